Background: an optimization exercise with open tools, aiming at small area and a short achievable clock period. Do not read the settings as production practice.
RTL that was checked went through simulation tests only; none was proved equivalent to the original.
Runs are listed by start time; runs that overlapped did not see each other's results, and the first one shown may already differ from the original design.
The series may have gaps, and a smaller design here may also do less where the tests do not look.
Function not checked in runs 1 to 7, 10, 11, 13 to 19, 21 to 24, 27 to 29, 43, 44, 46, 48, 52 and 53: the RTL went through the layout flow alone.
The clock cells of runs 4 to 24 and 26 to 57 come from the design's own scripts or RTL, not from TritonCTS.
No driver is modelled on the clock port, so clock power and skew are understated where the tree is cut down; a real chip needs a root buffer or a tree.
Power and IR drop assume default switching activity.

===== design/flow/run.sh =====
#!/bin/bash
# synth_recipe.tcl (not shown) runs the flow's synth.tcl, then flattens the netlist and writes it again
# the make line also repeats each setting of config.mk as NAME=value (left out here)
make -C /OpenROAD-flow-scripts/flow DESIGN_CONFIG=/design/flow/config.mk WORK_HOME=/design/flow/orfs CLKGATE_MAP_FILE= SYNTH_SCRIPT=/design/flow/synth_recipe.tcl finish

===== design/flow/config.mk =====
export PLATFORM = sky130hd
export DESIGN_NAME = PacketArbiter
export DESIGN_NICKNAME = PacketArbiter
export VERILOG_FILES = /design/flow/design.v
export SDC_FILE = /design/flow/constraint.sdc
export NUM_CORES = 4
export LEC_CHECK = 0
export ABC_CLOCK_PERIOD_IN_PS = 1200
export CAP_MARGIN = 20
export CORE_MARGIN = 2
export CORE_UTILIZATION = 40
export SETUP_SLACK_MARGIN = 2.5
export SLEW_MARGIN = 20

===== design/flow/constraint.sdc =====
create_clock -name core_clock -period 4.0 [get_ports {clk}]
set_input_delay 0.8000 -clock core_clock [delete_from_list [all_inputs] [get_ports {clk}]]
set_output_delay 0.8000 -clock core_clock [all_outputs]
set_load 0.01 [all_outputs]

===== design/flow/design.v =====
module PacketArbiter #
 ( parameter WIDTH = 8,
   parameter DEPTH = 8,
   parameter DLOG2 = 3,
   parameter KLOG2 = 3)
 ( input   clk,
   input   reset,
   input  [WIDTH-1:0]  A_tdata,
   input   A_tvalid,
   input   A_tlast,
   output reg A_tready,
   input  [WIDTH-1:0]  B_tdata,
   input   B_tvalid,
   input   B_tlast,
   output reg B_tready,
   output reg [WIDTH-1:0]  K_tdata,
   output reg K_tvalid,
   output reg K_tlast,
   input   K_tready);
  reg [WIDTH-1:0] A_mem [0:DEPTH-1];
  reg [WIDTH-1:0] B_mem [0:DEPTH-1];
  reg [WIDTH-1:0] K_mem [0:DEPTH-1];
  reg [DLOG2-1:0] wa, wb, lenA, lenB, ra, rb;
  reg [KLOG2-1:0] kw, kr;
  reg grant;
  reg [WIDTH-1:0] cdata;
  reg [KLOG2-1:0] kwd;
  reg             kwv;
  wire endA = (lenA != 0) && (lenA == kw);
  wire endB = (lenB != 0) && (lenB == kw);
  wire endc = grant ? endB : endA;
  wire klast = grant ? ((lenA != 0) && (lenA == kr))
                     : ((lenB != 0) && (lenB == kr));
  always @(posedge clk, posedge reset) begin
    if (reset) begin
      wa <= 0; wb <= 0; lenA <= 0; lenB <= 0;
      A_tready <= 1'b0; B_tready <= 1'b0;
    end else begin
      if (A_tvalid) begin
        A_tready <= ~A_tlast;
        wa <= A_tlast ? {DLOG2{1'b0}} : wa + 1'b1;
        if (A_tlast) lenA <= wa;
      end
      if (B_tvalid) begin
        B_tready <= ~B_tlast;
        wb <= B_tlast ? {DLOG2{1'b0}} : wb + 1'b1;
        if (B_tlast) lenB <= wb;
      end
    end
  end
  always @(posedge clk, posedge reset) begin
    if (reset) begin
      ra <= 0; rb <= 0; kw <= 0; grant <= 1'b0;
    end else begin
      if (grant) rb <= rb + 1'b1;
      else       ra <= ra + 1'b1;
      kw <= endc ? {KLOG2{1'b0}} : kw + 1'b1;
      grant <= grant ^ endc;
    end
  end
  always @(posedge clk, posedge reset) begin
    if (reset) begin
      kr <= 0; K_tvalid <= 1'b0; K_tlast <= 1'b0;
    end else if (K_tready) begin
      K_tvalid <= 1'b1;
      K_tlast <= klast;
      kr <= klast ? {KLOG2{1'b0}} : kr + 1'b1;
    end
  end
  always @(posedge clk) begin
    if (A_tvalid && !reset) A_mem[wa] <= A_tdata;
    if (B_tvalid && !reset) B_mem[wb] <= B_tdata;
    cdata <= grant ? B_mem[rb] : A_mem[ra];
    kwd <= kw;
    kwv <= ~reset;
    if (kwv) K_mem[kwd] <= cdata;
    if (K_tready) K_tdata <= (kwv && kwd == kr) ? cdata : K_mem[kr];
  end
endmodule

==> summary.txt, run 1 <==
outcome finished clean; post-synthesis sequential area ratio 0.731; top post-synthesis cells by area edfxtp_1, dfrtp_1, mux4_2, mux4_1, dfxtp_1; core region area 0.0234 mm²; antenna violations before repair 0; Remaining DRCs 0; FF-to-FF setup slack approximately 2300 ps; Starting Density 0.407; # clock sinks between 200 and 250; hold path depth 0; number of top-level pins 35; Max Cap Viol 0; Max Clock Skew about 8 ps; final wirelength between 15,000 and 20,000 µm; Startpoint Class register; Hold Path Class reg2reg; slowest stage delay, CP 380 ps; fin area between 0.01 and 0.015 mm²; Setup Viol. Count Final 0; post-DR wirelength/cell between 20 and 25 µm; CTS root buf clkbuf_16; EDFF count, synth 200; worst-margin pin slew just under 800 ps; Slowest-stage cell, CP dfrtp_1; H-tree levels 1; critical path data required time 3200 ps; logic gate share of total power 0.300; Min-Delay Startpoint kw[1]; met1 usage 0.219; hold violation count in the final report 0; largest net degree at the start of global routing 20; critical-path cell list buf_2; Inserted Clock Buffers 24; GR peak layer met2; WP depth 1; ys async rst share 0.120; cts hold-fix bufs 0; WP buf/inv 1; Core Rows 56; Final min period 1830 ps; Ys Warns 1; Max Root-Sink Buffers 3; Chip Height between 150 and 200 µm; grt met3 use 0.0240; Switching Power ~0.0025 W; sequential power share 0.438; met2 global-route usage 0.271; Post-Syn Nets about 540; DP Area ~0.010 mm²; first-pass GRT wire length roughly 30,000 µm; CP top delay family flip-flops; synthesized area per cell ~19 µm²; clk slew on worst S/H paths ~60 ps; Netlist cell types 44; Lkg Pwr a little over 4 nW; fmax between 0.5 and 0.6 GHz; clock network fraction of total power 0.262; diode count 0; Die Width about 160 µm; Nets 633; R2R Path Start ra[0]; DRT iter0 DRCs 258; Slew Viols, Final 0; layout cell share with drive strength beyond 1 0.394; via count 4,822; CP Max Fanout 2; Routed Antenna Nets 0; hpwl dp 11,900 µm; type of destination of the critical path output pin; Post-Synthesis Cells 509; internal power approximately 0.006 W; total track usage 0.160; CTS tree built; drt pass-1 iters 4; Skew-Pair Late Insertion Delay between 500 and 600 ps; Synth area leader edfxtp_1; most common flop cell mapped by yosys edfxtp_1; Switching Share 0.294; Tcrit/Tclk final 0.458; port bufs 34; synthesized cell area around 0.0095 mm²; Via density 5.12; post-synth top area share 0.630; setup TNS 0 ps; R2R cell count 5; Setup CP Type reg2out; Seq cells post-synth between 200 and 250; RSZ-0062 raised after global routing yes; Slew Limit Headroom 0.486; grt ovf 0; Power Density around 700 mW/mm²; Synth-to-Final Area Change 25.2%; Worst Setup SP B_tready; RD Place Congestion ~0.76; Max VDD drop around 330 µV; DIE AREA 0.0251 mm²; vias in the first global route ~5,000; Worst Path Arrival a little over 1000 ps
[placed cells by master, fill, tap and decap left out, types with 10 or more instances in the layout]
master             n
edfxtp_1         200
buf_4             38
a21oi_1           15
dfxtp_1           12
dfrtp_1           14
clkbuf_16         25
buf_12            10
nand2_1           16
clkdlybuf4s50_1   18
buf_6             10
mux2i_1           19
nor2_1            14
mux4_2            46
buf_2             13
dfrtp_2           13
inv_1             10
[through the flow]
stage | total power [W] | setup WS [ps] | utilization | hold slack (ps) | std cells
final | 0.00850 | 2170 | 0.510 | 491 | 941
after global routing | 0.00891 | 2120 | 0.510 | 520 | 941
after CTS | 0.00843 | 2140 | 0.504 | 497 | 936
after detailed placement | 0.00557 | 984 | 0.438 | 457 | 842
after global placement | 0.00550 | 1070 | 0.438 | 450 | 842
after floorplan | 0.00512 | 1830 | - | 427 | 509
[synth_stat cells (all sizes together), types with 11 or more instances]
master,n
edfxtp,200
mux4,48
dfrtp,29
nor2,29
nand2,22
mux2i,19
a21oi,18
buf,15
inv,14
dfxtp,12
clkbuf,11
o21ai,11
[cell families after synthesis]
group,after synthesis,synth area share
mux,72,0.146
compound gates,49,0.0316
xor+xnor,16,0.0147
fa+ha+maj,6,0.00787
flops,241,0.731
simple gates,85,0.0421
buf+inv,40,0.0265
[worst paths after layout]
kind                             to
hold reg to reg              kwd[1]
setup reg to reg           cdata[4]
min in group asynchronous  B_tready
max in group asynchronous     rb[0]
hold / removal               kwd[1]
setup / recovery           B_tready
[area by class of cell]
class	instances	area, µm²
inverters	14	63.8
clock inverters	13	119
flip-flops and latches	241	7000
multi-input cells	228	2680
fillers	1908	11500
well taps	319	399
clock buffers	31	678
repair buffers	95	995
[per-layer routing]
metal,part of all wire,vias to the layer above
met3,0.052,29
met4,0.022,0
met1,0.43,2472
li1,-,2191
met2,0.50,130
met5,0,-
[registers in the layout, summed over array words and instances (netlist names)]
name      flops
grant         1
B_tready      1
kr            3
lenB          3
K_tvalid      1
B_mem        64
kwd           3
A_mem        64
rb            3
K_tlast       1
kwv           1
ra            3
kw            3
K_tdata       8
wa            3
cdata         8
wb            3
lenA          3
A_tready      1
K_mem        64
[power groups by stage]
stage | clock, W | combinational, W | sequential (W)
floorplan | 0 | 0.00164 | 0.00348
global placement | 0 | 0.00174 | 0.00376
detailed placement | 0 | 0.00177 | 0.00380
CTS | 0.00228 | 0.00243 | 0.00372
global route | 0.00237 | 0.00275 | 0.00379
finish | 0.00223 | 0.00255 | 0.00372
[timing repair]
item,CTS,global route
buffers inserted,45,5
cloned,5,0
pin swaps,22,18
resized for setup,134,29
setup endpoints to repair,247,125
==> inputs of run 2 (changes only) <==
--- a/design/flow/design.v
+++ b/design/flow/design.v
@@ -67,13 +67,33 @@
       kr <= klast ? {KLOG2{1'b0}} : kr + 1'b1;
     end
   end
+  wire [DEPTH-1:0] sa, sb, sk;
+  genvar j;
+  generate
+    for (j = 0; j < DEPTH; j = j + 1) begin : g_sel
+      assign sa[j] = ~grant & (ra == j);
+      assign sb[j] =  grant & (rb == j);
+      assign sk[j] = (kr == j);
+    end
+  endgenerate
+  reg [WIDTH-1:0] crd, krd;
+  integer i;
+  always @* begin
+    crd = {WIDTH{1'b0}};
+    krd = {WIDTH{1'b0}};
+    for (i = 0; i < DEPTH; i = i + 1) begin
+      crd = crd | ({WIDTH{sa[i]}} & A_mem[i]) | ({WIDTH{sb[i]}} & B_mem[i]);
+      krd = krd | ({WIDTH{sk[i]}} & K_mem[i]);
+    end
+  end
+  wire kbyp = kwv & (kwd == kr);
   always @(posedge clk) begin
     if (A_tvalid && !reset) A_mem[wa] <= A_tdata;
     if (B_tvalid && !reset) B_mem[wb] <= B_tdata;
-    cdata <= grant ? B_mem[rb] : A_mem[ra];
+    cdata <= crd;
     kwd <= kw;
     kwv <= ~reset;
     if (kwv) K_mem[kwd] <= cdata;
-    if (K_tready) K_tdata <= (kwv && kwd == kr) ? cdata : K_mem[kr];
+    if (K_tready) K_tdata <= kbyp ? cdata : krd;
   end
 endmodule
==> summary.txt, run 2 <==
clock network fraction of total power 0.255 (-0.007); diode count 0 (unchanged); R2R Path Start ra[1]; H-tree levels 1 (unchanged); number of top-level pins 35 (unchanged); Startpoint Class register; vias in the first global route 5,728 (+15%); CTS tree built; Synth Area in Simple Gates 0.0663 (+0.0241); first-pass GRT wire length 34,100 µm (+14%); Hold Path Class in2async; drt pass-1 iters 5 (+1); Ys Warns 1 (unchanged); Setup Viol. Count Final 0 (unchanged); Post-Syn Nets 671 (+25%); CTS root buf clkbuf_16; grt ovf 0 (unchanged); slowest stage delay, CP 410 ps (+30 ps); clk slew on worst S/H paths 60 ps (about the same); Lkg Pwr 4.06 nW (-0.30%); R2R cell count 6 (+1); Slew Viols, Final 0 (unchanged); Routed Antenna Nets 0 (unchanged); setup TNS 0 ps (unchanged); hpwl dp 14,300 µm (+20%); Die Width 159 µm (+0.30%); Synth top cells by count edfxtp_1, nor2_1, nand2_1, dfrtp_1; Max Cap Viol 0 (unchanged); Final min period 1870 ps (+38.8 ps); final wirelength 22,200 µm (+15%); RD Place Congestion 0.904 (+19%); RSZ-0062 raised after global routing yes; Max Clock Skew 22.1 ps (+13.9 ps); Max VDD drop 361 µV (+11%); core region area 0.0235 mm² (+0.60%); Synth Area in Adders 0.0274 (+0.0195); Synth area leader edfxtp_1; total track usage 0.174 (+0.0135); biggest regs A_mem: 64 flops, B_mem: 64 flops, K_mem: 64 flops; most common flop cell mapped by yosys edfxtp_1; Hold Worst Slack 398 ps (-93.4 ps); fmax 0.534 GHz (-2.1%); # clock sinks 241 (unchanged); CP top delay family flip-flops; antenna violations before repair 1 (+1); worst setup margin 2130 ps (-38.8 ps); critical path data required time 3200 ps (about the same); port bufs 34 (unchanged); Slew Limit Headroom 0.630 (+0.144); largest net degree at the start of global routing 27 (+35%); post-synthesis xor/xnor area fraction 0.0127 (-0.00205); DIE AREA 0.0252 mm² (+0.60%); post-DR wirelength/cell 21.3 µm (+4.2%); layout cell share with drive strength beyond 1 0.310 (-0.0841); Starting Density 0.407 (about the same); internal power 0.00575 W (-4.1%); Post-Synthesis Cells 627 (+23%); synthesized cell area 0.00959 mm² (+0.62%); Remaining DRCs 0 (unchanged); synthesized area per cell 15.3 µm² (-18%); most frequent cells in the layout edfxtp_1, buf_4, nand2_1; Max Root-Sink Buffers 3 (unchanged); outcome finished clean; Synth Area in Compound Gates 0.112 (+0.0802); logic gate share of total power 0.326 (+0.026); Slowest-stage cell, CP dfrtp_1; WP buf/inv 1 (unchanged); fillers 1,935 (+1.4%); Via density 5.46 (+6.5%); Core Rows 56 (unchanged); Inserted Clock Buffers 25 (+4.2%); Tcrit/Tclk final 0.468 (+0.00971); ys async rst share 0.120 (unchanged); hold violation count in the final report 0 (unchanged); top post-synthesis cells by area edfxtp_1, dfrtp_1, ha_1, dfxtp_1, nor2_1; post-synthesis sequential area ratio 0.727 (-0.00448); sequential power share 0.419 (-0.019); Netlist cell types 59 (+34%); Switching Share 0.330 (+0.0358); worst-margin pin slew 554 ps (-217 ps); DRT iter0 DRCs 490 (+90%); post-synth top area share 0.626 (-0.00386); Setup CP Type reg2out; Chip Height 159 µm (+0.30%); Synth-to-Final Area Change 27.2%; Power Density 703 mW/mm² (-1.3%); Finished Core Util 0.518 (+0.00855); worst r2r dst cdata[4]; via count 5,689 (+18%); most frequent cell after synthesis edfxtp_1; Nets 748 (+18%); pre-CTS WS 1130 ps (+150 ps); Seq cells post-synth 241 (unchanged); EDFF count, synth 200 (unchanged); Skew-Pair Late Insertion Delay 530 ps (+20 ps); FF-to-FF setup slack 2160 ps (-90 ps); type of destination of the critical path output pin; Worst Path Arrival 1070 ps (+40 ps); critical-path cell list buf_2; multiplexer area fraction after synthesis 0.0270 (-0.119); commonest non-fill, non-tap cell in the layout edfxtp_1; dominant combinational cell family by area after synthesis compound AO/OA/AOI/OAI gates; Switching Power 0.00283 W (+13%); CP Max Fanout 2 (unchanged)
run 2: cell type report:
cell class / count / area (µm²) / area share
flip-flops and latches: 241 / 6990 / 0.573
repair buffers: 85 / 832 / 0.0682
multi-input cells: 331 / 3120 / 0.255
clock inverters: 8 / 71.3 / 0.00584
inverters: 20 / 92.6 / 0.00759
well taps: 319 / 399 / 0.0327
clock buffers: 38 / 704 / 0.0577
run 2: cell families (layout without fill, tap and decap cells):
| logic type | Yosys count | in the layout |
|---|---|---|
| AOI/OAI and AO/OA | 139 | 139 |
| DFF | 241 | 241 |
| muxes | 24 | 24 |
| xor gates and xnor gates | 13 | 13 |
| buffers and inverters | 55 | 151 |
| adders and majority gates | 21 | 21 |
| and+or+nand+nor | 134 | 134 |
run 2: how the worst max path moves through the flow:
| stage | from | to | slack (ps) | cells past startpoint |
|---|---|---|---|---|
| floorplan | reset | B_mem[4][0] | 1940 | 3 |
| global placement | reset | B_mem[4][1] | 1230 | 4 |
| detailed placement | reset | B_mem[4][5] | 1130 | 4 |
| CTS | B_tready | B_tready | 2120 | 1 |
| global route | B_tready | B_tready | 2090 | 1 |
| finish | B_tready | B_tready | 2130 | 1 |
run 2: metal layers:
metal / global-route usage / share of wire / up-vias
li1: - / - / 2626
met1: 0.233 / 0.44 / 2850
met2: 0.290 / 0.49 / 172
met3: 0.0324 / 0.054 / 39
met4: 0.0508 / 0.023 / 2
met5: 0 / 0.00054 / -
run 2: stage by stage:
stage                     area [µm²]  std cells  power (W)
final                          12200       1042    0.00858
after global placement         10600        950    0.00575
after global routing           12200       1042    0.00899
after CTS                      12000       1032    0.00845
after detailed placement       10600        950    0.00581
after floorplan                10100        627    0.00519
run 2: repair_timing:
item                       4_1_cts  5_1_grt
resized for setup              126       33
setup buffers                   35       10
cloned                           1        0
hold buffers                     0        0
setup endpoints to repair      259      108
pin swaps                       32       25
run 2: power groups by stage:
stage          combinational [W]  clock [W]  sequential, W
4_1_cts                  0.00264    0.00224        0.00358
3_3_place_gp             0.00211          0        0.00364
5_1_grt                  0.00300    0.00234        0.00365
3_5_place_dp             0.00214          0        0.00367
6_report                 0.00280    0.00219        0.00360
2_1_floorplan            0.00167          0        0.00352
==> inputs of run 3 (changes only) <==
==> design/flow/flow/run.sh (new file) <==
#!/bin/bash
# Standard ORFS layout with a shallower clock tree: larger sink clusters and
# no dummy clock loads. Tool output goes to make.log here; ORFS's per-step
# logs stay under orfs/logs.
set -euo pipefail
bash standard.sh \
  "CTS_ARGS=-sink_clustering_enable -repair_clock_nets -dont_use_dummy_load -sink_clustering_size 30 -sink_clustering_max_diameter 80" \
  finish > make.log 2>&1
==> design/flow/standard.sh (new file) <==
#!/bin/bash
# synth_recipe.tcl (not shown) runs the flow's synth.tcl, then flattens the netlist and writes it again
# the make line also repeats each setting of config.mk as NAME=value (left out here)
make -C /OpenROAD-flow-scripts/flow DESIGN_CONFIG=/design/flow/config.mk WORK_HOME=/design/flow/orfs CLKGATE_MAP_FILE= SYNTH_SCRIPT=/design/flow/synth_recipe.tcl "${@:-finish}"
--- a/design/flow/config.mk
+++ b/design/flow/config.mk
@@ -8,6 +8,6 @@
 export ABC_CLOCK_PERIOD_IN_PS = 1200
 export CAP_MARGIN = 20
 export CORE_MARGIN = 2
-export CORE_UTILIZATION = 40
+export CORE_UTILIZATION = 60
 export SETUP_SLACK_MARGIN = 2.5
 export SLEW_MARGIN = 20
removed: design/flow/run.sh
==> summary.txt, run 3 <==
Synth area leader edfxtp_1; GR peak layer met2; diode count 0 (unchanged); biggest regs A_mem: 64 flops, B_mem: 64 flops, K_mem: 64 flops; Setup Viol. Count Final 0 (unchanged); post-synthesis sequential area ratio 0.727 (unchanged); Slew Limit Headroom 0.560 (-0.0704); Max Root-Sink Buffers 3 (unchanged); Max Cap Viol 0 (unchanged); clock network fraction of total power 0.161 (-0.094); Slowest-stage cell, CP dfrtp_1; Core Rows 46 (-18%); DIE AREA 0.0170 mm² (-33%); RSZ-0062 raised after global routing yes; post-synth top area share 0.626 (unchanged); commonest non-fill, non-tap cell in the layout edfxtp_1; Cells after DPL 846 (-11%); hpwl dp 14,200 µm (-0.67%); Ys Warns 1 (unchanged); most frequent cells in the layout edfxtp_1, buf_4, nand2_1; Seq cells post-synth 241 (unchanged); Skew-Pair Late Insertion Delay 480 ps (-50 ps); DRT iter0 DRCs 871 (+78%); post-synthesis xor/xnor area fraction 0.0127 (unchanged); hold violation count in the final report 0 (unchanged); Startpoint Class register; R2R cell count 5 (-1); internal power 0.00504 W (-12%); clk slew on worst S/H paths 110 ps (+50 ps); Setup CP Type reg2out; most frequent cell after synthesis edfxtp_1; CP Max Fanout 2 (unchanged); logic gate share of total power 0.373 (+0.047); Routed Antenna Nets 0 (unchanged); Inserted Clock Buffers 12 (-52%); outcome finished clean; WP buf/inv 1 (unchanged); layout cell share with drive strength beyond 1 0.302 (-0.00810); type of destination of the critical path output pin; Post-Synthesis Cells 627 (unchanged); Post-Syn Nets 671 (unchanged); antenna violations before repair 0 (-1); met2 global-route usage 0.456 (+0.166); # clock sinks 241 (unchanged); met1 usage 0.337 (+0.104); most common flop cell mapped by yosys edfxtp_1; core region area 0.0158 mm² (-33%); Final min period 1830 ps (-42.1 ps); top post-synthesis cells by area edfxtp_1, dfrtp_1, ha_1, dfxtp_1, nor2_1; fmax 0.547 GHz (+2.3%); Max VDD drop 485 µV (+34%); synthesized area per cell 15.3 µm² (unchanged); Synth top cells by count edfxtp_1, nor2_1, nand2_1, dfrtp_1; Final Power 0.00773 W (-10%); Lkg Pwr 3.84 nW (-5.5%); multiplexer area fraction after synthesis 0.0270 (unchanged); R2R Path Start ra[1]; Via density 6.35 (+16%); port bufs 34 (unchanged); cts hold-fix bufs 0 (unchanged); grt ovf 0 (unchanged); slowest stage delay, CP 410 ps (about the same); number of top-level pins 35 (unchanged); EDFF count, synth 200 (unchanged); dominant combinational cell family by area after synthesis compound AO/OA/AOI/OAI gates; Chip Height 130 µm (-18%); via count 5,790 (+1.8%); critical-path cell list buf_2; Netlist cell types 59 (unchanged); Nets 742 (-0.80%); Switching Share 0.348 (+0.0183); CP top delay family flip-flops; sequential power share 0.466 (+0.047); vias in the first global route 5,616 (-2.0%); largest net degree at the start of global routing 41 (+52%); Synth-to-Final Area Change 21.2%; setup TNS 0 ps (unchanged); synthesized cell area 0.00959 mm² (unchanged); Remaining DRCs 0 (unchanged); Finished Core Util 0.737 (+0.219); H-tree levels 1 (unchanged); Starting Density 0.608 (+0.201); FF-to-FF setup slack 2200 ps (+40 ps); total track usage 0.259 (+0.0855); CTS tree built; ys async rst share 0.120 (unchanged); worst-margin pin slew 661 ps (+106 ps); final wirelength 21,900 µm (-1.3%); Power Density 665 mW/mm² (-5.5%); Switching Power 0.00269 W (-5.0%); Synth Area in Adders 0.0274 (unchanged); Worst Path Arrival 1030 ps (-40 ps); Slew Viols, Final 0 (unchanged); drt pass-1 iters 6 (+1); critical path data required time 3200 ps (about the same); RD Place Congestion 0.869 (-3.9%); Max Clock Skew 43.6 ps (+21.4 ps); Hold Path Class in2async; post-DR wirelength/cell 24.0 µm (+13%); first-pass GRT wire length 32,400 µm (-4.9%); Tcrit/Tclk final 0.457 (-0.0105); grt met3 use 0.0297 (-0.00267); worst r2r dst cdata[3]; Post-Layout Cell Count 912 (-12%); Die Width 130 µm (-18%); Synth Area in Simple Gates 0.0663 (unchanged); CTS root buf clkbuf_16; Synth Area in Compound Gates 0.112 (unchanged)
run 3: cell counts after synthesis:
No cell type changed its count.
run 3: layout make-up:
| cell class | instances | area, µm² |
|---|---|---|
| flip-flops and latches | 241 | 6990 |
| fillers | 1000 | 4150 |
| multi-input cells | 332 | 3140 |
| repair buffers | 91 | 828 |
| clock buffers | 12 | 300 |
| well taps | 216 | 270 |
| inverters | 20 | 91.3 |
run 3: kinds of logic (layout without fill, tap and decap cells):
kind of cell	Yosys count	count (layout)
AND/OR/NAND/NOR	134	135
adder cells (fa/ha/maj)	21	21
AO/OA/AOI/OAI	139	139
buffers and inverters	55	123
XOR/XNOR	13	13
multiplexers	24	24
flip-flops	241	241
run 3: worst max path at each step:
stage	slack, ps	endpoint	cells past startpoint	from
after floorplan	1940	B_mem[4][0]	3	reset
after global placement	1250	B_mem[4][3]	4	reset
after detailed placement	1170	A_mem[3][3]	4	reset
after CTS	2170	B_tready	1	B_tready
after global routing	2150	B_tready	1	B_tready
final	2170	B_tready	1	B_tready
run 3: power by group through the flow:
stage                     clock (W)  combinational, W  sequential, W
after floorplan                   0           0.00167        0.00352
after global placement            0           0.00204        0.00366
after global routing        0.00133           0.00307        0.00364
after CTS                   0.00124           0.00276        0.00358
final                       0.00124           0.00289        0.00360
after detailed placement          0           0.00209        0.00369
run 3: tightest hold or removal path: stages:
cell and delay, ps:
buf_6 130, clkinvlp_4 90, buf_12 120
run 3: timing repair:
action	CTS	global route
endpoints found under the setup margin	248	152
gates resized for setup	138	22
pin swaps	32	21
buffers inserted	40	13
cloned	1	0
run 3: through the flow:
step / cell area [µm²] / hold WS [ps] / setup WS (ps)
floorplan: 10100 / 411 / 1940
global placement: 10400 / 448 / 1250
detailed placement: 10400 / 451 / 1170
CTS: 11500 / 373 / 2170
global route: 11600 / 338 / 2150
finish: 11600 / 328 / 2170
run 3: per-layer routing:
metal | vias to the layer above | share of wire
met1 | 2915 | 0.39
met2 | 243 | 0.51
li1 | 2582 | -
met4 | 0 | 0.040
met5 | - | 0
met3 | 50 | 0.057
==> inputs of run 4 (changes only) <==
==> design/flow/flow/run.sh (replaced) <==
#!/bin/bash
# Standard ORFS layout, except that the clock tree is built by flow/cts_pre.tcl
# (hooked in through PRE_CTS_TCL) instead of TritonCTS. make's output goes to
# make.log here; ORFS's per-step logs stay under orfs/logs.
set -euo pipefail
here=$(pwd)
bash standard.sh "PRE_CTS_TCL=$here/flow/cts_pre.tcl" finish > make.log 2>&1
==> design/flow/flow/cts_pre.tcl (new file) <==
# Sourced by ORFS's cts.tcl before clock_tree_synthesis (PRE_CTS_TCL): builds
# a two-level clock tree by hand (the clock port drives 4 mid buffers, which
# drive 8 leaf buffers, each leaf driving about 30 flip-flops), then turns
# the clock_tree_synthesis call that follows into a no-op.
source [file join [file dirname [info script]] mycts.tcl]
mycts_run 4 8 sky130_fd_sc_hd__clkbuf_16 sky130_fd_sc_hd__clkbuf_16
set_propagated_clock [all_clocks]
proc clock_tree_synthesis {args} {
  puts "clock_tree_synthesis skipped: manual clock tree in place"
}
==> design/flow/flow/mycts.tcl (new file) <==
proc mycts_centre {items} {
  set sx 0; set sy 0
  foreach s $items { set sx [expr {$sx + [lindex $s 1]}]; set sy [expr {$sy + [lindex $s 2]}] }
  set n [llength $items]
  return [list [expr {int($sx / $n)}] [expr {int($sy / $n)}]]
}
proc mycts_split {items ngroups} {
  set groups [list $items]
  set axis 0
  while {[llength $groups] < $ngroups} {
    set ng {}
    foreach g $groups {
      set idx [expr {$axis ? 2 : 1}]
      set s [lsort -real -index $idx $g]
      set h [expr {[llength $s] / 2}]
      lappend ng [lrange $s 0 [expr {$h - 1}]] [lrange $s $h end]
    }
    set groups $ng
    set axis [expr {1 - $axis}]
  }
  return $groups
}
proc mycts_buf {name cell xy innet} {
  set block [ord::get_db_block]
  set m [[ord::get_db] findMaster $cell]
  set b [odb::dbInst_create $block $m $name]
  set w [$m getWidth]
  $b setLocation [expr {[lindex $xy 0] - $w / 2}] [lindex $xy 1]
  $b setPlacementStatus PLACED
  set net [odb::dbNet_create $block net_$name]
  $net setSigType CLOCK
  [$b findITerm A] connect $innet
  [$b findITerm X] connect $net
  return $net
}
proc mycts_run {nmid nleaf midcell leafcell} {
  set block [ord::get_db_block]
  set clknet [$block findNet clk]
  $clknet setSigType CLOCK
  set sinks {}
  foreach it [$clknet getITerms] {
    set bb [[$it getInst] getBBox]
    lappend sinks [list $it [expr {([$bb xMin] + [$bb xMax]) / 2.0}] [expr {([$bb yMin] + [$bb yMax]) / 2.0}]]
  }
  set leaves {}
  set i 0
  foreach g [mycts_split $sinks $nleaf] {
    set c [mycts_centre $g]
    lappend leaves [list $g [lindex $c 0] [lindex $c 1] $i]
    incr i
  }
  set j 0
  foreach mg [mycts_split $leaves $nmid] {
    set mnet [mycts_buf clkmid_$j $midcell [mycts_centre $mg] $clknet]
    foreach lf $mg {
      set lnet [mycts_buf clkleaf_[lindex $lf 3] $leafcell [lrange $lf 1 2] $mnet]
      foreach s [lindex $lf 0] {
        set it [lindex $s 0]
        $it disconnect
        $it connect $lnet
      }
    }
    incr j
  }
}
==> design/flow/config.mk (replaced) <==
export PLATFORM = sky130hd
export DESIGN_NAME = PacketArbiter
export DESIGN_NICKNAME = PacketArbiter
export VERILOG_FILES = /design/flow/design.v
export SDC_FILE = /design/flow/constraint.sdc
export NUM_CORES = 4
export LEC_CHECK = 0
export CAP_MARGIN = 20
export CORE_MARGIN = 2
export CORE_UTILIZATION = 60
export SETUP_SLACK_MARGIN = 2.3
export SLEW_MARGIN = 20
==> summary.txt, run 4 <==
outcome finished clean; R2R Path Start ra[1]; Max VDD drop 549 µV (+13%); Seq cells post-synth 241 (unchanged); Final min period 1780 ps (-52.4 ps); most frequent cells in the layout edfxtp_1, buf_4, nand2_1; synthesized area per cell 15.3 µm² (unchanged); vias in the first global route 5,648 (+0.57%); Power Density 669 mW/mm² (+0.64%); fmax 0.563 GHz (+2.9%); Nets 733 (-1.2%); Starting Density 0.608 (unchanged); FF-to-FF setup slack 2220 ps (+20 ps); Hold Worst Slack 477 ps (+150 ps); EDFF count, synth 200 (unchanged); Setup Viol. Count Final 0 (unchanged); CP top delay family compound AO/OA/AOI/OAI gates; Worst Hold Path EP K_tvalid; critical path data required time 4190 ps (+990 ps); Slowest-stage cell, CP dfrtp_1; multiplexer area fraction after synthesis 0.0270 (unchanged); cts hold-fix bufs 0 (unchanged); Synth Area in Compound Gates 0.112 (unchanged); RSZ-0062 raised after global routing yes; most common flop cell mapped by yosys edfxtp_1; Ys Warns 1 (unchanged); Synth Area in Simple Gates 0.0663 (unchanged); area of the multi-input gates 0.00307 mm² (-2.4%); number of top-level pins 35 (unchanged); Storage cell area 0.00699 mm² (about the same); final wirelength 22,200 µm (+1.2%); largest net degree at the start of global routing 32 (-22%); drt pass-1 iters 7 (+1); Synth Area in Adders 0.0274 (unchanged); Core Rows 46 (unchanged); Lkg Pwr 3.81 nW (-0.92%); antenna violations before repair 1 (+1); most frequent cell after synthesis edfxtp_1; Post-Synthesis Cells 627 (unchanged); Synth area leader edfxtp_1; critical-path cell list buf_6, ha_4, ha_4, a221oi_2, a41oi_1, a211o_1; slowest stage delay, CP 430 ps (+20 ps); core region area 0.0158 mm² (unchanged); Setup CP Type reg2reg; CP Max Fanout 8 (+6); Routed Antenna Nets 0 (unchanged); hpwl dp 14,300 µm (+0.19%); layout cell share with drive strength beyond 1 0.278 (-0.0237); dominant combinational cell family by area after synthesis compound AO/OA/AOI/OAI gates; biggest regs A_mem: 64 flops, B_mem: 64 flops, K_mem: 64 flops; Max Cap Viol 0 (unchanged); Most common cell on crit path ha_4; post-synth top area share 0.626 (unchanged); post-synthesis xor/xnor area fraction 0.0127 (unchanged); Slew Limit Headroom 0.622 (+0.0625); post-DR wirelength/cell 24.5 µm (+2.1%); Skew-Pair Late Insertion Delay 300 ps (-180 ps); port bufs 34 (unchanged); Remaining DRCs 0 (unchanged); Synth-to-Final Area Change 19.8%; Post-Syn Nets 671 (unchanged); synthesized cell area 0.00959 mm² (unchanged); Netlist cell types 59 (unchanged); DIE AREA 0.0170 mm² (unchanged); Hold Path Class reg2reg; type of destination of the critical path register; RD Place Congestion 0.872 (+0.33%); via count 5,780 (-0.17%); R2R cell count 6 (+1); first-pass GRT wire length 33,100 µm (+2.1%); DRT iter0 DRCs 544 (-38%); Worst Path Arrival 1970 ps (+940 ps); fillers 1,047 (+4.7%); Min-Delay Startpoint K_tvalid; hold path depth 1; Die Width 130 µm (unchanged); grt ovf 0 (unchanged); Via density 6.39 (+0.71%); ys async rst share 0.120 (unchanged); commonest non-fill, non-tap cell in the layout edfxtp_1; setup TNS 0 ps (unchanged); Startpoint Class register; Synth top cells by count edfxtp_1, nor2_1, nand2_1, dfrtp_1; worst r2r dst cdata[1]; top post-synthesis cells by area edfxtp_1, dfrtp_1, ha_1, dfxtp_1, nor2_1; Slew Viols, Final 0 (unchanged); Max Clock Skew 18.1 ps (-25.5 ps); clk slew on worst S/H paths 110 ps (about the same); worst-margin pin slew 566 ps (-94.4 ps); total track usage 0.262 (+0.00283); Tcrit/Tclk final 0.444 (-0.0131); WP buf/inv 1 (unchanged); hold violation count in the final report 0 (unchanged); Chip Height 130 µm (unchanged); post-synthesis sequential area ratio 0.727 (unchanged)
-- run 4: changes by cell type in the layout (fill, tap and decap cells not counted), moves of 5 or more --
cell	change
buf_4	-7
inv_1	+5
nor2_4	-6
nor2_2	+6
-- run 4: what timing repair did --
item                       in CTS  in global routing
gates cloned                    3                  0
setup endpoints to repair     212                 91
buffers inserted               37                  3
pin swaps                      32                 22
gates resized for setup       141                 26
-- run 4: metal layers --
layer,track usage,wire length (µm),vias to the layer above
met2,0.461,11400,200
met5,0,0,-
li1,-,-,2576
met4,0.0601,580,0
met3,0.0338,1320,40
met1,0.356,8890,2964
-- run 4: worst max path at each step --
stage | startpoint | end | slack (ps) | depth (start not counted)
final | ra[1] | cdata[1] | 2220 | 6
after global routing | ra[1] | cdata[2] | 2190 | 7
after CTS | kwv | K_mem[5][4] | 2220 | 2
after detailed placement | reset | B_mem[4][5] | 1230 | 4
after global placement | A_tvalid | A_mem[4][3] | 1270 | 3
after floorplan | reset | B_mem[4][0] | 1940 | 3
-- run 4: layout make-up --
| type | instances | share of cell area |
|---|---|---|
| flip-flops and latches | 241 | 0.608 |
| multi-input cells | 332 | 0.267 |
| repair buffers | 82 | 0.0676 |
| plain buffers | 12 | 0.0261 |
| well taps | 216 | 0.0235 |
| inverters | 20 | 0.00762 |
| diodes | 1 | 0.000218 |
-- run 4: logic make-up (layout without fill, tap and decap cells) --
family / after synthesis / after routing
AOI/OAI and AO/OA: 139 / 139
adders and majority gates: 21 / 21
muxes: 24 / 24
other: 0 / 1
xor gates and xnor gates: 13 / 13
and+or+nand+nor: 134 / 135
DFF: 241 / 241
buffers and inverters: 55 / 114
-- run 4: report_power, final --
group          total (W)  internal [W]  leakage (nW)  switching [W]
clock network    0.00121      0.000544         0.148       0.000665
registers        0.00360       0.00322          2.26       0.000383
logic            0.00288       0.00131          1.40        0.00157
total            0.00769       0.00507          3.81        0.00262
-- run 4: per-stage QoR --
stage	cell area [µm²]	total power, W	util	worst slack, ps	std cells
2_1_floorplan	9910	0.00503	-	1940	627
3_3_place_gp	10300	0.00559	0.654	1270	848
3_5_place_dp	10300	0.00566	0.654	1230	848
4_1_cts	11400	0.00753	0.721	2220	900
5_1_grt	11500	0.00802	0.729	2190	904
6_report	11500	0.00769	0.729	2220	904
==> inputs of run 5 (changes only) <==
--- a/design/flow/design.v
+++ b/design/flow/design.v
@@ -20,7 +20,8 @@
   reg [WIDTH-1:0] A_mem [0:DEPTH-1];
   reg [WIDTH-1:0] B_mem [0:DEPTH-1];
   reg [WIDTH-1:0] K_mem [0:DEPTH-1];
-  reg [DLOG2-1:0] wa, wb, lenA, lenB, ra, rb;
+  reg [DLOG2-1:0] wa, wb, lenA, lenB;
+  reg [DEPTH-1:0] ra, rb;    
   reg [KLOG2-1:0] kw, kr;
   reg grant;
   reg [WIDTH-1:0] cdata;
@@ -50,10 +51,10 @@
   end
   always @(posedge clk, posedge reset) begin
     if (reset) begin
-      ra <= 0; rb <= 0; kw <= 0; grant <= 1'b0;
+      ra <= 1; rb <= 1; kw <= 0; grant <= 1'b0;
     end else begin
-      if (grant) rb <= rb + 1'b1;
-      else       ra <= ra + 1'b1;
+      if (grant) rb <= {rb[DEPTH-2:0], rb[DEPTH-1]};
+      else       ra <= {ra[DEPTH-2:0], ra[DEPTH-1]};
       kw <= endc ? {KLOG2{1'b0}} : kw + 1'b1;
       grant <= grant ^ endc;
     end
@@ -71,8 +72,8 @@
   genvar j;
   generate
     for (j = 0; j < DEPTH; j = j + 1) begin : g_sel
-      assign sa[j] = ~grant & (ra == j);
-      assign sb[j] =  grant & (rb == j);
+      assign sa[j] = ~grant & ra[j];
+      assign sb[j] =  grant & rb[j];
       assign sk[j] = (kr == j);
     end
   endgenerate
==> summary.txt, run 5 <==
core region area 0.0153 mm² (-3.2%); Remaining DRCs 0 (unchanged); R2R Path Start kr[1]; worst r2r dst K_tdata[2]; RSZ-0062 raised after global routing yes; R2R cell count 7 (+1); diode count 0 (-1); Final min period 1910 ps (+133 ps); sequential power share 0.585 (+0.117); Seq cells post-synth 251 (+4.1%); first-pass GRT wire length 32,000 µm (-3.4%); Nets 656 (-11%); Cells after DPL 794 (-6.4%); fmax 0.524 GHz (-6.9%); worst-margin pin slew 852 ps (+286 ps); Ys Warns 1 (unchanged); Max VDD drop 502 µV (-8.7%); most frequent cell after synthesis edfxtp_1; FF-to-FF setup slack 2090 ps (-130 ps); most frequent cells in the layout edfxtp_1, a22oi_1, dfrtp_1; Via density 6.50 (+1.6%); post-DR wirelength/cell 25.0 µm (+2.2%); Chip Height 129 µm (-0.82%); Starting Density 0.618 (+0.00982); Die Width 129 µm (-0.82%); cts hold-fix bufs 0 (unchanged); largest net degree at the start of global routing 41 (+28%); Most common cell on crit path a222oi_1; vias in the first global route 5,406 (-4.3%); Slew Viols, Final 0 (unchanged); EDFF count, synth 200 (unchanged); DRT iter0 DRCs 646 (+19%); WP buf/inv 2 (+1); Setup Viol. Count Final 0 (unchanged); Lkg Pwr 3.60 nW (-5.4%); slowest stage delay, CP 450 ps (+20 ps); Max Cap Viol 0 (unchanged); Worst Hold Path EP K_tvalid; biggest regs A_mem: 64 flops, B_mem: 64 flops, K_mem: 64 flops; Skew-Pair Late Insertion Delay 310 ps (about the same); setup TNS 0 ps (unchanged); Worst Path Arrival 1970 ps (about the same); Tcrit/Tclk final 0.477 (+0.0332); logic gate share of total power 0.213 (-0.162); antenna violations before repair 1 (unchanged); hold violation count in the final report 0 (unchanged); Synth top cells by count edfxtp_1, dfrtp_1, a22oi_1, nor2_1, nand2_1; Min-Delay Startpoint K_tvalid; Netlist cell types 46 (-22%); Switching Share 0.283 (-0.0575); internal power 0.00436 W (-14%); synthesized cell area 0.00943 mm² (-1.7%); Post-Synthesis Cells 582 (-7.2%); commonest non-fill, non-tap cell in the layout edfxtp_1; hold path depth 1 (unchanged); number of top-level pins 35 (unchanged); post-synthesis sequential area ratio 0.766 (+0.0392); critical-path cell list inv_4, ha_4, buf_4, a222oi_1, nand2_1, a222oi_1, a21oi_1; drt pass-1 iters 5 (-2); ys async rst share 0.155 (+0.0350); RD Place Congestion 0.900 (+3.3%); final wirelength 20,900 µm (-5.9%); Synth area leader edfxtp_1; Startpoint Class register; Slowest-stage cell, CP dfrtp_2; most common flop cell mapped by yosys edfxtp_1; grt ovf 0 (unchanged); type of destination of the critical path register; clk slew on worst S/H paths 120 ps (about the same); Max Clock Skew 19.8 ps (+1.69 ps); DIE AREA 0.0167 mm² (-1.6%); Post-Syn Nets 614 (-8.5%); Synth-to-Final Area Change 13.9%; total track usage 0.256 (-0.00620); top post-synthesis cells by area edfxtp_1, dfrtp_1, a22oi_1, dfxtp_1, mux2_2; hpwl dp 13,800 µm (-3.2%); synthesized area per cell 16.2 µm² (+5.9%); Switching Power 0.00172 W (-34%); Routed Antenna Nets 0 (unchanged); fillers 1,021 (-2.5%); layout cell share with drive strength beyond 1 0.211 (-0.0674); CP top delay family compound AO/OA/AOI/OAI gates; Hold Path Class reg2reg; outcome finished clean; port bufs 34 (unchanged); clock network fraction of total power 0.202 (+0.045); Post-Layout Cell Count 833 (-7.9%); Core Rows 45 (-2.2%); post-synth top area share 0.637 (+0.0107); via count 5,413 (-6.3%); critical path data required time 4060 ps (-130 ps); Power Density 566 mW/mm² (-15%); Slew Limit Headroom 0.429 (-0.193); CP Max Fanout 12 (+4); Setup CP Type reg2reg
[run 5: metal layers]
layer	GRT usage	routed length, µm
met5	0	0
met4	0.0518	380
met2	0.430	10200
met3	0.0314	1310
met1	0.370	8990
[run 5: worst max path at each step]
stage | start | end | slack, ps | cells after the start
finish | kr[1] | K_tdata[2] | 2090 | 7
global route | kr[1] | K_tdata[5] | 1940 | 6
CTS | kr[1] | K_tdata[5] | 2060 | 6
detailed placement | B_tvalid | B_mem[1][0] | 1100 | 3
global placement | B_tvalid | B_mem[1][4] | 1160 | 3
floorplan | reset | A_mem[0][0] | 1790 | 3
[run 5: cell type report]
class,instances,area (µm²),area share
sequential,251,7240,0.674
multi-input combinational,280,2340,0.218
timing repair buffer,63,531,0.0494
buffer,12,300,0.0280
tap,211,264,0.0246
inverter,16,71.3,0.00664
[run 5: logic make-up after synthesis]
| logic type | after synthesis | synth area share |
|---|---|---|
| adders and majority gates | 9 | 0.0119 |
| DFF | 251 | 0.766 |
| AOI/OAI and AO/OA | 133 | 0.110 |
| buffers and inverters | 51 | 0.0243 |
| muxes | 22 | 0.0259 |
| and+or+nand+nor | 105 | 0.0517 |
| xor gates and xnor gates | 11 | 0.0102 |
[run 5: per-stage QoR]
stage	cell area [µm²]	utilization	worst slack, ps	power, W	hold WS [ps]
after floorplan	9760	-	1790	0.00436	411
after global placement	10200	0.667	1160	0.00473	452
after detailed placement	10200	0.667	1100	0.00478	456
after CTS	10700	0.703	2060	0.00606	483
after global routing	10700	0.704	1940	0.00634	496
final	10700	0.704	2090	0.00608	480
[run 5: power groups by stage]
stage	Clock, W	Sequential, W	Combinational (W)
finish	0.00123	0.00355	0.00130
global route	0.00132	0.00359	0.00142
CTS	0.00123	0.00355	0.00128
detailed placement	0	0.00364	0.00114
global placement	0	0.00361	0.00112
floorplan	0	0.00352	0.000845
[run 5: repair_timing]
action	4_1_cts	5_1_grt
endpoints found under the setup margin	238	69
pin swaps	17	10
setup buffers	27	0
resized for setup	82	8
==> inputs of run 6 (changes only) <==
--- a/design/flow/design.v
+++ b/design/flow/design.v
@@ -24,9 +24,6 @@
   reg [DEPTH-1:0] ra, rb;    
   reg [KLOG2-1:0] kw, kr;
   reg grant;
-  reg [WIDTH-1:0] cdata;
-  reg [KLOG2-1:0] kwd;
-  reg             kwv;
   wire endA = (lenA != 0) && (lenA == kw);
   wire endB = (lenB != 0) && (lenB == kw);
   wire endc = grant ? endB : endA;
@@ -87,14 +84,10 @@
       krd = krd | ({WIDTH{sk[i]}} & K_mem[i]);
     end
   end
-  wire kbyp = kwv & (kwd == kr);
   always @(posedge clk) begin
     if (A_tvalid && !reset) A_mem[wa] <= A_tdata;
     if (B_tvalid && !reset) B_mem[wb] <= B_tdata;
-    cdata <= crd;
-    kwd <= kw;
-    kwv <= ~reset;
-    if (kwv) K_mem[kwd] <= cdata;
-    if (K_tready) K_tdata <= kbyp ? cdata : krd;
+    if (!reset) K_mem[kw] <= crd;
+    if (K_tready) K_tdata <= krd;
   end
 endmodule
==> summary.txt, run 6 <==
core region area 0.0150 mm² (-1.5%); CP top delay family compound AO/OA/AOI/OAI gates; pre-CTS WS 1130 ps (+31.9 ps); R2R cell count 5 (-2); fillers 962 (-5.8%); met1 usage 0.355 (-0.0146); EDFF count, synth 200 (unchanged); Slowest-stage cell, CP a222oi_1; GR peak layer met2; Synth-to-Final Area Change 17.8%; Post-Layout Cell Count 773 (-7.2%); Setup CP Type reg2reg; clk slew on worst S/H paths 120 ps (about the same); Worst Hold Path EP K_tvalid; worst setup margin 2030 ps (-62.7 ps); Max Clock Skew 19.1 ps (-0.635 ps); Startpoint Class register; synthesized cell area 0.00910 mm² (-3.5%); Hold Path Class reg2reg; most frequent cells in the layout edfxtp_1, buf_4, a22oi_1; Post-Syn Nets 568 (-7.5%); largest net degree at the start of global routing 35 (-15%); hold violation count in the final report 0 (unchanged); Seq cells post-synth 239 (-4.8%); critical-path cell list inv_4, ha_2, a222oi_1, mux2i_1, a221o_1; DRT iter0 DRCs 635 (-1.7%); Final Power 0.00596 W (-1.9%); Finished Core Util 0.713 (+0.00947); Skew-Pair Late Insertion Delay 300 ps (about the same); cts hold-fix bufs 0 (unchanged); hpwl dp 13,700 µm (-0.50%); WP buf/inv 1 (-1); worst r2r dst K_tdata[7]; post-DR wirelength/cell 26.8 µm (+6.9%); Synth area leader edfxtp_1; Tcrit/Tclk final 0.493 (+0.0157); grt met3 use 0.0289 (-0.00248); Power Density 556 mW/mm² (-1.8%); met2 global-route usage 0.445 (+0.0153); post-synthesis sequential area ratio 0.767 (+0.00141); RSZ-0062 raised after global routing yes; drt pass-1 iters 5 (unchanged); via count 5,096 (-5.9%); Setup Viol. Count Final 0 (unchanged); Chip Height 127 µm (-1.7%); Final min period 1970 ps (+62.7 ps); vias in the first global route 5,045 (-6.7%); # resized after CTS 111 (+35%); type of destination of the critical path register; worst-margin pin slew 625 ps (-227 ps); biggest regs A_mem: 64 flops, B_mem: 64 flops, K_mem: 64 flops; Ys Warns 1 (unchanged); hold path depth 1 (unchanged); Synth top cells by count edfxtp_1, dfrtp_1, a22oi_1, nor2_1, clkbuf_1; CP Max Fanout 16 (+4); setup TNS 0 ps (unchanged); antenna violations before repair 0 (-1); outcome finished clean; synthesized area per cell 17.0 µm² (+4.8%); Worst Path Arrival 2040 ps (+70 ps); Netlist cell types 40 (-13%); top post-synthesis cells by area edfxtp_1, dfrtp_1, a22oi_1, mux2_2, a222oi_1; DIE AREA 0.0162 mm² (-3.4%); commonest non-fill, non-tap cell in the layout edfxtp_1; fmax 0.507 GHz (-3.2%); Via density 6.59 (+1.5%); R2R Path Start kr[1]; Starting Density 0.605 (-0.0127); Lkg Pwr 3.60 nW (about the same); Min-Delay Startpoint K_tvalid; number of top-level pins 35 (unchanged); Routed Antenna Nets 0 (unchanged); Slew Viols, Final 0 (unchanged); total track usage 0.253 (-0.00271); FF-to-FF setup slack 2030 ps (-60 ps); Post-Synthesis Cells 536 (-7.9%); final wirelength 20,700 µm (-0.83%); Cells after DPL 726 (-8.6%); ys async rst share 0.163 (+0.00780); most frequent cell after synthesis edfxtp_1; port bufs 34 (unchanged); Die Width 127 µm (-1.7%); Max VDD drop 575 µV (+15%); layout cell share with drive strength beyond 1 0.303 (+0.0920); postcts setup bufs 26 (-3.7%); Remaining DRCs 0 (unchanged); most common flop cell mapped by yosys edfxtp_1; diode count 0 (unchanged); Core Rows 45 (unchanged); Max Cap Viol 0 (unchanged); slowest stage delay, CP 480 ps (+30 ps); post-synth top area share 0.660 (+0.0231); Slew Limit Headroom 0.580 (+0.151); RD Place Congestion 0.888 (-1.3%); Nets 619 (-5.6%); grt ovf 0 (unchanged); first-pass GRT wire length 30,800 µm (-3.7%); critical path data required time 4070 ps (about the same)
==> run 6: changes by cell type after synthesis, moves of 4 or more <==
cell and delta:
nand2_1 -11, a21oi_1 -6, mux2i_1 +8, a221o_1 +7, nor3_1 -5, nor2_1 -7
buf_1 -4, dfxtp_1 -12
==> run 6: final cells by class <==
class / instances / area, µm² / share of cell area
sequential: 239 / 7010 / 0.654
timing repair buffer: 72 / 622 / 0.0580
inverter: 15 / 68.8 / 0.00642
multi-input combinational: 247 / 2490 / 0.232
tap: 188 / 235 / 0.0219
buffer: 12 / 300 / 0.0280
==> run 6: worst max-delay path by stage <==
stage	from	endpoint	slack, ps	cells past startpoint
3_3_place_gp	reset	A_mem[4][0]	1220	4
5_1_grt	kr[0]	K_tdata[4]	2000	6
6_report	kr[1]	K_tdata[7]	2030	5
4_1_cts	kr[0]	K_tdata[7]	2040	5
2_1_floorplan	reset	A_mem[0][0]	1810	3
3_5_place_dp	reset	K_mem[6][2]	1130	4
==> run 6: per-layer routing <==
layer  wire (µm)  share of wire  vias up
met3        1320          0.064       30
li1            -              -     2242
met5           0              0        -
met2       10300           0.50      202
met1        8550           0.41     2622
met4         463          0.022        0
==> run 6: worst register-to-register path, stage by stage (launching register included) <==
cell,delay (ps)
dfrtp_2,440
inv_4,60
ha_2,290
a222oi_1,490
mux2i_1,180
a221o_1,290
==> run 6: kinds of logic after synthesis <==
group / after synthesis / share of synthesized area
buffers and inverters: 50 / 0.0249
AO/OA/AOI/OAI: 118 / 0.108
flip-flops: 239 / 0.767
AND/OR/NAND/NOR: 80 / 0.0418
multiplexers: 31 / 0.0368
XOR/XNOR: 9 / 0.00866
adder cells (fa/ha/maj): 9 / 0.0124
==> run 6: power by group <==
group / internal (W) / leakage, nW / total [W] / switching [W]
Combinational: 0.000597 / 1.15 / 0.00140 / 0.000799
Sequential: 0.00309 / 2.30 / 0.00336 / 0.000269
Clock: 0.000544 / 0.148 / 0.00120 / 0.000661
==> run 6: stage by stage <==
step	hold slack (ps)	instance area, µm²
after floorplan	502	9480
after global placement	449	9870
after detailed placement	449	9870
after CTS	475	10600
after global routing	484	10700
final	470	10700
==> inputs of run 7 (changes only) <==
--- a/design/flow/design.v
+++ b/design/flow/design.v
@@ -17,12 +17,14 @@
    output reg K_tvalid,
    output reg K_tlast,
    input   K_tready);
+  function [2:0] inc3(input [2:0] v);
+    inc3 = {v[2] ^ (v[1] & v[0]), v[1] ^ v[0], ~v[0]};
+  endfunction
   reg [WIDTH-1:0] A_mem [0:DEPTH-1];
   reg [WIDTH-1:0] B_mem [0:DEPTH-1];
   reg [WIDTH-1:0] K_mem [0:DEPTH-1];
-  reg [DLOG2-1:0] wa, wb, lenA, lenB;
+  reg [2:0] wa, wb, lenA, lenB, kw, kr;
   reg [DEPTH-1:0] ra, rb;    
-  reg [KLOG2-1:0] kw, kr;
   reg grant;
   wire endA = (lenA != 0) && (lenA == kw);
   wire endB = (lenB != 0) && (lenB == kw);
@@ -36,12 +38,12 @@
     end else begin
       if (A_tvalid) begin
         A_tready <= ~A_tlast;
-        wa <= A_tlast ? {DLOG2{1'b0}} : wa + 1'b1;
+        wa <= A_tlast ? 3'd0 : inc3(wa);
         if (A_tlast) lenA <= wa;
       end
       if (B_tvalid) begin
         B_tready <= ~B_tlast;
-        wb <= B_tlast ? {DLOG2{1'b0}} : wb + 1'b1;
+        wb <= B_tlast ? 3'd0 : inc3(wb);
         if (B_tlast) lenB <= wb;
       end
     end
@@ -52,7 +54,7 @@
     end else begin
       if (grant) rb <= {rb[DEPTH-2:0], rb[DEPTH-1]};
       else       ra <= {ra[DEPTH-2:0], ra[DEPTH-1]};
-      kw <= endc ? {KLOG2{1'b0}} : kw + 1'b1;
+      kw <= endc ? 3'd0 : inc3(kw);
       grant <= grant ^ endc;
     end
   end
@@ -62,32 +64,25 @@
     end else if (K_tready) begin
       K_tvalid <= 1'b1;
       K_tlast <= klast;
-      kr <= klast ? {KLOG2{1'b0}} : kr + 1'b1;
+      kr <= klast ? 3'd0 : inc3(kr);
     end
   end
-  wire [DEPTH-1:0] sa, sb, sk;
-  genvar j;
-  generate
-    for (j = 0; j < DEPTH; j = j + 1) begin : g_sel
-      assign sa[j] = ~grant & ra[j];
-      assign sb[j] =  grant & rb[j];
-      assign sk[j] = (kr == j);
-    end
-  endgenerate
-  reg [WIDTH-1:0] crd, krd;
+  reg [WIDTH-1:0] ard, brd, krd;
   integer i;
   always @* begin
-    crd = {WIDTH{1'b0}};
+    ard = {WIDTH{1'b0}};
+    brd = {WIDTH{1'b0}};
     krd = {WIDTH{1'b0}};
     for (i = 0; i < DEPTH; i = i + 1) begin
-      crd = crd | ({WIDTH{sa[i]}} & A_mem[i]) | ({WIDTH{sb[i]}} & B_mem[i]);
-      krd = krd | ({WIDTH{sk[i]}} & K_mem[i]);
+      ard = ard | ({WIDTH{ra[i]}} & A_mem[i]);
+      brd = brd | ({WIDTH{rb[i]}} & B_mem[i]);
+      krd = krd | ({WIDTH{kr == i}} & K_mem[i]);
     end
   end
   always @(posedge clk) begin
     if (A_tvalid && !reset) A_mem[wa] <= A_tdata;
     if (B_tvalid && !reset) B_mem[wb] <= B_tdata;
-    if (!reset) K_mem[kw] <= crd;
+    if (!reset) K_mem[kw] <= grant ? brd : ard;
     if (K_tready) K_tdata <= krd;
   end
 endmodule
==> summary.txt, run 7 <==
RD Place Congestion 0.914 (+2.9%); Tcrit/Tclk final 0.494 (+0.00139); grt ovf 0 (unchanged); Slowest-stage cell, CP dfrtp_2; fmax 0.506 GHz (-0.28%); hold violation count in the final report 0 (unchanged); ys async rst share 0.163 (unchanged); Post-Layout Cell Count 783 (+1.3%); commonest non-fill, non-tap cell in the layout edfxtp_1; Lkg Pwr 3.67 nW (+2.0%); post-synthesis sequential area ratio 0.770 (+0.00265); GR peak layer met2; type of destination of the critical path register; most common flop cell mapped by yosys edfxtp_1; Max Clock Skew 16.7 ps (-2.46 ps); worst r2r dst K_tdata[6]; Chip Height 127 µm (-0.17%); Setup Viol. Count Final 0 (unchanged); Seq cells post-synth 239 (unchanged); most frequent cells in the layout edfxtp_1, buf_4, a222oi_1; Via density 6.55 (-0.64%); Ys Warns 1 (unchanged); post-synth top area share 0.662 (+0.00228); diode count 0 (unchanged); met1 WL 8030 µm (-6.1%); post-DR wirelength/cell 25.3 µm (-5.4%); setup TNS 0 ps (unchanged); biggest regs A_mem: 64 flops, B_mem: 64 flops, K_mem: 64 flops; EDFF count, synth 200 (unchanged); Synth top cells by count edfxtp_1, dfrtp_1, a222oi_1, nand2_1, a22oi_1; Hold Path Class reg2reg; synthesized area per cell 16.9 µm² (-0.34%); Finished Core Util 0.741 (+0.0277); worst setup margin 2020 ps (-5.54 ps); synthesized cell area 0.00907 mm² (-0.34%); Power Density 571 mW/mm² (+2.8%); Starting Density 0.619 (+0.0140); worst-margin pin slew 680 ps (+54.9 ps); grt met3 use 0.0202 (-0.00865); antenna violations before repair 0 (unchanged); area of the multi-input gates 0.00246 mm² (-0.96%); critical-path cell list inv_4, ha_4, buf_6, clkbuf_16, a222oi_1, mux2i_1, a221o_1; highest routed layer met4; Skew-Pair Late Insertion Delay 300 ps (about the same); hpwl dp 13,200 µm (-4.3%); Setup CP Type reg2reg; via count 5,129 (+0.65%); Slew Viols, Final 0 (unchanged); first-pass GRT wire length 29,400 µm (-4.4%); pre-CTS WS 1070 ps (-65.0 ps); total track usage 0.240 (-0.0131); R2R cell count 7 (+2); Worst Path Arrival 2040 ps (about the same); RSZ-0062 raised after global routing yes; Post-Synthesis Cells 536 (unchanged); Max VDD drop 424 µV (-26%); top post-synthesis cells by area edfxtp_1, dfrtp_1, a222oi_1, mux2_2, a22oi_1; worst setup path end K_tdata[6]; Post-Syn Nets 568 (unchanged); Slew Limit Headroom 0.547 (-0.0335); number of top-level pins 35 (unchanged); drt pass-1 iters 6 (+1); core region area 0.0146 mm² (-2.6%); Die Width 127 µm (-0.17%); clk slew on worst S/H paths 110 ps (about the same); Cells after DPL 724 (-0.28%); layout cell share with drive strength beyond 1 0.331 (+0.0280); met2 wire len 10,200 µm (-1.8%); critical path data required time 4070 ps (about the same); port bufs 34 (unchanged); Synth area leader edfxtp_1; Nets 633 (+2.3%); Startpoint Class register; met1 usage 0.339 (-0.0163); R2R Path Start kr[0]; Remaining DRCs 0 (unchanged); DP Area 0.00984 mm² (-0.27%); Routed Antenna Nets 0 (unchanged); DRT iter0 DRCs 736 (+16%); met2 global-route usage 0.420 (-0.0250); fin area 0.0109 mm² (+1.2%); FF-to-FF setup slack 2020 ps (about the same); Hold Worst Slack 466 ps (-4.21 ps); Netlist cell types 44 (+10%); Core Rows 44 (-2.2%); Final Power 0.00620 W (+4.0%); Max Cap Viol 0 (unchanged); Synth-to-Final Area Change 19.7%; outcome finished clean; DIE AREA 0.0161 mm² (-0.33%); final wirelength 19,800 µm (-4.1%); met3 wire len 1180 µm (-10%); slowest stage delay, CP 440 ps (-40 ps); largest net degree at the start of global routing 31 (-11%); fillers 899 (-6.5%); Storage cell area 0.00701 mm² (unchanged); most frequent cell after synthesis edfxtp_1; Worst Setup SP kr[0]; CP Max Fanout 6 (-10); vias in the first global route 5,104 (+1.2%); Final min period 1980 ps (+5.54 ps); Min-Delay Startpoint K_tvalid
run 7: cell types whose count changed after synthesis, sizes merged, moves of 6 or more:
| cell | previous run | this run |
|---|---|---|
| nand4 | 8 | 0 |
| a22o | 16 | 4 |
| a222oi | 16 | 30 |
| nor2 | 25 | 16 |
| a211oi | 0 | 7 |
| nand2 | 19 | 29 |
| a21oi | 2 | 8 |
| nand3 | 2 | 17 |
| a31oi | 8 | 1 |
| a22oi | 32 | 21 |
run 7: worst min-delay path by stage:
stage / to / slack [ps] / depth (start not counted)
6_report: K_tvalid / 470 / 1
5_1_grt: K_tvalid / 510 / 1
4_1_cts: K_tvalid / 470 / 1
3_5_place_dp: K_tvalid / 450 / 1
3_3_place_gp: K_tvalid / 450 / 1
2_1_floorplan: K_tvalid / 510 / 1
run 7: final cells by class:
class / count / share of cell area
flip-flops and latches: 239 / 0.646
multi-input cells: 248 / 0.227
repair buffers: 85 / 0.0716
plain buffers: 12 / 0.0277
well taps: 184 / 0.0212
inverters: 15 / 0.00646
run 7: where the power goes:
group          total (W)  internal [W]  switching, W
clock            0.00118      0.000543      0.000637
combinational    0.00170      0.000752      0.000953
sequential       0.00331       0.00309      0.000219
run 7: timing repair:
action / in CTS / in global routing
pin swaps: 33 / 20
hold buffers: 0 / 0
endpoints found under the setup margin: 340 / 167
cloned: 0 / 1
gates resized for setup: 126 / 24
setup buffers: 30 / 16
run 7: cells by family (layout without fill, tap and decap cells):
| family | Yosys count | in the layout | share of synthesized area |
|---|---|---|---|
| flops | 239 | 239 | 0.770 |
| compound gates | 113 | 113 | 0.103 |
| xor+xnor | 9 | 9 | 0.00869 |
| mux | 30 | 30 | 0.0363 |
| buf+inv | 49 | 112 | 0.0247 |
| simple gates | 87 | 87 | 0.0447 |
| fa+ha+maj | 9 | 9 | 0.0124 |
run 7: critical path: cells and delay by family, from the launching register on:
kind | cells | cell delay [ps]
AO/OA/AOI/OAI | 2 | 630
adder cells (fa/ha/maj) | 1 | 190
buffers and inverters | 3 | 350
flip-flops | 1 | 440
multiplexers | 1 | 140
==> inputs of run 8 (changes only) <==
--- a/design/flow/design.v
+++ b/design/flow/design.v
@@ -23,14 +23,16 @@
   reg [WIDTH-1:0] A_mem [0:DEPTH-1];
   reg [WIDTH-1:0] B_mem [0:DEPTH-1];
   reg [WIDTH-1:0] K_mem [0:DEPTH-1];
-  reg [2:0] wa, wb, lenA, lenB, kw, kr;
-  reg [DEPTH-1:0] ra, rb;    
+  reg [2:0] wa, wb, lenA, lenB, kw;
+  reg [DEPTH-1:0] ra, rb, kr;    
   reg grant;
+  reg [WIDTH-1:0] cdata;
+  reg [DEPTH-1:0] kwe;
   wire endA = (lenA != 0) && (lenA == kw);
   wire endB = (lenB != 0) && (lenB == kw);
   wire endc = grant ? endB : endA;
-  wire klast = grant ? ((lenA != 0) && (lenA == kr))
-                     : ((lenB != 0) && (lenB == kr));
+  wire [DEPTH-1:0] krn = {kr[DEPTH-1:1], 1'b0};
+  wire klast = grant ? krn[lenA] : krn[lenB];
   always @(posedge clk, posedge reset) begin
     if (reset) begin
       wa <= 0; wb <= 0; lenA <= 0; lenB <= 0;
@@ -60,29 +62,33 @@
   end
   always @(posedge clk, posedge reset) begin
     if (reset) begin
-      kr <= 0; K_tvalid <= 1'b0; K_tlast <= 1'b0;
+      kr <= 1; K_tvalid <= 1'b0; K_tlast <= 1'b0;
     end else if (K_tready) begin
       K_tvalid <= 1'b1;
       K_tlast <= klast;
-      kr <= klast ? 3'd0 : inc3(kr);
+      kr <= klast ? {{(DEPTH-1){1'b0}}, 1'b1} : {kr[DEPTH-2:0], kr[DEPTH-1]};
     end
   end
-  reg [WIDTH-1:0] ard, brd, krd;
+  reg [WIDTH-1:0] crd, krd;
   integer i;
   always @* begin
-    ard = {WIDTH{1'b0}};
-    brd = {WIDTH{1'b0}};
+    crd = {WIDTH{1'b0}};
     krd = {WIDTH{1'b0}};
     for (i = 0; i < DEPTH; i = i + 1) begin
-      ard = ard | ({WIDTH{ra[i]}} & A_mem[i]);
-      brd = brd | ({WIDTH{rb[i]}} & B_mem[i]);
-      krd = krd | ({WIDTH{kr == i}} & K_mem[i]);
+      crd = crd | ({WIDTH{~grant & ra[i]}} & A_mem[i])
+                | ({WIDTH{ grant & rb[i]}} & B_mem[i]);
+      krd = krd | ({WIDTH{kr[i]}} & K_mem[i]);
     end
   end
+  wire kbyp = |(kwe & kr);
   always @(posedge clk) begin
     if (A_tvalid && !reset) A_mem[wa] <= A_tdata;
     if (B_tvalid && !reset) B_mem[wb] <= B_tdata;
-    if (!reset) K_mem[kw] <= grant ? brd : ard;
-    if (K_tready) K_tdata <= krd;
+    cdata <= crd;
+    for (i = 0; i < DEPTH; i = i + 1) begin
+      kwe[i] <= !reset && kw == i;
+      if (kwe[i]) K_mem[i] <= cdata;
+    end
+    if (K_tready) K_tdata <= kbyp ? cdata : krd;
   end
 endmodule
==> summary.txt, run 8 <==
outcome finished clean; Slowest-stage cell, CP dfrtp_2; GR peak layer met2; commonest non-fill, non-tap cell in the layout edfxtp_1; EDFF count, synth 200 (unchanged); Die Width 131 µm (+3.4%); worst-margin pin slew 619 ps (-60.9 ps); most frequent cells in the layout edfxtp_1, a22oi_1, dfrtp_1; post-synth top area share 0.618 (-0.0437); layout cell share with drive strength beyond 1 0.217 (-0.114); Remaining DRCs 0 (unchanged); ys async rst share 0.169 (+0.00605); critical path data required time 4160 ps (+90 ps); slowest stage delay, CP 440 ps (about the same); cts hold-fix bufs 0 (unchanged); CP Max Fanout 7 (+1); Slew Limit Headroom 0.587 (+0.0406); via count 5,308 (+3.5%); core region area 0.0158 mm² (+8.1%); synthesized area per cell 16.4 µm² (-3.1%); Hold Worst Slack 487 ps (+21.9 ps); Worst Path Arrival 1870 ps (-170 ps); Synth area leader edfxtp_1; hold violation count in the final report 0 (unchanged); Startpoint Class register; type of destination of the critical path register; Post-Syn Nets 623 (+9.7%); RD Place Congestion 0.780 (-15%); Setup CP Type reg2reg; Chip Height 131 µm (+3.4%); Synth-to-Final Area Change 14.0%; most frequent cell after synthesis edfxtp_1; vias in the first global route 5,462 (+7.0%); Max Cap Viol 0 (unchanged); Post-Synthesis Cells 592 (+10%); Hold Path Class reg2reg; Power Density 575 mW/mm² (+0.72%); Cells after DPL 812 (+12%); antenna violations before repair 1 (+1); first-pass GRT wire length 31,000 µm (+5.2%); grt ovf 0 (unchanged); Seq cells post-synth 260 (+8.8%); met1 usage 0.304 (-0.0352); number of top-level pins 35 (unchanged); setup TNS 0 ps (unchanged); top post-synthesis cells by area edfxtp_1, dfrtp_1, a22oi_1, dfxtp_1, mux2_2; drt pass-1 iters 5 (-1); synthesized cell area 0.00971 mm² (+7.1%); port bufs 34 (unchanged); critical-path cell list buf_12, mux2i_4, mux2i_1, o22ai_2, a2bb2oi_4, o22ai_1; Final Power 0.00637 W (+2.7%); Nets 670 (+5.8%); clk slew on worst S/H paths 120 ps (about the same); Final min period 1710 ps (-267 ps); fmax 0.585 GHz (+16%); Slew Viols, Final 0 (unchanged); final wirelength 19,500 µm (-1.6%); post-synthesis sequential area ratio 0.765 (-0.00480); Setup Viol. Count Final 0 (unchanged); Starting Density 0.614 (-0.00584); hpwl dp 12,500 µm (-4.6%); Core Rows 46 (+4.5%); RSZ-0062 raised after global routing yes; most common flop cell mapped by yosys edfxtp_1; Via density 6.22 (-5.1%); Max Clock Skew 14.1 ps (-2.52 ps); Tcrit/Tclk final 0.428 (-0.0667); total track usage 0.229 (-0.0114); met2 global-route usage 0.429 (+0.00896); Netlist cell types 49 (+11%); Lkg Pwr 3.81 nW (+3.9%); Skew-Pair Late Insertion Delay 300 ps (about the same); largest net degree at the start of global routing 34 (+9.7%); post-DR wirelength/cell 22.8 µm (-9.8%); Ys Warns 2 (+1); Post-Layout Cell Count 854 (+9.1%); worst setup margin 2290 ps (+267 ps); Max VDD drop 559 µV (+32%); Synth top cells by count edfxtp_1, a22oi_1, dfrtp_1, clkbuf_1, nor2_1; DRT iter0 DRCs 435 (-41%); DIE AREA 0.0172 mm² (+6.8%); pre-CTS WS 1140 ps (+69.0 ps); Finished Core Util 0.699 (-0.0419); DP Area 0.0103 mm² (+5.0%); biggest regs A_mem: 64 flops, B_mem: 64 flops, K_mem: 64 flops; Routed Antenna Nets 0 (unchanged); FF-to-FF setup slack 2290 ps (+270 ps); fin area 0.0111 mm² (+2.0%); grt met3 use 0.0154 (-0.00481)
## run 8: changes by cell type in the layout (fill, tap and decap cells not counted), moves of 10 or more
cell / delta
a22oi_1: +37
nand3_1: -13
nand4_1: +10
a221oi_1: +20
a222oi_1: -30
a22o_1: +20
dfxtp_1: +13
a31oi_1: +16
buf_4: -14
dfrtp_1: +14
nor2_1: +14
## run 8: cell families (layout without fill, tap and decap cells)
logic type	Yosys count	in the layout	synth area share
xor gates and xnor gates	4	4	0.00361
other	0	1	0
and+or+nand+nor	87	87	0.0434
adders and majority gates	8	8	0.0103
muxes	28	28	0.0338
DFF	260	260	0.765
buffers and inverters	51	95	0.0209
AOI/OAI and AO/OA	154	155	0.123
## run 8: layout make-up
class | count | area (µm²)
multi-input cells | 282 | 2300
inverters | 14 | 56.3
diodes | 1 | 2.50
repair inverters | 1 | 5.00
well taps | 216 | 270
repair buffers | 68 | 682
flip-flops and latches | 260 | 7450
plain buffers | 12 | 300
fillers | 1045 | 4760
## run 8: repair_timing
item | 4_1_cts | 5_1_grt
setup buffers | 21 | 4
cloned | 3 | 1
pin swaps | 9 | 7
resized for setup | 81 | 20
endpoints found under the setup margin | 194 | 83
## run 8: metal layers
metal | wire length [µm] | part of all wire
met1 | 8040 | 0.41
met2 | 10500 | 0.54
met3 | 676 | 0.035
met4 | 256 | 0.013
met5 | 0 | 0
## run 8: path summary, 6_finish.rpt
check | startpoint | endpoint | cells after the start
setup / recovery | grant | kr[2] | 6
hold / removal | K_tvalid | K_tvalid | 1
setup reg to reg | grant | kr[2] | 6
hold reg to reg | K_tvalid | K_tvalid | 1
max in group asynchronous | reset | kr[0] | 5
min in group asynchronous | reset | lenB[0] | 4
## run 8: report_power, final
| part | internal, W | switching (W) | total, W | leakage [nW] |
|---|---|---|---|---|
| Sequential | 0.00339 | 0.000463 | 0.00385 | 2.52 |
| Clock | 0.000544 | 0.000673 | 0.00122 | 0.148 |
| Combinational | 0.000666 | 0.000632 | 0.00130 | 1.15 |
| Total | 0.00460 | 0.00177 | 0.00637 | 3.81 |
## run 8: critical path: cells and delay by family (launching register included)
family / cells / cell delay, ps
AO/OA/AOI/OAI: 3 / 660
buffers and inverters: 1 / 140
flip-flops: 1 / 440
multiplexers: 2 / 340
==> inputs of run 9 (changes only) <==
--- a/design/flow/config.mk
+++ b/design/flow/config.mk
@@ -5,6 +5,7 @@
 export SDC_FILE = /design/flow/constraint.sdc
 export NUM_CORES = 4
 export LEC_CHECK = 0
+export ABC_CLOCK_PERIOD_IN_PS = 1500
 export CAP_MARGIN = 20
 export CORE_MARGIN = 2
 export CORE_UTILIZATION = 60
==> summary.txt, run 9 <==
logic gate share of total power 0.204 (about the same); highest routed layer met4; first-pass GRT wire length 31,000 µm (unchanged); Cells after DPL 812 (unchanged); via count 5,308 (unchanged); Remaining DRCs 0 (unchanged); most common flop cell mapped by yosys edfxtp_1; Max Cap Viol 0 (unchanged); largest net degree at the start of global routing 34 (unchanged); Post-Synthesis Cells 592 (unchanged); synthesized cell area 0.00971 mm² (unchanged); area of the multi-input gates 0.00230 mm² (unchanged); setup TNS 0 ps (unchanged); final wirelength 19,500 µm (unchanged); type of destination of the critical path register; DIE AREA 0.0172 mm² (unchanged); Skew-Pair Late Insertion Delay 300 ps (about the same); Worst Path Arrival 1870 ps (about the same); Storage cell area 0.00745 mm² (unchanged); internal power 0.00460 W (unchanged); drt pass-1 iters 5 (unchanged); Post-Layout Cell Count 854 (unchanged); met1 WL 8040 µm (unchanged); fillers 1,045 (unchanged); Setup Viol. Count Final 0 (unchanged); grt met3 use 0.0154 (unchanged); met2 wire len 10,500 µm (unchanged); met1 usage 0.304 (unchanged); synthesized area per cell 16.4 µm² (unchanged); port bufs 34 (unchanged); commonest non-fill, non-tap cell in the layout edfxtp_1; vias in the first global route 5,462 (unchanged); DRT iter0 DRCs 435 (unchanged); Power Density 575 mW/mm² (unchanged); Switching Share 0.278 (unchanged); outcome finished clean; Core Rows 46 (unchanged); EDFF count, synth 200 (unchanged); post-DR wirelength/cell 22.8 µm (unchanged); layout cell share with drive strength beyond 1 0.217 (unchanged); Startpoint Class register; core region area 0.0158 mm² (unchanged); ys async rst share 0.169 (unchanged); biggest regs A_mem: 64 flops, B_mem: 64 flops, K_mem: 64 flops; Switching Power 0.00177 W (unchanged); most frequent cells in the layout edfxtp_1, a22oi_1, dfrtp_1; Slew Viols, Final 0 (unchanged); Hold Path Class reg2reg; Slew Limit Headroom 0.587 (unchanged); Ys Warns 2 (unchanged); Chip Height 131 µm (unchanged); RSZ-0062 raised after global routing yes; sequential power share 0.605 (about the same); Final Power 0.00637 W (unchanged); hold violation count in the final report 0 (unchanged); met3 wire len 676 µm (unchanged); most frequent cell after synthesis edfxtp_1; Max VDD drop 559 µV (unchanged); Nets 670 (unchanged); CP Max Fanout 7 (unchanged); GR peak layer met2; post-synthesis sequential area ratio 0.765 (unchanged); grt ovf 0 (unchanged); fmax 0.585 GHz (unchanged); Tcrit/Tclk final 0.428 (unchanged); Via density 6.22 (unchanged); Synth area leader edfxtp_1; Seq cells post-synth 260 (unchanged); post-synth top area share 0.618 (unchanged); hpwl dp 12,500 µm (unchanged); clock network fraction of total power 0.191 (about the same); Hold Worst Slack 487 ps (unchanged); Routed Antenna Nets 0 (unchanged); antenna violations before repair 1 (unchanged); top post-synthesis cells by area edfxtp_1, dfrtp_1, a22oi_1, dfxtp_1, mux2_2; cts hold-fix bufs 0 (unchanged); RD Place Congestion 0.780 (unchanged); Netlist cell types 49 (unchanged); Starting Density 0.614 (unchanged); Lkg Pwr 3.81 nW (unchanged); critical path data required time 4160 ps (about the same); met2 global-route usage 0.429 (unchanged); number of top-level pins 35 (unchanged); Setup CP Type reg2reg; total track usage 0.229 (unchanged); Final min period 1710 ps (unchanged); worst-margin pin slew 619 ps (unchanged); Post-Syn Nets 623 (unchanged); Synth top cells by count edfxtp_1, a22oi_1, dfrtp_1, clkbuf_1, nor2_1; Max Clock Skew 14.1 ps (unchanged); Synth-to-Final Area Change 14.0% (unchanged); clk slew on worst S/H paths 120 ps (about the same); Die Width 131 µm (unchanged)
[run 9: cell counts in the layout (fill, tap and decap cells not counted)]
Identical to the previous run, type by type.
[run 9: what timing repair did]
item,4_1_cts,5_1_grt
setup endpoints to repair,194,83
cloned,3,1
resized for setup,81,20
buffers inserted,21,4
pin swaps,9,7
[run 9: through the flow]
stage / util / setup WS, ps / area, µm²
4_1_cts: 0.691 / 2300 / 10900
5_1_grt: 0.699 / 2200 / 11100
3_3_place_gp: 0.653 / 1190 / 10300
2_1_floorplan: - / 1660 / 9850
6_report: 0.699 / 2290 / 11100
3_5_place_dp: 0.653 / 1140 / 10300
[run 9: power by group through the flow]
stage	clock network (W)	registers, W	logic, W
after CTS	0.00124	0.00387	0.00121
after global routing	0.00134	0.00391	0.00142
after floorplan	0	0.00366	0.000846
after global placement	0	0.00390	0.00102
after detailed placement	0	0.00393	0.00106
final	0.00122	0.00385	0.00130
[run 9: kinds of logic (layout without fill, tap and decap cells)]
kind of cell / count (synthesis) / in the layout / synth area share
other: 0 / 1 / 0
AND/OR/NAND/NOR: 87 / 87 / 0.0434
AO/OA/AOI/OAI: 154 / 155 / 0.123
flip-flops: 260 / 260 / 0.765
XOR/XNOR: 4 / 4 / 0.00361
buffers and inverters: 51 / 95 / 0.0209
adder cells (fa/ha/maj): 8 / 8 / 0.0103
multiplexers: 28 / 28 / 0.0338
[run 9: cell type report]
type	count	share of cell area
timing repair buffer	68	0.0616
sequential	260	0.673
timing repair inverter	1	0.000452
tap	216	0.0244
antenna	1	0.000226
buffer	12	0.0271
multi-input combinational	282	0.208
inverter	14	0.00509
[run 9: path summary, 6_finish.rpt]
check	from	end	slack, ps	depth (start not counted)
worst min-delay path	K_tvalid	K_tvalid	490	1
max in group asynchronous	reset	kr[0]	2810	5
worst max register to register	grant	kr[2]	2290	6
min in group asynchronous	reset	lenB[0]	820	4
worst max-delay path	grant	kr[2]	2290	6
worst min register to register	K_tvalid	K_tvalid	490	1
[run 9: worst max-delay path, cell delays in order, from the launching register on]
cell	delay (ps)
dfrtp_2	440
buf_12	140
mux2i_4	190
mux2i_1	150
o22ai_2	270
a2bb2oi_4	260
o22ai_1	130
==> inputs of run 10 (changes only) <==
--- a/design/flow/design.v
+++ b/design/flow/design.v
@@ -26,8 +26,6 @@
   reg [2:0] wa, wb, lenA, lenB, kw;
   reg [DEPTH-1:0] ra, rb, kr;    
   reg grant;
-  reg [WIDTH-1:0] cdata;
-  reg [DEPTH-1:0] kwe;
   wire endA = (lenA != 0) && (lenA == kw);
   wire endB = (lenB != 0) && (lenB == kw);
   wire endc = grant ? endB : endA;
@@ -80,15 +78,10 @@
       krd = krd | ({WIDTH{kr[i]}} & K_mem[i]);
     end
   end
-  wire kbyp = |(kwe & kr);
   always @(posedge clk) begin
     if (A_tvalid && !reset) A_mem[wa] <= A_tdata;
     if (B_tvalid && !reset) B_mem[wb] <= B_tdata;
-    cdata <= crd;
-    for (i = 0; i < DEPTH; i = i + 1) begin
-      kwe[i] <= !reset && kw == i;
-      if (kwe[i]) K_mem[i] <= cdata;
-    end
-    if (K_tready) K_tdata <= kbyp ? cdata : krd;
+    if (!reset) K_mem[kw] <= crd;
+    if (K_tready) K_tdata <= krd;
   end
 endmodule
--- a/design/flow/config.mk
+++ b/design/flow/config.mk
@@ -5,7 +5,6 @@
 export SDC_FILE = /design/flow/constraint.sdc
 export NUM_CORES = 4
 export LEC_CHECK = 0
-export ABC_CLOCK_PERIOD_IN_PS = 1500
 export CAP_MARGIN = 20
 export CORE_MARGIN = 2
 export CORE_UTILIZATION = 60
==> summary.txt, run 10 <==
hpwl dp 14,000 µm (+11%); type of destination of the critical path register; Slew Limit Headroom 0.603 (+0.0158); Remaining DRCs 0 (unchanged); Post-Synthesis Cells 569 (-3.9%); R2R Path Start grant; worst-margin pin slew 596 ps (-23.6 ps); most frequent cells in the layout edfxtp_1, a22oi_1, dfrtp_1; Storage cell area 0.00713 mm² (-4.3%); R2R cell count 6 (unchanged); Hold Worst Slack 479 ps (-8.29 ps); cts hold-fix bufs 0 (unchanged); outcome finished clean; grt ovf 0 (unchanged); Power Density 557 mW/mm² (-3.2%); Hold Path Class reg2reg; final wirelength 21,000 µm (+7.6%); Final min period 1770 ps (+57.9 ps); Max Clock Skew 19.5 ps (+5.38 ps); Lkg Pwr 3.59 nW (-6.0%); WP buf/inv 1 (unchanged); Core Rows 45 (-2.2%); first-pass GRT wire length 32,200 µm (+3.9%); top post-synthesis cells by area edfxtp_1, dfrtp_1, a22oi_1, mux2_2, a221oi_1; drt pass-1 iters 5 (unchanged); clk slew on worst S/H paths 110 ps (about the same); Netlist cell types 42 (-14%); worst r2r dst K_tlast; Cells after DPL 761 (-6.3%); ys async rst share 0.180 (+0.0111); post-DR wirelength/cell 26.3 µm (+15%); most common flop cell mapped by yosys edfxtp_1; Setup Viol. Count Final 0 (unchanged); port bufs 34 (unchanged); Synth area leader edfxtp_1; antenna violations before repair 0 (-1); Synth-to-Final Area Change 17.4%; DIE AREA 0.0163 mm² (-5.2%); vias in the first global route 5,249 (-3.9%); RD Place Congestion 0.879 (+13%); synthesized cell area 0.00919 mm² (-5.3%); area of the multi-input gates 0.00242 mm² (+4.9%); hold violation count in the final report 0 (unchanged); Post-Syn Nets 595 (-4.5%); critical-path cell list buf_4, or2b_1, o32ai_4, o21ai_2, o22a_2, mux2_4; synthesized area per cell 16.2 µm² (-1.5%); commonest non-fill, non-tap cell in the layout edfxtp_1; hold path depth 1 (unchanged); DRT iter0 DRCs 723 (+66%); Max Cap Viol 0 (unchanged); Nets 637 (-4.9%); post-synth top area share 0.653 (+0.0349); Die Width 128 µm (-2.6%); core region area 0.0151 mm² (-4.7%); RSZ-0062 raised after global routing yes; layout cell share with drive strength beyond 1 0.266 (+0.0494); Post-Layout Cell Count 797 (-6.7%); diode count 0 (-1); CP top delay family compound AO/OA/AOI/OAI gates; Slew Viols, Final 0 (unchanged); post-synthesis sequential area ratio 0.774 (+0.00828); fmax 0.565 GHz (-3.3%); Min-Delay Startpoint K_tvalid; slowest stage delay, CP 470 ps (+30 ps); most frequent cell after synthesis edfxtp_1; Starting Density 0.609 (-0.00431); setup TNS 0 ps (unchanged); Seq cells post-synth 244 (-6.2%); biggest regs A_mem: 64 flops, B_mem: 64 flops, K_mem: 64 flops; worst setup margin 2230 ps (-57.9 ps); FF-to-FF setup slack 2230 ps (-60 ps); Worst Path Arrival 1980 ps (+110 ps); via count 5,305 (-0.057%); Startpoint Class register; Setup CP Type reg2reg; fillers 943 (-9.8%); pre-CTS WS 1050 ps (-90.1 ps); Tcrit/Tclk final 0.442 (+0.0145); critical path data required time 4210 ps (+50 ps); Max VDD drop 522 µV (-6.7%); Routed Antenna Nets 0 (unchanged); total track usage 0.261 (+0.0323); Worst Hold Path EP K_tvalid; Synth top cells by count edfxtp_1, a22oi_1, dfrtp_1, clkbuf_1, nand2_1; Chip Height 128 µm (-2.6%); largest net degree at the start of global routing 32 (-5.9%); EDFF count, synth 200 (unchanged); Skew-Pair Late Insertion Delay 310 ps (about the same); Slowest-stage cell, CP dfrtp_2; number of top-level pins 35 (unchanged); Ys Warns 1 (-1); Via density 6.66 (+7.1%); CP Max Fanout 5 (-2)
run 10: stage by stage:
step / total power (W) / cell area [µm²] / utilization
6_report: 0.00600 / 10800 / 0.715
5_1_grt: 0.00622 / 10800 / 0.715
4_1_cts: 0.00592 / 10600 / 0.701
3_5_place_dp: 0.00457 / 9870 / 0.654
3_3_place_gp: 0.00453 / 9870 / 0.654
2_1_floorplan: 0.00414 / 9400 / -
run 10: logic make-up (layout without fill, tap and decap cells):
kind of cell	Yosys count	after routing	synth area share
AO/OA/AOI/OAI	133	134	0.109
multiplexers	26	26	0.0314
XOR/XNOR	5	5	0.00476
AND/OR/NAND/NOR	101	101	0.0524
adder cells (fa/ha/maj)	3	3	0.00408
flip-flops	244	244	0.774
buffers and inverters	57	96	0.0246
run 10: repair_timing:
item                                    CTS  global route
buffers inserted                         20             2
endpoints found under the setup margin  334           137
gates cloned                              2             0
hold endpoints to repair                  0             0
pin swaps                                17            10
gates resized for setup                 108            33
run 10: power by group:
group / switching [W] / internal [W]
Clock: 0.000671 / 0.000544
Sequential: 0.000307 / 0.00316
Combinational: 0.000753 / 0.000572
Total: 0.00173 / 0.00427
run 10: layout make-up:
type / instances / area share
Buffer: 12 / 0.0278
Inverter: 18 / 0.00661
Multi-Input combinational cell: 269 / 0.224
Sequential cell: 244 / 0.661
Tap cell: 188 / 0.0218
Timing Repair Buffer: 66 / 0.0592
run 10: worst max path at each step:
stage,startpoint,to,slack (ps),cells after the start
2_1_floorplan,reset,B_mem[6][0],1580,4
3_3_place_gp,reset,B_mem[7][5],1110,4
3_5_place_dp,reset,B_mem[7][3],1050,4
4_1_cts,grant,K_tlast,2220,5
5_1_grt,grant,K_tlast,2180,5
6_report,grant,K_tlast,2230,6
run 10: layer usage:
| layer | vias to the layer above | wire length, µm | global-route usage |
|---|---|---|---|
| met1 | 2710 | 8850 | 0.390 |
| met2 | 254 | 10400 | 0.439 |
| met5 | - | 0 | 0 |
| met3 | 29 | 1390 | 0.0238 |
| met4 | 0 | 343 | 0.0375 |
| li1 | 2312 | - | - |
==> inputs of run 11 (changes only) <==
--- a/design/flow/design.v
+++ b/design/flow/design.v
@@ -20,12 +20,19 @@
   function [2:0] inc3(input [2:0] v);
     inc3 = {v[2] ^ (v[1] & v[0]), v[1] ^ v[0], ~v[0]};
   endfunction
+  function [7:0] jdec(input [3:0] j);
+    jdec = { j[3] & ~j[2], j[2] & ~j[1], j[1] & ~j[0], j[3] &  j[0],
+             j[2] & ~j[3], j[1] & ~j[2], j[0] & ~j[1], ~j[3] & ~j[0]};
+  endfunction
   reg [WIDTH-1:0] A_mem [0:DEPTH-1];
   reg [WIDTH-1:0] B_mem [0:DEPTH-1];
   reg [WIDTH-1:0] K_mem [0:DEPTH-1];
   reg [2:0] wa, wb, lenA, lenB, kw;
-  reg [DEPTH-1:0] ra, rb, kr;    
+  reg [3:0] ra, rb;              
+  reg [DEPTH-1:0] kr;            
   reg grant;
+  reg [WIDTH-1:0] cdata;
+  reg [DEPTH-1:0] kwe;
   wire endA = (lenA != 0) && (lenA == kw);
   wire endB = (lenB != 0) && (lenB == kw);
   wire endc = grant ? endB : endA;
@@ -50,10 +57,10 @@
   end
   always @(posedge clk, posedge reset) begin
     if (reset) begin
-      ra <= 1; rb <= 1; kw <= 0; grant <= 1'b0;
+      ra <= 0; rb <= 0; kw <= 0; grant <= 1'b0;
     end else begin
-      if (grant) rb <= {rb[DEPTH-2:0], rb[DEPTH-1]};
-      else       ra <= {ra[DEPTH-2:0], ra[DEPTH-1]};
+      if (grant) rb <= {rb[2:0], ~rb[3]};
+      else       ra <= {ra[2:0], ~ra[3]};
       kw <= endc ? 3'd0 : inc3(kw);
       grant <= grant ^ endc;
     end
@@ -67,21 +74,28 @@
       kr <= klast ? {{(DEPTH-1){1'b0}}, 1'b1} : {kr[DEPTH-2:0], kr[DEPTH-1]};
     end
   end
+  wire [DEPTH-1:0] sa = jdec(ra);
+  wire [DEPTH-1:0] sb = jdec(rb);
   reg [WIDTH-1:0] crd, krd;
   integer i;
   always @* begin
     crd = {WIDTH{1'b0}};
     krd = {WIDTH{1'b0}};
     for (i = 0; i < DEPTH; i = i + 1) begin
-      crd = crd | ({WIDTH{~grant & ra[i]}} & A_mem[i])
-                | ({WIDTH{ grant & rb[i]}} & B_mem[i]);
+      crd = crd | ({WIDTH{~grant & sa[i]}} & A_mem[i])
+                | ({WIDTH{ grant & sb[i]}} & B_mem[i]);
       krd = krd | ({WIDTH{kr[i]}} & K_mem[i]);
     end
   end
+  wire kbyp = |(kwe & kr);
   always @(posedge clk) begin
     if (A_tvalid && !reset) A_mem[wa] <= A_tdata;
     if (B_tvalid && !reset) B_mem[wb] <= B_tdata;
-    if (!reset) K_mem[kw] <= crd;
-    if (K_tready) K_tdata <= krd;
+    cdata <= crd;
+    for (i = 0; i < DEPTH; i = i + 1) begin
+      kwe[i] <= !reset && kw == i;
+      if (kwe[i]) K_mem[i] <= cdata;
+    end
+    if (K_tready) K_tdata <= kbyp ? cdata : krd;
   end
 endmodule
==> summary.txt, run 11 <==
outcome finished clean; RSZ-0062 raised after global routing yes; cts hold-fix bufs 0 (unchanged); most common flop cell mapped by yosys edfxtp_1; Hold Path Class in2async; Seq cells post-synth 252 (+3.3%); DIE AREA 0.0170 mm² (+3.9%); DRT iter0 DRCs 820 (+13%); core region area 0.0157 mm² (+4.1%); logic gate share of total power 0.300 (+0.079); Max VDD drop 596 µV (+14%); fmax 0.580 GHz (+2.6%); internal power 0.00489 W (+14%); Setup Viol. Count Final 0 (unchanged); Setup CP Type reg2reg; Tcrit/Tclk final 0.431 (-0.0112); drt pass-1 iters 5 (unchanged); Startpoint Class register; Core Rows 46 (+2.2%); vias in the first global route 5,709 (+8.8%); commonest non-fill, non-tap cell in the layout edfxtp_1; RD Place Congestion 0.873 (-0.71%); worst-margin pin slew 530 ps (-65.7 ps); diode count 0 (unchanged); post-synthesis sequential area ratio 0.756 (-0.0179); EDFF count, synth 200 (unchanged); grt ovf 0 (unchanged); largest net degree at the start of global routing 34 (+6.3%); Nets 702 (+10%); Starting Density 0.609 (about the same); Synth top cells by count edfxtp_1, a22oi_1, a221oi_1, dfrtp_1, nor2_1; Slew Limit Headroom 0.643 (+0.0400); total track usage 0.269 (+0.00805); most frequent cell after synthesis edfxtp_1; Pwr top sequential cells; type of destination of the critical path register; Die Width 130 µm (+1.9%); biggest regs A_mem: 64 flops, B_mem: 64 flops, K_mem: 64 flops; CP Max Fanout 6 (+1); Cells after DPL 834 (+9.6%); Routed Antenna Nets 0 (unchanged); number of top-level pins 35 (unchanged); ys async rst share 0.143 (-0.0375); Ys Warns 2 (+1); clock network fraction of total power 0.168 (-0.034); antenna violations before repair 0 (unchanged); Synth area leader edfxtp_1; Worst Path Arrival 1930 ps (-50 ps); final wirelength 22,500 µm (+7.0%); Post-Synthesis Cells 614 (+7.9%); FF-to-FF setup slack 2280 ps (+40 ps); critical path data required time 4200 ps (about the same); Power Density 671 mW/mm² (+20%); hpwl dp 14,300 µm (+2.5%); first-pass GRT wire length 34,000 µm (+5.6%); Max Cap Viol 0 (unchanged); hold violation count in the final report 0 (unchanged); Chip Height 130 µm (+1.9%); Netlist cell types 56 (+33%); Hold Worst Slack 474 ps (-5.65 ps); synthesized area per cell 15.6 µm² (-3.6%); Switching Share 0.335 (+0.0469); sequential power share 0.533 (-0.044); post-synth top area share 0.628 (-0.0255); Synth-to-Final Area Change 14.7%; via count 5,731 (+8.0%); Slew Viols, Final 0 (unchanged); Skew-Pair Late Insertion Delay 310 ps (about the same); Clock group 0.00123 W (about the same); Power Combinational 0.00220 W (+65%); most frequent cells in the layout edfxtp_1, a22oi_1, buf_4; port bufs 34 (unchanged); Lkg Pwr 3.72 nW (+3.6%); Seq group 0.00392 W (+13%); synthesized cell area 0.00957 mm² (+4.1%); Post-Syn Nets 645 (+8.4%); Via density 6.48 (-2.7%); Switching Power 0.00246 W (+42%); top post-synthesis cells by area edfxtp_1, dfrtp_1, a22oi_1, dfxtp_1, a221oi_1; setup TNS 0 ps (unchanged); layout cell share with drive strength beyond 1 0.212 (-0.0538); post-DR wirelength/cell 25.4 µm (-3.6%); clk slew on worst S/H paths 120 ps (about the same); Final min period 1720 ps (-44.7 ps); Post-Layout Cell Count 885 (+11%); Remaining DRCs 0 (unchanged); Max Clock Skew 23.0 ps (+3.43 ps)
-- run 11: cell types whose count changed after synthesis, moves of 7 or more --
cell,previous run,this run
a21o_1,0,9
a221oi_1,16,35
a22oi_1,64,47
buf_2,1,8
clkbuf_1,34,16
dfxtp_1,0,16
mux2_2,19,3
nand4_1,17,3
nor2_1,25,33
o21ai_0,7,17
-- run 11: worst max-delay path: stages, from the launching register on --
cell	delay, ps
dfrtp_2	500
buf_4	180
a22oi_1	230
nor2_1	80
a221oi_2	240
o2111ai_1	170
a22o_1	210
-- run 11: layout make-up --
class / instances / area [µm²]
buffer: 12 / 300
tap: 216 / 270
multi-input combinational: 305 / 2360
timing repair buffer: 73 / 627
inverter: 26 / 135
timing repair inverter: 1 / 16.3
sequential: 252 / 7260
fill: 1083 / 4740
-- run 11: what timing repair did --
item	4_1_cts	5_1_grt
hold endpoints to repair	0	0
gates resized for setup	107	23
pin swaps	7	0
setup buffers	28	9
setup endpoints to repair	186	41
gates cloned	1	1
-- run 11: cells by family after synthesis --
family                     synth area share
xor gates and xnor gates            0.00366
adders and majority gates            0.0105
AOI/OAI and AO/OA                     0.143
DFF                                   0.756
buffers and inverters                0.0259
muxes                                0.0102
and+or+nand+nor                      0.0509
-- run 11: path summary, 6_finish.rpt --
| path | from | to | cells past startpoint |
|---|---|---|---|
| min in group core_clock | K_tvalid | K_tvalid | 1 |
| worst max register to register | ra[2] | cdata[3] | 6 |
| worst min register to register | K_tvalid | K_tvalid | 1 |
| max in group asynchronous | reset | kr[0] | 2 |
| worst max-delay path | ra[2] | cdata[3] | 6 |
| worst min-delay path | reset | ra[2] | 2 |
-- run 11: metal layers --
metal  up-vias  share of wire  global-route usage
met5         -              0                   0
met2       299           0.48               0.445
met4         0          0.031              0.0753
li1       2539              -                   -
met1      2839           0.41               0.385
met3        54          0.077              0.0320
-- run 11: per-stage QoR --
step           setup WS [ps]  utilization  instance area [µm²]  power [W]
3_3_place_gp            1230        0.649                10200    0.00568
5_1_grt                 2230        0.698                11000    0.00767
6_report                2280        0.698                11000    0.00736
4_1_cts                 2270        0.688                10800    0.00714
2_1_floorplan           2220            -                 9770    0.00504
3_5_place_dp            1140        0.649                10200    0.00573
==> inputs of run 12 (changes only) <==
--- a/design/flow/design.v
+++ b/design/flow/design.v
@@ -20,16 +20,11 @@
   function [2:0] inc3(input [2:0] v);
     inc3 = {v[2] ^ (v[1] & v[0]), v[1] ^ v[0], ~v[0]};
   endfunction
-  function [7:0] jdec(input [3:0] j);
-    jdec = { j[3] & ~j[2], j[2] & ~j[1], j[1] & ~j[0], j[3] &  j[0],
-             j[2] & ~j[3], j[1] & ~j[2], j[0] & ~j[1], ~j[3] & ~j[0]};
-  endfunction
   reg [WIDTH-1:0] A_mem [0:DEPTH-1];
   reg [WIDTH-1:0] B_mem [0:DEPTH-1];
   reg [WIDTH-1:0] K_mem [0:DEPTH-1];
   reg [2:0] wa, wb, lenA, lenB, kw;
-  reg [3:0] ra, rb;              
-  reg [DEPTH-1:0] kr;            
+  reg [DEPTH-1:0] ra, rb, kr;    
   reg grant;
   reg [WIDTH-1:0] cdata;
   reg [DEPTH-1:0] kwe;
@@ -57,10 +52,10 @@
   end
   always @(posedge clk, posedge reset) begin
     if (reset) begin
-      ra <= 0; rb <= 0; kw <= 0; grant <= 1'b0;
+      ra <= 1; rb <= 1; kw <= 0; grant <= 1'b0;
     end else begin
-      if (grant) rb <= {rb[2:0], ~rb[3]};
-      else       ra <= {ra[2:0], ~ra[3]};
+      if (grant) rb <= {rb[DEPTH-2:0], rb[DEPTH-1]};
+      else       ra <= {ra[DEPTH-2:0], ra[DEPTH-1]};
       kw <= endc ? 3'd0 : inc3(kw);
       grant <= grant ^ endc;
     end
@@ -74,16 +69,14 @@
       kr <= klast ? {{(DEPTH-1){1'b0}}, 1'b1} : {kr[DEPTH-2:0], kr[DEPTH-1]};
     end
   end
-  wire [DEPTH-1:0] sa = jdec(ra);
-  wire [DEPTH-1:0] sb = jdec(rb);
   reg [WIDTH-1:0] crd, krd;
   integer i;
   always @* begin
     crd = {WIDTH{1'b0}};
     krd = {WIDTH{1'b0}};
     for (i = 0; i < DEPTH; i = i + 1) begin
-      crd = crd | ({WIDTH{~grant & sa[i]}} & A_mem[i])
-                | ({WIDTH{ grant & sb[i]}} & B_mem[i]);
+      crd = crd | ({WIDTH{~grant & ra[i]}} & A_mem[i])
+                | ({WIDTH{ grant & rb[i]}} & B_mem[i]);
       krd = krd | ({WIDTH{kr[i]}} & K_mem[i]);
     end
   end
==> design/flow/flow/run.sh (replaced) <==
#!/bin/bash
# Standard ORFS layout, except that:
# - the clock tree is built by flow/cts_pre.tcl (hooked in through PRE_CTS_TCL)
#   instead of TritonCTS;
# - a few slow cells are added to the platform's don't-use list, so that
#   synthesis maps their logic to other gates (registers are unaffected).
# make's output goes to make.log here; ORFS's per-step logs stay under orfs/logs.
set -euo pipefail
here=$(pwd)
platform_dont_use=$(awk '/^export DONT_USE_CELLS \+= /{on=1} on{print; if ($0 !~ /\\$/) exit}' \
  "$FLOW_HOME/platforms/sky130hd/config.mk" | grep -o 'sky130_fd_sc_hd__[A-Za-z0-9_]*' | tr '\n' ' ')
extra=$(cat "$here/flow/dont_use.txt" | tr -s ' \n' ' ')
bash standard.sh "PRE_CTS_TCL=$here/flow/cts_pre.tcl" "DONT_USE_CELLS=$platform_dont_use $extra" finish > make.log 2>&1
==> design/flow/flow/cts_pre.tcl (replaced) <==
# Sourced by ORFS's cts.tcl before clock_tree_synthesis (PRE_CTS_TCL): builds
# a two-level clock tree by hand (the clock port drives 4 mid buffers, which
# drive 10 leaf buffers, each leaf driving about 26 flip-flops), then turns
# the clock_tree_synthesis call that follows into a no-op.
source [file join [file dirname [info script]] mycts.tcl]
mycts_run 4 10 sky130_fd_sc_hd__clkbuf_16 sky130_fd_sc_hd__clkbuf_16
set_propagated_clock [all_clocks]
proc clock_tree_synthesis {args} {
  puts "clock_tree_synthesis skipped: manual clock tree in place"
}
==> design/flow/flow/dont_use.txt (new file) <==
sky130_fd_sc_hd__ha_1 sky130_fd_sc_hd__ha_2 sky130_fd_sc_hd__ha_4
sky130_fd_sc_hd__a222oi_1
--- a/design/flow/flow/mycts.tcl
+++ b/design/flow/flow/mycts.tcl
@@ -4,21 +4,17 @@
   set n [llength $items]
   return [list [expr {int($sx / $n)}] [expr {int($sy / $n)}]]
 }
-proc mycts_split {items ngroups} {
-  set groups [list $items]
-  set axis 0
-  while {[llength $groups] < $ngroups} {
-    set ng {}
-    foreach g $groups {
-      set idx [expr {$axis ? 2 : 1}]
-      set s [lsort -real -index $idx $g]
-      set h [expr {[llength $s] / 2}]
-      lappend ng [lrange $s 0 [expr {$h - 1}]] [lrange $s $h end]
-    }
-    set groups $ng
-    set axis [expr {1 - $axis}]
-  }
-  return $groups
+proc mycts_split {items ngroups {axis 0}} {
+  # cut items into ngroups groups of near-equal size, alternating the cut axis
+  if {$ngroups <= 1} { return [list $items] }
+  set n1 [expr {$ngroups / 2}]
+  set n2 [expr {$ngroups - $n1}]
+  set idx [expr {$axis ? 2 : 1}]
+  set s [lsort -real -index $idx $items]
+  set h [expr {int(round([llength $s] * double($n1) / $ngroups))}]
+  set next [expr {1 - $axis}]
+  return [concat [mycts_split [lrange $s 0 [expr {$h - 1}]] $n1 $next] \
+                 [mycts_split [lrange $s $h end] $n2 $next]]
 }
 proc mycts_buf {name cell xy innet} {
   set block [ord::get_db_block]
==> summary.txt, run 12 <==
outcome finished clean; critical path data required time 4200 ps (about the same); Post-Synthesis Cells 583 (-5.0%); number of top-level pins 35 (unchanged); synthesized area per cell 16.5 µm² (+5.7%); type of destination of the critical path register; Chip Height 130 µm (+0.17%); top post-synthesis cells by area edfxtp_1, dfrtp_1, a22oi_1, dfxtp_1, a22o_1; diode count 0 (unchanged); slowest stage delay, CP 430 ps (-70 ps); worst setup path end kr[7]; via count 5,445 (-5.0%); core region area 0.0158 mm² (+0.37%); Routed Antenna Nets 0 (unchanged); total track usage 0.254 (-0.0154); worst-margin pin slew 520 ps (-10.3 ps); fillers 1,053 (-2.8%); post-synthesis xor/xnor area fraction 0.00456 (+0.000900); most common flop cell mapped by yosys edfxtp_1; Worst Setup SP grant; vias in the first global route 5,401 (-5.4%); port bufs 34 (unchanged); Post-Syn Nets 606 (-6.0%); Worst Path Arrival 1970 ps (+40 ps); Starting Density 0.609 (about the same); Final min period 1760 ps (+38.1 ps); Storage cell area 0.00746 mm² (+2.7%); final wirelength 20,900 µm (-6.8%); EDFF count, synth 200 (unchanged); FF-to-FF setup slack 2240 ps (-40 ps); Tcrit/Tclk final 0.441 (+0.00951); Slowest-stage cell, CP dfrtp_2; Setup CP Type reg2reg; Hold Path Class reg2reg; Via density 6.39 (-1.3%); fin area 0.0111 mm² (+1.5%); Core Rows 46 (unchanged); Ys Warns 2 (unchanged); setup TNS 0 ps (unchanged); hold violation count in the final report 0 (unchanged); dominant combinational cell family by area after synthesis compound AO/OA/AOI/OAI gates; Synth top cells by count edfxtp_1, a22oi_1, dfrtp_1, nor2_1, a22o_1; DRT iter0 DRCs 550 (-33%); Remaining DRCs 0 (unchanged); Max VDD drop 461 µV (-23%); Synth-to-Final Area Change 16.0%; Final Power 0.00648 W (-12%); Synth Area in Simple Gates 0.0446 (-0.00631); Synth area leader edfxtp_1; synthesized cell area 0.00960 mm² (+0.35%); R2R cell count 7 (+1); RD Place Congestion 0.851 (-2.6%); Skew-Pair Late Insertion Delay 310 ps (about the same); Hold Worst Slack 473 ps (-0.552 ps); ys async rst share 0.169 (+0.0264); most frequent cell after synthesis edfxtp_1; Power Density 582 mW/mm² (-13%); post-DR wirelength/cell 24.6 µm (-3.2%); post-synthesis sequential area ratio 0.774 (+0.0185); Seq cells post-synth 260 (+3.2%); DIE AREA 0.0170 mm² (+0.34%); Lkg Pwr 3.84 nW (+3.4%); RSZ-0062 raised after global routing yes; most frequent cells in the layout edfxtp_1, a22oi_1, a22o_1; hpwl dp 13,100 µm (-8.8%); clk slew on worst S/H paths 100 ps (-20 ps); Max Cap Viol 0 (unchanged); layout cell share with drive strength beyond 1 0.242 (+0.0299); Synth Area in Compound Gates 0.127 (-0.0160); area of the multi-input gates 0.00221 mm² (-6.4%); DP Area 0.0102 mm² (+0.12%); drt pass-1 iters 5 (unchanged); Die Width 130 µm (+0.17%); Netlist cell types 41 (-27%); WP depth 7 (+1); Synth Area in Adders 0 (-0.0105); Slew Viols, Final 0 (unchanged); Max Clock Skew 35.8 ps (+12.8 ps); biggest regs A_mem: 64 flops, B_mem: 64 flops, K_mem: 64 flops; Startpoint Class register; WP buf/inv 3 (+2); Setup Viol. Count Final 0 (unchanged); CP Max Fanout 7 (+1); commonest non-fill, non-tap cell in the layout edfxtp_1; largest net degree at the start of global routing 46 (+35%); Slew Limit Headroom 0.654 (+0.0106); multiplexer area fraction after synthesis 0.0308 (+0.0206); antenna violations before repair 0 (unchanged); CP top delay family compound AO/OA/AOI/OAI gates; fmax 0.568 GHz (-2.2%); R2R Path Start grant; first-pass GRT wire length 32,300 µm (-4.9%); worst r2r dst kr[7]; critical-path cell list buf_12, buf_4, nor3_1, a2bb2oi_1, a211oi_4, buf_6, a22o_1; Nets 661 (-5.8%); grt ovf 0 (unchanged); post-synth top area share 0.626 (-0.00221)
[run 12: cell count changes in the layout (fill, tap and decap cells not counted), moves of 10 or more]
cell / previous run / this run
dfrtp_1: 19 / 29
mux2_2: 3 / 24
nand2_1: 29 / 11
a22o_1: 17 / 31
inv_1: 20 / 6
o21ai_0: 16 / 6
[run 12: worst min-delay path by stage]
stage / to / depth (start not counted) / start / slack [ps]
floorplan: wb[2] / 2 / wb[2] / 480
global placement: K_tvalid / 1 / K_tvalid / 450
detailed placement: K_tvalid / 1 / K_tvalid / 460
CTS: K_tvalid / 1 / K_tvalid / 470
global route: K_tvalid / 1 / K_tvalid / 510
finish: K_tvalid / 1 / K_tvalid / 470
[run 12: worst reg2reg max path, delay by kind of cell, from the launching register on]
family / cells / cell delay [ps]
buffers and inverters: 3 / 410
DFF: 1 / 430
AOI/OAI and AO/OA: 3 / 590
and+or+nand+nor: 1 / 220
[run 12: per-layer routing]
layer  global-route usage  share of wire
met5                    0              0
met4               0.0544          0.023
met3               0.0191          0.053
met2                0.439           0.50
met1                0.362           0.42
[run 12: final cells by class]
cell class,instances,area share
tap,216,0.0243
sequential,260,0.669
timing repair buffer,76,0.0736
multi-input combinational,278,0.198
buffer,14,0.0315
inverter,8,0.00315
[run 12: kinds of logic after synthesis]
family / count (synthesis)
DFF: 260
AOI/OAI and AO/OA: 158
and+or+nand+nor: 89
buffers and inverters: 45
muxes: 26
xor gates and xnor gates: 5
[run 12: what timing repair did]
action / in CTS / in global routing
cloned: 3 / 0
resized for setup: 95 / 25
buffers inserted: 32 / 3
hold buffers: 0 / 0
setup endpoints to repair: 179 / 59
pin swaps: 14 / 2
[run 12: report_power, final]
group / total, W / internal [W] / switching, W
Clock: 0.00135 / 0.000632 / 0.000722
Combinational: 0.00132 / 0.000692 / 0.000627
Sequential: 0.00381 / 0.00339 / 0.000422
Total: 0.00648 / 0.00471 / 0.00177
[run 12: stage by stage]
| stage | worst slack (ps) | utilization | instances |
|---|---|---|---|
| final | 2240 | 0.706 | 852 |
| after global routing | 2220 | 0.706 | 852 |
| after CTS | 2270 | 0.702 | 849 |
| after detailed placement | 1060 | 0.647 | 800 |
| after global placement | 1100 | 0.647 | 800 |
| after floorplan | 1640 | - | 583 |
==> inputs of run 13 (changes only) <==
--- a/design/flow/design.v
+++ b/design/flow/design.v
@@ -20,11 +20,16 @@
   function [2:0] inc3(input [2:0] v);
     inc3 = {v[2] ^ (v[1] & v[0]), v[1] ^ v[0], ~v[0]};
   endfunction
+  function [7:0] jdec(input [3:0] j);
+    jdec = { j[3] & ~j[2], j[2] & ~j[1], j[1] & ~j[0], j[3] &  j[0],
+             j[2] & ~j[3], j[1] & ~j[2], j[0] & ~j[1], ~j[3] & ~j[0]};
+  endfunction
   reg [WIDTH-1:0] A_mem [0:DEPTH-1];
   reg [WIDTH-1:0] B_mem [0:DEPTH-1];
   reg [WIDTH-1:0] K_mem [0:DEPTH-1];
   reg [2:0] wa, wb, lenA, lenB, kw;
-  reg [DEPTH-1:0] ra, rb, kr;    
+  reg [3:0] ra, rb;              
+  reg [DEPTH-1:0] kr;            
   reg grant;
   reg [WIDTH-1:0] cdata;
   reg [DEPTH-1:0] kwe;
@@ -52,10 +57,10 @@
   end
   always @(posedge clk, posedge reset) begin
     if (reset) begin
-      ra <= 1; rb <= 1; kw <= 0; grant <= 1'b0;
+      ra <= 0; rb <= 0; kw <= 0; grant <= 1'b0;
     end else begin
-      if (grant) rb <= {rb[DEPTH-2:0], rb[DEPTH-1]};
-      else       ra <= {ra[DEPTH-2:0], ra[DEPTH-1]};
+      if (grant) rb <= {rb[2:0], ~rb[3]};
+      else       ra <= {ra[2:0], ~ra[3]};
       kw <= endc ? 3'd0 : inc3(kw);
       grant <= grant ^ endc;
     end
@@ -69,14 +74,16 @@
       kr <= klast ? {{(DEPTH-1){1'b0}}, 1'b1} : {kr[DEPTH-2:0], kr[DEPTH-1]};
     end
   end
+  wire [DEPTH-1:0] sa = jdec(ra);
+  wire [DEPTH-1:0] sb = jdec(rb);
   reg [WIDTH-1:0] crd, krd;
   integer i;
   always @* begin
     crd = {WIDTH{1'b0}};
     krd = {WIDTH{1'b0}};
     for (i = 0; i < DEPTH; i = i + 1) begin
-      crd = crd | ({WIDTH{~grant & ra[i]}} & A_mem[i])
-                | ({WIDTH{ grant & rb[i]}} & B_mem[i]);
+      crd = crd | ({WIDTH{~grant & sa[i]}} & A_mem[i])
+                | ({WIDTH{ grant & sb[i]}} & B_mem[i]);
       krd = krd | ({WIDTH{kr[i]}} & K_mem[i]);
     end
   end
==> summary.txt, run 13 <==
outcome finished clean; DRT iter0 DRCs 698 (+27%); Skew-Pair Late Insertion Delay 310 ps (about the same); post-synthesis sequential area ratio 0.751 (-0.0235); vias in the first global route 5,749 (+6.4%); Slew Limit Headroom 0.670 (+0.0160); Synth-to-Final Area Change 18.4%; commonest non-fill, non-tap cell in the layout edfxtp_1; Post-Syn Nets 663 (+9.4%); Die Width 131 µm (+0.15%); grt ovf 0 (unchanged); Final Power 0.00753 W (+16%); diode count 0 (unchanged); ys async rst share 0.143 (-0.0264); Remaining DRCs 0 (unchanged); Netlist cell types 54 (+32%); pre-CTS WS 1110 ps (+49.3 ps); Hold Path Class reg2reg; core region area 0.0158 mm² (unchanged); Via density 6.51 (+1.8%); post-DR wirelength/cell 25.0 µm (+1.8%); DIE AREA 0.0171 mm² (+0.31%); post-synth top area share 0.624 (-0.00195); EDFF count, synth 200 (unchanged); port bufs 34 (unchanged); R2R Path Start grant; Power Density 661 mW/mm² (+14%); top post-synthesis cells by area edfxtp_1, dfrtp_1, a22oi_1, dfxtp_1, a221oi_1; synthesized area per cell 15.0 µm² (-8.6%); first-pass GRT wire length 34,700 µm (+7.2%); critical-path cell list or3b_1, a21o_1, a311oi_4, nor4b_4, buf_4, a211o_1; fin area 0.0114 mm² (+2.4%); fmax 0.537 GHz (-5.4%); RSZ-0062 raised after global routing yes; Worst Path Arrival 2100 ps (+130 ps); Core Rows 46 (unchanged); biggest regs A_mem: 64 flops, B_mem: 64 flops, K_mem: 64 flops; Nets 744 (+13%); CP Max Fanout 8 (+1); number of top-level pins 35 (unchanged); Seq cells post-synth 252 (-3.1%); Lkg Pwr 3.92 nW (+2.1%); Starting Density 0.611 (+0.00190); Max Cap Viol 0 (unchanged); Max Clock Skew 25.2 ps (-10.6 ps); antenna violations before repair 0 (unchanged); hpwl dp 14,700 µm (+12%); Tcrit/Tclk final 0.466 (+0.0252); fillers 1,065 (+1.1%); worst-margin pin slew 483 ps (-36.6 ps); most common flop cell mapped by yosys edfxtp_1; Synth top cells by count edfxtp_1, a22oi_1, nor2_1, dfrtp_1, clkbuf_1; Startpoint Class register; layout cell share with drive strength beyond 1 0.259 (+0.0166); Synth area leader edfxtp_1; clk slew on worst S/H paths 90 ps (about the same); worst setup margin 2140 ps (-101 ps); slowest stage delay, CP 450 ps (+20 ps); synthesized cell area 0.00963 mm² (+0.31%); via count 6,085 (+12%); Slew Viols, Final 0 (unchanged); most frequent cell after synthesis edfxtp_1; total track usage 0.273 (+0.0196); final wirelength 23,400 µm (+12%); Slowest-stage cell, CP dfrtp_2; Ys Warns 2 (unchanged); DP Area 0.0103 mm² (+0.49%); Final min period 1860 ps (+101 ps); Post-Synthesis Cells 640 (+9.8%); RD Place Congestion 0.898 (+5.6%); type of destination of the critical path register; Max VDD drop 554 µV (+20%); Chip Height 131 µm (+0.15%); hold violation count in the final report 0 (unchanged); Routed Antenna Nets 0 (unchanged); drt pass-1 iters 5 (unchanged); Worst Setup SP grant; largest net degree at the start of global routing 36 (-22%); critical path data required time 4240 ps (+40 ps); Min-Delay Startpoint K_tvalid; Setup CP Type reg2reg; most frequent cells in the layout edfxtp_1, buf_4, a22oi_1; Hold Worst Slack 487 ps (+14.4 ps); setup TNS 0 ps (unchanged); Setup Viol. Count Final 0 (unchanged)
[run 13: cell count changes in the layout (fill, tap and decap cells not counted), moves of 9 or more]
cell      previous run  this run
buf_4               25        52
a22o_1              31        12
mux2_2              24         5
nand2_1             11        28
o21ai_0              6        21
dfrtp_1             29        15
a221oi_1            24        11
mux2i_1              1        10
nand3_1              0         9
[run 13: worst paths after layout]
kind	endpoint	slack, ps	depth (start not counted)
setup / recovery	kr[0]	2140	6
hold / removal	K_tvalid	490	1
setup reg to reg	kr[0]	2140	6
hold reg to reg	K_tvalid	490	1
max in group asynchronous	kr[0]	3050	3
min in group asynchronous	wb[1]	540	3
[run 13: layout make-up]
type,count,area [µm²],share of cell area
plain buffers,14,350,0.0307
inverters,20,95.1,0.00834
multi-input cells,332,2530,0.222
flip-flops and latches,252,7270,0.637
well taps,216,270,0.0237
repair buffers,101,896,0.0786
[run 13: where the power goes]
group	switching [W]	leakage (nW)	total [W]	internal, W
logic	0.00130	1.38	0.00236	0.00106
clock network	0.000711	0.173	0.00134	0.000631
registers	0.000503	2.37	0.00383	0.00333
[run 13: kinds of logic after synthesis]
group	Yosys count	share of synthesized area
AO/OA/AOI/OAI	176	0.135
flip-flops	252	0.751
buffers and inverters	56	0.0227
AND/OR/NAND/NOR	135	0.0696
XOR/XNOR	5	0.00455
multiplexers	16	0.0173
[run 13: repair_timing]
| action | 4_1_cts | 5_1_grt |
|---|---|---|
| setup endpoints to repair | 208 | 85 |
| setup buffers | 49 | 12 |
| gates resized for setup | 111 | 52 |
| hold buffers | 0 | 0 |
| gates cloned | 0 | 1 |
| pin swaps | 16 | 14 |
[run 13: worst max-delay path, delay by kind of cell, from the launching register on]
| kind | cells | cell delay (ps) |
|---|---|---|
| AO/OA/AOI/OAI | 3 | 700 |
| AND/OR/NAND/NOR | 2 | 470 |
| flip-flops | 1 | 450 |
| buffers and inverters | 1 | 170 |
[run 13: through the flow]
stage	std cells	util
after floorplan	640	-
after global placement	859	0.651
after detailed placement	859	0.651
after CTS	922	0.707
after global routing	935	0.723
final	935	0.723
[run 13: per-layer routing]
layer	share of wire	track usage
met5	0	0
met1	0.41	0.394
met2	0.48	0.450
met4	0.030	0.0645
met3	0.079	0.0403
==> inputs of run 14 (changes only) <==
--- a/design/flow/design.v
+++ b/design/flow/design.v
@@ -31,13 +31,17 @@
   reg [3:0] ra, rb;              
   reg [DEPTH-1:0] kr;            
   reg grant;
+  reg [2:0] lsel;    
   reg [WIDTH-1:0] cdata;
   reg [DEPTH-1:0] kwe;
   wire endA = (lenA != 0) && (lenA == kw);
   wire endB = (lenB != 0) && (lenB == kw);
   wire endc = grant ? endB : endA;
   wire [DEPTH-1:0] krn = {kr[DEPTH-1:1], 1'b0};
-  wire klast = grant ? krn[lenA] : krn[lenB];
+  wire klast = krn[lsel];
+  wire [2:0] lenA_n = (A_tvalid && A_tlast) ? wa : lenA;
+  wire [2:0] lenB_n = (B_tvalid && B_tlast) ? wb : lenB;
+  wire grant_n = grant ^ endc;
   always @(posedge clk, posedge reset) begin
     if (reset) begin
       wa <= 0; wb <= 0; lenA <= 0; lenB <= 0;
@@ -57,12 +61,13 @@
   end
   always @(posedge clk, posedge reset) begin
     if (reset) begin
-      ra <= 0; rb <= 0; kw <= 0; grant <= 1'b0;
+      ra <= 0; rb <= 0; kw <= 0; grant <= 1'b0; lsel <= 0;
     end else begin
+      lsel <= grant_n ? lenA_n : lenB_n;
       if (grant) rb <= {rb[2:0], ~rb[3]};
       else       ra <= {ra[2:0], ~ra[3]};
       kw <= endc ? 3'd0 : inc3(kw);
-      grant <= grant ^ endc;
+      grant <= grant_n;
     end
   end
   always @(posedge clk, posedge reset) begin
==> design/flow/flow/run.sh (replaced) <==
#!/bin/bash
# Standard ORFS layout, except that the clock tree is built by flow/cts_pre.tcl
# (hooked in through PRE_CTS_TCL) instead of TritonCTS. make's output goes to
# make.log here; ORFS's per-step logs stay under orfs/logs.
set -euo pipefail
here=$(pwd)
bash standard.sh "PRE_CTS_TCL=$here/flow/cts_pre.tcl" finish > make.log 2>&1
removed: design/flow/flow/dont_use.txt
==> summary.txt, run 14 <==
ys async rst share 0.153 (+0.0101); Cells after DPL 827 (-3.7%); Starting Density 0.608 (-0.00301); Ys Warns 2 (unchanged); Post-Synthesis Cells 607 (-5.2%); final wirelength 22,200 µm (-5.2%); RSZ-0062 raised after global routing yes; number of top-level pins 35 (unchanged); antenna violations before repair 0 (unchanged); Max VDD drop 523 µV (-5.7%); cts hold-fix bufs 0 (unchanged); Chip Height 130 µm (-0.24%); pre-CTS WS 1140 ps (+29.6 ps); Worst Hold Path EP K_tvalid; total track usage 0.267 (-0.00607); grt ovf 0 (unchanged); DIE AREA 0.0170 mm² (-0.48%); diode count 0 (unchanged); drt pass-1 iters 5 (unchanged); DP Area 0.0104 mm² (+1.5%); largest net degree at the start of global routing 36 (unchanged); port bufs 34 (unchanged); Skew-Pair Late Insertion Delay 300 ps (about the same); synthesized cell area 0.00958 mm² (-0.49%); setup TNS 0 ps (unchanged); most common flop cell mapped by yosys edfxtp_1; post-DR wirelength/cell 24.4 µm (-2.2%); biggest regs A_mem: 64 flops, B_mem: 64 flops, K_mem: 64 flops; synthesized area per cell 15.8 µm² (+4.9%); Via density 6.39 (-1.9%); Max Cap Viol 0 (unchanged); Slew Viols, Final 0 (unchanged); vias in the first global route 5,640 (-1.9%); Nets 724 (-2.7%); Hold Path Class reg2reg; most frequent cells in the layout edfxtp_1, buf_4, a22oi_1; hold violation count in the final report 0 (unchanged); Tcrit/Tclk final 0.417 (-0.0485); first-pass GRT wire length 33,600 µm (-3.1%); EDFF count, synth 200 (unchanged); type of destination of the critical path register; Routed Antenna Nets 0 (unchanged); hold path depth 1 (unchanged); core region area 0.0158 mm² (unchanged); Post-Layout Cell Count 907 (-3.0%); hpwl dp 14,200 µm (-3.3%); R2R cell count 5 (-1); Netlist cell types 49 (-9.3%); Setup Viol. Count Final 0 (unchanged); via count 5,793 (-4.8%); most frequent cell after synthesis edfxtp_1; Core Rows 46 (unchanged); RD Place Congestion 0.892 (-0.65%); Synth area leader edfxtp_1; Hold Worst Slack 491 ps (+3.42 ps); Setup CP Type reg2reg; Post-Syn Nets 638 (-3.8%); outcome finished clean; FF-to-FF setup slack 2330 ps (+190 ps); post-synthesis sequential area ratio 0.762 (+0.0116); Synth top cells by count edfxtp_1, a22oi_1, dfrtp_1, clkbuf_1, nand2_1; worst-margin pin slew 636 ps (+152 ps); Slew Limit Headroom 0.576 (-0.0933); Seq cells post-synth 255 (+1.2%); Max Clock Skew 24.6 ps (-0.539 ps); post-synth top area share 0.627 (+0.00309); Final Power 0.00764 W (+1.4%); DRT iter0 DRCs 616 (-12%); Finished Core Util 0.730 (+0.00690); fin area 0.0115 mm² (+0.95%); critical path data required time 4170 ps (-70 ps); top post-synthesis cells by area edfxtp_1, dfrtp_1, a22oi_1, dfxtp_1, a221oi_1; Final min period 1670 ps (-194 ps); commonest non-fill, non-tap cell in the layout edfxtp_1; Power Density 663 mW/mm² (+0.42%); worst setup margin 2330 ps (+194 ps); Lkg Pwr 3.99 nW (+1.8%); Synth-to-Final Area Change 20.2%; CP Max Fanout 4 (-4); Min-Delay Startpoint K_tvalid; layout cell share with drive strength beyond 1 0.263 (+0.00469); worst r2r dst cdata[3]; Worst Path Arrival 1840 ps (-260 ps); clk slew on worst S/H paths 90 ps (about the same); R2R Path Start rb[3]; fmax 0.599 GHz (+12%); Remaining DRCs 0 (unchanged); Startpoint Class register; Die Width 130 µm (-0.24%)
-- run 14: worst max path at each step --
stage | slack, ps | start | depth (start not counted) | endpoint
floorplan | 1840 | reset | 3 | B_mem[3][0]
global placement | 1170 | A_tvalid | 4 | A_mem[2][2]
detailed placement | 1140 | A_tvalid | 4 | A_mem[2][2]
CTS | 2300 | K_tdata[4] | 1 | K_tdata[4]
global route | 2280 | rb[3] | 5 | cdata[3]
finish | 2330 | rb[3] | 5 | cdata[3]
-- run 14: power breakdown --
part | leakage [nW] | total, W | internal (W) | switching (W)
clock network | 0.173 | 0.00133 | 0.000631 | 0.000701
registers | 2.40 | 0.00387 | 0.00339 | 0.000473
logic | 1.42 | 0.00244 | 0.00112 | 0.00132
-- run 14: cells by family (layout without fill, tap and decap cells) --
kind of cell | Yosys count | in the layout | synth area share
xor gates and xnor gates | 5 | 5 | 0.00457
adders and majority gates | 8 | 8 | 0.0104
muxes | 13 | 13 | 0.0155
DFF | 255 | 255 | 0.762
and+or+nand+nor | 91 | 91 | 0.0462
AOI/OAI and AO/OA | 176 | 176 | 0.137
buffers and inverters | 59 | 143 | 0.0244
-- run 14: critical path, cell delays in order, from the launching register on --
cell	delay, ps
dfrtp_2	440
buf_4	150
buf_4	150
a221oi_1	280
o21ai_1	160
a221o_1	380
-- run 14: cell type report --
type | instances | area, µm²
multi-input cells | 293 | 2440
fillers | 1057 | 4260
inverters | 25 | 115
repair buffers | 104 | 1000
well taps | 216 | 270
plain buffers | 14 | 350
flip-flops and latches | 255 | 7330
-- run 14: timing repair --
item / 4_1_cts / 5_1_grt
buffers inserted: 42 / 24
pin swaps: 15 / 5
endpoints found under the setup margin: 224 / 41
gates resized for setup: 103 / 23
-- run 14: layer usage --
| layer | track usage | routed length, µm | vias up |
|---|---|---|---|
| met3 | 0.0281 | 1490 | 44 |
| met1 | 0.397 | 9240 | 2928 |
| met4 | 0.0501 | 530 | 0 |
| li1 | - | - | 2572 |
| met2 | 0.445 | 10900 | 249 |
| met5 | 0 | 0 | - |
==> inputs of run 15 (changes only) <==
==> design/flow/flow/run.sh (replaced) <==
#!/bin/bash
# Standard ORFS layout, except that:
# - the clock tree is built by flow/cts_pre.tcl (hooked in through PRE_CTS_TCL)
#   instead of TritonCTS;
# - the port buffers are buf_2 cells (BUFFER_PORTS_ARGS).
# make's output goes to make.log here; ORFS's per-step logs stay under orfs/logs.
set -euo pipefail
here=$(pwd)
bash standard.sh "PRE_CTS_TCL=$here/flow/cts_pre.tcl" \
  "BUFFER_PORTS_ARGS=-buffer_cell sky130_fd_sc_hd__buf_2" \
  finish > make.log 2>&1
==> summary.txt, run 15 <==
final wirelength 22,500 µm (+1.5%); Starting Density 0.608 (unchanged); layout cell share with drive strength beyond 1 0.305 (+0.0418); vias in the first global route 5,705 (+1.2%); Via density 6.40 (+0.19%); Slew Viols, Final 0 (unchanged); post-synth top area share 0.627 (unchanged); biggest regs A_mem: 64 flops, B_mem: 64 flops, K_mem: 64 flops; DP Area 0.0102 mm² (-1.8%); Slew Limit Headroom 0.614 (+0.0376); synthesized area per cell 15.8 µm² (unchanged); fin area 0.0115 mm² (-0.47%); Post-Synthesis Cells 607 (unchanged); Hold Path Class reg2reg; post-DR wirelength/cell 24.6 µm (+0.77%); Skew-Pair Late Insertion Delay 310 ps (about the same); Max VDD drop 477 µV (-8.8%); Synth area leader edfxtp_1; Worst Path Arrival 1920 ps (+80 ps); port bufs 34 (unchanged); Remaining DRCs 0 (unchanged); first-pass GRT wire length 33,600 µm (about the same); Setup Viol. Count Final 0 (unchanged); top post-synthesis cells by area edfxtp_1, dfrtp_1, a22oi_1, dfxtp_1, a221oi_1; outcome finished clean; synthesized cell area 0.00958 mm² (unchanged); hold violation count in the final report 0 (unchanged); EDFF count, synth 200 (unchanged); worst-margin pin slew 575 ps (-60.7 ps); diode count 0 (unchanged); Core Rows 46 (unchanged); Routed Antenna Nets 0 (unchanged); Netlist cell types 49 (unchanged); drt pass-1 iters 6 (+1); Chip Height 130 µm (unchanged); Seq cells post-synth 255 (unchanged); setup TNS 0 ps (unchanged); Startpoint Class register; Synth-to-Final Area Change 19.6%; post-synthesis sequential area ratio 0.762 (unchanged); total track usage 0.265 (-0.00255); fillers 1,058 (+0.095%); core region area 0.0158 mm² (unchanged); RD Place Congestion 0.898 (+0.67%); ys async rst share 0.153 (unchanged); postcts setup bufs 45 (+7.1%); DRT iter0 DRCs 630 (+2.3%); critical path data required time 4180 ps (about the same); hpwl dp 14,100 µm (-0.58%); Die Width 130 µm (unchanged); CP Max Fanout 5 (+1); DIE AREA 0.0170 mm² (unchanged); Finished Core Util 0.727 (-0.00341); Nets 731 (+0.97%); most common flop cell mapped by yosys edfxtp_1; # resized after CTS 35 (-66%); Post-Syn Nets 638 (unchanged); clk slew on worst S/H paths 100 ps (about the same); Ys Warns 2 (unchanged); commonest non-fill, non-tap cell in the layout edfxtp_1; Final min period 1750 ps (+80.6 ps); type of destination of the critical path register; Final Power 0.00775 W (+1.5%); Setup CP Type reg2reg; number of top-level pins 35 (unchanged); via count 5,849 (+0.97%); grt ovf 0 (unchanged); Max Cap Viol 0 (unchanged); most frequent cell after synthesis edfxtp_1; antenna violations before repair 0 (unchanged); largest net degree at the start of global routing 27 (-25%); Tcrit/Tclk final 0.437 (+0.0202); most frequent cells in the layout edfxtp_1, buf_4, a22oi_1; Synth top cells by count edfxtp_1, a22oi_1, dfrtp_1, clkbuf_1, nand2_1; RSZ-0062 raised after global routing yes; fmax 0.572 GHz (-4.6%); Lkg Pwr 4.00 nW (+0.19%); cts hold-fix bufs 0 (unchanged); Power Density 677 mW/mm² (+2.0%); Max Clock Skew 28.0 ps (+3.39 ps)
run 15: cell types whose count changed in the layout (fill, tap and decap cells not counted), moves of 5 or more:
cell,before,now
buf_2,13,31
clkdlybuf4s50_1,16,0
buf_4,50,64
buf_6,7,2
run 15: cell families (layout without fill, tap and decap cells):
group	Yosys count	count (layout)	synth area share
xor gates and xnor gates	5	5	0.00457
buffers and inverters	59	150	0.0244
adders and majority gates	8	8	0.0104
and+or+nand+nor	91	91	0.0462
muxes	13	13	0.0155
AOI/OAI and AO/OA	176	176	0.137
DFF	255	255	0.762
run 15: layout make-up:
type | instances | area (µm²) | share of cell area
Buffer | 14 | 350 | 0.0306
Multi-Input combinational cell | 293 | 2450 | 0.214
Timing Repair inverter | 1 | 5.00 | 0.000437
Sequential cell | 255 | 7350 | 0.641
Timing Repair Buffer | 110 | 918 | 0.0801
Tap cell | 216 | 270 | 0.0236
Inverter | 25 | 123 | 0.0107
run 15: critical path, cell delays in order (launching register included):
cell	delay (ps)
dfrtp_2	470
buf_4	180
a221oi_1	390
o21bai_2	190
a221o_1	390
run 15: worst paths after layout:
check | start | cells after the start | endpoint | slack [ps]
worst min-delay path | K_tvalid | 1 | K_tvalid | 470
worst max-delay path | ra[3] | 4 | cdata[3] | 2250
min in group asynchronous | reset | 2 | K_tlast | 560
worst min register to register | K_tvalid | 1 | K_tvalid | 470
worst max register to register | ra[3] | 4 | cdata[3] | 2250
max in group asynchronous | reset | 4 | wa[1] | 2810
run 15: power breakdown:
group | total [W] | switching [W] | internal, W
logic | 0.00252 | 0.00134 | 0.00117
registers | 0.00390 | 0.000499 | 0.00340
clock network | 0.00134 | 0.000704 | 0.000631
run 15: per-stage QoR:
stage	hold slack, ps	setup slack, ps	instances
finish	467	2250	914
global route	516	2240	914
CTS	468	2300	885
detailed placement	446	1350	825
global placement	451	1400	825
floorplan	456	1840	607
run 15: routing by layer:
metal / up-vias / share of wire / global-route usage
li1: 2593 / - / -
met1: 2950 / 0.42 / 0.397
met2: 274 / 0.49 / 0.431
met3: 32 / 0.077 / 0.0350
met4: 0 / 0.018 / 0.0494
met5: - / 0 / 0
==> inputs of run 16 (changes only) <==
==> design/flow/flow/run.sh (replaced) <==
#!/bin/bash
# Standard ORFS layout, except that the clock tree is built by flow/cts_pre.tcl
# (hooked in through PRE_CTS_TCL) instead of TritonCTS. make's output goes to
# make.log here; ORFS's per-step logs stay under orfs/logs.
set -euo pipefail
here=$(pwd)
bash standard.sh "PRE_CTS_TCL=$here/flow/cts_pre.tcl" finish > make.log 2>&1
--- a/design/flow/config.mk
+++ b/design/flow/config.mk
@@ -10,3 +10,4 @@
 export CORE_UTILIZATION = 60
 export SETUP_SLACK_MARGIN = 2.3
 export SLEW_MARGIN = 20
+export TNS_END_PERCENT = 5
==> summary.txt, run 16 <==
vias in the first global route 5,477 (-4.0%); dominant combinational cell family by area after synthesis compound AO/OA/AOI/OAI gates; antenna violations before repair 0 (unchanged); multiplexer area fraction after synthesis 0.0155 (unchanged); post-DR wirelength/cell 24.5 µm (-0.45%); critical path data required time 3200 ps (-980 ps); pre-CTS WS 1200 ps (-147 ps); clk slew on worst S/H paths 90 ps (about the same); Synth-to-Final Area Change 18.6%; first-pass GRT wire length 32,300 µm (-3.7%); most common flop cell mapped by yosys edfxtp_1; hpwl dp 13,600 µm (-3.6%); outcome finished clean; top post-synthesis cells by area edfxtp_1, dfrtp_1, a22oi_1, dfxtp_1, a221oi_1; RSZ-0062 raised after global routing yes; Setup CP Type reg2out; type of destination of the critical path output pin; Slowest-stage cell, CP edfxtp_1; slowest stage delay, CP 360 ps (-110 ps); grt ovf 0 (unchanged); DRT iter0 DRCs 818 (+30%); Remaining DRCs 0 (unchanged); Nets 706 (-3.4%); Synth Area in Simple Gates 0.0462 (unchanged); Max Cap Viol 0 (unchanged); RD Place Congestion 0.850 (-5.4%); core region area 0.0158 mm² (unchanged); biggest regs A_mem: 64 flops, B_mem: 64 flops, K_mem: 64 flops; Routed Antenna Nets 0 (unchanged); layout cell share with drive strength beyond 1 0.230 (-0.0748); post-synthesis sequential area ratio 0.762 (unchanged); number of top-level pins 35 (unchanged); Max VDD drop 529 µV (+11%); Hold Worst Slack 476 ps (+9.12 ps); Core Rows 46 (unchanged); Starting Density 0.608 (unchanged); Slew Limit Headroom 0.605 (-0.00868); setup TNS 0 ps (unchanged); WP buf/inv 1 (unchanged); Setup Viol. Count Final 0 (unchanged); most frequent cell after synthesis edfxtp_1; Synth area leader edfxtp_1; critical-path cell list dlygate4sd2_1; Slew Viols, Final 0 (unchanged); Netlist cell types 49 (unchanged); worst setup margin 2240 ps (-10.2 ps); fin area 0.0114 mm² (-0.80%); diode count 0 (unchanged); Die Width 130 µm (unchanged); Synth top cells by count edfxtp_1, a22oi_1, dfrtp_1, clkbuf_1, nand2_1; commonest non-fill, non-tap cell in the layout edfxtp_1; DIE AREA 0.0170 mm² (unchanged); fmax 0.568 GHz (-0.58%); Via density 6.36 (-0.60%); CP top delay family flip-flops; Power Density 671 mW/mm² (-0.81%); final wirelength 21,800 µm (-3.2%); Hold Path Class reg2reg; EDFF count, synth 200 (unchanged); Seq cells post-synth 255 (unchanged); worst-margin pin slew 592 ps (+17.3 ps); synthesized area per cell 15.8 µm² (unchanged); post-synthesis xor/xnor area fraction 0.00457 (unchanged); Synth Area in Compound Gates 0.137 (unchanged); via count 5,655 (-3.3%); Worst Path Arrival 960 ps (-960 ps); Post-Syn Nets 638 (unchanged); drt pass-1 iters 5 (-1); CP Max Fanout 1 (-4); Max Clock Skew 29.2 ps (+1.17 ps); Startpoint Class register; largest net degree at the start of global routing 37 (+37%); FF-to-FF setup slack 2280 ps (+30 ps); Lkg Pwr 3.89 nW (-2.6%); Tcrit/Tclk final 0.440 (+0.00255); most frequent cells in the layout edfxtp_1, a22oi_1, buf_4; Final min period 1760 ps (+10.2 ps); Synth Area in Adders 0.0104 (unchanged); Skew-Pair Late Insertion Delay 310 ps (about the same); Chip Height 130 µm (unchanged); ys async rst share 0.153 (unchanged); hold violation count in the final report 0 (unchanged); port bufs 34 (unchanged); synthesized cell area 0.00958 mm² (unchanged); total track usage 0.253 (-0.0113); post-synth top area share 0.627 (unchanged); DP Area 0.0103 mm² (+0.29%); Ys Warns 2 (unchanged); Post-Synthesis Cells 607 (unchanged)
## run 16: cell counts after synthesis
No cell type changed its count.
## run 16: cells by family after synthesis
kind of cell / after synthesis
flops: 255
compound gates: 176
simple gates: 91
buf+inv: 59
mux: 13
fa+ha+maj: 8
xor+xnor: 5
## run 16: final cells by class
cell class | count | area, µm²
Buffer | 14 | 350
Fill cell | 1037 | 4400
Inverter | 25 | 121
Multi-Input combinational cell | 293 | 2400
Sequential cell | 255 | 7330
Tap cell | 216 | 270
Timing Repair Buffer | 86 | 892
## run 16: power breakdown
group	total (W)	switching (W)	internal (W)
combinational	0.00233	0.00124	0.00109
clock	0.00134	0.000712	0.000631
sequential	0.00396	0.000566	0.00339
## run 16: path summary, 6_finish.rpt
check,from,endpoint,cells after the start
max,K_tdata[0],K_tdata[0],1
min,K_tvalid,K_tvalid,1
max reg2reg,ra[3],cdata[4],6
min reg2reg,K_tvalid,K_tvalid,1
max in group asynchronous,reset,kr[0],3
min in group asynchronous,reset,lsel[0],3
## run 16: routing by layer
metal	global-route usage	up-vias	share of wire
li1	-	2533	-
met1	0.358	2825	0.41
met2	0.438	261	0.50
met3	0.0269	36	0.067
met4	0.0551	0	0.024
met5	0	-	0
## run 16: through the flow
step / cells / total power, W / utilization
2_1_floorplan: 607 / 0.00506 / -
3_3_place_gp: 829 / 0.00572 / 0.650
3_5_place_dp: 829 / 0.00577 / 0.650
4_1_cts: 872 / 0.00729 / 0.701
5_1_grt: 889 / 0.00797 / 0.721
6_report: 889 / 0.00763 / 0.721
## run 16: what timing repair did
| action | in CTS | in global routing |
|---|---|---|
| hold endpoints to repair | 0 | 0 |
| resized for setup | 76 | 44 |
| setup buffers | 29 | 15 |
| cloned | 0 | 2 |
| setup endpoints to repair | 186 | 152 |
| hold buffers | 0 | 0 |
| pin swaps | 14 | 11 |
==> inputs of run 17 (changes only) <==
==> design/flow/flow/run.sh (replaced) <==
#!/bin/bash
# Standard ORFS layout, except that:
# - the clock tree is built by flow/cts_pre.tcl (hooked in through PRE_CTS_TCL)
#   instead of TritonCTS;
# - the port buffers are buf_2 cells (BUFFER_PORTS_ARGS);
# - setup repair only resizes gates and swaps pins (SETUP_MOVE_SEQUENCE).
# make's output goes to make.log here; ORFS's per-step logs stay under orfs/logs.
set -euo pipefail
here=$(pwd)
bash standard.sh "PRE_CTS_TCL=$here/flow/cts_pre.tcl" \
  "BUFFER_PORTS_ARGS=-buffer_cell sky130_fd_sc_hd__buf_2" \
  "SETUP_MOVE_SEQUENCE=unbuffer,sizeup,swap" \
  finish > make.log 2>&1
--- a/design/flow/config.mk
+++ b/design/flow/config.mk
@@ -10,4 +10,3 @@
 export CORE_UTILIZATION = 60
 export SETUP_SLACK_MARGIN = 2.3
 export SLEW_MARGIN = 20
-export TNS_END_PERCENT = 5
==> summary.txt, run 17 <==
Tcrit/Tclk final 0.516 (+0.0763); synthesized area per cell 15.8 µm² (unchanged); DRT iter0 DRCs 602 (-26%); critical path data required time 4160 ps (+960 ps); Hold Path Class reg2reg; Worst Path Arrival 2230 ps (+1270 ps); Final min period 2070 ps (+305 ps); Ys Warns 2 (unchanged); Post-Syn Nets 638 (unchanged); Max Cap Viol 0 (unchanged); Die Width 130 µm (unchanged); type of destination of the critical path register; post-synth top area share 0.627 (unchanged); hold violation count in the final report 0 (unchanged); Min-Delay Startpoint K_tvalid; Starting Density 0.608 (unchanged); DIE AREA 0.0170 mm² (unchanged); total track usage 0.253 (-0.000431); ys async rst share 0.153 (unchanged); post-DR wirelength/cell 25.0 µm (+2.2%); Synth-to-Final Area Change 13.2%; Netlist cell types 49 (unchanged); Nets 656 (-7.1%); Via density 6.55 (+2.9%); RSZ-0062 raised after global routing yes; core region area 0.0158 mm² (unchanged); area of the multi-input gates 0.00252 mm² (+4.8%); Synth top cells by count edfxtp_1, a22oi_1, dfrtp_1, clkbuf_1, nand2_1; Routed Antenna Nets 0 (unchanged); slowest stage delay, CP 630 ps (+270 ps); Lkg Pwr 3.63 nW (-6.9%); Seq cells post-synth 255 (unchanged); clk slew on worst S/H paths 100 ps (about the same); met3 wire len 1270 µm (-13%); met2 wire len 10,100 µm (-7.8%); fillers 1,109 (+6.9%); Skew-Pair Late Insertion Delay 310 ps (about the same); most common flop cell mapped by yosys edfxtp_1; EDFF count, synth 200 (unchanged); most frequent cell after synthesis edfxtp_1; Chip Height 130 µm (unchanged); Post-Synthesis Cells 607 (unchanged); final wirelength 21,000 µm (-3.6%); RD Place Congestion 0.898 (+5.7%); Synth area leader edfxtp_1; CP Max Fanout 16 (+15); CP top delay family compound AO/OA/AOI/OAI gates; number of top-level pins 35 (unchanged); Startpoint Class register; most frequent cells in the layout edfxtp_1, a22oi_1, buf_2; port bufs 34 (unchanged); Setup CP Type reg2reg; Worst Setup SP kr[3]; antenna violations before repair 0 (unchanged); outcome finished clean; vias in the first global route 5,439 (-0.69%); Slew Limit Headroom 0.483 (-0.122); worst-margin pin slew 773 ps (+181 ps); post-synthesis sequential area ratio 0.762 (unchanged); Remaining DRCs 0 (unchanged); Slowest-stage cell, CP nand4_1; met1 WL 9220 µm (+4.4%); critical-path cell list a22oi_2, nand4_1, a31oi_1, a21o_1; synthesized cell area 0.00958 mm² (unchanged); Setup Viol. Count Final 0 (unchanged); Power Density 667 mW/mm² (-0.70%); grt ovf 0 (unchanged); highest routed layer met4; postcts setup bufs 0 (-100%); top post-synthesis cells by area edfxtp_1, dfrtp_1, a22oi_1, dfxtp_1, a221oi_1; diode count 0 (unchanged); R2R Path Start kr[3]; fmax 0.484 GHz (-15%); layout cell share with drive strength beyond 1 0.236 (+0.00564); first-pass GRT wire length 32,200 µm (-0.36%); cts hold-fix bufs 0 (unchanged); fin area 0.0109 mm² (-4.6%); Hold Worst Slack 470 ps (-6.12 ps); Max VDD drop 477 µV (-9.7%); Slew Viols, Final 0 (unchanged); Core Rows 46 (unchanged); hpwl dp 14,100 µm (+3.8%); DP Area 0.0102 mm² (-0.29%); drt pass-1 iters 8 (+3); Storage cell area 0.00734 mm² (+0.20%); WP buf/inv 0 (-1); setup TNS 0 ps (unchanged); largest net degree at the start of global routing 27 (-27%); biggest regs A_mem: 64 flops, B_mem: 64 flops, K_mem: 64 flops; Max Clock Skew 27.8 ps (-1.43 ps); via count 5,492 (-2.9%); commonest non-fill, non-tap cell in the layout edfxtp_1
-- run 17: timing repair --
action / in CTS / in global routing
resized for setup: 59 / 22
pin swaps: 17 / 13
endpoints found under the setup margin: 158 / 134
endpoints found under the hold margin: 0 / 0
-- run 17: worst paths after layout --
check,slack [ps],endpoint,cells after the start
worst min register to register,470,K_tvalid,1
worst max-delay path,1930,K_tdata[6],4
worst max register to register,1930,K_tdata[6],4
min in group asynchronous,570,wb[2],2
max in group asynchronous,2710,wa[1],3
worst min-delay path,470,K_tvalid,1
-- run 17: cell families after synthesis --
kind of cell / Yosys count / synth area share
and+or+nand+nor: 91 / 0.0462
muxes: 13 / 0.0155
DFF: 255 / 0.762
buffers and inverters: 59 / 0.0244
adders and majority gates: 8 / 0.0104
xor gates and xnor gates: 5 / 0.00457
AOI/OAI and AO/OA: 176 / 0.137
-- run 17: worst register-to-register path, cell delays in order (launching register included) --
cell,delay (ps)
dfrtp_2,560
a22oi_2,210
nand4_1,630
a31oi_1,390
a21o_1,140
-- run 17: per-layer routing --
| layer | up-vias | track usage |
|---|---|---|
| li1 | 2440 | - |
| met1 | 2802 | 0.389 |
| met2 | 217 | 0.409 |
| met3 | 33 | 0.0269 |
| met4 | 0 | 0.0426 |
| met5 | - | 0 |
-- run 17: layout make-up --
type / instances / share of cell area
plain buffers: 14 / 0.0323
inverters: 25 / 0.0111
multi-input cells: 293 / 0.232
flip-flops and latches: 255 / 0.677
well taps: 216 / 0.0249
repair buffers: 36 / 0.0226
-- run 17: where the power goes --
part / internal, W / total [W] / leakage, nW / switching [W]
Clock: 0.000631 / 0.00133 / 0.173 / 0.000698
Sequential: 0.00340 / 0.00416 / 2.39 / 0.000757
Combinational: 0.000792 / 0.00174 / 1.06 / 0.000953
Total: 0.00482 / 0.00723 / 3.63 / 0.00241
-- run 17: per-stage QoR --
stage / power, W / cells / setup slack [ps] / util
floorplan: 0.00511 / 607 / 1840 / -
global placement: 0.00571 / 825 / 1400 / 0.648
detailed placement: 0.00575 / 825 / 1350 / 0.648
CTS: 0.00714 / 839 / 1940 / 0.682
global route: 0.00757 / 839 / 1800 / 0.688
finish: 0.00723 / 839 / 1930 / 0.688
==> inputs of run 18 (changes only) <==
--- a/design/flow/config.mk
+++ b/design/flow/config.mk
@@ -8,5 +8,5 @@
 export CAP_MARGIN = 20
 export CORE_MARGIN = 2
 export CORE_UTILIZATION = 60
-export SETUP_SLACK_MARGIN = 2.3
+export SETUP_SLACK_MARGIN = 2.4
 export SLEW_MARGIN = 20
==> summary.txt, run 18 <==
dominant combinational cell family by area after synthesis compound AO/OA/AOI/OAI gates; CP top delay family compound AO/OA/AOI/OAI gates; number of top-level pins 35 (unchanged); fillers 1,101 (-0.72%); commonest non-fill, non-tap cell in the layout edfxtp_1; Setup Viol. Count Final 0 (unchanged); drt pass-1 iters 5 (-3); Netlist cell types 49 (unchanged); largest net degree at the start of global routing 39 (+44%); post-synthesis sequential area ratio 0.762 (unchanged); post-DR wirelength/cell 25.2 µm (+0.72%); layout cell share with drive strength beyond 1 0.250 (+0.0140); Setup CP Type reg2reg; antenna violations before repair 0 (unchanged); Slowest-stage cell, CP nand4_1; Final min period 2120 ps (+50.1 ps); Chip Height 130 µm (unchanged); fin area 0.0110 mm² (+0.96%); port bufs 34 (unchanged); grt ovf 0 (unchanged); synthesized area per cell 15.8 µm² (unchanged); hpwl dp 13,900 µm (-1.4%); DP Area 0.0102 mm² (about the same); Synth-to-Final Area Change 14.3%; Seq cells post-synth 255 (unchanged); WP depth 4 (unchanged); Synth Area in Simple Gates 0.0462 (unchanged); DIE AREA 0.0170 mm² (unchanged); via count 5,486 (-0.11%); Synth top cells by count edfxtp_1, a22oi_1, dfrtp_1, clkbuf_1, nand2_1; WP buf/inv 0 (unchanged); ys async rst share 0.153 (unchanged); Max Clock Skew 25.0 ps (-2.80 ps); Ys Warns 2 (unchanged); Synth Area in Adders 0.0104 (unchanged); Skew-Pair Late Insertion Delay 310 ps (about the same); Slew Limit Headroom 0.502 (+0.0189); RSZ-0062 raised after global routing yes; biggest regs A_mem: 64 flops, B_mem: 64 flops, K_mem: 64 flops; Routed Antenna Nets 0 (unchanged); CP Max Fanout 16 (unchanged); total track usage 0.253 (about the same); worst-margin pin slew 745 ps (-28.3 ps); most common flop cell mapped by yosys edfxtp_1; Nets 657 (+0.15%); slowest stage delay, CP 620 ps (about the same); post-synthesis xor/xnor area fraction 0.00457 (unchanged); multiplexer area fraction after synthesis 0.0155 (unchanged); Worst Path Arrival 2290 ps (+60 ps); Tcrit/Tclk final 0.529 (+0.0125); Starting Density 0.608 (unchanged); Hold Path Class in2async; most frequent cell after synthesis edfxtp_1; setup TNS 0 ps (unchanged); cts hold-fix bufs 0 (unchanged); Core Rows 46 (unchanged); critical-path cell list a22oi_2, nand4_1, a31oi_1, a21o_1; area of the multi-input gates 0.00258 mm² (+2.6%); Max Cap Viol 0 (unchanged); Lkg Pwr 3.64 nW (+0.44%); Power Density 675 mW/mm² (+1.2%); RD Place Congestion 0.850 (-5.4%); clk slew on worst S/H paths 90 ps (about the same); Max VDD drop 570 µV (+20%); fmax 0.473 GHz (-2.4%); R2R cell count 4 (unchanged); Storage cell area 0.00735 mm² (about the same); DRT iter0 DRCs 552 (-8.3%); Die Width 130 µm (unchanged); synthesized cell area 0.00958 mm² (unchanged); post-synth top area share 0.627 (unchanged); Via density 6.53 (-0.23%); type of destination of the critical path register; Post-Syn Nets 638 (unchanged); Slew Viols, Final 0 (unchanged); diode count 0 (unchanged); Remaining DRCs 0 (unchanged); first-pass GRT wire length 32,100 µm (-0.19%); critical path data required time 4180 ps (+20 ps); Synth Area in Compound Gates 0.137 (unchanged); hold violation count in the final report 0 (unchanged); top post-synthesis cells by area edfxtp_1, dfrtp_1, a22oi_1, dfxtp_1, a221oi_1; vias in the first global route 5,299 (-2.6%); final wirelength 21,200 µm (+0.84%); Post-Synthesis Cells 607 (unchanged); most frequent cells in the layout edfxtp_1, a22oi_1, buf_2; core region area 0.0158 mm² (unchanged); Startpoint Class register; EDFF count, synth 200 (unchanged); Synth area leader edfxtp_1; outcome finished clean
[run 18: cell counts after synthesis]
Identical to the previous run, type by type.
[run 18: cell families after synthesis]
group | Yosys count
simple gates | 91
buf+inv | 59
xor+xnor | 5
mux | 13
flops | 255
fa+ha+maj | 8
compound gates | 176
[run 18: area by class of cell]
type,instances,area share
Multi-Input combinational cell,293,0.236
Inverter,25,0.0114
Buffer,14,0.0320
Timing Repair Buffer,37,0.0250
Tap cell,216,0.0247
Sequential cell,255,0.671
[run 18: per-stage QoR]
stage | std cells | worst slack [ps] | total power (W) | util | hold WS [ps]
2_1_floorplan | 607 | 1840 | 0.00511 | - | 456
3_3_place_gp | 826 | 1640 | 0.00574 | 0.649 | 445
3_5_place_dp | 826 | 1590 | 0.00580 | 0.649 | 450
4_1_cts | 840 | 1920 | 0.00728 | 0.687 | 472
5_1_grt | 840 | 1740 | 0.00774 | 0.695 | 476
6_report | 840 | 1880 | 0.00739 | 0.695 | 480
[run 18: report_power, final]
part	leakage, nW	switching (W)	internal (W)
clock network	0.173	0.000714	0.000631
logic	1.07	0.00105	0.000851
registers	2.39	0.000736	0.00341
total	3.64	0.00250	0.00489
[run 18: routing by layer]
metal,routed length [µm],track usage
met1,9320,0.390
met2,10400,0.408
met3,1220,0.0297
met4,289,0.0369
met5,0,0
[run 18: path summary, 6_finish.rpt]
path	from	to	slack [ps]
setup / recovery	kwe[2]	K_tdata[3]	1880
hold / removal	reset	rb[0]	480
setup reg to reg	kwe[2]	K_tdata[3]	1880
hold reg to reg	K_tvalid	K_tvalid	480
max in group asynchronous	reset	kr[0]	3010
min in group core_clock	K_tvalid	K_tvalid	480
[run 18: what timing repair did]
action	CTS	global route
setup buffers	0	0
pin swaps	28	21
endpoints found under the hold margin	0	0
gates cloned	0	0
gates resized for setup	78	28
endpoints found under the setup margin	171	161
==> inputs of run 19 (changes only) <==
==> design/flow/flow/run.sh (replaced) <==
#!/bin/bash
# Standard ORFS layout, except that:
# - the clock tree is built by flow/cts_pre.tcl (hooked in through PRE_CTS_TCL)
#   instead of TritonCTS;
# - the port buffers are buf_2 cells (BUFFER_PORTS_ARGS).
# make's output goes to make.log here; ORFS's per-step logs stay under orfs/logs.
set -euo pipefail
here=$(pwd)
bash standard.sh "PRE_CTS_TCL=$here/flow/cts_pre.tcl" \
  "BUFFER_PORTS_ARGS=-buffer_cell sky130_fd_sc_hd__buf_2" \
  finish > make.log 2>&1
--- a/design/flow/config.mk
+++ b/design/flow/config.mk
@@ -5,8 +5,9 @@
 export SDC_FILE = /design/flow/constraint.sdc
 export NUM_CORES = 4
 export LEC_CHECK = 0
+export ABC_CLOCK_PERIOD_IN_PS = 1000
 export CAP_MARGIN = 20
 export CORE_MARGIN = 2
 export CORE_UTILIZATION = 60
-export SETUP_SLACK_MARGIN = 2.4
+export SETUP_SLACK_MARGIN = 2.3
 export SLEW_MARGIN = 20
==> summary.txt, run 19 <==
diode count 0 (unchanged); Starting Density 0.608 (unchanged); hpwl dp 14,100 µm (+1.5%); antenna violations before repair 0 (unchanged); Slowest-stage cell, CP dfrtp_2; Post-Synthesis Cells 607 (unchanged); drt pass-1 iters 6 (+1); most frequent cell after synthesis edfxtp_1; Hold Path Class reg2reg; worst-margin pin slew 575 ps (-170 ps); Power Density 677 mW/mm² (+0.27%); ys async rst share 0.153 (unchanged); Chip Height 130 µm (unchanged); Synth area leader edfxtp_1; Worst Path Arrival 1920 ps (-370 ps); Seq cells post-synth 255 (unchanged); Via density 6.40 (-2.0%); number of top-level pins 35 (unchanged); Skew-Pair Late Insertion Delay 310 ps (about the same); Cells after DPL 825 (-0.12%); outcome finished clean; Ys Warns 2 (unchanged); pre-CTS WS 1350 ps (-237 ps); synthesized cell area 0.00958 mm² (unchanged); final wirelength 22,500 µm (+6.2%); Synth-to-Final Area Change 19.6%; met2 global-route usage 0.431 (+0.0222); Startpoint Class register; Synth top cells by count edfxtp_1, a22oi_1, dfrtp_1, clkbuf_1, nand2_1; Nets 731 (+11%); port bufs 34 (unchanged); largest net degree at the start of global routing 27 (-31%); Tcrit/Tclk final 0.437 (-0.0914); RSZ-0062 raised after global routing yes; Final min period 1750 ps (-366 ps); Die Width 130 µm (unchanged); Hold Worst Slack 467 ps (-12.8 ps); fin area 0.0115 mm² (+4.6%); type of destination of the critical path register; Setup CP Type reg2reg; top post-synthesis cells by area edfxtp_1, dfrtp_1, a22oi_1, dfxtp_1, a221oi_1; worst setup margin 2250 ps (+366 ps); commonest non-fill, non-tap cell in the layout edfxtp_1; vias in the first global route 5,705 (+7.7%); Max Cap Viol 0 (unchanged); GR peak layer met2; Final Power 0.00775 W (+4.9%); critical-path cell list buf_4, a221oi_1, o21bai_2, a221o_1; CP Max Fanout 5 (-11); met1 usage 0.397 (+0.00723); setup TNS 0 ps (unchanged); post-DR wirelength/cell 24.6 µm (-2.4%); hold violation count in the final report 0 (unchanged); DP Area 0.0102 mm² (about the same); most common flop cell mapped by yosys edfxtp_1; DIE AREA 0.0170 mm² (unchanged); slowest stage delay, CP 470 ps (-150 ps); clk slew on worst S/H paths 100 ps (about the same); EDFF count, synth 200 (unchanged); Routed Antenna Nets 0 (unchanged); DRT iter0 DRCs 630 (+14%); fillers 1,058 (-3.9%); Remaining DRCs 0 (unchanged); Slew Limit Headroom 0.614 (+0.112); via count 5,849 (+6.6%); RD Place Congestion 0.898 (+5.7%); Max Clock Skew 28.0 ps (+3.06 ps); Max VDD drop 477 µV (-16%); grt ovf 0 (unchanged); area of the multi-input gates 0.00245 mm² (-5.3%); Post-Syn Nets 638 (unchanged); FF-to-FF setup slack 2250 ps (+370 ps); first-pass GRT wire length 33,600 µm (+4.4%); most frequent cells in the layout edfxtp_1, buf_4, a22oi_1; Post-Layout Cell Count 914 (+8.8%); Lkg Pwr 4.00 nW (+9.8%); Finished Core Util 0.727 (+0.0321); synthesized area per cell 15.8 µm² (unchanged); layout cell share with drive strength beyond 1 0.305 (+0.0552); total track usage 0.265 (+0.0116); biggest regs A_mem: 64 flops, B_mem: 64 flops, K_mem: 64 flops; Slew Viols, Final 0 (unchanged); Setup Viol. Count Final 0 (unchanged); post-synth top area share 0.627 (unchanged); grt met3 use 0.0350 (+0.00529); fmax 0.572 GHz (+21%); Netlist cell types 49 (unchanged); Core Rows 46 (unchanged); Storage cell area 0.00735 mm² (about the same); critical path data required time 4180 ps (about the same); core region area 0.0158 mm² (unchanged); post-synthesis sequential area ratio 0.762 (unchanged)
==> run 19: path summary, 6_finish.rpt <==
kind,startpoint,endpoint,depth (start not counted)
worst min-delay path,K_tvalid,K_tvalid,1
worst max register to register,ra[3],cdata[3],4
max in group asynchronous,reset,wa[1],4
worst max-delay path,ra[3],cdata[3],4
worst min register to register,K_tvalid,K_tvalid,1
min in group asynchronous,reset,K_tlast,2
==> run 19: final cells by class <==
cell class	instances	share of cell area
Multi-Input combinational cell	293	0.214
Timing Repair inverter	1	0.000437
Sequential cell	255	0.641
Buffer	14	0.0306
Inverter	25	0.0107
Tap cell	216	0.0236
Timing Repair Buffer	110	0.0801
==> run 19: worst max-delay path, delay by kind of cell, from the launching register on <==
| kind | cells | cell delay [ps] |
|---|---|---|
| AOI/OAI and AO/OA | 3 | 970 |
| buffers and inverters | 1 | 180 |
| DFF | 1 | 470 |
==> run 19: what timing repair did <==
action | in CTS | in global routing
pin swaps | 13 | 7
gates resized for setup | 35 | 28
hold buffers | 0 | 0
setup buffers | 45 | 29
endpoints found under the setup margin | 158 | 76
gates cloned | 1 | 0
==> run 19: where the power goes <==
group	leakage [nW]	internal (W)	switching (W)
clock	0.173	0.000631	0.000704
sequential	2.40	0.00340	0.000499
combinational	1.43	0.00117	0.00134
==> run 19: per-layer routing <==
metal | vias to the layer above | share of wire
met4 | 0 | 0.018
met2 | 274 | 0.49
met5 | - | 0
met1 | 2950 | 0.42
met3 | 32 | 0.077
li1 | 2593 | -
==> run 19: kinds of logic after synthesis <==
kind of cell	synth area share
flip-flops	0.762
AO/OA/AOI/OAI	0.137
AND/OR/NAND/NOR	0.0462
buffers and inverters	0.0244
multiplexers	0.0155
adder cells (fa/ha/maj)	0.0104
XOR/XNOR	0.00457
==> inputs of run 20 (changes only) <==
--- a/design/flow/design.v
+++ b/design/flow/design.v
@@ -20,28 +20,19 @@
   function [2:0] inc3(input [2:0] v);
     inc3 = {v[2] ^ (v[1] & v[0]), v[1] ^ v[0], ~v[0]};
   endfunction
-  function [7:0] jdec(input [3:0] j);
-    jdec = { j[3] & ~j[2], j[2] & ~j[1], j[1] & ~j[0], j[3] &  j[0],
-             j[2] & ~j[3], j[1] & ~j[2], j[0] & ~j[1], ~j[3] & ~j[0]};
-  endfunction
   reg [WIDTH-1:0] A_mem [0:DEPTH-1];
   reg [WIDTH-1:0] B_mem [0:DEPTH-1];
   reg [WIDTH-1:0] K_mem [0:DEPTH-1];
   reg [2:0] wa, wb, lenA, lenB, kw;
-  reg [3:0] ra, rb;              
-  reg [DEPTH-1:0] kr;            
+  reg [DEPTH-1:0] ra, rb, kr;    
   reg grant;
-  reg [2:0] lsel;    
   reg [WIDTH-1:0] cdata;
   reg [DEPTH-1:0] kwe;
   wire endA = (lenA != 0) && (lenA == kw);
   wire endB = (lenB != 0) && (lenB == kw);
   wire endc = grant ? endB : endA;
   wire [DEPTH-1:0] krn = {kr[DEPTH-1:1], 1'b0};
-  wire klast = krn[lsel];
-  wire [2:0] lenA_n = (A_tvalid && A_tlast) ? wa : lenA;
-  wire [2:0] lenB_n = (B_tvalid && B_tlast) ? wb : lenB;
-  wire grant_n = grant ^ endc;
+  wire klast = grant ? krn[lenA] : krn[lenB];
   always @(posedge clk, posedge reset) begin
     if (reset) begin
       wa <= 0; wb <= 0; lenA <= 0; lenB <= 0;
@@ -61,13 +52,12 @@
   end
   always @(posedge clk, posedge reset) begin
     if (reset) begin
-      ra <= 0; rb <= 0; kw <= 0; grant <= 1'b0; lsel <= 0;
+      ra <= 1; rb <= 1; kw <= 0; grant <= 1'b0;
     end else begin
-      lsel <= grant_n ? lenA_n : lenB_n;
-      if (grant) rb <= {rb[2:0], ~rb[3]};
-      else       ra <= {ra[2:0], ~ra[3]};
+      if (grant) rb <= {rb[DEPTH-2:0], rb[DEPTH-1]};
+      else       ra <= {ra[DEPTH-2:0], ra[DEPTH-1]};
       kw <= endc ? 3'd0 : inc3(kw);
-      grant <= grant_n;
+      grant <= grant ^ endc;
     end
   end
   always @(posedge clk, posedge reset) begin
@@ -79,16 +69,14 @@
       kr <= klast ? {{(DEPTH-1){1'b0}}, 1'b1} : {kr[DEPTH-2:0], kr[DEPTH-1]};
     end
   end
-  wire [DEPTH-1:0] sa = jdec(ra);
-  wire [DEPTH-1:0] sb = jdec(rb);
   reg [WIDTH-1:0] crd, krd;
   integer i;
   always @* begin
     crd = {WIDTH{1'b0}};
     krd = {WIDTH{1'b0}};
     for (i = 0; i < DEPTH; i = i + 1) begin
-      crd = crd | ({WIDTH{~grant & sa[i]}} & A_mem[i])
-                | ({WIDTH{ grant & sb[i]}} & B_mem[i]);
+      crd = crd | ({WIDTH{~grant & ra[i]}} & A_mem[i])
+                | ({WIDTH{ grant & rb[i]}} & B_mem[i]);
       krd = krd | ({WIDTH{kr[i]}} & K_mem[i]);
     end
   end
==> summary.txt, run 20 <==
Synth-to-Final Area Change 12.1%; Startpoint Class register; Routed Antenna Nets 0 (unchanged); type of destination of the critical path register; Netlist cell types 49 (unchanged); Slew Limit Headroom 0.631 (+0.0168); Setup CP Type reg2reg; largest net degree at the start of global routing 34 (+26%); slowest stage delay, CP 440 ps (-30 ps); outcome finished clean; Ys Warns 2 (unchanged); worst setup margin 2190 ps (-58.7 ps); Chip Height 131 µm (+0.65%); antenna violations before repair 1 (+1); via count 5,354 (-8.5%); Core Rows 46 (unchanged); fmax 0.553 GHz (-3.2%); DIE AREA 0.0172 mm² (+1.3%); Storage cell area 0.00745 mm² (+1.5%); CP Max Fanout 4 (-1); most frequent cell after synthesis edfxtp_1; cts hold-fix bufs 0 (unchanged); R2R cell count 6 (+2); first-pass GRT wire length 32,100 µm (-4.4%); Remaining DRCs 0 (unchanged); Synth area leader edfxtp_1; area of the multi-input gates 0.00232 mm² (-5.2%); Max Cap Viol 0 (unchanged); Hold Worst Slack 478 ps (+10.5 ps); ys async rst share 0.169 (+0.0163); WP depth 6 (+2); post-DR wirelength/cell 24.0 µm (-2.5%); Tcrit/Tclk final 0.452 (+0.0147); hpwl dp 13,300 µm (-5.8%); critical path data required time 4190 ps (about the same); Slowest-stage cell, CP dfrtp_2; RSZ-0062 raised after global routing yes; Lkg Pwr 3.75 nW (-6.2%); Post-Synthesis Cells 592 (-2.5%); Final min period 1810 ps (+58.7 ps); Power Density 593 mW/mm² (-12%); CP top delay family multiplexers; Post-Syn Nets 623 (-2.4%); core region area 0.0158 mm² (+0.37%); hold path depth 1 (unchanged); Setup Viol. Count Final 0 (unchanged); most common flop cell mapped by yosys edfxtp_1; most frequent cells in the layout edfxtp_1, a22oi_1, buf_2; RD Place Congestion 0.876 (-2.5%); Synth top cells by count edfxtp_1, a22oi_1, dfrtp_1, clkbuf_1, nor2_1; clk slew on worst S/H paths 90 ps (about the same); drt pass-1 iters 5 (-1); number of top-level pins 35 (unchanged); post-synth top area share 0.618 (-0.00832); Nets 660 (-9.7%); EDFF count, synth 200 (unchanged); post-synthesis sequential area ratio 0.765 (+0.00303); Worst Path Arrival 2000 ps (+80 ps); Hold Path Class reg2reg; total track usage 0.239 (-0.0255); WP buf/inv 1 (unchanged); Via density 6.34 (-0.87%); port bufs 34 (unchanged); Seq cells post-synth 260 (+2.0%); synthesized area per cell 16.4 µm² (+3.9%); synthesized cell area 0.00971 mm² (+1.3%); Skew-Pair Late Insertion Delay 300 ps (about the same); DRT iter0 DRCs 528 (-16%); grt ovf 0 (unchanged); setup TNS 0 ps (unchanged); Starting Density 0.614 (+0.00593); Max Clock Skew 20.3 ps (-7.70 ps); Slew Viols, Final 0 (unchanged); Max VDD drop 416 µV (-13%); vias in the first global route 5,486 (-3.8%); top post-synthesis cells by area edfxtp_1, dfrtp_1, a22oi_1, dfxtp_1, mux2_2; biggest regs A_mem: 64 flops, B_mem: 64 flops, K_mem: 64 flops; pre-CTS WS 1630 ps (+280 ps); Die Width 131 µm (+0.65%); layout cell share with drive strength beyond 1 0.241 (-0.0643); worst-margin pin slew 554 ps (-20.9 ps); commonest non-fill, non-tap cell in the layout edfxtp_1; fillers 1,087 (+2.7%); hold violation count in the final report 0 (unchanged); final wirelength 20,300 µm (-10%); critical-path cell list buf_12, mux2i_4, mux2i_2, o22ai_4, a2bb2oi_4, mux2_4
==> run 20: final cells by class <==
class,count,share of cell area
Multi-Input combinational cell,282,0.213
Inverter,14,0.00517
Buffer,14,0.0322
Sequential cell,260,0.685
Antenna cell,1,0.000230
Timing Repair Buffer,57,0.0398
Tap cell,216,0.0248
==> run 20: worst register-to-register path: stages (launching register included) <==
cell,delay (ps)
dfrtp_2,440
buf_12,130
mux2i_4,250
mux2i_2,300
o22ai_4,130
a2bb2oi_4,170
mux2_4,270
==> run 20: metrics by stage <==
step           area [µm²]  std cells  total power [W]   util
2_1_floorplan        9850        592          0.00450      -
3_3_place_gp        10200        810          0.00485  0.642
3_5_place_dp        10200        810          0.00492  0.642
4_1_cts             10800        839          0.00640  0.682
5_1_grt             10900        844          0.00675  0.688
6_report            10900        844          0.00645  0.688
==> run 20: final timing paths <==
kind | from | end | slack (ps)
setup / recovery | grant | K_tlast | 2190
hold / removal | K_tvalid | K_tvalid | 480
setup reg to reg | grant | K_tlast | 2190
hold reg to reg | K_tvalid | K_tvalid | 480
max in group asynchronous | reset | rb[0] | 2830
min in group asynchronous | reset | ra[2] | 720
==> run 20: kinds of logic (layout without fill, tap and decap cells) <==
logic type	after synthesis	after routing	share of synthesized area
multiplexers	28	28	0.0338
AND/OR/NAND/NOR	87	87	0.0434
adder cells (fa/ha/maj)	8	8	0.0103
flip-flops	260	260	0.765
other	0	1	0
XOR/XNOR	4	4	0.00361
buffers and inverters	51	85	0.0209
AO/OA/AOI/OAI	154	155	0.123
==> run 20: routing by layer <==
layer | wire [µm] | global-route usage
met1 | 8710 | 0.339
met2 | 10300 | 0.419
met3 | 896 | 0.0185
met4 | 307 | 0.0423
met5 | 0 | 0
==> run 20: timing repair <==
action | 4_1_cts | 5_1_grt
setup endpoints to repair | 120 | 80
cloned | 2 | 0
resized for setup | 22 | 22
setup buffers | 13 | 4
pin swaps | 16 | 8
==> run 20: report_power, final <==
part | total (W) | internal (W) | leakage (nW) | switching, W
Clock | 0.00135 | 0.000632 | 0.173 | 0.000715
Combinational | 0.00123 | 0.000617 | 1.06 | 0.000609
Sequential | 0.00388 | 0.00339 | 2.52 | 0.000488
Total | 0.00645 | 0.00464 | 3.75 | 0.00181
==> inputs of run 21 (changes only) <==
==> design/flow/design.v (replaced) <==
module PacketArbiter #
 ( parameter WIDTH = 8,
   parameter DEPTH = 8,
   parameter DLOG2 = 3,
   parameter KLOG2 = 3)
 ( input   clk,
   input   reset,
   input  [WIDTH-1:0]  A_tdata,
   input   A_tvalid,
   input   A_tlast,
   output reg A_tready,
   input  [WIDTH-1:0]  B_tdata,
   input   B_tvalid,
   input   B_tlast,
   output reg B_tready,
   output reg [WIDTH-1:0]  K_tdata,
   output reg K_tvalid,
   output reg K_tlast,
   input   K_tready);
  function [2:0] nxt3(input [2:0] v);
    nxt3 = {v[1], v[0], v[2] ^ (v[1] | ~v[0])};
  endfunction
  function [7:0] c2e(input [7:0] c);
    c2e = {c[5], c[6], c[3], c[7], c[4], c[2], c[1], c[0]};
  endfunction
  function [7:0] jdec(input [3:0] j);
    jdec = { j[3] & ~j[2], j[2] & ~j[1], j[1] & ~j[0], j[3] &  j[0],
             j[2] & ~j[3], j[1] & ~j[2], j[0] & ~j[1], ~j[3] & ~j[0]};
  endfunction
  reg [WIDTH-1:0] A_mem [0:DEPTH-1];
  reg [WIDTH-1:0] B_mem [0:DEPTH-1];
  reg [WIDTH-1:0] K_mem [0:DEPTH-1];
  reg [2:0] wa, wb, lenA, lenB, kw;
  reg [3:0] ra, rb;              
  reg [DEPTH-1:0] kr;            
  reg grant;
  reg [2:0] lsel;                
  reg [WIDTH-1:0] cdata;
  reg [DEPTH-1:0] kwe;
  wire endA = (lenA != 0) && (lenA == kw);
  wire endB = (lenB != 0) && (lenB == kw);
  wire endc = grant ? endB : endA;
  wire [DEPTH-1:0] ks = c2e(kr);           
  wire [DEPTH-1:0] ksn = {ks[DEPTH-1:1], 1'b0};
  wire klast = ksn[lsel];
  wire [2:0] lenA_n = (A_tvalid && A_tlast) ? wa : lenA;
  wire [2:0] lenB_n = (B_tvalid && B_tlast) ? wb : lenB;
  wire grant_n = grant ^ endc;
  always @(posedge clk, posedge reset) begin
    if (reset) begin
      wa <= 0; wb <= 0; lenA <= 0; lenB <= 0;
      A_tready <= 1'b0; B_tready <= 1'b0;
    end else begin
      if (A_tvalid) begin
        A_tready <= ~A_tlast;
        wa <= A_tlast ? 3'd0 : nxt3(wa);
        if (A_tlast) lenA <= wa;
      end
      if (B_tvalid) begin
        B_tready <= ~B_tlast;
        wb <= B_tlast ? 3'd0 : nxt3(wb);
        if (B_tlast) lenB <= wb;
      end
    end
  end
  always @(posedge clk, posedge reset) begin
    if (reset) begin
      ra <= 0; rb <= 0; kw <= 0; grant <= 1'b0; lsel <= 0;
    end else begin
      lsel <= grant_n ? lenA_n : lenB_n;
      if (grant) rb <= {rb[2:0], ~rb[3]};
      else       ra <= {ra[2:0], ~ra[3]};
      kw <= endc ? 3'd0 : nxt3(kw);
      grant <= grant_n;
    end
  end
  always @(posedge clk, posedge reset) begin
    if (reset) begin
      kr <= 1; K_tvalid <= 1'b0; K_tlast <= 1'b0;
    end else if (K_tready) begin
      K_tvalid <= 1'b1;
      K_tlast <= klast;
      kr <= klast ? {{(DEPTH-1){1'b0}}, 1'b1} : {kr[DEPTH-2:0], kr[DEPTH-1]};
    end
  end
  wire [DEPTH-1:0] sa = c2e(jdec(ra));
  wire [DEPTH-1:0] sb = c2e(jdec(rb));
  reg [WIDTH-1:0] crd, krd;
  integer i;
  always @* begin
    crd = {WIDTH{1'b0}};
    krd = {WIDTH{1'b0}};
    for (i = 0; i < DEPTH; i = i + 1) begin
      crd = crd | ({WIDTH{~grant & sa[i]}} & A_mem[i])
                | ({WIDTH{ grant & sb[i]}} & B_mem[i]);
      krd = krd | ({WIDTH{ks[i]}} & K_mem[i]);
    end
  end
  wire kbyp = |(kwe & ks);
  always @(posedge clk) begin
    if (A_tvalid && !reset) A_mem[wa] <= A_tdata;
    if (B_tvalid && !reset) B_mem[wb] <= B_tdata;
    cdata <= crd;
    for (i = 0; i < DEPTH; i = i + 1) begin
      kwe[i] <= !reset && kw == i;
      if (kwe[i]) K_mem[i] <= cdata;
    end
    if (K_tready) K_tdata <= kbyp ? cdata : krd;
  end
endmodule
==> design/flow/flow/run.sh (replaced) <==
#!/bin/bash
# Standard ORFS layout, except that the clock tree is built by flow/cts_pre.tcl
# (hooked in through PRE_CTS_TCL) instead of TritonCTS. make's output goes to
# make.log here; ORFS's per-step logs stay under orfs/logs.
set -euo pipefail
here=$(pwd)
bash standard.sh "PRE_CTS_TCL=$here/flow/cts_pre.tcl" finish > make.log 2>&1
--- a/design/flow/config.mk
+++ b/design/flow/config.mk
@@ -5,7 +5,6 @@
 export SDC_FILE = /design/flow/constraint.sdc
 export NUM_CORES = 4
 export LEC_CHECK = 0
-export ABC_CLOCK_PERIOD_IN_PS = 1000
 export CAP_MARGIN = 20
 export CORE_MARGIN = 2
 export CORE_UTILIZATION = 60
==> summary.txt, run 21 <==
FF-to-FF setup slack 2280 ps (+90 ps); Nets 722 (+9.4%); Lkg Pwr 3.98 nW (+5.9%); Startpoint Class register; EDFF count, synth 200 (unchanged); R2R Path Start kw[0]; Setup CP Type reg2reg; number of top-level pins 35 (unchanged); Tcrit/Tclk final 0.430 (-0.0217); Hold Path Class reg2reg; port bufs 34 (unchanged); Slowest-stage cell, CP dfrtp_1; Max VDD drop 533 µV (+28%); Chip Height 130 µm (-0.67%); most common flop cell mapped by yosys edfxtp_1; outcome finished clean; Synth top cells by count edfxtp_1, a22oi_1, dfrtp_1, clkbuf_1, nand2_1; Worst Hold Path EP K_tvalid; biggest regs A_mem: 64 flops, B_mem: 64 flops, K_mem: 64 flops; RD Place Congestion 0.878 (+0.26%); critical path data required time 4200 ps (about the same); via count 5,863 (+9.5%); Slew Limit Headroom 0.594 (-0.0371); worst-margin pin slew 610 ps (+55.6 ps); Core Rows 46 (unchanged); Power Density 658 mW/mm² (+11%); largest net degree at the start of global routing 41 (+21%); critical-path cell list buf_6, xor2_4, nor4_4, o32ai_4, mux2_4; R2R cell count 5 (-1); diode count 0 (-1); Setup Viol. Count Final 0 (unchanged); setup TNS 0 ps (unchanged); layout cell share with drive strength beyond 1 0.266 (+0.0254); WP depth 5 (-1); Worst Path Arrival 1920 ps (-80 ps); Min-Delay Startpoint K_tvalid; synthesized area per cell 15.7 µm² (-4.1%); first-pass GRT wire length 34,800 µm (+8.6%); worst r2r dst lsel[0]; hpwl dp 14,700 µm (+10%); slowest stage delay, CP 430 ps (about the same); drt pass-1 iters 5 (unchanged); core region area 0.0157 mm² (-0.73%); ys async rst share 0.153 (-0.0163); Starting Density 0.609 (-0.00403); Synth area leader edfxtp_1; Post-Syn Nets 634 (+1.8%); Final min period 1720 ps (-86.9 ps); worst setup path end lsel[0]; synthesized cell area 0.00958 mm² (-1.4%); CP Max Fanout 4 (unchanged); hold path depth 1 (unchanged); Seq cells post-synth 255 (-1.9%); Finished Core Util 0.731 (+0.0433); Slew Viols, Final 0 (unchanged); Worst Setup SP kw[0]; hold violation count in the final report 0 (unchanged); most frequent cells in the layout edfxtp_1, buf_4, a22oi_1; clk slew on worst S/H paths 100 ps (about the same); fmax 0.581 GHz (+5.0%); antenna violations before repair 0 (-1); grt ovf 0 (unchanged); vias in the first global route 5,720 (+4.3%); total track usage 0.277 (+0.0380); Post-Synthesis Cells 609 (+2.9%); Ys Warns 2 (unchanged); DRT iter0 DRCs 622 (+18%); WP buf/inv 1 (unchanged); final wirelength 23,400 µm (+16%); RSZ-0062 raised after global routing yes; DIE AREA 0.0170 mm² (-1.3%); post-DR wirelength/cell 25.7 µm (+7.2%); Via density 6.44 (+1.5%); Skew-Pair Late Insertion Delay 310 ps (about the same); type of destination of the critical path register; Max Cap Viol 0 (unchanged); Max Clock Skew 31.3 ps (+11.0 ps); commonest non-fill, non-tap cell in the layout edfxtp_1; post-synth top area share 0.627 (+0.00865); post-synthesis sequential area ratio 0.763 (-0.00263); Synth-to-Final Area Change 20.0%; cts hold-fix bufs 0 (unchanged); Routed Antenna Nets 0 (unchanged); Netlist cell types 57 (+16%); top post-synthesis cells by area edfxtp_1, dfrtp_1, dfxtp_1, a22oi_1, a221oi_1; Die Width 130 µm (-0.67%); Remaining DRCs 0 (unchanged); CP top delay family flip-flops; most frequent cell after synthesis edfxtp_1
run 21: cell count changes in the layout (fill, tap and decap cells not counted), moves of 7 or more:
| cell | previous run | this run |
|---|---|---|
| dfrtp_2 | 10 | 20 |
| nand4_1 | 10 | 1 |
| clkdlybuf4s50_1 | 0 | 16 |
| mux2_2 | 23 | 2 |
| buf_6 | 0 | 9 |
| dfrtp_1 | 31 | 17 |
| buf_2 | 33 | 11 |
| a22oi_1 | 52 | 40 |
| o21ai_0 | 5 | 19 |
| nand2_1 | 16 | 28 |
| nor4_4 | 2 | 9 |
| buf_4 | 18 | 56 |
run 21: metrics by stage:
step                instances  hold slack, ps  cell area (µm²)  total power [W]  worst slack [ps]
finish                    911             475            11500          0.00757              2280
global placement          830             450            10300          0.00559              1100
global route              911             511            11500          0.00786              2230
detailed placement        830             459            10300          0.00563              1020
CTS                       894             476            11300          0.00736              2290
floorplan                 609             429             9820          0.00492              1770
run 21: what timing repair did:
item | 4_1_cts | 5_1_grt
cloned | 1 | 0
resized for setup | 123 | 24
pin swaps | 20 | 3
endpoints found under the setup margin | 232 | 71
setup buffers | 49 | 17
run 21: layout make-up:
type | count | area [µm²]
flip-flops and latches | 255 | 7340
fillers | 1049 | 4220
multi-input cells | 296 | 2430
repair buffers | 107 | 973
plain buffers | 14 | 350
well taps | 216 | 270
inverters | 23 | 118
run 21: kinds of logic (layout without fill, tap and decap cells):
group,Yosys count,in the layout,share of synthesized area
compound gates,175,175,0.139
xor+xnor,6,6,0.00549
fa+ha+maj,2,2,0.00261
buf+inv,58,144,0.0235
flops,255,255,0.763
mux,11,11,0.0135
simple gates,102,102,0.0532
run 21: routing by layer:
layer | share of wire | GRT usage | wire length, µm | up-vias
met4 | 0.028 | 0.0663 | 660 | 0
met3 | 0.074 | 0.0361 | 1740 | 51
met2 | 0.50 | 0.460 | 11700 | 308
li1 | - | - | - | 2585
met5 | 0 | 0 | 0 | -
met1 | 0.40 | 0.400 | 9330 | 2919
run 21: power by group:
part	switching (W)	internal, W
registers	0.000508	0.00337
logic	0.00126	0.00107
clock network	0.000728	0.000632
==> inputs of run 22 (changes only) <==
==> design/flow/flow/run.sh (replaced) <==
#!/bin/bash
# Standard ORFS layout, except that:
# - the clock tree is built by flow/cts_pre.tcl (hooked in through PRE_CTS_TCL)
#   instead of TritonCTS;
# - the port buffers are buf_2 cells (BUFFER_PORTS_ARGS).
# make's output goes to make.log here; ORFS's per-step logs stay under orfs/logs.
set -euo pipefail
here=$(pwd)
bash standard.sh "PRE_CTS_TCL=$here/flow/cts_pre.tcl" \
  "BUFFER_PORTS_ARGS=-buffer_cell sky130_fd_sc_hd__buf_2" \
  finish > make.log 2>&1
==> summary.txt, run 22 <==
Worst Setup SP rb[1]; diode count 0 (unchanged); layout cell share with drive strength beyond 1 0.260 (-0.00577); internal power 0.00498 W (-1.8%); cts hold-fix bufs 0 (unchanged); met1 WL 9150 µm (-1.9%); Netlist cell types 57 (unchanged); Synth top cells by count edfxtp_1, a22oi_1, dfrtp_1, clkbuf_1, nand2_1; most frequent cells in the layout edfxtp_1, a22oi_1, buf_2; Die Width 130 µm (unchanged); Setup Viol. Count Final 0 (unchanged); Max Clock Skew 32.4 ps (+1.07 ps); port bufs 34 (unchanged); setup TNS 0 ps (unchanged); clock network fraction of total power 0.183 (+0.003); largest net degree at the start of global routing 41 (unchanged); synthesized area per cell 15.7 µm² (unchanged); biggest regs A_mem: 64 flops, B_mem: 64 flops, K_mem: 64 flops; Power Density 655 mW/mm² (-0.47%); Via density 6.41 (-0.37%); hold violation count in the final report 0 (unchanged); final wirelength 22,000 µm (-6.2%); Final min period 1700 ps (-21.2 ps); Storage cell area 0.00735 mm² (about the same); R2R Path Start rb[1]; worst-margin pin slew 543 ps (-66.9 ps); total track usage 0.257 (-0.0201); Max Cap Viol 0 (unchanged); met3 wire len 1160 µm (-33%); Tcrit/Tclk final 0.425 (-0.00531); RSZ-0062 raised after global routing yes; post-synth top area share 0.627 (unchanged); grt ovf 0 (unchanged); Skew-Pair Late Insertion Delay 310 ps (about the same); hold path depth 1 (unchanged); sequential power share 0.537 (+0.024); Starting Density 0.609 (unchanged); critical-path cell list inv_1, a221oi_1, o221ai_1, o31a_1; Setup CP Type reg2reg; RD Place Congestion 0.867 (-1.3%); CP Max Fanout 16 (+12); clk slew on worst S/H paths 100 ps (about the same); antenna violations before repair 0 (unchanged); via count 5,694 (-2.9%); Worst Hold Path EP K_tvalid; Ys Warns 2 (unchanged); Lkg Pwr 3.86 nW (-2.9%); outcome finished clean; logic gate share of total power 0.280 (-0.028); Synth-to-Final Area Change 17.2%; Min-Delay Startpoint K_tvalid; post-synthesis sequential area ratio 0.763 (unchanged); Worst Path Arrival 1880 ps (-40 ps); Remaining DRCs 0 (unchanged); Core Rows 46 (unchanged); number of top-level pins 35 (unchanged); hpwl dp 13,600 µm (-7.0%); Slew Viols, Final 0 (unchanged); core region area 0.0157 mm² (unchanged); critical path data required time 4180 ps (-20 ps); fillers 1,024 (-2.4%); Finished Core Util 0.714 (-0.0171); most frequent cell after synthesis edfxtp_1; Startpoint Class register; first-pass GRT wire length 32,700 µm (-6.1%); Slowest-stage cell, CP dfrtp_2; Chip Height 130 µm (unchanged); met2 wire len 11,300 µm (-3.4%); type of destination of the critical path register; fmax 0.588 GHz (+1.2%); EDFF count, synth 200 (unchanged); Max VDD drop 528 µV (-0.86%); FF-to-FF setup slack 2300 ps (+20 ps); highest routed layer met4; Switching Power 0.00237 W (-4.8%); drt pass-1 iters 5 (unchanged); post-DR wirelength/cell 24.8 µm (-3.8%); ys async rst share 0.153 (unchanged); Seq cells post-synth 255 (unchanged); Post-Syn Nets 634 (unchanged); commonest non-fill, non-tap cell in the layout edfxtp_1; DRT iter0 DRCs 624 (+0.32%); area of the multi-input gates 0.00239 mm² (-1.7%); vias in the first global route 5,487 (-4.1%); R2R cell count 4 (-1); DIE AREA 0.0170 mm² (unchanged); Routed Antenna Nets 0 (unchanged); top post-synthesis cells by area edfxtp_1, dfrtp_1, dfxtp_1, a22oi_1, a221oi_1; slowest stage delay, CP 590 ps (+160 ps); worst r2r dst cdata[5]; synthesized cell area 0.00958 mm² (unchanged); Switching Share 0.323 (-0.00687); most common flop cell mapped by yosys edfxtp_1; Hold Path Class reg2reg; Synth area leader edfxtp_1; Nets 699 (-3.2%); Post-Synthesis Cells 609 (unchanged); Slew Limit Headroom 0.638 (+0.0441)
[run 22: cell counts after synthesis]
No cell type changed its count.
[run 22: layout make-up]
type                    instances  share of cell area
multi-input cells             296               0.213
flip-flops and latches        255               0.655
inverters                      23             0.00881
repair buffers                 84              0.0680
plain buffers                  14              0.0312
well taps                     216              0.0241
[run 22: routing by layer]
metal | vias to the layer above | GRT usage
met5 | - | 0
met4 | 0 | 0.0350
met3 | 26 | 0.0238
met2 | 209 | 0.453
met1 | 2912 | 0.365
li1 | 2547 | -
[run 22: through the flow]
stage	worst slack, ps	std cells	area (µm²)	power [W]	hold slack (ps)
finish	2300	888	11200	0.00735	472
global route	2260	888	11200	0.00768	489
CTS	1940	864	10900	0.00710	470
detailed placement	1570	827	10100	0.00555	449
global placement	1590	827	10100	0.00549	444
floorplan	1770	609	9820	0.00492	429
[run 22: timing repair]
| item | CTS | global route |
|---|---|---|
| resized for setup | 40 | 27 |
| gates cloned | 1 | 0 |
| setup endpoints to repair | 162 | 88 |
| setup buffers | 22 | 24 |
| pin swaps | 14 | 5 |
[run 22: worst max-delay path, delay by kind of cell (launching register included)]
| family | cells | cell delay [ps] |
|---|---|---|
| buffers and inverters | 1 | 240 |
| flip-flops | 1 | 590 |
| AO/OA/AOI/OAI | 3 | 740 |
[run 22: power by group through the flow]
stage	clock, W	sequential, W	combinational, W
floorplan	0	0.00363	0.00129
global placement	0	0.00403	0.00147
detailed placement	0	0.00405	0.00150
CTS	0.00136	0.00400	0.00174
global route	0.00145	0.00401	0.00222
finish	0.00134	0.00395	0.00206
[run 22: logic make-up (layout without fill, tap and decap cells)]
group                      after synthesis  in the layout  synth area share
xor gates and xnor gates                 6              6           0.00549
AOI/OAI and AO/OA                      175            175             0.139
adders and majority gates                2              2           0.00261
muxes                                   11             11            0.0135
buffers and inverters                   58            121            0.0235
and+or+nand+nor                        102            102            0.0532
DFF                                    255            255             0.763
[run 22: worst max-delay path by stage]
stage,to,slack [ps],cells after the start
floorplan,B_mem[7][0],1770,4
global placement,cdata[4],1590,4
detailed placement,cdata[4],1570,4
CTS,A_mem[5][5],1940,3
global route,lsel[1],2260,4
finish,cdata[5],2300,4
==> inputs of run 23 (changes only) <==
==> design/flow/design.v: back to that of run 14 <==
==> design/flow/flow/run.sh (replaced) <==
#!/bin/bash
# Standard ORFS layout, except that the clock tree is built by flow/cts_pre.tcl
# (hooked in through PRE_CTS_TCL) instead of TritonCTS. make's output goes to
# make.log here; ORFS's per-step logs stay under orfs/logs.
set -euo pipefail
here=$(pwd)
bash standard.sh "PRE_CTS_TCL=$here/flow/cts_pre.tcl" finish > make.log 2>&1
--- a/design/flow/config.mk
+++ b/design/flow/config.mk
@@ -8,5 +8,5 @@
 export CAP_MARGIN = 20
 export CORE_MARGIN = 2
 export CORE_UTILIZATION = 60
-export SETUP_SLACK_MARGIN = 2.3
+export SETUP_SLACK_MARGIN = 2.0
 export SLEW_MARGIN = 20
==> summary.txt, run 23 <==
outcome finished clean; Max Clock Skew 30.6 ps (-1.80 ps); synthesized area per cell 15.8 µm² (+0.38%); drt pass-1 iters 5 (unchanged); hold violation count in the final report 0 (unchanged); ys async rst share 0.153 (unchanged); Setup CP Type reg2reg; Core Rows 46 (unchanged); WP depth 4 (unchanged); Tcrit/Tclk final 0.497 (+0.0718); number of top-level pins 35 (unchanged); Startpoint Class register; Slew Limit Headroom 0.581 (-0.0565); most frequent cell after synthesis edfxtp_1; post-DR wirelength/cell 24.1 µm (-2.6%); Remaining DRCs 0 (unchanged); FF-to-FF setup slack 2010 ps (-290 ps); Worst Setup SP rb[1]; grt ovf 0 (unchanged); via count 5,488 (-3.6%); Starting Density 0.608 (-0.00191); final wirelength 20,800 µm (-5.2%); antenna violations before repair 0 (unchanged); fin area 0.0109 mm² (-2.5%); Routed Antenna Nets 0 (unchanged); Slew Viols, Final 0 (unchanged); fillers 1,079 (+5.4%); Setup Viol. Count Final 0 (unchanged); DRT iter0 DRCs 484 (-22%); Power Density 653 mW/mm² (-0.32%); WP buf/inv 1 (unchanged); RD Place Congestion 0.872 (+0.57%); Synth area leader edfxtp_1; DP Area 0.0103 mm² (+1.7%); most common flop cell mapped by yosys edfxtp_1; synthesized cell area 0.00958 mm² (about the same); Nets 681 (-2.6%); clk slew on worst S/H paths 90 ps (about the same); R2R cell count 4 (unchanged); Max VDD drop 489 µV (-7.4%); fmax 0.503 GHz (-14%); Synth-to-Final Area Change 14.2%; slowest stage delay, CP 570 ps (-20 ps); Final min period 1990 ps (+287 ps); biggest regs A_mem: 64 flops, B_mem: 64 flops, K_mem: 64 flops; Post-Synthesis Cells 607 (-0.33%); Seq cells post-synth 255 (unchanged); most frequent cells in the layout edfxtp_1, a22oi_1, dfrtp_1; top post-synthesis cells by area edfxtp_1, dfrtp_1, a22oi_1, dfxtp_1, a221oi_1; setup TNS 0 ps (unchanged); hpwl dp 13,600 µm (-0.46%); layout cell share with drive strength beyond 1 0.137 (-0.123); Hold Path Class reg2reg; DIE AREA 0.0170 mm² (about the same); Chip Height 130 µm (about the same); total track usage 0.250 (-0.00765); port bufs 34 (unchanged); worst setup margin 2010 ps (-287 ps); post-synth top area share 0.627 (about the same); Die Width 130 µm (about the same); type of destination of the critical path register; Ys Warns 2 (unchanged); cts hold-fix bufs 0 (unchanged); Via density 6.35 (-0.94%); Slowest-stage cell, CP dfrtp_2; Skew-Pair Late Insertion Delay 310 ps (about the same); Netlist cell types 49 (-14%); R2R Path Start rb[1]; core region area 0.0158 mm² (+0.37%); post-synthesis sequential area ratio 0.762 (about the same); worst-margin pin slew 628 ps (+85.5 ps); Hold Worst Slack 511 ps (+38.9 ps); Lkg Pwr 3.78 nW (-2.0%); first-pass GRT wire length 31,900 µm (-2.3%); worst setup path end cdata[3]; EDFF count, synth 200 (unchanged); Finished Core Util 0.694 (-0.0203); CP Max Fanout 14 (-2); worst r2r dst cdata[3]; largest net degree at the start of global routing 36 (-12%); Synth top cells by count edfxtp_1, a22oi_1, dfrtp_1, clkbuf_1, nand2_1; Worst Path Arrival 2150 ps (+270 ps); vias in the first global route 5,464 (-0.42%); Max Cap Viol 0 (unchanged); commonest non-fill, non-tap cell in the layout edfxtp_1; Post-Syn Nets 638 (+0.63%); critical-path cell list inv_1, a221oi_1, o21ai_0, a221o_1; RSZ-0062 raised after global routing yes; pre-CTS WS 870 ps (-702 ps); diode count 0 (unchanged); CP top delay family compound AO/OA/AOI/OAI gates; critical path data required time 4170 ps (about the same)
-- run 23: changes by cell type after synthesis, moves of 4 or more --
cell / change
a221oi_1: -9
a22oi_1: +6
and3_1: +4
clkbuf_1: -5
ha_1: +6
inv_1: +5
nand2_1: -7
nand2b_1: -4
o21ai_0: +6
-- run 23: repair_timing --
item / in CTS / in global routing
cloned: 1 / 0
setup endpoints to repair: 184 / 17
hold endpoints to repair: 0 / 0
pin swaps: 13 / 0
resized for setup: 25 / 9
buffers inserted: 20 / 0
-- run 23: metrics by stage --
step                      std cells  power, W
after global placement          829   0.00575
after global routing            864   0.00748
after CTS                       864   0.00715
after floorplan                 607   0.00506
final                           864   0.00715
after detailed placement        829   0.00581
-- run 23: where the power goes --
group          total [W]  switching [W]  internal, W  leakage, nW
Sequential       0.00405       0.000672      0.00338         2.42
Clock            0.00134       0.000705     0.000631        0.173
Combinational    0.00176       0.000968     0.000795         1.20
-- run 23: routing by layer --
metal	track usage	wire [µm]	share of wire
met5	0	0	0
met4	0.0532	529	0.025
met3	0.0171	1110	0.053
met2	0.432	10400	0.50
met1	0.358	8760	0.42
-- run 23: kinds of logic (layout without fill, tap and decap cells) --
kind of cell / Yosys count / after routing / synth area share
flip-flops: 255 / 255 / 0.762
AO/OA/AOI/OAI: 176 / 176 / 0.137
AND/OR/NAND/NOR: 91 / 91 / 0.0462
buffers and inverters: 59 / 100 / 0.0244
multiplexers: 13 / 13 / 0.0155
adder cells (fa/ha/maj): 8 / 8 / 0.0104
XOR/XNOR: 5 / 5 / 0.00457
-- run 23: final cells by class --
type	instances	area [µm²]	share of cell area
sequential	255	7310	0.668
multi-input combinational	293	2260	0.207
timing repair buffer	60	638	0.0583
buffer	14	350	0.0320
tap	216	270	0.0247
inverter	25	104	0.00949
timing repair inverter	1	5.00	0.000457
-- run 23: how the worst min path moves through the flow --
stage	startpoint	end	slack (ps)	cells after the start
floorplan	B_mem[1][6]	cdata[6]	460	2
global placement	K_tlast	K_tlast	490	2
detailed placement	K_tlast	K_tlast	500	2
CTS	K_tlast	K_tlast	520	2
global route	K_tvalid	K_tvalid	540	1
finish	K_tlast	K_tlast	510	2
==> inputs of run 24 (changes only) <==
--- a/design/flow/config.mk
+++ b/design/flow/config.mk
@@ -8,5 +8,5 @@
 export CAP_MARGIN = 20
 export CORE_MARGIN = 2
 export CORE_UTILIZATION = 60
-export SETUP_SLACK_MARGIN = 2.0
+export SETUP_SLACK_MARGIN = 2.2
 export SLEW_MARGIN = 20
==> summary.txt, run 24 <==
top post-synthesis cells by area edfxtp_1, dfrtp_1, a22oi_1, dfxtp_1, a221oi_1; Cells after DPL 828 (-0.12%); RSZ-0062 raised after global routing yes; synthesized area per cell 15.8 µm² (unchanged); Synth area leader edfxtp_1; Nets 704 (+3.4%); Lkg Pwr 3.88 nW (+2.6%); R2R cell count 5 (+1); drt pass-1 iters 5 (unchanged); number of top-level pins 35 (unchanged); Netlist cell types 49 (unchanged); Tcrit/Tclk final 0.446 (-0.0507); diode count 0 (unchanged); post-synthesis sequential area ratio 0.762 (unchanged); Slew Viols, Final 0 (unchanged); Max VDD drop 543 µV (+11%); Finished Core Util 0.716 (+0.0222); synthesized cell area 0.00958 mm² (unchanged); layout cell share with drive strength beyond 1 0.218 (+0.0802); Core Rows 46 (unchanged); Synth-to-Final Area Change 17.9%; cts hold-fix bufs 0 (unchanged); core region area 0.0158 mm² (unchanged); post-synth top area share 0.627 (unchanged); Hold Path Class reg2reg; largest net degree at the start of global routing 36 (unchanged); Ys Warns 2 (unchanged); Slowest-stage cell, CP dfrtp_4; Skew-Pair Late Insertion Delay 320 ps (about the same); Max Cap Viol 0 (unchanged); vias in the first global route 5,677 (+3.9%); Worst Path Arrival 1920 ps (-230 ps); Starting Density 0.608 (unchanged); Seq cells post-synth 255 (unchanged); DRT iter0 DRCs 652 (+35%); Routed Antenna Nets 0 (unchanged); Post-Layout Cell Count 887 (+2.7%); most frequent cells in the layout edfxtp_1, a22oi_1, buf_4; Chip Height 130 µm (unchanged); Remaining DRCs 0 (unchanged); fillers 1,068 (-1.0%); worst-margin pin slew 663 ps (+34.7 ps); Via density 6.46 (+1.7%); clock network fraction of total power 0.179 (-0.008); type of destination of the critical path register; commonest non-fill, non-tap cell in the layout edfxtp_1; internal power 0.00503 W (+4.7%); Storage cell area 0.00733 mm² (+0.29%); port bufs 34 (unchanged); final wirelength 22,500 µm (+7.8%); first-pass GRT wire length 34,000 µm (+6.6%); hold path depth 1 (-1); FF-to-FF setup slack 2220 ps (+200 ps); CP Max Fanout 10 (-4); EDFF count, synth 200 (unchanged); area of the multi-input gates 0.00238 mm² (+5.0%); sequential power share 0.529 (-0.037); grt ovf 0 (unchanged); Setup Viol. Count Final 0 (unchanged); Power Density 665 mW/mm² (+1.7%); post-DR wirelength/cell 25.3 µm (+5.0%); fmax 0.560 GHz (+11%); ys async rst share 0.153 (unchanged); Startpoint Class register; biggest regs A_mem: 64 flops, B_mem: 64 flops, K_mem: 64 flops; Post-Synthesis Cells 607 (unchanged); logic gate share of total power 0.292 (+0.045); slowest stage delay, CP 540 ps (-30 ps); Setup CP Type reg2reg; hpwl dp 14,400 µm (+6.5%); Slew Limit Headroom 0.558 (-0.0231); setup TNS 0 ps (unchanged); Final min period 1780 ps (-203 ps); critical-path cell list buf_12, a221oi_1, nor2_1, nor3_2, o221ai_1; RD Place Congestion 0.851 (-2.4%); Synth top cells by count edfxtp_1, a22oi_1, dfrtp_1, clkbuf_1, nand2_1; total track usage 0.269 (+0.0195); hold violation count in the final report 0 (unchanged); Max Clock Skew 42.0 ps (+11.5 ps); most frequent cell after synthesis edfxtp_1; Die Width 130 µm (unchanged); Final Power 0.00751 W (+5.0%); pre-CTS WS 1150 ps (+281 ps); DIE AREA 0.0170 mm² (unchanged); antenna violations before repair 0 (unchanged); critical path data required time 4130 ps (-40 ps); Post-Syn Nets 638 (unchanged); worst setup margin 2220 ps (+203 ps); Switching Power 0.00248 W (+5.7%); via count 5,732 (+4.4%); clk slew on worst S/H paths 90 ps (about the same); most common flop cell mapped by yosys edfxtp_1; outcome finished clean; Switching Share 0.330 (+0.00206)
==> run 24: stage by stage <==
stage	cell area, µm²	hold WS, ps
2_1_floorplan	9900	456
3_3_place_gp	10400	453
3_5_place_dp	10400	452
4_1_cts	11100	471
5_1_grt	11300	478
6_report	11300	467
==> run 24: worst max-delay path: cells and delay by family, from the launching register on <==
kind | cells | cell delay [ps]
and+or+nand+nor | 2 | 330
DFF | 1 | 540
buffers and inverters | 1 | 160
AOI/OAI and AO/OA | 2 | 580
==> run 24: routing by layer <==
layer	routed length (µm)	up-vias	GRT usage	share of wire
met1	9050	2886	0.385	0.40
li1	-	2532	-	-
met4	393	0	0.0451	0.017
met2	11300	284	0.465	0.50
met5	0	-	0	0
met3	1710	30	0.0293	0.076
==> run 24: path summary, 6_finish.rpt <==
path | to | from
worst max register to register | cdata[6] | ra[1]
worst max-delay path | cdata[6] | ra[1]
worst min-delay path | K_tvalid | K_tvalid
max in group asynchronous | kr[0] | reset
worst min register to register | K_tvalid | K_tvalid
min in group asynchronous | ra[0] | reset
==> run 24: power groups by stage <==
stage	Sequential, W	Combinational (W)	Clock, W
floorplan	0.00369	0.00141	0
global placement	0.00409	0.00170	0
detailed placement	0.00410	0.00173	0
CTS	0.00399	0.00200	0.00136
global route	0.00403	0.00237	0.00145
finish	0.00397	0.00219	0.00134
==> run 24: kinds of logic after synthesis <==
group           count (synthesis)  share of synthesized area
flops                         255                      0.762
compound gates                176                      0.137
simple gates                   91                     0.0462
buf+inv                        59                     0.0244
mux                            13                     0.0155
fa+ha+maj                       8                     0.0104
xor+xnor                        5                    0.00457
==> run 24: repair_timing <==
item / CTS / global route
pin swaps: 16 / 2
gates cloned: 1 / 1
setup endpoints to repair: 185 / 55
buffers inserted: 33 / 10
resized for setup: 56 / 29
hold endpoints to repair: 0 / 0
==> run 24: final cells by class <==
class | count | share of cell area
tap | 216 | 0.0239
buffer | 14 | 0.0310
timing repair buffer | 83 | 0.0743
multi-input combinational | 293 | 0.210
timing repair inverter | 1 | 0.000443
sequential | 255 | 0.649
inverter | 25 | 0.0105
==> inputs of run 25 (changes only) <==
--- a/design/flow/design.v
+++ b/design/flow/design.v
@@ -20,28 +20,19 @@
   function [2:0] inc3(input [2:0] v);
     inc3 = {v[2] ^ (v[1] & v[0]), v[1] ^ v[0], ~v[0]};
   endfunction
-  function [7:0] jdec(input [3:0] j);
-    jdec = { j[3] & ~j[2], j[2] & ~j[1], j[1] & ~j[0], j[3] &  j[0],
-             j[2] & ~j[3], j[1] & ~j[2], j[0] & ~j[1], ~j[3] & ~j[0]};
-  endfunction
   reg [WIDTH-1:0] A_mem [0:DEPTH-1];
   reg [WIDTH-1:0] B_mem [0:DEPTH-1];
   reg [WIDTH-1:0] K_mem [0:DEPTH-1];
   reg [2:0] wa, wb, lenA, lenB, kw;
-  reg [3:0] ra, rb;              
-  reg [DEPTH-1:0] kr;            
+  reg [DEPTH-1:0] ra, rb, kr;    
   reg grant;
-  reg [2:0] lsel;    
   reg [WIDTH-1:0] cdata;
   reg [DEPTH-1:0] kwe;
   wire endA = (lenA != 0) && (lenA == kw);
   wire endB = (lenB != 0) && (lenB == kw);
   wire endc = grant ? endB : endA;
   wire [DEPTH-1:0] krn = {kr[DEPTH-1:1], 1'b0};
-  wire klast = krn[lsel];
-  wire [2:0] lenA_n = (A_tvalid && A_tlast) ? wa : lenA;
-  wire [2:0] lenB_n = (B_tvalid && B_tlast) ? wb : lenB;
-  wire grant_n = grant ^ endc;
+  wire klast = grant ? krn[lenA] : krn[lenB];
   always @(posedge clk, posedge reset) begin
     if (reset) begin
       wa <= 0; wb <= 0; lenA <= 0; lenB <= 0;
@@ -61,13 +52,12 @@
   end
   always @(posedge clk, posedge reset) begin
     if (reset) begin
-      ra <= 0; rb <= 0; kw <= 0; grant <= 1'b0; lsel <= 0;
+      ra <= 1; rb <= 1; kw <= 0; grant <= 1'b0;
     end else begin
-      lsel <= grant_n ? lenA_n : lenB_n;
-      if (grant) rb <= {rb[2:0], ~rb[3]};
-      else       ra <= {ra[2:0], ~ra[3]};
+      if (grant) rb <= {rb[DEPTH-2:0], rb[DEPTH-1]};
+      else       ra <= {ra[DEPTH-2:0], ra[DEPTH-1]};
       kw <= endc ? 3'd0 : inc3(kw);
-      grant <= grant_n;
+      grant <= grant ^ endc;
     end
   end
   always @(posedge clk, posedge reset) begin
@@ -79,16 +69,14 @@
       kr <= klast ? {{(DEPTH-1){1'b0}}, 1'b1} : {kr[DEPTH-2:0], kr[DEPTH-1]};
     end
   end
-  wire [DEPTH-1:0] sa = jdec(ra);
-  wire [DEPTH-1:0] sb = jdec(rb);
   reg [WIDTH-1:0] crd, krd;
   integer i;
   always @* begin
     crd = {WIDTH{1'b0}};
     krd = {WIDTH{1'b0}};
     for (i = 0; i < DEPTH; i = i + 1) begin
-      crd = crd | ({WIDTH{~grant & sa[i]}} & A_mem[i])
-                | ({WIDTH{ grant & sb[i]}} & B_mem[i]);
+      crd = crd | ({WIDTH{~grant & ra[i]}} & A_mem[i])
+                | ({WIDTH{ grant & rb[i]}} & B_mem[i]);
       krd = krd | ({WIDTH{kr[i]}} & K_mem[i]);
     end
   end
==> design/flow/flow/run.sh (replaced) <==
#!/bin/bash
# Standard ORFS layout, except that:
# - the clock tree is built by flow/cts_pre.tcl (hooked in through PRE_CTS_TCL)
#   instead of TritonCTS;
# - the port buffers are buf_2 cells (BUFFER_PORTS_ARGS).
# make's output goes to make.log here; ORFS's per-step logs stay under orfs/logs.
set -euo pipefail
here=$(pwd)
bash standard.sh "PRE_CTS_TCL=$here/flow/cts_pre.tcl" \
  "BUFFER_PORTS_ARGS=-buffer_cell sky130_fd_sc_hd__buf_2" \
  finish > make.log 2>&1
==> design/flow/flow/cts_pre.tcl (replaced) <==
# Sourced by ORFS's cts.tcl before clock_tree_synthesis (PRE_CTS_TCL): builds
# a two-level clock tree by hand (the clock port drives 4 mid clock inverters,
# which drive 10 leaf clock inverters, each leaf driving about 26 flip-flops;
# two inversions, so the flip-flops see the port's clock), then turns the
# clock_tree_synthesis call that follows into a no-op.
source [file join [file dirname [info script]] mycts.tcl]
mycts_run 4 10 sky130_fd_sc_hd__clkinv_16 sky130_fd_sc_hd__clkinv_16
set_propagated_clock [all_clocks]
proc clock_tree_synthesis {args} {
  puts "clock_tree_synthesis skipped: manual clock tree in place"
}
--- a/design/flow/flow/mycts.tcl
+++ b/design/flow/flow/mycts.tcl
@@ -26,7 +26,9 @@
   set net [odb::dbNet_create $block net_$name]
   $net setSigType CLOCK
   [$b findITerm A] connect $innet
-  [$b findITerm X] connect $net
+  set out [$b findITerm X]
+  if {$out eq "NULL" || $out eq ""} { set out [$b findITerm Y] }
+  $out connect $net
   return $net
 }
 proc mycts_run {nmid nleaf midcell leafcell} {
--- a/design/flow/config.mk
+++ b/design/flow/config.mk
@@ -8,5 +8,5 @@
 export CAP_MARGIN = 20
 export CORE_MARGIN = 2
 export CORE_UTILIZATION = 60
-export SETUP_SLACK_MARGIN = 2.2
+export SETUP_SLACK_MARGIN = 2.4
 export SLEW_MARGIN = 20
==> summary.txt, run 25 <==
Starting Density 0.614 (+0.00593); post-synthesis sequential area ratio 0.765 (+0.00303); most common flop cell mapped by yosys edfxtp_1; hpwl dp 12,900 µm (-11%); Chip Height 131 µm (+0.65%); Post-Synthesis Cells 592 (-2.5%); synthesized cell area 0.00971 mm² (+1.3%); Ys Warns 2 (unchanged); Post-Syn Nets 623 (-2.4%); Synth area leader edfxtp_1; Synth top cells by count edfxtp_1, a22oi_1, dfrtp_1, clkbuf_1, nor2_1; number of top-level pins 35 (unchanged); Core Rows 46 (unchanged); most frequent cell after synthesis edfxtp_1; outcome aborted with a tool error; port bufs 34 (unchanged); failing step clock tree synthesis; top post-synthesis cells by area edfxtp_1, dfrtp_1, a22oi_1, dfxtp_1, mux2_2; Seq cells post-synth 260 (+2.0%); ys async rst share 0.169 (+0.0163); post-synth top area share 0.618 (-0.00832); First Err [ERROR DPL-0038] Utilization greater than 100%, impossible to legalize; pre-CTS WS 1610 ps (+457 ps); Netlist cell types 49 (unchanged); synthesized area per cell 16.4 µm² (+3.9%); Die Width 131 µm (+0.65%); RD Place Congestion 0.841 (-1.2%); EDFF count, synth 200 (unchanged)
-- run 25: cell count changes after synthesis, moves of 5 or more --
cell     before  now
mux2_2        5   24
mux2i_1       7    2
nand4_1       3   10
o21ai_0      25    5
nor2_1       17   27
a22oi_1      46   52
inv_1        21   14
a21oi_1      10    4
nand2_1      26   19
nor3_1       10    4
nor4_1        9    4
-- run 25: cells by family after synthesis --
logic type / Yosys count / share of synthesized area
buffers and inverters: 51 / 0.0209
AND/OR/NAND/NOR: 87 / 0.0434
XOR/XNOR: 4 / 0.00361
adder cells (fa/ha/maj): 8 / 0.0103
flip-flops: 260 / 0.765
AO/OA/AOI/OAI: 154 / 0.123
multiplexers: 28 / 0.0338
-- run 25: metrics by stage --
step | utilization | instance area, µm² | cells
after global placement | 0.642 | 10200 | 810
after floorplan | - | 9850 | 592
after detailed placement | 0.642 | 10200 | 810
-- run 25: how the worst min path moves through the flow --
stage / from / end / slack (ps) / cells past startpoint
floorplan: wa[2] / wa[2] / 480 / 2
global placement: K_tvalid / K_tvalid / 450 / 1
detailed placement: K_tvalid / K_tvalid / 450 / 1
-- run 25: power groups by stage --
| stage | sequential, W | clock [W] | combinational (W) |
|---|---|---|---|
| after floorplan | 0.00366 | 0 | 0.000846 |
| after global placement | 0.00389 | 0 | 0.000959 |
| after detailed placement | 0.00392 | 0 | 0.000986 |
==> inputs of run 26 (changes only) <==
==> design/flow/flow/cts_pre.tcl (replaced) <==
# Sourced by ORFS's cts.tcl before clock_tree_synthesis (PRE_CTS_TCL): builds
# a two-level clock tree by hand (the clock port drives 4 mid clock inverters,
# which drive 10 leaf clock inverters, each leaf driving about 26 flip-flops;
# two inversions, so the flip-flops see the port's clock), then turns the
# repair_clock_inverters and clock_tree_synthesis calls that follow into
# no-ops (repair_clock_inverters would clone the leaf inverters per flip-flop).
source [file join [file dirname [info script]] mycts.tcl]
mycts_run 4 10 sky130_fd_sc_hd__clkinv_16 sky130_fd_sc_hd__clkinv_16
set_propagated_clock [all_clocks]
proc repair_clock_inverters {args} {
  puts "repair_clock_inverters skipped: manual clock tree in place"
}
proc clock_tree_synthesis {args} {
  puts "clock_tree_synthesis skipped: manual clock tree in place"
}
==> summary.txt, run 26 <==
Skew-Pair Late Insertion Delay roughly 180 ps; largest net degree at the start of global routing 42; Seq group 0.00383 W; number of top-level pins 35 (unchanged); Worst Path Arrival ~1800 ps; Remaining DRCs 0; outcome finished clean; Power Density 578 mW/mm²; Startpoint Class register; Pwr top sequential cells; hold violation count in the final report 0; Nets 690; Slew Limit Headroom 0.616; hpwl dp 12,900 µm (unchanged); Slowest-stage cell, CP dfrtp_2; total track usage 0.245; Synth top cells by count edfxtp_1, a22oi_1, dfrtp_1, clkbuf_1, nor2_1; antenna violations before repair 0; ys async rst share 0.169 (unchanged); Synth area leader edfxtp_1; top post-synthesis cells by area edfxtp_1, dfrtp_1, a22oi_1, dfxtp_1, mux2_2; port bufs 34 (unchanged); Chip Height 131 µm (unchanged); EDFF count, synth 200 (unchanged); post-DR wirelength/cell between 20 and 25 µm; most common flop cell mapped by yosys edfxtp_1; Ys Warns 2 (unchanged); fin area 0.0115 mm²; Clock group around 0.0013 W; type of destination of the critical path register; drt pass-1 iters 5; DP Area 0.0102 mm² (unchanged); Post-Synthesis Cells 592 (unchanged); grt ovf 0; Routed Antenna Nets 0; DRT iter0 DRCs just over 500; Via density roughly 6.3; commonest non-fill, non-tap cell in the layout edfxtp_1; biggest regs A_mem: 64 flops, B_mem: 64 flops, K_mem: 64 flops; clk slew on worst S/H paths around 60 ps; vias in the first global route ~5,600; critical-path cell list mux2i_4, mux2i_2, o22ai_4, a2bb2oi_4, mux2_4; Seq cells post-synth 260 (unchanged); post-synthesis sequential area ratio 0.765 (unchanged); core region area 0.0158 mm²; Final min period 1690 ps; synthesized cell area 0.00971 mm² (unchanged); Netlist cell types 49 (unchanged); fmax 0.592 GHz; Max Cap Viol 0; RSZ-0062 raised after global routing yes; Tcrit/Tclk final 0.422; worst-margin pin slew between 500 and 600 ps; Synth-to-Final Area Change 18.3%; most frequent cells in the layout edfxtp_1, a22oi_1, buf_2; clock network fraction of total power 0.189; Setup CP Type reg2reg; slowest stage delay, CP 420 ps; Finished Core Util 0.726; RD Place Congestion 0.841 (unchanged); DIE AREA 0.0172 mm²; Max Clock Skew ~37 ps; Slew Viols, Final 0; Starting Density 0.614 (unchanged); via count approximately 5,500; critical path data required time 4060 ps; sequential power share 0.576; Setup Viol. Count Final 0; Lkg Pwr 3.99 nW; Switching Share 0.326; post-synth top area share 0.618 (unchanged); Power Combinational between 0.0015 and 0.002 W; most frequent cell after synthesis edfxtp_1; CP Max Fanout 4; Die Width 131 µm (unchanged); first-pass GRT wire length roughly 33,000 µm; internal power between 0.004 and 0.005 W; Core Rows 46 (unchanged); Post-Syn Nets 623 (unchanged); final wirelength 21,100 µm; Hold Path Class reg2reg; layout cell share with drive strength beyond 1 0.292; setup TNS 0 ps; logic gate share of total power 0.235; Switching Power 0.00216 W; FF-to-FF setup slack roughly 2300 ps; synthesized area per cell 16.4 µm² (unchanged); diode count 0; Max VDD drop approximately 410 µV
[run 26: cell counts after synthesis]
Identical to the previous run, type by type.
[run 26: cell type report]
| class | count | area (µm²) |
|---|---|---|
| flip-flops and latches | 260 | 7450 |
| fillers | 974 | 4340 |
| multi-input cells | 282 | 2420 |
| repair buffers | 87 | 865 |
| inverters | 28 | 477 |
| well taps | 216 | 270 |
[run 26: logic make-up after synthesis]
| group | share of synthesized area |
|---|---|
| AO/OA/AOI/OAI | 0.123 |
| XOR/XNOR | 0.00361 |
| adder cells (fa/ha/maj) | 0.0103 |
| buffers and inverters | 0.0209 |
| flip-flops | 0.765 |
| multiplexers | 0.0338 |
| AND/OR/NAND/NOR | 0.0434 |
[run 26: worst paths after layout]
check / from / to / depth (start not counted)
setup / recovery: grant / K_tlast / 5
hold / removal: K_tvalid / K_tvalid / 1
setup reg to reg: grant / K_tlast / 5
hold reg to reg: K_tvalid / K_tvalid / 1
max in group asynchronous: reset / kr[0] / 4
min in group asynchronous: reset / rb[5] / 3
[run 26: critical path: cells and delay by family, from the launching register on]
family,cells,cell delay [ps]
flops,1,420
mux,3,860
compound gates,2,290
[run 26: through the flow]
| step | hold slack [ps] | cells | setup slack [ps] | total power (W) |
|---|---|---|---|---|
| 2_1_floorplan | 477 | 592 | 1660 | 0.00450 |
| 3_3_place_gp | 446 | 810 | 1700 | 0.00485 |
| 6_report | 460 | 873 | 2310 | 0.00664 |
| 5_1_grt | 506 | 873 | 2270 | 0.00694 |
| 4_1_cts | 467 | 860 | 2320 | 0.00649 |
| 3_5_place_dp | 451 | 810 | 1610 | 0.00491 |
[run 26: what timing repair did]
action                                 CTS  global route
gates cloned                             3             0
buffers inserted                        33            13
resized for setup                       62            22
setup endpoints to repair              148           131
hold buffers                             0             0
pin swaps                               18            14
endpoints found under the hold margin    0             0
[run 26: routing by layer]
| layer | vias up | routed length (µm) | GRT usage |
|---|---|---|---|
| met1 | 2841 | 8560 | 0.332 |
| met3 | 37 | 916 | 0.0243 |
| met5 | - | 0 | 0 |
| met2 | 156 | 11000 | 0.426 |
| met4 | 0 | 631 | 0.0737 |
| li1 | 2468 | - | - |
==> inputs of run 27 (changes only) <==
--- a/design/flow/design.v
+++ b/design/flow/design.v
@@ -20,19 +20,28 @@
   function [2:0] inc3(input [2:0] v);
     inc3 = {v[2] ^ (v[1] & v[0]), v[1] ^ v[0], ~v[0]};
   endfunction
+  function [7:0] jdec(input [3:0] j);
+    jdec = { j[3] & ~j[2], j[2] & ~j[1], j[1] & ~j[0], j[3] &  j[0],
+             j[2] & ~j[3], j[1] & ~j[2], j[0] & ~j[1], ~j[3] & ~j[0]};
+  endfunction
   reg [WIDTH-1:0] A_mem [0:DEPTH-1];
   reg [WIDTH-1:0] B_mem [0:DEPTH-1];
   reg [WIDTH-1:0] K_mem [0:DEPTH-1];
   reg [2:0] wa, wb, lenA, lenB, kw;
-  reg [DEPTH-1:0] ra, rb, kr;    
+  reg [3:0] ra, rb;              
+  reg [DEPTH-1:0] kr;            
   reg grant;
+  reg [2:0] lsel;    
   reg [WIDTH-1:0] cdata;
   reg [DEPTH-1:0] kwe;
   wire endA = (lenA != 0) && (lenA == kw);
   wire endB = (lenB != 0) && (lenB == kw);
   wire endc = grant ? endB : endA;
   wire [DEPTH-1:0] krn = {kr[DEPTH-1:1], 1'b0};
-  wire klast = grant ? krn[lenA] : krn[lenB];
+  wire klast = krn[lsel];
+  wire [2:0] lenA_n = (A_tvalid && A_tlast) ? wa : lenA;
+  wire [2:0] lenB_n = (B_tvalid && B_tlast) ? wb : lenB;
+  wire grant_n = grant ^ endc;
   always @(posedge clk, posedge reset) begin
     if (reset) begin
       wa <= 0; wb <= 0; lenA <= 0; lenB <= 0;
@@ -52,12 +61,13 @@
   end
   always @(posedge clk, posedge reset) begin
     if (reset) begin
-      ra <= 1; rb <= 1; kw <= 0; grant <= 1'b0;
+      ra <= 0; rb <= 0; kw <= 0; grant <= 1'b0; lsel <= 0;
     end else begin
-      if (grant) rb <= {rb[DEPTH-2:0], rb[DEPTH-1]};
-      else       ra <= {ra[DEPTH-2:0], ra[DEPTH-1]};
+      lsel <= grant_n ? lenA_n : lenB_n;
+      if (grant) rb <= {rb[2:0], ~rb[3]};
+      else       ra <= {ra[2:0], ~ra[3]};
       kw <= endc ? 3'd0 : inc3(kw);
-      grant <= grant ^ endc;
+      grant <= grant_n;
     end
   end
   always @(posedge clk, posedge reset) begin
@@ -69,14 +79,16 @@
       kr <= klast ? {{(DEPTH-1){1'b0}}, 1'b1} : {kr[DEPTH-2:0], kr[DEPTH-1]};
     end
   end
+  wire [DEPTH-1:0] sa = jdec(ra);
+  wire [DEPTH-1:0] sb = jdec(rb);
   reg [WIDTH-1:0] crd, krd;
   integer i;
   always @* begin
     crd = {WIDTH{1'b0}};
     krd = {WIDTH{1'b0}};
     for (i = 0; i < DEPTH; i = i + 1) begin
-      crd = crd | ({WIDTH{~grant & ra[i]}} & A_mem[i])
-                | ({WIDTH{ grant & rb[i]}} & B_mem[i]);
+      crd = crd | ({WIDTH{~grant & sa[i]}} & A_mem[i])
+                | ({WIDTH{ grant & sb[i]}} & B_mem[i]);
       krd = krd | ({WIDTH{kr[i]}} & K_mem[i]);
     end
   end
==> summary.txt, run 27 <==
post-synth top area share 0.627 (+0.00832); Netlist cell types 49 (unchanged); Storage cell area 0.00734 mm² (-1.5%); Core Rows 46 (unchanged); EDFF count, synth 200 (unchanged); Max Clock Skew 43.3 ps (+5.82 ps); total track usage 0.279 (+0.0343); most common flop cell mapped by yosys edfxtp_1; worst setup margin 2230 ps (-84.8 ps); Setup Viol. Count Final 0 (unchanged); Setup CP Type reg2reg; Lkg Pwr 4.23 nW (+6.1%); Hold Path Class reg2reg; via count 5,944 (+8.0%); Hold Worst Slack 472 ps (+11.7 ps); Min-Delay Startpoint K_tvalid; commonest non-fill, non-tap cell in the layout edfxtp_1; pre-CTS WS 1590 ps (-20.0 ps); largest net degree at the start of global routing 39 (-7.1%); Startpoint Class register; core region area 0.0158 mm² (-0.36%); Synth-to-Final Area Change 26.5%; setup TNS 0 ps (unchanged); Post-Syn Nets 638 (+2.4%); DIE AREA 0.0170 mm² (-1.3%); Final Power 0.00800 W (+20%); grt ovf 0 (unchanged); antenna violations before repair 0 (unchanged); most frequent cell after synthesis edfxtp_1; Via density 6.36 (+0.98%); hpwl dp 13,900 µm (+7.5%); Skew-Pair Late Insertion Delay 180 ps (about the same); Power Density 660 mW/mm² (+14%); fmax 0.564 GHz (-4.8%); Chip Height 130 µm (-0.64%); biggest regs A_mem: 64 flops, B_mem: 64 flops, K_mem: 64 flops; number of top-level pins 35 (unchanged); Remaining DRCs 0 (unchanged); R2R cell count 7 (+2); outcome finished clean; type of destination of the critical path register; diode count 0 (unchanged); synthesized area per cell 15.8 µm² (-3.8%); fillers 934 (-4.1%); Slew Limit Headroom 0.648 (+0.0318); critical path data required time 4040 ps (-20 ps); FF-to-FF setup slack 2230 ps (-80 ps); Seq cells post-synth 255 (-1.9%); Synth top cells by count edfxtp_1, a22oi_1, dfrtp_1, clkbuf_1, nand2_1; Slew Viols, Final 0 (unchanged); Worst Setup SP ra[3]; area of the multi-input gates 0.00262 mm² (+8.0%); Routed Antenna Nets 0 (unchanged); most frequent cells in the layout edfxtp_1, buf_4, a22oi_1; Post-Synthesis Cells 607 (+2.5%); post-synthesis sequential area ratio 0.762 (-0.00303); post-DR wirelength/cell 25.2 µm (+4.5%); Die Width 130 µm (-0.64%); Nets 751 (+8.8%); CP Max Fanout 10 (+6); Final min period 1770 ps (+84.8 ps); worst setup path end cdata[4]; RSZ-0062 raised after global routing yes; vias in the first global route 5,830 (+3.5%); first-pass GRT wire length 35,000 µm (+7.7%); DRT iter0 DRCs 560 (+9.6%); R2R Path Start ra[3]; worst r2r dst cdata[4]; clk slew on worst S/H paths 70 ps (about the same); final wirelength 23,600 µm (+12%); Max Cap Viol 0 (unchanged); ys async rst share 0.153 (-0.0163); hold violation count in the final report 0 (unchanged); drt pass-1 iters 5 (unchanged); Worst Path Arrival 1810 ps (+60 ps); RD Place Congestion 0.850 (+1.0%); cts hold-fix bufs 0 (unchanged); port bufs 34 (unchanged); # resized after CTS 81 (+31%); Max VDD drop 526 µV (+28%); layout cell share with drive strength beyond 1 0.364 (+0.0713); Synth area leader edfxtp_1; worst-margin pin slew 529 ps (-47.7 ps); Tcrit/Tclk final 0.443 (+0.0212); top post-synthesis cells by area edfxtp_1, dfrtp_1, a22oi_1, dfxtp_1, a221oi_1; postcts setup bufs 77 (+130%); Ys Warns 2 (unchanged); Finished Core Util 0.768 (+0.0425); synthesized cell area 0.00958 mm² (-1.3%); Starting Density 0.608 (-0.00593)
==> run 27: per-stage QoR <==
step | std cells | cell area, µm²
6_report | 934 | 12100
5_1_grt | 934 | 12100
3_5_place_dp | 826 | 10200
4_1_cts | 918 | 11800
2_1_floorplan | 607 | 9960
3_3_place_gp | 826 | 10200
==> run 27: cell type report <==
class / count / share of cell area
Inverter: 39 / 0.0446
Multi-Input combinational cell: 293 / 0.216
Tap cell: 216 / 0.0223
Timing Repair Buffer: 131 / 0.111
Sequential cell: 255 / 0.606
==> run 27: worst max-delay path, cell delays in order, from the launching register on <==
cell     delay (ps)
dfrtp_1         410
buf_4           150
buf_4           120
buf_6           120
buf_16          140
a32o_2          270
nor4_4          330
a31oi_2          90
==> run 27: report_power, final <==
part / leakage [nW] / switching [W] / internal [W]
Sequential: 2.40 / 0.000461 / 0.00340
Combinational: 1.67 / 0.00153 / 0.00134
Clock: 0.160 / 0.000976 / 0.000287
==> run 27: per-layer routing <==
| layer | global-route usage | wire, µm | share of wire | vias up |
|---|---|---|---|---|
| met5 | 0 | 0 | 0 | - |
| met3 | 0.0293 | 1310 | 0.056 | 36 |
| met1 | 0.416 | 9870 | 0.42 | 3047 |
| met2 | 0.467 | 11900 | 0.51 | 239 |
| met4 | 0.0426 | 443 | 0.019 | 0 |
| li1 | - | - | - | 2622 |
==> run 27: kinds of logic (layout without fill, tap and decap cells) <==
logic type                 count (synthesis)  after routing  synth area share
DFF                                      255            255             0.762
AOI/OAI and AO/OA                        176            176             0.137
and+or+nand+nor                           91             91            0.0462
buffers and inverters                     59            170            0.0244
muxes                                     13             13            0.0155
adders and majority gates                  8              8            0.0104
xor gates and xnor gates                   5              5           0.00457
==> run 27: worst min-delay path by stage <==
| stage | to | slack [ps] | depth (start not counted) |
|---|---|---|---|
| 6_report | K_tvalid | 470 | 1 |
| 5_1_grt | K_tvalid | 500 | 1 |
| 4_1_cts | K_tvalid | 470 | 1 |
| 3_5_place_dp | K_tvalid | 450 | 1 |
| 3_3_place_gp | K_tvalid | 450 | 1 |
| 2_1_floorplan | cdata[6] | 460 | 2 |
==> inputs of run 28 (changes only) <==
--- a/design/flow/design.v
+++ b/design/flow/design.v
@@ -20,16 +20,11 @@
   function [2:0] inc3(input [2:0] v);
     inc3 = {v[2] ^ (v[1] & v[0]), v[1] ^ v[0], ~v[0]};
   endfunction
-  function [7:0] jdec(input [3:0] j);
-    jdec = { j[3] & ~j[2], j[2] & ~j[1], j[1] & ~j[0], j[3] &  j[0],
-             j[2] & ~j[3], j[1] & ~j[2], j[0] & ~j[1], ~j[3] & ~j[0]};
-  endfunction
   reg [WIDTH-1:0] A_mem [0:DEPTH-1];
   reg [WIDTH-1:0] B_mem [0:DEPTH-1];
   reg [WIDTH-1:0] K_mem [0:DEPTH-1];
   reg [2:0] wa, wb, lenA, lenB, kw;
-  reg [3:0] ra, rb;              
-  reg [DEPTH-1:0] kr;            
+  reg [DEPTH-1:0] ra, rb, kr;    
   reg grant;
   reg [2:0] lsel;    
   reg [WIDTH-1:0] cdata;
@@ -61,11 +56,11 @@
   end
   always @(posedge clk, posedge reset) begin
     if (reset) begin
-      ra <= 0; rb <= 0; kw <= 0; grant <= 1'b0; lsel <= 0;
+      ra <= 1; rb <= 1; kw <= 0; grant <= 1'b0; lsel <= 0;
     end else begin
       lsel <= grant_n ? lenA_n : lenB_n;
-      if (grant) rb <= {rb[2:0], ~rb[3]};
-      else       ra <= {ra[2:0], ~ra[3]};
+      if (grant) rb <= {rb[DEPTH-2:0], rb[DEPTH-1]};
+      else       ra <= {ra[DEPTH-2:0], ra[DEPTH-1]};
       kw <= endc ? 3'd0 : inc3(kw);
       grant <= grant_n;
     end
@@ -79,16 +74,14 @@
       kr <= klast ? {{(DEPTH-1){1'b0}}, 1'b1} : {kr[DEPTH-2:0], kr[DEPTH-1]};
     end
   end
-  wire [DEPTH-1:0] sa = jdec(ra);
-  wire [DEPTH-1:0] sb = jdec(rb);
   reg [WIDTH-1:0] crd, krd;
   integer i;
   always @* begin
     crd = {WIDTH{1'b0}};
     krd = {WIDTH{1'b0}};
     for (i = 0; i < DEPTH; i = i + 1) begin
-      crd = crd | ({WIDTH{~grant & sa[i]}} & A_mem[i])
-                | ({WIDTH{ grant & sb[i]}} & B_mem[i]);
+      crd = crd | ({WIDTH{~grant & ra[i]}} & A_mem[i])
+                | ({WIDTH{ grant & rb[i]}} & B_mem[i]);
       krd = krd | ({WIDTH{kr[i]}} & K_mem[i]);
     end
   end
==> design/flow/flow/cts_pre.tcl (replaced) <==
# Sourced by ORFS's cts.tcl before clock_tree_synthesis (PRE_CTS_TCL): builds
# a two-level clock tree by hand (the clock port drives 4 mid buffers, which
# drive 10 leaf buffers, each leaf driving about 26 flip-flops), then turns
# the clock_tree_synthesis call that follows into a no-op.
source [file join [file dirname [info script]] mycts.tcl]
mycts_run 4 10 sky130_fd_sc_hd__clkbuf_16 sky130_fd_sc_hd__clkbuf_16
set_propagated_clock [all_clocks]
proc clock_tree_synthesis {args} {
  puts "clock_tree_synthesis skipped: manual clock tree in place"
}
--- a/design/flow/flow/mycts.tcl
+++ b/design/flow/flow/mycts.tcl
@@ -26,9 +26,7 @@
   set net [odb::dbNet_create $block net_$name]
   $net setSigType CLOCK
   [$b findITerm A] connect $innet
-  set out [$b findITerm X]
-  if {$out eq "NULL" || $out eq ""} { set out [$b findITerm Y] }
-  $out connect $net
+  [$b findITerm X] connect $net
   return $net
 }
 proc mycts_run {nmid nleaf midcell leafcell} {
--- a/design/flow/config.mk
+++ b/design/flow/config.mk
@@ -8,5 +8,5 @@
 export CAP_MARGIN = 20
 export CORE_MARGIN = 2
 export CORE_UTILIZATION = 60
-export SETUP_SLACK_MARGIN = 2.4
+export SETUP_SLACK_MARGIN = 2.3
 export SLEW_MARGIN = 20
==> summary.txt, run 28 <==
Storage cell area 0.00753 mm² (+2.6%); Final min period 1730 ps (-45.9 ps); setup TNS 0 ps (unchanged); diode count 0 (unchanged); Core Rows 46 (unchanged); DIE AREA 0.0172 mm² (+1.3%); Max Cap Viol 0 (unchanged); Post-Syn Nets 604 (-5.3%); fillers 1,024 (+9.6%); Worst Path Arrival 1930 ps (+120 ps); core region area 0.0158 mm² (+0.37%); Setup CP Type reg2reg; Synth area leader edfxtp_1; Die Width 131 µm (+0.67%); cts hold-fix bufs 0 (unchanged); Remaining DRCs 0 (unchanged); most frequent cells in the layout edfxtp_1, a22oi_1, buf_4; total track usage 0.251 (-0.0282); fmax 0.579 GHz (+2.7%); Synth top cells by count edfxtp_1, a22oi_1, dfrtp_1, clkbuf_1, a22o_1; Seq cells post-synth 263 (+3.1%); most frequent cell after synthesis edfxtp_1; worst r2r dst lsel[1]; commonest non-fill, non-tap cell in the layout edfxtp_1; # resized after CTS 14 (-83%); outcome finished clean; hold path depth 1 (unchanged); largest net degree at the start of global routing 36 (-7.7%); post-synth top area share 0.618 (-0.00856); postcts setup bufs 35 (-55%); Synth-to-Final Area Change 15.0%; Power Density 592 mW/mm² (-10%); CP top delay family simple AND/OR/NAND/NOR gates; Min-Delay Startpoint K_tvalid; clk slew on worst S/H paths 90 ps (+20 ps); post-DR wirelength/cell 24.9 µm (-1.1%); Netlist cell types 43 (-12%); layout cell share with drive strength beyond 1 0.286 (-0.0776); first-pass GRT wire length 32,900 µm (-6.0%); most common flop cell mapped by yosys edfxtp_1; Lkg Pwr 3.94 nW (-6.8%); worst-margin pin slew 816 ps (+287 ps); ys async rst share 0.179 (+0.0258); number of top-level pins 35 (unchanged); EDFF count, synth 200 (unchanged); hpwl dp 13,800 µm (-0.55%); final wirelength 21,200 µm (-10%); FF-to-FF setup slack 2270 ps (+50 ps); antenna violations before repair 0 (unchanged); Setup Viol. Count Final 0 (unchanged); CP Max Fanout 4 (-6); R2R Path Start kw[2]; RD Place Congestion 0.888 (+4.5%); Worst Hold Path EP K_tvalid; Hold Path Class reg2reg; Post-Synthesis Cells 573 (-5.6%); type of destination of the critical path register; WP buf/inv 0 (-4); top post-synthesis cells by area edfxtp_1, dfrtp_1, a22oi_1, dfxtp_1, a22o_1; Slew Limit Headroom 0.453 (-0.194); Max Clock Skew 25.2 ps (-18.0 ps); Startpoint Class register; Max VDD drop 488 µV (-7.2%); Tcrit/Tclk final 0.432 (-0.0115); Finished Core Util 0.706 (-0.0627); Slowest-stage cell, CP or4_4; biggest regs A_mem: 64 flops, B_mem: 64 flops, K_mem: 64 flops; Skew-Pair Late Insertion Delay 310 ps (+130 ps); Ys Warns 2 (unchanged); grt ovf 0 (unchanged); Via density 6.32 (-0.65%); Nets 666 (-11%); critical-path cell list xor2_1, or4_4, o2bb2ai_4, mux2_4; drt pass-1 iters 5 (unchanged); RSZ-0062 raised after global routing yes; synthesized cell area 0.00971 mm² (+1.4%); R2R cell count 4 (-3); synthesized area per cell 17.0 µm² (+7.4%); DRT iter0 DRCs 563 (+0.54%); critical path data required time 4200 ps (+160 ps); slowest stage delay, CP 560 ps (+150 ps); Routed Antenna Nets 0 (unchanged); vias in the first global route 5,492 (-5.8%); via count 5,368 (-9.7%); Slew Viols, Final 0 (unchanged); area of the multi-input gates 0.00227 mm² (-13%); Starting Density 0.614 (+0.00617); hold violation count in the final report 0 (unchanged); post-synthesis sequential area ratio 0.773 (+0.0105); port bufs 34 (unchanged); Chip Height 131 µm (+0.67%)
## run 28: changes by cell type after synthesis, moves of 5 or more
cell     change
a22oi_1      +6
nor2_1       +5
nand2_1     -15
o21ai_0     -20
inv_1        -8
a21oi_1      -9
a22o_1      +11
mux2_2      +17
nand4_1      +6
and3_1       -5
nor4_1       -7
dfrtp_1      +6
## run 28: kinds of logic after synthesis
family | synth area share
AND/OR/NAND/NOR | 0.0374
XOR/XNOR | 0.00451
AO/OA/AOI/OAI | 0.119
buffers and inverters | 0.0198
adder cells (fa/ha/maj) | 0.0103
multiplexers | 0.0366
flip-flops | 0.773
## run 28: worst register-to-register path: stages, from the launching register on
cell and delay, ps:
dfrtp_2 440, xor2_1 140, or4_4 560, o2bb2ai_4 170, mux2_4 320
## run 28: per-stage QoR
step                      worst slack (ps)  instance area (µm²)  power, W  hold slack (ps)  cells
after global placement                1270                10300   0.00494              448    790
final                                 2270                11200   0.00661              478    849
after CTS                             2270                11000   0.00657              480    840
after global routing                  2230                11200   0.00691              512    849
after floorplan                       1680                 9980   0.00457              509    573
after detailed placement              1190                10300   0.00499              455    790
## run 28: worst max-delay path by stage
| stage | start | to | slack, ps | cells after the start |
|---|---|---|---|---|
| 2_1_floorplan | reset | A_mem[4][0] | 1680 | 3 |
| 3_3_place_gp | reset | A_mem[4][2] | 1270 | 4 |
| 3_5_place_dp | reset | A_mem[4][5] | 1190 | 4 |
| 4_1_cts | lenA[2] | lsel[2] | 2270 | 4 |
| 5_1_grt | kw[2] | lsel[1] | 2230 | 4 |
| 6_report | kw[2] | lsel[1] | 2270 | 4 |
## run 28: area by class of cell
cell class	instances	share of cell area
Inverter	14	0.00504
Tap cell	216	0.0242
Buffer	14	0.0314
Multi-Input combinational cell	261	0.203
Timing Repair inverter	1	0.000448
Sequential cell	263	0.674
Timing Repair Buffer	80	0.0611
## run 28: report_power, final
group	internal (W)	leakage [nW]	switching, W
sequential	0.00345	2.56	0.000355
combinational	0.000716	1.21	0.000726
clock	0.000632	0.173	0.000736
## run 28: metal layers
metal,share of wire,vias up,wire [µm],global-route usage
met3,0.054,33,1140,0.0239
met2,0.51,188,10700,0.429
li1,-,2394,-,-
met1,0.42,2753,8870,0.360
met4,0.021,0,454,0.0507
met5,0,-,0,0
==> inputs of run 29 (changes only) <==
==> design/flow/flow/cts_pre.tcl (replaced) <==
# Sourced by ORFS's cts.tcl before clock_tree_synthesis (PRE_CTS_TCL): builds
# a two-level clock tree by hand (the clock port drives 4 mid clock inverters,
# which drive 10 leaf clock inverters, each leaf driving about 26 flip-flops;
# two inversions, so the flip-flops see the port's clock), then turns the
# repair_clock_inverters and clock_tree_synthesis calls that follow into
# no-ops (repair_clock_inverters would clone the leaf inverters per flip-flop).
source [file join [file dirname [info script]] mycts.tcl]
mycts_run 4 10 sky130_fd_sc_hd__clkinv_8 sky130_fd_sc_hd__clkinv_16
set_propagated_clock [all_clocks]
proc repair_clock_inverters {args} {
  puts "repair_clock_inverters skipped: manual clock tree in place"
}
proc clock_tree_synthesis {args} {
  puts "clock_tree_synthesis skipped: manual clock tree in place"
}
--- a/design/flow/flow/mycts.tcl
+++ b/design/flow/flow/mycts.tcl
@@ -26,7 +26,9 @@
   set net [odb::dbNet_create $block net_$name]
   $net setSigType CLOCK
   [$b findITerm A] connect $innet
-  [$b findITerm X] connect $net
+  set out [$b findITerm X]
+  if {$out eq "NULL" || $out eq ""} { set out [$b findITerm Y] }
+  $out connect $net
   return $net
 }
 proc mycts_run {nmid nleaf midcell leafcell} {
--- a/design/flow/config.mk
+++ b/design/flow/config.mk
@@ -8,5 +8,5 @@
 export CAP_MARGIN = 20
 export CORE_MARGIN = 2
 export CORE_UTILIZATION = 60
-export SETUP_SLACK_MARGIN = 2.3
+export SETUP_SLACK_MARGIN = 2.4
 export SLEW_MARGIN = 20
==> summary.txt, run 29 <==
CP Max Fanout 6 (+2); worst r2r dst K_tdata[3]; DRT iter0 DRCs 549 (-2.5%); slowest stage delay, CP 490 ps (-70 ps); Slew Viols, Final 0 (unchanged); Synth-to-Final Area Change 18.5%; Startpoint Class register; drt pass-1 iters 5 (unchanged); Setup CP Type reg2reg; commonest non-fill, non-tap cell in the layout edfxtp_1; most frequent cells in the layout edfxtp_1, a22oi_1, buf_2, buf_4, a22o_1; Switching Share 0.322 (+0.0474); antenna violations before repair 0 (unchanged); internal power 0.00452 W (-5.7%); Max VDD drop 386 µV (-21%); CP top delay family flip-flops; Max Clock Skew 57.4 ps (+32.2 ps); RSZ-0062 raised after global routing yes; logic gate share of total power 0.245 (+0.027); Hold Path Class reg2reg; first-pass GRT wire length 33,600 µm (+2.1%); Slowest-stage cell, CP dfrtp_2; Via density 6.37 (+0.82%); most common flop cell mapped by yosys edfxtp_1; RD Place Congestion 0.888 (unchanged); synthesized area per cell 17.0 µm² (unchanged); Core Rows 46 (unchanged); R2R Path Start kr[4]; Routed Antenna Nets 0 (unchanged); Seq cells post-synth 263 (unchanged); pre-CTS WS 1190 ps (unchanged); sequential power share 0.572 (-0.003); diode count 0 (unchanged); hold violation count in the final report 0 (unchanged); fmax 0.577 GHz (-0.35%); Post-Layout Cell Count 863 (+1.6%); Setup Viol. Count Final 0 (unchanged); critical-path cell list buf_6, a22oi_2, nand4_1, buf_6, a21o_1; Post-Synthesis Cells 573 (unchanged); clk slew on worst S/H paths 70 ps (-20 ps); top post-synthesis cells by area edfxtp_1, dfrtp_1, a22oi_1, dfxtp_1, a22o_1; Starting Density 0.614 (unchanged); port bufs 34 (unchanged); post-DR wirelength/cell 25.2 µm (+1.1%); Hold Worst Slack 486 ps (+7.44 ps); Most common cell on crit path buf_6; Nets 680 (+2.1%); FF-to-FF setup slack 2270 ps (about the same); number of top-level pins 35 (unchanged); hold path depth 1 (unchanged); Final min period 1730 ps (+6.06 ps); Slew Limit Headroom 0.535 (+0.0822); Synth area leader edfxtp_1; Worst Hold Path EP K_tvalid; core region area 0.0158 mm² (unchanged); Max Cap Viol 0 (unchanged); largest net degree at the start of global routing 36 (unchanged); outcome finished clean; type of destination of the critical path register; post-synth top area share 0.618 (unchanged); worst setup margin 2270 ps (-6.06 ps); clock network fraction of total power 0.182 (-0.025); Ys Warns 2 (unchanged); R2R cell count 5 (+1); Netlist cell types 43 (unchanged); Cells after DPL 790 (unchanged); hpwl dp 13,800 µm (unchanged); Die Width 131 µm (unchanged); post-synthesis sequential area ratio 0.773 (unchanged); most frequent cell after synthesis edfxtp_1; setup TNS 0 ps (unchanged); Post-Syn Nets 604 (unchanged); via count 5,501 (+2.5%); WP buf/inv 2 (+2); DIE AREA 0.0172 mm² (unchanged); grt ovf 0 (unchanged); Lkg Pwr 4.02 nW (+2.1%); worst-margin pin slew 697 ps (-119 ps); EDFF count, synth 200 (unchanged); cts hold-fix bufs 0 (unchanged); Power Density 579 mW/mm² (-2.1%); vias in the first global route 5,508 (+0.29%); total track usage 0.258 (+0.00677); biggest regs A_mem: 64 flops, B_mem: 64 flops, K_mem: 64 flops; synthesized cell area 0.00971 mm² (unchanged); Chip Height 131 µm (unchanged); Switching Power 0.00215 W (+18%); Skew-Pair Late Insertion Delay 220 ps (-90 ps); Worst Path Arrival 1660 ps (-270 ps); ys async rst share 0.179 (unchanged); Min-Delay Startpoint K_tvalid; critical path data required time 3930 ps (-270 ps); layout cell share with drive strength beyond 1 0.328 (+0.0417); Finished Core Util 0.727 (+0.0216); Tcrit/Tclk final 0.434 (+0.00152); Synth top cells by count edfxtp_1, a22oi_1, dfrtp_1, clkbuf_1, a22o_1; Remaining DRCs 0 (unchanged); final wirelength 21,800 µm (+2.8%)
run 29: per-layer routing:
metal	share of wire	GRT usage
met5	0	0
met3	0.058	0.0255
met1	0.41	0.370
met2	0.51	0.443
met4	0.024	0.0459
run 29: cell type report:
| class | count | area (µm²) |
|---|---|---|
| fill | 985 | 4320 |
| inverter | 28 | 425 |
| multi-input combinational | 261 | 2360 |
| sequential | 263 | 7540 |
| tap | 216 | 270 |
| timing repair buffer | 94 | 912 |
| timing repair inverter | 1 | 7.51 |
run 29: worst max-delay path by stage:
stage	from	to	slack, ps	depth (start not counted)
floorplan	reset	A_mem[4][0]	1680	3
global placement	reset	A_mem[4][2]	1270	4
detailed placement	reset	A_mem[4][5]	1190	4
CTS	lenA[2]	lsel[2]	2270	4
global route	kw[2]	lsel[1]	2240	4
finish	kr[4]	K_tdata[3]	2270	5
run 29: worst reg2reg max path: stages, from the launching register on:
cell and delay (ps):
dfrtp_2 490, buf_6 160, a22oi_2 150, nand4_1 240
buf_6 230, a21o_1 180
run 29: logic make-up (layout without fill, tap and decap cells):
logic type / after synthesis / in the layout / share of synthesized area
DFF: 263 / 263 / 0.773
adders and majority gates: 8 / 8 / 0.0103
buffers and inverters: 49 / 123 / 0.0198
xor gates and xnor gates: 5 / 5 / 0.00451
and+or+nand+nor: 72 / 72 / 0.0374
AOI/OAI and AO/OA: 146 / 146 / 0.119
muxes: 30 / 30 / 0.0366
run 29: what timing repair did:
action / CTS / global route
buffers inserted: 46 / 11
pin swaps: 16 / 14
endpoints found under the setup margin: 174 / 126
gates resized for setup: 42 / 28
cloned: 1 / 1
run 29: power groups by stage:
stage	registers (W)	logic (W)	clock network [W]
6_report	0.00382	0.00164	0.00122
5_1_grt	0.00387	0.00178	0.00135
4_1_cts	0.00381	0.00146	0.00124
3_5_place_dp	0.00400	0.000990	0
3_3_place_gp	0.00398	0.000963	0
2_1_floorplan	0.00372	0.000849	0
run 29: per-stage QoR:
| step | instance area (µm²) | total power [W] |
|---|---|---|
| floorplan | 9980 | 0.00457 |
| global placement | 10300 | 0.00494 |
| detailed placement | 10300 | 0.00499 |
| CTS | 11300 | 0.00652 |
| global route | 11500 | 0.00700 |
| finish | 11500 | 0.00667 |
==> inputs of run 30 (changes only) <==
--- a/design/flow/design.v
+++ b/design/flow/design.v
@@ -23,46 +23,45 @@
   reg [WIDTH-1:0] A_mem [0:DEPTH-1];
   reg [WIDTH-1:0] B_mem [0:DEPTH-1];
   reg [WIDTH-1:0] K_mem [0:DEPTH-1];
-  reg [2:0] wa, wb, lenA, lenB, kw;
+  reg [2:0] wa, wb, kw;
+  reg [2:0] lsel;                
+  reg [2:0] csel;                
   reg [DEPTH-1:0] ra, rb, kr;    
   reg grant;
-  reg [2:0] lsel;    
   reg [WIDTH-1:0] cdata;
   reg [DEPTH-1:0] kwe;
-  wire endA = (lenA != 0) && (lenA == kw);
-  wire endB = (lenB != 0) && (lenB == kw);
-  wire endc = grant ? endB : endA;
+  wire endc = (csel != 0) && (csel == kw);
   wire [DEPTH-1:0] krn = {kr[DEPTH-1:1], 1'b0};
   wire klast = krn[lsel];
-  wire [2:0] lenA_n = (A_tvalid && A_tlast) ? wa : lenA;
-  wire [2:0] lenB_n = (B_tvalid && B_tlast) ? wb : lenB;
-  wire grant_n = grant ^ endc;
+  wire alast = A_tvalid && A_tlast;
+  wire blast = B_tvalid && B_tlast;
+  wire [2:0] lsel_n = (grant ? alast : blast) ? (grant ? wa : wb) : lsel;
+  wire [2:0] csel_n = (grant ? blast : alast) ? (grant ? wb : wa) : csel;
   always @(posedge clk, posedge reset) begin
     if (reset) begin
-      wa <= 0; wb <= 0; lenA <= 0; lenB <= 0;
+      wa <= 0; wb <= 0;
       A_tready <= 1'b0; B_tready <= 1'b0;
     end else begin
       if (A_tvalid) begin
         A_tready <= ~A_tlast;
         wa <= A_tlast ? 3'd0 : inc3(wa);
-        if (A_tlast) lenA <= wa;
       end
       if (B_tvalid) begin
         B_tready <= ~B_tlast;
         wb <= B_tlast ? 3'd0 : inc3(wb);
-        if (B_tlast) lenB <= wb;
       end
     end
   end
   always @(posedge clk, posedge reset) begin
     if (reset) begin
-      ra <= 1; rb <= 1; kw <= 0; grant <= 1'b0; lsel <= 0;
+      ra <= 1; rb <= 1; kw <= 0; grant <= 1'b0; lsel <= 0; csel <= 0;
     end else begin
-      lsel <= grant_n ? lenA_n : lenB_n;
+      lsel <= endc ? csel_n : lsel_n;
+      csel <= endc ? lsel_n : csel_n;
       if (grant) rb <= {rb[DEPTH-2:0], rb[DEPTH-1]};
       else       ra <= {ra[DEPTH-2:0], ra[DEPTH-1]};
       kw <= endc ? 3'd0 : inc3(kw);
-      grant <= grant_n;
+      grant <= grant ^ endc;
     end
   end
   always @(posedge clk, posedge reset) begin
==> design/flow/flow/run.sh (replaced) <==
#!/bin/bash
# Standard ORFS layout, except that the clock tree is built by flow/cts_pre.tcl
# (hooked in through PRE_CTS_TCL) instead of TritonCTS. make's output goes to
# make.log here; ORFS's per-step logs stay under orfs/logs.
set -euo pipefail
here=$(pwd)
bash standard.sh "PRE_CTS_TCL=$here/flow/cts_pre.tcl" finish > make.log 2>&1
==> design/flow/flow/cts_pre.tcl (replaced) <==
# Sourced by ORFS's cts.tcl before clock_tree_synthesis (PRE_CTS_TCL): builds
# a two-level clock tree by hand (the clock port drives 4 mid buffers, which
# drive 10 leaf buffers, each leaf driving about 26 flip-flops), then turns
# the clock_tree_synthesis call that follows into a no-op.
source [file join [file dirname [info script]] mycts.tcl]
mycts_run 4 10 sky130_fd_sc_hd__clkbuf_16 sky130_fd_sc_hd__clkbuf_16
set_propagated_clock [all_clocks]
proc clock_tree_synthesis {args} {
  puts "clock_tree_synthesis skipped: manual clock tree in place"
}
--- a/design/flow/flow/mycts.tcl
+++ b/design/flow/flow/mycts.tcl
@@ -26,9 +26,7 @@
   set net [odb::dbNet_create $block net_$name]
   $net setSigType CLOCK
   [$b findITerm A] connect $innet
-  set out [$b findITerm X]
-  if {$out eq "NULL" || $out eq ""} { set out [$b findITerm Y] }
-  $out connect $net
+  [$b findITerm X] connect $net
   return $net
 }
 proc mycts_run {nmid nleaf midcell leafcell} {
--- a/design/flow/config.mk
+++ b/design/flow/config.mk
@@ -8,5 +8,5 @@
 export CAP_MARGIN = 20
 export CORE_MARGIN = 2
 export CORE_UTILIZATION = 60
-export SETUP_SLACK_MARGIN = 2.4
+export SETUP_SLACK_MARGIN = 2.3
 export SLEW_MARGIN = 20
==> summary.txt, run 30 <==
hold violation count in the final report 0 (unchanged); DP Area 0.0104 mm² (+1.1%); number of top-level pins 35 (unchanged); ys async rst share 0.169 (-0.00948); type of destination of the critical path register; Skew-Pair Late Insertion Delay 310 ps (+90 ps); Via density 6.28 (-1.5%); Worst Path Arrival 1690 ps (+30 ps); grt ovf 0 (unchanged); Post-Layout Cell Count 840 (-2.7%); Core Rows 46 (unchanged); area of the multi-input gates 0.00235 mm² (-0.37%); worst-margin pin slew 500 ps (-197 ps); RSZ-0062 raised after global routing yes; CP Max Fanout 8 (+2); R2R Path Start wb[2]; Remaining DRCs 0 (unchanged); Startpoint Class input pin; Synth-to-Final Area Change 14.6%; antenna violations before repair 0 (unchanged); final wirelength 20,200 µm (-7.4%); RD Place Congestion 0.814 (-8.3%); Tcrit/Tclk final 0.420 (-0.0132); clk slew on worst S/H paths 100 ps (+30 ps); Max VDD drop 477 µV (+24%); most common flop cell mapped by yosys edfxtp_1; Ys Warns 2 (unchanged); Setup Viol. Count Final 0 (unchanged); outcome finished clean; Max Clock Skew 28.3 ps (-29.1 ps); Lkg Pwr 3.81 nW (-5.2%); worst r2r dst B_mem[6][1]; most frequent cells in the layout edfxtp_1, a22oi_1, dfrtp_1; pre-CTS WS 1170 ps (-29.1 ps); drt pass-1 iters 5 (unchanged); R2R cell count 3 (-2); fillers 1,038 (+5.4%); first-pass GRT wire length 31,800 µm (-5.4%); Nets 657 (-3.4%); hpwl dp 12,700 µm (-8.3%); diode count 0 (unchanged); Die Width 131 µm (about the same); setup TNS 0 ps (unchanged); total track usage 0.238 (-0.0191); critical path data required time 4010 ps (+80 ps); synthesized area per cell 16.7 µm² (-1.8%); Cells after DPL 800 (+1.3%); Routed Antenna Nets 0 (unchanged); worst setup margin 2320 ps (+52.8 ps); Synth area leader edfxtp_1; via count 5,276 (-4.1%); Chip Height 131 µm (about the same); EDFF count, synth 200 (unchanged); fin area 0.0111 mm² (-3.3%); Slew Limit Headroom 0.666 (+0.131); layout cell share with drive strength beyond 1 0.234 (-0.0937); Final min period 1680 ps (-52.8 ps); Post-Synthesis Cells 583 (+1.7%); Setup CP Type in2reg; post-DR wirelength/cell 24.0 µm (-4.8%); worst setup path end B_mem[5][1]; Synth top cells by count edfxtp_1, a22oi_1, dfrtp_1, a22o_1, mux2_2; Netlist cell types 44 (+2.3%); Storage cell area 0.00746 mm² (-1.0%); core region area 0.0158 mm² (unchanged); Starting Density 0.614 (about the same); FF-to-FF setup slack 2360 ps (+90 ps); Post-Syn Nets 614 (+1.7%); DRT iter0 DRCs 477 (-13%); most frequent cell after synthesis edfxtp_1; synthesized cell area 0.00971 mm² (about the same); Max Cap Viol 0 (unchanged); Power Density 575 mW/mm² (-0.80%); post-synth top area share 0.618 (about the same); commonest non-fill, non-tap cell in the layout edfxtp_1; Worst Setup SP reset; post-synthesis sequential area ratio 0.765 (-0.00743); top post-synthesis cells by area edfxtp_1, dfrtp_1, a22oi_1, dfxtp_1, mux2_2; DIE AREA 0.0172 mm² (about the same); largest net degree at the start of global routing 35 (-2.8%); biggest regs A_mem: 64 flops, B_mem: 64 flops, K_mem: 64 flops; Hold Path Class reg2reg; port bufs 34 (unchanged); Seq cells post-synth 260 (-1.1%); fmax 0.595 GHz (+3.1%); vias in the first global route 5,444 (-1.2%); Slew Viols, Final 0 (unchanged)
-- run 30: worst min-delay path by stage --
stage / end / slack (ps) / from / cells after the start
2_1_floorplan: cdata[0] / 480 / A_mem[0][0] / 2
3_3_place_gp: K_tvalid / 460 / K_tvalid / 1
3_5_place_dp: K_tvalid / 470 / K_tvalid / 1
4_1_cts: K_tvalid / 490 / K_tvalid / 1
5_1_grt: K_tvalid / 520 / K_tvalid / 1
6_report: B_tready / 490 / B_tready / 1
-- run 30: logic make-up (layout without fill, tap and decap cells) --
kind of cell	count (synthesis)	after routing	share of synthesized area
XOR/XNOR	3	3	0.00271
multiplexers	38	38	0.0420
adder cells (fa/ha/maj)	8	8	0.0103
flip-flops	260	260	0.765
AND/OR/NAND/NOR	80	80	0.0421
buffers and inverters	48	89	0.0220
AO/OA/AOI/OAI	146	146	0.116
-- run 30: power breakdown --
group	total [W]	internal [W]	leakage, nW	switching (W)
Sequential	0.00393	0.00340	2.51	0.000529
Combinational	0.00112	0.000581	1.13	0.000544
Clock	0.00134	0.000631	0.173	0.000713
Total	0.00640	0.00461	3.81	0.00179
-- run 30: per-stage QoR --
stage	total power, W	utilization	hold WS (ps)
finish	0.00640	0.703	490
global placement	0.00500	0.656	459
detailed placement	0.00504	0.656	474
CTS	0.00637	0.698	493
global route	0.00670	0.703	523
floorplan	0.00456	-	484
-- run 30: final cells by class --
class,instances,area share
repair buffers,65,0.0591
well taps,216,0.0243
inverters,10,0.00382
multi-input cells,275,0.211
flip-flops and latches,260,0.670
plain buffers,14,0.0315
-- run 30: worst max-delay path, stage by stage --
cell and delay [ps]:
buf_6 100, buf_12 120, clkinvlp_4 140, nand2_4 130, nor3_4 240, buf_12 160
-- run 30: timing repair --
item                       4_1_cts  5_1_grt
gates resized for setup         83       30
pin swaps                       15        5
setup buffers                   19        7
hold buffers                     0        0
setup endpoints to repair      227       65
-- run 30: per-layer routing --
layer	global-route usage	vias up	share of wire
li1	-	2386	-
met1	0.340	2722	0.42
met2	0.413	141	0.51
met3	0.0150	27	0.039
met4	0.0543	0	0.025
met5	0	-	0
==> inputs of run 31 (changes only) <==
==> design/flow/flow/run.sh (replaced) <==
#!/bin/bash
# Standard ORFS layout, except that:
# - the clock tree is built by flow/cts_pre.tcl (hooked in through PRE_CTS_TCL)
#   instead of TritonCTS;
# - the port buffers are buf_2 cells (BUFFER_PORTS_ARGS).
# make's output goes to make.log here; ORFS's per-step logs stay under orfs/logs.
set -euo pipefail
here=$(pwd)
bash standard.sh "PRE_CTS_TCL=$here/flow/cts_pre.tcl" \
  "BUFFER_PORTS_ARGS=-buffer_cell sky130_fd_sc_hd__buf_2" \
  finish > make.log 2>&1
==> summary.txt, run 31 <==
Synth area leader edfxtp_1; core region area 0.0158 mm² (unchanged); Slowest-stage cell, CP nor3_4; Setup CP Type in2reg; antenna violations before repair 0 (unchanged); worst r2r dst B_mem[5][2]; biggest regs A_mem: 64 flops, B_mem: 64 flops, K_mem: 64 flops; diode count 0 (unchanged); fillers 1,073 (+3.4%); Synth top cells by count edfxtp_1, a22oi_1, dfrtp_1, a22o_1, mux2_2; R2R Path Start wb[0]; largest net degree at the start of global routing 28 (-20%); cts hold-fix bufs 0 (unchanged); Max Clock Skew 30.5 ps (+2.16 ps); EDFF count, synth 200 (unchanged); total track usage 0.246 (+0.00730); DP Area 0.0102 mm² (-1.8%); outcome finished clean; Worst Path Arrival 1670 ps (-20 ps); Slew Viols, Final 0 (unchanged); port bufs 34 (unchanged); worst-margin pin slew 787 ps (+287 ps); Worst Setup SP B_tvalid; critical-path cell list buf_4, nand3_1, nor3_4, buf_4; Core Rows 46 (unchanged); ys async rst share 0.169 (unchanged); Die Width 131 µm (unchanged); Synth-to-Final Area Change 12.2%; Most common cell on crit path buf_4; Final min period 1660 ps (-17.5 ps); via count 5,322 (+0.87%); grt ovf 0 (unchanged); synthesized cell area 0.00971 mm² (unchanged); post-synth top area share 0.618 (unchanged); Post-Syn Nets 614 (unchanged); DIE AREA 0.0172 mm² (unchanged); WP buf/inv 2 (-2); post-DR wirelength/cell 25.1 µm (+4.4%); Post-Layout Cell Count 836 (-0.48%); Max Cap Viol 0 (unchanged); Routed Antenna Nets 0 (unchanged); Storage cell area 0.00746 mm² (about the same); Chip Height 131 µm (unchanged); Ys Warns 2 (unchanged); Skew-Pair Late Insertion Delay 310 ps (about the same); worst setup margin 2340 ps (+17.5 ps); most common flop cell mapped by yosys edfxtp_1; Cells after DPL 798 (-0.25%); Setup Viol. Count Final 0 (unchanged); worst setup path end B_mem[6][3]; Seq cells post-synth 260 (unchanged); final wirelength 21,000 µm (+3.9%); synthesized area per cell 16.7 µm² (unchanged); Nets 653 (-0.61%); CP top delay family simple AND/OR/NAND/NOR gates; post-synthesis sequential area ratio 0.765 (unchanged); number of top-level pins 35 (unchanged); vias in the first global route 5,541 (+1.8%); setup TNS 0 ps (unchanged); Startpoint Class input pin; WP depth 4 (-2); FF-to-FF setup slack 2360 ps (about the same); Hold Path Class reg2reg; Max VDD drop 493 µV (+3.4%); Slew Limit Headroom 0.473 (-0.194); most frequent cells in the layout edfxtp_1, a22oi_1, buf_2; CP Max Fanout 11 (+3); commonest non-fill, non-tap cell in the layout edfxtp_1; DRT iter0 DRCs 517 (+8.4%); type of destination of the critical path register; RD Place Congestion 0.788 (-3.2%); hpwl dp 13,300 µm (+4.9%); Netlist cell types 44 (unchanged); most frequent cell after synthesis edfxtp_1; first-pass GRT wire length 32,800 µm (+3.1%); Post-Synthesis Cells 583 (unchanged); top post-synthesis cells by area edfxtp_1, dfrtp_1, a22oi_1, dfxtp_1, mux2_2; hold violation count in the final report 0 (unchanged); RSZ-0062 raised after global routing yes; clk slew on worst S/H paths 100 ps (about the same); area of the multi-input gates 0.00231 mm² (-1.6%); drt pass-1 iters 5 (unchanged); Starting Density 0.614 (unchanged); slowest stage delay, CP 260 ps (+20 ps); Via density 6.37 (+1.4%); Min-Delay Startpoint K_tvalid; critical path data required time 4000 ps (about the same); Remaining DRCs 0 (unchanged); fmax 0.601 GHz (+1.1%); fin area 0.0109 mm² (-2.1%); layout cell share with drive strength beyond 1 0.250 (+0.0160); pre-CTS WS 1310 ps (+145 ps); Tcrit/Tclk final 0.416 (-0.00438); R2R cell count 3 (unchanged); Lkg Pwr 3.77 nW (-1.1%); Power Density 588 mW/mm² (+2.4%)
-- run 31: per-layer routing --
layer / wire, µm / GRT usage / up-vias
met3: 992 / 0.0201 / 42
met2: 10800 / 0.430 / 180
met4: 582 / 0.0598 / 0
met1: 8620 / 0.340 / 2719
met5: 0 / 0 / -
li1: - / - / 2381
-- run 31: cells by family after synthesis --
family / share of synthesized area
AO/OA/AOI/OAI: 0.116
XOR/XNOR: 0.00271
adder cells (fa/ha/maj): 0.0103
buffers and inverters: 0.0220
flip-flops: 0.765
multiplexers: 0.0420
AND/OR/NAND/NOR: 0.0421
-- run 31: stage by stage --
step	hold WS (ps)	power (W)	util
after floorplan	484	0.00456	-
after global placement	452	0.00492	0.644
after detailed placement	455	0.00497	0.644
after CTS	479	0.00637	0.683
after global routing	496	0.00670	0.688
final	480	0.00641	0.688
-- run 31: how the worst min path moves through the flow --
stage | slack (ps) | cells past startpoint | to
2_1_floorplan | 480 | 2 | cdata[0]
3_3_place_gp | 450 | 1 | K_tvalid
3_5_place_dp | 450 | 1 | K_tvalid
4_1_cts | 480 | 1 | K_tvalid
5_1_grt | 500 | 1 | K_tvalid
6_report | 480 | 1 | K_tvalid
-- run 31: repair_timing --
action                     CTS  global route
setup endpoints to repair  169            52
buffers inserted            18             5
pin swaps                    9             6
resized for setup           27             8
gates cloned                 1             0
-- run 31: power breakdown --
part / switching [W] / total [W] / internal (W)
combinational: 0.000572 / 0.00114 / 0.000566
sequential: 0.000511 / 0.00391 / 0.00340
clock: 0.000731 / 0.00136 / 0.000632
-- run 31: layout make-up --
cell class / instances / area share
buffer: 14 / 0.0322
sequential: 260 / 0.684
timing repair inverter: 1 / 0.000459
timing repair buffer: 60 / 0.0421
tap: 216 / 0.0248
multi-input combinational: 275 / 0.212
inverter: 10 / 0.00390
-- run 31: worst reg2reg max path, cell delays in order, from the launching register on --
cell and delay [ps]:
dfrtp_1 760, nand2_4 190, nor3_4 230, buf_12 150
==> inputs of run 32 (changes only) <==
--- a/design/flow/design.v
+++ b/design/flow/design.v
@@ -86,11 +86,11 @@
   end
   wire kbyp = |(kwe & kr);
   always @(posedge clk) begin
-    if (A_tvalid && !reset) A_mem[wa] <= A_tdata;
-    if (B_tvalid && !reset) B_mem[wb] <= B_tdata;
+    if (A_tvalid && (wa != 0 || !reset)) A_mem[wa] <= A_tdata;
+    if (B_tvalid && (wb != 0 || !reset)) B_mem[wb] <= B_tdata;
     cdata <= crd;
     for (i = 0; i < DEPTH; i = i + 1) begin
-      kwe[i] <= !reset && kw == i;
+      kwe[i] <= kw == i && (i != 0 || !reset);
       if (kwe[i]) K_mem[i] <= cdata;
     end
     if (K_tready) K_tdata <= kbyp ? cdata : krd;
==> summary.txt, run 32 <==
Seq cells post-synth 260 (unchanged); antenna violations before repair 0 (unchanged); diode count 0 (unchanged); Post-Syn Nets 621 (+1.1%); Slew Limit Headroom 0.474 (+0.00131); most frequent cells in the layout edfxtp_1, a22oi_1, buf_2; Synth top cells by count edfxtp_1, a22oi_1, dfrtp_1, a22o_1, nand2_1; worst setup margin 2290 ps (-50.5 ps); port bufs 34 (unchanged); post-DR wirelength/cell 24.2 µm (-3.5%); Netlist cell types 44 (unchanged); ys async rst share 0.169 (unchanged); Worst Setup SP A_tvalid; RD Place Congestion 0.814 (+3.3%); Min-Delay Startpoint K_tvalid; hold violation count in the final report 0 (unchanged); fmax 0.583 GHz (-2.9%); most common flop cell mapped by yosys edfxtp_1; synthesized cell area 0.00978 mm² (+0.68%); FF-to-FF setup slack 2350 ps (about the same); type of destination of the critical path register; Max Clock Skew 34.6 ps (+4.14 ps); clk slew on worst S/H paths 100 ps (about the same); critical path data required time 3950 ps (-50 ps); Core Rows 46 (unchanged); total track usage 0.233 (-0.0125); Routed Antenna Nets 0 (unchanged); Synth-to-Final Area Change 11.1%; Startpoint Class input pin; fillers 1,087 (+1.3%); layout cell share with drive strength beyond 1 0.228 (-0.0221); CP Max Fanout 10 (-1); largest net degree at the start of global routing 54 (+93%); post-synthesis sequential area ratio 0.760 (-0.00519); drt pass-1 iters 5 (unchanged); Power Density 625 mW/mm² (+6.1%); final wirelength 20,300 µm (-3.1%); Chip Height 132 µm (+0.33%); R2R Path Start kwe[2]; post-synth top area share 0.614 (-0.00419); hpwl dp 12,600 µm (-5.3%); Starting Density 0.615 (+0.00195); DRT iter0 DRCs 514 (-0.58%); Max VDD drop 460 µV (-6.8%); RSZ-0062 raised after global routing yes; Final Power 0.00679 W (+5.9%); Die Width 132 µm (+0.33%); Synth area leader edfxtp_1; Setup CP Type in2reg; grt met3 use 0.0150 (-0.00502); Slew Viols, Final 0 (unchanged); Max Cap Viol 0 (unchanged); via count 5,337 (+0.28%); DIE AREA 0.0173 mm² (+0.66%); Ys Warns 2 (unchanged); Skew-Pair Late Insertion Delay 310 ps (about the same); worst-margin pin slew 785 ps (-1.96 ps); outcome finished clean; Hold Path Class reg2reg; DP Area 0.0102 mm² (-0.44%); Nets 658 (+0.77%); Final min period 1710 ps (+50.5 ps); biggest regs A_mem: 64 flops, B_mem: 64 flops, K_mem: 64 flops; met1 usage 0.339 (-0.000855); fin area 0.0109 mm² (-0.26%); core region area 0.0159 mm² (+0.36%); first-pass GRT wire length 31,300 µm (-4.6%); pre-CTS WS 1810 ps (+498 ps); most frequent cell after synthesis edfxtp_1; Via density 6.36 (about the same); EDFF count, synth 200 (unchanged); synthesized area per cell 16.6 µm² (-0.17%); Setup Viol. Count Final 0 (unchanged); number of top-level pins 35 (unchanged); cts hold-fix bufs 0 (unchanged); vias in the first global route 5,213 (-5.9%); GR peak layer met2; grt ovf 0 (unchanged); Worst Path Arrival 1660 ps (about the same); top post-synthesis cells by area edfxtp_1, dfrtp_1, a22oi_1, dfxtp_1, a22o_1; met2 global-route usage 0.391 (-0.0392); setup TNS 0 ps (unchanged); Tcrit/Tclk final 0.429 (+0.0126); Remaining DRCs 0 (unchanged); commonest non-fill, non-tap cell in the layout edfxtp_1; Post-Synthesis Cells 588 (+0.86%); Lkg Pwr 3.76 nW (-0.16%)
-- run 32: cell count changes after synthesis, moves of 4 or more --
cell and delta:
mux2_2 -6, inv_1 +5, nand3_1 -6, clkbuf_1 -7, nand2_1 +10, nor4_1 -4
-- run 32: layout make-up --
class	count	area, µm²	share of cell area
plain buffers	14	350	0.0322
multi-input cells	281	2310	0.213
well taps	216	270	0.0249
repair buffers	52	413	0.0380
flip-flops and latches	260	7450	0.686
repair inverters	1	5.00	0.000461
inverters	15	63.8	0.00587
-- run 32: power breakdown --
part	leakage [nW]	switching, W	internal, W	total (W)
Sequential	2.52	0.000563	0.00355	0.00411
Combinational	1.07	0.000712	0.000608	0.00132
Clock	0.173	0.000722	0.000632	0.00135
-- run 32: kinds of logic after synthesis --
kind of cell / Yosys count / synth area share
compound gates: 154 / 0.121
simple gates: 78 / 0.0398
mux: 34 / 0.0369
buf+inv: 49 / 0.0265
xor+xnor: 3 / 0.00269
flops: 260 / 0.760
fa+ha+maj: 10 / 0.0128
-- run 32: critical path: stages --
cell,delay [ps]
buf_2,170
nand2_1,220
nor2_2,460
-- run 32: repair_timing --
| item | 4_1_cts | 5_1_grt |
|---|---|---|
| buffers inserted | 14 | 2 |
| pin swaps | 9 | 3 |
| setup endpoints to repair | 111 | 102 |
| resized for setup | 15 | 24 |
| gates cloned | 2 | 1 |
-- run 32: metrics by stage --
step	hold WS (ps)	util	std cells
floorplan	454	-	588
global placement	460	0.639	806
detailed placement	456	0.639	806
CTS	491	0.678	836
global route	528	0.684	839
finish	484	0.684	839
-- run 32: per-layer routing --
| layer | up-vias | wire length (µm) |
|---|---|---|
| li1 | 2390 | - |
| met4 | 0 | 519 |
| met1 | 2720 | 8440 |
| met5 | - | 0 |
| met3 | 36 | 1120 |
| met2 | 191 | 10200 |
-- run 32: path summary, 6_finish.rpt --
check	to	depth (start not counted)
max in group asynchronous	ra[0]	3
worst min-delay path	K_tvalid	1
worst max-delay path	A_mem[7][6]	3
min in group asynchronous	wb[0]	2
worst min register to register	K_tvalid	1
worst max register to register	K_tdata[6]	3
==> inputs of run 33 (changes only) <==
==> design/flow/flow/cts_pre.tcl (replaced) <==
# Sourced by ORFS's cts.tcl before clock_tree_synthesis (PRE_CTS_TCL): builds
# a two-level clock tree by hand (the clock port drives 4 mid clock inverters,
# which drive 10 leaf clock inverters, each leaf driving about 26 flip-flops;
# two inversions, so the flip-flops see the port's clock), then turns the
# repair_clock_inverters and clock_tree_synthesis calls that follow into
# no-ops (repair_clock_inverters would clone the leaf inverters per flip-flop).
source [file join [file dirname [info script]] mycts.tcl]
mycts_run 4 10 sky130_fd_sc_hd__clkinv_8 sky130_fd_sc_hd__clkinv_16
set_propagated_clock [all_clocks]
proc repair_clock_inverters {args} {
  puts "repair_clock_inverters skipped: manual clock tree in place"
}
proc clock_tree_synthesis {args} {
  puts "clock_tree_synthesis skipped: manual clock tree in place"
}
--- a/design/flow/flow/mycts.tcl
+++ b/design/flow/flow/mycts.tcl
@@ -26,7 +26,9 @@
   set net [odb::dbNet_create $block net_$name]
   $net setSigType CLOCK
   [$b findITerm A] connect $innet
-  [$b findITerm X] connect $net
+  set out [$b findITerm X]
+  if {$out eq "NULL" || $out eq ""} { set out [$b findITerm Y] }
+  $out connect $net
   return $net
 }
 proc mycts_run {nmid nleaf midcell leafcell} {
--- a/design/flow/config.mk
+++ b/design/flow/config.mk
@@ -8,5 +8,5 @@
 export CAP_MARGIN = 20
 export CORE_MARGIN = 2
 export CORE_UTILIZATION = 60
-export SETUP_SLACK_MARGIN = 2.3
+export SETUP_SLACK_MARGIN = 2.4
 export SLEW_MARGIN = 20
==> summary.txt, run 33 <==
CP Max Fanout 8 (-2); WP depth 3 (unchanged); core region area 0.0159 mm² (unchanged); Worst Setup SP kr[2]; EDFF count, synth 200 (unchanged); Ys Warns 2 (unchanged); Synth Area in Simple Gates 0.0398 (unchanged); first-pass GRT wire length 32,200 µm (+2.8%); post-DR wirelength/cell 24.0 µm (-0.77%); Max Clock Skew 55.4 ps (+20.8 ps); Setup Viol. Count Final 0 (unchanged); post-synth top area share 0.614 (unchanged); WP buf/inv 0 (-1); setup TNS 0 ps (unchanged); FF-to-FF setup slack 2350 ps (about the same); Routed Antenna Nets 0 (unchanged); Max Cap Viol 0 (unchanged); Min-Delay Startpoint K_tvalid; most common flop cell mapped by yosys edfxtp_1; cts hold-fix bufs 0 (unchanged); Setup CP Type reg2reg; commonest non-fill, non-tap cell in the layout edfxtp_1; Core Rows 46 (unchanged); multiplexer area fraction after synthesis 0.0369 (unchanged); total track usage 0.242 (+0.00832); CP top delay family compound AO/OA/AOI/OAI gates; Synth-to-Final Area Change 15.2%; Post-Synthesis Cells 588 (unchanged); synthesized cell area 0.00978 mm² (unchanged); Remaining DRCs 0 (unchanged); RD Place Congestion 0.792 (-2.7%); R2R Path Start kr[2]; Synth Area in Compound Gates 0.121 (unchanged); synthesized area per cell 16.6 µm² (unchanged); biggest regs A_mem: 64 flops, B_mem: 64 flops, K_mem: 64 flops; antenna violations before repair 0 (unchanged); DRT iter0 DRCs 465 (-9.5%); Slew Viols, Final 0 (unchanged); critical path data required time 3920 ps (-30 ps); most frequent cell after synthesis edfxtp_1; post-synthesis xor/xnor area fraction 0.00269 (unchanged); Hold Path Class reg2reg; DP Area 0.0102 mm² (+0.33%); layout cell share with drive strength beyond 1 0.288 (+0.0600); Synth top cells by count edfxtp_1, a22oi_1, dfrtp_1, a22o_1, nand2_1; Via density 6.35 (-0.25%); Lkg Pwr 3.93 nW (+4.5%); most frequent cells in the layout edfxtp_1, a22oi_1, buf_4; Startpoint Class register; Post-Layout Cell Count 869 (+3.6%); Die Width 132 µm (unchanged); Chip Height 132 µm (unchanged); Starting Density 0.615 (unchanged); vias in the first global route 5,494 (+5.4%); Slowest-stage cell, CP dfrtp_4; hold path depth 1 (unchanged); clk slew on worst S/H paths 70 ps (-30 ps); pre-CTS WS 1890 ps (+78.3 ps); type of destination of the critical path register; hpwl dp 12,500 µm (-0.88%); grt ovf 0 (unchanged); fmax 0.605 GHz (+3.6%); Nets 688 (+4.6%); Tcrit/Tclk final 0.414 (-0.0151); Seq cells post-synth 260 (unchanged); Netlist cell types 44 (unchanged); DIE AREA 0.0173 mm² (unchanged); number of top-level pins 35 (unchanged); Synth Area in Adders 0.0128 (unchanged); Max VDD drop 401 µV (-13%); via count 5,514 (+3.3%); RSZ-0062 raised after global routing yes; outcome finished clean; drt pass-1 iters 4 (-1); Skew-Pair Late Insertion Delay 220 ps (-90 ps); worst setup margin 2350 ps (+60.3 ps); Finished Core Util 0.709 (+0.0251); Synth area leader edfxtp_1; final wirelength 20,900 µm (+2.8%); diode count 0 (unchanged); Cells after DPL 806 (unchanged); post-synthesis sequential area ratio 0.760 (unchanged); Power Density 614 mW/mm² (-1.7%); dominant combinational cell family by area after synthesis compound AO/OA/AOI/OAI gates; Post-Syn Nets 621 (unchanged); Worst Path Arrival 1570 ps (-90 ps); port bufs 34 (unchanged); fin area 0.0113 mm² (+3.7%); Final min period 1650 ps (-60.3 ps); hold violation count in the final report 0 (unchanged); Slew Limit Headroom 0.619 (+0.145); worst-margin pin slew 569 ps (-216 ps); fillers 1,068 (-1.7%); critical-path cell list a22oi_2, nand4_4, a21o_1; slowest stage delay, CP 530 ps (+70 ps); R2R cell count 3 (unchanged); ys async rst share 0.169 (unchanged); top post-synthesis cells by area edfxtp_1, dfrtp_1, a22oi_1, dfxtp_1, a22o_1; largest net degree at the start of global routing 33 (-39%)
==> run 33: cell counts after synthesis <==
Identical to the previous run, type by type.
==> run 33: kinds of logic after synthesis <==
family          count (synthesis)
flops                         260
fa+ha+maj                      10
compound gates                154
mux                            34
xor+xnor                        3
buf+inv                        49
simple gates                   78
==> run 33: path summary, 6_finish.rpt <==
| check | end |
|---|---|
| min in group asynchronous | wb[2] |
| setup / recovery | K_tdata[6] |
| hold / removal | K_tvalid |
| hold reg to reg | K_tvalid |
| setup reg to reg | K_tdata[6] |
| max in group asynchronous | rb[0] |
==> run 33: repair_timing <==
action | 4_1_cts | 5_1_grt
buffers inserted | 26 | 21
setup endpoints to repair | 176 | 88
pin swaps | 12 | 11
cloned | 2 | 0
resized for setup | 54 | 15
==> run 33: layer usage <==
layer | vias up | global-route usage | wire length (µm)
met3 | 41 | 0.0193 | 982
met1 | 2844 | 0.339 | 8460
met4 | 0 | 0.0797 | 733
li1 | 2447 | - | -
met5 | - | 0 | 0
met2 | 182 | 0.407 | 10700
==> run 33: worst reg2reg max path, stage by stage, from the launching register on <==
cell and delay, ps:
dfrtp_4 530, a22oi_2 340, nand4_4 230, a21o_1 250
==> run 33: power breakdown <==
group          leakage [nW]  internal [W]  switching (W)
clock                 0.142      0.000230       0.000962
combinational          1.27      0.000786       0.000828
sequential             2.52       0.00356       0.000547
==> run 33: layout make-up <==
class	instances	area (µm²)	share of cell area
inverters	29	429	0.0381
multi-input cells	280	2400	0.213
flip-flops and latches	260	7460	0.663
well taps	216	270	0.0240
repair buffers	83	696	0.0618
repair inverters	1	5.00	0.000444
==> run 33: through the flow <==
step	hold WS [ps]	power [W]
floorplan	454	0.00493
global placement	445	0.00531
detailed placement	445	0.00538
CTS	465	0.00678
global route	501	0.00726
finish	469	0.00691
==> inputs of run 34 (changes only) <==
--- a/design/flow/design.v
+++ b/design/flow/design.v
@@ -86,11 +86,11 @@
   end
   wire kbyp = |(kwe & kr);
   always @(posedge clk) begin
-    if (A_tvalid && (wa != 0 || !reset)) A_mem[wa] <= A_tdata;
-    if (B_tvalid && (wb != 0 || !reset)) B_mem[wb] <= B_tdata;
+    if (A_tvalid && !reset) A_mem[wa] <= A_tdata;
+    if (B_tvalid && !reset) B_mem[wb] <= B_tdata;
     cdata <= crd;
     for (i = 0; i < DEPTH; i = i + 1) begin
-      kwe[i] <= kw == i && (i != 0 || !reset);
+      kwe[i] <= !reset && kw == i;
       if (kwe[i]) K_mem[i] <= cdata;
     end
     if (K_tready) K_tdata <= kbyp ? cdata : krd;
==> summary.txt, run 34 <==
sequential power share 0.584 (-0.010); met2 wire len 10,900 µm (+1.9%); Hold Path Class reg2reg; RSZ-0062 raised after global routing yes; Netlist cell types 44 (unchanged); vias in the first global route 5,345 (-2.7%); commonest non-fill, non-tap cell in the layout edfxtp_1; biggest regs A_mem: 64 flops, B_mem: 64 flops, K_mem: 64 flops; R2R cell count 2 (-1); Slew Viols, Final 0 (unchanged); Synth area leader edfxtp_1; most common flop cell mapped by yosys edfxtp_1; critical-path cell list buf_16, or3_4, nor2_4; most frequent cell after synthesis edfxtp_1; Startpoint Class input pin; clk slew on worst S/H paths 70 ps (about the same); Remaining DRCs 0 (unchanged); highest routed layer met4; Die Width 131 µm (-0.33%); critical path data required time 3840 ps (-80 ps); drt pass-1 iters 5 (+1); largest net degree at the start of global routing 41 (+24%); Chip Height 131 µm (-0.33%); via count 5,462 (-0.94%); port bufs 34 (unchanged); layout cell share with drive strength beyond 1 0.320 (+0.0317); Worst Path Arrival 1560 ps (about the same); Core Rows 46 (unchanged); most frequent cells in the layout edfxtp_1, a22oi_1, buf_4; Switching Power 0.00215 W (-7.8%); first-pass GRT wire length 32,100 µm (about the same); clock network fraction of total power 0.183 (+0.011); met1 WL 8800 µm (+3.9%); antenna violations before repair 0 (unchanged); hpwl dp 12,900 µm (+3.7%); CP Max Fanout 8 (unchanged); outcome finished clean; post-synth top area share 0.618 (+0.00419); number of top-level pins 35 (unchanged); setup TNS 0 ps (unchanged); Slew Limit Headroom 0.651 (+0.0326); Max Clock Skew 60.5 ps (+5.15 ps); internal power 0.00442 W (-3.4%); Setup CP Type in2reg; post-DR wirelength/cell 24.1 µm (+0.43%); DIE AREA 0.0172 mm² (-0.66%); Ys Warns 2 (unchanged); Max VDD drop 392 µV (-2.4%); met3 wire len 987 µm (+0.51%); Seq cells post-synth 260 (unchanged); Switching Share 0.328 (-0.0105); EDFF count, synth 200 (unchanged); hold violation count in the final report 0 (unchanged); total track usage 0.241 (-0.000408); Slowest-stage cell, CP or3_4; worst-margin pin slew 520 ps (-48.6 ps); Hold Worst Slack 477 ps (+8.48 ps); Nets 687 (-0.15%); Skew-Pair Late Insertion Delay 220 ps (about the same); Routed Antenna Nets 0 (unchanged); Max Cap Viol 0 (unchanged); Tcrit/Tclk final 0.428 (+0.0141); Post-Synthesis Cells 583 (-0.85%); Starting Density 0.614 (-0.00195); diode count 0 (unchanged); RD Place Congestion 0.855 (+7.9%); grt ovf 0 (unchanged); Synth-to-Final Area Change 17.9%; Power Density 575 mW/mm² (-6.4%); synthesized area per cell 16.7 µm² (+0.17%); Post-Syn Nets 614 (-1.1%); Final Power 0.00658 W (-4.9%); cts hold-fix bufs 0 (unchanged); post-synthesis sequential area ratio 0.765 (+0.00519); final wirelength 21,000 µm (+0.55%); DRT iter0 DRCs 536 (+15%); synthesized cell area 0.00971 mm² (-0.68%); type of destination of the critical path register; fmax 0.585 GHz (-3.3%); core region area 0.0158 mm² (-0.36%); Lkg Pwr 3.98 nW (+1.1%); hold path depth 1 (unchanged); Final min period 1710 ps (+56.5 ps); logic gate share of total power 0.233 (about the same); slowest stage delay, CP 360 ps (-170 ps); Setup Viol. Count Final 0 (unchanged); Via density 6.28 (-1.1%); ys async rst share 0.169 (unchanged); FF-to-FF setup slack 2390 ps (+40 ps); Synth top cells by count edfxtp_1, a22oi_1, dfrtp_1, a22o_1, mux2_2; top post-synthesis cells by area edfxtp_1, dfrtp_1, a22oi_1, dfxtp_1, mux2_2
run 34: path summary, 6_finish.rpt:
kind / start / to
worst min register to register: B_tready / B_tready
min in group asynchronous: reset / wb[0]
worst max-delay path: reset / A_mem[6][2]
max in group asynchronous: reset / kr[0]
worst max register to register: wa[0] / A_mem[6][2]
worst min-delay path: B_tready / B_tready
run 34: power groups by stage:
stage                     logic (W)  registers (W)  clock network, W
after global routing        0.00167        0.00389           0.00134
after global placement     0.000998        0.00393                 0
after CTS                   0.00122        0.00387           0.00123
after detailed placement    0.00102        0.00395                 0
after floorplan            0.000907        0.00366                 0
final                       0.00153        0.00384           0.00120
run 34: metal layers:
layer  up-vias  global-route usage
li1       2455                   -
met1      2820               0.352
met2       160               0.414
met3        27              0.0201
met4         0              0.0356
met5         -                   0
run 34: repair_timing:
action	CTS	global route
pin swaps	17	11
gates resized for setup	55	24
endpoints found under the hold margin	0	0
buffers inserted	34	21
cloned	2	1
endpoints found under the setup margin	187	130
run 34: cell families after synthesis:
family | count (synthesis) | synth area share
AO/OA/AOI/OAI | 146 | 0.116
XOR/XNOR | 3 | 0.00271
adder cells (fa/ha/maj) | 8 | 0.0103
buffers and inverters | 48 | 0.0220
flip-flops | 260 | 0.765
multiplexers | 38 | 0.0420
AND/OR/NAND/NOR | 80 | 0.0421
run 34: critical path, delay by kind of cell:
family	cells	cell delay (ps)
AND/OR/NAND/NOR	2	610
buffers and inverters	1	130
run 34: final cells by class:
type | count | area (µm²)
well taps | 216 | 270
multi-input cells | 276 | 2450
fillers | 988 | 4380
inverters | 24 | 409
repair inverters | 1 | 5.00
repair buffers | 93 | 852
flip-flops and latches | 260 | 7460
run 34: stage by stage:
stage          instance area (µm²)  cells  utilization  setup slack [ps]
6_report                     11400    870        0.723              2290
5_1_grt                      11400    870        0.723              2280
4_1_cts                      11100    848        0.704              2300
3_5_place_dp                 10200    798        0.646              1450
3_3_place_gp                 10200    798        0.646              1500
2_1_floorplan                 9980    583            -              1830
==> inputs of run 35 (changes only) <==
--- a/design/flow/design.v
+++ b/design/flow/design.v
@@ -86,11 +86,11 @@
   end
   wire kbyp = |(kwe & kr);
   always @(posedge clk) begin
-    if (A_tvalid && !reset) A_mem[wa] <= A_tdata;
-    if (B_tvalid && !reset) B_mem[wb] <= B_tdata;
+    if (A_tvalid && (wa != 0 || !reset)) A_mem[wa] <= A_tdata;
+    if (B_tvalid && (wb != 0 || !reset)) B_mem[wb] <= B_tdata;
     cdata <= crd;
     for (i = 0; i < DEPTH; i = i + 1) begin
-      kwe[i] <= !reset && kw == i;
+      kwe[i] <= kw == i && (i != 0 || !reset);
       if (kwe[i]) K_mem[i] <= cdata;
     end
     if (K_tready) K_tdata <= kbyp ? cdata : krd;
==> design/flow/flow/cts_pre.tcl (replaced) <==
# Sourced by ORFS's cts.tcl before clock_tree_synthesis (PRE_CTS_TCL): builds
# a two-level clock tree by hand (the clock port drives 4 mid buffers, which
# drive 10 leaf buffers, each leaf driving about 26 flip-flops), then turns
# the clock_tree_synthesis call that follows into a no-op.
source [file join [file dirname [info script]] mycts.tcl]
mycts_run 4 10 sky130_fd_sc_hd__clkbuf_16 sky130_fd_sc_hd__clkbuf_16
set_propagated_clock [all_clocks]
proc clock_tree_synthesis {args} {
  puts "clock_tree_synthesis skipped: manual clock tree in place"
}
--- a/design/flow/flow/mycts.tcl
+++ b/design/flow/flow/mycts.tcl
@@ -26,9 +26,7 @@
   set net [odb::dbNet_create $block net_$name]
   $net setSigType CLOCK
   [$b findITerm A] connect $innet
-  set out [$b findITerm X]
-  if {$out eq "NULL" || $out eq ""} { set out [$b findITerm Y] }
-  $out connect $net
+  [$b findITerm X] connect $net
   return $net
 }
 proc mycts_run {nmid nleaf midcell leafcell} {
--- a/design/flow/config.mk
+++ b/design/flow/config.mk
@@ -8,5 +8,5 @@
 export CAP_MARGIN = 20
 export CORE_MARGIN = 2
 export CORE_UTILIZATION = 60
-export SETUP_SLACK_MARGIN = 2.4
+export SETUP_SLACK_MARGIN = 2.35
 export SLEW_MARGIN = 20
==> summary.txt, run 35 <==
area of the multi-input gates 0.00231 mm² (-5.6%); Remaining DRCs 0 (unchanged); grt met3 use 0.0185 (-0.00154); RD Place Congestion 0.818 (-4.2%); critical path data required time 3200 ps (-640 ps); Slew Limit Headroom 0.507 (-0.144); Netlist cell types 44 (unchanged); final wirelength 20,400 µm (-2.8%); Seq cells post-synth 260 (unchanged); GR peak layer met2; Setup CP Type reg2out; RSZ-0062 raised after global routing yes; met2 global-route usage 0.406 (-0.00769); diode count 0 (unchanged); Routed Antenna Nets 0 (unchanged); drt pass-1 iters 4 (-1); post-DR wirelength/cell 24.3 µm (+0.67%); vias in the first global route 5,396 (+0.95%); Synth area leader edfxtp_1; outcome finished clean; core region area 0.0159 mm² (+0.36%); Synth-to-Final Area Change 11.7%; Synth top cells by count edfxtp_1, a22oi_1, dfrtp_1, a22o_1, nand2_1; clock network fraction of total power 0.200 (+0.017); CP Max Fanout 1 (-7); critical-path cell list buf_2; ys async rst share 0.169 (unchanged); setup TNS 0 ps (unchanged); logic gate share of total power 0.191 (-0.042); Switching Share 0.291 (-0.0364); met1 usage 0.340 (-0.0121); number of top-level pins 35 (unchanged); synthesized area per cell 16.6 µm² (-0.17%); Hold Path Class reg2reg; hold violation count in the final report 0 (unchanged); biggest regs A_mem: 64 flops, B_mem: 64 flops, K_mem: 64 flops; pre-CTS WS 1900 ps (+452 ps); Setup Viol. Count Final 0 (unchanged); worst setup margin 2330 ps (+43.1 ps); DIE AREA 0.0173 mm² (+0.66%); Max Clock Skew 24.9 ps (-35.7 ps); most frequent cell after synthesis edfxtp_1; type of destination of the critical path output pin; slowest stage delay, CP 400 ps (+40 ps); hpwl dp 12,800 µm (-1.4%); largest net degree at the start of global routing 33 (-20%); Via density 6.20 (-1.2%); port bufs 34 (unchanged); top post-synthesis cells by area edfxtp_1, dfrtp_1, a22oi_1, dfxtp_1, a22o_1; first-pass GRT wire length 31,900 µm (-0.86%); fmax 0.600 GHz (+2.6%); clk slew on worst S/H paths 100 ps (+30 ps); Slowest-stage cell, CP edfxtp_1; fin area 0.0109 mm² (-4.6%); sequential power share 0.609 (+0.025); Lkg Pwr 3.78 nW (-4.9%); Max Cap Viol 0 (unchanged); EDFF count, synth 200 (unchanged); most common flop cell mapped by yosys edfxtp_1; internal power 0.00483 W (+9.3%); cts hold-fix bufs 0 (unchanged); post-synth top area share 0.614 (-0.00419); Worst Path Arrival 870 ps (-690 ps); grt ovf 0 (unchanged); antenna violations before repair 0 (unchanged); Final min period 1670 ps (-43.1 ps); commonest non-fill, non-tap cell in the layout edfxtp_1; Max VDD drop 503 µV (+29%); DP Area 0.0102 mm² (-0.33%); Core Rows 46 (unchanged); WP buf/inv 1 (unchanged); Nets 659 (-4.1%); Post-Syn Nets 621 (+1.1%); Ys Warns 2 (unchanged); Post-Synthesis Cells 588 (+0.86%); synthesized cell area 0.00978 mm² (+0.68%); Skew-Pair Late Insertion Delay 310 ps (+90 ps); Switching Power 0.00199 W (-7.8%); fillers 1,084 (+9.7%); Slew Viols, Final 0 (unchanged); total track usage 0.236 (-0.00479); Chip Height 132 µm (+0.33%); DRT iter0 DRCs 534 (-0.37%); Startpoint Class register; via count 5,209 (-4.6%); layout cell share with drive strength beyond 1 0.239 (-0.0808); worst-margin pin slew 736 ps (+215 ps); Starting Density 0.615 (+0.00195); Storage cell area 0.00746 mm² (unchanged); Tcrit/Tclk final 0.417 (-0.0108); CP top delay family flip-flops; Die Width 132 µm (+0.33%); post-synthesis sequential area ratio 0.760 (-0.00519); Power Density 625 mW/mm² (+8.7%); most frequent cells in the layout edfxtp_1, a22oi_1, buf_2
==> run 35: metal layers <==
layer | vias to the layer above | wire length (µm)
li1 | 2388 | -
met3 | 26 | 747
met5 | - | 0
met1 | 2671 | 8760
met4 | 0 | 410
met2 | 124 | 10500
==> run 35: power by group through the flow <==
stage,clock network (W),logic (W),registers [W]
final,0.00136,0.00130,0.00415
after global routing,0.00147,0.00145,0.00423
after CTS,0.00138,0.00121,0.00417
after detailed placement,0,0.00114,0.00422
after global placement,0,0.00112,0.00419
after floorplan,0,0.00105,0.00388
==> run 35: cells by family (layout without fill, tap and decap cells) <==
family | after synthesis | in the layout | share of synthesized area
DFF | 260 | 260 | 0.760
AOI/OAI and AO/OA | 154 | 154 | 0.121
and+or+nand+nor | 78 | 78 | 0.0398
buffers and inverters | 49 | 85 | 0.0265
muxes | 34 | 34 | 0.0369
adders and majority gates | 10 | 10 | 0.0128
xor gates and xnor gates | 3 | 3 | 0.00269
==> run 35: final cells by class <==
class,instances,area share
Buffer,14,0.0321
Inverter,15,0.00562
Multi-Input combinational cell,279,0.212
Sequential cell,260,0.683
Tap cell,216,0.0248
Timing Repair Buffer,55,0.0421
Timing Repair inverter,1,0.000458
==> run 35: final timing paths <==
check,from,to,slack [ps],depth (start not counted)
max,K_tdata[1],K_tdata[1],2330,1
min,kw[0],kw[0],490,1
max reg2reg,rb[4],cdata[7],2410,3
min reg2reg,kw[0],kw[0],490,1
max in group asynchronous,reset,grant,2650,3
min in group asynchronous,reset,wb[0],550,2
==> run 35: repair_timing <==
action / in CTS / in global routing
setup endpoints to repair: 155 / 121
resized for setup: 24 / 17
pin swaps: 6 / 5
gates cloned: 1 / 0
buffers inserted: 10 / 9
==> run 35: stage by stage <==
stage | util | instances | hold WS [ps] | total power, W
after CTS | 0.677 | 831 | 504 | 0.00675
final | 0.687 | 840 | 495 | 0.00682
after global routing | 0.687 | 840 | 526 | 0.00714
after global placement | 0.641 | 806 | 454 | 0.00531
after floorplan | - | 588 | 454 | 0.00493
after detailed placement | 0.641 | 806 | 489 | 0.00536
==> inputs of run 36 (changes only) <==
--- a/design/flow/config.mk
+++ b/design/flow/config.mk
@@ -8,5 +8,5 @@
 export CAP_MARGIN = 20
 export CORE_MARGIN = 2
 export CORE_UTILIZATION = 60
-export SETUP_SLACK_MARGIN = 2.35
+export SETUP_SLACK_MARGIN = 2.45
 export SLEW_MARGIN = 20
==> summary.txt, run 36 <==
R2R Path Start wb[1]; core region area 0.0159 mm² (unchanged); commonest non-fill, non-tap cell in the layout edfxtp_1; Ys Warns 2 (unchanged); Seq cells post-synth 260 (unchanged); clock network fraction of total power 0.188 (-0.012); hpwl dp 12,500 µm (-2.4%); DIE AREA 0.0173 mm² (unchanged); Max Clock Skew 31.1 ps (+6.28 ps); CP Max Fanout 2 (+1); RD Place Congestion 0.803 (-1.8%); met3 wire len 1060 µm (+42%); total track usage 0.244 (+0.00794); antenna violations before repair 0 (unchanged); final wirelength 21,200 µm (+4.0%); R2R cell count 5 (+2); fin area 0.0114 mm² (+4.3%); Post-Synthesis Cells 588 (unchanged); Synth top cells by count edfxtp_1, a22oi_1, dfrtp_1, a22o_1, nand2_1; Slew Limit Headroom 0.480 (-0.0272); Routed Antenna Nets 0 (unchanged); Max Cap Viol 0 (unchanged); post-DR wirelength/cell 24.1 µm (-0.69%); via count 5,547 (+6.5%); Power Density 631 mW/mm² (+1.0%); highest routed layer met4; Die Width 132 µm (unchanged); Startpoint Class register; grt ovf 0 (unchanged); diode count 0 (unchanged); Synth-to-Final Area Change 16.5%; post-synthesis sequential area ratio 0.760 (unchanged); biggest regs A_mem: 64 flops, B_mem: 64 flops, K_mem: 64 flops; type of destination of the critical path output pin; DP Area 0.0102 mm² (+0.55%); met2 wire len 10,700 µm (+2.0%); critical-path cell list buf_2; logic gate share of total power 0.245 (+0.054); Core Rows 46 (unchanged); hold path depth 1 (unchanged); most frequent cell after synthesis edfxtp_1; port bufs 34 (unchanged); first-pass GRT wire length 32,400 µm (+1.8%); Max VDD drop 574 µV (+14%); Hold Path Class reg2reg; Switching Power 0.00213 W (+7.2%); EDFF count, synth 200 (unchanged); Final min period 1680 ps (+7.67 ps); Switching Share 0.296 (+0.00497); worst r2r dst B_mem[1][2]; most common flop cell mapped by yosys edfxtp_1; critical path data required time 3200 ps (about the same); Netlist cell types 44 (unchanged); top post-synthesis cells by area edfxtp_1, dfrtp_1, a22oi_1, dfxtp_1, a22o_1; Lkg Pwr 4.04 nW (+6.8%); hold violation count in the final report 0 (unchanged); worst setup path end B_tready; synthesized area per cell 16.6 µm² (unchanged); clk slew on worst S/H paths 100 ps (about the same); most frequent cells in the layout edfxtp_1, a22oi_1, buf_4; WP buf/inv 1 (unchanged); drt pass-1 iters 6 (+2); vias in the first global route 5,527 (+2.4%); number of top-level pins 35 (unchanged); CP top delay family flip-flops; Post-Syn Nets 621 (unchanged); DRT iter0 DRCs 481 (-9.9%); fmax 0.597 GHz (-0.46%); synthesized cell area 0.00978 mm² (unchanged); Skew-Pair Late Insertion Delay 310 ps (about the same); fillers 1,034 (-4.6%); RSZ-0062 raised after global routing yes; layout cell share with drive strength beyond 1 0.307 (+0.0684); cts hold-fix bufs 0 (unchanged); sequential power share 0.567 (-0.042); Remaining DRCs 0 (unchanged); Nets 699 (+6.1%); Synth area leader edfxtp_1; Slew Viols, Final 0 (unchanged); Via density 6.30 (+1.6%); met1 WL 8910 µm (+1.7%); largest net degree at the start of global routing 27 (-18%); Chip Height 132 µm (unchanged); internal power 0.00506 W (+4.6%); FF-to-FF setup slack 2420 ps (about the same); WP depth 1 (unchanged); Worst Setup SP B_tready; Starting Density 0.615 (unchanged); Worst Path Arrival 880 ps (about the same); Tcrit/Tclk final 0.419 (+0.00192); setup TNS 0 ps (unchanged); ys async rst share 0.169 (unchanged); slowest stage delay, CP 420 ps (+20 ps); worst-margin pin slew 776 ps (+40.5 ps); Setup CP Type reg2out; Setup Viol. Count Final 0 (unchanged); outcome finished clean; post-synth top area share 0.614 (unchanged); Slowest-stage cell, CP dfrtp_1
==> run 36: logic make-up after synthesis <==
logic type	Yosys count	synth area share
xor+xnor	3	0.00269
flops	260	0.760
buf+inv	49	0.0265
fa+ha+maj	10	0.0128
mux	34	0.0369
simple gates	78	0.0398
compound gates	154	0.121
==> run 36: final cells by class <==
type                            instances  area (µm²)  area share
Buffer                                 14         350      0.0308
Sequential cell                       260        7460       0.655
Inverter                               15        62.6     0.00549
Tap cell                              216         270      0.0237
Timing Repair Buffer                   94         818      0.0719
Timing Repair inverter                  1        5.00    0.000439
Multi-Input combinational cell        280        2420       0.212
==> run 36: routing by layer <==
metal  vias to the layer above  global-route usage
li1                       2473                   -
met4                         0              0.0598
met2                       180               0.422
met3                        42              0.0193
met1                      2852               0.342
met5                         -                   0
==> run 36: how the worst min path moves through the flow <==
stage | slack, ps | from | endpoint
floorplan | 450 | kw[0] | kw[0]
global placement | 450 | K_tvalid | K_tvalid
detailed placement | 450 | K_tvalid | K_tvalid
CTS | 480 | K_tvalid | K_tvalid
global route | 540 | reset | wb[2]
finish | 510 | kw[0] | kw[0]
==> run 36: through the flow <==
step	hold WS [ps]	worst slack (ps)	std cells	util	power, W
4_1_cts	480	2320	863	0.703	0.00704
3_3_place_gp	450	1900	805	0.645	0.00532
5_1_grt	537	2310	880	0.717	0.00750
2_1_floorplan	454	2130	588	-	0.00494
3_5_place_dp	454	1850	805	0.645	0.00538
6_report	511	2320	880	0.717	0.00718
==> run 36: power groups by stage <==
stage               logic, W  registers, W  clock network [W]
floorplan            0.00107       0.00388                  0
global placement     0.00109       0.00423                  0
detailed placement   0.00111       0.00427                  0
CTS                  0.00160       0.00408            0.00136
global route         0.00191       0.00413            0.00146
finish               0.00176       0.00407            0.00135
==> run 36: timing repair <==
action / CTS / global route
pin swaps: 19 / 11
endpoints found under the setup margin: 160 / 77
gates resized for setup: 38 / 22
buffers inserted: 42 / 16
gates cloned: 2 / 1
==> inputs of run 37 (changes only) <==
==> design/flow/flow/cts_pre.tcl (replaced) <==
# Sourced by ORFS's cts.tcl before clock_tree_synthesis (PRE_CTS_TCL): builds
# a two-level clock tree by hand (the clock port drives 4 mid clock inverters,
# which drive 10 leaf clock inverters, each leaf driving about 26 flip-flops;
# two inversions, so the flip-flops see the port's clock), then turns the
# repair_clock_inverters and clock_tree_synthesis calls that follow into
# no-ops (repair_clock_inverters would clone the leaf inverters per flip-flop).
source [file join [file dirname [info script]] mycts.tcl]
mycts_run 4 10 sky130_fd_sc_hd__clkinv_8 sky130_fd_sc_hd__clkinv_16
set_propagated_clock [all_clocks]
proc repair_clock_inverters {args} {
  puts "repair_clock_inverters skipped: manual clock tree in place"
}
proc clock_tree_synthesis {args} {
  puts "clock_tree_synthesis skipped: manual clock tree in place"
}
--- a/design/flow/flow/mycts.tcl
+++ b/design/flow/flow/mycts.tcl
@@ -26,7 +26,9 @@
   set net [odb::dbNet_create $block net_$name]
   $net setSigType CLOCK
   [$b findITerm A] connect $innet
-  [$b findITerm X] connect $net
+  set out [$b findITerm X]
+  if {$out eq "NULL" || $out eq ""} { set out [$b findITerm Y] }
+  $out connect $net
   return $net
 }
 proc mycts_run {nmid nleaf midcell leafcell} {
--- a/design/flow/config.mk
+++ b/design/flow/config.mk
@@ -8,5 +8,5 @@
 export CAP_MARGIN = 20
 export CORE_MARGIN = 2
 export CORE_UTILIZATION = 60
-export SETUP_SLACK_MARGIN = 2.45
+export SETUP_SLACK_MARGIN = 2.3
 export SLEW_MARGIN = 20
==> summary.txt, run 37 <==
outcome finished clean; Max Clock Skew 64.4 ps (+33.3 ps); grt ovf 0 (unchanged); post-DR wirelength/cell 24.1 µm (about the same); number of top-level pins 35 (unchanged); Chip Height 132 µm (unchanged); post-synth top area share 0.614 (unchanged); slowest stage delay, CP 250 ps (-170 ps); worst-margin pin slew 757 ps (-19.2 ps); Hold Worst Slack 472 ps (-38.5 ps); CP top delay family buffers and inverters; Synth-to-Final Area Change 11.7%; Synth area leader edfxtp_1; EDFF count, synth 200 (unchanged); diode count 0 (unchanged); synthesized area per cell 16.6 µm² (unchanged); type of destination of the critical path register; Slowest-stage cell, CP nor3b_4; Core Rows 46 (unchanged); antenna violations before repair 0 (unchanged); Synth top cells by count edfxtp_1, a22oi_1, dfrtp_1, a22o_1, nand2_1; commonest non-fill, non-tap cell in the layout edfxtp_1; critical-path cell list buf_2, a21oi_4, nor3b_4, buf_12; DP Area 0.0102 mm² (-0.86%); Ys Warns 2 (unchanged); Setup CP Type in2reg; Slew Viols, Final 0 (unchanged); post-synthesis sequential area ratio 0.760 (unchanged); drt pass-1 iters 5 (-1); Starting Density 0.615 (unchanged); total track usage 0.234 (-0.0102); clk slew on worst S/H paths 60 ps (-40 ps); Hold Path Class reg2reg; Setup Viol. Count Final 0 (unchanged); Die Width 132 µm (unchanged); CP Max Fanout 8 (+6); RD Place Congestion 0.814 (+1.3%); DRT iter0 DRCs 551 (+15%); Slew Limit Headroom 0.492 (+0.0129); Via density 6.34 (+0.64%); Max Cap Viol 0 (unchanged); WP buf/inv 2 (+1); hpwl dp 12,600 µm (+1.1%); Routed Antenna Nets 0 (unchanged); fillers 1,079 (+4.4%); layout cell share with drive strength beyond 1 0.229 (-0.0784); worst setup margin 2320 ps (-8.28 ps); Final min period 1680 ps (+8.28 ps); hold violation count in the final report 0 (unchanged); fmax 0.594 GHz (-0.49%); Nets 660 (-5.6%); Netlist cell types 44 (unchanged); Post-Synthesis Cells 588 (unchanged); Worst Path Arrival 1570 ps (+690 ps); Startpoint Class input pin; biggest regs A_mem: 64 flops, B_mem: 64 flops, K_mem: 64 flops; Final Power 0.00665 W (-7.4%); Post-Syn Nets 621 (unchanged); first-pass GRT wire length 31,400 µm (-3.2%); fin area 0.0109 mm² (-4.1%); Power Density 609 mW/mm² (-3.4%); DIE AREA 0.0173 mm² (unchanged); core region area 0.0159 mm² (unchanged); RSZ-0062 raised after global routing yes; Skew-Pair Late Insertion Delay 220 ps (-90 ps); via count 5,335 (-3.8%); ys async rst share 0.169 (unchanged); pre-CTS WS 1810 ps (-39.2 ps); Seq cells post-synth 260 (unchanged); port bufs 34 (unchanged); synthesized cell area 0.00978 mm² (unchanged); most common flop cell mapped by yosys edfxtp_1; largest net degree at the start of global routing 54 (+100%); Lkg Pwr 3.75 nW (-7.1%); top post-synthesis cells by area edfxtp_1, dfrtp_1, a22oi_1, dfxtp_1, a22o_1; most frequent cell after synthesis edfxtp_1; final wirelength 20,300 µm (-4.4%); vias in the first global route 5,250 (-5.0%); Tcrit/Tclk final 0.421 (+0.00207); Max VDD drop 392 µV (-32%); most frequent cells in the layout edfxtp_1, a22oi_1, buf_2; Remaining DRCs 0 (unchanged); setup TNS 0 ps (unchanged); critical path data required time 3880 ps (+680 ps); cts hold-fix bufs 0 (unchanged)
run 37: cell counts after synthesis:
Identical to the previous run, type by type.
run 37: worst paths after layout:
check                      slack, ps  cells past startpoint          end     start
max in group asynchronous       2520                      3        ra[0]     reset
max reg2reg                     2340                      5   K_tdata[6]    kwe[2]
min reg2reg                      470                      1     K_tvalid  K_tvalid
max                             2320                      4  B_mem[1][4]     reset
min                              470                      1     K_tvalid  K_tvalid
min in group asynchronous        640                      2        wb[0]     reset
run 37: layout make-up:
| type | count | area [µm²] | area share |
|---|---|---|---|
| Multi-Input combinational cell | 280 | 2310 | 0.212 |
| Timing Repair Buffer | 55 | 452 | 0.0414 |
| Tap cell | 216 | 270 | 0.0248 |
| Inverter | 29 | 427 | 0.0391 |
| Sequential cell | 260 | 7450 | 0.683 |
| Timing Repair inverter | 1 | 5.00 | 0.000458 |
run 37: per-layer routing:
layer,up-vias,global-route usage,wire length (µm)
met5,-,0,0
met4,0,0.0489,410
met3,33,0.0154,807
met2,154,0.403,10500
met1,2761,0.336,8520
li1,2387,-,-
run 37: timing repair:
action	CTS	global route
buffers inserted	15	4
pin swaps	8	3
gates resized for setup	19	23
setup endpoints to repair	152	85
cloned	2	0
run 37: per-stage QoR:
stage	utilization	cells
final	0.687	841
after global routing	0.687	841
after CTS	0.680	837
after detailed placement	0.639	806
after global placement	0.639	806
after floorplan	-	588
run 37: power by group:
part	internal (W)	switching, W	leakage [nW]	total, W
Clock	0.000229	0.000971	0.142	0.00120
Combinational	0.000634	0.000709	1.09	0.00134
Sequential	0.00355	0.000560	2.52	0.00411
run 37: kinds of logic after synthesis:
family          share of synthesized area
compound gates                      0.121
simple gates                       0.0398
mux                                0.0369
flops                               0.760
xor+xnor                          0.00269
fa+ha+maj                          0.0128
buf+inv                            0.0265
run 37: worst register-to-register path, cell delays in order, from the launching register on:
cell and delay [ps]:
dfxtp_1 670, a22oi_2 200, nand4_4 120, buf_12 150
a31oi_1 60, a21o_1 170
==> inputs of run 38 (changes only) <==
--- a/design/flow/config.mk
+++ b/design/flow/config.mk
@@ -7,6 +7,6 @@
 export LEC_CHECK = 0
 export CAP_MARGIN = 20
 export CORE_MARGIN = 2
-export CORE_UTILIZATION = 60
-export SETUP_SLACK_MARGIN = 2.3
+export CORE_UTILIZATION = 72
+export SETUP_SLACK_MARGIN = 2.35
 export SLEW_MARGIN = 20
==> summary.txt, run 38 <==
Finished Core Util 0.831 (+0.144); critical path data required time 3970 ps (+90 ps); Startpoint Class register; biggest regs A_mem: 64 flops, B_mem: 64 flops, K_mem: 64 flops; Post-Synthesis Cells 588 (unchanged); R2R Path Start kr[2]; grt ovf 0 (unchanged); largest net degree at the start of global routing 54 (unchanged); Synth-to-Final Area Change 12.6%; core region area 0.0132 mm² (-17%); Worst Setup SP kr[2]; diode count 0 (unchanged); Hold Path Class reg2reg; post-synthesis sequential area ratio 0.760 (unchanged); Seq cells post-synth 260 (unchanged); Setup Viol. Count Final 0 (unchanged); clk slew on worst S/H paths 70 ps (about the same); Slew Limit Headroom 0.663 (+0.171); post-synthesis xor/xnor area fraction 0.00269 (unchanged); most common flop cell mapped by yosys edfxtp_1; multiplexer area fraction after synthesis 0.0369 (unchanged); sequential power share 0.600 (-0.018); clock network fraction of total power 0.176 (-0.004); layout cell share with drive strength beyond 1 0.255 (+0.0263); Max Cap Viol 0 (unchanged); Worst Path Arrival 1620 ps (+50 ps); port bufs 34 (unchanged); EDFF count, synth 200 (unchanged); Skew-Pair Late Insertion Delay 220 ps (about the same); vias in the first global route 5,505 (+4.9%); Synth Area in Simple Gates 0.0398 (unchanged); RD Place Congestion 0.837 (+2.8%); worst setup path end K_tdata[3]; top post-synthesis cells by area edfxtp_1, dfrtp_1, a22oi_1, dfxtp_1, a22o_1; Post-Syn Nets 621 (unchanged); post-DR wirelength/cell 25.4 µm (+5.3%); Max VDD drop 419 µV (+6.8%); DRT iter0 DRCs 653 (+19%); internal power 0.00449 W (+1.7%); RSZ-0062 raised after global routing yes; FF-to-FF setup slack 2350 ps (about the same); hpwl dp 12,700 µm (+0.73%); CP Max Fanout 8 (unchanged); worst r2r dst K_tdata[3]; synthesized cell area 0.00978 mm² (unchanged); Setup CP Type reg2reg; dominant combinational cell family by area after synthesis compound AO/OA/AOI/OAI gates; hold violation count in the final report 0 (unchanged); most frequent cells in the layout edfxtp_1, a22oi_1, buf_2; Routed Antenna Nets 0 (unchanged); outcome finished clean; commonest non-fill, non-tap cell in the layout edfxtp_1; via count 5,612 (+5.2%); Die Width 121 µm (-8.4%); Remaining DRCs 0 (unchanged); Worst Hold Path EP kw[0]; type of destination of the critical path register; DIE AREA 0.0145 mm² (-16%); Synth Area in Adders 0.0128 (unchanged); Netlist cell types 44 (unchanged); Chip Height 121 µm (-8.4%); total track usage 0.288 (+0.0539); worst-margin pin slew 505 ps (-252 ps); ys async rst share 0.169 (unchanged); post-synth top area share 0.614 (unchanged); Power Density 619 mW/mm² (+1.6%); Switching Share 0.341 (+0.00438); Via density 6.89 (+8.5%); Nets 674 (+2.1%); hold path depth 1 (unchanged); logic gate share of total power 0.224 (+0.022); Synth top cells by count edfxtp_1, a22oi_1, dfrtp_1, a22o_1, nand2_1; Slew Viols, Final 0 (unchanged); final wirelength 20,700 µm (+2.1%); cts hold-fix bufs 0 (unchanged); drt pass-1 iters 5 (unchanged); Synth area leader edfxtp_1; most frequent cell after synthesis edfxtp_1; Synth Area in Compound Gates 0.121 (unchanged); Final min period 1650 ps (-37.2 ps); Tcrit/Tclk final 0.412 (-0.00930); Min-Delay Startpoint kw[0]; number of top-level pins 35 (unchanged); setup TNS 0 ps (unchanged); fmax 0.607 GHz (+2.3%); synthesized area per cell 16.6 µm² (unchanged); Starting Density 0.738 (+0.123); Lkg Pwr 3.84 nW (+2.3%); Core Rows 42 (-8.7%); Switching Power 0.00232 W (+3.7%); Max Clock Skew 54.9 ps (-9.48 ps); R2R cell count 4 (-1); Ys Warns 2 (unchanged); first-pass GRT wire length 31,500 µm (+0.13%); antenna violations before repair 0 (unchanged)
-- run 38: changes by cell type in the layout (fill, tap and decap cells not counted), sizes merged --
cell / delta
nand4: +1
buf: +16
clkbuf: -2
nor3: -1
inv: +1
clkinv: -1
-- run 38: timing repair --
| item | in CTS | in global routing |
|---|---|---|
| gates resized for setup | 32 | 19 |
| endpoints found under the setup margin | 151 | 53 |
| pin swaps | 6 | 10 |
| cloned | 1 | 1 |
| setup buffers | 14 | 19 |
-- run 38: layer usage --
| layer | vias to the layer above | global-route usage | part of all wire |
|---|---|---|---|
| li1 | 2418 | - | - |
| met1 | 2850 | 0.414 | 0.39 |
| met2 | 293 | 0.482 | 0.51 |
| met3 | 51 | 0.0269 | 0.074 |
| met4 | 0 | 0.0828 | 0.029 |
| met5 | - | 0 | 0 |
-- run 38: cell families after synthesis --
family | count (synthesis)
adder cells (fa/ha/maj) | 10
AND/OR/NAND/NOR | 78
flip-flops | 260
buffers and inverters | 49
XOR/XNOR | 3
AO/OA/AOI/OAI | 154
multiplexers | 34
-- run 38: stage by stage --
stage / std cells / hold WS [ps] / instance area, µm² / power (W) / setup slack (ps)
after floorplan: 588 / 454 / 9950 / 0.00493 / 2130
after global placement: 766 / 473 / 10100 / 0.00528 / 1990
after detailed placement: 766 / 498 / 10100 / 0.00538 / 1940
after CTS: 795 / 510 / 10800 / 0.00666 / 2340
after global routing: 815 / 525 / 11000 / 0.00709 / 2320
final: 815 / 507 / 11000 / 0.00681 / 2350
-- run 38: final cells by class --
class                           count  area [µm²]
Tap cell                          176         220
Fill cell                         684        2240
Multi-Input combinational cell    280        2330
Inverter                           29         428
Timing Repair Buffer               69         567
Sequential cell                   260        7460
Timing Repair inverter              1        5.00
-- run 38: power groups by stage --
stage | Combinational (W) | Clock (W) | Sequential (W)
2_1_floorplan | 0.00105 | 0 | 0.00388
3_3_place_gp | 0.00116 | 0 | 0.00413
3_5_place_dp | 0.00122 | 0 | 0.00417
4_1_cts | 0.00132 | 0.00120 | 0.00413
5_1_grt | 0.00164 | 0.00131 | 0.00414
6_report | 0.00153 | 0.00120 | 0.00409
-- run 38: worst max-delay path, stage by stage (launching register included) --
cell     delay (ps)
dfrtp_2         490
a22oi_2         310
buf_4           180
nand4_4         170
a21o_1          250
==> inputs of run 39 (changes only) <==
--- a/design/flow/config.mk
+++ b/design/flow/config.mk
@@ -7,6 +7,6 @@
 export LEC_CHECK = 0
 export CAP_MARGIN = 20
 export CORE_MARGIN = 2
-export CORE_UTILIZATION = 72
+export CORE_UTILIZATION = 50
 export SETUP_SLACK_MARGIN = 2.35
 export SLEW_MARGIN = 20
==> summary.txt, run 39 <==
outcome finished clean; Chip Height 144 µm (+19%); total track usage 0.202 (-0.0858); Final min period 1640 ps (-7.21 ps); worst-margin pin slew 490 ps (-15.0 ps); Hold Worst Slack 462 ps (-45.5 ps); worst setup margin 2360 ps (+7.21 ps); Core Rows 51 (+21%); sequential power share 0.599 (about the same); most frequent cells in the layout edfxtp_1, a22oi_1, buf_4; RD Place Congestion 0.772 (-7.8%); Post-Syn Nets 621 (unchanged); hpwl dp 12,600 µm (-0.95%); Final Power 0.00681 W (about the same); post-DR wirelength/cell 22.8 µm (-10%); clk slew on worst S/H paths 70 ps (about the same); Switching Power 0.00229 W (-1.6%); layout cell share with drive strength beyond 1 0.270 (+0.0154); core region area 0.0193 mm² (+46%); Hold Path Class reg2reg; Via density 5.88 (-15%); fillers 1,497 (+120%); post-synthesis sequential area ratio 0.760 (unchanged); synthesized cell area 0.00978 mm² (unchanged); critical path data required time 4060 ps (+90 ps); diode count 0 (unchanged); setup TNS 0 ps (unchanged); slowest stage delay, CP 560 ps (+70 ps); Slowest-stage cell, CP dfrtp_1; Synth top cells by count edfxtp_1, a22oi_1, dfrtp_1, a22o_1, nand2_1; top post-synthesis cells by area edfxtp_1, dfrtp_1, a22oi_1, dfxtp_1, a22o_1; Slew Limit Headroom 0.673 (+0.0100); Power Density 608 mW/mm² (-1.8%); Max Clock Skew 54.2 ps (-0.731 ps); hold violation count in the final report 0 (unchanged); EDFF count, synth 200 (unchanged); Min-Delay Startpoint K_tvalid; CP top delay family compound AO/OA/AOI/OAI gates; R2R Path Start ra[3]; Routed Antenna Nets 0 (unchanged); Seq cells post-synth 260 (unchanged); first-pass GRT wire length 31,800 µm (+1.0%); commonest non-fill, non-tap cell in the layout edfxtp_1; Netlist cell types 44 (unchanged); DRT iter0 DRCs 360 (-45%); final wirelength 20,800 µm (+0.38%); Synth area leader edfxtp_1; antenna violations before repair 0 (unchanged); internal power 0.00452 W (+0.76%); type of destination of the critical path register; Setup CP Type reg2reg; synthesized area per cell 16.6 µm² (unchanged); cts hold-fix bufs 0 (unchanged); grt ovf 0 (unchanged); port bufs 34 (unchanged); WP buf/inv 0 (-1); Tcrit/Tclk final 0.410 (-0.00180); FF-to-FF setup slack 2360 ps (about the same); via count 5,366 (-4.4%); Synth-to-Final Area Change 14.6%; most common flop cell mapped by yosys edfxtp_1; Post-Synthesis Cells 588 (unchanged); CP Max Fanout 10 (+2); Worst Path Arrival 1700 ps (+80 ps); R2R cell count 4 (unchanged); Ys Warns 2 (unchanged); Max VDD drop 279 µV (-33%); biggest regs A_mem: 64 flops, B_mem: 64 flops, K_mem: 64 flops; ys async rst share 0.169 (unchanged); Switching Share 0.336 (-0.00524); hold path depth 1 (unchanged); DIE AREA 0.0207 mm² (+42%); Slew Viols, Final 0 (unchanged); number of top-level pins 35 (unchanged); drt pass-1 iters 5 (unchanged); post-synth top area share 0.614 (unchanged); Die Width 144 µm (+19%); Worst Hold Path EP K_tvalid; clock network fraction of total power 0.179 (+0.003); worst r2r dst cdata[3]; Startpoint Class register; logic gate share of total power 0.221 (-0.003); Skew-Pair Late Insertion Delay 220 ps (about the same); Setup Viol. Count Final 0 (unchanged); Lkg Pwr 3.88 nW (+1.2%); Max Cap Viol 0 (unchanged); pre-CTS WS 1910 ps (-34.4 ps); fmax 0.610 GHz (+0.44%); RSZ-0062 raised after global routing yes; largest net degree at the start of global routing 29 (-46%); critical-path cell list a22o_1, a221oi_1, nand3_1, a21o_1; Remaining DRCs 0 (unchanged); Starting Density 0.506 (-0.233); vias in the first global route 5,259 (-4.5%); most frequent cell after synthesis edfxtp_1; Nets 682 (+1.2%)
run 39: cell counts after synthesis:
No cell type changed its count.
run 39: per-layer routing:
metal | routed length [µm] | GRT usage | vias up
met5 | 0 | 0 | -
met4 | 386 | 0.0325 | 0
met3 | 989 | 0.0160 | 28
met2 | 10700 | 0.359 | 148
met1 | 8670 | 0.280 | 2762
li1 | - | - | 2428
run 39: what timing repair did:
action	4_1_cts	5_1_grt
setup endpoints to repair	152	74
pin swaps	9	8
resized for setup	34	20
buffers inserted	18	25
cloned	1	0
run 39: worst register-to-register path, delay by kind of cell (launching register included):
family / cells / cell delay [ps]
AND/OR/NAND/NOR: 1 / 140
AO/OA/AOI/OAI: 3 / 770
flip-flops: 1 / 560
run 39: cell families (layout without fill, tap and decap cells):
kind of cell	count (synthesis)	in the layout	share of synthesized area
compound gates	154	154	0.121
xor+xnor	3	3	0.00269
fa+ha+maj	10	10	0.0128
buf+inv	49	107	0.0265
flops	260	260	0.760
mux	34	34	0.0369
simple gates	78	79	0.0398
run 39: final cells by class:
cell class              count  area, µm²  area share
well taps                 265        332      0.0296
multi-input cells         280       2330       0.208
repair buffers             78        649      0.0580
inverters                  29        427      0.0381
flip-flops and latches    260       7470       0.666
run 39: worst max path at each step:
| stage | to | cells past startpoint | from |
|---|---|---|---|
| after floorplan | kwe[0] | 2 | reset |
| after global placement | B_mem[1][2] | 3 | reset |
| after detailed placement | kr[7] | 4 | K_tready |
| after CTS | B_mem[0][4] | 4 | reset |
| after global routing | K_tdata[3] | 4 | kr[4] |
| final | cdata[3] | 4 | ra[3] |
run 39: stage by stage:
stage               utilization  area [µm²]  instances
finish                    0.579       11200        912
global route              0.579       11200        912
CTS                       0.567       11000        887
detailed placement        0.530       10200        854
global placement          0.530       10200        854
floorplan                     -        9950        588
run 39: power by group through the flow:
stage	clock [W]	combinational (W)	sequential, W
final	0.00122	0.00151	0.00408
after global routing	0.00137	0.00166	0.00416
after CTS	0.00125	0.00127	0.00419
after detailed placement	0	0.00110	0.00426
after global placement	0	0.00107	0.00424
after floorplan	0	0.00105	0.00388
==> inputs of run 40 (changes only) <==
--- a/design/flow/design.v
+++ b/design/flow/design.v
@@ -86,11 +86,11 @@
   end
   wire kbyp = |(kwe & kr);
   always @(posedge clk) begin
-    if (A_tvalid && (wa != 0 || !reset)) A_mem[wa] <= A_tdata;
-    if (B_tvalid && (wb != 0 || !reset)) B_mem[wb] <= B_tdata;
+    if (A_tvalid && !reset) A_mem[wa] <= A_tdata;
+    if (B_tvalid && !reset) B_mem[wb] <= B_tdata;
     cdata <= crd;
     for (i = 0; i < DEPTH; i = i + 1) begin
-      kwe[i] <= kw == i && (i != 0 || !reset);
+      kwe[i] <= !reset && kw == i;
       if (kwe[i]) K_mem[i] <= cdata;
     end
     if (K_tready) K_tdata <= kbyp ? cdata : krd;
--- a/design/flow/config.mk
+++ b/design/flow/config.mk
@@ -7,6 +7,6 @@
 export LEC_CHECK = 0
 export CAP_MARGIN = 20
 export CORE_MARGIN = 2
-export CORE_UTILIZATION = 50
+export CORE_UTILIZATION = 60
 export SETUP_SLACK_MARGIN = 2.35
 export SLEW_MARGIN = 20
==> summary.txt, run 40 <==
FF-to-FF setup slack 2370 ps (about the same); slowest stage delay, CP 190 ps (-370 ps); Core Rows 46 (-9.8%); worst r2r dst cdata[2]; port bufs 34 (unchanged); post-synthesis xor/xnor area fraction 0.00271 (+0.0000184); grt ovf 0 (unchanged); total track usage 0.238 (+0.0360); met1 WL 8660 µm (-0.14%); met1 usage 0.336 (+0.0562); worst-margin pin slew 683 ps (+193 ps); hold violation count in the final report 0 (unchanged); Post-Synthesis Cells 583 (-0.85%); met2 wire len 10,700 µm (-0.59%); Worst Path Arrival 1570 ps (-130 ps); Lkg Pwr 3.93 nW (+1.3%); Starting Density 0.614 (+0.108); DIE AREA 0.0172 mm² (-17%); Startpoint Class input pin; dominant combinational cell family by area after synthesis compound AO/OA/AOI/OAI gates; Die Width 131 µm (-8.8%); GR peak layer met2; R2R Path Start ra[1]; Synth Area in Adders 0.0103 (-0.00249); antenna violations before repair 0 (unchanged); Slowest-stage cell, CP nor3_4; vias in the first global route 5,460 (+3.8%); top post-synthesis cells by area edfxtp_1, dfrtp_1, a22oi_1, dfxtp_1, mux2_2; Synth Area in Compound Gates 0.116 (-0.00574); Chip Height 131 µm (-8.8%); Max Clock Skew 59.0 ps (+4.83 ps); Setup Viol. Count Final 0 (unchanged); biggest regs A_mem: 64 flops, B_mem: 64 flops, K_mem: 64 flops; cts hold-fix bufs 0 (unchanged); commonest non-fill, non-tap cell in the layout edfxtp_1; Setup CP Type in2reg; post-DR wirelength/cell 23.8 µm (+4.5%); drt pass-1 iters 5 (unchanged); Hold Path Class reg2reg; setup TNS 0 ps (unchanged); Ys Warns 2 (unchanged); clk slew on worst S/H paths 70 ps (about the same); most frequent cell after synthesis edfxtp_1; Synth-to-Final Area Change 16.3%; most frequent cells in the layout edfxtp_1, a22oi_1, buf_4; EDFF count, synth 200 (unchanged); CP Max Fanout 8 (-2); Post-Layout Cell Count 867 (-4.9%); Synth Area in Simple Gates 0.0421 (+0.00233); R2R cell count 4 (unchanged); post-synthesis sequential area ratio 0.765 (+0.00519); outcome finished clean; Remaining DRCs 0 (unchanged); most common flop cell mapped by yosys edfxtp_1; Worst Setup SP reset; DRT iter0 DRCs 464 (+29%); Slew Limit Headroom 0.544 (-0.129); met3 wire len 872 µm (-12%); grt met3 use 0.0231 (+0.00715); Skew-Pair Late Insertion Delay 220 ps (about the same); multiplexer area fraction after synthesis 0.0420 (+0.00515); Via density 6.24 (+6.1%); met2 global-route usage 0.409 (+0.0499); fmax 0.598 GHz (-1.9%); fillers 1,049 (-30%); type of destination of the critical path register; Tcrit/Tclk final 0.418 (+0.00805); Netlist cell types 44 (unchanged); Max VDD drop 390 µV (+40%); largest net degree at the start of global routing 32 (+10%); Seq cells post-synth 260 (unchanged); hpwl dp 13,100 µm (+4.1%); Synth area leader edfxtp_1; Nets 684 (+0.29%); Post-Syn Nets 614 (-1.1%); core region area 0.0158 mm² (-18%); Max Cap Viol 0 (unchanged); Power Density 568 mW/mm² (-6.6%); synthesized area per cell 16.7 µm² (+0.17%); Final min period 1670 ps (+32.2 ps); Synth top cells by count edfxtp_1, a22oi_1, dfrtp_1, a22o_1, mux2_2; post-synth top area share 0.618 (+0.00419); Slew Viols, Final 0 (unchanged); diode count 0 (unchanged); ys async rst share 0.169 (unchanged); critical-path cell list buf_16, clkinvlp_4, nand2_4, nor3_4, buf_12; RSZ-0062 raised after global routing yes; Cells after DPL 799 (-6.4%); layout cell share with drive strength beyond 1 0.300 (+0.0291); via count 5,412 (+0.86%); RD Place Congestion 0.811 (+5.1%); highest routed layer met4; number of top-level pins 35 (unchanged); worst setup path end B_mem[1][6]; Routed Antenna Nets 0 (unchanged); final wirelength 20,600 µm (-0.64%); synthesized cell area 0.00971 mm² (-0.68%); critical path data required time 3900 ps (-160 ps); first-pass GRT wire length 32,000 µm (+0.61%)
[run 40: cell types whose count changed in the layout (fill, tap and decap cells not counted), sizes merged, moves of 4 or more]
cell,before,now
buf,77,88
inv,13,9
mux2,16,22
nand2,23,13
nand3,4,10
nor4,0,4
[run 40: where the power goes]
group          leakage, nW  total [W]  switching, W  internal (W)
combinational         1.28    0.00137      0.000686      0.000686
clock                0.142    0.00122      0.000985      0.000230
sequential            2.51    0.00383      0.000426       0.00340
total                 3.93    0.00641       0.00210       0.00432
[run 40: worst min-delay path by stage]
stage	start	end	slack, ps	depth (start not counted)
detailed placement	K_tvalid	K_tvalid	450	1
finish	K_tvalid	K_tvalid	470	1
global placement	K_tvalid	K_tvalid	450	1
CTS	K_tvalid	K_tvalid	470	1
floorplan	A_mem[0][0]	cdata[0]	480	2
global route	K_tvalid	K_tvalid	480	1
[run 40: cell type report]
cell class / instances / area [µm²] / share of cell area
inverter: 24 / 409 / 0.0362
sequential: 260 / 7460 / 0.661
multi-input combinational: 276 / 2390 / 0.212
timing repair buffer: 90 / 756 / 0.0669
tap: 216 / 270 / 0.0239
timing repair inverter: 1 / 5.00 / 0.000443
[run 40: cells by family (layout without fill, tap and decap cells)]
kind of cell             after synthesis  in the layout
flip-flops                           260            260
XOR/XNOR                               3              3
AO/OA/AOI/OAI                        146            146
AND/OR/NAND/NOR                       80             81
multiplexers                          38             38
buffers and inverters                 48            115
adder cells (fa/ha/maj)                8              8
[run 40: repair_timing]
item                                    CTS  global route
pin swaps                                16            12
gates cloned                              1             1
buffers inserted                         23            29
gates resized for setup                  40            18
endpoints found under the hold margin     0             0
endpoints found under the setup margin  174            98
[run 40: worst max-delay path: cells and delay by family]
family / cells / cell delay [ps]
buffers and inverters: 3 / 450
and+or+nand+nor: 2 / 310
[run 40: metrics by stage]
step,util,area [µm²],power [W],setup WS [ps],hold WS (ps)
after floorplan,-,9980,0.00457,1830,484
after global placement,0.646,10200,0.00492,1520,451
after detailed placement,0.646,10200,0.00497,1490,447
after CTS,0.695,11000,0.00629,2310,465
after global routing,0.714,11300,0.00673,2280,478
final,0.714,11300,0.00641,2330,469
==> inputs of run 41 (changes only) <==
==> design/flow/flow/cts_pre.tcl (replaced) <==
# Sourced by ORFS's cts.tcl before clock_tree_synthesis (PRE_CTS_TCL): builds
# a two-level clock tree by hand (the clock port drives 4 mid buffers, which
# drive 10 leaf buffers, each leaf driving about 26 flip-flops), then turns
# the clock_tree_synthesis call that follows into a no-op.
source [file join [file dirname [info script]] mycts.tcl]
mycts_run 4 10 sky130_fd_sc_hd__clkbuf_16 sky130_fd_sc_hd__clkbuf_16
set_propagated_clock [all_clocks]
proc clock_tree_synthesis {args} {
  puts "clock_tree_synthesis skipped: manual clock tree in place"
}
--- a/design/flow/flow/mycts.tcl
+++ b/design/flow/flow/mycts.tcl
@@ -26,9 +26,7 @@
   set net [odb::dbNet_create $block net_$name]
   $net setSigType CLOCK
   [$b findITerm A] connect $innet
-  set out [$b findITerm X]
-  if {$out eq "NULL" || $out eq ""} { set out [$b findITerm Y] }
-  $out connect $net
+  [$b findITerm X] connect $net
   return $net
 }
 proc mycts_run {nmid nleaf midcell leafcell} {
==> summary.txt, run 41 <==
outcome finished clean; Synth-to-Final Area Change 15.4%; Slew Limit Headroom 0.665 (+0.120); slowest stage delay, CP 410 ps (+220 ps); Setup CP Type reg2out; post-DR wirelength/cell 24.1 µm (+1.1%); largest net degree at the start of global routing 32 (unchanged); met2 wire len 10,800 µm (+1.7%); most frequent cell after synthesis edfxtp_1; critical path data required time 3200 ps (-700 ps); fillers 1,067 (+1.7%); drt pass-1 iters 5 (unchanged); Remaining DRCs 0 (unchanged); total track usage 0.236 (-0.00181); Finished Core Util 0.708 (-0.00553); DRT iter0 DRCs 482 (+3.9%); Synth top cells by count edfxtp_1, a22oi_1, dfrtp_1, a22o_1, mux2_2; Nets 682 (-0.29%); antenna violations before repair 0 (unchanged); Slowest-stage cell, CP dfrtp_1; core region area 0.0158 mm² (unchanged); met3 wire len 973 µm (+12%); Startpoint Class register; RSZ-0062 raised after global routing yes; Ys Warns 2 (unchanged); worst-margin pin slew 500 ps (-183 ps); grt ovf 0 (unchanged); Power Density 586 mW/mm² (+3.1%); setup TNS 0 ps (unchanged); commonest non-fill, non-tap cell in the layout edfxtp_1; Worst Path Arrival 850 ps (-720 ps); critical-path cell list buf_6; Skew-Pair Late Insertion Delay 310 ps (+90 ps); vias in the first global route 5,425 (-0.64%); pre-CTS WS 1490 ps (unchanged); Lkg Pwr 3.94 nW (+0.20%); CP top delay family flip-flops; Max VDD drop 470 µV (+21%); area of the multi-input gates 0.00236 mm² (-1.4%); Setup Viol. Count Final 0 (unchanged); Netlist cell types 44 (unchanged); cts hold-fix bufs 0 (unchanged); Post-Syn Nets 614 (unchanged); WP buf/inv 1 (-2); Die Width 131 µm (unchanged); highest routed layer met4; WP depth 1 (-4); clk slew on worst S/H paths 100 ps (+30 ps); Chip Height 131 µm (unchanged); Post-Synthesis Cells 583 (unchanged); hold path depth 1 (unchanged); RD Place Congestion 0.811 (unchanged); Max Clock Skew 26.0 ps (-33.0 ps); port bufs 34 (unchanged); Starting Density 0.614 (unchanged); hpwl dp 13,100 µm (unchanged); Seq cells post-synth 260 (unchanged); post-synthesis sequential area ratio 0.765 (unchanged); layout cell share with drive strength beyond 1 0.297 (-0.00216); diode count 0 (unchanged); DIE AREA 0.0172 mm² (unchanged); hold violation count in the final report 0 (unchanged); post-synth top area share 0.618 (unchanged); Hold Path Class reg2reg; Tcrit/Tclk final 0.412 (-0.00571); EDFF count, synth 200 (unchanged); ys async rst share 0.169 (unchanged); final wirelength 20,800 µm (+0.82%); Synth area leader edfxtp_1; via count 5,418 (+0.11%); top post-synthesis cells by area edfxtp_1, dfrtp_1, a22oi_1, dfxtp_1, mux2_2; met1 WL 8580 µm (-0.92%); most frequent cells in the layout edfxtp_1, a22oi_1, buf_4; biggest regs A_mem: 64 flops, B_mem: 64 flops, K_mem: 64 flops; worst setup margin 2350 ps (+22.9 ps); number of top-level pins 35 (unchanged); synthesized cell area 0.00971 mm² (unchanged); R2R cell count 4 (unchanged); most common flop cell mapped by yosys edfxtp_1; first-pass GRT wire length 31,900 µm (-0.19%); fmax 0.607 GHz (+1.4%); Via density 6.26 (+0.34%); CP Max Fanout 2 (-6); Routed Antenna Nets 0 (unchanged); synthesized area per cell 16.7 µm² (unchanged); Final min period 1650 ps (-22.9 ps); Max Cap Viol 0 (unchanged); Core Rows 46 (unchanged); Storage cell area 0.00746 mm² (about the same); type of destination of the critical path output pin; Slew Viols, Final 0 (unchanged)
run 41: cell counts after synthesis:
No cell type changed its count.
run 41: stage by stage:
stage / area [µm²] / hold WS [ps] / total power, W / std cells
floorplan: 9980 / 484 / 0.00457 / 583
global placement: 10200 / 451 / 0.00492 / 799
detailed placement: 10200 / 447 / 0.00497 / 799
CTS: 10900 / 472 / 0.00637 / 832
global route: 11200 / 485 / 0.00684 / 865
finish: 11200 / 476 / 0.00656 / 865
run 41: metal layers:
metal / track usage / up-vias
li1: - / 2440
met1: 0.333 / 2781
met2: 0.415 / 164
met3: 0.0181 / 33
met4: 0.0453 / 0
met5: 0 / -
run 41: power by group:
group	switching, W	internal [W]	leakage [nW]
Sequential	0.000435	0.00340	2.51
Combinational	0.000674	0.000685	1.26
Clock	0.000737	0.000633	0.173
Total	0.00185	0.00472	3.94
run 41: area by class of cell:
class / count / area share
sequential: 260 / 0.666
multi-input combinational: 276 / 0.211
timing repair buffer: 88 / 0.0639
buffer: 14 / 0.0313
tap: 216 / 0.0241
inverter: 10 / 0.00380
timing repair inverter: 1 / 0.000447
run 41: timing repair:
action,in CTS,in global routing
gates cloned,1,1
gates resized for setup,29,20
endpoints found under the hold margin,0,0
pin swaps,12,10
setup endpoints to repair,172,88
setup buffers,18,32
run 41: path summary, 6_finish.rpt:
kind,from,end,slack (ps)
max,K_tlast,K_tlast,2350
min,K_tvalid,K_tvalid,480
max reg2reg,kr[7],K_tdata[0],2360
min reg2reg,K_tvalid,K_tvalid,480
max in group asynchronous,reset,kr[0],2520
min in group asynchronous,reset,wb[0],580
run 41: cell families (layout without fill, tap and decap cells):
logic type               Yosys count  in the layout  share of synthesized area
AO/OA/AOI/OAI                    146            146                      0.116
multiplexers                      38             38                     0.0420
flip-flops                       260            260                      0.765
buffers and inverters             48            113                     0.0220
adder cells (fa/ha/maj)            8              8                     0.0103
AND/OR/NAND/NOR                   80             81                     0.0421
XOR/XNOR                           3              3                    0.00271
==> inputs of run 42 (changes only) <==
--- a/design/flow/design.v
+++ b/design/flow/design.v
@@ -86,11 +86,11 @@
   end
   wire kbyp = |(kwe & kr);
   always @(posedge clk) begin
-    if (A_tvalid && !reset) A_mem[wa] <= A_tdata;
-    if (B_tvalid && !reset) B_mem[wb] <= B_tdata;
+    if (A_tvalid && (wa != 0 || !reset)) A_mem[wa] <= A_tdata;
+    if (B_tvalid && (wb != 0 || !reset)) B_mem[wb] <= B_tdata;
     cdata <= crd;
     for (i = 0; i < DEPTH; i = i + 1) begin
-      kwe[i] <= !reset && kw == i;
+      kwe[i] <= kw == i && (i != 0 || !reset);
       if (kwe[i]) K_mem[i] <= cdata;
     end
     if (K_tready) K_tdata <= kbyp ? cdata : krd;
==> design/flow/flow/cts_pre.tcl (replaced) <==
# Sourced by ORFS's cts.tcl before clock_tree_synthesis (PRE_CTS_TCL): builds
# a two-level clock tree by hand (the clock port drives 4 mid clock inverters,
# which drive 10 leaf clock inverters, each leaf driving about 26 flip-flops;
# two inversions, so the flip-flops see the port's clock), then turns the
# repair_clock_inverters and clock_tree_synthesis calls that follow into
# no-ops (repair_clock_inverters would clone the leaf inverters per flip-flop).
source [file join [file dirname [info script]] mycts.tcl]
mycts_run 4 10 sky130_fd_sc_hd__clkinv_8 sky130_fd_sc_hd__clkinv_16
set_propagated_clock [all_clocks]
proc repair_clock_inverters {args} {
  puts "repair_clock_inverters skipped: manual clock tree in place"
}
proc clock_tree_synthesis {args} {
  puts "clock_tree_synthesis skipped: manual clock tree in place"
}
--- a/design/flow/flow/mycts.tcl
+++ b/design/flow/flow/mycts.tcl
@@ -26,7 +26,9 @@
   set net [odb::dbNet_create $block net_$name]
   $net setSigType CLOCK
   [$b findITerm A] connect $innet
-  [$b findITerm X] connect $net
+  set out [$b findITerm X]
+  if {$out eq "NULL" || $out eq ""} { set out [$b findITerm Y] }
+  $out connect $net
   return $net
 }
 proc mycts_run {nmid nleaf midcell leafcell} {
==> summary.txt, run 42 <==
Slew Viols, Final 0 (unchanged); Post-Synthesis Cells 588 (+0.86%); final wirelength 20,600 µm (-0.89%); Max VDD drop 485 µV (+3.3%); post-synthesis xor/xnor area fraction 0.00269 (-0.0000184); largest net degree at the start of global routing 33 (+3.1%); Ys Warns 2 (unchanged); DIE AREA 0.0173 mm² (+0.66%); internal power 0.00445 W (-5.6%); via count 5,263 (-2.9%); CP Max Fanout 8 (+6); RSZ-0062 raised after global routing yes; fmax 0.610 GHz (+0.57%); Seq cells post-synth 260 (unchanged); Switching Power 0.00228 W (+23%); Starting Density 0.615 (+0.00195); worst-margin pin slew 772 ps (+272 ps); first-pass GRT wire length 32,100 µm (+0.60%); Synth Area in Compound Gates 0.121 (+0.00574); Storage cell area 0.00746 mm² (unchanged); hold violation count in the final report 0 (unchanged); sequential power share 0.616 (+0.032); DRT iter0 DRCs 464 (-3.7%); layout cell share with drive strength beyond 1 0.250 (-0.0478); dominant combinational cell family by area after synthesis compound AO/OA/AOI/OAI gates; EDFF count, synth 200 (unchanged); Synth top cells by count edfxtp_1, a22oi_1, dfrtp_1, a22o_1, nand2_1; Max Clock Skew 54.2 ps (+28.2 ps); Via density 6.23 (-0.56%); post-DR wirelength/cell 24.4 µm (+1.5%); Slowest-stage cell, CP nor3b_4; fin area 0.0110 mm² (-1.6%); diode count 0 (unchanged); type of destination of the critical path register; Slew Limit Headroom 0.482 (-0.182); critical-path cell list buf_12, a21oi_4, nor3b_4, buf_12; Lkg Pwr 3.79 nW (-3.7%); antenna violations before repair 0 (unchanged); logic gate share of total power 0.203 (-0.004); most common flop cell mapped by yosys edfxtp_1; DP Area 0.0102 mm² (-0.37%); most frequent cell after synthesis edfxtp_1; most frequent cells in the layout edfxtp_1, a22oi_1, buf_2; Setup Viol. Count Final 0 (unchanged); Nets 664 (-2.6%); Netlist cell types 44 (unchanged); Synth Area in Adders 0.0128 (+0.00249); Max Cap Viol 0 (unchanged); Hold Path Class reg2reg; number of top-level pins 35 (unchanged); critical path data required time 3890 ps (+690 ps); hpwl dp 12,800 µm (-2.4%); Synth area leader edfxtp_1; clock network fraction of total power 0.181 (-0.028); outcome finished clean; Setup CP Type in2reg; synthesized cell area 0.00978 mm² (+0.68%); CP top delay family buffers and inverters; cts hold-fix bufs 0 (unchanged); Final min period 1640 ps (-9.33 ps); commonest non-fill, non-tap cell in the layout edfxtp_1; Post-Syn Nets 621 (+1.1%); setup TNS 0 ps (unchanged); Remaining DRCs 0 (unchanged); RD Place Congestion 0.818 (+0.85%); Most common cell on crit path buf_12; synthesized area per cell 16.6 µm² (-0.17%); vias in the first global route 5,426 (+0.018%); Finished Core Util 0.694 (-0.0137); top post-synthesis cells by area edfxtp_1, dfrtp_1, a22oi_1, dfxtp_1, a22o_1; Routed Antenna Nets 0 (unchanged); multiplexer area fraction after synthesis 0.0369 (-0.00515); ys async rst share 0.169 (unchanged); post-synthesis sequential area ratio 0.760 (-0.00519); biggest regs A_mem: 64 flops, B_mem: 64 flops, K_mem: 64 flops; Startpoint Class input pin; Tcrit/Tclk final 0.410 (-0.00233); core region area 0.0159 mm² (+0.36%); Core Rows 46 (unchanged); drt pass-1 iters 5 (unchanged); grt ovf 0 (unchanged); WP buf/inv 2 (+1); Synth Area in Simple Gates 0.0398 (-0.00233); Die Width 132 µm (+0.33%); port bufs 34 (unchanged); fillers 1,073 (+0.56%); slowest stage delay, CP 260 ps (-150 ps); Worst Path Arrival 1530 ps (+680 ps); Synth-to-Final Area Change 12.8%; area of the multi-input gates 0.00235 mm² (-0.37%); post-synth top area share 0.614 (-0.00419); Switching Share 0.338 (+0.0569); Chip Height 132 µm (+0.33%); total track usage 0.239 (+0.00256); clk slew on worst S/H paths 70 ps (-30 ps); Skew-Pair Late Insertion Delay 220 ps (-90 ps); Power Density 610 mW/mm² (+4.2%)
## run 42: changes by cell type after synthesis, sizes merged, moves of 4 or more
cell and change:
nand2 +10, inv +5, mux2 -6, nor4 -4, nand3 -6, clkbuf -5
## run 42: worst register-to-register path, stage by stage (launching register included)
cell     delay, ps
dfrtp_4        660
buf_4          350
nor2_1         150
a31oi_1        290
## run 42: layout make-up
class,count,area share
inverter,29,0.0388
tap,216,0.0245
sequential,260,0.676
timing repair inverter,1,0.000454
multi-input combinational,280,0.213
timing repair buffer,59,0.0465
## run 42: worst paths after layout
| kind | from | endpoint | slack [ps] | cells past startpoint |
|---|---|---|---|---|
| setup / recovery | reset | B_mem[0][0] | 2360 | 4 |
| hold / removal | kw[0] | kw[0] | 490 | 1 |
| setup reg to reg | grant | cdata[0] | 2390 | 3 |
| hold reg to reg | kw[0] | kw[0] | 490 | 1 |
| max in group asynchronous | reset | grant | 2480 | 4 |
| min in group asynchronous | reset | ra[7] | 560 | 2 |
## run 42: metal layers
layer / global-route usage / part of all wire / vias up
met5: 0 / 0 / -
met2: 0.408 / 0.51 / 120
li1: - / - / 2394
met3: 0.0193 / 0.037 / 26
met4: 0.0513 / 0.020 / 0
met1: 0.343 / 0.43 / 2723
## run 42: timing repair
| action | CTS | global route |
|---|---|---|
| endpoints found under the setup margin | 174 | 66 |
| buffers inserted | 12 | 11 |
| cloned | 1 | 1 |
| resized for setup | 20 | 36 |
| pin swaps | 8 | 8 |
## run 42: power groups by stage
stage | sequential (W) | clock (W) | combinational, W
final | 0.00415 | 0.00122 | 0.00137
after global routing | 0.00422 | 0.00135 | 0.00151
after CTS | 0.00416 | 0.00124 | 0.00121
after detailed placement | 0.00422 | 0 | 0.00114
after global placement | 0.00419 | 0 | 0.00112
after floorplan | 0.00388 | 0 | 0.00105
## run 42: metrics by stage
| stage | hold WS, ps | std cells | setup slack [ps] | total power [W] |
|---|---|---|---|---|
| 2_1_floorplan | 454 | 588 | 2130 | 0.00493 |
| 3_3_place_gp | 454 | 806 | 1930 | 0.00531 |
| 3_5_place_dp | 489 | 806 | 1900 | 0.00536 |
| 4_1_cts | 500 | 833 | 2170 | 0.00662 |
| 5_1_grt | 521 | 845 | 2340 | 0.00708 |
| 6_report | 491 | 845 | 2360 | 0.00673 |
==> inputs of run 43 (changes only) <==
--- a/design/flow/design.v
+++ b/design/flow/design.v
@@ -28,8 +28,6 @@
   reg [2:0] csel;                
   reg [DEPTH-1:0] ra, rb, kr;    
   reg grant;
-  reg [WIDTH-1:0] cdata;
-  reg [DEPTH-1:0] kwe;
   wire endc = (csel != 0) && (csel == kw);
   wire [DEPTH-1:0] krn = {kr[DEPTH-1:1], 1'b0};
   wire klast = krn[lsel];
@@ -84,15 +82,10 @@
       krd = krd | ({WIDTH{kr[i]}} & K_mem[i]);
     end
   end
-  wire kbyp = |(kwe & kr);
   always @(posedge clk) begin
-    if (A_tvalid && (wa != 0 || !reset)) A_mem[wa] <= A_tdata;
-    if (B_tvalid && (wb != 0 || !reset)) B_mem[wb] <= B_tdata;
-    cdata <= crd;
-    for (i = 0; i < DEPTH; i = i + 1) begin
-      kwe[i] <= kw == i && (i != 0 || !reset);
-      if (kwe[i]) K_mem[i] <= cdata;
-    end
-    if (K_tready) K_tdata <= kbyp ? cdata : krd;
+    if (A_tvalid && !reset) A_mem[wa] <= A_tdata;
+    if (B_tvalid && !reset) B_mem[wb] <= B_tdata;
+    if (!reset) K_mem[kw] <= crd;
+    if (K_tready) K_tdata <= krd;
   end
 endmodule
==> design/flow/flow/cts_pre.tcl (replaced) <==
# Sourced by ORFS's cts.tcl before clock_tree_synthesis (PRE_CTS_TCL): builds
# a two-level clock tree by hand (the clock port drives 4 mid buffers, which
# drive 10 leaf buffers, each leaf driving about 26 flip-flops), then turns
# the clock_tree_synthesis call that follows into a no-op.
source [file join [file dirname [info script]] mycts.tcl]
mycts_run 4 10 sky130_fd_sc_hd__clkbuf_16 sky130_fd_sc_hd__clkbuf_16
set_propagated_clock [all_clocks]
proc clock_tree_synthesis {args} {
  puts "clock_tree_synthesis skipped: manual clock tree in place"
}
--- a/design/flow/flow/mycts.tcl
+++ b/design/flow/flow/mycts.tcl
@@ -26,9 +26,7 @@
   set net [odb::dbNet_create $block net_$name]
   $net setSigType CLOCK
   [$b findITerm A] connect $innet
-  set out [$b findITerm X]
-  if {$out eq "NULL" || $out eq ""} { set out [$b findITerm Y] }
-  $out connect $net
+  [$b findITerm X] connect $net
   return $net
 }
 proc mycts_run {nmid nleaf midcell leafcell} {
--- a/design/flow/config.mk
+++ b/design/flow/config.mk
@@ -8,5 +8,5 @@
 export CAP_MARGIN = 20
 export CORE_MARGIN = 2
 export CORE_UTILIZATION = 60
-export SETUP_SLACK_MARGIN = 2.35
+export SETUP_SLACK_MARGIN = 2.3
 export SLEW_MARGIN = 20
==> summary.txt, run 43 <==
EDFF count, synth 200 (unchanged); synthesized cell area 0.00921 mm² (-5.8%); Nets 630 (-5.1%); Via density 6.47 (+3.8%); antenna violations before repair 0 (unchanged); drt pass-1 iters 5 (unchanged); fmax 0.604 GHz (-1.0%); RD Place Congestion 0.845 (+3.2%); port bufs 34 (unchanged); post-synth top area share 0.652 (+0.0378); Final Power 0.00612 W (-9.0%); R2R Path Start rb[3]; cts hold-fix bufs 0 (unchanged); Skew-Pair Late Insertion Delay 300 ps (+80 ps); Synth-to-Final Area Change 18.1%; Tcrit/Tclk final 0.414 (+0.00429); worst-margin pin slew 510 ps (-262 ps); Starting Density 0.610 (-0.00510); Seq cells post-synth 244 (-6.2%); total track usage 0.250 (+0.0108); Hold Path Class reg2reg; Chip Height 128 µm (-2.9%); Setup Viol. Count Final 0 (unchanged); Slew Viols, Final 0 (unchanged); Die Width 128 µm (-2.9%); type of destination of the critical path register; outcome finished clean; Netlist cell types 39 (-11%); most common flop cell mapped by yosys edfxtp_1; commonest non-fill, non-tap cell in the layout edfxtp_1; Startpoint Class input pin; Max VDD drop 422 µV (-13%); final wirelength 20,000 µm (-3.0%); core region area 0.0151 mm² (-5.0%); setup TNS 0 ps (unchanged); post-DR wirelength/cell 25.3 µm (+3.8%); layout cell share with drive strength beyond 1 0.324 (+0.0743); Final min period 1660 ps (+17.2 ps); vias in the first global route 5,179 (-4.6%); first-pass GRT wire length 31,100 µm (-3.1%); postcts setup bufs 27 (+15); DRT iter0 DRCs 456 (-1.7%); Setup CP Type in2reg; Max Clock Skew 28.2 ps (-26.0 ps); via count 5,108 (-2.9%); synthesized area per cell 16.7 µm² (+0.35%); biggest regs A_mem: 64 flops, B_mem: 64 flops, K_mem: 64 flops; Power Density 563 mW/mm² (-7.8%); Post-Syn Nets 578 (-6.9%); Core Rows 45 (-2.2%); grt ovf 0 (unchanged); Min-Delay Startpoint K_tvalid; ys async rst share 0.180 (+0.0111); most frequent cell after synthesis edfxtp_1; Routed Antenna Nets 0 (unchanged); Ys Warns 1 (-1); DIE AREA 0.0164 mm² (-5.6%); Max Cap Viol 0 (unchanged); Post-Synthesis Cells 552 (-6.1%); pre-CTS WS 1210 ps (-698 ps); diode count 0 (unchanged); hpwl dp 12,700 µm (-0.19%); # resized after CTS 50 (+150%); post-synthesis sequential area ratio 0.772 (+0.0120); FF-to-FF setup slack 2350 ps (-40 ps); worst setup margin 2340 ps (-17.2 ps); number of top-level pins 35 (unchanged); most frequent cells in the layout edfxtp_1, a22oi_1, buf_2; RSZ-0062 raised after global routing yes; Remaining DRCs 0 (unchanged); Worst Path Arrival 1680 ps (+150 ps); fin area 0.0109 mm² (-1.3%); Synth area leader edfxtp_1; critical path data required time 4020 ps (+130 ps); DP Area 0.00979 mm² (-3.9%); hold violation count in the final report 0 (unchanged); Lkg Pwr 3.66 nW (-3.6%); top post-synthesis cells by area edfxtp_1, dfrtp_1, a22oi_1, mux2_2, a22o_1; largest net degree at the start of global routing 28 (-15%); Synth top cells by count edfxtp_1, a22oi_1, dfrtp_1, clkbuf_1, a22o_1; Slew Limit Headroom 0.660 (+0.178); clk slew on worst S/H paths 90 ps (+20 ps); Worst Setup SP A_tvalid; CP Max Fanout 11 (+3)
[run 43: changes by cell type in the layout (fill, tap and decap cells not counted), moves of 11 or more]
| cell | change |
|---|---|
| a31oi_1 | -16 |
| a221oi_1 | -18 |
| a22oi_1 | +17 |
| buf_4 | +11 |
| clkbuf_16 | +14 |
| a221oi_2 | +13 |
[run 43: logic make-up (layout without fill, tap and decap cells)]
logic type / Yosys count / after routing / synth area share
flops: 244 / 244 / 0.772
compound gates: 128 / 128 / 0.106
simple gates: 86 / 86 / 0.0482
buf+inv: 50 / 100 / 0.0235
mux: 37 / 37 / 0.0427
xor+xnor: 4 / 4 / 0.00380
fa+ha+maj: 3 / 3 / 0.00408
[run 43: layout make-up]
| class | count | area (µm²) |
|---|---|---|
| plain buffers | 14 | 350 |
| fillers | 940 | 4210 |
| repair buffers | 72 | 641 |
| inverters | 13 | 56.3 |
| flip-flops and latches | 244 | 7140 |
| multi-input cells | 258 | 2450 |
| repair inverters | 1 | 5.00 |
| well taps | 188 | 235 |
[run 43: path summary, 6_finish.rpt]
| check | to | cells after the start |
|---|---|---|
| setup / recovery | A_mem[1][5] | 4 |
| hold / removal | K_tvalid | 1 |
| setup reg to reg | K_mem[3][7] | 3 |
| hold reg to reg | K_tvalid | 1 |
| max in group asynchronous | kr[0] | 3 |
| min in group asynchronous | ra[2] | 2 |
[run 43: power breakdown]
group	switching [W]	internal, W	leakage, nW
combinational	0.000714	0.000548	1.13
clock	0.000682	0.000630	0.173
sequential	0.000373	0.00318	2.36
[run 43: worst max-delay path, cell delays in order]
cell and delay, ps:
clkbuf_4 210, nand2_2 120, nor4_4 350, buf_12 180
[run 43: routing by layer]
layer | vias to the layer above | part of all wire | wire length, µm | GRT usage
met5 | - | 0 | 0 | 0
met2 | 166 | 0.50 | 9910 | 0.424
met1 | 2611 | 0.43 | 8640 | 0.368
li1 | 2303 | - | - | -
met3 | 28 | 0.055 | 1090 | 0.0230
met4 | 0 | 0.018 | 365 | 0.0362
[run 43: per-stage QoR]
step | cells | utilization | hold WS (ps)
finish | 790 | 0.721 | 470
global route | 790 | 0.721 | 495
CTS | 783 | 0.709 | 471
detailed placement | 741 | 0.649 | 449
global placement | 741 | 0.649 | 450
floorplan | 552 | - | 509
==> inputs of run 44 (changes only) <==
==> design/flow/flow/cts_pre.tcl (replaced) <==
# Sourced by ORFS's cts.tcl before clock_tree_synthesis (PRE_CTS_TCL): builds
# a two-level clock tree by hand (the clock port drives 4 mid clock inverters,
# which drive 10 leaf clock inverters, each leaf driving about 26 flip-flops;
# two inversions, so the flip-flops see the port's clock), then turns the
# repair_clock_inverters and clock_tree_synthesis calls that follow into
# no-ops (repair_clock_inverters would clone the leaf inverters per flip-flop).
source [file join [file dirname [info script]] mycts.tcl]
mycts_run 4 10 sky130_fd_sc_hd__clkinv_8 sky130_fd_sc_hd__clkinv_16
set_propagated_clock [all_clocks]
proc repair_clock_inverters {args} {
  puts "repair_clock_inverters skipped: manual clock tree in place"
}
proc clock_tree_synthesis {args} {
  puts "clock_tree_synthesis skipped: manual clock tree in place"
}
--- a/design/flow/flow/mycts.tcl
+++ b/design/flow/flow/mycts.tcl
@@ -26,7 +26,9 @@
   set net [odb::dbNet_create $block net_$name]
   $net setSigType CLOCK
   [$b findITerm A] connect $innet
-  [$b findITerm X] connect $net
+  set out [$b findITerm X]
+  if {$out eq "NULL" || $out eq ""} { set out [$b findITerm Y] }
+  $out connect $net
   return $net
 }
 proc mycts_run {nmid nleaf midcell leafcell} {
--- a/design/flow/config.mk
+++ b/design/flow/config.mk
@@ -8,5 +8,5 @@
 export CAP_MARGIN = 20
 export CORE_MARGIN = 2
 export CORE_UTILIZATION = 60
-export SETUP_SLACK_MARGIN = 2.3
+export SETUP_SLACK_MARGIN = 2.35
 export SLEW_MARGIN = 20
==> summary.txt, run 44 <==
outcome finished clean; Max Clock Skew 61.6 ps (+33.4 ps); DIE AREA 0.0164 mm² (unchanged); Worst Path Arrival 1550 ps (-130 ps); most frequent cells in the layout edfxtp_1, a22oi_1, buf_2; ys async rst share 0.180 (unchanged); CP Max Fanout 7 (-4); critical-path cell list buf_16, or3_4, nor2_4, buf_12; Post-Synthesis Cells 552 (unchanged); Lkg Pwr 3.68 nW (+0.62%); via count 5,106 (-0.039%); RSZ-0062 raised after global routing yes; port bufs 34 (unchanged); Final min period 1670 ps (+9.18 ps); grt met3 use 0.0213 (-0.00167); Slew Viols, Final 0 (unchanged); DRT iter0 DRCs 525 (+15%); Hold Path Class reg2reg; Synth top cells by count edfxtp_1, a22oi_1, dfrtp_1, clkbuf_1, a22o_1; Power Combinational 0.00127 W (about the same); met1 usage 0.349 (-0.0197); setup TNS 0 ps (unchanged); Setup Viol. Count Final 0 (unchanged); slowest stage delay, CP 360 ps (about the same); commonest non-fill, non-tap cell in the layout edfxtp_1; Synth-to-Final Area Change 20.9%; critical path data required time 3880 ps (-140 ps); worst r2r dst A_mem[6][1]; diode count 0 (unchanged); Slowest-stage cell, CP or3_4; Ys Warns 1 (unchanged); worst-margin pin slew 503 ps (-6.38 ps); RD Place Congestion 0.828 (-2.0%); met1 WL 8310 µm (-3.8%); post-DR wirelength/cell 24.8 µm (-2.0%); largest net degree at the start of global routing 36 (+29%); Pwr top sequential cells; Chip Height 128 µm (unchanged); WP buf/inv 2 (unchanged); CP top delay family simple AND/OR/NAND/NOR gates; post-synth top area share 0.652 (unchanged); clk slew on worst S/H paths 70 ps (-20 ps); Seq group 0.00354 W (about the same); area of the multi-input gates 0.00257 mm² (+4.9%); met3 wire len 685 µm (-37%); synthesized area per cell 16.7 µm² (unchanged); Core Rows 45 (unchanged); top post-synthesis cells by area edfxtp_1, dfrtp_1, a22oi_1, mux2_2, a22o_1; Nets 632 (+0.32%); Setup CP Type in2reg; most frequent cell after synthesis edfxtp_1; layout cell share with drive strength beyond 1 0.353 (+0.0287); post-synthesis xor/xnor area fraction 0.00380 (unchanged); Tcrit/Tclk final 0.416 (+0.00229); FF-to-FF setup slack 2370 ps (+20 ps); Hold Worst Slack 470 ps (+0.521 ps); Synth Area in Compound Gates 0.106 (unchanged); dominant combinational cell family by area after synthesis compound AO/OA/AOI/OAI gates; hpwl dp 12,700 µm (-0.51%); Switching Share 0.338 (+0.0491); sequential power share 0.592 (+0.012); Worst Hold Path EP K_tvalid; biggest regs A_mem: 64 flops, B_mem: 64 flops, K_mem: 64 flops; Min-Delay Startpoint K_tvalid; first-pass GRT wire length 30,800 µm (-1.0%); hold violation count in the final report 0 (unchanged); Max Cap Viol 0 (unchanged); Startpoint Class input pin; logic gate share of total power 0.213 (+0.007); Clock group 0.00117 W (-11%); multiplexer area fraction after synthesis 0.0427 (unchanged); Netlist cell types 39 (unchanged); Switching Power 0.00202 W (+14%); highest routed layer met4; grt ovf 0 (unchanged); synthesized cell area 0.00921 mm² (unchanged); Storage cell area 0.00715 mm² (about the same); vias in the first global route 5,329 (+2.9%); R2R cell count 3 (unchanged); total track usage 0.247 (-0.00278); EDFF count, synth 200 (unchanged); Remaining DRCs 0 (unchanged); most common flop cell mapped by yosys edfxtp_1; internal power 0.00396 W (-9.1%); Seq cells post-synth 244 (unchanged); final wirelength 19,700 µm (-1.8%); clock network fraction of total power 0.195 (-0.019); Finished Core Util 0.738 (+0.0165); type of destination of the critical path register; fillers 893 (-5.0%); Routed Antenna Nets 0 (unchanged); Die Width 128 µm (unchanged); Skew-Pair Late Insertion Delay 220 ps (-80 ps); number of top-level pins 35 (unchanged); hold path depth 1 (unchanged); Synth area leader edfxtp_1; GR peak layer met2; Via density 6.45 (-0.29%); met2 global-route usage 0.430 (+0.00598); met2 wire len 10,200 µm (+3.1%); core region area 0.0151 mm² (unchanged); antenna violations before repair 0 (unchanged); Post-Syn Nets 578 (unchanged); Starting Density 0.610 (unchanged); Max VDD drop 371 µV (-12%); post-synthesis sequential area ratio 0.772 (unchanged); fmax 0.600 GHz (-0.55%); Power Density 537 mW/mm² (-4.6%); R2R Path Start wa[0]; Synth Area in Simple Gates 0.0482 (unchanged); drt pass-1 iters 4 (-1); Synth Area in Adders 0.00408 (unchanged); Slew Limit Headroom 0.664 (+0.00426)
## run 44: cell types whose count changed in the layout (fill, tap and decap cells not counted), sizes merged
cell / before / now
buf: 71 / 74
clkbuf: 15 / 1
clkinv: 0 / 15
clkinvlp: 3 / 1
## run 44: worst register-to-register path, cell delays in order, from the launching register on
cell and delay (ps):
dfrtp_2 550, or3_4 480, nor2_4 130, buf_12 140
## run 44: what timing repair did
action / CTS / global route
hold buffers: 0 / 0
endpoints found under the hold margin: 0 / 0
pin swaps: 24 / 7
setup endpoints to repair: 310 / 168
setup buffers: 34 / 4
gates resized for setup: 69 / 38
gates cloned: 0 / 0
## run 44: worst max-delay path by stage
| stage | start | endpoint | slack (ps) | cells after the start |
|---|---|---|---|---|
| floorplan | reset | A_mem[7][0] | 1870 | 3 |
| global placement | reset | K_mem[6][0] | 1420 | 4 |
| detailed placement | reset | K_mem[5][0] | 1350 | 4 |
| CTS | rb[7] | K_mem[2][3] | 2300 | 3 |
| global route | kw[1] | K_mem[2][7] | 2340 | 3 |
| finish | reset | A_mem[6][1] | 2330 | 4 |
## run 44: final cells by class
cell class | count | share of cell area
multi-input cells | 258 | 0.231
well taps | 188 | 0.0211
repair buffers | 75 | 0.0677
flip-flops and latches | 244 | 0.642
inverters | 27 | 0.0379
## run 44: kinds of logic (layout without fill, tap and decap cells)
| kind of cell | Yosys count | in the layout |
|---|---|---|
| XOR/XNOR | 4 | 4 |
| multiplexers | 37 | 37 |
| AO/OA/AOI/OAI | 128 | 128 |
| AND/OR/NAND/NOR | 86 | 86 |
| flip-flops | 244 | 244 |
| buffers and inverters | 50 | 102 |
| adder cells (fa/ha/maj) | 3 | 3 |
## run 44: per-stage QoR
| step | cell area, µm² | total power [W] | instances | setup slack, ps |
|---|---|---|---|---|
| after floorplan | 9610 | 0.00422 | 552 | 1870 |
| after global routing | 11100 | 0.00625 | 792 | 2340 |
| final | 11100 | 0.00597 | 792 | 2330 |
| after global placement | 9820 | 0.00457 | 740 | 1420 |
| after detailed placement | 9820 | 0.00460 | 740 | 1350 |
| after CTS | 11000 | 0.00596 | 788 | 2300 |
==> inputs of run 45 (changes only) <==
--- a/design/flow/design.v
+++ b/design/flow/design.v
@@ -83,9 +83,9 @@
     end
   end
   always @(posedge clk) begin
-    if (A_tvalid && !reset) A_mem[wa] <= A_tdata;
-    if (B_tvalid && !reset) B_mem[wb] <= B_tdata;
-    if (!reset) K_mem[kw] <= crd;
+    if (A_tvalid && (wa != 0 || !reset)) A_mem[wa] <= A_tdata;
+    if (B_tvalid && (wb != 0 || !reset)) B_mem[wb] <= B_tdata;
+    if (kw != 0 || !reset) K_mem[kw] <= crd;
     if (K_tready) K_tdata <= krd;
   end
 endmodule
==> design/flow/flow/cts_pre.tcl (replaced) <==
# Sourced by ORFS's cts.tcl before clock_tree_synthesis (PRE_CTS_TCL): builds
# a two-level clock tree by hand (the clock port drives 4 mid buffers, which
# drive 10 leaf buffers, each leaf driving about 26 flip-flops), then turns
# the clock_tree_synthesis call that follows into a no-op.
source [file join [file dirname [info script]] mycts.tcl]
mycts_run 4 10 sky130_fd_sc_hd__clkbuf_16 sky130_fd_sc_hd__clkbuf_16
set_propagated_clock [all_clocks]
proc clock_tree_synthesis {args} {
  puts "clock_tree_synthesis skipped: manual clock tree in place"
}
--- a/design/flow/flow/mycts.tcl
+++ b/design/flow/flow/mycts.tcl
@@ -26,9 +26,7 @@
   set net [odb::dbNet_create $block net_$name]
   $net setSigType CLOCK
   [$b findITerm A] connect $innet
-  set out [$b findITerm X]
-  if {$out eq "NULL" || $out eq ""} { set out [$b findITerm Y] }
-  $out connect $net
+  [$b findITerm X] connect $net
   return $net
 }
 proc mycts_run {nmid nleaf midcell leafcell} {
--- a/design/flow/config.mk
+++ b/design/flow/config.mk
@@ -8,5 +8,5 @@
 export CAP_MARGIN = 20
 export CORE_MARGIN = 2
 export CORE_UTILIZATION = 60
-export SETUP_SLACK_MARGIN = 2.35
+export SETUP_SLACK_MARGIN = 2.3
 export SLEW_MARGIN = 20
==> summary.txt, run 45 <==
outcome finished clean; Die Width 128 µm (about the same); Startpoint Class register; Final Power 0.00633 W (+5.9%); Seq cells post-synth 244 (unchanged); synthesized area per cell 16.5 µm² (-0.90%); Power Density 601 mW/mm² (+12%); Skew-Pair Late Insertion Delay 310 ps (+90 ps); setup TNS 0 ps (unchanged); met2 wire len 9710 µm (-5.0%); Worst Path Arrival 1720 ps (+170 ps); post-synth top area share 0.651 (-0.00115); grt ovf 0 (unchanged); GR peak layer met2; pre-CTS WS 1760 ps (+408 ps); hold violation count in the final report 0 (unchanged); critical-path cell list a22oi_2, nand4_1, nor2_2, a31oi_4; most common flop cell mapped by yosys edfxtp_1; most frequent cells in the layout edfxtp_1, a22oi_1, buf_2; Cells after DPL 749 (+1.2%); Nets 631 (-0.16%); biggest regs A_mem: 64 flops, B_mem: 64 flops, K_mem: 64 flops; Post-Layout Cell Count 788 (-0.51%); area of the multi-input gates 0.00226 mm² (-12%); met1 WL 8540 µm (+2.8%); DIE AREA 0.0164 mm² (+0.17%); Max Clock Skew 42.4 ps (-19.1 ps); DRT iter0 DRCs 551 (+5.0%); Setup Viol. Count Final 0 (unchanged); fmax 0.583 GHz (-2.8%); EDFF count, synth 200 (unchanged); Slew Viols, Final 0 (unchanged); post-DR wirelength/cell 25.7 µm (+3.5%); Chip Height 128 µm (about the same); Via density 6.55 (+1.6%); Synth top cells by count edfxtp_1, a22oi_1, dfrtp_1, nor2_1, nand2_1; first-pass GRT wire length 30,500 µm (-0.79%); core region area 0.0151 mm² (unchanged); Synth-to-Final Area Change 14.1%; Storage cell area 0.00714 mm² (about the same); met2 global-route usage 0.398 (-0.0318); clk slew on worst S/H paths 100 ps (+30 ps); Lkg Pwr 3.56 nW (-3.5%); drt pass-1 iters 5 (+1); synthesized cell area 0.00923 mm² (+0.18%); Slowest-stage cell, CP dfrtp_2; met1 usage 0.372 (+0.0231); antenna violations before repair 0 (unchanged); Ys Warns 1 (unchanged); most frequent cell after synthesis edfxtp_1; Netlist cell types 36 (-7.7%); layout cell share with drive strength beyond 1 0.305 (-0.0476); vias in the first global route 5,121 (-3.9%); grt met3 use 0.0292 (+0.00793); largest net degree at the start of global routing 45 (+25%); Final min period 1710 ps (+48.5 ps); Max VDD drop 497 µV (+34%); Hold Path Class reg2reg; highest routed layer met4; commonest non-fill, non-tap cell in the layout edfxtp_1; Routed Antenna Nets 0 (unchanged); RD Place Congestion 0.882 (+6.5%); Remaining DRCs 0 (unchanged); Post-Synthesis Cells 558 (+1.1%); via count 5,164 (+1.1%); met3 wire len 1370 µm (+100%); critical path data required time 4000 ps (+120 ps); Starting Density 0.611 (+0.00108); number of top-level pins 35 (unchanged); worst setup margin 2290 ps (-48.5 ps); top post-synthesis cells by area edfxtp_1, dfrtp_1, a22oi_1, a22o_1, mux2_2; total track usage 0.249 (+0.00204); Tcrit/Tclk final 0.428 (+0.0121); RSZ-0062 raised after global routing yes; hpwl dp 13,200 µm (+4.0%); Setup CP Type reg2reg; worst-margin pin slew 979 ps (+476 ps); CP Max Fanout 10 (+3); ys async rst share 0.180 (unchanged); post-synthesis sequential area ratio 0.771 (-0.00136); Synth area leader edfxtp_1; Max Cap Viol 0 (unchanged); final wirelength 20,200 µm (+3.0%); Slew Limit Headroom 0.346 (-0.319); fillers 996 (+12%); diode count 0 (unchanged); Post-Syn Nets 587 (+1.6%); port bufs 34 (unchanged); type of destination of the critical path register; Core Rows 45 (unchanged); slowest stage delay, CP 520 ps (+160 ps)
run 45: changes by cell type after synthesis, sizes merged, moves of 3 or more:
| cell | before | now |
|---|---|---|
| nor3 | 7 | 1 |
| a21oi | 1 | 4 |
| buf | 13 | 10 |
| nand2 | 19 | 24 |
| ha | 3 | 6 |
| nor4 | 8 | 0 |
| and3 | 0 | 4 |
| nor2 | 20 | 32 |
run 45: worst paths after layout:
path | from | slack [ps] | depth (start not counted) | endpoint
setup / recovery | ra[6] | 2290 | 4 | K_mem[1][4]
hold / removal | K_tvalid | 470 | 1 | K_tvalid
setup reg to reg | ra[6] | 2290 | 4 | K_mem[1][4]
hold reg to reg | K_tvalid | 470 | 1 | K_tvalid
max in group asynchronous | reset | 2610 | 2 | rb[5]
min in group asynchronous | reset | 770 | 2 | ra[2]
run 45: area by class of cell:
type	instances	share of cell area
sequential	244	0.678
multi-input combinational	267	0.215
timing repair buffer	60	0.0444
buffer	14	0.0333
tap	188	0.0223
inverter	15	0.00665
run 45: what timing repair did:
action / in CTS / in global routing
setup buffers: 12 / 13
gates resized for setup: 62 / 39
hold buffers: 0 / 0
pin swaps: 11 / 15
endpoints found under the setup margin: 256 / 240
run 45: critical path: cells and delay by family (launching register included):
family           cells  cell delay, ps
flip-flops           1             520
AND/OR/NAND/NOR      2             570
AO/OA/AOI/OAI        2             310
run 45: kinds of logic (layout without fill, tap and decap cells):
group,count (synthesis),in the layout,share of synthesized area
flops,244,244,0.771
fa+ha+maj,6,6,0.00814
xor+xnor,4,4,0.00380
mux,34,34,0.0392
compound gates,134,134,0.111
buf+inv,47,89,0.0214
simple gates,89,89,0.0460
run 45: metrics by stage:
stage	instance area [µm²]	util	hold slack [ps]
6_report	10500	0.698	469
5_1_grt	10500	0.698	492
4_1_cts	10200	0.679	478
3_5_place_dp	9530	0.631	452
3_3_place_gp	9530	0.631	445
2_1_floorplan	9250	-	509
run 45: power by group:
part / internal [W] / switching (W) / total (W)
combinational: 0.000561 / 0.000785 / 0.00135
sequential: 0.00331 / 0.000355 / 0.00367
clock: 0.000630 / 0.000680 / 0.00131
total: 0.00451 / 0.00182 / 0.00633
==> inputs of run 46 (changes only) <==
--- a/design/flow/design.v
+++ b/design/flow/design.v
@@ -20,16 +20,22 @@
   function [2:0] inc3(input [2:0] v);
     inc3 = {v[2] ^ (v[1] & v[0]), v[1] ^ v[0], ~v[0]};
   endfunction
+  function [7:0] jdec(input [3:0] j);
+    jdec = { j[3] & ~j[2], j[2] & ~j[1], j[1] & ~j[0], j[3] &  j[0],
+             j[2] & ~j[3], j[1] & ~j[2], j[0] & ~j[1], ~j[3] & ~j[0]};
+  endfunction
   reg [WIDTH-1:0] A_mem [0:DEPTH-1];
   reg [WIDTH-1:0] B_mem [0:DEPTH-1];
   reg [WIDTH-1:0] K_mem [0:DEPTH-1];
   reg [2:0] wa, wb, kw;
   reg [2:0] lsel;                
   reg [2:0] csel;                
-  reg [DEPTH-1:0] ra, rb, kr;    
+  reg [DEPTH-1:0] ra, rb;        
+  reg [3:0] kr;                  
   reg grant;
   wire endc = (csel != 0) && (csel == kw);
-  wire [DEPTH-1:0] krn = {kr[DEPTH-1:1], 1'b0};
+  wire [DEPTH-1:0] kd = jdec(kr);
+  wire [DEPTH-1:0] krn = {kd[DEPTH-1:1], 1'b0};
   wire klast = krn[lsel];
   wire alast = A_tvalid && A_tlast;
   wire blast = B_tvalid && B_tlast;
@@ -64,11 +70,11 @@
   end
   always @(posedge clk, posedge reset) begin
     if (reset) begin
-      kr <= 1; K_tvalid <= 1'b0; K_tlast <= 1'b0;
+      kr <= 0; K_tvalid <= 1'b0; K_tlast <= 1'b0;
     end else if (K_tready) begin
       K_tvalid <= 1'b1;
       K_tlast <= klast;
-      kr <= klast ? {{(DEPTH-1){1'b0}}, 1'b1} : {kr[DEPTH-2:0], kr[DEPTH-1]};
+      kr <= klast ? 4'd0 : {kr[2:0], ~kr[3]};
     end
   end
   reg [WIDTH-1:0] crd, krd;
@@ -79,13 +85,13 @@
     for (i = 0; i < DEPTH; i = i + 1) begin
       crd = crd | ({WIDTH{~grant & ra[i]}} & A_mem[i])
                 | ({WIDTH{ grant & rb[i]}} & B_mem[i]);
-      krd = krd | ({WIDTH{kr[i]}} & K_mem[i]);
+      krd = krd | ({WIDTH{kd[i]}} & K_mem[i]);
     end
   end
   always @(posedge clk) begin
-    if (A_tvalid && (wa != 0 || !reset)) A_mem[wa] <= A_tdata;
-    if (B_tvalid && (wb != 0 || !reset)) B_mem[wb] <= B_tdata;
-    if (kw != 0 || !reset) K_mem[kw] <= crd;
+    if (A_tvalid && !reset) A_mem[wa] <= A_tdata;
+    if (B_tvalid && !reset) B_mem[wb] <= B_tdata;
+    if (!reset) K_mem[kw] <= crd;
     if (K_tready) K_tdata <= krd;
   end
 endmodule
==> summary.txt, run 46 <==
grt ovf 0 (unchanged); antenna violations before repair 0 (unchanged); worst r2r dst K_mem[5][7]; first-pass GRT wire length 30,600 µm (+0.11%); number of top-level pins 35 (unchanged); Skew-Pair Late Insertion Delay 310 ps (about the same); postcts setup bufs 30 (+18); pre-CTS WS 1230 ps (-531 ps); port bufs 34 (unchanged); total track usage 0.245 (-0.00423); Max Cap Viol 0 (unchanged); most frequent cells in the layout edfxtp_1, a22oi_1, buf_2; critical path data required time 3980 ps (-20 ps); Post-Layout Cell Count 798 (+1.3%); type of destination of the critical path register; synthesized area per cell 16.5 µm² (about the same); Lkg Pwr 3.70 nW (+4.0%); Seq cells post-synth 240 (-1.6%); Slew Viols, Final 0 (unchanged); layout cell share with drive strength beyond 1 0.326 (+0.0212); worst setup path end K_mem[5][7]; biggest regs A_mem: 64 flops, B_mem: 64 flops, K_mem: 64 flops; Cells after DPL 746 (-0.40%); Tcrit/Tclk final 0.445 (+0.0163); Slew Limit Headroom 0.597 (+0.251); FF-to-FF setup slack 2220 ps (-70 ps); CP Max Fanout 10 (unchanged); most common flop cell mapped by yosys edfxtp_1; diode count 0 (unchanged); via count 5,203 (+0.76%); final wirelength 19,900 µm (-1.7%); worst setup margin 2220 ps (-65.1 ps); hold violation count in the final report 0 (unchanged); Starting Density 0.611 (about the same); Nets 638 (+1.1%); Routed Antenna Nets 0 (unchanged); commonest non-fill, non-tap cell in the layout edfxtp_1; Chip Height 128 µm (about the same); Final min period 1780 ps (+65.1 ps); outcome finished clean; hpwl dp 13,000 µm (-1.7%); DRT iter0 DRCs 504 (-8.5%); fmax 0.562 GHz (-3.7%); most frequent cell after synthesis edfxtp_1; Die Width 128 µm (about the same); Synth-to-Final Area Change 18.6%; EDFF count, synth 200 (unchanged); vias in the first global route 5,356 (+4.6%); Core Rows 45 (unchanged); post-synthesis sequential area ratio 0.760 (-0.0108); Post-Syn Nets 584 (-0.51%); post-synth top area share 0.651 (about the same); synthesized cell area 0.00922 mm² (about the same); Netlist cell types 50 (+39%); cts hold-fix bufs 0 (unchanged); Startpoint Class register; R2R Path Start rb[3]; core region area 0.0151 mm² (unchanged); Remaining DRCs 0 (unchanged); Synth top cells by count edfxtp_1, a22oi_1, dfrtp_1, a221oi_1; post-DR wirelength/cell 24.9 µm (-2.9%); Ys Warns 1 (unchanged); Setup Viol. Count Final 0 (unchanged); Synth area leader edfxtp_1; DIE AREA 0.0164 mm² (about the same); R2R cell count 3 (-1); top post-synthesis cells by area edfxtp_1, dfrtp_1, a22oi_1, a221oi_1, mux2_2; Max Clock Skew 35.7 ps (-6.74 ps); worst-margin pin slew 601 ps (-379 ps); Power Density 560 mW/mm² (-6.8%); RSZ-0062 raised after global routing yes; drt pass-1 iters 4 (-1); Max VDD drop 486 µV (-2.2%); Setup CP Type reg2reg; ys async rst share 0.167 (-0.0137); Worst Setup SP rb[3]; RD Place Congestion 0.853 (-3.3%); Worst Path Arrival 1760 ps (+40 ps); Hold Path Class reg2reg; clk slew on worst S/H paths 100 ps (about the same); # resized after CTS 42 (-32%); setup TNS 0 ps (unchanged); Via density 6.52 (-0.51%); largest net degree at the start of global routing 27 (-40%); Post-Synthesis Cells 558 (unchanged)
-- run 46: cell types whose count changed after synthesis, moves of 8 or more --
cell and delta:
a221oi_1 +8, a22oi_1 -9, nor4_1 +8, nor2_1 -12
nand4_1 -8, nor3_1 +10
-- run 46: layer usage --
metal,GRT usage,vias to the layer above,wire (µm)
met5,0,-,0
met4,0.0420,0,393
met3,0.0230,20,944
met2,0.432,155,10400
met1,0.342,2691,8150
li1,-,2337,-
-- run 46: metrics by stage --
step | util | total power [W] | area (µm²) | hold slack, ps
floorplan | - | 0.00424 | 9620 | 509
global placement | 0.650 | 0.00456 | 9810 | 443
detailed placement | 0.650 | 0.00460 | 9810 | 446
CTS | 0.709 | 0.00601 | 10700 | 471
global route | 0.725 | 0.00637 | 10900 | 505
finish | 0.725 | 0.00612 | 10900 | 469
-- run 46: final cells by class --
cell class	instances	area [µm²]
Timing Repair inverter	1	5.00
Timing Repair Buffer	74	661
Tap cell	188	235
Multi-Input combinational cell	264	2570
Buffer	14	350
Inverter	17	80.1
Sequential cell	240	7040
Fill cell	928	4150
-- run 46: worst min-delay path by stage --
| stage | from | end | cells past startpoint |
|---|---|---|---|
| 2_1_floorplan | K_tvalid | K_tvalid | 1 |
| 3_3_place_gp | K_tvalid | K_tvalid | 1 |
| 3_5_place_dp | K_tvalid | K_tvalid | 1 |
| 4_1_cts | K_tvalid | K_tvalid | 1 |
| 5_1_grt | K_tvalid | K_tvalid | 1 |
| 6_report | K_tvalid | K_tvalid | 1 |
-- run 46: worst max-delay path, cell delays in order (launching register included) --
cell and delay, ps:
dfrtp_1 540, a22o_1 260, a221oi_1 440, a31oi_4 240
-- run 46: kinds of logic (layout without fill, tap and decap cells) --
family | count (synthesis) | count (layout) | synth area share
buf+inv | 54 | 106 | 0.0260
compound gates | 138 | 138 | 0.118
simple gates | 82 | 82 | 0.0453
fa+ha+maj | 3 | 3 | 0.00407
xor+xnor | 4 | 4 | 0.00380
flops | 240 | 240 | 0.760
mux | 37 | 37 | 0.0426
-- run 46: report_power, final --
group	total, W	leakage, nW	internal (W)	switching, W
clock	0.00132	0.173	0.000630	0.000687
combinational	0.00136	1.22	0.000573	0.000791
sequential	0.00344	2.31	0.00311	0.000329
==> inputs of run 47 (changes only) <==
--- a/design/flow/design.v
+++ b/design/flow/design.v
@@ -20,22 +20,16 @@
   function [2:0] inc3(input [2:0] v);
     inc3 = {v[2] ^ (v[1] & v[0]), v[1] ^ v[0], ~v[0]};
   endfunction
-  function [7:0] jdec(input [3:0] j);
-    jdec = { j[3] & ~j[2], j[2] & ~j[1], j[1] & ~j[0], j[3] &  j[0],
-             j[2] & ~j[3], j[1] & ~j[2], j[0] & ~j[1], ~j[3] & ~j[0]};
-  endfunction
   reg [WIDTH-1:0] A_mem [0:DEPTH-1];
   reg [WIDTH-1:0] B_mem [0:DEPTH-1];
   reg [WIDTH-1:0] K_mem [0:DEPTH-1];
   reg [2:0] wa, wb, kw;
   reg [2:0] lsel;                
   reg [2:0] csel;                
-  reg [DEPTH-1:0] ra, rb;        
-  reg [3:0] kr;                  
+  reg [DEPTH-1:0] ra, rb, kr;    
   reg grant;
   wire endc = (csel != 0) && (csel == kw);
-  wire [DEPTH-1:0] kd = jdec(kr);
-  wire [DEPTH-1:0] krn = {kd[DEPTH-1:1], 1'b0};
+  wire [DEPTH-1:0] krn = {kr[DEPTH-1:1], 1'b0};
   wire klast = krn[lsel];
   wire alast = A_tvalid && A_tlast;
   wire blast = B_tvalid && B_tlast;
@@ -70,11 +64,11 @@
   end
   always @(posedge clk, posedge reset) begin
     if (reset) begin
-      kr <= 0; K_tvalid <= 1'b0; K_tlast <= 1'b0;
+      kr <= 1; K_tvalid <= 1'b0; K_tlast <= 1'b0;
     end else if (K_tready) begin
       K_tvalid <= 1'b1;
       K_tlast <= klast;
-      kr <= klast ? 4'd0 : {kr[2:0], ~kr[3]};
+      kr <= klast ? {{(DEPTH-1){1'b0}}, 1'b1} : {kr[DEPTH-2:0], kr[DEPTH-1]};
     end
   end
   reg [WIDTH-1:0] crd, krd;
@@ -85,13 +79,13 @@
     for (i = 0; i < DEPTH; i = i + 1) begin
       crd = crd | ({WIDTH{~grant & ra[i]}} & A_mem[i])
                 | ({WIDTH{ grant & rb[i]}} & B_mem[i]);
-      krd = krd | ({WIDTH{kd[i]}} & K_mem[i]);
+      krd = krd | ({WIDTH{kr[i]}} & K_mem[i]);
     end
   end
   always @(posedge clk) begin
-    if (A_tvalid && !reset) A_mem[wa] <= A_tdata;
-    if (B_tvalid && !reset) B_mem[wb] <= B_tdata;
-    if (!reset) K_mem[kw] <= crd;
+    if (A_tvalid && (wa != 0 || !reset)) A_mem[wa] <= A_tdata;
+    if (B_tvalid && (wb != 0 || !reset)) B_mem[wb] <= B_tdata;
+    if (kw != 0 || !reset) K_mem[kw] <= crd;
     if (K_tready) K_tdata <= krd;
   end
 endmodule
==> design/flow/flow/cts_pre.tcl (replaced) <==
# Sourced by ORFS's cts.tcl before clock_tree_synthesis (PRE_CTS_TCL): builds
# a two-level clock tree by hand (the clock port drives 4 mid clock inverters,
# which drive 10 leaf clock inverters, each leaf driving about 26 flip-flops;
# two inversions, so the flip-flops see the port's clock), then turns the
# repair_clock_inverters and clock_tree_synthesis calls that follow into
# no-ops (repair_clock_inverters would clone the leaf inverters per flip-flop).
source [file join [file dirname [info script]] mycts.tcl]
mycts_run 4 10 sky130_fd_sc_hd__clkinv_8 sky130_fd_sc_hd__clkinv_16
set_propagated_clock [all_clocks]
proc repair_clock_inverters {args} {
  puts "repair_clock_inverters skipped: manual clock tree in place"
}
proc clock_tree_synthesis {args} {
  puts "clock_tree_synthesis skipped: manual clock tree in place"
}
--- a/design/flow/flow/mycts.tcl
+++ b/design/flow/flow/mycts.tcl
@@ -26,7 +26,9 @@
   set net [odb::dbNet_create $block net_$name]
   $net setSigType CLOCK
   [$b findITerm A] connect $innet
-  [$b findITerm X] connect $net
+  set out [$b findITerm X]
+  if {$out eq "NULL" || $out eq ""} { set out [$b findITerm Y] }
+  $out connect $net
   return $net
 }
 proc mycts_run {nmid nleaf midcell leafcell} {
--- a/design/flow/config.mk
+++ b/design/flow/config.mk
@@ -8,5 +8,5 @@
 export CAP_MARGIN = 20
 export CORE_MARGIN = 2
 export CORE_UTILIZATION = 60
-export SETUP_SLACK_MARGIN = 2.3
+export SETUP_SLACK_MARGIN = 2.35
 export SLEW_MARGIN = 20
==> summary.txt, run 47 <==
Via density 6.53 (+0.18%); cts hold-fix bufs 0 (unchanged); post-synth top area share 0.651 (about the same); CP Max Fanout 7 (-3); Power Density 583 mW/mm² (+4.3%); antenna violations before repair 0 (unchanged); Routed Antenna Nets 0 (unchanged); layout cell share with drive strength beyond 1 0.330 (+0.00377); DRT iter0 DRCs 426 (-15%); most frequent cells in the layout edfxtp_1, a22oi_1, buf_2; grt ovf 0 (unchanged); R2R cell count 6 (+3); outcome finished clean; clk slew on worst S/H paths 70 ps (-30 ps); Netlist cell types 36 (-28%); Lkg Pwr 3.58 nW (-3.2%); Post-Syn Nets 587 (+0.51%); diode count 0 (unchanged); top post-synthesis cells by area edfxtp_1, dfrtp_1, a22oi_1, a22o_1, mux2_2; Skew-Pair Late Insertion Delay 220 ps (-90 ps); Die Width 128 µm (about the same); number of top-level pins 35 (unchanged); post-DR wirelength/cell 25.3 µm (+1.5%); via count 5,147 (-1.1%); Worst Path Arrival 1530 ps (-230 ps); WP buf/inv 2 (+2); Startpoint Class input pin; Ys Warns 1 (unchanged); type of destination of the critical path register; Setup Viol. Count Final 0 (unchanged); Core Rows 45 (unchanged); Nets 631 (-1.1%); biggest regs A_mem: 64 flops, B_mem: 64 flops, K_mem: 64 flops; post-synthesis sequential area ratio 0.771 (+0.0108); Final min period 1650 ps (-127 ps); Remaining DRCs 0 (unchanged); first-pass GRT wire length 30,400 µm (-0.39%); FF-to-FF setup slack 2380 ps (+160 ps); most common flop cell mapped by yosys edfxtp_1; most frequent cell after synthesis edfxtp_1; fmax 0.605 GHz (+7.7%); hold violation count in the final report 0 (unchanged); Chip Height 128 µm (about the same); critical path data required time 3880 ps (-100 ps); slowest stage delay, CP 220 ps (-320 ps); port bufs 34 (unchanged); Starting Density 0.611 (about the same); commonest non-fill, non-tap cell in the layout edfxtp_1; WP depth 5 (+2); final wirelength 20,000 µm (+0.26%); Max Cap Viol 0 (unchanged); Synth-to-Final Area Change 16.3%; Slowest-stage cell, CP a21oi_4; CP top delay family buffers and inverters; Slew Viols, Final 0 (unchanged); DIE AREA 0.0164 mm² (about the same); ys async rst share 0.180 (+0.0137); Slew Limit Headroom 0.612 (+0.0150); Final Power 0.00626 W (+2.3%); worst-margin pin slew 582 ps (-18.6 ps); vias in the first global route 5,136 (-4.1%); critical-path cell list buf_6, a21oi_4, nand2_4, nor2_4, buf_12; RSZ-0062 raised after global routing yes; largest net degree at the start of global routing 45 (+67%); synthesized area per cell 16.5 µm² (about the same); RD Place Congestion 0.889 (+4.2%); Synth top cells by count edfxtp_1, a22oi_1, dfrtp_1, nor2_1, nand2_1; setup TNS 0 ps (unchanged); fin area 0.0107 mm² (-1.9%); EDFF count, synth 200 (unchanged); hold path depth 1 (unchanged); synthesized cell area 0.00923 mm² (about the same); Tcrit/Tclk final 0.413 (-0.0317); DP Area 0.00958 mm² (-2.4%); drt pass-1 iters 5 (+1); Hold Path Class reg2reg; hpwl dp 13,000 µm (+0.14%); Max VDD drop 344 µV (-29%); Post-Synthesis Cells 558 (unchanged); Synth area leader edfxtp_1; core region area 0.0151 mm² (unchanged); Max Clock Skew 61.7 ps (+26.0 ps); Setup CP Type in2reg; Seq cells post-synth 244 (+1.7%); total track usage 0.246 (+0.000803)
==> run 47: changes by cell type after synthesis, moves of 5 or more <==
cell,previous run,this run
a22oi_1,55,64
nor3_1,10,0
nor2_1,20,32
nor4_1,8,0
nand4_1,8,16
a22o_1,16,23
a221oi_1,24,16
o221ai_1,5,0
buf_2,12,5
==> run 47: timing repair <==
action,CTS,global route
buffers inserted,20,3
gates resized for setup,84,45
pin swaps,19,17
setup endpoints to repair,233,189
==> run 47: area by class of cell <==
cell class                 count  area [µm²]
multi-input combinational    267        2420
timing repair buffer          60         499
tap                          188         235
fill                         973        4360
sequential                   244        7140
inverter                      29         429
==> run 47: final timing paths <==
check	startpoint	to
max	reset	A_mem[3][6]
min	K_tvalid	K_tvalid
max reg2reg	ra[0]	K_mem[4][7]
min reg2reg	K_tvalid	K_tvalid
max in group asynchronous	reset	rb[0]
min in group asynchronous	reset	wa[0]
==> run 47: where the power goes <==
group	internal, W	switching (W)	leakage (nW)	total [W]
registers	0.00332	0.000325	2.37	0.00364
logic	0.000586	0.000867	1.07	0.00145
clock network	0.000229	0.000938	0.142	0.00117
==> run 47: cell families after synthesis <==
family	after synthesis	synth area share
multiplexers	34	0.0392
XOR/XNOR	4	0.00380
flip-flops	244	0.771
adder cells (fa/ha/maj)	6	0.00814
AND/OR/NAND/NOR	89	0.0460
AO/OA/AOI/OAI	134	0.111
buffers and inverters	47	0.0214
==> run 47: layer usage <==
| metal | vias up | routed length (µm) | track usage |
|---|---|---|---|
| li1 | 2275 | - | - |
| met1 | 2672 | 8590 | 0.364 |
| met2 | 169 | 10000 | 0.416 |
| met3 | 31 | 977 | 0.0179 |
| met4 | 0 | 394 | 0.0420 |
| met5 | - | 0 | 0 |
==> run 47: through the flow <==
stage                     hold WS, ps  utilization  worst slack [ps]  std cells
after floorplan                   509            -              2210        558
after global placement            446        0.635              1810        750
after detailed placement          444        0.635              1790        750
after CTS                         464        0.696              2310        784
after global routing              495        0.711              2300        788
final                             463        0.711              2350        788
==> inputs of run 48 (changes only) <==
--- a/design/flow/design.v
+++ b/design/flow/design.v
@@ -26,7 +26,11 @@
   reg [2:0] wa, wb, kw;
   reg [2:0] lsel;                
   reg [2:0] csel;                
-  reg [DEPTH-1:0] ra, rb, kr;    
+  reg [DEPTH-1:0] ra_q, rb_q, kr_q;    
+  localparam [DEPTH-1:0] INV0 = {{(DEPTH-1){1'b0}}, 1'b1};
+  wire [DEPTH-1:0] ra = ra_q ^ INV0;
+  wire [DEPTH-1:0] rb = rb_q ^ INV0;
+  wire [DEPTH-1:0] kr = kr_q ^ INV0;
   reg grant;
   wire endc = (csel != 0) && (csel == kw);
   wire [DEPTH-1:0] krn = {kr[DEPTH-1:1], 1'b0};
@@ -52,23 +56,23 @@
   end
   always @(posedge clk, posedge reset) begin
     if (reset) begin
-      ra <= 1; rb <= 1; kw <= 0; grant <= 1'b0; lsel <= 0; csel <= 0;
+      ra_q <= 0; rb_q <= 0; kw <= 0; grant <= 1'b0; lsel <= 0; csel <= 0;
     end else begin
       lsel <= endc ? csel_n : lsel_n;
       csel <= endc ? lsel_n : csel_n;
-      if (grant) rb <= {rb[DEPTH-2:0], rb[DEPTH-1]};
-      else       ra <= {ra[DEPTH-2:0], ra[DEPTH-1]};
+      if (grant) rb_q <= {rb[DEPTH-2:0], rb[DEPTH-1]} ^ INV0;
+      else       ra_q <= {ra[DEPTH-2:0], ra[DEPTH-1]} ^ INV0;
       kw <= endc ? 3'd0 : inc3(kw);
       grant <= grant ^ endc;
     end
   end
   always @(posedge clk, posedge reset) begin
     if (reset) begin
-      kr <= 1; K_tvalid <= 1'b0; K_tlast <= 1'b0;
+      kr_q <= 0; K_tvalid <= 1'b0; K_tlast <= 1'b0;
     end else if (K_tready) begin
       K_tvalid <= 1'b1;
       K_tlast <= klast;
-      kr <= klast ? {{(DEPTH-1){1'b0}}, 1'b1} : {kr[DEPTH-2:0], kr[DEPTH-1]};
+      kr_q <= (klast ? INV0 : {kr[DEPTH-2:0], kr[DEPTH-1]}) ^ INV0;
     end
   end
   reg [WIDTH-1:0] crd, krd;
==> design/flow/flow/cts_pre.tcl (replaced) <==
# Sourced by ORFS's cts.tcl before clock_tree_synthesis (PRE_CTS_TCL): builds
# a two-level clock tree by hand (the clock port drives 4 mid buffers, which
# drive 10 leaf buffers, each leaf driving about 26 flip-flops), then turns
# the clock_tree_synthesis call that follows into a no-op.
source [file join [file dirname [info script]] mycts.tcl]
mycts_run 4 10 sky130_fd_sc_hd__clkbuf_16 sky130_fd_sc_hd__clkbuf_16
set_propagated_clock [all_clocks]
proc clock_tree_synthesis {args} {
  puts "clock_tree_synthesis skipped: manual clock tree in place"
}
--- a/design/flow/flow/mycts.tcl
+++ b/design/flow/flow/mycts.tcl
@@ -26,9 +26,7 @@
   set net [odb::dbNet_create $block net_$name]
   $net setSigType CLOCK
   [$b findITerm A] connect $innet
-  set out [$b findITerm X]
-  if {$out eq "NULL" || $out eq ""} { set out [$b findITerm Y] }
-  $out connect $net
+  [$b findITerm X] connect $net
   return $net
 }
 proc mycts_run {nmid nleaf midcell leafcell} {
--- a/design/flow/config.mk
+++ b/design/flow/config.mk
@@ -8,5 +8,5 @@
 export CAP_MARGIN = 20
 export CORE_MARGIN = 2
 export CORE_UTILIZATION = 60
-export SETUP_SLACK_MARGIN = 2.35
+export SETUP_SLACK_MARGIN = 2.3
 export SLEW_MARGIN = 20
==> summary.txt, run 48 <==
critical path data required time 3990 ps (+110 ps); Core Rows 45 (unchanged); R2R cell count 3 (-3); Synth area leader edfxtp_1; via count 5,221 (+1.4%); total track usage 0.249 (+0.00361); Ys Warns 1 (unchanged); slowest stage delay, CP 610 ps (+390 ps); Post-Syn Nets 586 (-0.17%); Max Cap Viol 0 (unchanged); largest net degree at the start of global routing 48 (+6.7%); post-DR wirelength/cell 25.7 µm (+1.4%); RSZ-0062 raised after global routing yes; Finished Core Util 0.688 (-0.0235); RD Place Congestion 0.868 (-2.4%); grt met3 use 0.0250 (+0.00710); diode count 0 (unchanged); critical-path cell list buf_4, a222oi_1, a31oi_4; Setup CP Type reg2reg; fillers 983 (+1.0%); first-pass GRT wire length 30,500 µm (+0.20%); DRT iter0 DRCs 571 (+34%); Worst Path Arrival 1740 ps (+210 ps); GR peak layer met2; Setup Viol. Count Final 0 (unchanged); Slew Limit Headroom 0.361 (-0.250); setup TNS 0 ps (unchanged); Synth-to-Final Area Change 12.7%; Slowest-stage cell, CP a222oi_1; WP buf/inv 1 (-1); met2 global-route usage 0.430 (+0.0142); Remaining DRCs 0 (unchanged); type of destination of the critical path register; Startpoint Class register; Starting Density 0.610 (-0.00136); hold path depth 1 (unchanged); post-synth top area share 0.650 (-0.000970); Routed Antenna Nets 0 (unchanged); Die Width 128 µm (about the same); Synth top cells by count edfxtp_1, a22oi_1, dfrtp_1, nand2_1, nor2_1; top post-synthesis cells by area edfxtp_1, dfrtp_1, a22oi_1, mux2i_1, mux2_1; Via density 6.58 (+0.80%); fmax 0.573 GHz (-5.3%); Final min period 1740 ps (+92.8 ps); CP top delay family compound AO/OA/AOI/OAI gates; Chip Height 128 µm (about the same); worst-margin pin slew 956 ps (+374 ps); synthesized area per cell 16.6 µm² (+0.33%); WP depth 3 (-2); Post-Synthesis Cells 557 (-0.18%); Tcrit/Tclk final 0.436 (+0.0232); Netlist cell types 36 (unchanged); commonest non-fill, non-tap cell in the layout edfxtp_1; R2R Path Start ra_q[3]; drt pass-1 iters 6 (+1); Skew-Pair Late Insertion Delay 310 ps (+90 ps); biggest regs A_mem: 64 flops, B_mem: 64 flops, K_mem: 64 flops; cts hold-fix bufs 0 (unchanged); most frequent cells in the layout edfxtp_1, a22oi_1, buf_2; final wirelength 20,400 µm (+2.1%); outcome finished clean; Worst Setup SP ra_q[3]; DIE AREA 0.0164 mm² (+0.14%); CP Max Fanout 8 (+1); most common flop cell mapped by yosys edfxtp_1; Hold Path Class reg2reg; met1 usage 0.353 (-0.0111); grt ovf 0 (unchanged); ys async rst share 0.180 (unchanged); Lkg Pwr 3.60 nW (+0.54%); vias in the first global route 5,135 (-0.019%); synthesized cell area 0.00924 mm² (+0.15%); hold violation count in the final report 0 (unchanged); core region area 0.0151 mm² (+0.37%); Nets 636 (+0.79%); EDFF count, synth 200 (unchanged); Max Clock Skew 43.0 ps (-18.8 ps); post-synthesis sequential area ratio 0.769 (-0.00155); port bufs 34 (unchanged); clk slew on worst S/H paths 90 ps (+20 ps); most frequent cell after synthesis edfxtp_1; Seq cells post-synth 244 (unchanged); layout cell share with drive strength beyond 1 0.258 (-0.0721); hpwl dp 13,400 µm (+3.3%); Max VDD drop 577 µV (+68%); Min-Delay Startpoint K_tvalid; Slew Viols, Final 0 (unchanged); number of top-level pins 35 (unchanged); Power Density 701 mW/mm² (+20%); antenna violations before repair 0 (unchanged)
run 48: per-stage QoR:
| step | total power, W | setup WS (ps) | hold slack (ps) | area, µm² | instances |
|---|---|---|---|---|---|
| floorplan | 0.00502 | 2170 | 435 | 9250 | 557 |
| detailed placement | 0.00564 | 1780 | 444 | 9540 | 751 |
| CTS | 0.00714 | 2160 | 469 | 10200 | 778 |
| global placement | 0.00559 | 1810 | 440 | 9540 | 751 |
| global route | 0.00762 | 2160 | 478 | 10400 | 793 |
| finish | 0.00730 | 2260 | 466 | 10400 | 793 |
run 48: final timing paths:
check                              end  slack (ps)
min reg2reg                   K_tvalid         470
min in group asynchronous        wb[2]         770
max reg2reg                K_mem[7][7]        2260
max                        K_mem[7][7]        2260
min                           K_tvalid         470
max in group asynchronous      ra_q[6]        2630
run 48: area by class of cell:
| type | count | area (µm²) | share of cell area |
|---|---|---|---|
| repair buffers | 63 | 429 | 0.0412 |
| well taps | 188 | 235 | 0.0226 |
| inverters | 19 | 101 | 0.00973 |
| flip-flops and latches | 244 | 7120 | 0.684 |
| multi-input cells | 265 | 2170 | 0.209 |
| plain buffers | 14 | 350 | 0.0336 |
run 48: cell families (layout without fill, tap and decap cells):
kind of cell | after synthesis | count (layout) | share of synthesized area
AO/OA/AOI/OAI | 135 | 135 | 0.111
multiplexers | 32 | 32 | 0.0366
flip-flops | 244 | 244 | 0.769
buffers and inverters | 48 | 96 | 0.0241
adder cells (fa/ha/maj) | 6 | 6 | 0.00812
AND/OR/NAND/NOR | 88 | 88 | 0.0469
XOR/XNOR | 4 | 4 | 0.00379
run 48: report_power, final:
part | switching (W) | leakage [nW] | total [W] | internal (W)
clock network | 0.000684 | 0.173 | 0.00131 | 0.000630
logic | 0.00120 | 1.06 | 0.00205 | 0.000845
registers | 0.000425 | 2.37 | 0.00394 | 0.00351
run 48: timing repair:
| action | 4_1_cts | 5_1_grt |
|---|---|---|
| pin swaps | 11 | 7 |
| buffers inserted | 13 | 15 |
| setup endpoints to repair | 246 | 206 |
| resized for setup | 56 | 29 |
| endpoints found under the hold margin | 0 | 0 |
run 48: routing by layer:
layer  vias up  wire (µm)
li1       2299          -
met1      2662       8230
met2       223      10300
met3        37       1390
met4         0        429
met5         -          0
==> inputs of run 49 (changes only) <==
--- a/design/flow/design.v
+++ b/design/flow/design.v
@@ -26,11 +26,7 @@
   reg [2:0] wa, wb, kw;
   reg [2:0] lsel;                
   reg [2:0] csel;                
-  reg [DEPTH-1:0] ra_q, rb_q, kr_q;    
-  localparam [DEPTH-1:0] INV0 = {{(DEPTH-1){1'b0}}, 1'b1};
-  wire [DEPTH-1:0] ra = ra_q ^ INV0;
-  wire [DEPTH-1:0] rb = rb_q ^ INV0;
-  wire [DEPTH-1:0] kr = kr_q ^ INV0;
+  reg [DEPTH-1:0] ra, rb, kr;    
   reg grant;
   wire endc = (csel != 0) && (csel == kw);
   wire [DEPTH-1:0] krn = {kr[DEPTH-1:1], 1'b0};
@@ -56,23 +52,23 @@
   end
   always @(posedge clk, posedge reset) begin
     if (reset) begin
-      ra_q <= 0; rb_q <= 0; kw <= 0; grant <= 1'b0; lsel <= 0; csel <= 0;
+      ra <= 1; rb <= 1; kw <= 0; grant <= 1'b0; lsel <= 0; csel <= 0;
     end else begin
       lsel <= endc ? csel_n : lsel_n;
       csel <= endc ? lsel_n : csel_n;
-      if (grant) rb_q <= {rb[DEPTH-2:0], rb[DEPTH-1]} ^ INV0;
-      else       ra_q <= {ra[DEPTH-2:0], ra[DEPTH-1]} ^ INV0;
+      if (grant) rb <= {rb[DEPTH-2:0], rb[DEPTH-1]};
+      else       ra <= {ra[DEPTH-2:0], ra[DEPTH-1]};
       kw <= endc ? 3'd0 : inc3(kw);
       grant <= grant ^ endc;
     end
   end
   always @(posedge clk, posedge reset) begin
     if (reset) begin
-      kr_q <= 0; K_tvalid <= 1'b0; K_tlast <= 1'b0;
+      kr <= 1; K_tvalid <= 1'b0; K_tlast <= 1'b0;
     end else if (K_tready) begin
       K_tvalid <= 1'b1;
       K_tlast <= klast;
-      kr_q <= (klast ? INV0 : {kr[DEPTH-2:0], kr[DEPTH-1]}) ^ INV0;
+      kr <= klast ? {{(DEPTH-1){1'b0}}, 1'b1} : {kr[DEPTH-2:0], kr[DEPTH-1]};
     end
   end
   reg [WIDTH-1:0] crd, krd;
--- a/design/flow/config.mk
+++ b/design/flow/config.mk
@@ -8,5 +8,5 @@
 export CAP_MARGIN = 20
 export CORE_MARGIN = 2
 export CORE_UTILIZATION = 60
-export SETUP_SLACK_MARGIN = 2.3
+export SETUP_SLACK_MARGIN = 2.35
 export SLEW_MARGIN = 20
==> summary.txt, run 49 <==
Max Clock Skew 33.9 ps (-9.03 ps); outcome finished clean; RSZ-0062 raised after global routing yes; drt pass-1 iters 5 (-1); Lkg Pwr 3.55 nW (-1.4%); GR peak layer met2; clk slew on worst S/H paths 90 ps (about the same); Netlist cell types 36 (unchanged); EDFF count, synth 200 (unchanged); post-synthesis sequential area ratio 0.771 (+0.00155); logic gate share of total power 0.219 (-0.061); Hold Path Class reg2reg; pre-CTS WS 1790 ps (+16.7 ps); worst-margin pin slew 981 ps (+24.9 ps); Post-Layout Cell Count 785 (-1.0%); Post-Syn Nets 587 (+0.17%); post-DR wirelength/cell 25.4 µm (-1.1%); Remaining DRCs 0 (unchanged); antenna violations before repair 0 (unchanged); RD Place Congestion 0.889 (+2.4%); Slew Viols, Final 0 (unchanged); worst setup margin 2360 ps (+105 ps); post-synth top area share 0.651 (+0.000970); final wirelength 19,900 µm (-2.1%); commonest non-fill, non-tap cell in the layout edfxtp_1; grt ovf 0 (unchanged); Switching Share 0.290 (-0.0264); diode count 0 (unchanged); WP buf/inv 1 (unchanged); vias in the first global route 5,084 (-0.99%); largest net degree at the start of global routing 45 (-6.3%); core region area 0.0151 mm² (-0.37%); Nets 628 (-1.3%); internal power 0.00449 W (-10%); first-pass GRT wire length 30,100 µm (-1.3%); Slowest-stage cell, CP dfrtp_1; Synth top cells by count edfxtp_1, a22oi_1, dfrtp_1, nor2_1, nand2_1; Cells after DPL 750 (-0.13%); Setup CP Type reg2out; Skew-Pair Late Insertion Delay 310 ps (about the same); DRT iter0 DRCs 499 (-13%); number of top-level pins 35 (unchanged); hold violation count in the final report 0 (unchanged); Slew Limit Headroom 0.345 (-0.0166); Synth area leader edfxtp_1; layout cell share with drive strength beyond 1 0.308 (+0.0504); met2 global-route usage 0.417 (-0.0126); biggest regs A_mem: 64 flops, B_mem: 64 flops, K_mem: 64 flops; FF-to-FF setup slack 2390 ps (+130 ps); Synth-to-Final Area Change 14.2%; Routed Antenna Nets 0 (unchanged); Max Cap Viol 0 (unchanged); critical-path cell list buf_2; Ys Warns 1 (unchanged); slowest stage delay, CP 400 ps (-210 ps); Via density 6.51 (-1.1%); met1 usage 0.355 (+0.00220); Switching Power 0.00184 W (-21%); Tcrit/Tclk final 0.410 (-0.0262); Chip Height 128 µm (about the same); Post-Synthesis Cells 558 (+0.18%); top post-synthesis cells by area edfxtp_1, dfrtp_1, a22oi_1, a22o_1, mux2_2; Core Rows 45 (unchanged); hpwl dp 13,000 µm (-3.2%); sequential power share 0.574 (+0.034); clock network fraction of total power 0.207 (+0.027); Final min period 1640 ps (-105 ps); fmax 0.610 GHz (+6.4%); setup TNS 0 ps (unchanged); type of destination of the critical path output pin; Startpoint Class register; Worst Path Arrival 840 ps (-900 ps); grt met3 use 0.0205 (-0.00459); port bufs 34 (unchanged); fin area 0.0105 mm² (+1.2%); most common flop cell mapped by yosys edfxtp_1; CP Max Fanout 2 (-6); Max VDD drop 547 µV (-5.1%); Seq cells post-synth 244 (unchanged); Starting Density 0.611 (+0.00136); cts hold-fix bufs 0 (unchanged); fillers 999 (+1.6%); DIE AREA 0.0164 mm² (-0.14%); critical path data required time 3200 ps (-790 ps); total track usage 0.243 (-0.00608); Power Density 600 mW/mm² (-14%); CP top delay family flip-flops; via count 5,113 (-2.1%); ys async rst share 0.180 (unchanged); most frequent cell after synthesis edfxtp_1; synthesized area per cell 16.5 µm² (-0.33%); Setup Viol. Count Final 0 (unchanged); Die Width 128 µm (about the same); synthesized cell area 0.00923 mm² (-0.15%); most frequent cells in the layout edfxtp_1, a22oi_1, buf_2; DP Area 0.00958 mm² (+0.43%)
run 49: changes by cell type in the layout (fill, tap and decap cells not counted), sizes merged, moves of 4 or more:
cell	previous run	this run
a221oi	8	16
a222oi	6	0
a22o	15	23
a22oi	69	64
a31oi	2	8
buf	63	56
inv	17	13
nor2	24	32
o21a	6	1
run 49: cell families after synthesis:
logic type / after synthesis / synth area share
flops: 244 / 0.771
compound gates: 134 / 0.111
simple gates: 89 / 0.0460
buf+inv: 47 / 0.0214
mux: 34 / 0.0392
fa+ha+maj: 6 / 0.00814
xor+xnor: 4 / 0.00380
run 49: layout make-up:
| class | count | area [µm²] | area share |
|---|---|---|---|
| multi-input cells | 267 | 2330 | 0.221 |
| flip-flops and latches | 244 | 7140 | 0.678 |
| plain buffers | 14 | 350 | 0.0332 |
| repair buffers | 57 | 415 | 0.0394 |
| well taps | 188 | 235 | 0.0223 |
| inverters | 15 | 66.3 | 0.00629 |
run 49: timing repair:
action / CTS / global route
resized for setup: 68 / 32
buffers inserted: 16 / 5
pin swaps: 9 / 11
hold endpoints to repair: 0 / 0
endpoints found under the setup margin: 224 / 207
run 49: worst paths after layout:
kind	end	cells past startpoint	from
min in group asynchronous	wa[0]	2	reset
min	K_tvalid	1	K_tvalid
min reg2reg	K_tvalid	1	K_tvalid
max in group asynchronous	grant	2	reset
max reg2reg	K_mem[7][6]	3	rb[1]
max	B_tready	1	B_tready
run 49: power groups by stage:
stage / Clock, W / Sequential (W) / Combinational [W]
after floorplan: 0 / 0.00350 / 0.000876
after CTS: 0.00133 / 0.00364 / 0.00130
after global placement: 0 / 0.00368 / 0.00109
after global routing: 0.00141 / 0.00367 / 0.00151
final: 0.00131 / 0.00363 / 0.00138
after detailed placement: 0 / 0.00369 / 0.00112
run 49: routing by layer:
| metal | wire [µm] | part of all wire |
|---|---|---|
| met5 | 0 | 0 |
| met3 | 887 | 0.044 |
| met2 | 9890 | 0.50 |
| met1 | 8750 | 0.44 |
| met4 | 422 | 0.021 |
run 49: metrics by stage:
stage	hold slack [ps]	util	power, W
2_1_floorplan	509	-	0.00438
4_1_cts	470	0.688	0.00627
5_1_grt	501	0.698	0.00659
6_report	467	0.698	0.00633
3_5_place_dp	444	0.635	0.00481
3_3_place_gp	446	0.635	0.00477
==> inputs of run 50 (changes only) <==
==> design/flow/flow/cts_pre.tcl (replaced) <==
# Sourced by ORFS's cts.tcl before clock_tree_synthesis (PRE_CTS_TCL): builds
# a two-level clock tree by hand (the clock port drives 4 mid clock inverters,
# which drive 10 leaf clock inverters, each leaf driving about 26 flip-flops;
# two inversions, so the flip-flops see the port's clock), then turns the
# repair_clock_inverters and clock_tree_synthesis calls that follow into
# no-ops (repair_clock_inverters would clone the leaf inverters per flip-flop).
source [file join [file dirname [info script]] mycts.tcl]
mycts_run 4 10 sky130_fd_sc_hd__clkinv_8 sky130_fd_sc_hd__clkinv_16
set_propagated_clock [all_clocks]
proc repair_clock_inverters {args} {
  puts "repair_clock_inverters skipped: manual clock tree in place"
}
proc clock_tree_synthesis {args} {
  puts "clock_tree_synthesis skipped: manual clock tree in place"
}
--- a/design/flow/flow/mycts.tcl
+++ b/design/flow/flow/mycts.tcl
@@ -26,7 +26,9 @@
   set net [odb::dbNet_create $block net_$name]
   $net setSigType CLOCK
   [$b findITerm A] connect $innet
-  [$b findITerm X] connect $net
+  set out [$b findITerm X]
+  if {$out eq "NULL" || $out eq ""} { set out [$b findITerm Y] }
+  $out connect $net
   return $net
 }
 proc mycts_run {nmid nleaf midcell leafcell} {
--- a/design/flow/config.mk
+++ b/design/flow/config.mk
@@ -8,5 +8,5 @@
 export CAP_MARGIN = 20
 export CORE_MARGIN = 2
 export CORE_UTILIZATION = 60
-export SETUP_SLACK_MARGIN = 2.35
+export SETUP_SLACK_MARGIN = 2.45
 export SLEW_MARGIN = 20
==> summary.txt, run 50 <==
core region area 0.0151 mm² (unchanged); Worst Path Arrival 1620 ps (+780 ps); final wirelength 21,000 µm (+5.3%); most frequent cells in the layout edfxtp_1, a22oi_1, buf_2; fillers 898 (-10%); Synth-to-Final Area Change 21.3%; Die Width 128 µm (unchanged); critical-path cell list a22oi_2, nand4_1, nor2_2, a31oi_4; first-pass GRT wire length 31,100 µm (+3.3%); grt ovf 0 (unchanged); outcome finished clean; setup TNS 0 ps (unchanged); RSZ-0062 raised after global routing yes; Slew Viols, Final 0 (unchanged); EDFF count, synth 200 (unchanged); Remaining DRCs 0 (unchanged); Netlist cell types 36 (unchanged); Synth area leader edfxtp_1; Post-Syn Nets 587 (unchanged); most frequent cell after synthesis edfxtp_1; Post-Synthesis Cells 558 (unchanged); biggest regs A_mem: 64 flops, B_mem: 64 flops, K_mem: 64 flops; layout cell share with drive strength beyond 1 0.396 (+0.0883); type of destination of the critical path register; Setup CP Type reg2reg; DIE AREA 0.0164 mm² (unchanged); number of top-level pins 35 (unchanged); Power Density 577 mW/mm² (-3.9%); hold violation count in the final report 0 (unchanged); worst setup margin 2350 ps (-14.1 ps); most common flop cell mapped by yosys edfxtp_1; WP buf/inv 0 (-1); synthesized area per cell 16.5 µm² (unchanged); via count 5,245 (+2.6%); Via density 6.47 (-0.71%); Max Cap Viol 0 (unchanged); DRT iter0 DRCs 407 (-18%); top post-synthesis cells by area edfxtp_1, dfrtp_1, a22oi_1, a22o_1, mux2_2; ys async rst share 0.180 (unchanged); vias in the first global route 5,197 (+2.2%); Final min period 1650 ps (+14.1 ps); Starting Density 0.611 (unchanged); Core Rows 45 (unchanged); Slew Limit Headroom 0.231 (-0.114); Tcrit/Tclk final 0.414 (+0.00352); CP top delay family flip-flops; fmax 0.605 GHz (-0.85%); clk slew on worst S/H paths 70 ps (-20 ps); diode count 0 (unchanged); worst-margin pin slew 1150 ps (+167 ps); commonest non-fill, non-tap cell in the layout edfxtp_1; port bufs 34 (unchanged); Ys Warns 1 (unchanged); # resized after CTS 105 (+54%); CP Max Fanout 8 (+6); Max VDD drop 436 µV (-20%); post-DR wirelength/cell 25.9 µm (+1.9%); Startpoint Class register; drt pass-1 iters 5 (unchanged); Max Clock Skew 60.4 ps (+26.5 ps); Routed Antenna Nets 0 (unchanged); antenna violations before repair 0 (unchanged); cts hold-fix bufs 0 (unchanged); synthesized cell area 0.00923 mm² (unchanged); RD Place Congestion 0.881 (-0.86%); Synth top cells by count edfxtp_1, a22oi_1, dfrtp_1, nor2_1, nand2_1; largest net degree at the start of global routing 45 (unchanged); slowest stage delay, CP 680 ps (+280 ps); Nets 654 (+4.1%); post-synth top area share 0.651 (unchanged); Seq cells post-synth 244 (unchanged); postcts setup bufs 19 (+3); Skew-Pair Late Insertion Delay 220 ps (-90 ps); post-synthesis sequential area ratio 0.771 (unchanged); Setup Viol. Count Final 0 (unchanged); critical path data required time 3960 ps (+760 ps); Lkg Pwr 3.78 nW (+6.4%); pre-CTS WS 1700 ps (-90.6 ps); Slowest-stage cell, CP dfstp_2; hpwl dp 12,500 µm (-3.6%); Chip Height 128 µm (unchanged); total track usage 0.253 (+0.0104); Hold Path Class reg2reg
[run 50: cell counts after synthesis]
No cell type changed its count.
[run 50: area by class of cell]
type | count | area (µm²) | share of cell area
sequential | 244 | 7150 | 0.638
multi-input combinational | 269 | 2650 | 0.237
timing repair buffer | 80 | 721 | 0.0644
inverter | 29 | 434 | 0.0388
tap | 188 | 235 | 0.0210
timing repair inverter | 1 | 5.00 | 0.000447
[run 50: worst paths after layout]
kind / startpoint / end / slack, ps / depth (start not counted)
max: ra[0] / K_mem[6][6] / 2350 / 4
min: K_tvalid / K_tvalid / 460 / 1
max reg2reg: ra[0] / K_mem[6][6] / 2350 / 4
min reg2reg: K_tvalid / K_tvalid / 460 / 1
max in group asynchronous: reset / ra[7] / 2580 / 2
min in group asynchronous: reset / wa[0] / 760 / 3
[run 50: metrics by stage]
step / cells / util / instance area [µm²] / hold slack [ps] / power (W)
floorplan: 558 / - / 9430 / 509 / 0.00444
global placement: 749 / 0.642 / 9690 / 445 / 0.00483
detailed placement: 749 / 0.642 / 9690 / 452 / 0.00486
CTS: 783 / 0.710 / 10700 / 464 / 0.00629
global route: 811 / 0.742 / 11200 / 495 / 0.00676
finish: 811 / 0.742 / 11200 / 460 / 0.00646
[run 50: layer usage]
metal	vias up	routed length (µm)	GRT usage
li1	2332	-	-
met1	2705	8890	0.367
met2	172	10700	0.433
met3	36	916	0.0217
met4	0	518	0.0498
met5	-	0	0
[run 50: cells by family (layout without fill, tap and decap cells)]
kind of cell | Yosys count | count (layout) | share of synthesized area
muxes | 34 | 34 | 0.0392
buffers and inverters | 47 | 110 | 0.0214
and+or+nand+nor | 89 | 90 | 0.0460
xor gates and xnor gates | 4 | 4 | 0.00380
adders and majority gates | 6 | 6 | 0.00814
DFF | 244 | 244 | 0.771
AOI/OAI and AO/OA | 134 | 135 | 0.111
[run 50: power breakdown]
| group | switching (W) | internal [W] | leakage (nW) | total [W] |
|---|---|---|---|---|
| logic | 0.000953 | 0.000686 | 1.27 | 0.00164 |
| registers | 0.000324 | 0.00332 | 2.36 | 0.00364 |
| clock network | 0.000950 | 0.000228 | 0.142 | 0.00118 |
==> inputs of run 51 (changes only) <==
--- a/design/flow/config.mk
+++ b/design/flow/config.mk
@@ -8,5 +8,5 @@
 export CAP_MARGIN = 20
 export CORE_MARGIN = 2
 export CORE_UTILIZATION = 60
-export SETUP_SLACK_MARGIN = 2.45
+export SETUP_SLACK_MARGIN = 2.55
 export SLEW_MARGIN = 20
==> summary.txt, run 51 <==
pre-CTS WS 1930 ps (+229 ps); FF-to-FF setup slack 2360 ps (+20 ps); Seq cells post-synth 244 (unchanged); GR peak layer met2; Remaining DRCs 0 (unchanged); port bufs 34 (unchanged); top post-synthesis cells by area edfxtp_1, dfrtp_1, a22oi_1, a22o_1, mux2_2; hold violation count in the final report 0 (unchanged); hold path depth 1 (unchanged); highest routed layer met4; layout cell share with drive strength beyond 1 0.441 (+0.0443); hpwl dp 11,700 µm (-6.3%); Core Rows 45 (unchanged); ys async rst share 0.180 (unchanged); Startpoint Class register; most common flop cell mapped by yosys edfxtp_1; first-pass GRT wire length 31,000 µm (-0.20%); post-synthesis sequential area ratio 0.771 (unchanged); Setup Viol. Count Final 0 (unchanged); fillers 854 (-4.9%); met3 wire len 733 µm (-20%); Routed Antenna Nets 0 (unchanged); final wirelength 21,000 µm (+0.22%); met2 global-route usage 0.440 (+0.00661); type of destination of the critical path register; grt ovf 0 (unchanged); most frequent cell after synthesis edfxtp_1; Worst Path Arrival 1530 ps (-90 ps); antenna violations before repair 0 (unchanged); most frequent cells in the layout edfxtp_1, a22oi_1, buf_4; EDFF count, synth 200 (unchanged); Worst Hold Path EP K_tvalid; Slew Limit Headroom 0.640 (+0.409); met2 wire len 10,800 µm (+1.6%); vias in the first global route 5,310 (+2.2%); Via density 6.31 (-2.4%); Netlist cell types 36 (unchanged); cts hold-fix bufs 0 (unchanged); DRT iter0 DRCs 435 (+6.9%); worst-margin pin slew 539 ps (-609 ps); outcome finished clean; Ys Warns 1 (unchanged); commonest non-fill, non-tap cell in the layout edfxtp_1; Slew Viols, Final 0 (unchanged); critical path data required time 3890 ps (-70 ps); Lkg Pwr 4.02 nW (+6.4%); R2R Path Start ra[1]; core region area 0.0151 mm² (unchanged); Max Cap Viol 0 (unchanged); Nets 689 (+5.4%); clk slew on worst S/H paths 70 ps (about the same); post-DR wirelength/cell 24.9 µm (-3.9%); biggest regs A_mem: 64 flops, B_mem: 64 flops, K_mem: 64 flops; Tcrit/Tclk final 0.409 (-0.00410); RD Place Congestion 0.769 (-13%); Post-Syn Nets 587 (unchanged); worst r2r dst K_mem[0][6]; Skew-Pair Late Insertion Delay 230 ps (about the same); synthesized area per cell 16.5 µm² (unchanged); Hold Path Class reg2reg; synthesized cell area 0.00923 mm² (unchanged); setup TNS 0 ps (unchanged); Synth-to-Final Area Change 27.4%; Final min period 1640 ps (-16.4 ps); Power Density 571 mW/mm² (-1.0%); via count 5,338 (+1.8%); DIE AREA 0.0164 mm² (unchanged); met1 WL 9000 µm (+1.2%); grt met3 use 0.0175 (-0.00417); Max VDD drop 513 µV (+17%); number of top-level pins 35 (unchanged); Synth top cells by count edfxtp_1, a22oi_1, dfrtp_1, nor2_1, nand2_1; worst setup margin 2360 ps (+16.4 ps); diode count 0 (unchanged); Post-Synthesis Cells 558 (unchanged); Min-Delay Startpoint K_tvalid; Die Width 128 µm (unchanged); post-synth top area share 0.651 (unchanged); Chip Height 128 µm (unchanged); Synth area leader edfxtp_1; drt pass-1 iters 4 (-1); met1 usage 0.360 (-0.00675); RSZ-0062 raised after global routing yes; total track usage 0.252 (-0.00111); Max Clock Skew 68.3 ps (+7.85 ps); CP Max Fanout 8 (unchanged); Setup CP Type reg2reg; R2R cell count 5 (+1); Starting Density 0.611 (unchanged); fmax 0.611 GHz (+1.0%); largest net degree at the start of global routing 45 (unchanged)
[run 51: cell families (layout without fill, tap and decap cells)]
logic type,Yosys count,after routing,synth area share
AO/OA/AOI/OAI,134,135,0.111
adder cells (fa/ha/maj),6,6,0.00814
XOR/XNOR,4,4,0.00380
AND/OR/NAND/NOR,89,89,0.0460
flip-flops,244,244,0.771
buffers and inverters,47,146,0.0214
multiplexers,34,34,0.0392
[run 51: cell type report]
type / count / area [µm²] / share of cell area
sequential: 244 / 7150 / 0.608
multi-input combinational: 268 / 2680 / 0.228
timing repair buffer: 116 / 1240 / 0.105
inverter: 29 / 444 / 0.0378
tap: 188 / 235 / 0.0200
timing repair inverter: 1 / 7.51 / 0.000639
[run 51: repair_timing]
item | 4_1_cts | 5_1_grt
hold endpoints to repair | 0 | 0
cloned | 1 | 2
setup endpoints to repair | 312 | 234
pin swaps | 34 | 32
resized for setup | 102 | 39
setup buffers | 54 | 27
[run 51: per-stage QoR]
| step | cells | cell area, µm² | hold slack (ps) | utilization | power [W] |
|---|---|---|---|---|---|
| global placement | 748 | 9840 | 446 | 0.652 | 0.00485 |
| global route | 846 | 11800 | 517 | 0.779 | 0.00700 |
| finish | 846 | 11800 | 480 | 0.779 | 0.00671 |
| floorplan | 558 | 9600 | 509 | - | 0.00451 |
| CTS | 817 | 11300 | 476 | 0.749 | 0.00646 |
| detailed placement | 748 | 9840 | 457 | 0.652 | 0.00491 |
[run 51: worst max path at each step]
| stage | end | depth (start not counted) | from | slack, ps |
|---|---|---|---|---|
| final | K_mem[0][6] | 5 | ra[1] | 2360 |
| after global routing | K_mem[0][6] | 5 | ra[7] | 2300 |
| after CTS | K_mem[3][6] | 5 | reset | 2410 |
| after detailed placement | B_mem[3][3] | 4 | reset | 1930 |
| after global placement | B_mem[3][1] | 4 | reset | 1930 |
| after floorplan | B_mem[3][0] | 5 | wb[1] | 2320 |
[run 51: power breakdown]
part           switching (W)  internal, W  total (W)
clock               0.000941     0.000228    0.00117
sequential          0.000223      0.00332    0.00354
combinational        0.00112     0.000881    0.00200
total                0.00228      0.00443    0.00671
[run 51: worst max-delay path: stages (launching register included)]
cell and delay [ps]:
dfrtp_2 480, buf_6 160, a22oi_1 170, nand4_1 200, nor2_2 210, a31oi_4 80
==> inputs of run 52 (changes only) <==
--- a/design/flow/design.v
+++ b/design/flow/design.v
@@ -23,14 +23,13 @@
   reg [WIDTH-1:0] A_mem [0:DEPTH-1];
   reg [WIDTH-1:0] B_mem [0:DEPTH-1];
   reg [WIDTH-1:0] K_mem [0:DEPTH-1];
-  reg [2:0] wa, wb, kw;
+  reg [2:0] wa, wb, kw, kr;
   reg [2:0] lsel;                
   reg [2:0] csel;                
-  reg [DEPTH-1:0] ra, rb, kr;    
+  reg [DEPTH-1:0] ra, rb;        
   reg grant;
   wire endc = (csel != 0) && (csel == kw);
-  wire [DEPTH-1:0] krn = {kr[DEPTH-1:1], 1'b0};
-  wire klast = krn[lsel];
+  wire klast = (lsel != 0) && (lsel == kr);
   wire alast = A_tvalid && A_tlast;
   wire blast = B_tvalid && B_tlast;
   wire [2:0] lsel_n = (grant ? alast : blast) ? (grant ? wa : wb) : lsel;
@@ -64,11 +63,11 @@
   end
   always @(posedge clk, posedge reset) begin
     if (reset) begin
-      kr <= 1; K_tvalid <= 1'b0; K_tlast <= 1'b0;
+      kr <= 0; K_tvalid <= 1'b0; K_tlast <= 1'b0;
     end else if (K_tready) begin
       K_tvalid <= 1'b1;
       K_tlast <= klast;
-      kr <= klast ? {{(DEPTH-1){1'b0}}, 1'b1} : {kr[DEPTH-2:0], kr[DEPTH-1]};
+      kr <= klast ? 3'd0 : inc3(kr);
     end
   end
   reg [WIDTH-1:0] crd, krd;
@@ -79,7 +78,7 @@
     for (i = 0; i < DEPTH; i = i + 1) begin
       crd = crd | ({WIDTH{~grant & ra[i]}} & A_mem[i])
                 | ({WIDTH{ grant & rb[i]}} & B_mem[i]);
-      krd = krd | ({WIDTH{kr[i]}} & K_mem[i]);
+      krd = krd | ({WIDTH{kr == i}} & K_mem[i]);
     end
   end
   always @(posedge clk) begin
==> design/flow/flow/cts_pre.tcl (replaced) <==
# Sourced by ORFS's cts.tcl before clock_tree_synthesis (PRE_CTS_TCL): builds
# a two-level clock tree by hand (the clock port drives 4 mid buffers, which
# drive 10 leaf buffers, each leaf driving about 26 flip-flops), then turns
# the clock_tree_synthesis call that follows into a no-op.
source [file join [file dirname [info script]] mycts.tcl]
mycts_run 4 10 sky130_fd_sc_hd__clkbuf_16 sky130_fd_sc_hd__clkbuf_16
set_propagated_clock [all_clocks]
proc clock_tree_synthesis {args} {
  puts "clock_tree_synthesis skipped: manual clock tree in place"
}
--- a/design/flow/flow/mycts.tcl
+++ b/design/flow/flow/mycts.tcl
@@ -26,9 +26,7 @@
   set net [odb::dbNet_create $block net_$name]
   $net setSigType CLOCK
   [$b findITerm A] connect $innet
-  set out [$b findITerm X]
-  if {$out eq "NULL" || $out eq ""} { set out [$b findITerm Y] }
-  $out connect $net
+  [$b findITerm X] connect $net
   return $net
 }
 proc mycts_run {nmid nleaf midcell leafcell} {
--- a/design/flow/config.mk
+++ b/design/flow/config.mk
@@ -8,5 +8,5 @@
 export CAP_MARGIN = 20
 export CORE_MARGIN = 2
 export CORE_UTILIZATION = 60
-export SETUP_SLACK_MARGIN = 2.55
+export SETUP_SLACK_MARGIN = 2.35
 export SLEW_MARGIN = 20
==> summary.txt, run 52 <==
outcome finished clean; top post-synthesis cells by area edfxtp_1, dfrtp_1, mux2_2, a221oi_1, mux2i_1; fillers 901 (+5.5%); antenna violations before repair 0 (unchanged); Hold Worst Slack 502 ps (+21.6 ps); Routed Antenna Nets 0 (unchanged); number of top-level pins 35 (unchanged); Storage cell area 0.00701 mm² (-1.9%); Leading cell kind flip-flops and latches; most frequent cell after synthesis edfxtp_1; layout cell share with drive strength beyond 1 0.379 (-0.0615); Nets 654 (-5.1%); Synth-to-Final Area Change 19.7%; Chip Height 128 µm (about the same); clock network fraction of total power 0.198 (+0.024); Die Width 128 µm (about the same); Slew Viols, Final 0 (unchanged); Switching Share 0.294 (-0.0465); Synth top cells by count edfxtp_1, dfrtp_1, mux2_2, a221oi_1, nor2_1; worst-margin pin slew 843 ps (+304 ps); internal power 0.00471 W (+6.3%); Synth area leader edfxtp_1; area of the multi-input gates 0.00265 mm² (-1.2%); Seq Cell Count 239 (-2.0%); RD Place Congestion 0.781 (+1.5%); grt ovf 0 (unchanged); hpwl dp 12,400 µm (+5.7%); Tcrit/Tclk final 0.452 (+0.0430); Max Clock Skew 36.2 ps (-32.0 ps); most common flop cell mapped by yosys edfxtp_1; Remaining DRCs 0 (unchanged); type of destination of the critical path register; first-pass GRT wire length 30,100 µm (-3.0%); setup TNS 0 ps (unchanged); Max Cap Viol 0 (unchanged); Ys Warns 1 (unchanged); Core Rows 45 (unchanged); drt pass-1 iters 5 (+1); clk slew on worst S/H paths 90 ps (+20 ps); nonclk inv count 15 (-50%); Setup Viol. Count Final 0 (unchanged); Setup CP Type reg2reg; vias in the first global route 5,150 (-3.0%); DRT iter0 DRCs 477 (+9.7%); multi-input combinational area share 0.239 (+0.0114); post-synth top area share 0.650 (-0.00123); Switching Power 0.00196 W (-14%); Startpoint Class register; Hold Path Class reg2reg; commonest non-fill, non-tap cell in the layout edfxtp_1; Post-Syn Nets 584 (-0.51%); core region area 0.0151 mm² (+0.37%); post-synthesis sequential area ratio 0.756 (-0.0151); Via density 6.35 (+0.66%); Tapcells 188 (unchanged); Max VDD drop 532 µV (+3.7%); Starting Density 0.610 (-0.00112); hold violation count in the final report 0 (unchanged); Netlist cell types 45 (+25%); sequential power share 0.517 (-0.011); final wirelength 20,000 µm (-5.0%); most frequent cells in the layout edfxtp_1, buf_4, mux2_2, buf_2, a22oi_1; largest net degree at the start of global routing 40 (-11%); fraction of area in registers 0.634 (+0.0254); fmax 0.553 GHz (-9.5%); total track usage 0.241 (-0.0109); post-DR wirelength/cell 24.8 µm (-0.16%); Power Density 602 mW/mm² (+5.5%); Seq cells post-synth 239 (-2.0%); RSZ-0062 raised after global routing yes; Skew-Pair Late Insertion Delay 310 ps (+80 ps); CP Max Fanout 10 (+2); via count 5,113 (-4.2%); critical path data required time 4020 ps (+130 ps); #MultiIn Comb 263 (-1.9%); Lkg Pwr 3.82 nW (-5.0%); synthesized cell area 0.00924 mm² (+0.19%); diode count 0 (unchanged); port bufs 34 (unchanged); EDFF count, synth 200 (unchanged); Post-Synthesis Cells 549 (-1.6%); Slew Limit Headroom 0.437 (-0.203); Final min period 1810 ps (+172 ps); DIE AREA 0.0164 mm² (+0.18%); Worst Path Arrival 1830 ps (+300 ps); logic gate share of total power 0.286 (-0.012); ys async rst share 0.163 (-0.0171); biggest regs A_mem: 64 flops, B_mem: 64 flops, K_mem: 64 flops; synthesized area per cell 16.8 µm² (+1.8%)
run 52: cell count changes after synthesis, moves of 10 or more:
cell,before,now
a222oi_1,0,16
a22oi_1,64,25
mux2_2,17,31
a22o_1,23,12
a221oi_1,16,27
nand4_1,16,6
run 52: metrics by stage:
stage	power (W)	util	setup WS [ps]	cells	instance area [µm²]
finish	0.00667	0.730	2190	805	11100
floorplan	0.00446	-	2210	549	9410
global route	0.00694	0.730	2160	805	11100
detailed placement	0.00490	0.637	1770	741	9640
CTS	0.00649	0.703	2180	785	10600
global placement	0.00483	0.637	1780	741	9640
run 52: cells by family after synthesis:
group                      count (synthesis)  share of synthesized area
buffers and inverters                     47                     0.0238
AOI/OAI and AO/OA                        115                     0.0970
xor gates and xnor gates                   7                    0.00663
adders and majority gates                 12                     0.0162
and+or+nand+nor                           77                     0.0397
DFF                                      239                      0.756
muxes                                     52                     0.0610
run 52: what timing repair did:
item                       in CTS  in global routing
setup buffers                  30                 20
hold buffers                    0                  0
pin swaps                      20                 29
setup endpoints to repair     251                209
gates resized for setup        77                 55
run 52: critical path: stages (launching register included):
cell and delay (ps):
dfrtp_2 530, a222oi_1 520, nand3_1 190, a22o_4 310
run 52: path summary, 6_finish.rpt:
kind                           from     endpoint  slack, ps  depth (start not counted)
max reg2reg                   ra[3]  K_mem[0][5]       2190                          3
max                           ra[3]  K_mem[0][5]       2190                          3
min in group asynchronous     reset        wb[2]        650                          2
min reg2reg                K_tvalid     K_tvalid        500                          1
min                        K_tvalid     K_tvalid        500                          1
max in group asynchronous     reset        ra[3]       2820                          2
run 52: power by group through the flow:
stage	combinational, W	sequential, W	clock [W]
after floorplan	0.000995	0.00347	0
after global placement	0.00131	0.00353	0
after detailed placement	0.00135	0.00354	0
after CTS	0.00174	0.00343	0.00132
after global routing	0.00206	0.00348	0.00140
final	0.00191	0.00344	0.00132
run 52: per-layer routing:
| metal | up-vias | wire (µm) | track usage | share of wire |
|---|---|---|---|---|
| met5 | - | 0 | 0 | 0 |
| met4 | 0 | 392 | 0.0549 | 0.020 |
| met3 | 26 | 729 | 0.0179 | 0.036 |
| met2 | 137 | 10300 | 0.414 | 0.52 |
| met1 | 2639 | 8550 | 0.346 | 0.43 |
| li1 | 2311 | - | - | - |
==> inputs of run 53 (changes only) <==
--- a/design/flow/design.v
+++ b/design/flow/design.v
@@ -23,13 +23,14 @@
   reg [WIDTH-1:0] A_mem [0:DEPTH-1];
   reg [WIDTH-1:0] B_mem [0:DEPTH-1];
   reg [WIDTH-1:0] K_mem [0:DEPTH-1];
-  reg [2:0] wa, wb, kw, kr;
+  reg [2:0] wa, wb, kw;
   reg [2:0] lsel;                
   reg [2:0] csel;                
-  reg [DEPTH-1:0] ra, rb;        
+  reg [DEPTH-1:0] ra, rb, kr;    
   reg grant;
   wire endc = (csel != 0) && (csel == kw);
-  wire klast = (lsel != 0) && (lsel == kr);
+  wire [DEPTH-1:0] krn = {kr[DEPTH-1:1], 1'b0};
+  wire klast = krn[lsel];
   wire alast = A_tvalid && A_tlast;
   wire blast = B_tvalid && B_tlast;
   wire [2:0] lsel_n = (grant ? alast : blast) ? (grant ? wa : wb) : lsel;
@@ -63,11 +64,11 @@
   end
   always @(posedge clk, posedge reset) begin
     if (reset) begin
-      kr <= 0; K_tvalid <= 1'b0; K_tlast <= 1'b0;
+      kr <= 1; K_tvalid <= 1'b0; K_tlast <= 1'b0;
     end else if (K_tready) begin
       K_tvalid <= 1'b1;
       K_tlast <= klast;
-      kr <= klast ? 3'd0 : inc3(kr);
+      kr <= klast ? {{(DEPTH-1){1'b0}}, 1'b1} : {kr[DEPTH-2:0], kr[DEPTH-1]};
     end
   end
   reg [WIDTH-1:0] crd, krd;
@@ -78,13 +79,13 @@
     for (i = 0; i < DEPTH; i = i + 1) begin
       crd = crd | ({WIDTH{~grant & ra[i]}} & A_mem[i])
                 | ({WIDTH{ grant & rb[i]}} & B_mem[i]);
-      krd = krd | ({WIDTH{kr == i}} & K_mem[i]);
+      krd = krd | ({WIDTH{kr[i]}} & K_mem[i]);
     end
   end
   always @(posedge clk) begin
-    if (A_tvalid && (wa != 0 || !reset)) A_mem[wa] <= A_tdata;
-    if (B_tvalid && (wb != 0 || !reset)) B_mem[wb] <= B_tdata;
-    if (kw != 0 || !reset) K_mem[kw] <= crd;
+    if (A_tvalid && !reset) A_mem[wa] <= A_tdata;
+    if (B_tvalid && !reset) B_mem[wb] <= B_tdata;
+    if (!reset) K_mem[kw] <= crd;
     if (K_tready) K_tdata <= krd;
   end
 endmodule
==> summary.txt, run 53 <==
outcome finished clean; fmax 0.601 GHz (+8.8%); setup TNS 0 ps (unchanged); synthesized cell area 0.00921 mm² (-0.37%); RD Place Congestion 0.828 (+6.0%); Synth top cells by count edfxtp_1, a22oi_1, dfrtp_1, clkbuf_1, a22o_1; clk slew on worst S/H paths 90 ps (about the same); worst r2r dst K_mem[7][3]; most frequent cell after synthesis edfxtp_1; worst setup margin 2340 ps (+147 ps); Setup Viol. Count Final 0 (unchanged); synthesized area per cell 16.7 µm² (-0.91%); Synth Area in Adders 0.00408 (-0.0122); Die Width 128 µm (-0.18%); Seq cells post-synth 244 (+2.1%); critical-path cell list a22o_1, a221oi_1, a31oi_4; grt ovf 0 (unchanged); Synth Area in Compound Gates 0.106 (+0.00864); Post-Syn Nets 578 (-1.0%); cts hold-fix bufs 0 (unchanged); hold violation count in the final report 0 (unchanged); first-pass GRT wire length 30,100 µm (about the same); Cells after DPL 740 (-0.13%); DRT iter0 DRCs 489 (+2.5%); final wirelength 19,200 µm (-4.1%); top post-synthesis cells by area edfxtp_1, dfrtp_1, a22oi_1, mux2_2, a22o_1; Post-Layout Cell Count 785 (-2.5%); Final Power 0.00609 W (-8.7%); DP Area 0.00982 mm² (+1.8%); Hold Path Class reg2reg; Lkg Pwr 3.64 nW (-4.6%); FF-to-FF setup slack 2340 ps (+150 ps); Synth-to-Final Area Change 18.6%; via count 5,062 (-1.0%); post-synth top area share 0.652 (+0.00238); post-synthesis sequential area ratio 0.772 (+0.0165); antenna violations before repair 0 (unchanged); fin area 0.0109 mm² (-1.3%); biggest regs A_mem: 64 flops, B_mem: 64 flops, K_mem: 64 flops; critical path data required time 3990 ps (-30 ps); vias in the first global route 5,245 (+1.8%); slowest stage delay, CP 520 ps (about the same); Hold Worst Slack 477 ps (-24.8 ps); CP Max Fanout 10 (unchanged); Netlist cell types 39 (-13%); R2R Path Start rb[2]; Slew Limit Headroom 0.681 (+0.244); Tcrit/Tclk final 0.416 (-0.0367); Worst Setup SP rb[2]; Post-Synthesis Cells 552 (+0.55%); DIE AREA 0.0164 mm² (-0.35%); worst-margin pin slew 478 ps (-364 ps); Routed Antenna Nets 0 (unchanged); multiplexer area fraction after synthesis 0.0427 (-0.0184); layout cell share with drive strength beyond 1 0.328 (-0.0509); Setup CP Type reg2reg; Skew-Pair Late Insertion Delay 310 ps (about the same); port bufs 34 (unchanged); Synth Area in Simple Gates 0.0482 (+0.00857); ys async rst share 0.180 (+0.0171); commonest non-fill, non-tap cell in the layout edfxtp_1; dominant combinational cell family by area after synthesis compound AO/OA/AOI/OAI gates; EDFF count, synth 200 (unchanged); Ys Warns 1 (unchanged); hpwl dp 12,700 µm (+2.3%); Max Cap Viol 0 (unchanged); Power Density 557 mW/mm² (-7.5%); Startpoint Class register; Final min period 1660 ps (-147 ps); Slowest-stage cell, CP dfrtp_2; RSZ-0062 raised after global routing yes; Via density 6.45 (+1.5%); Worst Path Arrival 1650 ps (-180 ps); pre-CTS WS 1350 ps (-417 ps); total track usage 0.241 (-0.000296); Slew Viols, Final 0 (unchanged); post-synthesis xor/xnor area fraction 0.00380 (-0.00283); R2R cell count 3 (unchanged); most frequent cells in the layout edfxtp_1, a22oi_1, buf_2; post-DR wirelength/cell 24.4 µm (-1.7%); Starting Density 0.610 (about the same); Max VDD drop 510 µV (-4.1%); type of destination of the critical path register; worst setup path end K_mem[7][3]; core region area 0.0151 mm² (-0.37%); largest net degree at the start of global routing 36 (-10%); Max Clock Skew 30.4 ps (-5.88 ps); Chip Height 128 µm (-0.18%); Synth area leader edfxtp_1; most common flop cell mapped by yosys edfxtp_1; drt pass-1 iters 5 (unchanged); number of top-level pins 35 (unchanged); Remaining DRCs 0 (unchanged); Core Rows 45 (unchanged); Nets 625 (-4.4%); diode count 0 (unchanged); Finished Core Util 0.724 (-0.00681)
run 53: changes by cell type in the layout (fill, tap and decap cells not counted), sizes merged, moves of 10 or more:
cell | previous run | this run
a22oi | 25 | 64
buf | 86 | 68
a222oi | 16 | 0
mux2 | 32 | 18
a221oi | 27 | 16
a22o | 12 | 23
nand4 | 6 | 16
run 53: logic make-up (layout without fill, tap and decap cells):
| kind of cell | Yosys count | in the layout |
|---|---|---|
| xor+xnor | 4 | 4 |
| buf+inv | 50 | 95 |
| flops | 244 | 244 |
| mux | 37 | 37 |
| fa+ha+maj | 3 | 3 |
| simple gates | 86 | 86 |
| compound gates | 128 | 128 |
run 53: power breakdown:
part | leakage, nW | switching (W) | total, W | internal [W]
logic | 1.12 | 0.000713 | 0.00124 | 0.000525
clock network | 0.173 | 0.000680 | 0.00131 | 0.000630
registers | 2.36 | 0.000357 | 0.00354 | 0.00318
run 53: worst min-delay path by stage:
stage	end	depth (start not counted)	from	slack (ps)
after floorplan	K_tvalid	1	K_tvalid	510
after global placement	K_tvalid	1	K_tvalid	450
final	K_tvalid	1	K_tvalid	480
after detailed placement	K_tvalid	1	K_tvalid	460
after CTS	K_tvalid	1	K_tvalid	480
after global routing	K_tvalid	1	K_tvalid	500
run 53: critical path, delay by kind of cell (launching register included):
| kind | cells | cell delay [ps] |
|---|---|---|
| flip-flops | 1 | 520 |
| AO/OA/AOI/OAI | 3 | 850 |
run 53: area by class of cell:
cell class / count / area (µm²)
sequential: 244 / 7140
fill: 929 / 4170
multi-input combinational: 258 / 2520
timing repair buffer: 68 / 612
buffer: 14 / 350
tap: 188 / 235
inverter: 13 / 56.3
run 53: metal layers:
layer	track usage	part of all wire	wire length (µm)	vias to the layer above
met5	0	0	0	-
met4	0.0530	0.025	477	0
met3	0.0163	0.036	690	33
met2	0.420	0.51	9850	133
met1	0.342	0.43	8150	2610
li1	-	-	-	2286
run 53: repair_timing:
action                                  4_1_cts  5_1_grt
setup buffers                                28        3
endpoints found under the setup margin      275      174
gates resized for setup                      50       30
cloned                                        0        0
pin swaps                                    17        1
==> inputs of run 54 (changes only) <==
--- a/design/flow/design.v
+++ b/design/flow/design.v
@@ -83,9 +83,9 @@
     end
   end
   always @(posedge clk) begin
-    if (A_tvalid && !reset) A_mem[wa] <= A_tdata;
-    if (B_tvalid && !reset) B_mem[wb] <= B_tdata;
-    if (!reset) K_mem[kw] <= crd;
+    if (A_tvalid && (wa != 0 || !reset)) A_mem[wa] <= A_tdata;
+    if (B_tvalid && (wb != 0 || !reset)) B_mem[wb] <= B_tdata;
+    if (kw != 0 || !reset) K_mem[kw] <= crd;
     if (K_tready) K_tdata <= krd;
   end
 endmodule
==> design/flow/flow/cts_pre.tcl (replaced) <==
# Sourced by ORFS's cts.tcl before clock_tree_synthesis (PRE_CTS_TCL): builds
# a two-level clock tree by hand (the clock port drives 4 mid clock inverters,
# which drive 12 leaf clock inverters, each leaf driving about 20 flip-flops;
# two inversions, so the flip-flops see the port's clock), then turns the
# repair_clock_inverters and clock_tree_synthesis calls that follow into
# no-ops (repair_clock_inverters would clone the leaf inverters per flip-flop).
source [file join [file dirname [info script]] mycts.tcl]
mycts_run 4 12 sky130_fd_sc_hd__clkinv_4 sky130_fd_sc_hd__clkinv_8
set_propagated_clock [all_clocks]
proc repair_clock_inverters {args} {
  puts "repair_clock_inverters skipped: manual clock tree in place"
}
proc clock_tree_synthesis {args} {
  puts "clock_tree_synthesis skipped: manual clock tree in place"
}
--- a/design/flow/flow/mycts.tcl
+++ b/design/flow/flow/mycts.tcl
@@ -26,7 +26,9 @@
   set net [odb::dbNet_create $block net_$name]
   $net setSigType CLOCK
   [$b findITerm A] connect $innet
-  [$b findITerm X] connect $net
+  set out [$b findITerm X]
+  if {$out eq "NULL" || $out eq ""} { set out [$b findITerm Y] }
+  $out connect $net
   return $net
 }
 proc mycts_run {nmid nleaf midcell leafcell} {
==> summary.txt, run 54 <==
outcome finished clean; setup TNS 0 ps (unchanged); first-pass GRT wire length 30,200 µm (+0.21%); Post-Synthesis Cells 558 (+1.1%); most common flop cell mapped by yosys edfxtp_1; CP Max Fanout 10 (unchanged); Lkg Pwr 3.48 nW (-4.6%); cts hold-fix bufs 0 (unchanged); Seq cells post-synth 244 (unchanged); Final min period 1660 ps (-7.04 ps); Slew Limit Headroom 0.631 (-0.0499); EDFF count, synth 200 (unchanged); Via density 6.46 (+0.12%); Power Density 574 mW/mm² (+3.0%); antenna violations before repair 0 (unchanged); Setup Viol. Count Final 0 (unchanged); Core Rows 45 (unchanged); RSZ-0062 raised after global routing yes; core region area 0.0151 mm² (unchanged); layout cell share with drive strength beyond 1 0.306 (-0.0224); via count 5,055 (-0.14%); port bufs 34 (unchanged); Slowest-stage cell, CP dfrtp_1; commonest non-fill, non-tap cell in the layout edfxtp_1; Worst Path Arrival 1600 ps (-50 ps); Tcrit/Tclk final 0.414 (-0.00176); Finished Core Util 0.691 (-0.0322); most frequent cells in the layout edfxtp_1, a22oi_1, buf_2; worst-margin pin slew 553 ps (+74.3 ps); Netlist cell types 36 (-7.7%); diode count 0 (unchanged); Synth-to-Final Area Change 13.1%; Startpoint Class register; Hold Path Class reg2reg; synthesized cell area 0.00923 mm² (+0.18%); ys async rst share 0.180 (unchanged); number of top-level pins 35 (unchanged); post-synthesis sequential area ratio 0.771 (-0.00136); critical-path cell list a22o_1, a221oi_2, a31oi_4; hpwl dp 13,000 µm (+2.4%); Starting Density 0.611 (+0.00108); largest net degree at the start of global routing 45 (+25%); Max Cap Viol 0 (unchanged); WP buf/inv 0 (unchanged); Max Clock Skew 15.2 ps (-15.1 ps); fmax 0.604 GHz (+0.42%); Synth area leader edfxtp_1; Slew Viols, Final 0 (unchanged); vias in the first global route 5,117 (-2.4%); DIE AREA 0.0164 mm² (+0.17%); CP top delay family compound AO/OA/AOI/OAI gates; Skew-Pair Late Insertion Delay 240 ps (-70 ps); Synth top cells by count edfxtp_1, a22oi_1, dfrtp_1, nor2_1, nand2_1; total track usage 0.243 (+0.00197); Remaining DRCs 0 (unchanged); post-DR wirelength/cell 25.3 µm (+3.6%); type of destination of the critical path register; drt pass-1 iters 5 (unchanged); grt ovf 0 (unchanged); Nets 626 (+0.16%); slowest stage delay, CP 530 ps (about the same); Post-Syn Nets 587 (+1.6%); final wirelength 19,800 µm (+3.3%); top post-synthesis cells by area edfxtp_1, dfrtp_1, a22oi_1, a22o_1, mux2_2; synthesized area per cell 16.5 µm² (-0.90%); hold violation count in the final report 0 (unchanged); critical path data required time 3940 ps (-50 ps); DRT iter0 DRCs 497 (+1.6%); Chip Height 128 µm (about the same); Ys Warns 1 (unchanged); Die Width 128 µm (about the same); most frequent cell after synthesis edfxtp_1; post-synth top area share 0.651 (-0.00115); Setup CP Type reg2reg; Routed Antenna Nets 0 (unchanged); clk slew on worst S/H paths 80 ps (about the same); FF-to-FF setup slack 2340 ps (about the same); Max VDD drop 294 µV (-42%); biggest regs A_mem: 64 flops, B_mem: 64 flops, K_mem: 64 flops; RD Place Congestion 0.889 (+7.4%)
-- run 54: path summary, 6_finish.rpt --
check / to / depth (start not counted) / start
max in group asynchronous: rb[0] / 3 / reset
setup / recovery: K_mem[6][5] / 3 / rb[3]
setup reg to reg: K_mem[6][5] / 3 / rb[3]
min in group asynchronous: wa[2] / 2 / reset
hold / removal: K_tvalid / 1 / K_tvalid
hold reg to reg: K_tvalid / 1 / K_tvalid
-- run 54: cell families after synthesis --
group,synth area share
mux,0.0392
flops,0.771
compound gates,0.111
simple gates,0.0460
buf+inv,0.0214
fa+ha+maj,0.00814
xor+xnor,0.00380
-- run 54: routing by layer --
metal,global-route usage,share of wire,wire [µm],vias up
li1,-,-,-,2278
met1,0.360,0.44,8710,2613
met2,0.415,0.50,9990,143
met3,0.0175,0.040,791,21
met4,0.0349,0.015,303,0
met5,0,0,0,-
-- run 54: layout make-up --
cell class,count,area [µm²]
Fill cell,1015,4660
Inverter,31,292
Multi-Input combinational cell,267,2370
Sequential cell,244,7140
Tap cell,188,235
Timing Repair Buffer,53,395
-- run 54: per-stage QoR --
stage	hold slack (ps)	setup WS, ps	total power, W	cells	cell area [µm²]
global route	499	2300	0.00626	783	10400
detailed placement	444	1790	0.00481	750	9580
finish	472	2340	0.00599	783	10400
floorplan	509	2210	0.00438	558	9310
global placement	446	1810	0.00477	750	9580
CTS	468	2330	0.00593	778	10300
-- run 54: repair_timing --
action,CTS,global route
endpoints found under the setup margin,223,209
pin swaps,8,6
gates resized for setup,77,27
setup buffers,12,4
gates cloned,0,0
-- run 54: report_power, final --
part	switching, W	total, W	internal (W)
clock network	0.000832	0.000972	0.000140
logic	0.000840	0.00138	0.000543
registers	0.000317	0.00363	0.00332
total	0.00199	0.00599	0.00400
==> inputs of run 55 (changes only) <==
==> design/flow/flow/cts_pre.tcl (replaced) <==
# Sourced by ORFS's cts.tcl before clock_tree_synthesis (PRE_CTS_TCL): builds
# a two-level clock tree by hand (the clock port drives 4 mid clock inverters,
# which drive 8 leaf clock inverters, each leaf driving about 30 flip-flops;
# two inversions, so the flip-flops see the port's clock), then turns the
# repair_clock_inverters and clock_tree_synthesis calls that follow into
# no-ops (repair_clock_inverters would clone the leaf inverters per flip-flop).
source [file join [file dirname [info script]] mycts.tcl]
mycts_run 4 8 sky130_fd_sc_hd__clkinv_8 sky130_fd_sc_hd__clkinv_16
set_propagated_clock [all_clocks]
proc repair_clock_inverters {args} {
  puts "repair_clock_inverters skipped: manual clock tree in place"
}
proc clock_tree_synthesis {args} {
  puts "clock_tree_synthesis skipped: manual clock tree in place"
}
==> summary.txt, run 55 <==
outcome finished clean; Power Density 577 mW/mm² (+0.49%); Worst Hold Path EP K_tvalid; commonest non-fill, non-tap cell in the layout edfxtp_1; diode count 0 (unchanged); biggest regs A_mem: 64 flops, B_mem: 64 flops, K_mem: 64 flops; core region area 0.0151 mm² (unchanged); Synth Area in Adders 0.00814 (unchanged); Die Width 128 µm (unchanged); number of top-level pins 35 (unchanged); DIE AREA 0.0164 mm² (unchanged); Max VDD drop 490 µV (+67%); final wirelength 19,900 µm (+0.55%); antenna violations before repair 0 (unchanged); post-synth top area share 0.651 (unchanged); Cells after DPL 750 (unchanged); Ys Warns 1 (unchanged); post-DR wirelength/cell 25.5 µm (+0.68%); post-synthesis xor/xnor area fraction 0.00380 (unchanged); first-pass GRT wire length 30,400 µm (+0.71%); RSZ-0062 raised after global routing yes; R2R cell count 4 (+1); hold path depth 1 (unchanged); CP top delay family flip-flops; Max Clock Skew 20.0 ps (+4.82 ps); Min-Delay Startpoint K_tvalid; synthesized cell area 0.00923 mm² (unchanged); DRT iter0 DRCs 468 (-5.8%); Chip Height 128 µm (unchanged); post-synthesis sequential area ratio 0.771 (unchanged); Synth Area in Simple Gates 0.0460 (unchanged); Skew-Pair Late Insertion Delay 180 ps (-60 ps); Tcrit/Tclk final 0.403 (-0.0112); Hold Path Class reg2reg; most frequent cells in the layout edfxtp_1, a22oi_1, buf_2; vias in the first global route 5,107 (-0.20%); EDFF count, synth 200 (unchanged); CP Max Fanout 10 (unchanged); Synth-to-Final Area Change 14.8%; multiplexer area fraction after synthesis 0.0392 (unchanged); Core Rows 45 (unchanged); drt pass-1 iters 5 (unchanged); Max Cap Viol 0 (unchanged); Slowest-stage cell, CP dfstp_4; clk slew on worst S/H paths 80 ps (about the same); Final Power 0.00611 W (+2.0%); synthesized area per cell 16.5 µm² (unchanged); FF-to-FF setup slack 2390 ps (+40 ps); fillers 988 (-2.7%); most common flop cell mapped by yosys edfxtp_1; R2R Path Start ra[0]; critical-path cell list a22oi_1, nand4_1, nor2_1, a31oi_4; WP buf/inv 0 (unchanged); total track usage 0.245 (+0.00166); Routed Antenna Nets 0 (unchanged); Post-Syn Nets 587 (unchanged); type of destination of the critical path register; top post-synthesis cells by area edfxtp_1, dfrtp_1, a22oi_1, a22o_1, mux2_2; layout cell share with drive strength beyond 1 0.313 (+0.00725); Final min period 1610 ps (-44.8 ps); Worst Path Arrival 1580 ps (-20 ps); postcts setup bufs 14 (+2); via count 5,126 (+1.4%); critical path data required time 3970 ps (+30 ps); hpwl dp 13,000 µm (unchanged); port bufs 34 (unchanged); Setup CP Type reg2reg; worst-margin pin slew 573 ps (+19.9 ps); Slew Limit Headroom 0.618 (-0.0133); fmax 0.621 GHz (+2.8%); Startpoint Class register; worst r2r dst K_mem[2][7]; grt ovf 0 (unchanged); Synth top cells by count edfxtp_1, a22oi_1, dfrtp_1, nor2_1, nand2_1; Nets 625 (-0.16%); cts hold-fix bufs 0 (unchanged); RD Place Congestion 0.889 (unchanged); setup TNS 0 ps (unchanged); Seq cells post-synth 244 (unchanged); Post-Layout Cell Count 782 (-0.13%); Setup Viol. Count Final 0 (unchanged); Starting Density 0.611 (unchanged); Synth Area in Compound Gates 0.111 (unchanged); Via density 6.55 (+1.5%); Post-Synthesis Cells 558 (unchanged); Remaining DRCs 0 (unchanged); most frequent cell after synthesis edfxtp_1; Lkg Pwr 3.53 nW (+1.4%); ys async rst share 0.180 (unchanged); # resized after CTS 79 (+2.6%); slowest stage delay, CP 720 ps (+190 ps); dominant combinational cell family by area after synthesis compound AO/OA/AOI/OAI gates; Netlist cell types 36 (unchanged); largest net degree at the start of global routing 45 (unchanged); hold violation count in the final report 0 (unchanged); Synth area leader edfxtp_1; Slew Viols, Final 0 (unchanged)
-- run 55: cell types whose count changed in the layout (fill, tap and decap cells not counted), sizes merged --
cell | before | now
buf | 51 | 54
clkinv | 17 | 13
-- run 55: worst reg2reg max path: stages (launching register included) --
cell     delay (ps)
dfstp_4         720
a22oi_1         110
nand4_1         170
nor2_1           90
a31oi_4         310
-- run 55: kinds of logic after synthesis --
kind of cell,count (synthesis)
flops,244
compound gates,134
simple gates,89
buf+inv,47
mux,34
fa+ha+maj,6
xor+xnor,4
-- run 55: area by class of cell --
| class | instances | area (µm²) | area share |
|---|---|---|---|
| Tap cell | 188 | 235 | 0.0222 |
| Multi-Input combinational cell | 267 | 2390 | 0.226 |
| Inverter | 27 | 367 | 0.0346 |
| Timing Repair Buffer | 56 | 450 | 0.0425 |
| Sequential cell | 244 | 7150 | 0.675 |
-- run 55: stage by stage --
stage / hold slack, ps / setup slack [ps] / util / cell area [µm²]
global route: 496 / 2330 / 0.702 / 10600
global placement: 446 / 1810 / 0.635 / 9580
floorplan: 509 / 2210 / - / 9310
CTS: 465 / 2290 / 0.689 / 10400
detailed placement: 444 / 1790 / 0.635 / 9580
finish: 463 / 2390 / 0.702 / 10600
-- run 55: worst max path at each step --
| stage | start | cells after the start | to | slack [ps] |
|---|---|---|---|---|
| 6_report | ra[0] | 4 | K_mem[2][7] | 2390 |
| 5_1_grt | ra[0] | 4 | K_mem[2][3] | 2330 |
| 2_1_floorplan | B_tvalid | 3 | B_mem[2][0] | 2210 |
| 3_5_place_dp | reset | 4 | B_mem[0][1] | 1790 |
| 4_1_cts | ra[0] | 4 | K_mem[5][4] | 2290 |
| 3_3_place_gp | reset | 4 | B_mem[0][1] | 1810 |
-- run 55: power breakdown --
group	switching, W	internal (W)	total, W
Sequential	0.000321	0.00332	0.00364
Clock	0.000862	0.000202	0.00106
Combinational	0.000849	0.000558	0.00141
Total	0.00203	0.00408	0.00611
-- run 55: routing by layer --
metal,track usage,vias to the layer above,part of all wire
met5,0,-,0
met4,0.0452,0,0.020
met3,0.0142,25,0.042
met2,0.415,148,0.50
met1,0.364,2687,0.43
li1,-,2266,-
==> inputs of run 56 (changes only) <==
--- a/design/flow/config.mk
+++ b/design/flow/config.mk
@@ -8,5 +8,5 @@
 export CAP_MARGIN = 20
 export CORE_MARGIN = 2
 export CORE_UTILIZATION = 60
-export SETUP_SLACK_MARGIN = 2.35
+export SETUP_SLACK_MARGIN = 2.4
 export SLEW_MARGIN = 20
==> summary.txt, run 56 <==
highest routed layer met4; Synth top cells by count edfxtp_1, a22oi_1, dfrtp_1, nor2_1, nand2_1; Max Cap Viol 0 (unchanged); total track usage 0.252 (+0.00738); final wirelength 20,800 µm (+4.5%); Power Density 558 mW/mm² (-3.3%); vias in the first global route 5,197 (+1.8%); fillers 948 (-4.0%); Die Width 128 µm (unchanged); post-synth top area share 0.651 (unchanged); R2R Path Start kw[2]; Starting Density 0.611 (unchanged); Startpoint Class register; Netlist cell types 36 (unchanged); Seq cells post-synth 244 (unchanged); met2 wire len 10,600 µm (+5.2%); Routed Antenna Nets 0 (unchanged); cts hold-fix bufs 0 (unchanged); diode count 0 (unchanged); type of destination of the critical path register; Min-Delay Startpoint K_tvalid; fin area 0.0111 mm² (+4.4%); top post-synthesis cells by area edfxtp_1, dfrtp_1, a22oi_1, a22o_1, mux2_2; drt pass-1 iters 7 (+2); Via density 6.42 (-2.0%); antenna violations before repair 0 (unchanged); Post-Syn Nets 587 (unchanged); Hold Path Class reg2reg; Chip Height 128 µm (unchanged); Worst Path Arrival 1490 ps (-90 ps); Slew Limit Headroom 0.234 (-0.384); biggest regs A_mem: 64 flops, B_mem: 64 flops, K_mem: 64 flops; synthesized area per cell 16.5 µm² (unchanged); Setup CP Type reg2reg; layout cell share with drive strength beyond 1 0.377 (+0.0639); WP buf/inv 0 (unchanged); Worst Setup SP kw[2]; Core Rows 45 (unchanged); critical-path cell list nand2_1, nor2_1; number of top-level pins 35 (unchanged); worst-margin pin slew 1140 ps (+570 ps); CP top delay family simple AND/OR/NAND/NOR gates; grt ovf 0 (unchanged); Slowest-stage cell, CP nor2_1; Lkg Pwr 3.75 nW (+6.5%); largest net degree at the start of global routing 45 (unchanged); Post-Synthesis Cells 558 (unchanged); Max VDD drop 394 µV (-20%); FF-to-FF setup slack 2310 ps (-80 ps); most frequent cells in the layout edfxtp_1, a22oi_1, buf_2, buf_4; Synth-to-Final Area Change 19.8%; post-synthesis sequential area ratio 0.771 (unchanged); DIE AREA 0.0164 mm² (unchanged); post-DR wirelength/cell 25.5 µm (+0.37%); RSZ-0062 raised after global routing yes; ys async rst share 0.180 (unchanged); most common flop cell mapped by yosys edfxtp_1; Ys Warns 1 (unchanged); setup TNS 0 ps (unchanged); clk slew on worst S/H paths 80 ps (about the same); EDFF count, synth 200 (unchanged); DP Area 0.00962 mm² (+0.40%); Skew-Pair Late Insertion Delay 180 ps (about the same); Setup Viol. Count Final 0 (unchanged); core region area 0.0151 mm² (unchanged); Nets 657 (+5.1%); Final min period 1690 ps (+77.6 ps); most frequent cell after synthesis edfxtp_1; commonest non-fill, non-tap cell in the layout edfxtp_1; port bufs 34 (unchanged); critical path data required time 3800 ps (-170 ps); Remaining DRCs 0 (unchanged); hold violation count in the final report 0 (unchanged); fmax 0.592 GHz (-4.6%); met3 wire len 984 µm (+16%); via count 5,229 (+2.0%); outcome finished clean; first-pass GRT wire length 31,000 µm (+2.1%); RD Place Congestion 0.809 (-9.0%); Tcrit/Tclk final 0.422 (+0.0194); met1 WL 8750 µm (+1.6%); Synth area leader edfxtp_1; Max Clock Skew 14.1 ps (-5.96 ps); DRT iter0 DRCs 391 (-16%); hpwl dp 12,500 µm (-3.4%); Slew Viols, Final 0 (unchanged); synthesized cell area 0.00923 mm² (unchanged); slowest stage delay, CP 720 ps (about the same); CP Max Fanout 8 (-2)
## run 56: cell counts after synthesis
Identical to the previous run, type by type.
## run 56: where the power goes
part | total [W] | internal, W | switching [W]
combinational | 0.00147 | 0.000598 | 0.000870
sequential | 0.00364 | 0.00332 | 0.000320
clock | 0.00106 | 0.000202 | 0.000859
## run 56: timing repair
action	4_1_cts	5_1_grt
cloned	1	1
endpoints found under the hold margin	0	0
pin swaps	19	23
buffers inserted	21	29
gates resized for setup	105	38
setup endpoints to repair	269	192
## run 56: final cells by class
type,instances,area (µm²),share of cell area
well taps,188,235,0.0213
multi-input cells,268,2530,0.229
inverters,27,368,0.0333
flip-flops and latches,244,7140,0.646
repair buffers,86,777,0.0703
repair inverters,1,5.00,0.000453
## run 56: per-stage QoR
stage                     std cells  power [W]  setup slack, ps   util  hold WS (ps)
after global placement          750    0.00477             1710  0.637           445
after CTS                       784    0.00612             2310  0.707           475
after detailed placement        750    0.00482             1660  0.637           455
after floorplan                 558    0.00439             2220      -           509
after global routing            814    0.00647             2220  0.733           497
final                           814    0.00616             2310  0.733           468
## run 56: final timing paths
check	to	depth (start not counted)
max reg2reg	K_mem[6][5]	2
min in group asynchronous	ra[5]	2
max in group asynchronous	wa[0]	2
min	K_tvalid	1
max	K_mem[6][5]	2
min reg2reg	K_tvalid	1
## run 56: kinds of logic after synthesis
kind of cell,Yosys count,synth area share
adder cells (fa/ha/maj),6,0.00814
flip-flops,244,0.771
multiplexers,34,0.0392
buffers and inverters,47,0.0214
AO/OA/AOI/OAI,134,0.111
XOR/XNOR,4,0.00380
AND/OR/NAND/NOR,89,0.0460
## run 56: per-layer routing
metal | global-route usage | vias to the layer above
met5 | 0 | -
met2 | 0.448 | 169
met1 | 0.348 | 2694
met3 | 0.0259 | 32
met4 | 0.0440 | 0
li1 | - | 2334
==> inputs of run 57 (changes only) <==
--- a/design/flow/config.mk
+++ b/design/flow/config.mk
@@ -7,6 +7,6 @@
 export LEC_CHECK = 0
 export CAP_MARGIN = 20
 export CORE_MARGIN = 2
-export CORE_UTILIZATION = 60
-export SETUP_SLACK_MARGIN = 2.4
+export CORE_UTILIZATION = 65
+export SETUP_SLACK_MARGIN = 2.35
 export SLEW_MARGIN = 20
==> summary.txt, run 57 <==
Slowest-stage cell, CP dfrtp_2; Max VDD drop 487 µV (+24%); largest net degree at the start of global routing 45 (unchanged); top post-synthesis cells by area edfxtp_1, dfrtp_1, a22oi_1, a22o_1, mux2_2; fin area 0.0107 mm² (-3.6%); Lkg Pwr 3.57 nW (-5.0%); Slew Viols, Final 0 (unchanged); Starting Density 0.665 (+0.0532); Final Power 0.00618 W (+0.29%); EDFF count, synth 200 (unchanged); Chip Height 123 µm (-3.8%); Skew-Pair Late Insertion Delay 190 ps (about the same); Netlist cell types 36 (unchanged); Slew Limit Headroom 0.356 (+0.122); outcome finished clean; logic gate share of total power 0.234 (-0.004); Power Density 580 mW/mm² (+4.0%); area of the multi-input gates 0.00241 mm² (-4.7%); Hold Path Class reg2reg; CP Max Fanout 8 (unchanged); most frequent cells in the layout edfxtp_1, a22oi_1, buf_2; Setup Viol. Count Final 0 (unchanged); DIE AREA 0.0152 mm² (-7.5%); Synth area leader edfxtp_1; fillers 783 (-17%); RD Place Congestion 0.895 (+11%); RSZ-0062 raised after global routing yes; synthesized area per cell 16.5 µm² (unchanged); layout cell share with drive strength beyond 1 0.321 (-0.0565); Switching Power 0.00206 W (+0.75%); Switching Share 0.334 (+0.00153); Final min period 1660 ps (-26.5 ps); ys async rst share 0.180 (unchanged); Storage cell area 0.00714 mm² (about the same); hold path depth 1 (unchanged); port bufs 34 (unchanged); Post-Syn Nets 587 (unchanged); vias in the first global route 5,192 (-0.096%); slowest stage delay, CP 480 ps (-240 ps); DP Area 0.00957 mm² (-0.51%); Remaining DRCs 0 (unchanged); WP buf/inv 1 (+1); most frequent cell after synthesis edfxtp_1; post-DR wirelength/cell 25.9 µm (+1.5%); post-synthesis sequential area ratio 0.771 (unchanged); number of top-level pins 35 (unchanged); Post-Synthesis Cells 558 (unchanged); R2R cell count 5 (+3); grt ovf 0 (unchanged); drt pass-1 iters 7 (unchanged); setup TNS 0 ps (unchanged); post-synth top area share 0.651 (unchanged); critical path data required time 3890 ps (+90 ps); Worst Path Arrival 1550 ps (+60 ps); type of destination of the critical path register; WP depth 5 (+3); DRT iter0 DRCs 535 (+37%); Via density 6.60 (+2.7%); clk slew on worst S/H paths 80 ps (about the same); Max Clock Skew 22.8 ps (+8.76 ps); Synth-to-Final Area Change 15.5%; antenna violations before repair 0 (unchanged); fmax 0.602 GHz (+1.6%); Hold Worst Slack 471 ps (+3.58 ps); clock network fraction of total power 0.171 (about the same); Tcrit/Tclk final 0.416 (-0.00662); core region area 0.0139 mm² (-8.0%); synthesized cell area 0.00923 mm² (unchanged); sequential power share 0.595 (+0.005); internal power 0.00412 W (about the same); Core Rows 43 (-4.4%); Routed Antenna Nets 0 (unchanged); critical-path cell list buf_2, a22oi_1, nand4_1, nor2_1, a31oi_4; Max Cap Viol 0 (unchanged); Die Width 123 µm (-3.8%); diode count 0 (unchanged); worst-margin pin slew 964 ps (-179 ps); most common flop cell mapped by yosys edfxtp_1; Nets 630 (-4.1%); first-pass GRT wire length 30,000 µm (-3.3%); Setup CP Type reg2reg; commonest non-fill, non-tap cell in the layout edfxtp_1; total track usage 0.265 (+0.0132); Seq cells post-synth 244 (unchanged); CP top delay family flip-flops; Synth top cells by count edfxtp_1, a22oi_1, dfrtp_1, nor2_1, nand2_1; Startpoint Class register; biggest regs A_mem: 64 flops, B_mem: 64 flops, K_mem: 64 flops; via count 5,139 (-1.7%); Ys Warns 1 (unchanged); hpwl dp 12,600 µm (+0.45%); hold violation count in the final report 0 (unchanged); final wirelength 20,200 µm (-2.8%)
==> run 57: power groups by stage <==
stage                     registers, W  logic [W]  clock network [W]
after floorplan                0.00350   0.000876                  0
after CTS                      0.00370    0.00129            0.00106
after global placement         0.00371    0.00104                  0
final                          0.00368    0.00145            0.00106
after detailed placement       0.00372    0.00110                  0
after global routing           0.00372    0.00157            0.00116
==> run 57: cell families after synthesis <==
group | count (synthesis) | share of synthesized area
flops | 244 | 0.771
compound gates | 134 | 0.111
simple gates | 89 | 0.0460
buf+inv | 47 | 0.0214
mux | 34 | 0.0392
fa+ha+maj | 6 | 0.00814
xor+xnor | 4 | 0.00380
==> run 57: cell type report <==
cell class              instances  area share
flip-flops and latches        244       0.670
multi-input cells             267       0.226
repair buffers                 61      0.0481
inverters                      27      0.0344
well taps                     180      0.0211
==> run 57: final timing paths <==
path                            startpoint          end  slack (ps)
worst max-delay path                 ra[7]  K_mem[6][7]        2340
worst min-delay path              K_tvalid     K_tvalid         470
worst max register to register       ra[7]  K_mem[6][7]        2340
worst min register to register    K_tvalid     K_tvalid         470
max in group asynchronous            reset        grant        2570
min in group asynchronous            reset        wa[1]         830
==> run 57: worst register-to-register path: stages (launching register included) <==
cell and delay (ps):
dfrtp_2 480, buf_2 200, a22oi_1 190, nand4_1 160, nor2_1 230, a31oi_4 110
==> run 57: stage by stage <==
| stage | std cells | setup WS (ps) | utilization |
|---|---|---|---|
| 5_1_grt | 779 | 2290 | 0.768 |
| 2_1_floorplan | 558 | 2210 | - |
| 6_report | 779 | 2340 | 0.768 |
| 4_1_cts | 764 | 2290 | 0.746 |
| 3_5_place_dp | 742 | 1710 | 0.689 |
| 3_3_place_gp | 742 | 1810 | 0.689 |
==> run 57: timing repair <==
| action | CTS | global route |
|---|---|---|
| pin swaps | 17 | 16 |
| hold buffers | 0 | 0 |
| gates resized for setup | 77 | 44 |
| gates cloned | 0 | 0 |
| endpoints found under the hold margin | 0 | 0 |
| setup endpoints to repair | 260 | 210 |
| buffers inserted | 10 | 15 |
==> run 57: layer usage <==
metal  GRT usage  vias up  share of wire
met4      0.0419        0          0.017
met5           0        -              0
met3      0.0235       25          0.061
met1       0.377     2636           0.40
li1            -     2275              -
met2       0.464      203           0.52

[separate check: timing with driven ports]
Ports are ideal in the flow. The routed layouts listed here were re-timed in OpenROAD.
Step 1 sets driving cells, clkbuf_16 on the clock port and buf_2 on the other inputs (assumed; they add their load-dependent delay and slew).
Step 2 times the ports against the registers' clock, not the clock port: input delays grow and output delays shrink by t, the midpoint of the rising clock arrivals with the driver on.
Three values: ideal ports, drivers, drivers and shift; two values: the first two.
run | t, ns | setup WS [ns] | hold slack, ns | clock arrival spread, ns | worst data-port slew with drivers (ns)
run 1 | 0.553 | 2.168 / 2.122 / 1.984 | 0.491 / 0.491 / 0.491 | 0.009 / 0.010 | 0.03
run 2 | 0.562 | 2.129 / 2.080 / 1.997 | 0.398 / 0.382 / 0.472 | 0.023 / 0.024 | 0.05
run 3 | 0.497 | 2.171 / 2.128 / 2.053 | 0.328 / 0.315 / 0.488 | 0.047 / 0.047 | 0.04
run 4 | 0.390 | 2.223 / 2.223 / 2.001 | 0.477 / 0.477 / 0.477 | 0.020 / 0.020 | 0.06
run 5 | 0.389 | 2.091 / 2.091 / 2.014 | 0.480 / 0.480 / 0.480 | 0.020 / 0.020 | 0.04
run 6 | 0.386 | 2.028 / 2.028 / 1.988 | 0.470 / 0.470 / 0.470 | 0.020 / 0.020 | 0.06
run 7 | 0.382 | 2.023 / 2.023 / 1.983 | 0.466 / 0.466 / 0.466 | 0.016 / 0.017 | 0.06
run 8 | 0.390 | 2.289 / 2.239 / 1.988 | 0.487 / 0.487 / 0.487 | 0.020 / 0.020 | 0.06
run 9 | 0.390 | 2.289 / 2.239 / 1.988 | 0.487 / 0.487 / 0.487 | 0.020 / 0.020 | 0.06
run 10 | 0.396 | 2.231 / 2.231 / 1.998 | 0.479 / 0.479 / 0.479 | 0.021 / 0.022 | 0.04
run 11 | 0.394 | 2.276 / 2.268 / 2.033 | 0.474 / 0.407 / 0.477 | 0.025 / 0.025 | 0.04
run 12 | 0.384 | 2.238 / 2.235 / 1.994 | 0.473 / 0.473 / 0.473 | 0.038 / 0.038 | 0.04
run 13 | 0.389 | 2.137 / 2.137 / 1.937 | 0.487 / 0.487 / 0.487 | 0.032 / 0.032 | 0.06
run 14 | 0.383 | 2.331 / 2.271 / 1.996 | 0.491 / 0.491 / 0.491 | 0.026 / 0.026 | 0.05
run 15 | 0.390 | 2.250 / 2.250 / 2.012 | 0.467 / 0.467 / 0.467 | 0.028 / 0.028 | 0.05
run 16 | 0.389 | 2.240 / 2.147 / 1.889 | 0.476 / 0.476 / 0.476 | 0.029 / 0.030 | 0.07
run 17 | 0.386 | 1.935 / 1.935 / 1.655 | 0.470 / 0.470 / 0.470 | 0.028 / 0.028 | 0.08
run 18 | 0.386 | 1.885 / 1.885 / 1.885 | 0.480 / 0.437 / 0.480 | 0.028 / 0.028 | 0.09
run 19 | 0.390 | 2.250 / 2.250 / 2.012 | 0.467 / 0.467 / 0.467 | 0.028 / 0.028 | 0.05
run 20 | 0.381 | 2.192 / 2.192 / 2.004 | 0.478 / 0.478 / 0.478 | 0.027 / 0.027 | 0.05
run 21 | 0.389 | 2.279 / 2.214 / 1.980 | 0.475 / 0.475 / 0.475 | 0.031 / 0.032 | 0.04
run 22 | 0.390 | 2.300 / 2.206 / 1.983 | 0.472 / 0.472 / 0.472 | 0.033 / 0.032 | 0.06
run 23 | 0.383 | 2.013 / 1.953 / 1.739 | 0.511 / 0.511 / 0.511 | 0.031 / 0.031 | 0.06
run 24 | 0.388 | 2.215 / 2.140 / 1.909 | 0.467 / 0.467 / 0.467 | 0.045 / 0.044 | 0.04
run 26 | 0.371 | 2.311 / 2.274 / 2.116 | 0.460 / 0.461 / 0.461 | 0.041 / 0.047 | 0.07
run 27 | 0.380 | 2.226 / 2.226 / 2.029 | 0.472 / 0.473 / 0.473 | 0.044 / 0.053 | 0.09
run 28 | 0.384 | 2.272 / 2.272 / 2.002 | 0.478 / 0.478 / 0.478 | 0.030 / 0.030 | 0.09
run 29 | 0.343 | 2.266 / 2.266 / 2.037 | 0.486 / 0.486 / 0.486 | 0.059 / 0.058 | 0.09
run 30 | 0.385 | 2.319 / 2.260 / 1.989 | 0.490 / 0.490 / 0.490 | 0.029 / 0.029 | 0.04
run 31 | 0.383 | 2.336 / 2.276 / 2.016 | 0.480 / 0.480 / 0.480 | 0.031 / 0.031 | 0.04
run 32 | 0.381 | 2.286 / 2.251 / 1.969 | 0.484 / 0.475 / 0.484 | 0.035 / 0.035 | 0.04
run 33 | 0.345 | 2.346 / 2.271 / 2.148 | 0.469 / 0.469 / 0.469 | 0.057 / 0.056 | 0.06
run 34 | 0.342 | 2.289 / 2.305 / 2.034 | 0.477 / 0.477 / 0.477 | 0.062 / 0.061 | 0.09
run 35 | 0.388 | 2.333 / 2.240 / 2.096 | 0.495 / 0.476 / 0.495 | 0.025 / 0.026 | 0.03
run 36 | 0.381 | 2.325 / 2.237 / 2.059 | 0.511 / 0.472 / 0.511 | 0.032 / 0.032 | 0.06
run 37 | 0.340 | 2.317 / 2.288 / 2.101 | 0.472 / 0.472 / 0.472 | 0.064 / 0.065 | 0.04
run 38 | 0.336 | 2.354 / 2.281 / 2.112 | 0.507 / 0.417 / 0.507 | 0.055 / 0.055 | 0.06
run 39 | 0.343 | 2.361 / 2.257 / 2.114 | 0.462 / 0.462 / 0.462 | 0.057 / 0.056 | 0.07
run 40 | 0.344 | 2.329 / 2.301 / 2.069 | 0.469 / 0.469 / 0.469 | 0.059 / 0.059 | 0.09
run 41 | 0.384 | 2.352 / 2.263 / 2.008 | 0.476 / 0.476 / 0.476 | 0.028 / 0.028 | 0.10
run 42 | 0.344 | 2.361 / 2.280 / 2.119 | 0.491 / 0.454 / 0.491 | 0.057 / 0.056 | 0.06
run 43 | 0.385 | 2.344 / 2.251 / 1.984 | 0.470 / 0.470 / 0.470 | 0.029 / 0.029 | 0.07
run 44 | 0.342 | 2.335 / 2.298 / 2.085 | 0.470 / 0.470 / 0.470 | 0.062 / 0.062 | 0.08
run 45 | 0.385 | 2.286 / 2.228 / 2.019 | 0.469 / 0.469 / 0.469 | 0.043 / 0.043 | 0.03
run 46 | 0.381 | 2.221 / 2.221 / 1.965 | 0.469 / 0.469 / 0.469 | 0.037 / 0.037 | 0.05
run 47 | 0.336 | 2.348 / 2.296 / 2.127 | 0.463 / 0.464 / 0.464 | 0.062 / 0.062 | 0.04
run 48 | 0.382 | 2.255 / 2.255 / 2.025 | 0.466 / 0.466 / 0.466 | 0.043 / 0.044 | 0.03
run 49 | 0.381 | 2.360 / 2.270 / 2.102 | 0.467 / 0.467 / 0.467 | 0.034 / 0.035 | 0.04
run 50 | 0.343 | 2.346 / 2.289 / 2.104 | 0.460 / 0.461 / 0.461 | 0.061 / 0.060 | 0.07
run 51 | 0.341 | 2.362 / 2.288 / 2.171 | 0.480 / 0.480 / 0.480 | 0.069 / 0.068 | 0.07
run 52 | 0.376 | 2.190 / 2.190 / 2.012 | 0.502 / 0.502 / 0.502 | 0.037 / 0.037 | 0.04
run 53 | 0.385 | 2.337 / 2.262 / 2.048 | 0.477 / 0.477 / 0.477 | 0.031 / 0.031 | 0.06
run 54 | 0.333 | 2.344 / 2.322 / 2.109 | 0.472 / 0.472 / 0.472 | 0.017 / 0.017 | 0.04
run 55 | 0.319 | 2.389 / 2.338 / 2.200 | 0.463 / 0.463 / 0.463 | 0.021 / 0.021 | 0.05
run 56 | 0.329 | 2.311 / 2.311 / 2.142 | 0.468 / 0.468 / 0.468 | 0.015 / 0.014 | 0.06
run 57 | 0.319 | 2.338 / 2.309 / 2.162 | 0.471 / 0.471 / 0.471 | 0.023 / 0.024 | 0.05
After both steps every run listed still meets setup and hold. For run 43, which loses most, drivers alone change the setup slack by -0.093 ns; drivers and shift together by -0.360 ns.
